This is an optimization exercise on Yosys and OpenROAD, whose aim is small area and a short achievable clock period, not a production implementation. The RTL was checked by simulation tests, not by an equivalence proof against the original design. Order is by start time. A run may have started before the one above it ended, and the first run may already hold edits. The series may have gaps, and a smaller design here may also do less where the tests do not look.

$ cat design/flow/config.mk
export PLATFORM = sky130hd
export DESIGN_NAME = cal_abs_angle
export DESIGN_NICKNAME = cal_abs_angle
export VERILOG_FILES = /design/flow/design.v
export SDC_FILE = /design/flow/constraint.sdc
export NUM_CORES = 4
export LEC_CHECK = 0
export CAP_MARGIN = 20
export CORE_MARGIN = 2
export CORE_UTILIZATION = 40
export SLEW_MARGIN = 20
export SYNTH_MEMORY_MAX_BITS = 65536
$ cat design/flow/constraint.sdc
create_clock -name core_clock -period 28.0 [get_ports {clk}]
set_input_delay 5.6000 -clock core_clock [delete_from_list [all_inputs] [get_ports {clk}]]
set_output_delay 5.6000 -clock core_clock [all_outputs]
set_load 0.01 [all_outputs]
$ cat design/flow/design.v
module pow_2_mul_wrapper(
    input [7:0] data_i,
    output [15:0] data_o,
    input clk
    );
    reg [15:0] p;
    always @(posedge clk) p <= $signed(data_i) * $signed(data_i);
    assign data_o = p;
endmodule
module unsigned_pow_2_mul_wrapper(
    input           clk     ,
    input   [7:0]   data_i  ,
    output  [15:0]  data_o
    );
    reg [15:0] p;
    always @(posedge clk) p <= data_i * data_i;
    assign data_o = p;
endmodule
module mul_para_A_wrapper(
    input           clk             ,
    input [15:0]    atan_poly_pow_2 ,
    output [22:0]   mul_A_p
    );
    reg [22:0] p;
    always @(posedge clk) p <= $signed({7'b0, atan_poly_pow_2}) * $signed(-23'sd37);
    assign mul_A_p = p;
endmodule
module mul_para_B_wrapper(
    input           clk         ,
    input [7:0]     atan_poly_i ,
    output [15:0]   mul_B_p
    );
    reg [15:0] p;
    always @(posedge clk) p <= atan_poly_i * 16'd138;
    assign mul_B_p = p;
endmodule
module mul_k_gen_0_wrapper(
    input        clk,
    input [19:0] co_K,
    input [15:0] sqrt_poly_in,
    output [29:0] mid_mul_K
    );
    reg [29:0] p;
    wire [35:0] full = sqrt_poly_in * co_K;
    always @(posedge clk) p <= full[29:0];
    assign mid_mul_K = p;
endmodule
module co_K_rom_wrapper(
    input       clk,
    input       val_i,
    input [9:0] read_addr,
    output [19:0] para_out
    );
    reg [19:0] rom [0:1023];
    initial $readmemh("co_K_rom.hex", rom);
    reg [19:0] q;
    always @(posedge clk) if (val_i) q <= rom[read_addr];
    assign para_out = q;
endmodule
module co_B_rom_wrapper(
    input clk,
    input val_i,
    input [9:0] read_addr,
    output [15:0] para_out
    );
    reg [15:0] rom [0:1023];
    initial $readmemh("co_B_rom.hex", rom);
    reg [15:0] q;
    always @(posedge clk) if (val_i) q <= rom[read_addr];
    assign para_out = q;
endmodule
module cal_angle_div_wrapper(
    input         clk       ,
    input [15:0]  dividened ,
    input [7:0]   divisor   ,
    input         val_i     ,
    output        val_o     ,
    output [23:0] div_res
    );
    wire [14:0] n = dividened[14:0];
    wire [14:0] q = (divisor == 8'd0) ? 15'h7fff : n / divisor;
    wire [7:0]  r = (divisor == 8'd0) ? 8'd0 : n % divisor;
    reg  [23:0] res;
    reg         v;
    always @(posedge clk) begin
        res <= {1'b0, q, r};
        v   <= val_i;
    end
    assign div_res = res;
    assign val_o   = v;
endmodule
`timescale 1ns / 1ps
module pattern_match(
    input           clk         ,
    input           val_i       ,
    input [7:0]     real_i      ,
    input [7:0]     imag_i      ,
    output [7:0]    into_atan_poly,
    output [2:0]    case_flag   ,
    output          val_o       
    );
    reg [3:0] val_r;
    assign    val_o = val_r[3];
    always@(posedge clk) begin
        val_r[0] <= val_i;
        val_r[1] <= val_r[0];
        val_r[2] <= val_r[1];
        val_r[3] <= val_r[2];
    end
    wire [7:0] abs_real_w = (real_i[7]? ~real_i + 1'b1 : real_i) ;
    wire [7:0] abs_imag_w = (imag_i[7]? ~imag_i + 1'b1 : imag_i) ;
    reg  [7:0] abs_real_r;
    reg  [7:0] abs_imag_r;
    reg        real_sign_r;
    reg        imag_sign_r;
    always@(posedge clk) begin
        real_sign_r <= real_i[7];
        imag_sign_r <= imag_i[7];
        abs_real_r <= abs_real_w;
        abs_imag_r <= abs_imag_w;
    end
    wire real_sign = real_sign_r;
    wire imag_sign = imag_sign_r;
    wire imag_eq_zero = (abs_imag_r == 0)?1:0;
    wire real_eq_zero = (abs_real_r == 0)?1:0;
    wire div_sign = (real_sign ^ imag_sign) & (~imag_eq_zero) & (~real_eq_zero);
    wire imag_eq_real = (((abs_real_r == abs_imag_r)&&(~imag_eq_zero))?1'b1 : 1'b0);
    wire imag_ls_real = ((abs_real_r > abs_imag_r)?1'b1 : 1'b0);
    wire imag_bg_real = ((abs_real_r < abs_imag_r)?1'b1 : 1'b0);
    wire all_zero = (~(abs_real_r && abs_imag_r)); 
    wire abs_div_within = ~div_sign;
    wire abs_div_without = ((~div_sign) && ~(real_eq_zero && (imag_sign)));
    reg [2:0]   case_flag_r;
    reg [2:0]   case_flag_r_1;
    reg [15:0]  dividened_r;
    reg [7:0]   divisor_r;
    assign      case_flag = case_flag_r_1;
    always@(posedge clk) begin
        case_flag_r_1 <= case_flag_r;
    end
    always@(posedge clk) begin
        if(all_zero && val_r[1]) begin
            case_flag_r <= 0;
            dividened_r <= 0;
            divisor_r <= 1;
        end
        if((imag_ls_real || imag_eq_real) && val_r[1]) begin
            dividened_r <= {abs_imag_r, 7'b0};
            divisor_r <= abs_real_r;
            if(abs_div_within) begin
                if(real_sign)
                    case_flag_r <= 0;
                else
                    case_flag_r <= 1;
            end
            else begin
                if(real_sign)
                    case_flag_r <= 2;
                else
                    case_flag_r <= 3;
            end
        end
        if(imag_bg_real && val_r[1]) begin
            dividened_r <= {abs_real_r, 7'b0};
            divisor_r <= abs_imag_r;
            if(abs_div_without) begin
                if(real_sign)
                    case_flag_r <= 4;
                else
                    case_flag_r <= 5;
            end
            else begin
                if(real_sign)
                    case_flag_r <= 6;
                else
                    case_flag_r <= 7;
            end
        end   
    end
    wire    [23:0]  div_res;
    wire            div_val_o;
    assign          into_atan_poly = div_res[15:8];
    cal_angle_div_wrapper cal_angle_div(
        .clk      (clk) ,
        .dividened(dividened_r) ,   
        .divisor  (divisor_r) ,   
        .val_i    (val_r[2]) ,
        .val_o    (div_val_o) ,
        .div_res  (div_res)     
    );
endmodule
`timescale 1ns / 1ps
module atan_poly(
    input           clk         ,
    input           val_i       ,
    output          val_o       ,
    input   [7:0]   atan_poly_i ,
    output  [15:0]  atan_poly_o 
    );
    reg [3:0] val_r;
    assign val_o = val_r[2];
    always@(posedge clk) begin
      val_r[0] <= val_i;
      val_r[1] <= val_r[0];
      val_r[2] <= val_r[1];
      val_r[3] <= val_r[2];
    end
    wire [15:0] atan_poly_pow_2;
    unsigned_pow_2_mul_wrapper unsigned_pow_2_mul(
        .data_i(atan_poly_i),
        .data_o(atan_poly_pow_2),
        .clk(clk)
    );
    wire [15:0] mul_B_w;
    reg [15:0] add_C_r;
    reg [22:0] mid_res;
    mul_para_B_wrapper mul_para_B(
      .clk        (clk) ,
      .atan_poly_i(atan_poly_i) ,
      .mul_B_p    (mul_B_w) 
    );
    wire [22:0] mul_A_w;
    mul_para_A_wrapper mul_para_A(
      .clk            (clk) ,
      .atan_poly_pow_2(atan_poly_pow_2) ,
      .mul_A_p        (mul_A_w) 
    );
    assign atan_poly_o = {{3{mid_res[22]}}, mid_res[21:9]};
    always@(posedge clk) begin
        add_C_r <= mul_B_w - 16'h55 ;
        mid_res <= {add_C_r, 7'b0} + mul_A_w;
    end
endmodule
`timescale 1ns / 1ps
module cal_angle(
    input           clk     ,
    input           val_i   ,
    input  [7: 0]   real_i  ,
    input  [7: 0]   imag_i  ,
    output [15: 0]  angle_o ,
    output          val_o   
    );
    wire [2: 0] case_flag;
	wire [7: 0]	into_atan_poly;
	wire        pattern_match_val_o;
    pattern_match pattern_match_inst(
        .clk            (clk),
        .val_i          (val_i),
        .real_i         (real_i),
        .imag_i         (imag_i),
        .into_atan_poly (into_atan_poly),
        .case_flag      (case_flag),
        .val_o          (pattern_match_val_o)
    );
    wire [15: 0] atan_poly_o;
    wire		 atan_poly_val_o;
    atan_poly atan_poly_inst(
        .clk        (clk) ,
        .val_i      (pattern_match_val_o) ,
        .val_o      (atan_poly_val_o) ,
        .atan_poly_i(into_atan_poly) ,
        .atan_poly_o(atan_poly_o) 
    );
    reg   [1:0] val_r;
    assign      val_o = val_r[0];
    always@(posedge clk) begin
        val_r[0] <= atan_poly_val_o;
        val_r[1] <= val_r[0];
    end 
    localparam [15:0] pi_div_2_fix  = 16'd6434;
    localparam [15:0] pi_fix        = 16'd12868;
    reg [15:0] angle_r;
    reg [15:0] atan_poly_o_r;
    reg [15:0] pi_para_r;
    reg [8:0]  case_flag_r;
    always@(posedge clk) begin
        case_flag_r[2:0] <= case_flag;
        case_flag_r[5:3] <= case_flag_r[2:0];
        case_flag_r[8:6] <= case_flag_r[5:3];
    end
    always@(*) begin
        case(case_flag_r[8:6]) 
            0: begin 
                atan_poly_o_r =  atan_poly_o; 
                pi_para_r     =  -pi_fix; 
            end
            1 : begin 
                atan_poly_o_r =  atan_poly_o; 
                pi_para_r     =  0; 
            end 
            2 : begin 
                atan_poly_o_r =  -atan_poly_o; 
                pi_para_r     =  pi_fix; 
            end 
            3 : begin 
                atan_poly_o_r =  -atan_poly_o; 
                pi_para_r     =  0; 
            end
            4 : begin 
                atan_poly_o_r =  -atan_poly_o; 
                pi_para_r     =  -pi_div_2_fix; 
            end
            5 : begin 
                atan_poly_o_r =  -atan_poly_o; 
                pi_para_r     =  pi_div_2_fix; 
            end
            6 : begin 
                atan_poly_o_r =  atan_poly_o; 
                pi_para_r     =  pi_div_2_fix; 
            end
            7 : begin 
                atan_poly_o_r =  atan_poly_o; 
                pi_para_r     =  -pi_div_2_fix; 
            end
            default : begin
                atan_poly_o_r =  atan_poly_o; 
                pi_para_r     =  0; 
            end
        endcase
    end
    assign      angle_o = angle_r;
    always@(posedge clk) begin
        angle_r <= (atan_poly_val_o)?(atan_poly_o_r + pi_para_r):0;
    end
endmodule
`timescale 1ns / 1ps
module sqrt_lut(
    input        clk,
    input [15:0] sqrt_lut_i,
    input        val_i,
    output [7:0] sqrt_lut_o,
    output       val_o
    );
    reg  [2:0]  val_r;
    assign      val_o = val_r[2];
    always@(posedge clk) begin
        val_r[0] <= val_i;
        val_r[1] <= val_r[0];
        val_r[2] <= val_r[1];
    end
    wire [19:0] co_K;
    wire [15:0] co_B;
    co_K_rom_wrapper co_K_rom_inst(
        .clk(clk),
        .val_i(val_r[0]),
        .read_addr(sqrt_lut_i[13:4]),
        .para_out(co_K)
    );
    co_B_rom_wrapper co_B_rom_inst(
        .clk(clk),
        .val_i(val_r[1]),
        .read_addr(sqrt_lut_i_r[13:4]),
        .para_out(co_B)
    );
    reg [15:0] sqrt_lut_i_r;
    reg [15:0] sqrt_lut_i_r_1;
    always@(posedge clk) begin
        sqrt_lut_i_r <= sqrt_lut_i;
        sqrt_lut_i_r_1 <= sqrt_lut_i_r;
    end
    wire [29:0] mid_mul_K;
    mul_k_gen_0_wrapper mul_k(
        .clk(clk),
        .co_K(co_K),
        .sqrt_poly_in(sqrt_lut_i_r),
        .mid_mul_K(mid_mul_K)
    );
    wire [29:0] mid_add_B = mid_mul_K + {co_B, 14'b0};
    reg  [29:0] mid_add_B_r;
    always@(posedge clk) begin
        if(val_r[1])
            mid_add_B_r <= mid_add_B;
        else
            mid_add_B_r <= 0;
    end
    assign      sqrt_lut_o = mid_add_B[28:21];
endmodule
`timescale 1ns / 1ps
module cal_abs(
    input           clk     ,
    input           val_i   ,
    input [7:0]     real_i  ,
    input [7:0]     imag_i  ,
    output [7:0]    abs_o   ,
    output          val_o
    );
    wire [15:0] real_pow_2_w;
    wire [15:0] imag_pow_2_w;
    pow_2_mul_wrapper real_pow_2_mul(
        .data_i(real_i),
        .data_o(real_pow_2_w),
        .clk(clk)
    );
    pow_2_mul_wrapper imag_pow_2_mul(
        .data_i(imag_i),
        .data_o(imag_pow_2_w),
        .clk(clk)
    );
    reg [15:0] real_pow_2_r;
    reg [15:0] imag_pow_2_r;
    reg        val_r;
    always@(posedge clk) begin
        real_pow_2_r <= real_pow_2_w;
        imag_pow_2_r <= imag_pow_2_w;
        val_r <= val_i;
    end
    wire [15:0] sqrt_lut_in = real_pow_2_w + imag_pow_2_w;
    sqrt_lut sqrt_lut_inst(
        .clk(clk),
        .sqrt_lut_i(sqrt_lut_in),
        .val_i(val_r),
        .sqrt_lut_o(abs_o),
        .val_o(val_o)
    );
endmodule
`timescale 1ns / 1ps
module cal_abs_angle(
    input           clk     ,
    input [7:0]     real_i  ,
    input [7:0]     imag_i  ,
    input           val_i   ,
    output [7:0]    abs_o   ,
    output [15:0]   angle_o ,
    output          val_o   
    );
    wire        cal_abs_val_o;
    wire[7:0]   cal_abs_o;
    reg [7:0]   abs_o_r[4:0];
    cal_abs cal_abs_inst(
        .clk   (clk),
        .val_i (val_i),
        .real_i(real_i),
        .imag_i(imag_i),
        .abs_o (cal_abs_o),
        .val_o (cal_abs_val_o)
    );
    assign abs_o = abs_o_r[3];
    always@(posedge clk) begin
        abs_o_r[0] <= cal_abs_o;
        abs_o_r[1] <= abs_o_r[0];
        abs_o_r[2] <= abs_o_r[1];
        abs_o_r[3] <= abs_o_r[2];
        abs_o_r[4] <= abs_o_r[3];
    end
    wire cal_angle_val_o;
    cal_angle cal_angle_inst(
        .clk    (clk),
        .val_i  (val_i),
        .real_i (real_i),
        .imag_i (imag_i),
        .angle_o(angle_o),
        .val_o  (cal_angle_val_o)
    );
    assign val_o = cal_angle_val_o;
endmodule
$ cat design/flow/co_B_rom.hex
0000
00d4
0145
019b
01e3
0222
025a
028e
02be
02eb
0316
033e
0365
0389
03ad
03cf
03f0
0410
042f
044d
046a
0487
04a3
04be
04d9
04f3
050d
0526
053e
0556
056e
0586
059d
05b3
05c9
05df
05f5
060a
061f
0634
0649
065d
0671
0685
0698
06ab
06be
06d1
06e4
06f6
0709
071b
072d
073e
0750
0761
0773
0784
0795
07a6
07b6
07c7
07d7
07e7
07f8
0808
0817
0827
0837
0846
0856
0865
0874
0883
0892
08a1
08b0
08bf
08cd
08dc
08ea
08f8
0907
0915
0923
0931
093f
094c
095a
0968
0975
0983
0990
099e
09ab
09b8
09c5
09d2
09df
09ec
09f9
0a06
0a13
0a1f
0a2c
0a39
0a45
0a51
0a5e
0a6a
0a76
0a83
0a8f
0a9b
0aa7
0ab3
0abf
0acb
0ad7
0ae2
0aee
0afa
0b05
0b11
0b1c
0b28
0b33
0b3f
0b4a
0b55
0b61
0b6c
0b77
0b82
0b8d
0b98
0ba3
0bae
0bb9
0bc4
0bcf
0bda
0be5
0bef
0bfa
0c05
0c0f
0c1a
0c25
0c2f
0c3a
0c44
0c4f
0c59
0c63
0c6e
0c78
0c82
0c8c
0c96
0ca1
0cab
0cb5
0cbf
0cc9
0cd3
0cdd
0ce7
0cf1
0cfb
0d04
0d0e
0d18
0d22
0d2c
0d35
0d3f
0d49
0d52
0d5c
0d65
0d6f
0d78
0d82
0d8b
0d95
0d9e
0da8
0db1
0dba
0dc4
0dcd
0dd6
0ddf
0de9
0df2
0dfb
0e04
0e0d
0e16
0e1f
0e28
0e31
0e3a
0e43
0e4c
0e55
0e5e
0e67
0e70
0e79
0e82
0e8b
0e93
0e9c
0ea5
0eae
0eb6
0ebf
0ec8
0ed0
0ed9
0ee2
0eea
0ef3
0efb
0f04
0f0c
0f15
0f1d
0f26
0f2e
0f37
0f3f
0f47
0f50
0f58
0f60
0f69
0f71
0f79
0f82
0f8a
0f92
0f9a
0fa2
0fab
0fb3
0fbb
0fc3
0fcb
0fd3
0fdb
0fe3
0feb
0ff3
0ffc
1004
100b
1013
101b
1023
102b
1033
103b
1043
104b
1053
105a
1062
106a
1072
107a
1081
1089
1091
1099
10a0
10a8
10b0
10b7
10bf
10c7
10ce
10d6
10dd
10e5
10ed
10f4
10fc
1103
110b
1112
111a
1121
1129
1130
1138
113f
1146
114e
1155
115d
1164
116b
1173
117a
1181
1189
1190
1197
119e
11a6
11ad
11b4
11bb
11c3
11ca
11d1
11d8
11df
11e7
11ee
11f5
11fc
1203
120a
1211
1218
121f
1226
122d
1235
123c
1243
124a
1251
1258
125f
1265
126c
1273
127a
1281
1288
128f
1296
129d
12a4
12ab
12b1
12b8
12bf
12c6
12cd
12d4
12da
12e1
12e8
12ef
12f5
12fc
1303
130a
1310
1317
131e
1324
132b
1332
1338
133f
1346
134c
1353
135a
1360
1367
136d
1374
137b
1381
1388
138e
1395
139b
13a2
13a8
13af
13b5
13bc
13c2
13c9
13cf
13d6
13dc
13e3
13e9
13ef
13f6
13fc
1403
1409
140f
1416
141c
1423
1429
142f
1436
143c
1442
1449
144f
1455
145b
1462
1468
146e
1475
147b
1481
1487
148e
1494
149a
14a0
14a6
14ad
14b3
14b9
14bf
14c5
14cb
14d2
14d8
14de
14e4
14ea
14f0
14f6
14fc
1503
1509
150f
1515
151b
1521
1527
152d
1533
1539
153f
1545
154b
1551
1557
155d
1563
1569
156f
1575
157b
1581
1587
158d
1593
1599
159f
15a5
15aa
15b0
15b6
15bc
15c2
15c8
15ce
15d4
15da
15df
15e5
15eb
15f1
15f7
15fd
1602
1608
160e
1614
161a
161f
1625
162b
1631
1637
163c
1642
1648
164e
1653
1659
165f
1664
166a
1670
1676
167b
1681
1687
168c
1692
1698
169d
16a3
16a9
16ae
16b4
16ba
16bf
16c5
16ca
16d0
16d6
16db
16e1
16e6
16ec
16f2
16f7
16fd
1702
1708
170d
1713
1718
171e
1724
1729
172f
1734
173a
173f
1745
174a
1750
1755
175b
1760
1766
176b
1771
1776
177b
1781
1786
178c
1791
1797
179c
17a1
17a7
17ac
17b2
17b7
17bc
17c2
17c7
17cd
17d2
17d7
17dd
17e2
17e7
17ed
17f2
17f7
17fd
1802
1807
180d
1812
1817
181d
1822
1827
182d
1832
1837
183d
1842
1847
184c
1852
1857
185c
1861
1867
186c
1871
1876
187c
1881
1886
188b
1890
1896
189b
18a0
18a5
18aa
18b0
18b5
18ba
18bf
18c4
18ca
18cf
18d4
18d9
18de
18e3
18e8
18ee
18f3
18f8
18fd
1902
1907
190c
1911
1917
191c
1921
1926
192b
1930
1935
193a
193f
1944
1949
194e
1953
1958
195e
1963
1968
196d
1972
1977
197c
1981
1986
198b
1990
1995
199a
199f
19a4
19a9
19ae
19b3
19b8
19bd
19c2
19c7
19cc
19d1
19d6
19da
19df
19e4
19e9
19ee
19f3
19f8
19fd
1a02
1a07
1a0c
1a11
1a16
1a1b
1a1f
1a24
1a29
1a2e
1a33
1a38
1a3d
1a42
1a47
1a4b
1a50
1a55
1a5a
1a5f
1a64
1a69
1a6d
1a72
1a77
1a7c
1a81
1a86
1a8a
1a8f
1a94
1a99
1a9e
1aa2
1aa7
1aac
1ab1
1ab6
1aba
1abf
1ac4
1ac9
1ace
1ad2
1ad7
1adc
1ae1
1ae5
1aea
1aef
1af4
1af8
1afd
1b02
1b07
1b0b
1b10
1b15
1b1a
1b1e
1b23
1b28
1b2c
1b31
1b36
1b3b
1b3f
1b44
1b49
1b4d
1b52
1b57
1b5b
1b60
1b65
1b69
1b6e
1b73
1b77
1b7c
1b81
1b85
1b8a
1b8f
1b93
1b98
1b9d
1ba1
1ba6
1baa
1baf
1bb4
1bb8
1bbd
1bc2
1bc6
1bcb
1bcf
1bd4
1bd9
1bdd
1be2
1be6
1beb
1bef
1bf4
1bf9
1bfd
1c02
1c06
1c0b
1c0f
1c14
1c19
1c1d
1c22
1c26
1c2b
1c2f
1c34
1c38
1c3d
1c41
1c46
1c4b
1c4f
1c54
1c58
1c5d
1c61
1c66
1c6a
1c6f
1c73
1c78
1c7c
1c81
1c85
1c8a
1c8e
1c93
1c97
1c9c
1ca0
1ca4
1ca9
1cad
1cb2
1cb6
1cbb
1cbf
1cc4
1cc8
1ccd
1cd1
1cd5
1cda
1cde
1ce3
1ce7
1cec
1cf0
1cf4
1cf9
1cfd
1d02
1d06
1d0b
1d0f
1d13
1d18
1d1c
1d21
1d25
1d29
1d2e
1d32
1d36
1d3b
1d3f
1d44
1d48
1d4c
1d51
1d55
1d59
1d5e
1d62
1d67
1d6b
1d6f
1d74
1d78
1d7c
1d81
1d85
1d89
1d8e
1d92
1d96
1d9b
1d9f
1da3
1da8
1dac
1db0
1db4
1db9
1dbd
1dc1
1dc6
1dca
1dce
1dd3
1dd7
1ddb
1ddf
1de4
1de8
1dec
1df1
1df5
1df9
1dfd
1e02
1e06
1e0a
1e0e
1e13
1e17
1e1b
1e1f
1e24
1e28
1e2c
1e30
1e35
1e39
1e3d
1e41
1e46
1e4a
1e4e
1e52
1e56
1e5b
1e5f
1e63
1e67
1e6c
1e70
1e74
1e78
1e7c
1e81
1e85
1e89
1e8d
1e91
1e96
1e9a
1e9e
1ea2
1ea6
1eaa
1eaf
1eb3
1eb7
1ebb
1ebf
1ec3
1ec8
1ecc
1ed0
1ed4
1ed8
1edc
1ee0
1ee5
1ee9
1eed
1ef1
1ef5
1ef9
1efd
1f02
1f06
1f0a
1f0e
1f12
1f16
1f1a
1f1e
1f23
1f27
1f2b
1f2f
1f33
1f37
1f3b
1f3f
1f43
1f47
1f4c
1f50
1f54
1f58
1f5c
1f60
1f64
1f68
1f6c
1f70
1f74
1f78
1f7c
1f81
1f85
1f89
1f8d
1f91
1f95
1f99
1f9d
1fa1
1fa5
1fa9
1fad
1fb1
1fb5
1fb9
1fbd
1fc1
1fc5
1fc9
1fcd
1fd1
1fd5
1fd9
1fdd
1fe1
1fe5
1fe9
1fed
1ff1
1ff5
1ffa
$ cat design/flow/co_K_rom.hex
80000
3504f
28aee
224c2
1e377
1b516
191f1
1761e
15f61
14c58
13c1a
12e08
121b0
116be
10cf4
10421
0fc1e
0f4ce
0ee18
0e7e8
0e22e
0dcdb
0d7e4
0d33f
0cee3
0caca
0c6ed
0c346
0bfd1
0bc8a
0b96c
0b674
0b3a0
0b0ec
0ae57
0abde
0a97f
0a738
0a509
0a2ee
0a0e8
09ef5
09d13
09b42
09981
097cf
0962b
09494
0930a
0918c
09019
08eb1
08d53
08bff
08ab5
08974
0883b
0870a
085e2
084c0
083a6
08293
08187
08081
07f80
07e86
07d92
07ca3
07bb9
07ad4
079f5
07919
07843
07771
076a3
075d9
07513
07451
07393
072d8
07221
0716d
070bd
0700f
06f65
06ebe
06e1a
06d78
06cd9
06c3d
06ba4
06b0d
06a78
069e6
06956
068c9
0683d
067b4
0672d
066a8
06625
065a4
06524
064a7
0642b
063b2
06339
062c3
0624e
061db
06169
060f9
0608b
0601e
05fb2
05f48
05edf
05e77
05e11
05dac
05d48
05ce6
05c84
05c24
05bc5
05b68
05b0b
05aaf
05a55
059fb
059a3
0594c
058f5
058a0
0584b
057f8
057a5
05753
05702
056b2
05663
05615
055c8
0557b
0552f
054e4
0549a
05450
05407
053bf
05378
05331
052eb
052a6
05261
0521e
051da
05198
05156
05114
050d4
05093
05054
05015
04fd6
04f99
04f5b
04f1f
04ee2
04ea7
04e6c
04e31
04df7
04dbd
04d84
04d4b
04d13
04cdc
04ca5
04c6e
04c37
04c02
04bcc
04b97
04b63
04b2f
04afb
04ac8
04a95
04a63
04a30
049ff
049ce
0499d
0496c
0493c
0490c
048dd
048ae
0487f
04851
04823
047f5
047c8
0479b
0476e
04742
04716
046ea
046bf
04694
04669
0463e
04614
045ea
045c1
04598
0456f
04546
0451d
044f5
044cd
044a6
0447e
04457
04430
0440a
043e3
043bd
04398
04372
0434d
04328
04303
042de
042ba
04296
04272
0424e
0422a
04207
041e4
041c1
0419f
0417c
0415a
04138
04116
040f5
040d4
040b2
04091
04071
04050
04030
04010
03ff0
03fd0
03fb0
03f91
03f71
03f52
03f33
03f15
03ef6
03ed8
03eba
03e9b
03e7e
03e60
03e42
03e25
03e08
03deb
03dce
03db1
03d94
03d78
03d5c
03d40
03d24
03d08
03cec
03cd1
03cb5
03c9a
03c7f
03c64
03c49
03c2e
03c14
03bf9
03bdf
03bc5
03bab
03b91
03b77
03b5e
03b44
03b2b
03b12
03af9
03ae0
03ac7
03aae
03a96
03a7d
03a65
03a4c
03a34
03a1c
03a04
039ed
039d5
039bd
039a6
0398f
03977
03960
03949
03932
0391c
03905
038ee
038d8
038c1
038ab
03895
0387f
03869
03853
0383d
03828
03812
037fd
037e7
037d2
037bd
037a8
03793
0377e
03769
03754
03740
0372b
03717
03702
036ee
036da
036c6
036b2
0369e
0368a
03676
03662
0364f
0363b
03628
03615
03601
035ee
035db
035c8
035b5
035a2
0358f
0357d
0356a
03557
03545
03533
03520
0350e
034fc
034ea
034d8
034c6
034b4
034a2
03490
0347e
0346d
0345b
0344a
03438
03427
03416
03404
033f3
033e2
033d1
033c0
033af
0339f
0338e
0337d
0336c
0335c
0334b
0333b
0332b
0331a
0330a
032fa
032ea
032da
032c9
032ba
032aa
0329a
0328a
0327a
0326b
0325b
0324b
0323c
0322c
0321d
0320e
031fe
031ef
031e0
031d1
031c2
031b3
031a4
03195
03186
03177
03169
0315a
0314b
0313d
0312e
03120
03111
03103
030f4
030e6
030d8
030ca
030bb
030ad
0309f
03091
03083
03075
03068
0305a
0304c
0303e
03031
03023
03015
03008
02ffa
02fed
02fdf
02fd2
02fc5
02fb7
02faa
02f9d
02f90
02f83
02f76
02f69
02f5c
02f4f
02f42
02f35
02f28
02f1b
02f0f
02f02
02ef5
02ee9
02edc
02ecf
02ec3
02eb6
02eaa
02e9e
02e91
02e85
02e79
02e6c
02e60
02e54
02e48
02e3c
02e30
02e24
02e18
02e0c
02e00
02df4
02de8
02ddd
02dd1
02dc5
02db9
02dae
02da2
02d97
02d8b
02d7f
02d74
02d69
02d5d
02d52
02d46
02d3b
02d30
02d25
02d19
02d0e
02d03
02cf8
02ced
02ce2
02cd7
02ccc
02cc1
02cb6
02cab
02ca0
02c95
02c8a
02c80
02c75
02c6a
02c60
02c55
02c4a
02c40
02c35
02c2b
02c20
02c16
02c0b
02c01
02bf6
02bec
02be2
02bd7
02bcd
02bc3
02bb9
02bae
02ba4
02b9a
02b90
02b86
02b7c
02b72
02b68
02b5e
02b54
02b4a
02b40
02b36
02b2c
02b23
02b19
02b0f
02b05
02afc
02af2
02ae8
02adf
02ad5
02acc
02ac2
02ab8
02aaf
02aa5
02a9c
02a93
02a89
02a80
02a76
02a6d
02a64
02a5a
02a51
02a48
02a3f
02a36
02a2c
02a23
02a1a
02a11
02a08
029ff
029f6
029ed
029e4
029db
029d2
029c9
029c0
029b7
029ae
029a6
0299d
02994
0298b
02982
0297a
02971
02968
02960
02957
0294e
02946
0293d
02935
0292c
02924
0291b
02913
0290a
02902
028f9
028f1
028e9
028e0
028d8
028d0
028c7
028bf
028b7
028af
028a6
0289e
02896
0288e
02886
0287e
02876
0286e
02865
0285d
02855
0284d
02845
0283d
02836
0282e
02826
0281e
02816
0280e
02806
027fe
027f7
027ef
027e7
027df
027d8
027d0
027c8
027c0
027b9
027b1
027aa
027a2
0279a
02793
0278b
02784
0277c
02775
0276d
02766
0275e
02757
0274f
02748
02741
02739
02732
0272a
02723
0271c
02715
0270d
02706
026ff
026f8
026f0
026e9
026e2
026db
026d4
026cc
026c5
026be
026b7
026b0
026a9
026a2
0269b
02694
0268d
02686
0267f
02678
02671
0266a
02663
0265c
02655
0264f
02648
02641
0263a
02633
0262c
02626
0261f
02618
02611
0260b
02604
025fd
025f7
025f0
025e9
025e3
025dc
025d5
025cf
025c8
025c2
025bb
025b4
025ae
025a7
025a1
0259a
02594
0258d
02587
02580
0257a
02574
0256d
02567
02560
0255a
02554
0254d
02547
02541
0253a
02534
0252e
02528
02521
0251b
02515
0250f
02508
02502
024fc
024f6
024f0
024ea
024e3
024dd
024d7
024d1
024cb
024c5
024bf
024b9
024b3
024ad
024a7
024a1
0249b
02495
0248f
02489
02483
0247d
02477
02471
0246b
02465
0245f
0245a
02454
0244e
02448
02442
0243c
02437
02431
0242b
02425
0241f
0241a
02414
0240e
02409
02403
023fd
023f7
023f2
023ec
023e6
023e1
023db
023d6
023d0
023ca
023c5
023bf
023ba
023b4
023ae
023a9
023a3
0239e
02398
02393
0238d
02388
02382
0237d
02378
02372
0236d
02367
02362
0235c
02357
02352
0234c
02347
02342
0233c
02337
02332
0232c
02327
02322
0231c
02317
02312
0230d
02307
02302
022fd
022f8
022f2
022ed
022e8
022e3
022de
022d8
022d3
022ce
022c9
022c4
022bf
022ba
022b4
022af
022aa
022a5
022a0
0229b
02296
02291
0228c
02287
02282
0227d
02278
02273
0226e
02269
02264
0225f
0225a
02255
02250
0224b
02246
02241
0223c
02238
02233
0222e
02229
02224
0221f
0221a
02216
02211
0220c
02207
02202
021fd
021f9
021f4
021ef
021ea
021e6
021e1
021dc
021d7
021d3
021ce
021c9
021c4
021c0
021bb
021b6
021b2
021ad
021a8
021a4
0219f
0219a
02196
02191
0218d
02188
02183
0217f
0217a
02176
02171
0216d
02168
02163
0215f
0215a
02156
02151
0214d
02148
02144
0213f
0213b
02136
02132
0212d
02129
02125
02120
0211c
02117
02113
0210e
0210a
02106
02101
020fd
020f8
020f4
020f0
020eb
020e7
020e3
020de
020da
020d6
020d1
020cd
020c9
020c4
020c0
020bc
020b8
020b3
020af
020ab
020a6
020a2
0209e
0209a
02096
02091
0208d
02089
02085
02080
0207c
02078
02074
02070
0206c
02067
02063
0205f
0205b
02057
02053
0204f
0204b
02046
02042
0203e
0203a
02036
02032
0202e
0202a
02026
02022
0201e
0201a
02016
02012
0200e
0200a
02006
02002
$ cat design/flow/run.sh
#!/bin/bash
# synth_recipe.tcl (not shown) runs the flow's synth.tcl, then flattens the netlist and writes it again
# the make line also repeats each setting of config.mk as NAME=value (left out here)
make -C /OpenROAD-flow-scripts/flow DESIGN_CONFIG=/design/flow/config.mk WORK_HOME=/design/flow/orfs CLKGATE_MAP_FILE= SYNTH_SCRIPT=/design/flow/synth_recipe.tcl finish
==> results.json, run 1 <==
{
  "clock_path_buffers": 3,
  "synth-seq-cells": 278,
  "routabilityCongestion": 1.08,
  "cts_root_buf": "clkbuf_16",
  "die_area_mm2": 0.126,
  "start_kind": "flip-flop",
  "start_util_pct": 40.3,
  "cpMostUsedCell": "a21o_1",
  "synth_cells": 6617,
  "setup-tns-final_ps": 0,
  "drt-initial-drc-count": 7970,
  "relSlewSlack_pct": 6.80,
  "synth_area_mm2": 0.0491,
  "end_kind": "flip-flop",
  "num_vias": 51800,
  "clkTransAtPathRegs_ps": 60,
  "drt-total-wl_um": 200000,
  "worst_path_largest_cell_delay_ps": 530,
  "path_delay_family": "compound AO/OA/AOI/OAI gates",
  "layout_min_cycle_time_ps": 26460,
  "portBuffers": 42,
  "ios": 43,
  "first_global_vias": 49600,
  "die_width_um": 354,
  "ys.warnings.count": 15,
  "dp_hpwl_um": 141000,
  "hold_viol": 0,
  "cp.arrival_ps": 26880,
  "post-route-period-util_pct": 94.5,
  "crit_slowest_cell": "o41a_1",
  "ant_nets": 0,
  "synth_top_flop_cell": "dfxtp_1",
  "syn_area_per_cell_um2": 7.42,
  "gr-usage-all-layers_pct": 30.9,
  "grt_use_met2_pct": 46.0,
  "final_nets": 7186,
  "synth-edff-count": 51,
  "drive_gt1_share_pct": 6.26,
  "ys_seq_area_share_pct": 12.4,
  "crit_path_max_fanout": 7,
  "tightest_slew_ps": 1380,
  "firstDrtPassIters": 7,
  "cts.sinks": 278,
  "coreArea_mm2": 0.122,
  "antenna_found_initial": 8,
  "ys_types": 101,
  "cts_buffers": 34,
  "synth-async-reset-ratio_pct": 0,
  "max_freq_mhz": 37.8,
  "cts_max_level": 2,
  "rows": 128,
  "final_common_cell": "nand2_1",
  "skew_ps": 17.3,
  "drv_slew": 0,
  "drc": 0,
  "layout_common_cells": "nand2_1 (805), a21oi_1 (568), inv_1 (555)",
  "cts_tree": "built",
  "cp_num_buf_inv": 9,
  "grt_pass1_wl_um": 305000,
  "grt-ovfl-total": 0,
  "die_y_um": 354,
  "met1_usage_pct": 40.8,
  "wl_per_cell_um": 25.1,
  "worstSetupPathType": "reg2reg",
  "routed_via_density": 6.48,
  "clk_latency_ps": 550,
  "use_met3_pct": 7.98,
  "worst_ep_required_time_ps": 28410,
  "status": "finished clean",
  "grt_max_degree": 174,
  "finalSetupViolations": 0,
  "max_cap_violations": 0,
  "worstHoldPathType": "reg2reg",
  "syn_to_final_growth_pct": 6.67,
  "busiest_layer": "met2"
}
==> Yosys cell counts, drive strengths merged (48+ instances only) <==
cell type	count	area share, %
o221ai	56	1.0
nand2b	48	0.62
o22ai	72	0.92
clkbuf	417	3.2
a21o	59	0.90
buf	108	0.83
nand2	807	6.2
nand3	123	1.3
nor3	149	1.5
ha	456	12
a21oi	581	5.9
and2	166	2.1
o311ai	68	1.2
xnor2	141	2.5
inv	566	4.3
a311oi	69	1.2
a211oi	118	1.8
dfxtp	227	9.3
nor2	543	4.2
o21bai	52	0.79
a31oi	91	1.2
fa	378	15
o211ai	160	2.4
xor2	67	1.2
edfxtp	51	3.1
o21ai	472	4.8
o21a	63	0.96
==> path summary, 6_finish.rpt <==
path | slack, ps | start | to | cells past startpoint
setup reg to reg | 1540 | cal_angle_inst.pattern_match_inst.divisor_r[4] | flip-flop | 130
hold / removal | 330 | abs_o_r[2][7] | abs_o_r[3][7] | 0
hold reg to reg | 330 | abs_o_r[2][7] | abs_o_r[3][7] | 0
setup / recovery | 1540 | cal_angle_inst.pattern_match_inst.divisor_r[4] | flip-flop | 130
==> through the flow <==
step | hold WS, ps | cell area, um2 | instances | util [%] | setup slack [ps]
2_1_floorplan | 310 | 49100 | 6617 | - | 660
3_3_place_gp | 311 | 50800 | 7900 | 41.7 | 520
3_5_place_dp | 312 | 50800 | 7901 | 41.7 | 67.5
4_1_cts | 326 | 52000 | 7963 | 42.7 | 75.6
5_1_grt | 332 | 52400 | 7984 | 43.0 | -103
6_report | 326 | 52400 | 7990 | 43.0 | 1540
==> area by class of cell <==
type	instances	area, um2
Inverter	571	2160
Clock buffer	40	947
Timing Repair Buffer	206	1700
Multi-Input combinational cell	5243	39200
Tap cell	1625	2030
Fill cell	12500	69500
Sequential cell	278	6100
Clock inverter	20	211
Antenna cell	7	17.5
==> flip-flops by register name, indices dropped and copies added, names as in the netlist, 8 cells and up <==
register / cells
cal_abs_inst.sqrt_lut_inst.co_B_rom_inst.q: 13
abs_o_r: 32
cal_abs_inst.sqrt_lut_inst.co_K_rom_inst.q: 19
cal_angle_inst.case_flag_r: 9
cal_angle_inst.pattern_match_inst.cal_angle_div.res: 8
cal_angle_inst.atan_poly_inst.mid_res: 14
cal_angle_inst.pattern_match_inst.dividened_r: 8
cal_abs_inst.sqrt_lut_inst.mul_k.p: 15
cal_abs_inst.real_pow_2_mul.p: 15
cal_abs_inst.imag_pow_2_mul.p: 15
cal_angle_inst.pattern_match_inst.divisor_r: 8
cal_angle_inst.atan_poly_inst.mul_para_B.p: 14
cal_angle_inst.atan_poly_inst.mul_para_A.p: 16
cal_angle_inst.atan_poly_inst.unsigned_pow_2_mul.p: 15
cal_abs_inst.sqrt_lut_inst.sqrt_lut_i_r: 16
cal_angle_inst.angle_r: 16
cal_angle_inst.atan_poly_inst.add_C_r: 15
==> cells by family (layout without fill, tap and decap cells) <==
kind of cell             count (synthesis)  after routing  synth area share (%)
flip-flops                             278            278                  12.4
multiplexers                            81             81                  2.46
XOR/XNOR                               208            208                  3.73
AND/OR/NAND/NOR                       2004           2004                  18.2
buffers and inverters                 1096            837                  8.39
AO/OA/AOI/OAI                         2114           2114                  27.8
other                                    0              7                     0
adder cells (fa/ha/maj)                836            836                  27.1
==> routing by layer <==
metal	vias to the layer above	wire length (um)
met5	-	50
met4	8	13200
met3	904	23600
met2	3526	83500
met1	24500	80000
li1	22800	-
==> what timing repair did <==
item / in CTS / in global routing
setup endpoints to repair: 1 / 2
gates resized for setup: 1 / 61
pin swaps: 1 / 23
hold endpoints to repair: 0 / 0
hold buffers: 0 / 0
buffers inserted: 2 / 20
Power of run 1 is not shown: default switching activity piles up to over one toggle a cycle in this logic, so the estimate is an artifact.
--- run 2: outline of the changes from run 1 ---
design/flow/design.v: 455 -> 33160 lines; modules unchanged: 0
  atan_poly: edited, 41 -> 266 lines
  sqrt_lut: edited, 51 -> 32778 lines, shown in part
  cal_abs_angle: edited, 39 -> 116 lines
  removed: pow_2_mul_wrapper, unsigned_pow_2_mul_wrapper, mul_para_A_wrapper, mul_para_B_wrapper, mul_k_gen_0_wrapper, co_K_rom_wrapper, co_B_rom_wrapper, cal_angle_div_wrapper, pattern_match, cal_angle, cal_abs
  code outside the modules changed too, not shown
==> module atan_poly as of run 2 <==
module atan_poly(
    input      [7:0]  q,
    output reg [12:0] p
    );
    always @(*) begin
        case (q)
            8'd0: p = 13'd8170;
            8'd1: p = 13'd13;
            8'd2: p = 13'd47;
            8'd3: p = 13'd81;
            8'd4: p = 13'd115;
            8'd5: p = 13'd149;
            8'd6: p = 13'd183;
            8'd7: p = 13'd216;
            8'd8: p = 13'd250;
            8'd9: p = 13'd283;
            8'd10: p = 13'd316;
            8'd11: p = 13'd349;
            8'd12: p = 13'd382;
            8'd13: p = 13'd415;
            8'd14: p = 13'd447;
            8'd15: p = 13'd479;
            8'd16: p = 13'd512;
            8'd17: p = 13'd544;
            8'd18: p = 13'd576;
            8'd19: p = 13'd608;
            8'd20: p = 13'd639;
            8'd21: p = 13'd671;
            8'd22: p = 13'd702;
            8'd23: p = 13'd734;
            8'd24: p = 13'd765;
            8'd25: p = 13'd796;
            8'd26: p = 13'd826;
            8'd27: p = 13'd857;
            8'd28: p = 13'd888;
            8'd29: p = 13'd918;
            8'd30: p = 13'd948;
            8'd31: p = 13'd978;
            8'd32: p = 13'd1008;
            8'd33: p = 13'd1038;
            8'd34: p = 13'd1068;
            8'd35: p = 13'd1097;
            8'd36: p = 13'd1127;
            8'd37: p = 13'd1156;
            8'd38: p = 13'd1185;
            8'd39: p = 13'd1214;
            8'd40: p = 13'd1243;
            8'd41: p = 13'd1271;
            8'd42: p = 13'd1300;
            8'd43: p = 13'd1328;
            8'd44: p = 13'd1356;
            8'd45: p = 13'd1384;
            8'd46: p = 13'd1412;
            8'd47: p = 13'd1440;
            8'd48: p = 13'd1468;
            8'd49: p = 13'd1495;
            8'd50: p = 13'd1523;
            8'd51: p = 13'd1550;
            8'd52: p = 13'd1577;
            8'd53: p = 13'd1604;
            8'd54: p = 13'd1631;
            8'd55: p = 13'd1657;
            8'd56: p = 13'd1684;
            8'd57: p = 13'd1710;
            8'd58: p = 13'd1736;
            8'd59: p = 13'd1762;
            8'd60: p = 13'd1788;
            8'd61: p = 13'd1814;
            8'd62: p = 13'd1839;
            8'd63: p = 13'd1865;
            8'd64: p = 13'd1890;
            8'd65: p = 13'd1915;
            8'd66: p = 13'd1940;
            8'd67: p = 13'd1965;
            8'd68: p = 13'd1990;
            8'd69: p = 13'd2015;
            8'd70: p = 13'd2039;
            8'd71: p = 13'd2063;
            8'd72: p = 13'd2088;
            8'd73: p = 13'd2112;
            8'd74: p = 13'd2136;
            8'd75: p = 13'd2159;
            8'd76: p = 13'd2183;
            8'd77: p = 13'd2206;
            8'd78: p = 13'd2230;
            8'd79: p = 13'd2253;
            8'd80: p = 13'd2276;
            8'd81: p = 13'd2299;
            8'd82: p = 13'd2321;
            8'd83: p = 13'd2344;
            8'd84: p = 13'd2366;
            8'd85: p = 13'd2389;
            8'd86: p = 13'd2411;
            8'd87: p = 13'd2433;
            8'd88: p = 13'd2455;
            8'd89: p = 13'd2476;
            8'd90: p = 13'd2498;
            8'd91: p = 13'd2519;
            8'd92: p = 13'd2541;
            8'd93: p = 13'd2562;
            8'd94: p = 13'd2583;
            8'd95: p = 13'd2604;
            8'd96: p = 13'd2624;
            8'd97: p = 13'd2645;
            8'd98: p = 13'd2665;
            8'd99: p = 13'd2685;
            8'd100: p = 13'd2706;
            8'd101: p = 13'd2726;
            8'd102: p = 13'd2745;
            8'd103: p = 13'd2765;
            8'd104: p = 13'd2785;
            8'd105: p = 13'd2804;
            8'd106: p = 13'd2823;
            8'd107: p = 13'd2842;
            8'd108: p = 13'd2861;
            8'd109: p = 13'd2880;
            8'd110: p = 13'd2899;
            8'd111: p = 13'd2917;
            8'd112: p = 13'd2936;
            8'd113: p = 13'd2954;
            8'd114: p = 13'd2972;
            8'd115: p = 13'd2990;
            8'd116: p = 13'd3008;
            8'd117: p = 13'd3026;
            8'd118: p = 13'd3043;
            8'd119: p = 13'd3060;
            8'd120: p = 13'd3078;
            8'd121: p = 13'd3095;
            8'd122: p = 13'd3112;
            8'd123: p = 13'd3128;
            8'd124: p = 13'd3145;
            8'd125: p = 13'd3162;
            8'd126: p = 13'd3178;
            8'd127: p = 13'd3194;
            8'd128: p = 13'd3210;
            8'd129: p = 13'd3210;
            8'd130: p = 13'd3210;
            8'd131: p = 13'd3210;
            8'd132: p = 13'd3210;
            8'd133: p = 13'd3210;
            8'd134: p = 13'd3210;
            8'd135: p = 13'd3210;
            8'd136: p = 13'd3210;
            8'd137: p = 13'd3210;
            8'd138: p = 13'd3210;
            8'd139: p = 13'd3210;
            8'd140: p = 13'd3210;
            8'd141: p = 13'd3210;
            8'd142: p = 13'd3210;
            8'd143: p = 13'd3210;
            8'd144: p = 13'd3210;
            8'd145: p = 13'd3210;
            8'd146: p = 13'd3210;
            8'd147: p = 13'd3210;
            8'd148: p = 13'd3210;
            8'd149: p = 13'd3210;
            8'd150: p = 13'd3210;
            8'd151: p = 13'd3210;
            8'd152: p = 13'd3210;
            8'd153: p = 13'd3210;
            8'd154: p = 13'd3210;
            8'd155: p = 13'd3210;
            8'd156: p = 13'd3210;
            8'd157: p = 13'd3210;
            8'd158: p = 13'd3210;
            8'd159: p = 13'd3210;
            8'd160: p = 13'd3210;
            8'd161: p = 13'd3210;
            8'd162: p = 13'd3210;
            8'd163: p = 13'd3210;
            8'd164: p = 13'd3210;
            8'd165: p = 13'd3210;
            8'd166: p = 13'd3210;
            8'd167: p = 13'd3210;
            8'd168: p = 13'd3210;
            8'd169: p = 13'd3210;
            8'd170: p = 13'd3210;
            8'd171: p = 13'd3210;
            8'd172: p = 13'd3210;
            8'd173: p = 13'd3210;
            8'd174: p = 13'd3210;
            8'd175: p = 13'd3210;
            8'd176: p = 13'd3210;
            8'd177: p = 13'd3210;
            8'd178: p = 13'd3210;
            8'd179: p = 13'd3210;
            8'd180: p = 13'd3210;
            8'd181: p = 13'd3210;
            8'd182: p = 13'd3210;
            8'd183: p = 13'd3210;
            8'd184: p = 13'd3210;
            8'd185: p = 13'd3210;
            8'd186: p = 13'd3210;
            8'd187: p = 13'd3210;
            8'd188: p = 13'd3210;
            8'd189: p = 13'd3210;
            8'd190: p = 13'd3210;
            8'd191: p = 13'd3210;
            8'd192: p = 13'd3210;
            8'd193: p = 13'd3210;
            8'd194: p = 13'd3210;
            8'd195: p = 13'd3210;
            8'd196: p = 13'd3210;
            8'd197: p = 13'd3210;
            8'd198: p = 13'd3210;
            8'd199: p = 13'd3210;
            8'd200: p = 13'd3210;
            8'd201: p = 13'd3210;
            8'd202: p = 13'd3210;
            8'd203: p = 13'd3210;
            8'd204: p = 13'd3210;
            8'd205: p = 13'd3210;
            8'd206: p = 13'd3210;
            8'd207: p = 13'd3210;
            8'd208: p = 13'd3210;
            8'd209: p = 13'd3210;
            8'd210: p = 13'd3210;
            8'd211: p = 13'd3210;
            8'd212: p = 13'd3210;
            8'd213: p = 13'd3210;
            8'd214: p = 13'd3210;
            8'd215: p = 13'd3210;
            8'd216: p = 13'd3210;
            8'd217: p = 13'd3210;
            8'd218: p = 13'd3210;
            8'd219: p = 13'd3210;
            8'd220: p = 13'd3210;
            8'd221: p = 13'd3210;
            8'd222: p = 13'd3210;
            8'd223: p = 13'd3210;
            8'd224: p = 13'd3210;
            8'd225: p = 13'd3210;
            8'd226: p = 13'd3210;
            8'd227: p = 13'd3210;
            8'd228: p = 13'd3210;
            8'd229: p = 13'd3210;
            8'd230: p = 13'd3210;
            8'd231: p = 13'd3210;
            8'd232: p = 13'd3210;
            8'd233: p = 13'd3210;
            8'd234: p = 13'd3210;
            8'd235: p = 13'd3210;
            8'd236: p = 13'd3210;
            8'd237: p = 13'd3210;
            8'd238: p = 13'd3210;
            8'd239: p = 13'd3210;
            8'd240: p = 13'd3210;
            8'd241: p = 13'd3210;
            8'd242: p = 13'd3210;
            8'd243: p = 13'd3210;
            8'd244: p = 13'd3210;
            8'd245: p = 13'd3210;
            8'd246: p = 13'd3210;
            8'd247: p = 13'd3210;
            8'd248: p = 13'd3210;
            8'd249: p = 13'd3210;
            8'd250: p = 13'd3210;
            8'd251: p = 13'd3210;
            8'd252: p = 13'd3210;
            8'd253: p = 13'd3210;
            8'd254: p = 13'd3210;
            8'd255: p = 13'd3210;
            default: p = 13'd0;
        endcase
    end
endmodule
==> module sqrt_lut, changes in run 2, first 160 of 32826 lines <==
@@ -1,51 +1,32778 @@
 module sqrt_lut(
-    input        clk,
-    input [15:0] sqrt_lut_i,
-    input        val_i,
-    output [7:0] sqrt_lut_o,
-    output       val_o
+    input  [14:0] s,
+    output reg [7:0] v
     );
-    reg  [2:0]  val_r;
-    assign      val_o = val_r[2];
-    always@(posedge clk) begin
-        val_r[0] <= val_i;
-        val_r[1] <= val_r[0];
-        val_r[2] <= val_r[1];
+    always @(*) begin
+        case (s)
+0:v=0;
+1:v=0;
+2:v=0;
+3:v=0;
+4:v=1;
+5:v=1;
+6:v=1;
+7:v=1;
+8:v=2;
+9:v=2;
+10:v=2;
+11:v=2;
+12:v=3;
+13:v=3;
+14:v=3;
+15:v=3;
+16:v=3;
+17:v=3;
+18:v=3;
+19:v=3;
+20:v=3;
+21:v=3;
+22:v=3;
+23:v=3;
+24:v=4;
+25:v=4;
+26:v=4;
+27:v=4;
+28:v=4;
+29:v=4;
+30:v=4;
+31:v=4;
+32:v=5;
+33:v=5;
+34:v=5;
+35:v=5;
+36:v=5;
+37:v=5;
+38:v=5;
+39:v=5;
+40:v=5;
+41:v=5;
+42:v=5;
+43:v=5;
+44:v=6;
+45:v=6;
+46:v=6;
+47:v=6;
+48:v=6;
+49:v=6;
+50:v=6;
+51:v=6;
+52:v=6;
+53:v=6;
+54:v=6;
+55:v=6;
+56:v=7;
+57:v=7;
+58:v=7;
+59:v=7;
+60:v=7;
+61:v=7;
+62:v=7;
+63:v=7;
+64:v=7;
+65:v=7;
+66:v=7;
+67:v=7;
+68:v=7;
+69:v=7;
+70:v=7;
+71:v=7;
+72:v=8;
+73:v=8;
+74:v=8;
+75:v=8;
+76:v=8;
+77:v=8;
+78:v=8;
+79:v=8;
+80:v=8;
+81:v=8;
+82:v=8;
+83:v=8;
+84:v=8;
+85:v=8;
+86:v=8;
+87:v=8;
+88:v=9;
+89:v=9;
+90:v=9;
+91:v=9;
+92:v=9;
+93:v=9;
+94:v=9;
+95:v=9;
+96:v=9;
+97:v=9;
+98:v=9;
+99:v=9;
+100:v=9;
+101:v=9;
+102:v=9;
+103:v=9;
+104:v=9;
+105:v=9;
+106:v=9;
+107:v=9;
+108:v=10;
+109:v=10;
+110:v=10;
+111:v=10;
+112:v=10;
+113:v=10;
+114:v=10;
+115:v=10;
+116:v=10;
+117:v=10;
+118:v=10;
+119:v=10;
+120:v=10;
+121:v=10;
+122:v=10;
+123:v=10;
+124:v=10;
+125:v=10;
+126:v=10;
+127:v=10;
+128:v=10;
+129:v=10;
+130:v=11;
+131:v=11;
+132:v=11;
+133:v=11;
+134:v=11;
+135:v=11;
+136:v=11;
+137:v=11;
+138:v=11;
+139:v=11;
+140:v=11;
+141:v=11;
==> module cal_abs_angle as of run 2 <==
module cal_abs_angle(
    input           clk     ,
    input [7:0]     real_i  ,
    input [7:0]     imag_i  ,
    input           val_i   ,
    output [7:0]    abs_o   ,
    output [15:0]   angle_o ,
    output          val_o
    );
    reg [7:0] val_r;
    always @(posedge clk) val_r <= {val_r[6:0], val_i};
    assign val_o = val_r[7];
    reg [7:0] re1, im1, re2, im2, re3, im3;
    always @(posedge clk) begin
        re1 <= real_i; im1 <= imag_i;
        re2 <= re1;    im2 <= im1;
        re3 <= re2;    im3 <= im2;
    end
    wire       rs = re3[7];
    wire       is = im3[7];
    wire [7:0] a  = rs ? -re3 : re3;
    wire [7:0] b  = is ? -im3 : im3;
    wire       rz = (re3 == 8'd0);
    wire       iz = (im3 == 8'd0);
    wire       ge = (a >= b);
    wire       eq = (a == b);
    wire       ds = (rs ^ is) & ~iz & ~rz;
    reg  [2:0] cs_a;
    always @(*) begin
        if (rz & iz)       cs_a = 3'd0;
        else if (ge)       cs_a = ds ? (rs ? 3'd2 : 3'd3) : (rs ? 3'd0 : 3'd1);
        else               cs_a = (~ds & ~(rz & is)) ? (rs ? 3'd4 : 3'd5) : (rs ? 3'd6 : 3'd7);
    end
    wire [7:0] mn = ge ? b : a;
    wire [7:0] mx = ge ? a : b;
    wire       q7_a = eq & ~rz;
    wire [7:0] r0   = eq ? 8'd0 : mn;
    wire [7:0] d_a  = {mx[7:1], mx[0] | (rz & iz)};
    wire [8:0] t6   = {r0, 1'b0} - {1'b0, d_a};
    wire       q6_a = ~t6[8];
    wire [7:0] r1_a = q6_a ? t6[7:0] : {r0[6:0], 1'b0};
    wire [14:0] s_a = a * a + b * b;
    reg [14:0] s4;
    reg [7:0]  rem4, d4;
    reg [1:0]  q4;
    reg [2:0]  cs4;
    always @(posedge clk) begin
        s4   <= s_a;
        rem4 <= r1_a;
        d4   <= d_a;
        q4   <= {q7_a, q6_a};
        cs4  <= cs_a;
    end
    wire [7:0] abs_b;
    sqrt_lut sqrt_lut_inst(.s(s4), .v(abs_b));
    wire [8:0] t5 = {rem4, 1'b0} - {1'b0, d4};
    wire       q5 = ~t5[8];
    wire [7:0] u5 = q5 ? t5[7:0] : {rem4[6:0], 1'b0};
    wire [8:0] t4 = {u5, 1'b0} - {1'b0, d4};
    wire       q4b = ~t4[8];
    wire [7:0] u4 = q4b ? t4[7:0] : {u5[6:0], 1'b0};
    wire [8:0] t3 = {u4, 1'b0} - {1'b0, d4};
    wire       q3 = ~t3[8];
    wire [7:0] u3 = q3 ? t3[7:0] : {u4[6:0], 1'b0};
    reg [7:0] abs5, rem5, d5;
    reg [4:0] q5r;
    reg [2:0] cs5;
    always @(posedge clk) begin
        abs5 <= abs_b;
        rem5 <= u3;
        d5   <= d4;
        q5r  <= {q4, q5, q4b, q3};
        cs5  <= cs4;
    end
    wire [8:0] t2 = {rem5, 1'b0} - {1'b0, d5};
    wire       q2 = ~t2[8];
    wire [7:0] u2 = q2 ? t2[7:0] : {rem5[6:0], 1'b0};
    wire [8:0] t1 = {u2, 1'b0} - {1'b0, d5};
    wire       q1 = ~t1[8];
    wire [7:0] u1 = q1 ? t1[7:0] : {u2[6:0], 1'b0};
    wire [8:0] t0 = {u1, 1'b0} - {1'b0, d5};
    wire       q0 = ~t0[8];
    reg [7:0] abs6, q6r;
    reg [2:0] cs6;
    always @(posedge clk) begin
        abs6 <= abs5;
        q6r  <= {q5r, q2, q1, q0};
        cs6  <= cs5;
    end
    wire [12:0] p;
    atan_poly atan_poly_inst(.q(q6r), .p(p));
    wire [15:0] ps = {{3{p[12]}}, p};
    localparam [15:0] PI   = 16'd12868;
    localparam [15:0] PI_2 = 16'd6434;
    reg [15:0] ang_d;
    always @(*) begin
        case (cs6)
            3'd0: ang_d =  ps - PI;
            3'd1: ang_d =  ps;
            3'd2: ang_d =  PI - ps;
            3'd3: ang_d = -ps;
            3'd4: ang_d = -ps - PI_2;
            3'd5: ang_d =  PI_2 - ps;
            3'd6: ang_d =  ps + PI_2;
            default: ang_d = ps - PI_2;
        endcase
    end
    reg [7:0]  abs7;
    reg [15:0] ang7;
    always @(posedge clk) begin
        abs7 <= abs6;
        ang7 <= ang_d;
    end
    assign abs_o   = abs7;
    assign angle_o = ang7;
endmodule
removed: design/flow/co_B_rom.hex
removed: design/flow/co_K_rom.hex
--- a/design/flow/config.mk
+++ b/design/flow/config.mk
@@ -11,2 +11,2 @@
 export SLEW_MARGIN = 20
-export SYNTH_MEMORY_MAX_BITS = 65536
+export SYNTH_MEMORY_MAX_BITS = 262144
==> run 2 against run 1 <==
  * First-iteration DRC count is 65% lower
  * Routed wire length is 68% lower
  * Final area is 61% lower
  * Via count is 62% lower
  * Global-route usage is 5.0 points lower
  * Clock skew is 4.6 ps higher
  * Non-clock buffer count is 127 lower
  * Register-to-register slack better by 17000 ps
  * Cell count is 61% lower
  * Die area is 61% lower
  * Largest cell class unchanged
==> results.json, run 2 <==
{
  "layout_common_cells": "nor2_1 (255), nand2_1 (243), a21oi_1 (218)",
  "ant_nets": 0,
  "synth_top_flop_cell": "dfxtp_1",
  "routed_via_density": 6.32,
  "crit_path_max_fanout": 40,
  "reg2reg_setup_slack_ps": 18630,
  "routabilityCongestion": 0.936,
  "rsz0062_at_grt": "no",
  "tightest_slew_ps": 1010,
  "post_cts_buffers": 0,
  "setup-tns-final_ps": 0,
  "synth_commonest_cells": "nor2_1 (255), nand2_1 (243), a21oi_1 (218)",
  "antenna_cells": 0,
  "synth_cells": 2559,
  "start_kind": "flip-flop",
  "synth-seq-cells": 172,
  "skew_ps": 21.9,
  "die_y_um": 222,
  "syn_to_final_growth_pct": 7.30,
  "worstHoldPathType": "reg2reg",
  "end_kind": "flip-flop",
  "cts_buffers": 17,
  "crit_slowest_cell": "nor2_4",
  "drc": 0,
  "ios": 43,
  "status": "finished clean",
  "worstSetupPathType": "reg2reg",
  "cp.arrival_ps": 9740,
  "final_cell_area_mm2": 0.0204,
  "firstDrtPassIters": 19,
  "die_area_mm2": 0.0492,
  "drt-initial-drc-count": 2796,
  "cts_tree": "built",
  "grt_max_degree": 77,
  "cts.sinks": 172,
  "fillCellCount": 4735,
  "portBuffers": 42,
  "drt-total-wl_um": 65100,
  "post_cts_resize_count": 0,
  "ys_types": 90,
  "max_freq_mhz": 107,
  "ys_seq_area_share_pct": 18.2,
  "dp_hpwl_um": 46100,
  "cpMostUsedCell": "ha_1",
  "relSlewSlack_pct": 32.0,
  "final_nets": 2725,
  "layout_min_cycle_time_ps": 9370,
  "hold_viol": 0,
  "yosys-top-cells-area": "dfxtp_1 (18%), ha_1 (10%), fa_1 (8.0%), a21oi_1 (5.8%), o21ai_0 (5.3%)",
  "drv_slew": 0,
  "wl_per_cell_um": 21.0,
  "synth_area_leader_cell": "dfxtp_1",
  "start_util_pct": 40.7,
  "fin_util_pct": 43.6,
  "worst_path_largest_cell_delay_ps": 720,
  "top_register": "ang7",
  "antenna_found_initial": 1,
  "grt_pass1_wl_um": 103000,
  "placedInstanceArea_mm2": 0.0197,
  "synth_top_area_share_pct": 18.2,
  "final_common_cell": "nor2_1",
  "coreArea_mm2": 0.0467,
  "cts_max_level": 4,
  "die_width_um": 222,
  "clk_latency_ps": 480,
  "num_vias": 19600,
  "synth-async-reset-ratio_pct": 0,
  "grt-ovfl-total": 0,
  "largest_reg_flops": 16,
  "yosysMostFrequentCell": "nor2_1",
  "finalSetupViolations": 0,
  "cts_root_buf": "clkbuf_16",
  "rows": 79,
  "syn_area_per_cell_um2": 7.41,
  "worst_ep_required_time_ps": 28370,
  "drive_gt1_share_pct": 5.58,
  "gr-usage-all-layers_pct": 25.9,
  "ys.warnings.count": 3,
  "holdBufCountCts": 0,
  "post-route-period-util_pct": 33.5,
  "max_cap_violations": 0,
  "first_global_vias": 18800,
  "synth-edff-count": 0,
  "clock_path_buffers": 2,
  "synth_area_mm2": 0.0190,
  "clkTransAtPathRegs_ps": 90
}
## run 2: changes by cell type after synthesis, moves of 75 or more
cell      change
a211oi_1     -79
a21oi_1     -363
and2_1      -146
buf_1        -81
clkbuf_1    -276
fa_1        -302
ha_1        -303
inv_1       -393
nand2_1     -562
nand3_1      -75
nor2_1      -287
nor3_1       -90
o211ai_1    -123
o21ai_0     -270
## run 2: path summary, 6_finish.rpt
check	from	to	depth (start not counted)
max reg2reg	d5[0]	p[1]	32
max	d5[0]	p[1]	32
min	im2[5]	im3[5]	0
min reg2reg	im2[5]	im3[5]	0
## run 2: final cells by class
cell class	count	area, um2	area share (%)
multi-input cells	2027	14100	69.4
flip-flops and latches	172	3450	17.0
well taps	607	759	3.73
repair buffers	79	698	3.43
inverters	181	679	3.34
clock buffers	17	425	2.09
clock inverters	15	210	1.03
## run 2: cells by family after synthesis
| family | synth area share (%) |
|---|---|
| other | 0.0396 |
| buffers and inverters | 7.56 |
| DFF | 18.2 |
| adders and majority gates | 18.1 |
| and+or+nand+nor | 18.5 |
| muxes | 2.43 |
| xor gates and xnor gates | 4.80 |
| AOI/OAI and AO/OA | 30.4 |
## run 2: routing by layer
layer	share of wire, %	track usage, %	vias to the layer above
li1	-	-	9051
met1	41	33.8	9245
met2	45	41.0	1075
met3	9.8	5.92	208
met4	3.7	11.2	2
met5	0.020	0	-
## run 2: through the flow
| step | instances | hold slack [ps] | setup slack (ps) |
|---|---|---|---|
| floorplan | 2569 | 310 | 20050 |
| global placement | 3066 | 310 | 18740 |
| detailed placement | 3066 | 312 | 18760 |
| CTS | 3098 | 318 | 18740 |
| global route | 3098 | 330 | 18020 |
| finish | 3098 | 318 | 18630 |
## run 2: worst max-delay path, delay by kind of cell, from the launching register on
kind,cells,cell delay [ps]
DFF,1,480
buffers and inverters,5,1210
AOI/OAI and AO/OA,11,2740
adders and majority gates,4,1550
xor gates and xnor gates,3,440
and+or+nand+nor,7,2240
muxes,2,540
Power of run 2 is left out for the same reason.
==> run 3, diff against run 2 <==
--- a/design/flow/design.v
+++ b/design/flow/design.v
@@ -33056,3 +33056,3 @@
     assign val_o = val_r[7];
-    reg [7:0] re1, im1, re2, im2, re3, im3;
+    reg [7:0] re1, im1, re2, im2;
     always @(posedge clk) begin
@@ -33060,12 +33060,11 @@
         re2 <= re1;    im2 <= im1;
-        re3 <= re2;    im3 <= im2;
     end
-    wire       rs = re3[7];
-    wire       is = im3[7];
-    wire [7:0] a  = rs ? -re3 : re3;
-    wire [7:0] b  = is ? -im3 : im3;
-    wire       rz = (re3 == 8'd0);
-    wire       iz = (im3 == 8'd0);
+    wire       rs = re2[7];
+    wire       is = im2[7];
+    wire [7:0] a  = rs ? -re2 : re2;
+    wire [7:0] b  = is ? -im2 : im2;
+    wire       rz = (re2 == 8'd0);
+    wire       iz = (im2 == 8'd0);
     wire       ge = (a >= b);
-    wire       eq = (a == b);
+    wire       eq = (re2 == im2) | (re2 == -im2);
     wire       ds = (rs ^ is) & ~iz & ~rz;
@@ -33085,44 +33084,130 @@
     wire [7:0] r1_a = q6_a ? t6[7:0] : {r0[6:0], 1'b0};
-    wire [14:0] s_a = a * a + b * b;
-    reg [14:0] s4;
-    reg [7:0]  rem4, d4;
-    reg [1:0]  q4;
-    reg [2:0]  cs4;
-    always @(posedge clk) begin
-        s4   <= s_a;
-        rem4 <= r1_a;
-        d4   <= d_a;
-        q4   <= {q7_a, q6_a};
-        cs4  <= cs_a;
+    wire sq_0 = b[3] ^ (b[2] & b[3]) ^ (b[1] & b[4]);
+    wire sq_1 = (b[3] & (b[2] & b[3])) | (b[3] & (b[1] & b[4])) | ((b[2] & b[3]) & (b[1] & b[4]));
+    wire sq_2 = (b[2] & b[4]) ^ (b[1] & b[5]);
+    wire sq_3 = (b[2] & b[4]) & (b[1] & b[5]);
+    wire sq_4 = b[4] ^ (b[3] & b[4]) ^ (b[2] & b[5]);
+    wire sq_5 = (b[4] & (b[3] & b[4])) | (b[4] & (b[2] & b[5])) | ((b[3] & b[4]) & (b[2] & b[5]));
+    wire sq_6 = (b[1] & b[6]) ^ a[4];
+    wire sq_7 = (b[1] & b[6]) & a[4];
+    wire sq_8 = b[2] ^ (b[1] & b[2]) ^ (b[0] & b[3]);
+    wire sq_9 = (b[2] & (b[1] & b[2])) | (b[2] & (b[0] & b[3])) | ((b[1] & b[2]) & (b[0] & b[3]));
+    wire sq_10 = (b[1] & b[3]) ^ (b[0] & b[4]);
+    wire sq_11 = (b[1] & b[3]) & (b[0] & b[4]);
+    wire sq_12 = (b[0] & b[5]) ^ a[3] ^ (a[2] & a[3]);
+    wire sq_13 = ((b[0] & b[5]) & a[3]) | ((b[0] & b[5]) & (a[2] & a[3])) | (a[3] & (a[2] & a[3]));
+    wire sq_14 = (a[1] & a[4]) ^ (a[0] & a[5]);
+    wire sq_15 = (a[1] & a[4]) & (a[0] & a[5]);
+    wire sq_16 = sq_1 ^ (b[0] & b[6]) ^ (a[2] & a[4]);
+    wire sq_17 = (sq_1 & (b[0] & b[6])) | (sq_1 & (a[2] & a[4])) | ((b[0] & b[6]) & (a[2] & a[4]));
+    wire sq_18 = (a[1] & a[5]) ^ (a[0] & a[6]) ^ sq_2;
+    wire sq_19 = ((a[1] & a[5]) & (a[0] & a[6])) | ((a[1] & a[5]) & sq_2) | ((a[0] & a[6]) & sq_2);
+    wire sq_20 = sq_3 ^ (a[3] & a[4]) ^ (a[2] & a[5]);
+    wire sq_21 = (sq_3 & (a[3] & a[4])) | (sq_3 & (a[2] & a[5])) | ((a[3] & a[4]) & (a[2] & a[5]));
+    wire sq_22 = (a[1] & a[6]) ^ sq_4 ^ sq_6;
+    wire sq_23 = ((a[1] & a[6]) & sq_4) | ((a[1] & a[6]) & sq_6) | (sq_4 & sq_6);
+    wire sq_24 = sq_7 ^ sq_5 ^ (b[3] & b[5]);
+    wire sq_25 = (sq_7 & sq_5) | (sq_7 & (b[3] & b[5])) | (sq_5 & (b[3] & b[5]));
+    wire sq_26 = (b[2] & b[6]) ^ (a[3] & a[5]) ^ (a[2] & a[6]);
+    wire sq_27 = ((b[2] & b[6]) & (a[3] & a[5])) | ((b[2] & b[6]) & (a[2] & a[6])) | ((a[3] & a[5]) & (a[2] & a[6]));
+    wire sq_28 = b[5] ^ (b[4] & b[5]) ^ (b[3] & b[6]);
+    wire sq_29 = (b[5] & (b[4] & b[5])) | (b[5] & (b[3] & b[6])) | ((b[4] & b[5]) & (b[3] & b[6]));
+    wire sq_30 = a[5] ^ (a[4] & a[5]) ^ (a[3] & a[6]);
+    wire sq_31 = (a[5] & (a[4] & a[5])) | (a[5] & (a[3] & a[6])) | ((a[4] & a[5]) & (a[3] & a[6]));
+    wire sq_32 = b[1] ^ (b[0] & b[1]);
+    wire sq_33 = b[1] & (b[0] & b[1]);
+    wire sq_34 = a[2] ^ (a[1] & a[2]);
+    wire sq_35 = a[2] & (a[1] & a[2]);
+    wire sq_36 = sq_9 ^ (a[1] & a[3]) ^ (a[0] & a[4]);
+    wire sq_37 = (sq_9 & (a[1] & a[3])) | (sq_9 & (a[0] & a[4])) | ((a[1] & a[3]) & (a[0] & a[4]));
+    wire sq_38 = sq_11 ^ sq_0 ^ sq_12;
+    wire sq_39 = (sq_11 & sq_0) | (sq_11 & sq_12) | (sq_0 & sq_12);
+    wire sq_40 = sq_15 ^ sq_13 ^ sq_16;
+    wire sq_41 = (sq_15 & sq_13) | (sq_15 & sq_16) | (sq_13 & sq_16);
+    wire sq_42 = sq_19 ^ sq_17 ^ sq_20;
+    wire sq_43 = (sq_19 & sq_17) | (sq_19 & sq_20) | (sq_17 & sq_20);
+    wire sq_44 = sq_23 ^ sq_21 ^ sq_24;
+    wire sq_45 = (sq_23 & sq_21) | (sq_23 & sq_24) | (sq_21 & sq_24);
+    wire sq_46 = sq_27 ^ sq_25 ^ sq_28;
+    wire sq_47 = (sq_27 & sq_25) | (sq_27 & sq_28) | (sq_25 & sq_28);
+    wire sq_48 = sq_31 ^ sq_29 ^ (b[4] & b[6]);
+    wire sq_49 = (sq_31 & sq_29) | (sq_31 & (b[4] & b[6])) | (sq_29 & (b[4] & b[6]));
+    wire sq_50 = b[6] ^ (b[5] & b[6]) ^ a[6];
+    wire sq_51 = (b[6] & (b[5] & b[6])) | (b[6] & a[6]) | ((b[5] & b[6]) & a[6]);
+    wire sq_52 = a[1] ^ (a[0] & a[1]);
+    wire sq_53 = a[1] & (a[0] & a[1]);
+    wire sq_54 = sq_33 ^ (b[0] & b[2]) ^ (a[0] & a[2]);
+    wire sq_55 = (sq_33 & (b[0] & b[2])) | (sq_33 & (a[0] & a[2])) | ((b[0] & b[2]) & (a[0] & a[2]));
+    wire sq_56 = (a[0] & a[3]) ^ sq_8 ^ sq_34;
+    wire sq_57 = ((a[0] & a[3]) & sq_8) | ((a[0] & a[3]) & sq_34) | (sq_8 & sq_34);
+    wire sq_58 = sq_35 ^ sq_10 ^ sq_36;
+    wire sq_59 = (sq_35 & sq_10) | (sq_35 & sq_36) | (sq_10 & sq_36);
+    wire sq_60 = sq_37 ^ sq_14 ^ sq_38;
+    wire sq_61 = (sq_37 & sq_14) | (sq_37 & sq_38) | (sq_14 & sq_38);
+    wire sq_62 = sq_39 ^ sq_18 ^ sq_40;
+    wire sq_63 = (sq_39 & sq_18) | (sq_39 & sq_40) | (sq_18 & sq_40);
+    wire sq_64 = sq_41 ^ sq_22 ^ sq_42;
+    wire sq_65 = (sq_41 & sq_22) | (sq_41 & sq_42) | (sq_22 & sq_42);
+    wire sq_66 = sq_43 ^ sq_26 ^ sq_44;
+    wire sq_67 = (sq_43 & sq_26) | (sq_43 & sq_44) | (sq_26 & sq_44);
+    wire sq_68 = sq_45 ^ sq_30 ^ sq_46;
+    wire sq_69 = (sq_45 & sq_30) | (sq_45 & sq_46) | (sq_30 & sq_46);
+    wire sq_70 = sq_47 ^ (a[4] & a[6]) ^ sq_48;
+    wire sq_71 = (sq_47 & (a[4] & a[6])) | (sq_47 & sq_48) | ((a[4] & a[6]) & sq_48);
+    wire sq_72 = sq_49 ^ (a[5] & a[6]) ^ sq_50;
+    wire sq_73 = (sq_49 & (a[5] & a[6])) | (sq_49 & sq_50) | ((a[5] & a[6]) & sq_50);
+    wire [14:0] s_r0 = {a[7], sq_51, sq_72, sq_70, sq_68, sq_66, sq_64, sq_62, sq_60, sq_58, sq_56, sq_54, sq_52, 1'b0, a[0]};
+    wire [14:0] s_r1 = {b[7], sq_73, sq_71, sq_69, sq_67, sq_65, sq_63, sq_61, sq_59, sq_57, sq_55, sq_53, sq_32, 1'b0, b[0]};
+    wire [14:0] s_a  = s_r0 + s_r1;
+    reg [14:0] s3;
+    reg [7:0]  rem3, d3;
+    reg [1:0]  q3;
+    reg [2:0]  cs3;
+    always @(posedge clk) begin
+        s3   <= s_a;
+        rem3 <= r1_a;
+        d3   <= d_a;
+        q3   <= {q7_a, q6_a};
+        cs3  <= cs_a;
     end
     wire [7:0] abs_b;
-    sqrt_lut sqrt_lut_inst(.s(s4), .v(abs_b));
-    wire [8:0] t5 = {rem4, 1'b0} - {1'b0, d4};
-    wire       q5 = ~t5[8];
-    wire [7:0] u5 = q5 ? t5[7:0] : {rem4[6:0], 1'b0};
-    wire [8:0] t4 = {u5, 1'b0} - {1'b0, d4};
-    wire       q4b = ~t4[8];
-    wire [7:0] u4 = q4b ? t4[7:0] : {u5[6:0], 1'b0};
-    wire [8:0] t3 = {u4, 1'b0} - {1'b0, d4};
-    wire       q3 = ~t3[8];
-    wire [7:0] u3 = q3 ? t3[7:0] : {u4[6:0], 1'b0};
+    sqrt_lut sqrt_lut_inst(.s(s3), .v(abs_b));
+    wire [8:0] tb1 = {rem3, 1'b0} - {1'b0, d3};
+    wire       qb1 = ~tb1[8];
+    wire [7:0] ub1 = qb1 ? tb1[7:0] : {rem3[6:0], 1'b0};
+    wire [8:0] tb2 = {ub1, 1'b0} - {1'b0, d3};
+    wire       qb2 = ~tb2[8];
+    wire [7:0] ub2 = qb2 ? tb2[7:0] : {ub1[6:0], 1'b0};
+    reg [7:0] abs4, rem4, d4;
+    reg [3:0] q4;
+    reg [2:0] cs4;
+    always @(posedge clk) begin
+        abs4 <= abs_b;
+        rem4 <= ub2;
+        d4   <= d3;
+        q4   <= {q3, qb1, qb2};
+        cs4  <= cs3;
+    end
+    wire [8:0] tc1 = {rem4, 1'b0} - {1'b0, d4};
+    wire       qc1 = ~tc1[8];
+    wire [7:0] uc1 = qc1 ? tc1[7:0] : {rem4[6:0], 1'b0};
+    wire [8:0] tc2 = {uc1, 1'b0} - {1'b0, d4};
+    wire       qc2 = ~tc2[8];
+    wire [7:0] uc2 = qc2 ? tc2[7:0] : {uc1[6:0], 1'b0};
     reg [7:0] abs5, rem5, d5;
-    reg [4:0] q5r;
+    reg [5:0] q5;
     reg [2:0] cs5;
     always @(posedge clk) begin
-        abs5 <= abs_b;
-        rem5 <= u3;
+        abs5 <= abs4;
+        rem5 <= uc2;
         d5   <= d4;
-        q5r  <= {q4, q5, q4b, q3};
+        q5   <= {q4, qc1, qc2};
         cs5  <= cs4;
     end
-    wire [8:0] t2 = {rem5, 1'b0} - {1'b0, d5};
-    wire       q2 = ~t2[8];
-    wire [7:0] u2 = q2 ? t2[7:0] : {rem5[6:0], 1'b0};
-    wire [8:0] t1 = {u2, 1'b0} - {1'b0, d5};
-    wire       q1 = ~t1[8];
-    wire [7:0] u1 = q1 ? t1[7:0] : {u2[6:0], 1'b0};
-    wire [8:0] t0 = {u1, 1'b0} - {1'b0, d5};
-    wire       q0 = ~t0[8];
-    reg [7:0] abs6, q6r;
+    wire [8:0] td1 = {rem5, 1'b0} - {1'b0, d5};
+    wire       qd1 = ~td1[8];
+    wire [7:0] ud1 = qd1 ? td1[7:0] : {rem5[6:0], 1'b0};
+    wire [8:0] td2 = {ud1, 1'b0} - {1'b0, d5};
+    wire       qd2 = ~td2[8];
+    reg [7:0] abs6, q6;
     reg [2:0] cs6;
@@ -33130,3 +33215,3 @@
         abs6 <= abs5;
-        q6r  <= {q5r, q2, q1, q0};
+        q6   <= {q5, qd1, qd2};
         cs6  <= cs5;
@@ -33134,19 +33219,16 @@
     wire [12:0] p;
-    atan_poly atan_poly_inst(.q(q6r), .p(p));
-    wire [15:0] ps = {{3{p[12]}}, p};
-    localparam [15:0] PI   = 16'd12868;
-    localparam [15:0] PI_2 = 16'd6434;
-    reg [15:0] ang_d;
+    atan_poly atan_poly_inst(.q(q6), .p(p));
+    wire        neg = (cs6 == 3'd2) | (cs6 == 3'd3) | (cs6 == 3'd4) | (cs6 == 3'd5);
+    reg  [15:0] off;
     always @(*) begin
         case (cs6)
-            3'd0: ang_d =  ps - PI;
-            3'd1: ang_d =  ps;
-            3'd2: ang_d =  PI - ps;
-            3'd3: ang_d = -ps;
-            3'd4: ang_d = -ps - PI_2;
-            3'd5: ang_d =  PI_2 - ps;
-            3'd6: ang_d =  ps + PI_2;
-            default: ang_d = ps - PI_2;
+            3'd0: off = -16'd12868;
+            3'd2: off =  16'd12868;
+            3'd4, 3'd7: off = -16'd6434;
+            3'd5, 3'd6: off =  16'd6434;
+            default: off = 16'd0;
         endcase
     end
+    wire [15:0] px = {{3{p[12]}}, p} ^ {16{neg}};
+    wire [15:0] ang_e = off + px + {15'd0, neg};
     reg [7:0]  abs7;
@@ -33155,3 +33237,3 @@
         abs7 <= abs6;
-        ang7 <= ang_d;
+        ang7 <= ang_e;
     end
--- a/design/flow/config.mk
+++ b/design/flow/config.mk
@@ -11,2 +11,2 @@
 export SLEW_MARGIN = 20
-export SYNTH_MEMORY_MAX_BITS = 262144
+export SYNTH_MEMORY_MAX_BITS = 65536
==> run 3 against run 2 <==
  * The flow now stops in synthesis (1_2_yosys)
==> results.json, run 3 <==
{
  "status": "aborted with a tool error",
  "stop_stage": "synthesis (1_2_yosys)",
  "firstError": "ERROR: TCL interpreter returned an error: Source files actually used in the design:",
  "ys.warnings.count": 3
}
==> run 4, diff against run 3 <==
--- a/design/flow/config.mk
+++ b/design/flow/config.mk
@@ -11,2 +11,2 @@
 export SLEW_MARGIN = 20
-export SYNTH_MEMORY_MAX_BITS = 65536
+export SYNTH_MEMORY_MAX_BITS = 262144
==> run 4 against run 3 <==
  * The run now finishes clean
==> results.json, run 4 <==
{
  "status": "finished clean",
  "wl_per_cell_um": 20.8,
  "drc": 0,
  "max_cap_violations": 0,
  "clock_path_buffers": 2,
  "synth-edff-count": 0,
  "routabilityCongestion": 0.990,
  "worst_ep_required_time_ps": 22400,
  "rsz0062_at_grt": "no",
  "layout_common_cells": "nor2_1 (242), a21oi_1 (207), nand2_1 (190)",
  "ant_nets": 0,
  "synth_cells": 2187,
  "routed_via_density": 6.25,
  "worstHoldPathType": "reg2reg",
  "crit_path_max_fanout": 1,
  "rows": 74,
  "worstSetupPathType": "reg2out",
  "holdBufCountCts": 0,
  "path_delay_family": "buffers and inverters",
  "cts_tree": "built",
  "skew_ps": 10.4,
  "antenna_found_initial": 1,
  "antenna_cells": 0,
  "setup-tns-final_ps": 0,
  "hold_viol": 0,
  "drt-initial-drc-count": 2320,
  "crit_slowest_cell": "clkdlybuf4s50_1",
  "worst_path_largest_cell_delay_ps": 530,
  "cts_root_buf": "clkbuf_16",
  "gr-usage-all-layers_pct": 26.1,
  "cp.arrival_ps": 1330,
  "ios": 43,
  "cp_num_buf_inv": 1,
  "yosys-top-cells-area": "dfxtp_1 (23%), ha_1 (9.9%), a21oi_1 (6.3%), o21ai_0 (5.5%), nor2_1 (5.5%)",
  "clk_latency_ps": 490,
  "max_freq_mhz": 144,
  "synth_top_area_share_pct": 22.9,
  "top_register": "ang7",
  "tightest_slew_ps": 1100,
  "ys_seq_area_share_pct": 22.9,
  "die_width_um": 207,
  "grt_pass1_wl_um": 87900,
  "die_area_mm2": 0.0427,
  "synth_area_mm2": 0.0164,
  "finalSetupViolations": 0,
  "yosysMostFrequentCell": "nor2_1",
  "synth_commonest_cells": "nor2_1 (242), a21oi_1 (207), nand2_1 (190)",
  "num_vias": 16700,
  "drive_gt1_share_pct": 5.51,
  "grt-ovfl-total": 0,
  "drt-total-wl_um": 55700,
  "layout_min_cycle_time_ps": 6930,
  "start_kind": "flip-flop",
  "portBuffers": 42,
  "dp_hpwl_um": 39100,
  "die_y_um": 207,
  "clkTransAtPathRegs_ps": 80,
  "grt_max_degree": 79,
  "first_global_vias": 15800,
  "syn_to_final_growth_pct": 8.29,
  "ys.warnings.count": 3,
  "syn_area_per_cell_um2": 7.51,
  "crit_chain": "clkdlybuf4s50_1",
  "cts_buffers": 17,
  "post_cts_resize_count": 0,
  "end_kind": "output port",
  "cts.sinks": 188,
  "synth_area_leader_cell": "dfxtp_1",
  "coreArea_mm2": 0.0406,
  "start_util_pct": 40.4,
  "post_cts_buffers": 0,
  "synth-async-reset-ratio_pct": 0,
  "ys_types": 93,
  "synth_top_flop_cell": "dfxtp_1",
  "drv_slew": 0,
  "relSlewSlack_pct": 26.3,
  "synth-seq-cells": 188,
  "final_nets": 2305,
  "final_common_cell": "nor2_1",
  "firstDrtPassIters": 6,
  "post-route-period-util_pct": 24.7,
  "cts_max_level": 4,
  "largest_reg_flops": 16
}
[run 4: cell families (layout without fill, tap and decap cells)]
logic type               count (synthesis)  after routing  synth area share [%]
AO/OA/AOI/OAI                          771            771                  30.3
flip-flops                             188            188                  22.9
multiplexers                            34             34                  2.54
adder cells (fa/ha/maj)                160            160                  13.5
AND/OR/NAND/NOR                        664            664                  18.4
XOR/XNOR                               113            113                  6.32
buffers and inverters                  257            211                  6.03
[run 4: path summary, 6_finish.rpt]
path / start / to / slack [ps] / cells past startpoint
min reg2reg: abs5[4] / abs6[4] / 330 / 0
max reg2reg: im2[0] / rem3[6] / 21260 / 21
min: abs5[4] / abs6[4] / 330 / 0
max: abs7[2] / abs_o[2] / 21070 / 1
[run 4: area by class of cell]
class / instances / area (um2)
Fill cell: 4091 / 22900
Multi-Input combinational cell: 1742 / 11700
Sequential cell: 188 / 3770
Tap cell: 532 / 666
Timing Repair Buffer: 74 / 661
Clock buffer: 18 / 439
Inverter: 105 / 394
Clock inverter: 14 / 183
[run 4: stage by stage]
| step | util (%) | cell area, um2 | cells | worst slack, ps | hold WS (ps) |
|---|---|---|---|---|---|
| final | 43.8 | 17800 | 2673 | 21070 | 328 |
| after global routing | 43.8 | 17800 | 2673 | 20760 | 334 |
| after CTS | 43.8 | 17800 | 2673 | 21020 | 330 |
| after detailed placement | 42.2 | 17200 | 2641 | 21310 | 312 |
| after global placement | 42.2 | 17200 | 2641 | 21580 | 310 |
| after floorplan | - | 16400 | 2187 | 22070 | 310 |
[run 4: per-layer routing]
layer | vias to the layer above | wire length (um) | GRT usage [%]
li1 | 7795 | - | -
met1 | 7705 | 22600 | 34.0
met2 | 1001 | 24600 | 39.8
met3 | 209 | 5810 | 6.42
met4 | 0 | 2750 | 14.3
met5 | - | 0 | 0
Power of run 4 is left out for the same reason.
==> run 5, diff against run 4 <==
--- a/design/flow/design.v
+++ b/design/flow/design.v
@@ -1,266 +1,751 @@
-module atan_poly(
-    input      [7:0]  q,
-    output reg [12:0] p
-    );
-    always @(*) begin
-        case (q)
-            8'd0: p = 13'd8170;
-            8'd1: p = 13'd13;
-            8'd2: p = 13'd47;
-            8'd3: p = 13'd81;
-            8'd4: p = 13'd115;
-            8'd5: p = 13'd149;
-            8'd6: p = 13'd183;
-            8'd7: p = 13'd216;
-            8'd8: p = 13'd250;
-            8'd9: p = 13'd283;
-            8'd10: p = 13'd316;
-            8'd11: p = 13'd349;
-            8'd12: p = 13'd382;
-            8'd13: p = 13'd415;
-            8'd14: p = 13'd447;
-            8'd15: p = 13'd479;
-            8'd16: p = 13'd512;
-            8'd17: p = 13'd544;
-            8'd18: p = 13'd576;
-            8'd19: p = 13'd608;
-            8'd20: p = 13'd639;
-            8'd21: p = 13'd671;
-            8'd22: p = 13'd702;
-            8'd23: p = 13'd734;
-            8'd24: p = 13'd765;
-            8'd25: p = 13'd796;
-            8'd26: p = 13'd826;
-            8'd27: p = 13'd857;
-            8'd28: p = 13'd888;
-            8'd29: p = 13'd918;
-            8'd30: p = 13'd948;
-            8'd31: p = 13'd978;
-            8'd32: p = 13'd1008;
-            8'd33: p = 13'd1038;
-            8'd34: p = 13'd1068;
-            8'd35: p = 13'd1097;
-            8'd36: p = 13'd1127;
-            8'd37: p = 13'd1156;
-            8'd38: p = 13'd1185;
-            8'd39: p = 13'd1214;
-            8'd40: p = 13'd1243;
-            8'd41: p = 13'd1271;
-            8'd42: p = 13'd1300;
-            8'd43: p = 13'd1328;
-            8'd44: p = 13'd1356;
-            8'd45: p = 13'd1384;
-            8'd46: p = 13'd1412;
-            8'd47: p = 13'd1440;
-            8'd48: p = 13'd1468;
-            8'd49: p = 13'd1495;
-            8'd50: p = 13'd1523;
-            8'd51: p = 13'd1550;
-            8'd52: p = 13'd1577;
-            8'd53: p = 13'd1604;
-            8'd54: p = 13'd1631;
-            8'd55: p = 13'd1657;
-            8'd56: p = 13'd1684;
-            8'd57: p = 13'd1710;
-            8'd58: p = 13'd1736;
-            8'd59: p = 13'd1762;
-            8'd60: p = 13'd1788;
-            8'd61: p = 13'd1814;
-            8'd62: p = 13'd1839;
-            8'd63: p = 13'd1865;
-            8'd64: p = 13'd1890;
-            8'd65: p = 13'd1915;
-            8'd66: p = 13'd1940;
-            8'd67: p = 13'd1965;
-            8'd68: p = 13'd1990;
-            8'd69: p = 13'd2015;
-            8'd70: p = 13'd2039;
-            8'd71: p = 13'd2063;
-            8'd72: p = 13'd2088;
-            8'd73: p = 13'd2112;
-            8'd74: p = 13'd2136;
-            8'd75: p = 13'd2159;
-            8'd76: p = 13'd2183;
-            8'd77: p = 13'd2206;
-            8'd78: p = 13'd2230;
-            8'd79: p = 13'd2253;
-            8'd80: p = 13'd2276;
-            8'd81: p = 13'd2299;
-            8'd82: p = 13'd2321;
-            8'd83: p = 13'd2344;
-            8'd84: p = 13'd2366;
-            8'd85: p = 13'd2389;
-            8'd86: p = 13'd2411;
-            8'd87: p = 13'd2433;
-            8'd88: p = 13'd2455;
-            8'd89: p = 13'd2476;
-            8'd90: p = 13'd2498;
-            8'd91: p = 13'd2519;
-            8'd92: p = 13'd2541;
-            8'd93: p = 13'd2562;
-            8'd94: p = 13'd2583;
-            8'd95: p = 13'd2604;
-            8'd96: p = 13'd2624;
-            8'd97: p = 13'd2645;
-            8'd98: p = 13'd2665;
-            8'd99: p = 13'd2685;
-            8'd100: p = 13'd2706;
-            8'd101: p = 13'd2726;
-            8'd102: p = 13'd2745;
-            8'd103: p = 13'd2765;
-            8'd104: p = 13'd2785;
-            8'd105: p = 13'd2804;
-            8'd106: p = 13'd2823;
-            8'd107: p = 13'd2842;
-            8'd108: p = 13'd2861;
-            8'd109: p = 13'd2880;
-            8'd110: p = 13'd2899;
-            8'd111: p = 13'd2917;
-            8'd112: p = 13'd2936;
-            8'd113: p = 13'd2954;
-            8'd114: p = 13'd2972;
-            8'd115: p = 13'd2990;
-            8'd116: p = 13'd3008;
-            8'd117: p = 13'd3026;
-            8'd118: p = 13'd3043;
-            8'd119: p = 13'd3060;
-            8'd120: p = 13'd3078;
-            8'd121: p = 13'd3095;
-            8'd122: p = 13'd3112;
-            8'd123: p = 13'd3128;
-            8'd124: p = 13'd3145;
-            8'd125: p = 13'd3162;
-            8'd126: p = 13'd3178;
-            8'd127: p = 13'd3194;
-            8'd128: p = 13'd3210;
-            8'd129: p = 13'd3210;
-            8'd130: p = 13'd3210;
-            8'd131: p = 13'd3210;
-            8'd132: p = 13'd3210;
-            8'd133: p = 13'd3210;
-            8'd134: p = 13'd3210;
-            8'd135: p = 13'd3210;
-            8'd136: p = 13'd3210;
-            8'd137: p = 13'd3210;
-            8'd138: p = 13'd3210;
-            8'd139: p = 13'd3210;
-            8'd140: p = 13'd3210;
-            8'd141: p = 13'd3210;
-            8'd142: p = 13'd3210;
-            8'd143: p = 13'd3210;
-            8'd144: p = 13'd3210;
-            8'd145: p = 13'd3210;
-            8'd146: p = 13'd3210;
-            8'd147: p = 13'd3210;
-            8'd148: p = 13'd3210;
-            8'd149: p = 13'd3210;
-            8'd150: p = 13'd3210;
-            8'd151: p = 13'd3210;
-            8'd152: p = 13'd3210;
-            8'd153: p = 13'd3210;
-            8'd154: p = 13'd3210;
-            8'd155: p = 13'd3210;
-            8'd156: p = 13'd3210;
-            8'd157: p = 13'd3210;
-            8'd158: p = 13'd3210;
-            8'd159: p = 13'd3210;
-            8'd160: p = 13'd3210;
-            8'd161: p = 13'd3210;
-            8'd162: p = 13'd3210;
-            8'd163: p = 13'd3210;
-            8'd164: p = 13'd3210;
-            8'd165: p = 13'd3210;
-            8'd166: p = 13'd3210;
-            8'd167: p = 13'd3210;
-            8'd168: p = 13'd3210;
-            8'd169: p = 13'd3210;
-            8'd170: p = 13'd3210;
-            8'd171: p = 13'd3210;
-            8'd172: p = 13'd3210;
-            8'd173: p = 13'd3210;
-            8'd174: p = 13'd3210;
-            8'd175: p = 13'd3210;
-            8'd176: p = 13'd3210;
-            8'd177: p = 13'd3210;
-            8'd178: p = 13'd3210;
-            8'd179: p = 13'd3210;
-            8'd180: p = 13'd3210;
-            8'd181: p = 13'd3210;
-            8'd182: p = 13'd3210;
-            8'd183: p = 13'd3210;
-            8'd184: p = 13'd3210;
-            8'd185: p = 13'd3210;
-            8'd186: p = 13'd3210;
-            8'd187: p = 13'd3210;
-            8'd188: p = 13'd3210;
-            8'd189: p = 13'd3210;
-            8'd190: p = 13'd3210;
-            8'd191: p = 13'd3210;
-            8'd192: p = 13'd3210;
-            8'd193: p = 13'd3210;
-            8'd194: p = 13'd3210;
-            8'd195: p = 13'd3210;
-            8'd196: p = 13'd3210;
-            8'd197: p = 13'd3210;
-            8'd198: p = 13'd3210;
-            8'd199: p = 13'd3210;
-            8'd200: p = 13'd3210;
-            8'd201: p = 13'd3210;
-            8'd202: p = 13'd3210;
-            8'd203: p = 13'd3210;
-            8'd204: p = 13'd3210;
-            8'd205: p = 13'd3210;
-            8'd206: p = 13'd3210;
-            8'd207: p = 13'd3210;
-            8'd208: p = 13'd3210;
-            8'd209: p = 13'd3210;
-            8'd210: p = 13'd3210;
-            8'd211: p = 13'd3210;
-            8'd212: p = 13'd3210;
-            8'd213: p = 13'd3210;
-            8'd214: p = 13'd3210;
-            8'd215: p = 13'd3210;
-            8'd216: p = 13'd3210;
-            8'd217: p = 13'd3210;
-            8'd218: p = 13'd3210;
-            8'd219: p = 13'd3210;
-            8'd220: p = 13'd3210;
-            8'd221: p = 13'd3210;
-            8'd222: p = 13'd3210;
-            8'd223: p = 13'd3210;
-            8'd224: p = 13'd3210;
-            8'd225: p = 13'd3210;
-            8'd226: p = 13'd3210;
-            8'd227: p = 13'd3210;
-            8'd228: p = 13'd3210;
-            8'd229: p = 13'd3210;
-            8'd230: p = 13'd3210;
-            8'd231: p = 13'd3210;
-            8'd232: p = 13'd3210;
-            8'd233: p = 13'd3210;
-            8'd234: p = 13'd3210;
-            8'd235: p = 13'd3210;
-            8'd236: p = 13'd3210;
-            8'd237: p = 13'd3210;
-            8'd238: p = 13'd3210;
-            8'd239: p = 13'd3210;
-            8'd240: p = 13'd3210;
-            8'd241: p = 13'd3210;
-            8'd242: p = 13'd3210;
-            8'd243: p = 13'd3210;
-            8'd244: p = 13'd3210;
-            8'd245: p = 13'd3210;
-            8'd246: p = 13'd3210;
-            8'd247: p = 13'd3210;
-            8'd248: p = 13'd3210;
-            8'd249: p = 13'd3210;
-            8'd250: p = 13'd3210;
-            8'd251: p = 13'd3210;
-            8'd252: p = 13'd3210;
-            8'd253: p = 13'd3210;
-            8'd254: p = 13'd3210;
-            8'd255: p = 13'd3210;
-            default: p = 13'd0;
-        endcase
-    end
+module atan_poly(q, p);
+  input [7:0] q;
+  wire [7:0] q;
+  output [12:0] p;
+  wire [12:0] p;
+  wire _0_;
+  wire _100_;
+  wire _101_;
+  wire _102_;
+  wire _103_;
+  wire _104_;
+  wire _105_;
+  wire _106_;
+  wire _107_;
+  wire _108_;
+  wire _109_;
+  wire _10_;
+  wire _110_;
+  wire _111_;
+  wire _112_;
+  wire _113_;
+  wire _114_;
+  wire _115_;
+  wire _116_;
+  wire _117_;
+  wire _118_;
+  wire _119_;
+  wire _11_;
+  wire _120_;
+  wire _121_;
+  wire _122_;
+  wire _123_;
+  wire _124_;
+  wire _125_;
+  wire _126_;
+  wire _127_;
+  wire _128_;
+  wire _129_;
+  wire _12_;
+  wire _130_;
+  wire _131_;
+  wire _132_;
+  wire _133_;
+  wire _134_;
+  wire _135_;
+  wire _136_;
+  wire _137_;
+  wire _138_;
+  wire _139_;
+  wire _13_;
+  wire _140_;
+  wire _141_;
+  wire _142_;
+  wire _143_;
+  wire _144_;
+  wire _145_;
+  wire _146_;
+  wire _147_;
+  wire _148_;
+  wire _149_;
+  wire _14_;
+  wire _150_;
+  wire _151_;
+  wire _152_;
+  wire _153_;
+  wire _154_;
+  wire _155_;
+  wire _156_;
+  wire _157_;
+  wire _158_;
+  wire _159_;
+  wire _15_;
+  wire _160_;
+  wire _161_;
+  wire _162_;
+  wire _163_;
+  wire _164_;
+  wire _165_;
+  wire _166_;
+  wire _167_;
+  wire _168_;
+  wire _169_;
+  wire _16_;
+  wire _170_;
+  wire _171_;
+  wire _172_;
+  wire _173_;
+  wire _174_;
+  wire _175_;
+  wire _176_;
+  wire _177_;
+  wire _178_;
+  wire _179_;
+  wire _17_;
+  wire _180_;
+  wire _181_;
+  wire _182_;
+  wire _183_;
+  wire _184_;
+  wire _185_;
+  wire _186_;
+  wire _187_;
+  wire _188_;
+  wire _189_;
+  wire _18_;
+  wire _190_;
+  wire _191_;
+  wire _192_;
+  wire _193_;
+  wire _194_;
+  wire _195_;
+  wire _196_;
+  wire _197_;
+  wire _198_;
+  wire _199_;
+  wire _19_;
+  wire _1_;
+  wire _200_;
+  wire _201_;
+  wire _202_;
+  wire _203_;
+  wire _204_;
+  wire _205_;
+  wire _206_;
+  wire _207_;
+  wire _208_;
+  wire _209_;
+  wire _20_;
+  wire _210_;
+  wire _211_;
+  wire _212_;
+  wire _213_;
+  wire _214_;
+  wire _215_;
+  wire _216_;
+  wire _217_;
+  wire _218_;
+  wire _219_;
+  wire _21_;
+  wire _220_;
+  wire _221_;
+  wire _222_;
+  wire _223_;
+  wire _224_;
+  wire _225_;
+  wire _226_;
+  wire _227_;
+  wire _228_;
+  wire _229_;
+  wire _22_;
+  wire _230_;
+  wire _231_;
+  wire _232_;
+  wire _233_;
+  wire _234_;
+  wire _235_;
+  wire _236_;
+  wire _237_;
+  wire _238_;
+  wire _239_;
+  wire _23_;
+  wire _240_;
+  wire _241_;
+  wire _242_;
+  wire _243_;
+  wire _244_;
+  wire _245_;
+  wire _246_;
+  wire _247_;
+  wire _248_;
+  wire _249_;
+  wire _24_;
+  wire _250_;
+  wire _251_;
+  wire _252_;
+  wire _253_;
+  wire _254_;
+  wire _255_;
+  wire _256_;
+  wire _257_;
+  wire _258_;
+  wire _259_;
+  wire _25_;
+  wire _260_;
+  wire _261_;
+  wire _262_;
+  wire _263_;
+  wire _264_;
+  wire _265_;
+  wire _266_;
+  wire _267_;
+  wire _268_;
+  wire _269_;
+  wire _26_;
+  wire _270_;
+  wire _271_;
+  wire _272_;
+  wire _273_;
+  wire _274_;
+  wire _275_;
+  wire _276_;
+  wire _277_;
+  wire _278_;
+  wire _279_;
+  wire _27_;
+  wire _280_;
+  wire _281_;
+  wire _282_;
+  wire _283_;
+  wire _284_;
+  wire _285_;
+  wire _286_;
+  wire _287_;
+  wire _288_;
+  wire _289_;
+  wire _28_;
+  wire _290_;
+  wire _291_;
+  wire _292_;
+  wire _293_;
+  wire _294_;
+  wire _295_;
+  wire _296_;
+  wire _297_;
+  wire _298_;
+  wire _299_;
+  wire _29_;
+  wire _2_;
+  wire _300_;
+  wire _301_;
+  wire _302_;
+  wire _303_;
+  wire _304_;
+  wire _305_;
+  wire _306_;
+  wire _307_;
+  wire _308_;
+  wire _309_;
+  wire _30_;
+  wire _310_;
+  wire _311_;
+  wire _312_;
+  wire _313_;
+  wire _314_;
+  wire _315_;
+  wire _316_;
+  wire _317_;
+  wire _318_;
+  wire _319_;
+  wire _31_;
+  wire _320_;
+  wire _321_;
+  wire _322_;
+  wire _323_;
+  wire _324_;
+  wire _325_;
+  wire _326_;
+  wire _327_;
+  wire _328_;
+  wire _329_;
+  wire _32_;
+  wire _330_;
+  wire _331_;
+  wire _332_;
+  wire _333_;
+  wire _334_;
+  wire _335_;
+  wire _336_;
+  wire _337_;
+  wire _338_;
+  wire _339_;
+  wire _33_;
+  wire _340_;
+  wire _341_;
+  wire _342_;
+  wire _343_;
+  wire _344_;
+  wire _345_;
+  wire _346_;
+  wire _347_;
+  wire _348_;
+  wire _349_;
+  wire _34_;
+  wire _350_;
+  wire _351_;
+  wire _352_;
+  wire _353_;
+  wire _354_;
+  wire _355_;
+  wire _356_;
+  wire _357_;
+  wire _358_;
+  wire _359_;
+  wire _35_;
+  wire _360_;
+  wire _361_;
+  wire _362_;
+  wire _363_;
+  wire _364_;
+  wire _365_;
+  wire _36_;
+  wire _37_;
+  wire _38_;
+  wire _39_;
+  wire _3_;
+  wire _40_;
+  wire _41_;
+  wire _42_;
+  wire _43_;
+  wire _44_;
+  wire _45_;
+  wire _46_;
+  wire _47_;
+  wire _48_;
+  wire _49_;
+  wire _4_;
+  wire _50_;
+  wire _51_;
+  wire _52_;
+  wire _53_;
+  wire _54_;
+  wire _55_;
+  wire _56_;
+  wire _57_;
+  wire _58_;
+  wire _59_;
+  wire _5_;
+  wire _60_;
+  wire _61_;
+  wire _62_;
+  wire _63_;
+  wire _64_;
+  wire _65_;
+  wire _66_;
+  wire _67_;
+  wire _68_;
+  wire _69_;
+  wire _6_;
+  wire _70_;
+  wire _71_;
+  wire _72_;
+  wire _73_;
+  wire _74_;
+  wire _75_;
+  wire _76_;
+  wire _77_;
+  wire _78_;
+  wire _79_;
+  wire _7_;
+  wire _80_;
+  wire _81_;
+  wire _82_;
+  wire _83_;
+  wire _84_;
+  wire _85_;
+  wire _86_;
+  wire _87_;
+  wire _88_;
+  wire _89_;
+  wire _8_;
+  wire _90_;
+  wire _91_;
+  wire _92_;
+  wire _93_;
+  wire _94_;
+  wire _95_;
+  wire _96_;
+  wire _97_;
+  wire _98_;
+  wire _99_;
+  wire _9_;
+  assign _344_ = ~q[3];
+  assign _343_ = ~q[0];
+  assign _342_ = ~q[4];
+  assign _341_ = ~q[5];
+  assign _340_ = q[3] | q[2];
+  assign _339_ = q[1] | q[2];
+  assign _338_ = q[3] | _339_;
+  assign _337_ = q[0] | q[4];
+  assign _336_ = ~(q[3] | q[4]);
+  assign _335_ = _343_ & ~(_339_);
+  assign _334_ = ~(_336_ & _335_);
+  assign _333_ = q[5] | _334_;
+  assign _332_ = q[6] | _333_;
+  assign _331_ = ~(q[1] & q[0]);
+  assign _330_ = ~(q[1] & q[2]);
+  assign _329_ = _343_ | _330_;
+  assign _328_ = ~(_336_ & _329_);
+  assign _327_ = q[5] | _328_;
+  assign _326_ = q[6] & _327_;
+  assign _325_ = ~(q[7] | _326_);
+  assign p[11] = ~(_332_ & _325_);
+  assign _324_ = q[3] & q[4];
+  assign _323_ = ~(q[5] & _324_);
+  assign _322_ = q[6] & _323_;
+  assign _321_ = ~(_327_ & _322_);
+  assign _320_ = ~(q[5] ^ _334_);
+  assign _319_ = q[6] | _320_;
+  assign _318_ = _321_ & _319_;
+  assign p[10] = q[7] | _318_;
+  assign _317_ = _341_ & _328_;
+  assign _316_ = ~(q[0] & q[2]);
+  assign _315_ = ~(_330_ & _316_);
+  assign _314_ = ~(_324_ & _315_);
+  assign _313_ = ~(_317_ & _314_);
+  assign _312_ = _340_ | ~(_331_);
+  assign _311_ = ~(q[4] & _312_);
+  assign _310_ = q[5] | ~(q[4]);
+  assign _309_ = _311_ & _310_;
+  assign _308_ = _334_ & _309_;
+  assign _307_ = q[6] | _308_;
+  assign _306_ = ~(_322_ & _313_);
+  assign _305_ = _307_ & _306_;
+  assign p[9] = ~(q[7] | _305_);
+  assign _304_ = q[4] & ~(q[3]);
+  assign _303_ = ~(q[3] & _315_);
+  assign _302_ = q[4] & _303_;
+  assign _301_ = ~(_338_ & _302_);
+  assign _300_ = ~(_317_ & _301_);
+  assign _299_ = ~(q[3] & _339_);
+  assign _298_ = _342_ & _299_;
+  assign _297_ = ~(q[5] & _298_);
+  assign _296_ = _323_ & _297_;
+  assign _295_ = ~(_300_ & _296_);
+  assign _294_ = q[6] & _295_;
+  assign _293_ = q[3] | _335_;
+  assign _292_ = q[1] | ~(q[3]);
+  assign _291_ = q[2] | ~(q[3]);
+  assign _290_ = q[2] | _292_;
+  assign _289_ = ~(_293_ & _290_);
+  assign _288_ = ~(_342_ & _289_);
+  assign _287_ = ~(_312_ & _302_);
+  assign _286_ = q[5] & _288_;
+  assign _285_ = ~(_287_ & _286_);
+  assign _284_ = _336_ | ~(_335_);
+  assign _283_ = _341_ & _284_;
+  assign _282_ = _293_ & _283_;
+  assign _281_ = ~(q[6] | _282_);
+  assign _280_ = ~(_285_ & _281_);
+  assign _279_ = ~(q[7] | _294_);
+  assign p[8] = _280_ & _279_;
+  assign _278_ = ~(q[3] & _330_);
+  assign _277_ = _344_ | _315_;
+  assign _276_ = q[1] | ~(q[2]);
+  assign _275_ = q[3] | ~(q[1]);
+  assign _274_ = _344_ & _276_;
+  assign _273_ = q[2] | ~(q[1]);
+  assign _272_ = q[1] & ~(q[0]);
+  assign _271_ = ~(q[1] & _316_);
+  assign _270_ = ~(_274_ & _271_);
+  assign _269_ = ~(_277_ & _270_);
+  assign _268_ = ~(q[4] & _269_);
+  assign _267_ = _342_ & _291_;
+  assign _266_ = ~(_270_ & _267_);
+  assign _265_ = _341_ & _266_;
+  assign _264_ = ~(_268_ & _265_);
+  assign _263_ = ~(_340_ & _298_);
+  assign _262_ = _335_ | ~(_304_);
+  assign _261_ = q[5] & _262_;
+  assign _260_ = ~(_263_ & _261_);
+  assign _259_ = q[0] | ~(q[2]);
+  assign _258_ = q[1] | _259_;
+  assign _257_ = q[2] | ~(q[0]);
+  assign _256_ = _273_ & _257_;
+  assign _255_ = _258_ & _256_;
+  assign _254_ = ~(_344_ & _255_);
+  assign _253_ = q[3] & _273_;
+  assign _252_ = ~(_276_ & _253_);
+  assign _251_ = _342_ & _252_;
+  assign _250_ = ~(_254_ & _251_);
+  assign _249_ = _311_ | ~(_277_);
+  assign _248_ = q[5] & _249_;
+  assign _247_ = ~(_250_ & _248_);
+  assign _246_ = q[4] & ~(q[2]);
+  assign _245_ = _304_ & ~(q[2]);
+  assign _244_ = _341_ & ~(_245_);
+  assign _243_ = ~(_255_ & _244_);
+  assign _242_ = _247_ & _243_;
+  assign _241_ = q[6] | _242_;
+  assign _240_ = q[6] & _260_;
+  assign _239_ = _264_ & _240_;
+  assign _238_ = ~(q[7] | _239_);
+  assign p[7] = ~(_241_ & _238_);
+  assign _237_ = ~(q[1] ^ q[0]);
+  assign _236_ = _237_ | ~(q[2]);
+  assign _235_ = _339_ & _236_;
+  assign _234_ = _304_ & _235_;
+  assign _233_ = ~(_258_ & _253_);
+  assign _232_ = _342_ | _233_;
+  assign _231_ = q[1] | ~(_257_);
+  assign _230_ = _259_ & _231_;
+  assign _229_ = q[3] & ~(q[4]);
+  assign _228_ = _230_ | ~(_229_);
+  assign _227_ = q[1] & _259_;
+  assign _226_ = ~(_336_ & _227_);
+  assign _225_ = _228_ & _226_;
+  assign _224_ = _341_ & ~(_234_);
+  assign _223_ = _225_ & _224_;
+  assign _222_ = ~(_232_ & _223_);
+  assign _221_ = ~(_274_ & _259_);
+  assign _220_ = _233_ & _221_;
+  assign _219_ = ~(_342_ & _220_);
+  assign _218_ = ~(_291_ & _256_);
+  assign _217_ = ~(q[4] & _218_);
+  assign _216_ = q[5] & _217_;
+  assign _215_ = ~(_219_ & _216_);
+  assign _214_ = _344_ | _235_;
+  assign _213_ = _316_ & _237_;
+  assign _212_ = ~(_344_ & _213_);
+  assign _211_ = q[4] & _212_;
+  assign _210_ = ~(_214_ & _211_);
+  assign _209_ = ~(_292_ & _212_);
+  assign _208_ = ~(_342_ & _209_);
+  assign _207_ = ~(_210_ & _208_);
+  assign _206_ = ~(q[5] & _207_);
+  assign _205_ = q[0] | _245_;
+  assign _204_ = ~(q[1] ^ _205_);
+  assign _203_ = ~(_341_ & _204_);
+  assign _202_ = ~(_206_ & _203_);
+  assign _201_ = q[6] | _202_;
+  assign _200_ = q[6] & _215_;
+  assign _199_ = _222_ & _200_;
+  assign _198_ = ~(q[7] | _199_);
+  assign p[6] = _201_ & _198_;
+  assign _197_ = q[0] ^ q[2];
+  assign _196_ = ~_197_;
+  assign _195_ = ~(q[1] & _197_);
+  assign _194_ = ~(_257_ & _236_);
+  assign _193_ = ~(_344_ & _194_);
+  assign _192_ = _344_ | _197_;
+  assign _191_ = ~(_193_ & _192_);
+  assign _190_ = ~(q[4] & _191_);
+  assign _189_ = q[0] & ~(q[4]);
+  assign _188_ = q[0] & _336_;
+  assign _187_ = ~(_330_ & _188_);
+  assign _186_ = q[0] | ~(q[3]);
+  assign _185_ = q[4] | _186_;
+  assign _184_ = q[5] & _185_;
+  assign _183_ = _187_ & _184_;
+  assign _182_ = ~(_190_ & _183_);
+  assign _181_ = ~(_344_ & _197_);
+  assign _180_ = ~(_186_ & _181_);
+  assign _179_ = ~(q[4] & _180_);
+  assign _178_ = ~(_337_ & _179_);
+  assign _177_ = _341_ & _178_;
+  assign _176_ = ~(q[6] | _177_);
+  assign _175_ = _182_ & _176_;
+  assign _174_ = q[2] | _272_;
+  assign _173_ = ~(_259_ & _174_);
+  assign _172_ = ~(_304_ & _173_);
+  assign _171_ = _343_ & ~(_330_);
+  assign _170_ = q[2] | ~(_237_);
+  assign _169_ = q[3] & _170_;
+  assign _168_ = q[2] | _237_;
+  assign _167_ = _171_ | ~(_169_);
+  assign _166_ = _344_ & ~(_171_);
+  assign _165_ = ~(_174_ & _166_);
+  assign _164_ = _342_ & _165_;
+  assign _163_ = ~(_167_ & _164_);
+  assign _162_ = ~(_172_ & _163_);
+  assign _161_ = ~(_341_ & _162_);
+  assign _160_ = ~(_292_ & _275_);
+  assign _159_ = _316_ ^ _160_;
+  assign _158_ = ~(_342_ & _159_);
+  assign _157_ = ~(_274_ & _168_);
+  assign _156_ = ~(q[3] & q[1]);
+  assign _155_ = ~(q[4] & _156_);
+  assign _154_ = _342_ | _274_;
+  assign _153_ = q[4] & _157_;
+  assign _152_ = ~(_156_ & _153_);
+  assign _151_ = q[5] & _158_;
+  assign _150_ = ~(_152_ & _151_);
+  assign _149_ = q[1] | _197_;
+  assign _148_ = _271_ & _149_;
+  assign _147_ = q[3] & _271_;
+  assign _146_ = ~(q[3] & _148_);
+  assign _145_ = _310_ | _146_;
+  assign _144_ = q[6] & _145_;
+  assign _143_ = _150_ & _144_;
+  assign _142_ = ~(_161_ & _143_);
+  assign _141_ = ~(q[7] | _175_);
+  assign p[5] = _142_ & _141_;
+  assign _140_ = _290_ & ~(_237_);
+  assign _139_ = ~(_167_ & _153_);
+  assign _138_ = ~(_342_ & _140_);
+  assign _137_ = ~(_139_ & _138_);
+  assign _136_ = ~(_341_ & _137_);
+  assign _135_ = q[4] | _197_;
+  assign _134_ = _292_ | ~(_257_);
+  assign _133_ = _231_ | ~(_229_);
+  assign _132_ = q[5] & _133_;
+  assign _131_ = _135_ & _132_;
+  assign _130_ = ~(_179_ & _131_);
+  assign _129_ = q[6] & _130_;
+  assign _128_ = _136_ & _129_;
+  assign _127_ = _335_ | ~(_329_);
+  assign _126_ = ~(_344_ & _127_);
+  assign _125_ = ~(_267_ & _126_);
+  assign _124_ = q[2] | _331_;
+  assign _123_ = ~(_274_ & _124_);
+  assign _122_ = q[4] & _134_;
+  assign _121_ = ~(_123_ & _122_);
+  assign _120_ = q[5] & _121_;
+  assign _119_ = ~(_125_ & _120_);
+  assign _118_ = _312_ & _244_;
+  assign _117_ = ~(q[6] | _118_);
+  assign _116_ = ~(_119_ & _117_);
+  assign _115_ = ~(q[7] | _128_);
+  assign p[4] = _116_ & _115_;
+  assign _114_ = ~(_181_ & _146_);
+  assign _113_ = ~(q[4] & _114_);
+  assign _112_ = _229_ | _189_;
+  assign _111_ = _253_ | ~(_112_);
+  assign _110_ = ~(_196_ & _112_);
+  assign _109_ = _111_ & _110_;
+  assign _108_ = _341_ & _109_;
+  assign _107_ = ~(_113_ & _108_);
+  assign _106_ = ~(_339_ & _197_);
+  assign _105_ = _278_ | _106_;
+  assign _104_ = ~(_275_ & _105_);
+  assign _103_ = ~(_342_ & _104_);
+  assign _102_ = _324_ | _246_;
+  assign _101_ = ~(_290_ & _102_);
+  assign _100_ = q[5] & _101_;
+  assign _99_ = ~(_103_ & _100_);
+  assign _98_ = ~(_107_ & _99_);
+  assign _97_ = ~(q[6] & _98_);
+  assign _96_ = _291_ | _237_;
+  assign _95_ = _330_ & _259_;
+  assign _94_ = _96_ & _95_;
+  assign _93_ = _340_ | ~(_237_);
+  assign _345_ = ~(_94_ & _93_);
+  assign _346_ = ~(q[4] & _345_);
+  assign _347_ = ~(_336_ & _230_);
+  assign _348_ = _132_ & _347_;
+  assign _349_ = ~(_346_ & _348_);
+  assign _350_ = _276_ & _195_;
+  assign _351_ = q[3] | _350_;
+  assign _352_ = ~(_342_ & _351_);
+  assign _353_ = ~(_340_ & _302_);
+  assign _354_ = _352_ & _353_;
+  assign _355_ = ~(_341_ & _354_);
+  assign _356_ = _349_ & _355_;
+  assign _357_ = q[6] | _356_;
+  assign _358_ = _97_ & _357_;
+  assign p[3] = q[7] | _358_;
+  assign _359_ = _174_ & _95_;
+  assign _360_ = ~(_324_ & _359_);
+  assign _361_ = ~(_304_ & _231_);
+  assign _362_ = ~(q[2] | q[4]);
+  assign _363_ = _331_ & _362_;
+  assign _364_ = ~(_275_ & _363_);
+  assign _365_ = q[6] & _364_;
+  assign _0_ = _361_ & _365_;
+  assign _1_ = ~(_360_ & _0_);
+  assign _2_ = ~(_214_ & _102_);
+  assign _3_ = q[3] | _237_;
+  assign _4_ = _298_ & _3_;
+  assign _5_ = ~(q[6] | _4_);
+  assign _6_ = ~(_2_ & _5_);
+  assign _7_ = ~(_1_ & _6_);
+  assign _8_ = ~(_341_ & _7_);
+  assign _9_ = ~(_257_ & _234_);
+  assign _10_ = ~(_316_ & _169_);
+  assign _11_ = ~(_170_ & _166_);
+  assign _12_ = _10_ & _11_;
+  assign _13_ = ~(_342_ & _12_);
+  assign _14_ = ~(_324_ & _227_);
+  assign _15_ = _9_ & _14_;
+  assign _16_ = _13_ & _15_;
+  assign _17_ = q[6] | _16_;
+  assign _18_ = _236_ & _229_;
+  assign _19_ = ~(_170_ & _18_);
+  assign _20_ = ~(_304_ & _227_);
+  assign _21_ = _339_ | ~(_324_);
+  assign _22_ = q[6] & _21_;
+  assign _23_ = _20_ & _22_;
+  assign _24_ = _23_ & ~(_188_);
+  assign _25_ = ~(_19_ & _24_);
+  assign _26_ = q[5] & _25_;
+  assign _27_ = ~(_17_ & _26_);
+  assign _28_ = _8_ & _27_;
+  assign p[2] = ~(q[7] | _28_);
+  assign _29_ = _274_ | _147_;
+  assign _30_ = ~(_342_ & _29_);
+  assign _31_ = q[4] & _233_;
+  assign _32_ = ~(_193_ & _31_);
+  assign _33_ = ~(_30_ & _32_);
+  assign _34_ = ~(q[5] & _33_);
+  assign _35_ = q[3] | _197_;
+  assign _36_ = ~(_146_ & _35_);
+  assign _37_ = q[2] | _275_;
+  assign _38_ = ~(_229_ & _350_);
+  assign _39_ = ~(q[4] & _36_);
+  assign _40_ = _37_ & _39_;
+  assign _41_ = ~(_38_ & _40_);
+  assign _42_ = ~(_341_ & _41_);
+  assign _43_ = q[6] & _34_;
+  assign _44_ = ~(_42_ & _43_);
+  assign _45_ = _192_ | ~(_339_);
+  assign _46_ = ~(_102_ & _45_);
+  assign _47_ = q[3] | _148_;
+  assign _48_ = ~(_298_ & _47_);
+  assign _49_ = ~(_291_ & _272_);
+  assign _50_ = _343_ | _292_;
+  assign _51_ = _49_ & _50_;
+  assign _52_ = ~(_257_ & _51_);
+  assign _53_ = ~(q[4] & _52_);
+  assign _54_ = q[5] & _53_;
+  assign _55_ = ~(_48_ & _54_);
+  assign _56_ = ~(_111_ & _46_);
+  assign _57_ = ~(_341_ & _56_);
+  assign _58_ = ~(_55_ & _57_);
+  assign _59_ = ~(q[6] | _58_);
+  assign _60_ = ~(q[7] | _59_);
+  assign p[1] = ~(_44_ & _60_);
+  assign _61_ = _169_ | _154_;
+  assign _62_ = _186_ | ~(_330_);
+  assign _63_ = _342_ & _62_;
+  assign _64_ = ~(_126_ & _63_);
+  assign _65_ = _61_ & _64_;
+  assign _66_ = ~(_341_ & _65_);
+  assign _67_ = _338_ & _35_;
+  assign _68_ = ~(_298_ & _67_);
+  assign _69_ = _344_ & _168_;
+  assign _70_ = ~(_95_ & _69_);
+  assign _71_ = q[4] & _278_;
+  assign _72_ = ~(_70_ & _71_);
+  assign _73_ = q[5] & _68_;
+  assign _74_ = _72_ & _73_;
+  assign _75_ = ~(_166_ | _155_);
+  assign _76_ = ~(_192_ & _75_);
+  assign _77_ = ~(_267_ & _231_);
+  assign _78_ = _184_ & _77_;
+  assign _79_ = ~(_76_ & _78_);
+  assign _80_ = ~(_259_ & _169_);
+  assign _81_ = ~(_211_ & _80_);
+  assign _82_ = ~(q[2] & _160_);
+  assign _83_ = ~(_343_ & _82_);
+  assign _84_ = _342_ & _50_;
+  assign _85_ = ~(_83_ & _84_);
+  assign _86_ = _81_ & _85_;
+  assign _87_ = ~(_341_ & _86_);
+  assign _88_ = q[6] & _79_;
+  assign _89_ = ~(_87_ & _88_);
+  assign _90_ = ~(q[6] | _74_);
+  assign _91_ = ~(_66_ & _90_);
+  assign _92_ = _89_ & _91_;
+  assign p[0] = ~(q[7] | _92_);
+  assign p[12] = ~(q[7] | _332_);
 endmodule
@@ -33081,5 +33566,2 @@
     wire [7:0] d_a  = {mx[7:1], mx[0] | (rz & iz)};
-    wire [8:0] t6   = {r0, 1'b0} - {1'b0, d_a};
-    wire       q6_a = ~t6[8];
-    wire [7:0] r1_a = q6_a ? t6[7:0] : {r0[6:0], 1'b0};
     wire sq_0 = b[3] ^ (b[2] & b[3]) ^ (b[1] & b[4]);
@@ -33163,3 +33645,3 @@
     reg [7:0]  rem3, d3;
-    reg [1:0]  q3;
+    reg        q3;
     reg [2:0]  cs3;
@@ -33167,5 +33649,5 @@
         s3   <= s_a;
-        rem3 <= r1_a;
+        rem3 <= r0;
         d3   <= d_a;
-        q3   <= {q7_a, q6_a};
+        q3   <= q7_a;
         cs3  <= cs_a;
@@ -33174,10 +33656,8 @@
     sqrt_lut sqrt_lut_inst(.s(s3), .v(abs_b));
-    wire [8:0] tb1 = {rem3, 1'b0} - {1'b0, d3};
-    wire       qb1 = ~tb1[8];
-    wire [7:0] ub1 = qb1 ? tb1[7:0] : {rem3[6:0], 1'b0};
-    wire [8:0] tb2 = {ub1, 1'b0} - {1'b0, d3};
-    wire       qb2 = ~tb2[8];
-    wire [7:0] ub2 = qb2 ? tb2[7:0] : {ub1[6:0], 1'b0};
+    wire       qb1, qb2;
+    wire [7:0] ub1, ub2;
+    divstep_fast sb1(.r(rem3), .d(d3), .q(qb1), .u(ub1));
+    divstep_slow sb2(.r(ub1),  .d(d3), .q(qb2), .u(ub2));
     reg [7:0] abs4, rem4, d4;
-    reg [3:0] q4;
+    reg [2:0] q4;
     reg [2:0] cs4;
@@ -33190,10 +33670,8 @@
     end
-    wire [8:0] tc1 = {rem4, 1'b0} - {1'b0, d4};
-    wire       qc1 = ~tc1[8];
-    wire [7:0] uc1 = qc1 ? tc1[7:0] : {rem4[6:0], 1'b0};
-    wire [8:0] tc2 = {uc1, 1'b0} - {1'b0, d4};
-    wire       qc2 = ~tc2[8];
-    wire [7:0] uc2 = qc2 ? tc2[7:0] : {uc1[6:0], 1'b0};
+    wire       qc1, qc2;
+    wire [7:0] uc1, uc2;
+    divstep_fast sc1(.r(rem4), .d(d4), .q(qc1), .u(uc1));
+    divstep_slow sc2(.r(uc1),  .d(d4), .q(qc2), .u(uc2));
     reg [7:0] abs5, rem5, d5;
-    reg [5:0] q5;
+    reg [4:0] q5;
     reg [2:0] cs5;
@@ -33206,7 +33684,8 @@
     end
-    wire [8:0] td1 = {rem5, 1'b0} - {1'b0, d5};
-    wire       qd1 = ~td1[8];
-    wire [7:0] ud1 = qd1 ? td1[7:0] : {rem5[6:0], 1'b0};
-    wire [8:0] td2 = {ud1, 1'b0} - {1'b0, d5};
-    wire       qd2 = ~td2[8];
+    wire       qd1, qd2;
+    wire [7:0] ud1, ud2;
+    divstep_fast sd1(.r(rem5), .d(d5), .q(qd1), .u(ud1));
+    divstep_fast sd2(.r(ud1),  .d(d5), .q(qd2), .u(ud2));
+    wire [8:0] td3 = {ud2, 1'b0} - {1'b0, d5};
+    wire       qd3 = ~td3[8];
     reg [7:0] abs6, q6;
@@ -33215,3 +33694,3 @@
         abs6 <= abs5;
-        q6   <= {q5, qd1, qd2};
+        q6   <= {q5, qd1, qd2, qd3};
         cs6  <= cs5;
@@ -33242 +33721,30 @@
 endmodule
+module divstep_fast(
+    input  [7:0] r,
+    input  [7:0] d,
+    output       q,
+    output [7:0] u
+    );
+    wire [8:0] t = {r, 1'b0} - {1'b0, d};
+    assign q = ~t[8];
+    assign u = q ? t[7:0] : {r[6:0], 1'b0};
+endmodule
+module divstep_slow(
+    input  [7:0] r,
+    input  [7:0] d,
+    output       q,
+    output [7:0] u
+    );
+    wire [8:0] x = {r, 1'b0};
+    wire [8:0] y = {1'b0, d};
+    wire [9:0] bw;
+    wire [8:0] t;
+    assign bw[0] = 1'b0;
+    genvar i;
+    generate for (i = 0; i < 9; i = i + 1) begin : g
+        assign t[i]    = x[i] ^ y[i] ^ bw[i];
+        assign bw[i+1] = (~x[i] & y[i]) | (~(x[i] ^ y[i]) & bw[i]);
+    end endgenerate
+    assign q = ~bw[9];
+    assign u = q ? t[7:0] : x[7:0];
+endmodule
==> run 5 against run 4 <==
  * Still clean
  * Final area decreased by 6.2%
  * Die area fell by 5.9%
  * Synthesized cell count fell by 6.4%
  * Via count down 7.3%
  * Cell count is 6.2% lower
  * Routed wire length shrank 11%
  * Maximum frequency rose by 0.39%
  * Critical endpoint is now abs_o[0]
  * Largest cell class unchanged
==> results.json, run 5 <==
{
  "cts_buffers": 17,
  "synth_commonest_cells": "nor2_1 (235), a21oi_1 (215), dfxtp_1 (180)",
  "post-route-period-util_pct": 24.6,
  "worst_ep_required_time_ps": 22400,
  "relSlewSlack_pct": 16.9,
  "busiest_layer": "met2",
  "first_global_vias": 14400,
  "synth_area_leader_cell": "dfxtp_1",
  "top_register": "ang7",
  "start_kind": "flip-flop",
  "drv_slew": 0,
  "grt_use_met2_pct": 36.3,
  "max_cap_violations": 0,
  "hold_viol": 0,
  "synth_top_area_share_pct": 23.3,
  "cp_num_buf_inv": 1,
  "die_area_mm2": 0.0402,
  "cp.arrival_ps": 1300,
  "synth_top_flop_cell": "dfxtp_1",
  "yosys-top-cells-area": "dfxtp_1 (23%), ha_1 (8.8%), a21oi_1 (7.0%), nor2_1 (5.7%), fa_1 (5.4%)",
  "grt-ovfl-total": 0,
  "drc": 0,
  "ys_seq_area_share_pct": 23.3,
  "tightest_slew_ps": 1240,
  "drt-initial-drc-count": 1851,
  "layout_min_cycle_time_ps": 6900,
  "ys.warnings.count": 2,
  "drt-total-wl_um": 49400,
  "cts_root_buf": "clkbuf_16",
  "cts_tree": "built",
  "firstDrtPassIters": 7,
  "grt_pass1_wl_um": 78500,
  "status": "finished clean",
  "synth_area_mm2": 0.0154,
  "path_delay_family": "buffers and inverters",
  "syn_area_per_cell_um2": 7.54,
  "ant_nets": 0,
  "crit_slowest_cell": "clkdlybuf4s50_1",
  "dp_hpwl_um": 34900,
  "reg2reg_setup_slack_ps": 22190,
  "antenna_cells": 0,
  "die_width_um": 200,
  "skew_ps": 16.1,
  "antenna_found_initial": 0,
  "clock_path_buffers": 2,
  "wl_per_cell_um": 19.7,
  "clk_latency_ps": 450,
  "rows": 71,
  "max_freq_mhz": 145,
  "die_y_um": 200,
  "cts.sinks": 180,
  "coreArea_mm2": 0.0378,
  "rsz0062_at_grt": "no",
  "portBuffers": 42,
  "synth-edff-count": 0,
  "num_vias": 15500,
  "routabilityCongestion": 1.01,
  "clkTransAtPathRegs_ps": 80,
  "synth-async-reset-ratio_pct": 0,
  "setup-tns-final_ps": 0,
  "met1_usage_pct": 32.7,
  "grt_max_degree": 77,
  "ios": 43,
  "start_util_pct": 40.8,
  "r2r_start": "d3[2]",
  "final_common_cell": "nor2_1",
  "holdBufCountCts": 0,
  "ys_types": 82,
  "synth-seq-cells": 180,
  "worstHoldPathType": "reg2reg",
  "yosysMostFrequentCell": "nor2_1",
  "worstSetupPathType": "reg2out",
  "post_cts_resize_count": 0,
  "crit_chain": "clkdlybuf4s50_1",
  "use_met3_pct": 5.60,
  "post_cts_buffers": 0,
  "min_from": "q4[2]",
  "crit_path_max_fanout": 1,
  "final_nets": 2151,
  "syn_to_final_growth_pct": 8.00,
  "gr-usage-all-layers_pct": 23.9,
  "synth_cells": 2048,
  "drive_gt1_share_pct": 5.71,
  "routed_via_density": 6.18,
  "cts_max_level": 4,
  "finalSetupViolations": 0,
  "worst_path_largest_cell_delay_ps": 540,
  "layout_common_cells": "nor2_1 (235), a21oi_1 (214), dfxtp_1 (174)",
  "end_kind": "output port",
  "crit_path_start": "abs7[0]",
  "largest_reg_flops": 16
}
==> run 5: cell count changes in the layout (fill, tap and decap cells not counted), sizes merged, moves of 8 or more <==
cell / previous run / this run
fa: 29 / 42
o221ai: 19 / 11
nand3: 29 / 38
ha: 130 / 109
dfxtp: 188 / 180
a21o: 28 / 14
o21ai: 190 / 162
xnor2: 72 / 60
nor3: 55 / 46
o21a: 27 / 14
nand2: 190 / 153
==> run 5: cells by family after synthesis <==
group	Yosys count	synth area share, %
buffers and inverters	263	6.89
adder cells (fa/ha/maj)	151	14.3
flip-flops	180	23.3
XOR/XNOR	95	5.39
multiplexers	36	2.70
AND/OR/NAND/NOR	618	18.3
AO/OA/AOI/OAI	705	29.1
==> run 5: cell type report <==
class | instances | area, um2
clock inverter | 14 | 178
timing repair buffer | 69 | 623
multi-input combinational | 1605 | 10800
fill | 3809 | 21200
tap | 511 | 639
clock buffer | 18 | 439
sequential | 180 | 3610
inverter | 109 | 409
==> run 5: through the flow <==
| step | hold slack (ps) | std cells | utilization, % | cell area (um2) | worst slack (ps) |
|---|---|---|---|---|---|
| 3_5_place_dp | 312 | 2474 | 42.4 | 16100 | 21550 |
| 5_1_grt | 318 | 2506 | 44.1 | 16700 | 21020 |
| 6_report | 311 | 2506 | 44.1 | 16700 | 21100 |
| 3_3_place_gp | 311 | 2474 | 42.4 | 16100 | 21570 |
| 2_1_floorplan | 310 | 2048 | - | 15400 | 22070 |
| 4_1_cts | 314 | 2506 | 44.1 | 16700 | 21050 |
==> run 5: metal layers <==
| layer | vias to the layer above | wire [um] |
|---|---|---|
| met3 | 137 | 5050 |
| met1 | 7229 | 21400 |
| met2 | 879 | 21300 |
| li1 | 7242 | - |
| met4 | 0 | 1740 |
| met5 | - | 0 |
==> run 5: final timing paths <==
path,endpoint,cells past startpoint
setup / recovery,abs_o[0],1
hold / removal,q5[4],0
setup reg to reg,rem4[6],20
hold reg to reg,q5[4],0
Power of run 5 is not shown: the default activity estimate is doubtful for this run.
==> run 6, diff against run 5 <==
==> design/flow/flow/run.sh (new file) <==
#!/bin/bash
# Own layout flow: the standard flow (standard.sh) with two changes:
#  - synthesis is synth_recipe.tcl's, but ABC maps the logic with the
#    area-oriented flow/abc_area.script instead of ORFS's speed script
#    (same registers: ABC only maps the combinational logic);
#  - the port buffers that buffer_ports inserts are sky130_fd_sc_hd__buf_2.
# Each step's output goes to a log file of its own in the work folder.
set -euo pipefail
W=$PWD
export OWN_ABC_SCRIPT=$W/flow/abc_area.script
sed "s#SYNTH_SCRIPT=[^ ]*#SYNTH_SCRIPT=$W/flow/synth.tcl#" standard.sh > "$W/own_synth.sh"
bash "$W/own_synth.sh" synth > "$W/flow_synth.log" 2>&1
export BUFFER_PORTS_ARGS="-buffer_cell sky130_fd_sc_hd__buf_2"
bash standard.sh > "$W/flow_layout.log" 2>&1
==> design/flow/flow/abc_area.script (new file) <==
strash
&get -n
&dch -f
&nf -R 1000
&put
topo
stime -c
==> design/flow/flow/synth.tcl (new file) <==
# synth_recipe.tcl (the standard synthesis), except that ABC maps the logic with
# flow/abc_area.script instead of ORFS's speed script.
proc synth {args} { yosys synth -nofsm -noshare {*}$args }
proc abc {args} {
  set i [lsearch -exact $args -script]
  if {$i >= 0} { lset args [expr {$i + 1}] $::env(OWN_ABC_SCRIPT) }
  yosys abc {*}$args
}
source $::env(SCRIPTS_DIR)/synth.tcl
# left out here: clear keep_hierarchy, flatten, clean up, hide names made inside functions, write 1_2_yosys.v
==> design/flow/standard.sh (new file) <==
#!/bin/bash
# synth_recipe.tcl (not shown) runs the flow's synth.tcl, then flattens the netlist and writes it again
# the make line also repeats each setting of config.mk as NAME=value (left out here)
make -C /OpenROAD-flow-scripts/flow DESIGN_CONFIG=/design/flow/config.mk WORK_HOME=/design/flow/orfs CLKGATE_MAP_FILE= SYNTH_SCRIPT=/design/flow/synth_recipe.tcl "${@:-finish}"
removed: design/flow/run.sh
==> run 6 against run 5 <==
  * Global-route usage increased by 1.1 points
  * Clock-buffer cell count decreased by 1
  * First-iteration DRC count increased by 22%
  * Maximum frequency increased by 6.5%
  * Still clean
  * Critical path depth unchanged
  * Die area decreased by 11%
  * Clock skew increased by 6.3 ps
  * Sequential cell count unchanged
  * Via count decreased by 7.9%
  * Cell count decreased by 6.6%
  * Sequential share of layout area increased by 1.9 points
  * Register-to-register slack got worse by 330 ps
==> results.json, run 6 <==
{
  "fillCellCount": 3431,
  "max_freq_mhz": 154,
  "grt_max_degree": 71,
  "firstDrtPassIters": 7,
  "first_global_vias": 13300,
  "yosys-top-cells-area": "dfxtp_1 (26%), ha_1 (9.9%), a21oi_1 (7.8%), o21ai_0 (7.2%), fa_1 (6.1%)",
  "crit_slowest_cell": "dfxtp_1",
  "ios": 43,
  "synth_cells": 1789,
  "drv_slew": 0,
  "drc": 0,
  "finalSetupViolations": 0,
  "cts_max_level": 4,
  "multi_input_area_mm2": 0.00977,
  "skew_ps": 22.3,
  "die_area_mm2": 0.0359,
  "crit_path_max_fanout": 1,
  "crit_chain": "buf_2",
  "top_register": "ang7",
  "cts_tree": "built",
  "rsz0062_at_grt": "no",
  "end_kind": "output port",
  "start_util_pct": 40.9,
  "coreArea_mm2": 0.0337,
  "largest_reg_flops": 16,
  "synth_top_area_share_pct": 26.2,
  "worstHoldPathType": "reg2reg",
  "clk_latency_ps": 460,
  "clock_path_buffers": 2,
  "path_delay_family": "flip-flops",
  "yosysMostFrequentCell": "nor2_1",
  "layout_common_cells": "nor2_1 (217), a21oi_1 (215), nand2_1 (198)",
  "worstSetupPathType": "reg2out",
  "drt-total-wl_um": 45200,
  "drive_gt1_share_pct": 5.87,
  "wl_per_cell_um": 19.3,
  "post_cts_buffers": 0,
  "relSlewSlack_pct": 29.5,
  "cp.arrival_ps": 880,
  "antenna_cells": 0,
  "synth_top_flop_cell": "dfxtp_1",
  "post-route-period-util_pct": 23.1,
  "hold_viol": 0,
  "die_y_um": 190,
  "die_width_um": 190,
  "setup-tns-final_ps": 0,
  "max_cap_violations": 0,
  "syn_area_per_cell_um2": 7.70,
  "ys_types": 56,
  "post_cts_resize_count": 0,
  "synth-seq-cells": 180,
  "synth-edff-count": 0,
  "routed_via_density": 6.09,
  "routabilityCongestion": 1.01,
  "cts_root_buf": "clkbuf_16",
  "portBuffers": 42,
  "cts_buffers": 17,
  "dp_hpwl_um": 32000,
  "register_area_mm2": 0.00361,
  "synth_commonest_cells": "nor2_1 (217), a21oi_1 (215), nand2_1 (198), o21ai_0 (198), dfxtp_1 (180)",
  "grt-ovfl-total": 0,
  "layout_min_cycle_time_ps": 6480,
  "synth_area_mm2": 0.0138,
  "syn_to_final_growth_pct": 11.5,
  "clkTransAtPathRegs_ps": 70,
  "tightest_slew_ps": 1050,
  "rows": 67,
  "worst_path_largest_cell_delay_ps": 310,
  "start_kind": "flip-flop",
  "worst_ep_required_time_ps": 22400,
  "gr-usage-all-layers_pct": 25.0,
  "final_common_cell": "nor2_1",
  "status": "finished clean",
  "ant_nets": 0,
  "cp_num_buf_inv": 1,
  "synth-async-reset-ratio_pct": 0,
  "num_vias": 14300,
  "ys.warnings.count": 2,
  "cts.sinks": 180,
  "final_nets": 2048,
  "antenna_found_initial": 0,
  "drt-initial-drc-count": 2260,
  "holdBufCountCts": 0,
  "grt_pass1_wl_um": 71700,
  "synth_area_leader_cell": "dfxtp_1",
  "ys_seq_area_share_pct": 26.2
}
run 6: changes by cell type in the layout (fill, tap and decap cells not counted), sizes merged, moves of 11 or more:
cell,previous run,this run
inv,112,7
clkinv,11,113
buf,27,72
nand2,153,198
clkdlybuf4s50,42,0
o21ai,162,198
a211oi,41,16
nor2,239,217
nor2b,33,13
mux2i,18,4
nand2b,32,18
or2,18,5
o21a,14,3
run 6: final timing paths:
check,to,slack (ps),from,cells past startpoint
hold / removal,abs5[4],320,abs4[4],0
setup / recovery,val_o,21520,val_r[7],1
hold reg to reg,abs5[4],320,abs4[4],0
setup reg to reg,q6[0],21860,rem5[0],27
run 6: stage by stage:
stage	setup WS (ps)	util, %	cells	instance area, um2	hold WS, ps
2_1_floorplan	22070	-	1789	13800	310
3_3_place_gp	21980	43.8	2308	14800	309
3_5_place_dp	21870	43.8	2308	14800	312
4_1_cts	21490	45.6	2340	15400	325
5_1_grt	21050	45.6	2340	15400	330
6_report	21520	45.6	2340	15400	323
run 6: cell type report:
class | instances | share of cell area, %
multi-input combinational | 1502 | 63.6
clock buffer | 17 | 2.77
tap | 448 | 3.65
sequential | 180 | 23.5
timing repair buffer | 72 | 2.84
inverter | 106 | 2.59
clock inverter | 15 | 1.06
run 6: routing by layer:
| metal | GRT usage, % | up-vias | wire (um) |
|---|---|---|---|
| met5 | 0 | - | 0 |
| met2 | 38.3 | 870 | 19900 |
| met4 | 10.9 | 0 | 1650 |
| met3 | 6.05 | 155 | 4790 |
| li1 | - | 6732 | - |
| met1 | 33.4 | 6499 | 18900 |
run 6: kinds of logic (layout without fill, tap and decap cells):
family                   Yosys count  count (layout)  synth area share (%)
multiplexers                      21              21                  1.84
buffers and inverters            107             210                  2.92
XOR/XNOR                          97              97                  6.17
AO/OA/AOI/OAI                    670             670                  29.4
adder cells (fa/ha/maj)          151             151                  16.0
AND/OR/NAND/NOR                  563             563                  17.5
flip-flops                       180             180                  26.2
Power of run 6 is not shown: the default activity estimate is doubtful for this run.
==> run 7, diff against run 6 <==
==> design/flow/design.v (replaced) <==
module atan_poly(q, p);
  input [7:0] q;
  wire [7:0] q;
  output [12:0] p;
  wire [12:0] p;
  wire _0_;
  wire _100_;
  wire _101_;
  wire _102_;
  wire _103_;
  wire _104_;
  wire _105_;
  wire _106_;
  wire _107_;
  wire _108_;
  wire _109_;
  wire _10_;
  wire _110_;
  wire _111_;
  wire _112_;
  wire _113_;
  wire _114_;
  wire _115_;
  wire _116_;
  wire _117_;
  wire _118_;
  wire _119_;
  wire _11_;
  wire _120_;
  wire _121_;
  wire _122_;
  wire _123_;
  wire _124_;
  wire _125_;
  wire _126_;
  wire _127_;
  wire _128_;
  wire _129_;
  wire _12_;
  wire _130_;
  wire _131_;
  wire _132_;
  wire _133_;
  wire _134_;
  wire _135_;
  wire _136_;
  wire _137_;
  wire _138_;
  wire _139_;
  wire _13_;
  wire _140_;
  wire _141_;
  wire _142_;
  wire _143_;
  wire _144_;
  wire _145_;
  wire _146_;
  wire _147_;
  wire _148_;
  wire _149_;
  wire _14_;
  wire _150_;
  wire _151_;
  wire _152_;
  wire _153_;
  wire _154_;
  wire _155_;
  wire _156_;
  wire _157_;
  wire _158_;
  wire _159_;
  wire _15_;
  wire _160_;
  wire _161_;
  wire _162_;
  wire _163_;
  wire _164_;
  wire _165_;
  wire _166_;
  wire _167_;
  wire _168_;
  wire _169_;
  wire _16_;
  wire _170_;
  wire _171_;
  wire _172_;
  wire _173_;
  wire _174_;
  wire _175_;
  wire _176_;
  wire _177_;
  wire _178_;
  wire _179_;
  wire _17_;
  wire _180_;
  wire _181_;
  wire _182_;
  wire _183_;
  wire _184_;
  wire _185_;
  wire _186_;
  wire _187_;
  wire _188_;
  wire _189_;
  wire _18_;
  wire _190_;
  wire _191_;
  wire _192_;
  wire _193_;
  wire _194_;
  wire _195_;
  wire _196_;
  wire _197_;
  wire _198_;
  wire _199_;
  wire _19_;
  wire _1_;
  wire _200_;
  wire _201_;
  wire _202_;
  wire _203_;
  wire _204_;
  wire _205_;
  wire _206_;
  wire _207_;
  wire _208_;
  wire _209_;
  wire _20_;
  wire _210_;
  wire _211_;
  wire _212_;
  wire _213_;
  wire _214_;
  wire _215_;
  wire _216_;
  wire _217_;
  wire _218_;
  wire _219_;
  wire _21_;
  wire _220_;
  wire _221_;
  wire _222_;
  wire _223_;
  wire _224_;
  wire _225_;
  wire _226_;
  wire _227_;
  wire _228_;
  wire _229_;
  wire _22_;
  wire _230_;
  wire _231_;
  wire _232_;
  wire _233_;
  wire _234_;
  wire _235_;
  wire _236_;
  wire _237_;
  wire _238_;
  wire _239_;
  wire _23_;
  wire _240_;
  wire _241_;
  wire _242_;
  wire _243_;
  wire _244_;
  wire _245_;
  wire _246_;
  wire _247_;
  wire _248_;
  wire _249_;
  wire _24_;
  wire _250_;
  wire _251_;
  wire _252_;
  wire _253_;
  wire _254_;
  wire _255_;
  wire _256_;
  wire _257_;
  wire _258_;
  wire _259_;
  wire _25_;
  wire _260_;
  wire _261_;
  wire _262_;
  wire _263_;
  wire _264_;
  wire _265_;
  wire _266_;
  wire _267_;
  wire _268_;
  wire _269_;
  wire _26_;
  wire _270_;
  wire _271_;
  wire _272_;
  wire _273_;
  wire _274_;
  wire _275_;
  wire _276_;
  wire _277_;
  wire _278_;
  wire _279_;
  wire _27_;
  wire _280_;
  wire _281_;
  wire _282_;
  wire _283_;
  wire _284_;
  wire _285_;
  wire _286_;
  wire _287_;
  wire _288_;
  wire _289_;
  wire _28_;
  wire _290_;
  wire _291_;
  wire _292_;
  wire _293_;
  wire _294_;
  wire _295_;
  wire _296_;
  wire _297_;
  wire _298_;
  wire _299_;
  wire _29_;
  wire _2_;
  wire _300_;
  wire _301_;
  wire _302_;
  wire _303_;
  wire _304_;
  wire _305_;
  wire _306_;
  wire _307_;
  wire _308_;
  wire _309_;
  wire _30_;
  wire _310_;
  wire _311_;
  wire _312_;
  wire _313_;
  wire _314_;
  wire _315_;
  wire _316_;
  wire _317_;
  wire _318_;
  wire _319_;
  wire _31_;
  wire _320_;
  wire _321_;
  wire _322_;
  wire _323_;
  wire _324_;
  wire _325_;
  wire _326_;
  wire _327_;
  wire _328_;
  wire _329_;
  wire _32_;
  wire _330_;
  wire _331_;
  wire _332_;
  wire _333_;
  wire _334_;
  wire _335_;
  wire _336_;
  wire _337_;
  wire _338_;
  wire _339_;
  wire _33_;
  wire _340_;
  wire _341_;
  wire _342_;
  wire _343_;
  wire _344_;
  wire _34_;
  wire _35_;
  wire _36_;
  wire _37_;
  wire _38_;
  wire _39_;
  wire _3_;
  wire _40_;
  wire _41_;
  wire _42_;
  wire _43_;
  wire _44_;
  wire _45_;
  wire _46_;
  wire _47_;
  wire _48_;
  wire _49_;
  wire _4_;
  wire _50_;
  wire _51_;
  wire _52_;
  wire _53_;
  wire _54_;
  wire _55_;
  wire _56_;
  wire _57_;
  wire _58_;
  wire _59_;
  wire _5_;
  wire _60_;
  wire _61_;
  wire _62_;
  wire _63_;
  wire _64_;
  wire _65_;
  wire _66_;
  wire _67_;
  wire _68_;
  wire _69_;
  wire _6_;
  wire _70_;
  wire _71_;
  wire _72_;
  wire _73_;
  wire _74_;
  wire _75_;
  wire _76_;
  wire _77_;
  wire _78_;
  wire _79_;
  wire _7_;
  wire _80_;
  wire _81_;
  wire _82_;
  wire _83_;
  wire _84_;
  wire _85_;
  wire _86_;
  wire _87_;
  wire _88_;
  wire _89_;
  wire _8_;
  wire _90_;
  wire _91_;
  wire _92_;
  wire _93_;
  wire _94_;
  wire _95_;
  wire _96_;
  wire _97_;
  wire _98_;
  wire _99_;
  wire _9_;
  assign _323_ = ~q[4];
  assign _322_ = ~q[2];
  assign _321_ = q[0] & q[1];
  assign _320_ = _321_ & ~(_322_);
  assign _319_ = _320_ | q[3];
  assign _318_ = _323_ & ~(_319_);
  assign _317_ = _318_ & ~(q[5]);
  assign _316_ = q[6] & ~(_317_);
  assign _315_ = ~(q[5] | q[6]);
  assign _314_ = ~_315_;
  assign _313_ = ~(q[0] | q[1]);
  assign _312_ = ~_313_;
  assign _311_ = ~(q[2] | q[3]);
  assign _310_ = _311_ & ~(_321_);
  assign _309_ = _310_ & ~(q[4]);
  assign _308_ = _309_ & ~(_312_);
  assign _307_ = _308_ & ~(_314_);
  assign _306_ = _307_ | q[7];
  assign p[11] = _306_ | _316_;
  assign _305_ = ~(q[4] & q[3]);
  assign _304_ = q[5] & ~(_305_);
  assign _303_ = ~_304_;
  assign _302_ = ~(_303_ & _316_);
  assign _301_ = _315_ & ~(_308_);
  assign _300_ = ~q[6];
  assign _299_ = ~q[5];
  assign _298_ = _311_ & ~(_323_);
  assign _297_ = _299_ & ~(_298_);
  assign _296_ = _313_ & ~(q[2]);
  assign _295_ = q[2] & ~(_313_);
  assign _294_ = ~(_295_ | _296_);
  assign _293_ = _297_ & ~(_294_);
  assign _292_ = _300_ & ~(_293_);
  assign _291_ = _292_ & _308_;
  assign _290_ = _291_ | _301_;
  assign _289_ = _302_ & ~(_290_);
  assign p[10] = _289_ | q[7];
  assign _288_ = ~q[3];
  assign _287_ = _295_ & ~(_288_);
  assign _286_ = q[4] & ~(_287_);
  assign _285_ = q[2] & ~(q[3]);
  assign _284_ = _285_ & ~(q[1]);
  assign _283_ = _323_ & ~(_284_);
  assign _282_ = _283_ & _319_;
  assign _281_ = ~(_282_ | _286_);
  assign _280_ = _299_ & ~(_281_);
  assign _279_ = _303_ & ~(_280_);
  assign _278_ = _279_ | _300_;
  assign _277_ = _300_ & ~(_308_);
  assign _276_ = _310_ & ~(_299_);
  assign _275_ = q[4] & ~(_276_);
  assign _274_ = _277_ & ~(_275_);
  assign _273_ = _274_ | q[7];
  assign p[9] = _278_ & ~(_273_);
  assign _272_ = q[4] & ~(_311_);
  assign _271_ = _272_ & ~(_287_);
  assign _270_ = _299_ & ~(_271_);
  assign _269_ = ~(q[1] | q[3]);
  assign _268_ = ~(_269_ | _285_);
  assign _267_ = _268_ | _321_;
  assign _266_ = ~(q[2] | q[1]);
  assign _265_ = q[3] & ~(_266_);
  assign _264_ = _265_ | _323_;
  assign _263_ = _267_ & ~(_264_);
  assign _262_ = ~(_263_ | _318_);
  assign _261_ = ~(_262_ & _270_);
  assign _260_ = _265_ | q[4];
  assign _259_ = q[5] & ~(_260_);
  assign _258_ = _259_ | _304_;
  assign _257_ = _261_ & ~(_258_);
  assign _256_ = _257_ | _300_;
  assign _255_ = ~(_260_ | _308_);
  assign _254_ = _286_ & ~(_310_);
  assign _253_ = _254_ | _255_;
  assign _252_ = q[5] & ~(q[6]);
  assign _251_ = ~_252_;
  assign _250_ = _253_ & ~(_251_);
  assign _249_ = q[3] & ~(_296_);
  assign _248_ = _301_ & ~(_249_);
  assign _247_ = _248_ | q[7];
  assign _246_ = _247_ | _250_;
  assign p[8] = _256_ & ~(_246_);
  assign _245_ = q[3] & ~(_295_);
  assign _244_ = q[2] & ~(_321_);
  assign _243_ = ~(_244_ | _268_);
  assign _242_ = ~(_243_ | _245_);
  assign _241_ = _244_ | q[4];
  assign _240_ = _241_ | _242_;
  assign _239_ = _242_ & ~(_323_);
  assign _238_ = _240_ & ~(_239_);
  assign _237_ = _238_ | q[5];
  assign _236_ = _260_ | _311_;
  assign _235_ = q[4] & ~(q[3]);
  assign _234_ = _235_ & ~(_296_);
  assign _233_ = _234_ | _299_;
  assign _232_ = _236_ & ~(_233_);
  assign _231_ = _237_ & ~(_232_);
  assign _230_ = _231_ | _300_;
  assign _229_ = q[3] & ~(q[1]);
  assign _228_ = _229_ & ~(q[2]);
  assign _227_ = _323_ & ~(_228_);
  assign _226_ = ~(_229_ | _294_);
  assign _225_ = _226_ | ~(_227_);
  assign _224_ = q[4] & ~(_310_);
  assign _223_ = _224_ & ~(_245_);
  assign _222_ = _223_ | _299_;
  assign _221_ = _225_ & ~(_222_);
  assign _220_ = _292_ & ~(_221_);
  assign _219_ = _230_ & ~(_220_);
  assign p[7] = _219_ | q[7];
  assign _218_ = q[2] & q[1];
  assign _217_ = ~(_313_ | _321_);
  assign _216_ = _288_ & ~(_217_);
  assign _215_ = _216_ & ~(_218_);
  assign _214_ = q[4] & ~(_215_);
  assign _213_ = _286_ & ~(_228_);
  assign _212_ = _213_ | _321_;
  assign _211_ = ~(_212_ & _214_);
  assign _210_ = ~(_215_ | _229_);
  assign _209_ = _323_ & ~(_210_);
  assign _208_ = _211_ & ~(_209_);
  assign _207_ = _300_ & ~(_208_);
  assign _206_ = ~(_226_ | _244_);
  assign _205_ = _206_ | _323_;
  assign _204_ = q[3] & ~(q[2]);
  assign _203_ = _323_ & ~(_204_);
  assign _202_ = _260_ & ~(_203_);
  assign _201_ = q[3] & ~(_313_);
  assign _200_ = _201_ | ~(_244_);
  assign _199_ = _200_ & ~(_202_);
  assign _198_ = _205_ & ~(_199_);
  assign _197_ = q[6] & ~(_198_);
  assign _196_ = _197_ | _299_;
  assign _195_ = _196_ | _207_;
  assign _194_ = ~q[1];
  assign _193_ = q[2] & ~(q[0]);
  assign _192_ = _193_ ^ _194_;
  assign _191_ = _288_ & ~(_192_);
  assign _190_ = _213_ & ~(_191_);
  assign _189_ = _323_ & ~(_267_);
  assign _188_ = _201_ & ~(_241_);
  assign _187_ = _188_ | _189_;
  assign _186_ = _187_ | _300_;
  assign _185_ = _186_ | _190_;
  assign _184_ = ~q[0];
  assign _183_ = _184_ & ~(_298_);
  assign _182_ = _183_ ^ q[1];
  assign _181_ = _300_ & ~(_182_);
  assign _180_ = _185_ & ~(_181_);
  assign _179_ = _299_ & ~(_180_);
  assign _178_ = _179_ | q[7];
  assign p[6] = _195_ & ~(_178_);
  assign _177_ = ~(q[2] | q[0]);
  assign _176_ = q[2] & q[0];
  assign _175_ = _194_ & ~(_176_);
  assign _174_ = ~(_175_ | _320_);
  assign _173_ = ~(_174_ | _177_);
  assign _172_ = q[3] & ~(_173_);
  assign _171_ = q[4] & ~(_172_);
  assign _170_ = ~(_177_ | _176_);
  assign _169_ = ~(_170_ | _175_);
  assign _168_ = ~(_169_ & _288_);
  assign _167_ = ~(_168_ & _171_);
  assign _166_ = ~_283_;
  assign _165_ = _177_ | _288_;
  assign _164_ = _175_ & ~(_165_);
  assign _163_ = ~(_164_ | _169_);
  assign _162_ = _163_ & ~(_166_);
  assign _161_ = _167_ & ~(_162_);
  assign _160_ = _299_ & ~(_161_);
  assign _159_ = _174_ ^ _288_;
  assign _158_ = _159_ | q[4];
  assign _157_ = q[4] & ~(_229_);
  assign _156_ = _310_ & ~(_313_);
  assign _155_ = ~(_156_ | _284_);
  assign _154_ = _155_ & _157_;
  assign _153_ = _158_ & ~(_154_);
  assign _152_ = q[5] & ~(_153_);
  assign _151_ = _152_ | _300_;
  assign _150_ = _151_ | _160_;
  assign _149_ = _184_ & ~(_218_);
  assign _148_ = ~(_149_ | _319_);
  assign _147_ = q[3] & ~(_170_);
  assign _146_ = _147_ | _323_;
  assign _145_ = _146_ | _148_;
  assign _144_ = q[0] & ~(q[3]);
  assign _143_ = _144_ & ~(_218_);
  assign _142_ = q[3] & ~(q[0]);
  assign _141_ = _323_ & ~(_142_);
  assign _140_ = _141_ & ~(_143_);
  assign _139_ = _140_ | _251_;
  assign _138_ = _145_ & ~(_139_);
  assign _137_ = _288_ & ~(_170_);
  assign _136_ = q[0] & q[3];
  assign _135_ = _136_ | _323_;
  assign _134_ = ~(_135_ | _137_);
  assign _133_ = _315_ & ~(_183_);
  assign _132_ = _133_ & ~(_134_);
  assign _131_ = _132_ | q[7];
  assign _130_ = _131_ | _138_;
  assign p[5] = _150_ & ~(_130_);
  assign _129_ = q[0] | ~(q[1]);
  assign _128_ = _129_ & ~(_173_);
  assign _127_ = _288_ & ~(_128_);
  assign _126_ = q[0] & ~(q[2]);
  assign _125_ = _194_ & ~(_126_);
  assign _124_ = _125_ | _127_;
  assign _123_ = _124_ & ~(_284_);
  assign _122_ = _123_ | _323_;
  assign _121_ = _137_ & ~(_217_);
  assign _120_ = _203_ & ~(_121_);
  assign _119_ = _120_ | _299_;
  assign _118_ = _122_ & ~(_119_);
  assign _117_ = _297_ & ~(_310_);
  assign _116_ = _117_ | q[6];
  assign _115_ = _116_ | _118_;
  assign _114_ = q[3] & ~(_169_);
  assign _113_ = _155_ & ~(_114_);
  assign _112_ = _285_ & ~(_129_);
  assign _111_ = _112_ | _323_;
  assign _110_ = _111_ | _164_;
  assign _109_ = _110_ | _113_;
  assign _108_ = _217_ & _227_;
  assign _107_ = _109_ & ~(_108_);
  assign _106_ = _107_ | q[5];
  assign _105_ = _170_ & ~(_142_);
  assign _104_ = _193_ & ~(_194_);
  assign _103_ = _104_ | q[4];
  assign _102_ = _103_ | _105_;
  assign _101_ = _134_ | _299_;
  assign _100_ = _102_ & ~(_101_);
  assign _99_ = _100_ | _300_;
  assign _98_ = _106_ & ~(_99_);
  assign _97_ = _98_ | q[7];
  assign p[4] = _115_ & ~(_97_);
  assign _96_ = ~(_128_ ^ _311_);
  assign _95_ = _96_ | _323_;
  assign _94_ = _313_ | q[3];
  assign _93_ = _94_ | _244_;
  assign _92_ = _229_ & ~(_126_);
  assign _91_ = _92_ | q[4];
  assign _90_ = _93_ & ~(_91_);
  assign _89_ = _95_ & ~(_90_);
  assign _88_ = _89_ | _299_;
  assign _87_ = _282_ | _309_;
  assign _86_ = _270_ & ~(_87_);
  assign _85_ = _88_ & ~(_86_);
  assign _84_ = _85_ | q[6];
  assign _83_ = ~_137_;
  assign _82_ = _83_ & ~(_172_);
  assign _81_ = q[4] & ~(_82_);
  assign _80_ = ~(_144_ | _202_);
  assign _79_ = _80_ & ~(_147_);
  assign _78_ = _79_ | q[5];
  assign _77_ = _78_ | _81_;
  assign _76_ = q[3] | ~(q[1]);
  assign _75_ = q[3] & ~(_192_);
  assign _74_ = _75_ & ~(_169_);
  assign _73_ = _323_ & ~(_74_);
  assign _72_ = ~(_73_ & _76_);
  assign _324_ = _272_ & ~(_265_);
  assign _325_ = _324_ | _299_;
  assign _326_ = _72_ & ~(_325_);
  assign _327_ = _326_ | _300_;
  assign _328_ = _77_ & ~(_327_);
  assign _329_ = _84_ & ~(_328_);
  assign p[3] = _329_ | q[7];
  assign _330_ = _322_ & ~(_72_);
  assign _331_ = _323_ & ~(_330_);
  assign _332_ = _157_ | _286_;
  assign _333_ = _165_ & ~(_125_);
  assign _334_ = _332_ & ~(_333_);
  assign _335_ = _334_ | q[5];
  assign _336_ = _335_ | _331_;
  assign _337_ = _174_ & ~(_288_);
  assign _338_ = _337_ | _184_;
  assign _339_ = _149_ & _265_;
  assign _340_ = _338_ & ~(_339_);
  assign _341_ = _340_ | q[4];
  assign _342_ = _263_ | _299_;
  assign _343_ = _341_ & ~(_342_);
  assign _344_ = _336_ & ~(_343_);
  assign _0_ = _344_ | _300_;
  assign _1_ = ~(_105_ & q[1]);
  assign _2_ = _176_ & ~(_288_);
  assign _3_ = _2_ | _296_;
  assign _4_ = _1_ & ~(_3_);
  assign _5_ = _4_ | q[4];
  assign _6_ = _157_ & ~(_192_);
  assign _7_ = _6_ & ~(_148_);
  assign _8_ = _5_ & ~(_7_);
  assign _9_ = _252_ & ~(_8_);
  assign _10_ = _75_ | ~(_272_);
  assign _11_ = _227_ & ~(_216_);
  assign _12_ = _11_ | _314_;
  assign _13_ = _10_ & ~(_12_);
  assign _14_ = _13_ | q[7];
  assign _15_ = _14_ | _9_;
  assign p[2] = _0_ & ~(_15_);
  assign _16_ = _244_ | ~(_268_);
  assign _17_ = _73_ & ~(_16_);
  assign _18_ = _170_ & ~(_268_);
  assign _19_ = _171_ & ~(_18_);
  assign _20_ = _19_ | q[5];
  assign _21_ = _20_ | _17_;
  assign _22_ = _337_ & ~(_194_);
  assign _23_ = _22_ | _166_;
  assign _24_ = _213_ & ~(_148_);
  assign _25_ = _24_ | _299_;
  assign _26_ = _23_ & ~(_25_);
  assign _27_ = _21_ & ~(_26_);
  assign _28_ = q[6] & ~(_27_);
  assign _29_ = ~(_126_ | _242_);
  assign _30_ = ~(_284_ | _320_);
  assign _31_ = _30_ & ~(_29_);
  assign _32_ = _31_ | _323_;
  assign _33_ = _173_ & ~(q[3]);
  assign _34_ = _227_ & ~(_33_);
  assign _35_ = _32_ & ~(_34_);
  assign _36_ = _35_ | _299_;
  assign _37_ = _299_ & ~(_80_);
  assign _38_ = _272_ & ~(_114_);
  assign _39_ = _37_ & ~(_38_);
  assign _40_ = _39_ | q[6];
  assign _41_ = _36_ & ~(_40_);
  assign _42_ = _41_ | q[7];
  assign p[1] = _42_ | _28_;
  assign _43_ = _29_ | q[4];
  assign _44_ = ~_204_;
  assign _45_ = _217_ | _44_;
  assign _46_ = _45_ & ~(_269_);
  assign _47_ = _272_ & ~(_46_);
  assign _48_ = _47_ | q[5];
  assign _49_ = _43_ & ~(_48_);
  assign _50_ = _49_ | q[6];
  assign _51_ = ~(_127_ | _218_);
  assign _52_ = _51_ | _323_;
  assign _53_ = _260_ | _310_;
  assign _54_ = _83_ & ~(_53_);
  assign _55_ = _54_ | _299_;
  assign _56_ = _52_ & ~(_55_);
  assign _57_ = _56_ | _50_;
  assign _58_ = _201_ & ~(_163_);
  assign _59_ = _214_ & ~(_58_);
  assign _60_ = _217_ | ~(_267_);
  assign _61_ = _60_ & ~(_148_);
  assign _62_ = _227_ & ~(_61_);
  assign _63_ = _62_ | _59_;
  assign _64_ = _63_ | q[5];
  assign _65_ = _44_ & ~(_125_);
  assign _66_ = _141_ & ~(_65_);
  assign _67_ = _110_ & ~(_66_);
  assign _68_ = q[5] & ~(_67_);
  assign _69_ = _68_ | _300_;
  assign _70_ = _64_ & ~(_69_);
  assign _71_ = _70_ | ~(_57_);
  assign p[0] = _71_ & ~(q[7]);
  assign p[12] = _307_ & ~(q[7]);
endmodule
module sqrt_lut(s, v);
  input [14:0] s;
  wire [14:0] s;
  output [7:0] v;
  wire [7:0] v;
  wire _0_;
  wire _1000_;
  wire _1001_;
  wire _1002_;
  wire _1003_;
  wire _1004_;
  wire _1005_;
  wire _1006_;
  wire _1007_;
  wire _1008_;
  wire _1009_;
  wire _100_;
  wire _1010_;
  wire _1011_;
  wire _1012_;
  wire _1013_;
  wire _1014_;
  wire _1015_;
  wire _1016_;
  wire _1017_;
  wire _1018_;
  wire _1019_;
  wire _101_;
  wire _1020_;
  wire _1021_;
  wire _1022_;
  wire _1023_;
  wire _1024_;
  wire _1025_;
  wire _1026_;
  wire _1027_;
  wire _1028_;
  wire _1029_;
  wire _102_;
  wire _1030_;
  wire _1031_;
  wire _1032_;
  wire _1033_;
  wire _1034_;
  wire _1035_;
  wire _1036_;
  wire _1037_;
  wire _1038_;
  wire _1039_;
  wire _103_;
  wire _1040_;
  wire _1041_;
  wire _1042_;
  wire _1043_;
  wire _1044_;
  wire _1045_;
  wire _1046_;
  wire _1047_;
  wire _1048_;
  wire _1049_;
  wire _104_;
  wire _1050_;
  wire _1051_;
  wire _1052_;
  wire _1053_;
  wire _1054_;
  wire _1055_;
  wire _1056_;
  wire _1057_;
  wire _1058_;
  wire _1059_;
  wire _105_;
  wire _1060_;
  wire _1061_;
  wire _1062_;
  wire _1063_;
  wire _1064_;
  wire _1065_;
  wire _1066_;
  wire _1067_;
  wire _1068_;
  wire _1069_;
  wire _106_;
  wire _1070_;
  wire _1071_;
  wire _1072_;
  wire _1073_;
  wire _1074_;
  wire _1075_;
  wire _1076_;
  wire _1077_;
  wire _1078_;
  wire _1079_;
  wire _107_;
  wire _1080_;
  wire _1081_;
  wire _1082_;
  wire _1083_;
  wire _1084_;
  wire _1085_;
  wire _1086_;
  wire _1087_;
  wire _1088_;
  wire _1089_;
  wire _108_;
  wire _1090_;
  wire _1091_;
  wire _1092_;
  wire _1093_;
  wire _1094_;
  wire _1095_;
  wire _1096_;
  wire _1097_;
  wire _1098_;
  wire _1099_;
  wire _109_;
  wire _10_;
  wire _1100_;
  wire _1101_;
  wire _1102_;
  wire _1103_;
  wire _110_;
  wire _111_;
  wire _112_;
  wire _113_;
  wire _114_;
  wire _115_;
  wire _116_;
  wire _117_;
  wire _118_;
  wire _119_;
  wire _11_;
  wire _120_;
  wire _121_;
  wire _122_;
  wire _123_;
  wire _124_;
  wire _125_;
  wire _126_;
  wire _127_;
  wire _128_;
  wire _129_;
  wire _12_;
  wire _130_;
  wire _131_;
  wire _132_;
  wire _133_;
  wire _134_;
  wire _135_;
  wire _136_;
  wire _137_;
  wire _138_;
  wire _139_;
  wire _13_;
  wire _140_;
  wire _141_;
  wire _142_;
  wire _143_;
  wire _144_;
  wire _145_;
  wire _146_;
  wire _147_;
  wire _148_;
  wire _149_;
  wire _14_;
  wire _150_;
  wire _151_;
  wire _152_;
  wire _153_;
  wire _154_;
  wire _155_;
  wire _156_;
  wire _157_;
  wire _158_;
  wire _159_;
  wire _15_;
  wire _160_;
  wire _161_;
  wire _162_;
  wire _163_;
  wire _164_;
  wire _165_;
  wire _166_;
  wire _167_;
  wire _168_;
  wire _169_;
  wire _16_;
  wire _170_;
  wire _171_;
  wire _172_;
  wire _173_;
  wire _174_;
  wire _175_;
  wire _176_;
  wire _177_;
  wire _178_;
  wire _179_;
  wire _17_;
  wire _180_;
  wire _181_;
  wire _182_;
  wire _183_;
  wire _184_;
  wire _185_;
  wire _186_;
  wire _187_;
  wire _188_;
  wire _189_;
  wire _18_;
  wire _190_;
  wire _191_;
  wire _192_;
  wire _193_;
  wire _194_;
  wire _195_;
  wire _196_;
  wire _197_;
  wire _198_;
  wire _199_;
  wire _19_;
  wire _1_;
  wire _200_;
  wire _201_;
  wire _202_;
  wire _203_;
  wire _204_;
  wire _205_;
  wire _206_;
  wire _207_;
  wire _208_;
  wire _209_;
  wire _20_;
  wire _210_;
  wire _211_;
  wire _212_;
  wire _213_;
  wire _214_;
  wire _215_;
  wire _216_;
  wire _217_;
  wire _218_;
  wire _219_;
  wire _21_;
  wire _220_;
  wire _221_;
  wire _222_;
  wire _223_;
  wire _224_;
  wire _225_;
  wire _226_;
  wire _227_;
  wire _228_;
  wire _229_;
  wire _22_;
  wire _230_;
  wire _231_;
  wire _232_;
  wire _233_;
  wire _234_;
  wire _235_;
  wire _236_;
  wire _237_;
  wire _238_;
  wire _239_;
  wire _23_;
  wire _240_;
  wire _241_;
  wire _242_;
  wire _243_;
  wire _244_;
  wire _245_;
  wire _246_;
  wire _247_;
  wire _248_;
  wire _249_;
  wire _24_;
  wire _250_;
  wire _251_;
  wire _252_;
  wire _253_;
  wire _254_;
  wire _255_;
  wire _256_;
  wire _257_;
  wire _258_;
  wire _259_;
  wire _25_;
  wire _260_;
  wire _261_;
  wire _262_;
  wire _263_;
  wire _264_;
  wire _265_;
  wire _266_;
  wire _267_;
  wire _268_;
  wire _269_;
  wire _26_;
  wire _270_;
  wire _271_;
  wire _272_;
  wire _273_;
  wire _274_;
  wire _275_;
  wire _276_;
  wire _277_;
  wire _278_;
  wire _279_;
  wire _27_;
  wire _280_;
  wire _281_;
  wire _282_;
  wire _283_;
  wire _284_;
  wire _285_;
  wire _286_;
  wire _287_;
  wire _288_;
  wire _289_;
  wire _28_;
  wire _290_;
  wire _291_;
  wire _292_;
  wire _293_;
  wire _294_;
  wire _295_;
  wire _296_;
  wire _297_;
  wire _298_;
  wire _299_;
  wire _29_;
  wire _2_;
  wire _300_;
  wire _301_;
  wire _302_;
  wire _303_;
  wire _304_;
  wire _305_;
  wire _306_;
  wire _307_;
  wire _308_;
  wire _309_;
  wire _30_;
  wire _310_;
  wire _311_;
  wire _312_;
  wire _313_;
  wire _314_;
  wire _315_;
  wire _316_;
  wire _317_;
  wire _318_;
  wire _319_;
  wire _31_;
  wire _320_;
  wire _321_;
  wire _322_;
  wire _323_;
  wire _324_;
  wire _325_;
  wire _326_;
  wire _327_;
  wire _328_;
  wire _329_;
  wire _32_;
  wire _330_;
  wire _331_;
  wire _332_;
  wire _333_;
  wire _334_;
  wire _335_;
  wire _336_;
  wire _337_;
  wire _338_;
  wire _339_;
  wire _33_;
  wire _340_;
  wire _341_;
  wire _342_;
  wire _343_;
  wire _344_;
  wire _345_;
  wire _346_;
  wire _347_;
  wire _348_;
  wire _349_;
  wire _34_;
  wire _350_;
  wire _351_;
  wire _352_;
  wire _353_;
  wire _354_;
  wire _355_;
  wire _356_;
  wire _357_;
  wire _358_;
  wire _359_;
  wire _35_;
  wire _360_;
  wire _361_;
  wire _362_;
  wire _363_;
  wire _364_;
  wire _365_;
  wire _366_;
  wire _367_;
  wire _368_;
  wire _369_;
  wire _36_;
  wire _370_;
  wire _371_;
  wire _372_;
  wire _373_;
  wire _374_;
  wire _375_;
  wire _376_;
  wire _377_;
  wire _378_;
  wire _379_;
  wire _37_;
  wire _380_;
  wire _381_;
  wire _382_;
  wire _383_;
  wire _384_;
  wire _385_;
  wire _386_;
  wire _387_;
  wire _388_;
  wire _389_;
  wire _38_;
  wire _390_;
  wire _391_;
  wire _392_;
  wire _393_;
  wire _394_;
  wire _395_;
  wire _396_;
  wire _397_;
  wire _398_;
  wire _399_;
  wire _39_;
  wire _3_;
  wire _400_;
  wire _401_;
  wire _402_;
  wire _403_;
  wire _404_;
  wire _405_;
  wire _406_;
  wire _407_;
  wire _408_;
  wire _409_;
  wire _40_;
  wire _410_;
  wire _411_;
  wire _412_;
  wire _413_;
  wire _414_;
  wire _415_;
  wire _416_;
  wire _417_;
  wire _418_;
  wire _419_;
  wire _41_;
  wire _420_;
  wire _421_;
  wire _422_;
  wire _423_;
  wire _424_;
  wire _425_;
  wire _426_;
  wire _427_;
  wire _428_;
  wire _429_;
  wire _42_;
  wire _430_;
  wire _431_;
  wire _432_;
  wire _433_;
  wire _434_;
  wire _435_;
  wire _436_;
  wire _437_;
  wire _438_;
  wire _439_;
  wire _43_;
  wire _440_;
  wire _441_;
  wire _442_;
  wire _443_;
  wire _444_;
  wire _445_;
  wire _446_;
  wire _447_;
  wire _448_;
  wire _449_;
  wire _44_;
  wire _450_;
  wire _451_;
  wire _452_;
  wire _453_;
  wire _454_;
  wire _455_;
  wire _456_;
  wire _457_;
  wire _458_;
  wire _459_;
  wire _45_;
  wire _460_;
  wire _461_;
  wire _462_;
  wire _463_;
  wire _464_;
  wire _465_;
  wire _466_;
  wire _467_;
  wire _468_;
  wire _469_;
  wire _46_;
  wire _470_;
  wire _471_;
  wire _472_;
  wire _473_;
  wire _474_;
  wire _475_;
  wire _476_;
  wire _477_;
  wire _478_;
  wire _479_;
  wire _47_;
  wire _480_;
  wire _481_;
  wire _482_;
  wire _483_;
  wire _484_;
  wire _485_;
  wire _486_;
  wire _487_;
  wire _488_;
  wire _489_;
  wire _48_;
  wire _490_;
  wire _491_;
  wire _492_;
  wire _493_;
  wire _494_;
  wire _495_;
  wire _496_;
  wire _497_;
  wire _498_;
  wire _499_;
  wire _49_;
  wire _4_;
  wire _500_;
  wire _501_;
  wire _502_;
  wire _503_;
  wire _504_;
  wire _505_;
  wire _506_;
  wire _507_;
  wire _508_;
  wire _509_;
  wire _50_;
  wire _510_;
  wire _511_;
  wire _512_;
  wire _513_;
  wire _514_;
  wire _515_;
  wire _516_;
  wire _517_;
  wire _518_;
  wire _519_;
  wire _51_;
  wire _520_;
  wire _521_;
  wire _522_;
  wire _523_;
  wire _524_;
  wire _525_;
  wire _526_;
  wire _527_;
  wire _528_;
  wire _529_;
  wire _52_;
  wire _530_;
  wire _531_;
  wire _532_;
  wire _533_;
  wire _534_;
  wire _535_;
  wire _536_;
  wire _537_;
  wire _538_;
  wire _539_;
  wire _53_;
  wire _540_;
  wire _541_;
  wire _542_;
  wire _543_;
  wire _544_;
  wire _545_;
  wire _546_;
  wire _547_;
  wire _548_;
  wire _549_;
  wire _54_;
  wire _550_;
  wire _551_;
  wire _552_;
  wire _553_;
  wire _554_;
  wire _555_;
  wire _556_;
  wire _557_;
  wire _558_;
  wire _559_;
  wire _55_;
  wire _560_;
  wire _561_;
  wire _562_;
  wire _563_;
  wire _564_;
  wire _565_;
  wire _566_;
  wire _567_;
  wire _568_;
  wire _569_;
  wire _56_;
  wire _570_;
  wire _571_;
  wire _572_;
  wire _573_;
  wire _574_;
  wire _575_;
  wire _576_;
  wire _577_;
  wire _578_;
  wire _579_;
  wire _57_;
  wire _580_;
  wire _581_;
  wire _582_;
  wire _583_;
  wire _584_;
  wire _585_;
  wire _586_;
  wire _587_;
  wire _588_;
  wire _589_;
  wire _58_;
  wire _590_;
  wire _591_;
  wire _592_;
  wire _593_;
  wire _594_;
  wire _595_;
  wire _596_;
  wire _597_;
  wire _598_;
  wire _599_;
  wire _59_;
  wire _5_;
  wire _600_;
  wire _601_;
  wire _602_;
  wire _603_;
  wire _604_;
  wire _605_;
  wire _606_;
  wire _607_;
  wire _608_;
  wire _609_;
  wire _60_;
  wire _610_;
  wire _611_;
  wire _612_;
  wire _613_;
  wire _614_;
  wire _615_;
  wire _616_;
  wire _617_;
  wire _618_;
  wire _619_;
  wire _61_;
  wire _620_;
  wire _621_;
  wire _622_;
  wire _623_;
  wire _624_;
  wire _625_;
  wire _626_;
  wire _627_;
  wire _628_;
  wire _629_;
  wire _62_;
  wire _630_;
  wire _631_;
  wire _632_;
  wire _633_;
  wire _634_;
  wire _635_;
  wire _636_;
  wire _637_;
  wire _638_;
  wire _639_;
  wire _63_;
  wire _640_;
  wire _641_;
  wire _642_;
  wire _643_;
  wire _644_;
  wire _645_;
  wire _646_;
  wire _647_;
  wire _648_;
  wire _649_;
  wire _64_;
  wire _650_;
  wire _651_;
  wire _652_;
  wire _653_;
  wire _654_;
  wire _655_;
  wire _656_;
  wire _657_;
  wire _658_;
  wire _659_;
  wire _65_;
  wire _660_;
  wire _661_;
  wire _662_;
  wire _663_;
  wire _664_;
  wire _665_;
  wire _666_;
  wire _667_;
  wire _668_;
  wire _669_;
  wire _66_;
  wire _670_;
  wire _671_;
  wire _672_;
  wire _673_;
  wire _674_;
  wire _675_;
  wire _676_;
  wire _677_;
  wire _678_;
  wire _679_;
  wire _67_;
  wire _680_;
  wire _681_;
  wire _682_;
  wire _683_;
  wire _684_;
  wire _685_;
  wire _686_;
  wire _687_;
  wire _688_;
  wire _689_;
  wire _68_;
  wire _690_;
  wire _691_;
  wire _692_;
  wire _693_;
  wire _694_;
  wire _695_;
  wire _696_;
  wire _697_;
  wire _698_;
  wire _699_;
  wire _69_;
  wire _6_;
  wire _700_;
  wire _701_;
  wire _702_;
  wire _703_;
  wire _704_;
  wire _705_;
  wire _706_;
  wire _707_;
  wire _708_;
  wire _709_;
  wire _70_;
  wire _710_;
  wire _711_;
  wire _712_;
  wire _713_;
  wire _714_;
  wire _715_;
  wire _716_;
  wire _717_;
  wire _718_;
  wire _719_;
  wire _71_;
  wire _720_;
  wire _721_;
  wire _722_;
  wire _723_;
  wire _724_;
  wire _725_;
  wire _726_;
  wire _727_;
  wire _728_;
  wire _729_;
  wire _72_;
  wire _730_;
  wire _731_;
  wire _732_;
  wire _733_;
  wire _734_;
  wire _735_;
  wire _736_;
  wire _737_;
  wire _738_;
  wire _739_;
  wire _73_;
  wire _740_;
  wire _741_;
  wire _742_;
  wire _743_;
  wire _744_;
  wire _745_;
  wire _746_;
  wire _747_;
  wire _748_;
  wire _749_;
  wire _74_;
  wire _750_;
  wire _751_;
  wire _752_;
  wire _753_;
  wire _754_;
  wire _755_;
  wire _756_;
  wire _757_;
  wire _758_;
  wire _759_;
  wire _75_;
  wire _760_;
  wire _761_;
  wire _762_;
  wire _763_;
  wire _764_;
  wire _765_;
  wire _766_;
  wire _767_;
  wire _768_;
  wire _769_;
  wire _76_;
  wire _770_;
  wire _771_;
  wire _772_;
  wire _773_;
  wire _774_;
  wire _775_;
  wire _776_;
  wire _777_;
  wire _778_;
  wire _779_;
  wire _77_;
  wire _780_;
  wire _781_;
  wire _782_;
  wire _783_;
  wire _784_;
  wire _785_;
  wire _786_;
  wire _787_;
  wire _788_;
  wire _789_;
  wire _78_;
  wire _790_;
  wire _791_;
  wire _792_;
  wire _793_;
  wire _794_;
  wire _795_;
  wire _796_;
  wire _797_;
  wire _798_;
  wire _799_;
  wire _79_;
  wire _7_;
  wire _800_;
  wire _801_;
  wire _802_;
  wire _803_;
  wire _804_;
  wire _805_;
  wire _806_;
  wire _807_;
  wire _808_;
  wire _809_;
  wire _80_;
  wire _810_;
  wire _811_;
  wire _812_;
  wire _813_;
  wire _814_;
  wire _815_;
  wire _816_;
  wire _817_;
  wire _818_;
  wire _819_;
  wire _81_;
  wire _820_;
  wire _821_;
  wire _822_;
  wire _823_;
  wire _824_;
  wire _825_;
  wire _826_;
  wire _827_;
  wire _828_;
  wire _829_;
  wire _82_;
  wire _830_;
  wire _831_;
  wire _832_;
  wire _833_;
  wire _834_;
  wire _835_;
  wire _836_;
  wire _837_;
  wire _838_;
  wire _839_;
  wire _83_;
  wire _840_;
  wire _841_;
  wire _842_;
  wire _843_;
  wire _844_;
  wire _845_;
  wire _846_;
  wire _847_;
  wire _848_;
  wire _849_;
  wire _84_;
  wire _850_;
  wire _851_;
  wire _852_;
  wire _853_;
  wire _854_;
  wire _855_;
  wire _856_;
  wire _857_;
  wire _858_;
  wire _859_;
  wire _85_;
  wire _860_;
  wire _861_;
  wire _862_;
  wire _863_;
  wire _864_;
  wire _865_;
  wire _866_;
  wire _867_;
  wire _868_;
  wire _869_;
  wire _86_;
  wire _870_;
  wire _871_;
  wire _872_;
  wire _873_;
  wire _874_;
  wire _875_;
  wire _876_;
  wire _877_;
  wire _878_;
  wire _879_;
  wire _87_;
  wire _880_;
  wire _881_;
  wire _882_;
  wire _883_;
  wire _884_;
  wire _885_;
  wire _886_;
  wire _887_;
  wire _888_;
  wire _889_;
  wire _88_;
  wire _890_;
  wire _891_;
  wire _892_;
  wire _893_;
  wire _894_;
  wire _895_;
  wire _896_;
  wire _897_;
  wire _898_;
  wire _899_;
  wire _89_;
  wire _8_;
  wire _900_;
  wire _901_;
  wire _902_;
  wire _903_;
  wire _904_;
  wire _905_;
  wire _906_;
  wire _907_;
  wire _908_;
  wire _909_;
  wire _90_;
  wire _910_;
  wire _911_;
  wire _912_;
  wire _913_;
  wire _914_;
  wire _915_;
  wire _916_;
  wire _917_;
  wire _918_;
  wire _919_;
  wire _91_;
  wire _920_;
  wire _921_;
  wire _922_;
  wire _923_;
  wire _924_;
  wire _925_;
  wire _926_;
  wire _927_;
  wire _928_;
  wire _929_;
  wire _92_;
  wire _930_;
  wire _931_;
  wire _932_;
  wire _933_;
  wire _934_;
  wire _935_;
  wire _936_;
  wire _937_;
  wire _938_;
  wire _939_;
  wire _93_;
  wire _940_;
  wire _941_;
  wire _942_;
  wire _943_;
  wire _944_;
  wire _945_;
  wire _946_;
  wire _947_;
  wire _948_;
  wire _949_;
  wire _94_;
  wire _950_;
  wire _951_;
  wire _952_;
  wire _953_;
  wire _954_;
  wire _955_;
  wire _956_;
  wire _957_;
  wire _958_;
  wire _959_;
  wire _95_;
  wire _960_;
  wire _961_;
  wire _962_;
  wire _963_;
  wire _964_;
  wire _965_;
  wire _966_;
  wire _967_;
  wire _968_;
  wire _969_;
  wire _96_;
  wire _970_;
  wire _971_;
  wire _972_;
  wire _973_;
  wire _974_;
  wire _975_;
  wire _976_;
  wire _977_;
  wire _978_;
  wire _979_;
  wire _97_;
  wire _980_;
  wire _981_;
  wire _982_;
  wire _983_;
  wire _984_;
  wire _985_;
  wire _986_;
  wire _987_;
  wire _988_;
  wire _989_;
  wire _98_;
  wire _990_;
  wire _991_;
  wire _992_;
  wire _993_;
  wire _994_;
  wire _995_;
  wire _996_;
  wire _997_;
  wire _998_;
  wire _999_;
  wire _99_;
  wire _9_;
  assign _1080_ = ~s[14];
  assign _1079_ = ~s[13];
  assign _1078_ = s[12] & ~(s[13]);
  assign _1077_ = ~(s[9] | s[8]);
  assign _1076_ = ~_1077_;
  assign _1075_ = ~(s[4] | s[3]);
  assign _1074_ = ~_1075_;
  assign _1073_ = ~(s[7] | s[5]);
  assign _1072_ = _1073_ & ~(s[6]);
  assign _1071_ = _1072_ & ~(_1074_);
  assign _1070_ = _1071_ & ~(_1076_);
  assign _1069_ = s[10] | s[11];
  assign _1068_ = _1070_ & ~(_1069_);
  assign _1067_ = _1078_ & ~(_1068_);
  assign _1066_ = _1079_ & ~(_1067_);
  assign _1065_ = _1080_ & ~(_1066_);
  assign _1064_ = ~(s[6] | s[5]);
  assign _1063_ = ~(s[7] | s[4]);
  assign _1062_ = _1063_ & _1064_;
  assign _1061_ = ~_1062_;
  assign _1060_ = s[8] & s[7];
  assign _1059_ = ~_1060_;
  assign _1058_ = ~s[8];
  assign _1057_ = ~s[6];
  assign _1056_ = s[7] & s[5];
  assign _1055_ = _1056_ & ~(_1057_);
  assign _1054_ = _1058_ & ~(_1055_);
  assign _1053_ = _1059_ & ~(_1054_);
  assign _1052_ = _1061_ & ~(_1053_);
  assign _1051_ = s[4] & ~(s[5]);
  assign _1050_ = s[5] & ~(s[4]);
  assign _1049_ = ~(_1050_ | _1051_);
  assign _1048_ = ~(s[8] | s[10]);
  assign _1047_ = ~(_1048_ & _1049_);
  assign _1046_ = _1052_ & ~(_1047_);
  assign _1045_ = s[4] & ~(s[3]);
  assign _1044_ = ~_1045_;
  assign _1043_ = _1055_ & ~(_1044_);
  assign _1042_ = s[9] & s[10];
  assign _1041_ = ~(_1042_ & s[8]);
  assign _1040_ = _1043_ & ~(_1041_);
  assign _1039_ = s[11] & ~(_1040_);
  assign _1038_ = ~s[7];
  assign _1037_ = s[5] & s[4];
  assign _1036_ = _1037_ & ~(_1057_);
  assign _1035_ = _1038_ & ~(_1036_);
  assign _1034_ = s[6] & s[4];
  assign _1033_ = ~(s[8] | s[7]);
  assign _1032_ = _1033_ & ~(_1034_);
  assign _1031_ = ~(s[5] | s[4]);
  assign _1030_ = _1031_ & ~(s[6]);
  assign _1029_ = ~(s[9] | s[10]);
  assign _1028_ = ~_1029_;
  assign _1027_ = _1028_ | _1030_;
  assign _1026_ = _1027_ | _1032_;
  assign _1025_ = _1035_ & ~(_1026_);
  assign _1024_ = ~s[9];
  assign _1023_ = _1024_ & ~(_1060_);
  assign _1022_ = ~_1023_;
  assign _1021_ = s[11] | ~(s[10]);
  assign _1020_ = s[8] & ~(_1062_);
  assign _1019_ = _1020_ & _1021_;
  assign _1018_ = _1022_ & ~(_1019_);
  assign _1017_ = _1018_ | _1025_;
  assign _1016_ = _1017_ | _1039_;
  assign _1015_ = _1016_ | _1046_;
  assign _1014_ = s[14] & ~(s[13]);
  assign _1013_ = _1067_ | ~(_1014_);
  assign _1012_ = _1015_ & ~(_1013_);
  assign v[6] = _1012_ | _1065_;
  assign _1011_ = ~(s[12] | s[11]);
  assign _1010_ = _1011_ & ~(_1042_);
  assign _1009_ = _1010_ & ~(s[13]);
  assign _1008_ = ~s[10];
  assign _1007_ = _1060_ & ~(_1008_);
  assign _1006_ = _1009_ & ~(_1007_);
  assign _1005_ = s[7] & ~(s[6]);
  assign _1004_ = _1058_ & ~(_1005_);
  assign _1003_ = s[4] & ~(_1004_);
  assign _1002_ = s[6] & s[5];
  assign _1001_ = _1002_ & ~(s[8]);
  assign _1000_ = ~(_1001_ | _1003_);
  assign _999_ = s[5] & ~(s[7]);
  assign _998_ = ~_999_;
  assign _997_ = _998_ | _1000_;
  assign _996_ = s[8] & ~(s[6]);
  assign _995_ = _996_ & ~(_1037_);
  assign _994_ = _997_ & ~(_995_);
  assign _993_ = ~(s[6] | s[4]);
  assign _992_ = _1049_ | _993_;
  assign _991_ = _1005_ & _1037_;
  assign _990_ = _992_ & ~(_991_);
  assign _989_ = _1058_ & ~(_990_);
  assign _988_ = _994_ & ~(_989_);
  assign _987_ = _1008_ & ~(_988_);
  assign _986_ = _987_ | s[9];
  assign _985_ = _987_ & ~(_1061_);
  assign _984_ = s[9] & ~(s[8]);
  assign _983_ = _984_ & ~(_1035_);
  assign _982_ = _983_ | _985_;
  assign _981_ = _986_ & ~(_982_);
  assign _980_ = _1006_ & ~(_981_);
  assign _979_ = ~(s[7] | s[6]);
  assign _978_ = _979_ & _1077_;
  assign _977_ = _978_ & ~(s[10]);
  assign _976_ = s[11] & ~(s[12]);
  assign _975_ = _976_ & ~(_977_);
  assign _974_ = _975_ & ~(_1040_);
  assign _973_ = _974_ | _980_;
  assign _972_ = ~(_1021_ | _1070_);
  assign _971_ = ~(_972_ & _1080_);
  assign _970_ = _973_ & ~(_971_);
  assign _969_ = ~_1031_;
  assign _968_ = s[6] & ~(_1029_);
  assign _967_ = _968_ | _969_;
  assign _966_ = _1037_ | s[6];
  assign _965_ = _1008_ & ~(_966_);
  assign _964_ = _967_ & ~(_965_);
  assign _963_ = _1033_ & ~(_964_);
  assign _962_ = s[10] & ~(_963_);
  assign _961_ = _1010_ & ~(_962_);
  assign _960_ = _1014_ | _1067_;
  assign _959_ = ~(_960_ | _961_);
  assign _958_ = s[14] & ~(_973_);
  assign _957_ = _958_ | _959_;
  assign v[5] = _957_ | _970_;
  assign _956_ = _1029_ & ~(_1058_);
  assign _955_ = s[2] & s[3];
  assign _954_ = s[1] & s[3];
  assign _953_ = ~(_954_ | _955_);
  assign _952_ = _953_ & _1062_;
  assign _951_ = _956_ & ~(_952_);
  assign _950_ = _1029_ & ~(_951_);
  assign _949_ = s[7] & ~(s[8]);
  assign _948_ = _1029_ & ~(_949_);
  assign _947_ = _1031_ & ~(_955_);
  assign _946_ = s[6] & ~(_947_);
  assign _945_ = s[8] & ~(s[7]);
  assign _944_ = _946_ & ~(_945_);
  assign _943_ = _944_ | ~(_948_);
  assign _942_ = ~_945_;
  assign _941_ = ~(s[1] | s[0]);
  assign _940_ = _941_ & ~(s[2]);
  assign _939_ = s[3] & ~(_940_);
  assign _938_ = _1030_ & ~(_939_);
  assign _937_ = _938_ & ~(_942_);
  assign _936_ = ~(_937_ | _943_);
  assign _935_ = s[9] & s[8];
  assign _934_ = ~(s[7] | s[10]);
  assign _933_ = ~s[4];
  assign _932_ = _933_ & ~(_955_);
  assign _931_ = _1002_ & ~(_932_);
  assign _930_ = _934_ & ~(_931_);
  assign _929_ = _930_ & _935_;
  assign _928_ = ~(s[13] | s[12]);
  assign _927_ = ~_928_;
  assign _926_ = _927_ | _929_;
  assign _925_ = ~(_926_ | _936_);
  assign _924_ = ~(_925_ & _950_);
  assign _923_ = ~(s[13] | s[11]);
  assign _922_ = s[12] & ~(_923_);
  assign _921_ = s[13] & s[11];
  assign _920_ = _950_ & ~(_921_);
  assign _919_ = _922_ & ~(_920_);
  assign _918_ = v[6] & ~(_919_);
  assign _917_ = _924_ & ~(_918_);
  assign _916_ = _917_ | _961_;
  assign _915_ = _1029_ & ~(_1020_);
  assign _914_ = s[8] & s[3];
  assign _913_ = _914_ | ~(_915_);
  assign _912_ = _972_ | s[14];
  assign _911_ = _913_ & ~(_912_);
  assign _910_ = _928_ & ~(_911_);
  assign _909_ = _916_ & ~(_910_);
  assign _908_ = _1060_ & _1031_;
  assign _907_ = ~_908_;
  assign _906_ = _1033_ & ~(s[4]);
  assign _905_ = ~s[5];
  assign _904_ = _1033_ & ~(_905_);
  assign _903_ = s[4] | ~(s[6]);
  assign _902_ = _905_ & ~(_903_);
  assign _901_ = _902_ | _904_;
  assign _900_ = _901_ & ~(_906_);
  assign _899_ = _907_ & ~(_900_);
  assign _898_ = _1024_ & ~(_899_);
  assign _897_ = _945_ & ~(_1030_);
  assign _896_ = _1024_ & ~(_1064_);
  assign _895_ = _897_ & ~(_896_);
  assign _894_ = s[4] & ~(s[7]);
  assign _893_ = _894_ & _1002_;
  assign _892_ = _1034_ & _1077_;
  assign _891_ = _892_ | _1069_;
  assign _890_ = _891_ | _893_;
  assign _889_ = _890_ | _895_;
  assign _888_ = s[8] & ~(s[9]);
  assign _887_ = ~_888_;
  assign _886_ = _991_ & ~(_887_);
  assign _885_ = s[5] & ~(s[6]);
  assign _884_ = ~_885_;
  assign _883_ = _906_ & ~(_884_);
  assign _882_ = _999_ | s[6];
  assign _881_ = _984_ & ~(_882_);
  assign _880_ = _881_ | _883_;
  assign _879_ = _880_ | _886_;
  assign _878_ = _879_ | _889_;
  assign _877_ = _878_ | _898_;
  assign _876_ = _1054_ | _1024_;
  assign _875_ = _978_ | s[10];
  assign _874_ = _876_ & ~(_875_);
  assign _873_ = _1039_ & ~(_874_);
  assign _872_ = ~_1033_;
  assign _871_ = _1064_ & ~(s[8]);
  assign _870_ = _872_ & ~(_871_);
  assign _869_ = _1060_ & ~(s[9]);
  assign _868_ = _869_ | _1021_;
  assign _867_ = _870_ & ~(_868_);
  assign _866_ = _867_ | _1080_;
  assign _865_ = _866_ | _873_;
  assign _864_ = _877_ & ~(_865_);
  assign v[4] = _864_ | _909_;
  assign _863_ = _945_ & _1064_;
  assign _862_ = _945_ & _1034_;
  assign _861_ = _862_ | _863_;
  assign _860_ = _1075_ & ~(s[2]);
  assign _859_ = _860_ & ~(s[1]);
  assign _858_ = _861_ & ~(_859_);
  assign _857_ = _979_ | s[4];
  assign _856_ = ~(_857_ | _870_);
  assign _855_ = s[6] & ~(s[7]);
  assign _854_ = _855_ | _1005_;
  assign _853_ = _1050_ & ~(_854_);
  assign _852_ = _991_ | _1028_;
  assign _851_ = _852_ | _853_;
  assign _850_ = _851_ | _856_;
  assign _849_ = _850_ | _858_;
  assign _848_ = s[3] & ~(s[4]);
  assign _847_ = _848_ & _1064_;
  assign _846_ = _847_ & ~(_942_);
  assign _845_ = s[10] & ~(_846_);
  assign _844_ = s[8] | s[5];
  assign _843_ = _1034_ & ~(_844_);
  assign _842_ = _1002_ | s[7];
  assign _841_ = ~(_935_ | _1077_);
  assign _840_ = ~(_841_ | _842_);
  assign _839_ = _840_ & ~(_843_);
  assign _838_ = _845_ & ~(_839_);
  assign _837_ = s[9] & ~(s[10]);
  assign _836_ = s[8] & s[6];
  assign _835_ = ~_836_;
  assign _834_ = _1062_ & ~(_1058_);
  assign _833_ = _835_ & ~(_834_);
  assign _832_ = s[6] & ~(s[5]);
  assign _831_ = ~_832_;
  assign _830_ = _1058_ & ~(_894_);
  assign _829_ = _831_ & ~(_830_);
  assign _828_ = _969_ & ~(_829_);
  assign _827_ = _833_ & ~(_828_);
  assign _826_ = _837_ & ~(_827_);
  assign _825_ = _826_ | _838_;
  assign _824_ = _849_ & ~(_825_);
  assign _823_ = _1008_ & ~(_1051_);
  assign _822_ = _935_ | _1038_;
  assign _821_ = _822_ | _823_;
  assign _820_ = _870_ & ~(_821_);
  assign _819_ = _820_ | s[11];
  assign _818_ = _819_ | _824_;
  assign _817_ = _842_ & ~(_887_);
  assign _816_ = s[10] & ~(s[9]);
  assign _815_ = ~_816_;
  assign _814_ = _1077_ & ~(_979_);
  assign _813_ = _815_ & ~(_814_);
  assign _812_ = _1054_ & ~(_813_);
  assign _811_ = _1008_ & ~(_1054_);
  assign _810_ = ~(_811_ | _812_);
  assign _809_ = ~(_810_ | _817_);
  assign _808_ = _1039_ & ~(_809_);
  assign _807_ = _808_ | _927_;
  assign _806_ = _818_ & ~(_807_);
  assign _805_ = ~s[11];
  assign _804_ = _1033_ & _1064_;
  assign _803_ = _1042_ & ~(_804_);
  assign _802_ = ~(s[8] | s[6]);
  assign _801_ = _802_ & ~(s[7]);
  assign _800_ = _848_ & _801_;
  assign _799_ = _803_ & ~(_800_);
  assign _798_ = _805_ & ~(_799_);
  assign _797_ = _798_ | s[13];
  assign _796_ = ~s[12];
  assign _795_ = _796_ & ~(_803_);
  assign _794_ = _795_ | _1011_;
  assign _793_ = _797_ & ~(_794_);
  assign _792_ = _793_ | _1080_;
  assign _791_ = _792_ | _806_;
  assign _790_ = ~(_938_ | _942_);
  assign _789_ = ~(s[10] | s[12]);
  assign _788_ = ~(_789_ & _1023_);
  assign _787_ = _788_ | _790_;
  assign _786_ = ~(s[12] & s[11]);
  assign _785_ = _1011_ | ~(_786_);
  assign _784_ = _787_ & ~(_785_);
  assign _783_ = ~(s[5] | s[3]);
  assign _782_ = _783_ & ~(s[4]);
  assign _781_ = s[6] & ~(_782_);
  assign _780_ = ~(_781_ | _872_);
  assign _779_ = _780_ & ~(s[9]);
  assign _778_ = s[10] & ~(_779_);
  assign _777_ = _784_ & ~(_778_);
  assign _776_ = _777_ | s[13];
  assign _775_ = _977_ & _782_;
  assign _774_ = _775_ & _784_;
  assign _773_ = _776_ & ~(_774_);
  assign _772_ = ~_1042_;
  assign _771_ = ~(_780_ | _772_);
  assign _770_ = _786_ | _950_;
  assign _769_ = _1058_ & ~(_780_);
  assign _768_ = ~(_769_ & _1008_);
  assign _767_ = _768_ & ~(_1071_);
  assign _766_ = _767_ | _810_;
  assign _765_ = ~_1011_;
  assign _764_ = _837_ | _935_;
  assign _763_ = s[6] & ~(_1031_);
  assign _762_ = _1033_ & ~(_763_);
  assign _761_ = _939_ & ~(_1057_);
  assign _760_ = _762_ & ~(_761_);
  assign _759_ = _764_ & ~(_760_);
  assign _758_ = _759_ | _765_;
  assign _757_ = _766_ & ~(_758_);
  assign _756_ = _770_ & ~(_757_);
  assign _755_ = ~(_756_ | _771_);
  assign _754_ = _755_ | _773_;
  assign _753_ = _762_ & ~(_1028_);
  assign _752_ = _753_ | _789_;
  assign _751_ = _953_ & ~(_969_);
  assign _750_ = s[6] & ~(_751_);
  assign _749_ = _1033_ & ~(_750_);
  assign _748_ = _837_ & ~(_749_);
  assign _747_ = _752_ & ~(_748_);
  assign _746_ = _747_ | _805_;
  assign _745_ = _950_ & ~(s[11]);
  assign _744_ = _745_ | _961_;
  assign _743_ = _746_ & ~(_744_);
  assign _742_ = s[13] & ~(_743_);
  assign _741_ = _742_ | s[14];
  assign _740_ = _754_ & ~(_741_);
  assign v[3] = _791_ & ~(_740_);
  assign _739_ = _1041_ | _1072_;
  assign _738_ = s[4] & ~(_953_);
  assign _737_ = _905_ & ~(_738_);
  assign _736_ = _737_ & _978_;
  assign _735_ = ~(_736_ | _786_);
  assign _734_ = _963_ | ~(_735_);
  assign _733_ = _734_ | _875_;
  assign _732_ = _1064_ & ~(_738_);
  assign _731_ = ~(_732_ | _1059_);
  assign _730_ = ~(_731_ | _815_);
  assign _729_ = ~_976_;
  assign _728_ = _748_ | _729_;
  assign _727_ = _728_ | _730_;
  assign _726_ = ~s[2];
  assign _725_ = s[4] & s[3];
  assign _724_ = _725_ & ~(_726_);
  assign _723_ = s[7] & ~(s[5]);
  assign _722_ = _723_ & _724_;
  assign _721_ = ~(_722_ | _870_);
  assign _720_ = _721_ & ~(_815_);
  assign _719_ = s[12] & ~(_720_);
  assign _718_ = _719_ | _735_;
  assign _717_ = _837_ | _951_;
  assign _716_ = _718_ & ~(_717_);
  assign _715_ = _1064_ & ~(_725_);
  assign _714_ = _715_ & ~(s[7]);
  assign _713_ = s[8] & ~(_714_);
  assign _712_ = _1029_ & ~(_713_);
  assign _711_ = _961_ & ~(_712_);
  assign _710_ = _711_ | _716_;
  assign _709_ = _727_ & ~(_710_);
  assign _708_ = _733_ & ~(_709_);
  assign _707_ = _739_ & ~(_708_);
  assign _706_ = _707_ | _1079_;
  assign _705_ = s[7] & ~(_715_);
  assign _704_ = _1029_ & ~(_1071_);
  assign _703_ = _704_ | _775_;
  assign _702_ = _715_ | s[8];
  assign _701_ = _766_ & ~(_702_);
  assign _700_ = _701_ | ~(_703_);
  assign _699_ = _700_ & ~(_771_);
  assign _698_ = _699_ | _705_;
  assign _697_ = ~(_761_ | _763_);
  assign _696_ = _1033_ & ~(_1024_);
  assign _695_ = ~(_696_ | _1070_);
  assign _694_ = _697_ & ~(_695_);
  assign _693_ = _694_ | _1029_;
  assign _692_ = ~(_693_ | _713_);
  assign _691_ = _692_ | _765_;
  assign _690_ = _698_ & ~(_691_);
  assign _689_ = _731_ | ~(_837_);
  assign _688_ = _951_ | _805_;
  assign _687_ = _688_ | _771_;
  assign _686_ = _689_ & ~(_687_);
  assign _685_ = _1048_ & ~(_705_);
  assign _684_ = _976_ & ~(_685_);
  assign _683_ = s[12] & ~(s[11]);
  assign _682_ = _984_ & ~(_1008_);
  assign _681_ = _682_ & ~(_705_);
  assign _680_ = _681_ | ~(_683_);
  assign _679_ = ~(_680_ | _704_);
  assign _678_ = _679_ | _684_;
  assign _677_ = _678_ | _686_;
  assign _676_ = _677_ | _690_;
  assign _675_ = _715_ & ~(_872_);
  assign _674_ = s[9] & ~(_675_);
  assign _673_ = _674_ | _779_;
  assign _672_ = _784_ & ~(_673_);
  assign _671_ = _672_ | s[13];
  assign _670_ = _676_ & ~(_671_);
  assign _669_ = _706_ & ~(_670_);
  assign _668_ = _1080_ & ~(_669_);
  assign _667_ = s[5] & ~(_939_);
  assign _666_ = _801_ & ~(_667_);
  assign _665_ = _802_ & _1056_;
  assign _664_ = _665_ | _1072_;
  assign _663_ = s[3] & ~(s[8]);
  assign _662_ = _664_ & ~(_663_);
  assign _661_ = _870_ & ~(_662_);
  assign _660_ = s[4] | ~(s[9]);
  assign _659_ = _660_ | _661_;
  assign _658_ = _859_ & _1072_;
  assign _657_ = _885_ & ~(s[7]);
  assign _656_ = s[8] & ~(_657_);
  assign _655_ = _656_ & ~(_658_);
  assign _654_ = _1045_ & ~(s[7]);
  assign _653_ = s[6] & ~(_654_);
  assign _652_ = _1024_ & ~(_653_);
  assign _651_ = _905_ & ~(_652_);
  assign _650_ = _655_ & ~(_651_);
  assign _649_ = _650_ | s[10];
  assign _648_ = _659_ & ~(_649_);
  assign _647_ = _648_ | _666_;
  assign _646_ = s[4] & ~(s[6]);
  assign _645_ = ~_646_;
  assign _644_ = ~(s[2] | s[3]);
  assign _643_ = _644_ & _1073_;
  assign _642_ = _643_ | _645_;
  assign _641_ = _722_ | _1076_;
  assign _640_ = _642_ & ~(_641_);
  assign _639_ = _984_ & ~(_1005_);
  assign _638_ = _639_ | s[5];
  assign _637_ = _855_ | _933_;
  assign _636_ = _638_ & ~(_637_);
  assign _635_ = _636_ | _640_;
  assign _634_ = _1057_ & ~(_696_);
  assign _633_ = _1037_ & ~(_634_);
  assign _632_ = _723_ | _1002_;
  assign _631_ = ~(_632_ | _857_);
  assign _630_ = _1002_ & ~(s[7]);
  assign _629_ = _630_ | _631_;
  assign _628_ = _629_ | _633_;
  assign _627_ = _635_ & ~(_628_);
  assign _626_ = _647_ & ~(_627_);
  assign _625_ = _1038_ & ~(_992_);
  assign _624_ = s[7] & s[6];
  assign _623_ = _624_ & _1031_;
  assign _622_ = _623_ | _664_;
  assign _621_ = _622_ | _625_;
  assign _620_ = _621_ | s[8];
  assign _619_ = ~(_845_ & _835_);
  assign _618_ = _619_ | ~(_620_);
  assign _617_ = ~(_618_ & _1009_);
  assign _616_ = _617_ | _626_;
  assign _615_ = _945_ & _1002_;
  assign _614_ = _1021_ | _1024_;
  assign _613_ = _614_ | _615_;
  assign _612_ = _613_ | _762_;
  assign _611_ = s[7] & ~(_836_);
  assign _610_ = _611_ & ~(_871_);
  assign _609_ = ~s[3];
  assign _608_ = _908_ & ~(_609_);
  assign _607_ = _608_ | _610_;
  assign _606_ = _607_ | _612_;
  assign _605_ = _816_ & ~(_721_);
  assign _604_ = ~(_605_ | _837_);
  assign _603_ = _902_ & _914_;
  assign _602_ = _603_ | _996_;
  assign _601_ = _1052_ & ~(_602_);
  assign _600_ = _601_ | _604_;
  assign _599_ = _624_ & ~(_1031_);
  assign _598_ = _1008_ & ~(_599_);
  assign _597_ = _598_ & _814_;
  assign _596_ = _644_ & _1037_;
  assign _595_ = _979_ & ~(_596_);
  assign _594_ = _595_ & _682_;
  assign _593_ = ~(_594_ | _817_);
  assign _592_ = ~(_593_ & _1039_);
  assign _591_ = _592_ | _597_;
  assign _590_ = _600_ & ~(_591_);
  assign _589_ = _606_ & ~(_590_);
  assign _588_ = _928_ & ~(_589_);
  assign _587_ = ~(_1034_ & _609_);
  assign _586_ = _587_ & ~(_863_);
  assign _585_ = _1045_ & ~(_1058_);
  assign _584_ = _585_ | _586_;
  assign _583_ = _842_ & ~(s[8]);
  assign _582_ = _583_ | _1043_;
  assign _581_ = _584_ & ~(_582_);
  assign _580_ = _581_ | _1024_;
  assign _579_ = s[13] | s[10];
  assign _578_ = _579_ | _935_;
  assign _577_ = _580_ & ~(_578_);
  assign _576_ = _786_ & ~(_577_);
  assign _575_ = s[14] & ~(_576_);
  assign _574_ = _792_ & ~(_575_);
  assign _573_ = _574_ | _588_;
  assign _572_ = _616_ & ~(_573_);
  assign v[2] = _572_ | _668_;
  assign _571_ = s[5] & ~(_932_);
  assign _570_ = _802_ & ~(_571_);
  assign _569_ = _570_ | _1033_;
  assign _568_ = _1008_ & ~(_569_);
  assign _567_ = _568_ | _837_;
  assign _566_ = _1038_ & ~(_763_);
  assign _565_ = _935_ & ~(_566_);
  assign _564_ = _565_ | _730_;
  assign _563_ = _564_ | _567_;
  assign _562_ = _1036_ & ~(_1059_);
  assign _561_ = _748_ & ~(_562_);
  assign _560_ = _561_ | _805_;
  assign _559_ = _563_ & ~(_560_);
  assign _558_ = _796_ & ~(_559_);
  assign _557_ = s[13] & ~(_558_);
  assign _556_ = _1033_ & _1051_;
  assign _555_ = _1072_ & ~(_556_);
  assign _554_ = _555_ | _841_;
  assign _553_ = s[7] & ~(_947_);
  assign _552_ = ~_553_;
  assign _551_ = _705_ | _887_;
  assign _550_ = _552_ & ~(_551_);
  assign _549_ = _550_ | _1021_;
  assign _548_ = _554_ & ~(_549_);
  assign _547_ = _993_ | _1038_;
  assign _546_ = _1056_ | ~(_984_);
  assign _545_ = _547_ & ~(_546_);
  assign _544_ = ~(_545_ | _1069_);
  assign _543_ = _888_ & ~(_714_);
  assign _542_ = _544_ & ~(_543_);
  assign _541_ = _542_ | _548_;
  assign _540_ = _541_ | _557_;
  assign _539_ = _734_ | _977_;
  assign _538_ = _1024_ & ~(_539_);
  assign _537_ = ~_984_;
  assign _536_ = _983_ & ~(_598_);
  assign _535_ = _536_ | _537_;
  assign _534_ = _605_ | _951_;
  assign _533_ = _535_ & ~(_534_);
  assign _532_ = _533_ | _796_;
  assign _531_ = _539_ & ~(_532_);
  assign _530_ = _531_ | _538_;
  assign _529_ = _540_ & ~(_530_);
  assign _528_ = _1033_ & ~(_946_);
  assign _527_ = ~(_528_ | _731_);
  assign _526_ = _527_ | ~(_837_);
  assign _525_ = s[8] & ~(_1064_);
  assign _524_ = _525_ & ~(_547_);
  assign _523_ = _771_ & ~(_524_);
  assign _522_ = _1055_ & ~(_932_);
  assign _521_ = _1077_ & ~(_1008_);
  assign _520_ = _521_ & ~(_522_);
  assign _519_ = _951_ | ~(_1078_);
  assign _518_ = _519_ | _520_;
  assign _517_ = _518_ | _523_;
  assign _516_ = _526_ & ~(_517_);
  assign _515_ = s[9] & ~(_947_);
  assign _514_ = _515_ | _571_;
  assign _513_ = _979_ & ~(_514_);
  assign _512_ = _513_ | _1058_;
  assign _511_ = _780_ | _1008_;
  assign _510_ = s[9] & ~(_934_);
  assign _509_ = _510_ & ~(_715_);
  assign _508_ = _511_ & ~(_509_);
  assign _507_ = _512_ & ~(_508_);
  assign _506_ = _925_ & ~(_507_);
  assign _505_ = _506_ | _923_;
  assign _504_ = _505_ | _516_;
  assign _503_ = _504_ | _529_;
  assign _502_ = _553_ ^ s[6];
  assign _501_ = _502_ | _766_;
  assign _500_ = _801_ & ~(_1045_);
  assign _499_ = _780_ & ~(_500_);
  assign _498_ = _832_ & _945_;
  assign _497_ = _904_ | _1002_;
  assign _496_ = _497_ | _498_;
  assign _495_ = _496_ & ~(_932_);
  assign _494_ = _1038_ & ~(_663_);
  assign _493_ = _715_ & ~(_494_);
  assign _492_ = _615_ | _1028_;
  assign _491_ = _492_ | _493_;
  assign _490_ = _491_ | _495_;
  assign _489_ = _490_ | _499_;
  assign _488_ = _501_ & ~(_489_);
  assign _487_ = _810_ & ~(_571_);
  assign _486_ = _487_ | _552_;
  assign _485_ = ~_624_;
  assign _484_ = _485_ & ~(_714_);
  assign _483_ = _872_ & ~(_484_);
  assign _482_ = _483_ | _1042_;
  assign _481_ = _482_ | _693_;
  assign _480_ = _486_ & ~(_481_);
  assign _479_ = _705_ & ~(_931_);
  assign _478_ = ~(_479_ | _601_);
  assign _477_ = _771_ & ~(_478_);
  assign _476_ = _477_ | s[12];
  assign _475_ = _476_ | _480_;
  assign _474_ = _475_ | _488_;
  assign _473_ = _1042_ & ~(_553_);
  assign _472_ = s[6] & ~(_473_);
  assign _471_ = _947_ | s[9];
  assign _470_ = _571_ | _942_;
  assign _469_ = _471_ & ~(_470_);
  assign _468_ = _1041_ & ~(_469_);
  assign _467_ = _468_ | _472_;
  assign _466_ = _1035_ & ~(_815_);
  assign _465_ = _466_ | _1077_;
  assign _464_ = _1029_ & ~(_1075_);
  assign _463_ = _780_ & ~(_464_);
  assign _462_ = _465_ & ~(_463_);
  assign _461_ = _705_ | _1008_;
  assign _460_ = _714_ | s[8];
  assign _459_ = _461_ & ~(_460_);
  assign _458_ = _459_ | _796_;
  assign _457_ = _458_ | _462_;
  assign _456_ = _457_ | ~(_467_);
  assign _455_ = ~(_456_ & _923_);
  assign _454_ = _474_ & ~(_455_);
  assign _453_ = _454_ | s[14];
  assign _452_ = _503_ & ~(_453_);
  assign _451_ = s[2] & ~(_941_);
  assign _450_ = ~(_451_ | _1044_);
  assign _449_ = _450_ | _942_;
  assign _448_ = _449_ & ~(_935_);
  assign _447_ = _646_ & _1073_;
  assign _446_ = _857_ & ~(_447_);
  assign _445_ = _446_ | _448_;
  assign _444_ = _979_ & ~(_1037_);
  assign _443_ = _444_ & ~(_667_);
  assign _442_ = _1075_ | ~(_1056_);
  assign _441_ = _903_ & ~(_442_);
  assign _440_ = _441_ | _537_;
  assign _439_ = _440_ | _443_;
  assign _438_ = _1064_ & _1075_;
  assign _437_ = s[5] & ~(_857_);
  assign _436_ = _437_ | _438_;
  assign _435_ = _640_ & ~(_436_);
  assign _434_ = _435_ | ~(_439_);
  assign _433_ = _434_ & ~(_623_);
  assign _432_ = _445_ & ~(_433_);
  assign _431_ = _432_ | s[10];
  assign _430_ = _836_ & ~(_999_);
  assign _429_ = s[8] & ~(s[5]);
  assign _428_ = _429_ & _1005_;
  assign _427_ = ~(_428_ | _430_);
  assign _426_ = _427_ & ~(_945_);
  assign _425_ = _645_ & ~(_426_);
  assign _424_ = _425_ | _621_;
  assign _423_ = _498_ | _772_;
  assign _422_ = _423_ | _603_;
  assign _421_ = _424_ & ~(_422_);
  assign _420_ = ~(_1034_ | _993_);
  assign _419_ = _1054_ & ~(_420_);
  assign _418_ = _1034_ | _1038_;
  assign _417_ = _1001_ & ~(_418_);
  assign _416_ = _665_ | _429_;
  assign _415_ = _416_ | _417_;
  assign _414_ = _415_ | _419_;
  assign _413_ = _885_ & _955_;
  assign _412_ = _413_ | _1024_;
  assign _411_ = ~(_412_ & _845_);
  assign _410_ = _414_ & ~(_411_);
  assign _409_ = s[3] & ~(s[7]);
  assign _408_ = _1034_ & ~(_409_);
  assign _407_ = _408_ | _885_;
  assign _406_ = _407_ | _658_;
  assign _405_ = ~(_956_ & _998_);
  assign _404_ = _406_ & ~(_405_);
  assign _403_ = _404_ | _410_;
  assign _402_ = _403_ | _421_;
  assign _401_ = _431_ & ~(_402_);
  assign _400_ = _401_ | _765_;
  assign _399_ = _947_ | ~(_1005_);
  assign _398_ = _908_ & ~(_399_);
  assign _397_ = _1024_ & ~(_398_);
  assign _396_ = _566_ | _1053_;
  assign _395_ = _397_ & ~(_396_);
  assign _394_ = _935_ & ~(_1043_);
  assign _393_ = _594_ | _1008_;
  assign _392_ = _393_ | _394_;
  assign _391_ = _392_ | _395_;
  assign _390_ = s[8] & ~(_848_);
  assign _389_ = _723_ & ~(_390_);
  assign _388_ = _837_ & ~(_389_);
  assign _387_ = _388_ | _847_;
  assign _386_ = _862_ | _1005_;
  assign _385_ = _802_ & _1031_;
  assign _384_ = _385_ | _615_;
  assign _383_ = _384_ | _386_;
  assign _382_ = _383_ | _893_;
  assign _381_ = _387_ & ~(_382_);
  assign _380_ = _585_ & ~(_884_);
  assign _379_ = _949_ & _1031_;
  assign _378_ = _979_ & ~(_1031_);
  assign _377_ = _378_ | _379_;
  assign _376_ = _802_ | ~(_1029_);
  assign _375_ = _376_ | _430_;
  assign _374_ = ~(_375_ | _377_);
  assign _373_ = _374_ & ~(_380_);
  assign _372_ = _373_ | _381_;
  assign _371_ = _391_ & ~(_372_);
  assign _370_ = _976_ & ~(_371_);
  assign _369_ = _1059_ & ~(_580_);
  assign _368_ = ~(_394_ | _915_);
  assign _367_ = ~(_368_ & _798_);
  assign _366_ = _367_ | _369_;
  assign _365_ = _599_ & ~(_1058_);
  assign _364_ = _1029_ & ~(_365_);
  assign _363_ = s[11] & ~(_364_);
  assign _362_ = _363_ | _796_;
  assign _361_ = _366_ & ~(_362_);
  assign _360_ = _361_ | _370_;
  assign _359_ = _400_ & ~(_360_);
  assign _358_ = _1014_ & ~(_359_);
  assign _357_ = _935_ & ~(s[11]);
  assign _356_ = _1008_ & ~(_357_);
  assign _355_ = _729_ & ~(_356_);
  assign _354_ = _355_ | _795_;
  assign _353_ = _935_ & ~(_547_);
  assign _352_ = ~(_353_ | _765_);
  assign _351_ = ~(s[13] & s[14]);
  assign _350_ = _351_ | _1010_;
  assign _349_ = _350_ | _352_;
  assign _348_ = _354_ & ~(_349_);
  assign _347_ = _348_ | _358_;
  assign v[1] = _347_ | _452_;
  assign _346_ = _903_ | ~(_1033_);
  assign _345_ = _832_ & ~(s[3]);
  assign _344_ = ~(_345_ | _1051_);
  assign _343_ = s[7] & ~(_344_);
  assign _342_ = _902_ & ~(_343_);
  assign _341_ = _833_ & ~(_497_);
  assign _340_ = _341_ | _342_;
  assign _339_ = _346_ & ~(_340_);
  assign _338_ = _339_ | _1024_;
  assign _337_ = ~(_831_ & _897_);
  assign _336_ = _1050_ & ~(_1038_);
  assign _335_ = _336_ & _663_;
  assign _334_ = _907_ & ~(_335_);
  assign _333_ = _1033_ & ~(s[5]);
  assign _332_ = _333_ | _417_;
  assign _331_ = _332_ | ~(_334_);
  assign _330_ = _337_ & ~(_331_);
  assign _329_ = _843_ | s[9];
  assign _328_ = _624_ & _429_;
  assign _327_ = _328_ | _380_;
  assign _326_ = _327_ | _329_;
  assign _325_ = _330_ & ~(_326_);
  assign _324_ = _338_ & ~(_325_);
  assign _323_ = _1064_ & ~(_1063_);
  assign _322_ = _323_ & ~(_390_);
  assign _321_ = _322_ | s[10];
  assign _320_ = _321_ | _324_;
  assign _319_ = _595_ | _870_;
  assign _318_ = _1043_ | _1038_;
  assign _317_ = _630_ & ~(_1044_);
  assign _316_ = _847_ | _1058_;
  assign _315_ = _316_ | _317_;
  assign _314_ = _318_ & ~(_315_);
  assign _313_ = _319_ & ~(_314_);
  assign _312_ = _313_ | _1024_;
  assign _311_ = ~(_1001_ | _1030_);
  assign _310_ = _1033_ & _1034_;
  assign _309_ = _1060_ & ~(_1002_);
  assign _308_ = _309_ | _995_;
  assign _307_ = _308_ | _310_;
  assign _306_ = _311_ & ~(_307_);
  assign _305_ = _397_ & ~(_306_);
  assign _304_ = _305_ | _1008_;
  assign _303_ = _312_ & ~(_304_);
  assign _302_ = _320_ & ~(_303_);
  assign _301_ = _302_ | _729_;
  assign _300_ = ~(_630_ | _571_);
  assign _299_ = _300_ | _407_;
  assign _298_ = ~(_882_ | _1049_);
  assign _297_ = _298_ | _343_;
  assign _296_ = _299_ & ~(_297_);
  assign _295_ = _296_ | _1058_;
  assign _294_ = _295_ & ~(_419_);
  assign _293_ = _1032_ & ~(_726_);
  assign _292_ = _293_ | _1008_;
  assign _291_ = _292_ | _294_;
  assign _290_ = _644_ & _1030_;
  assign _289_ = _290_ | _418_;
  assign _288_ = _289_ | _440_;
  assign _287_ = _848_ | s[8];
  assign _286_ = ~(_644_ & _1057_);
  assign _285_ = ~(_286_ & _1073_);
  assign _284_ = _287_ & ~(_285_);
  assign _283_ = _288_ & ~(_284_);
  assign _282_ = _1008_ & ~(_283_);
  assign _281_ = ~(_667_ & _1058_);
  assign _280_ = _281_ & ~(_1049_);
  assign _279_ = _979_ & ~(_280_);
  assign _278_ = _279_ | _1024_;
  assign _277_ = _278_ | _282_;
  assign _276_ = _291_ & ~(_277_);
  assign _275_ = s[3] | ~(s[2]);
  assign _274_ = ~(_275_ & _1031_);
  assign _273_ = _345_ | _1037_;
  assign _272_ = _274_ & ~(_273_);
  assign _271_ = _1038_ & ~(_272_);
  assign _270_ = _848_ & _1005_;
  assign _269_ = _270_ | _336_;
  assign _268_ = _860_ & ~(_485_);
  assign _267_ = _268_ | _269_;
  assign _266_ = _267_ | _271_;
  assign _265_ = _635_ & ~(_266_);
  assign _264_ = _1029_ & ~(_265_);
  assign _263_ = _871_ | _1003_;
  assign _262_ = _263_ | _846_;
  assign _261_ = _262_ | _332_;
  assign _260_ = ~(_644_ & s[7]);
  assign _259_ = _844_ | ~(_646_);
  assign _258_ = _260_ & ~(_259_);
  assign _257_ = _258_ | _815_;
  assign _256_ = _261_ & ~(_257_);
  assign _255_ = _256_ | _264_;
  assign _254_ = _255_ | _276_;
  assign _253_ = ~(s[5] | s[10]);
  assign _252_ = _860_ | ~(_934_);
  assign _251_ = _252_ & ~(_253_);
  assign _250_ = _888_ & ~(_251_);
  assign _249_ = _644_ & ~(s[1]);
  assign _248_ = _1072_ & ~(_249_);
  assign _247_ = _248_ & ~(_450_);
  assign _246_ = _653_ & ~(_1037_);
  assign _245_ = _246_ | _247_;
  assign _244_ = _250_ & ~(_245_);
  assign _243_ = _244_ | _765_;
  assign _242_ = _254_ & ~(_243_);
  assign _241_ = _581_ | ~(_837_);
  assign _240_ = _521_ | _796_;
  assign _239_ = _241_ & ~(_240_);
  assign _238_ = _657_ | _772_;
  assign _237_ = _802_ & ~(_609_);
  assign _236_ = _237_ | _556_;
  assign _235_ = _385_ | _428_;
  assign _234_ = _235_ | _236_;
  assign _233_ = _234_ | _238_;
  assign _232_ = _334_ & ~(_233_);
  assign _231_ = _363_ & ~(_232_);
  assign _230_ = _948_ & ~(_834_);
  assign _229_ = ~(_1056_ & s[8]);
  assign _228_ = _644_ & ~(_229_);
  assign _227_ = _799_ & ~(_228_);
  assign _226_ = _227_ | _230_;
  assign _225_ = _524_ | s[11];
  assign _224_ = _226_ & ~(_225_);
  assign _223_ = _224_ | _231_;
  assign _222_ = _239_ & ~(_223_);
  assign _221_ = _222_ | s[13];
  assign _220_ = _221_ | _242_;
  assign _219_ = _301_ & ~(_220_);
  assign _218_ = _1075_ & ~(s[7]);
  assign _217_ = _644_ & _646_;
  assign _216_ = _217_ | _218_;
  assign _215_ = _216_ | _427_;
  assign _214_ = s[7] & ~(_259_);
  assign _213_ = _657_ & _914_;
  assign _212_ = _213_ | s[9];
  assign _211_ = _212_ | _214_;
  assign _210_ = _211_ | ~(_215_);
  assign _209_ = ~(_210_ & _352_);
  assign _208_ = _935_ & ~(_444_);
  assign _207_ = _1008_ & ~(_208_);
  assign _206_ = _795_ & ~(_207_);
  assign _205_ = _356_ | _1042_;
  assign _204_ = s[11] & ~(_764_);
  assign _203_ = _1077_ & ~(_624_);
  assign _202_ = _203_ | _796_;
  assign _201_ = _202_ | _204_;
  assign _200_ = _205_ & ~(_201_);
  assign _199_ = s[14] & ~(_200_);
  assign _1081_ = _199_ & ~(_206_);
  assign _1082_ = ~(_1081_ & _209_);
  assign _1083_ = _1082_ & ~(_1014_);
  assign _1084_ = _1083_ | _219_;
  assign _1085_ = ~(_1051_ & s[6]);
  assign _1086_ = _409_ & ~(_1085_);
  assign _1087_ = _420_ & _783_;
  assign _1088_ = _1087_ | _1076_;
  assign _1089_ = _1088_ | _1086_;
  assign _1090_ = _932_ & ~(_998_);
  assign _1091_ = _1090_ | _1089_;
  assign _1092_ = _953_ & _993_;
  assign _1093_ = _1092_ | _884_;
  assign _1094_ = _1037_ & ~(_249_);
  assign _1095_ = _942_ | _782_;
  assign _1096_ = _1095_ | _1094_;
  assign _1097_ = _1093_ & ~(_1096_);
  assign _1098_ = _1091_ & ~(_1097_);
  assign _1099_ = _933_ & ~(_761_);
  assign _1100_ = _1056_ & ~(_1099_);
  assign _1101_ = _903_ | _726_;
  assign _1102_ = _1101_ & ~(_859_);
  assign _1103_ = _906_ & ~(s[2]);
  assign _0_ = _996_ | ~(_1031_);
  assign _1_ = _725_ & _885_;
  assign _2_ = _0_ & ~(_1_);
  assign _3_ = _2_ | _1103_;
  assign _4_ = _1102_ & ~(_3_);
  assign _5_ = _4_ | _1100_;
  assign _6_ = _5_ | _1098_;
  assign _7_ = _1060_ & ~(_715_);
  assign _8_ = s[6] & ~(_859_);
  assign _9_ = _8_ | _1002_;
  assign _10_ = _9_ & ~(_571_);
  assign _11_ = _7_ & ~(_10_);
  assign _12_ = _11_ | _1028_;
  assign _13_ = _6_ & ~(_12_);
  assign _14_ = _8_ | _838_;
  assign _15_ = _769_ & ~(_479_);
  assign _16_ = _7_ & ~(_1036_);
  assign _17_ = _16_ | _772_;
  assign _18_ = _17_ | _15_;
  assign _19_ = _14_ & ~(_18_);
  assign _20_ = s[4] & ~(_249_);
  assign _21_ = _1073_ & ~(_20_);
  assign _22_ = _750_ & ~(_21_);
  assign _23_ = _715_ & ~(_553_);
  assign _24_ = _23_ | _569_;
  assign _25_ = _24_ | _22_;
  assign _26_ = ~(_725_ & s[5]);
  assign _27_ = _26_ & _1054_;
  assign _28_ = _27_ & ~(_697_);
  assign _29_ = ~(_674_ & _1008_);
  assign _30_ = _29_ | _28_;
  assign _31_ = _25_ & ~(_30_);
  assign _32_ = _725_ & _1056_;
  assign _33_ = _998_ & ~(_32_);
  assign _34_ = _8_ & ~(_33_);
  assign _35_ = _571_ | ~(_1005_);
  assign _36_ = ~(_35_ & _713_);
  assign _37_ = _36_ | _34_;
  assign _38_ = ~(_1031_ & _726_);
  assign _39_ = _1005_ & ~(_38_);
  assign _40_ = _438_ | s[8];
  assign _41_ = ~(_40_ | _39_);
  assign _42_ = _41_ & ~(_750_);
  assign _43_ = _832_ & ~(_1038_);
  assign _44_ = _43_ & ~(_20_);
  assign _45_ = _44_ | _815_;
  assign _46_ = _45_ | _42_;
  assign _47_ = _37_ & ~(_46_);
  assign _48_ = _47_ | _765_;
  assign _49_ = _48_ | _31_;
  assign _50_ = _49_ | _19_;
  assign _51_ = _50_ | _13_;
  assign _52_ = _444_ & ~(_1008_);
  assign _53_ = _52_ | _467_;
  assign _54_ = s[5] & ~(_859_);
  assign _55_ = _54_ & _949_;
  assign _56_ = _484_ & ~(_55_);
  assign _57_ = _837_ & ~(_56_);
  assign _58_ = _466_ & ~(_769_);
  assign _59_ = _58_ | _680_;
  assign _60_ = ~(_953_ & _1030_);
  assign _61_ = ~(_1029_ & s[7]);
  assign _62_ = _60_ & ~(_61_);
  assign _63_ = _62_ | _1071_;
  assign _64_ = _996_ & ~(s[5]);
  assign _65_ = _64_ & ~(_20_);
  assign _66_ = _63_ & ~(_65_);
  assign _67_ = _485_ | _737_;
  assign _68_ = _1077_ & ~(_67_);
  assign _69_ = _68_ | _66_;
  assign _70_ = _69_ | _59_;
  assign _71_ = _70_ | _57_;
  assign _72_ = _53_ & ~(_71_);
  assign _73_ = _675_ | s[7];
  assign _74_ = _514_ & ~(_73_);
  assign _75_ = _1059_ & ~(_738_);
  assign _76_ = _54_ & ~(_75_);
  assign _77_ = _854_ & ~(_76_);
  assign _78_ = _77_ | _1008_;
  assign _79_ = _78_ | _74_;
  assign _80_ = _1094_ | ~(_979_);
  assign _81_ = ~(_80_ & _685_);
  assign _82_ = s[9] & ~(_81_);
  assign _83_ = _930_ & ~(_658_);
  assign _84_ = _67_ & ~(_83_);
  assign _85_ = _935_ & ~(_84_);
  assign _86_ = _85_ | _82_;
  assign _87_ = _1002_ & ~(_1075_);
  assign _88_ = _87_ | ~(_790_);
  assign _89_ = _20_ | _844_;
  assign _90_ = ~(_1042_ & s[7]);
  assign _91_ = _90_ | _751_;
  assign _92_ = _89_ & ~(_91_);
  assign _93_ = _943_ & ~(_92_);
  assign _94_ = _88_ & ~(_93_);
  assign _95_ = ~(_1092_ | _1064_);
  assign _96_ = ~(_949_ & _1029_);
  assign _97_ = _95_ & ~(_96_);
  assign _98_ = _779_ | _729_;
  assign _99_ = _98_ | _97_;
  assign _100_ = _99_ | _94_;
  assign _101_ = _100_ | _86_;
  assign _102_ = _79_ & ~(_101_);
  assign _103_ = _731_ | _1024_;
  assign _104_ = s[10] & ~(s[2]);
  assign _105_ = _1033_ | _609_;
  assign _106_ = _105_ | _104_;
  assign _107_ = _1036_ & ~(_106_);
  assign _108_ = ~(_253_ & _726_);
  assign _109_ = _1032_ & ~(_108_);
  assign _110_ = _109_ | _107_;
  assign _111_ = _769_ & ~(_110_);
  assign _112_ = _111_ | _103_;
  assign _113_ = _1077_ & ~(_522_);
  assign _114_ = _995_ & ~(_737_);
  assign _115_ = _114_ | _113_;
  assign _116_ = _643_ & ~(s[4]);
  assign _117_ = _979_ | _1008_;
  assign _118_ = _117_ | _116_;
  assign _119_ = _115_ & ~(_118_);
  assign _120_ = _1033_ & ~(_87_);
  assign _121_ = _950_ & ~(_120_);
  assign _122_ = _95_ & _869_;
  assign _123_ = _122_ | _786_;
  assign _124_ = _123_ | _121_;
  assign _125_ = _124_ | _119_;
  assign _126_ = _112_ & ~(_125_);
  assign _127_ = _126_ | s[13];
  assign _128_ = _127_ | _102_;
  assign _129_ = _128_ | _72_;
  assign _130_ = _51_ & ~(_129_);
  assign _131_ = _624_ & ~(_644_);
  assign _132_ = _887_ & ~(_131_);
  assign _133_ = _132_ & ~(_599_);
  assign _134_ = ~(_133_ | _731_);
  assign _135_ = _983_ & _587_;
  assign _136_ = _945_ & ~(_763_);
  assign _137_ = _136_ | _1008_;
  assign _138_ = _137_ | _135_;
  assign _139_ = _138_ | _134_;
  assign _140_ = _568_ & ~(_1022_);
  assign _141_ = _713_ & ~(_562_);
  assign _142_ = _748_ & ~(_141_);
  assign _143_ = _142_ | _140_;
  assign _144_ = _139_ & ~(_143_);
  assign _145_ = _144_ | _805_;
  assign _146_ = _1002_ & ~(_860_);
  assign _147_ = _1033_ & ~(_146_);
  assign _148_ = _713_ | s[9];
  assign _149_ = _148_ | _147_;
  assign _150_ = _644_ & ~(_1002_);
  assign _151_ = _365_ & ~(_150_);
  assign _152_ = _565_ | ~(_544_);
  assign _153_ = _152_ | _151_;
  assign _154_ = _149_ & ~(_153_);
  assign _155_ = ~(_1055_ & _1074_);
  assign _156_ = _663_ | _1072_;
  assign _157_ = _156_ | _583_;
  assign _158_ = _155_ & ~(_157_);
  assign _159_ = _762_ | _772_;
  assign _160_ = _159_ | _158_;
  assign _161_ = ~(_1089_ | _484_);
  assign _162_ = _161_ | _549_;
  assign _163_ = _160_ & ~(_162_);
  assign _164_ = _163_ | _154_;
  assign _165_ = _145_ & ~(_164_);
  assign _166_ = _165_ | s[12];
  assign _167_ = _934_ & ~(s[6]);
  assign _168_ = _713_ & ~(_167_);
  assign _169_ = _515_ | _724_;
  assign _170_ = _253_ | _1058_;
  assign _171_ = _170_ | _860_;
  assign _172_ = _169_ & ~(_171_);
  assign _173_ = _172_ | _168_;
  assign _174_ = ~(_173_ | _539_);
  assign _175_ = _290_ | _1059_;
  assign _176_ = ~(_175_ & _605_);
  assign _177_ = _977_ & ~(_1037_);
  assign _178_ = _177_ | _536_;
  assign _179_ = _951_ & ~(_522_);
  assign _180_ = _1073_ & ~(_724_);
  assign _181_ = _180_ | _117_;
  assign _182_ = _624_ | ~(_935_);
  assign _183_ = _182_ | _32_;
  assign _184_ = _181_ & ~(_183_);
  assign _185_ = _184_ | _179_;
  assign _186_ = _185_ | _178_;
  assign _187_ = _176_ & ~(_186_);
  assign _188_ = _683_ & ~(_187_);
  assign _189_ = _188_ | _1079_;
  assign _190_ = _189_ | _174_;
  assign _191_ = _166_ & ~(_190_);
  assign _192_ = _191_ | _130_;
  assign _193_ = _1080_ & ~(_192_);
  assign v[0] = _1084_ & ~(_193_);
  assign _194_ = _525_ | _893_;
  assign _195_ = ~(_194_ | _323_);
  assign _196_ = _195_ & ~(_631_);
  assign _197_ = _1029_ & ~(_196_);
  assign _198_ = _1006_ & ~(_197_);
  assign v[7] = s[14] & ~(_198_);
endmodule
module cal_abs_angle(
    input           clk     ,
    input [7:0]     real_i  ,
    input [7:0]     imag_i  ,
    input           val_i   ,
    output [7:0]    abs_o   ,
    output [15:0]   angle_o ,
    output          val_o
    );
    reg [7:0] val_r;
    always @(posedge clk) val_r <= {val_r[6:0], val_i};
    assign val_o = val_r[7];
    reg [7:0] re1, im1, re2, im2;
    always @(posedge clk) begin
        re1 <= real_i; im1 <= imag_i;
        re2 <= re1;    im2 <= im1;
    end
    wire       rs = re2[7];
    wire       is = im2[7];
    wire [7:0] a  = rs ? -re2 : re2;
    wire [7:0] b  = is ? -im2 : im2;
    wire       rz = (re2 == 8'd0);
    wire       iz = (im2 == 8'd0);
    wire       ge = (a >= b);
    wire       eq = (re2 == im2) | (re2 == -im2);
    wire       ds = (rs ^ is) & ~iz & ~rz;
    reg  [2:0] cs_a;
    always @(*) begin
        if (rz & iz)       cs_a = 3'd0;
        else if (ge)       cs_a = ds ? (rs ? 3'd2 : 3'd3) : (rs ? 3'd0 : 3'd1);
        else               cs_a = (~ds & ~(rz & is)) ? (rs ? 3'd4 : 3'd5) : (rs ? 3'd6 : 3'd7);
    end
    wire [7:0] mn = ge ? b : a;
    wire [7:0] mx = ge ? a : b;
    wire       q7_a = eq & ~rz;
    wire [7:0] r0   = eq ? 8'd0 : mn;
    wire [7:0] d_a  = {mx[7:1], mx[0] | (rz & iz)};
    wire sq_0 = b[3] ^ (b[2] & b[3]) ^ (b[1] & b[4]);
    wire sq_1 = (b[3] & (b[2] & b[3])) | (b[3] & (b[1] & b[4])) | ((b[2] & b[3]) & (b[1] & b[4]));
    wire sq_2 = (b[2] & b[4]) ^ (b[1] & b[5]);
    wire sq_3 = (b[2] & b[4]) & (b[1] & b[5]);
    wire sq_4 = b[4] ^ (b[3] & b[4]) ^ (b[2] & b[5]);
    wire sq_5 = (b[4] & (b[3] & b[4])) | (b[4] & (b[2] & b[5])) | ((b[3] & b[4]) & (b[2] & b[5]));
    wire sq_6 = (b[1] & b[6]) ^ a[4];
    wire sq_7 = (b[1] & b[6]) & a[4];
    wire sq_8 = b[2] ^ (b[1] & b[2]) ^ (b[0] & b[3]);
    wire sq_9 = (b[2] & (b[1] & b[2])) | (b[2] & (b[0] & b[3])) | ((b[1] & b[2]) & (b[0] & b[3]));
    wire sq_10 = (b[1] & b[3]) ^ (b[0] & b[4]);
    wire sq_11 = (b[1] & b[3]) & (b[0] & b[4]);
    wire sq_12 = (b[0] & b[5]) ^ a[3] ^ (a[2] & a[3]);
    wire sq_13 = ((b[0] & b[5]) & a[3]) | ((b[0] & b[5]) & (a[2] & a[3])) | (a[3] & (a[2] & a[3]));
    wire sq_14 = (a[1] & a[4]) ^ (a[0] & a[5]);
    wire sq_15 = (a[1] & a[4]) & (a[0] & a[5]);
    wire sq_16 = sq_1 ^ (b[0] & b[6]) ^ (a[2] & a[4]);
    wire sq_17 = (sq_1 & (b[0] & b[6])) | (sq_1 & (a[2] & a[4])) | ((b[0] & b[6]) & (a[2] & a[4]));
    wire sq_18 = (a[1] & a[5]) ^ (a[0] & a[6]) ^ sq_2;
    wire sq_19 = ((a[1] & a[5]) & (a[0] & a[6])) | ((a[1] & a[5]) & sq_2) | ((a[0] & a[6]) & sq_2);
    wire sq_20 = sq_3 ^ (a[3] & a[4]) ^ (a[2] & a[5]);
    wire sq_21 = (sq_3 & (a[3] & a[4])) | (sq_3 & (a[2] & a[5])) | ((a[3] & a[4]) & (a[2] & a[5]));
    wire sq_22 = (a[1] & a[6]) ^ sq_4 ^ sq_6;
    wire sq_23 = ((a[1] & a[6]) & sq_4) | ((a[1] & a[6]) & sq_6) | (sq_4 & sq_6);
    wire sq_24 = sq_7 ^ sq_5 ^ (b[3] & b[5]);
    wire sq_25 = (sq_7 & sq_5) | (sq_7 & (b[3] & b[5])) | (sq_5 & (b[3] & b[5]));
    wire sq_26 = (b[2] & b[6]) ^ (a[3] & a[5]) ^ (a[2] & a[6]);
    wire sq_27 = ((b[2] & b[6]) & (a[3] & a[5])) | ((b[2] & b[6]) & (a[2] & a[6])) | ((a[3] & a[5]) & (a[2] & a[6]));
    wire sq_28 = b[5] ^ (b[4] & b[5]) ^ (b[3] & b[6]);
    wire sq_29 = (b[5] & (b[4] & b[5])) | (b[5] & (b[3] & b[6])) | ((b[4] & b[5]) & (b[3] & b[6]));
    wire sq_30 = a[5] ^ (a[4] & a[5]) ^ (a[3] & a[6]);
    wire sq_31 = (a[5] & (a[4] & a[5])) | (a[5] & (a[3] & a[6])) | ((a[4] & a[5]) & (a[3] & a[6]));
    wire sq_32 = b[1] ^ (b[0] & b[1]);
    wire sq_33 = b[1] & (b[0] & b[1]);
    wire sq_34 = a[2] ^ (a[1] & a[2]);
    wire sq_35 = a[2] & (a[1] & a[2]);
    wire sq_36 = sq_9 ^ (a[1] & a[3]) ^ (a[0] & a[4]);
    wire sq_37 = (sq_9 & (a[1] & a[3])) | (sq_9 & (a[0] & a[4])) | ((a[1] & a[3]) & (a[0] & a[4]));
    wire sq_38 = sq_11 ^ sq_0 ^ sq_12;
    wire sq_39 = (sq_11 & sq_0) | (sq_11 & sq_12) | (sq_0 & sq_12);
    wire sq_40 = sq_15 ^ sq_13 ^ sq_16;
    wire sq_41 = (sq_15 & sq_13) | (sq_15 & sq_16) | (sq_13 & sq_16);
    wire sq_42 = sq_19 ^ sq_17 ^ sq_20;
    wire sq_43 = (sq_19 & sq_17) | (sq_19 & sq_20) | (sq_17 & sq_20);
    wire sq_44 = sq_23 ^ sq_21 ^ sq_24;
    wire sq_45 = (sq_23 & sq_21) | (sq_23 & sq_24) | (sq_21 & sq_24);
    wire sq_46 = sq_27 ^ sq_25 ^ sq_28;
    wire sq_47 = (sq_27 & sq_25) | (sq_27 & sq_28) | (sq_25 & sq_28);
    wire sq_48 = sq_31 ^ sq_29 ^ (b[4] & b[6]);
    wire sq_49 = (sq_31 & sq_29) | (sq_31 & (b[4] & b[6])) | (sq_29 & (b[4] & b[6]));
    wire sq_50 = b[6] ^ (b[5] & b[6]) ^ a[6];
    wire sq_51 = (b[6] & (b[5] & b[6])) | (b[6] & a[6]) | ((b[5] & b[6]) & a[6]);
    wire sq_52 = a[1] ^ (a[0] & a[1]);
    wire sq_53 = a[1] & (a[0] & a[1]);
    wire sq_54 = sq_33 ^ (b[0] & b[2]) ^ (a[0] & a[2]);
    wire sq_55 = (sq_33 & (b[0] & b[2])) | (sq_33 & (a[0] & a[2])) | ((b[0] & b[2]) & (a[0] & a[2]));
    wire sq_56 = (a[0] & a[3]) ^ sq_8 ^ sq_34;
    wire sq_57 = ((a[0] & a[3]) & sq_8) | ((a[0] & a[3]) & sq_34) | (sq_8 & sq_34);
    wire sq_58 = sq_35 ^ sq_10 ^ sq_36;
    wire sq_59 = (sq_35 & sq_10) | (sq_35 & sq_36) | (sq_10 & sq_36);
    wire sq_60 = sq_37 ^ sq_14 ^ sq_38;
    wire sq_61 = (sq_37 & sq_14) | (sq_37 & sq_38) | (sq_14 & sq_38);
    wire sq_62 = sq_39 ^ sq_18 ^ sq_40;
    wire sq_63 = (sq_39 & sq_18) | (sq_39 & sq_40) | (sq_18 & sq_40);
    wire sq_64 = sq_41 ^ sq_22 ^ sq_42;
    wire sq_65 = (sq_41 & sq_22) | (sq_41 & sq_42) | (sq_22 & sq_42);
    wire sq_66 = sq_43 ^ sq_26 ^ sq_44;
    wire sq_67 = (sq_43 & sq_26) | (sq_43 & sq_44) | (sq_26 & sq_44);
    wire sq_68 = sq_45 ^ sq_30 ^ sq_46;
    wire sq_69 = (sq_45 & sq_30) | (sq_45 & sq_46) | (sq_30 & sq_46);
    wire sq_70 = sq_47 ^ (a[4] & a[6]) ^ sq_48;
    wire sq_71 = (sq_47 & (a[4] & a[6])) | (sq_47 & sq_48) | ((a[4] & a[6]) & sq_48);
    wire sq_72 = sq_49 ^ (a[5] & a[6]) ^ sq_50;
    wire sq_73 = (sq_49 & (a[5] & a[6])) | (sq_49 & sq_50) | ((a[5] & a[6]) & sq_50);
    wire [14:0] s_r0 = {a[7], sq_51, sq_72, sq_70, sq_68, sq_66, sq_64, sq_62, sq_60, sq_58, sq_56, sq_54, sq_52, 1'b0, a[0]};
    wire [14:0] s_r1 = {b[7], sq_73, sq_71, sq_69, sq_67, sq_65, sq_63, sq_61, sq_59, sq_57, sq_55, sq_53, sq_32, 1'b0, b[0]};
    wire [14:0] s_a  = s_r0 + s_r1;
    reg [14:0] s3;
    reg [7:0]  rem3, d3;
    reg        q3;
    reg [2:0]  cs3;
    always @(posedge clk) begin
        s3   <= s_a;
        rem3 <= r0;
        d3   <= d_a;
        q3   <= q7_a;
        cs3  <= cs_a;
    end
    wire [7:0] abs_b;
    sqrt_lut sqrt_lut_inst(.s(s3), .v(abs_b));
    wire       qb1, qb2;
    wire [7:0] ub1, ub2;
    divstep_fast sb1(.r(rem3), .d(d3), .q(qb1), .u(ub1));
    divstep_slow sb2(.r(ub1),  .d(d3), .q(qb2), .u(ub2));
    reg [7:0] abs4, rem4, d4;
    reg [2:0] q4;
    reg [2:0] cs4;
    always @(posedge clk) begin
        abs4 <= abs_b;
        rem4 <= ub2;
        d4   <= d3;
        q4   <= {q3, qb1, qb2};
        cs4  <= cs3;
    end
    wire       qc1, qc2;
    wire [7:0] uc1, uc2;
    divstep_fast sc1(.r(rem4), .d(d4), .q(qc1), .u(uc1));
    divstep_slow sc2(.r(uc1),  .d(d4), .q(qc2), .u(uc2));
    reg [7:0] abs5, rem5, d5;
    reg [4:0] q5;
    reg [2:0] cs5;
    always @(posedge clk) begin
        abs5 <= abs4;
        rem5 <= uc2;
        d5   <= d4;
        q5   <= {q4, qc1, qc2};
        cs5  <= cs4;
    end
    wire       qd1, qd2;
    wire [7:0] ud1, ud2;
    divstep_fast sd1(.r(rem5), .d(d5), .q(qd1), .u(ud1));
    divstep_fast sd2(.r(ud1),  .d(d5), .q(qd2), .u(ud2));
    wire [8:0] td3 = {ud2, 1'b0} - {1'b0, d5};
    wire       qd3 = ~td3[8];
    reg [7:0] abs6, q6;
    reg [2:0] cs6;
    always @(posedge clk) begin
        abs6 <= abs5;
        q6   <= {q5, qd1, qd2, qd3};
        cs6  <= cs5;
    end
    wire [12:0] p;
    atan_poly atan_poly_inst(.q(q6), .p(p));
    wire        neg = (cs6 == 3'd2) | (cs6 == 3'd3) | (cs6 == 3'd4) | (cs6 == 3'd5);
    reg  [15:0] off;
    always @(*) begin
        case (cs6)
            3'd0: off = -16'd12868;
            3'd2: off =  16'd12868;
            3'd4, 3'd7: off = -16'd6434;
            3'd5, 3'd6: off =  16'd6434;
            default: off = 16'd0;
        endcase
    end
    wire [15:0] px = {{3{p[12]}}, p} ^ {16{neg}};
    wire [15:0] ang_e = off + px + {15'd0, neg};
    reg [7:0]  abs7;
    reg [15:0] ang7;
    always @(posedge clk) begin
        abs7 <= abs6;
        ang7 <= ang_e;
    end
    assign abs_o   = abs7;
    assign angle_o = ang7;
endmodule
module divstep_fast(
    input  [7:0] r,
    input  [7:0] d,
    output       q,
    output [7:0] u
    );
    wire [8:0] t = {r, 1'b0} - {1'b0, d};
    assign q = ~t[8];
    assign u = q ? t[7:0] : {r[6:0], 1'b0};
endmodule
module divstep_slow(
    input  [7:0] r,
    input  [7:0] d,
    output       q,
    output [7:0] u
    );
    wire [8:0] x = {r, 1'b0};
    wire [8:0] y = {1'b0, d};
    wire [9:0] bw;
    wire [8:0] t;
    assign bw[0] = 1'b0;
    genvar i;
    generate for (i = 0; i < 9; i = i + 1) begin : g
        assign t[i]    = x[i] ^ y[i] ^ bw[i];
        assign bw[i+1] = (~x[i] & y[i]) | (~(x[i] ^ y[i]) & bw[i]);
    end endgenerate
    assign q = ~bw[9];
    assign u = q ? t[7:0] : x[7:0];
endmodule
==> run 7 against run 6 <==
  * Non-clock buffer count up 10
  * Utilization up 0.34 points
  * Synthesized cell count down 4.8%
  * Area after synthesis down 3.6%
  * Cell count down 3.5%
  * Worst hold slack about the same
  * Sequential cell count unchanged
  * Critical endpoint is now abs_o[5]
  * Largest cell class unchanged
  * Highest routed layer unchanged
==> results.json, run 7 <==
{
  "ios": 43,
  "clk_latency_ps": 450,
  "ys.warnings.count": 1,
  "placedInstanceArea_mm2": 0.0143,
  "final_nets": 1975,
  "cp.arrival_ps": 870,
  "routed_via_density": 6.17,
  "start_util_pct": 40.7,
  "firstDrtPassIters": 8,
  "holdBufCountCts": 0,
  "layout_min_cycle_time_ps": 6470,
  "place_ws_ps": 21960,
  "synth_commonest_cells": "nor2_1 (219), a21oi_1 (199), nand2_1 (188)",
  "portBuffers": 42,
  "die_area_mm2": 0.0347,
  "cts_tree": "built",
  "tightest_slew_ps": 1090,
  "die_width_um": 186,
  "synth_area_leader_cell": "dfxtp_1",
  "min_from": "q5[1]",
  "drc": 0,
  "antenna_found_initial": 0,
  "cts_buffers": 17,
  "ys_seq_area_share_pct": 27.1,
  "start_kind": "flip-flop",
  "syn_area_per_cell_um2": 7.80,
  "post_cts_resize_count": 0,
  "gr-usage-all-layers_pct": 28.5,
  "syn_to_final_growth_pct": 12.8,
  "multi_input_area_mm2": 0.00927,
  "ys_types": 58,
  "synth_cells": 1703,
  "crit_path_max_fanout": 1,
  "max_cap_violations": 0,
  "max_freq_mhz": 155,
  "final_cell_area_mm2": 0.0150,
  "crit_slowest_cell": "dfxtp_1",
  "reg2reg_setup_slack_ps": 22140,
  "drv_slew": 0,
  "first_global_vias": 13400,
  "worstSetupPathType": "reg2out",
  "top_register": "ang7",
  "drive_gt1_share_pct": 6.39,
  "yosysMostFrequentCell": "nor2_1",
  "crit_path_start": "abs7[5]",
  "cts_max_level": 4,
  "rows": 66,
  "worst_path_largest_cell_delay_ps": 310,
  "layout_common_cells": "nor2_1 (218), a21oi_1 (199), nand2_1 (188)",
  "grt_max_degree": 49,
  "register_area_mm2": 0.00360,
  "synth_top_area_share_pct": 27.1,
  "crit_chain": "buf_2",
  "synth-seq-cells": 180,
  "end_kind": "output port",
  "synth-async-reset-ratio_pct": 0,
  "ant_nets": 0,
  "path_delay_family": "flip-flops",
  "wl_per_cell_um": 21.5,
  "finalSetupViolations": 0,
  "worstHoldPathType": "reg2reg",
  "status": "finished clean",
  "drt-total-wl_um": 48600,
  "hold_viol": 0,
  "antenna_cells": 0,
  "setup-tns-final_ps": 0,
  "clock_path_buffers": 2,
  "grt_pass1_wl_um": 76200,
  "skew_ps": 13.9,
  "worst_ep_required_time_ps": 22400,
  "post-route-period-util_pct": 23.1,
  "largest_reg_flops": 16,
  "r2r_start": "rem3[0]",
  "num_vias": 13900,
  "cts_root_buf": "clkbuf_16",
  "final_common_cell": "nor2_1",
  "synth_top_flop_cell": "dfxtp_1",
  "layout_setup_ws_ps": 21530,
  "coreArea_mm2": 0.0326,
  "die_y_um": 186,
  "cp_num_buf_inv": 1,
  "rsz0062_at_grt": "no",
  "routabilityCongestion": 1.05,
  "synth_area_mm2": 0.0133,
  "post_cts_buffers": 0,
  "synth-edff-count": 0,
  "relSlewSlack_pct": 26.4,
  "dp_hpwl_um": 35200,
  "fillCellCount": 3287,
  "cts.sinks": 180,
  "grt-ovfl-total": 0,
  "clkTransAtPathRegs_ps": 70,
  "yosys-top-cells-area": "dfxtp_1 (27%), ha_1 (11%), a21oi_1 (7.5%), fa_1 (6.3%), nor2_1 (6.2%)",
  "drt-initial-drc-count": 1893
}
## run 7: metrics by stage
step,std cells,util (%),hold slack (ps)
2_1_floorplan,1703,-,310
3_3_place_gp,2226,44.0,310
3_5_place_dp,2226,44.0,312
4_1_cts,2258,45.9,325
5_1_grt,2258,45.9,326
6_report,2258,45.9,323
## run 7: layout make-up
class	count	share of cell area [%]
Clock buffer	18	2.93
Tap cell	442	3.69
Inverter	111	2.78
Clock inverter	14	1.24
Sequential cell	180	24.1
Timing Repair Buffer	82	3.41
Multi-Input combinational cell	1411	61.9
## run 7: cells by family after synthesis
logic type	count (synthesis)	share of synthesized area, %
AOI/OAI and AO/OA	545	25.0
muxes	22	1.82
and+or+nand+nor	592	19.6
buffers and inverters	112	3.17
adders and majority gates	154	16.9
DFF	180	27.1
xor gates and xnor gates	98	6.46
## run 7: final timing paths
path,endpoint,cells past startpoint
worst min-delay path,q6[4],0
worst max register to register,rem4[1],21
worst max-delay path,abs_o[5],1
worst min register to register,q6[4],0
## run 7: per-layer routing
layer	track usage [%]	wire, um	up-vias
met3	8.22	5360	218
met4	14.5	2620	0
met5	0	0	-
met2	42.9	20500	938
li1	-	-	6347
met1	37.2	20100	6422
Power of run 7 is not shown: the default activity estimate is doubtful for this run.
==> run 8, diff against run 7 <==
--- a/design/flow/design.v
+++ b/design/flow/design.v
@@ -3060,3 +3060,3 @@
     wire [7:0] ub1, ub2;
-    divstep_fast sb1(.r(rem3), .d(d3), .q(qb1), .u(ub1));
+    divstep_slow sb1(.r(rem3), .d(d3), .q(qb1), .u(ub1));
     divstep_slow sb2(.r(ub1),  .d(d3), .q(qb2), .u(ub2));
@@ -3074,3 +3074,3 @@
     wire [7:0] uc1, uc2;
-    divstep_fast sc1(.r(rem4), .d(d4), .q(qc1), .u(uc1));
+    divstep_slow sc1(.r(rem4), .d(d4), .q(qc1), .u(uc1));
     divstep_slow sc2(.r(uc1),  .d(d4), .q(qc2), .u(uc2));
@@ -3088,3 +3088,3 @@
     wire [7:0] ud1, ud2;
-    divstep_fast sd1(.r(rem5), .d(d5), .q(qd1), .u(ud1));
+    divstep_slow sd1(.r(rem5), .d(d5), .q(qd1), .u(ud1));
     divstep_fast sd2(.r(ud1),  .d(d5), .q(qd2), .u(ud2));
--- a/design/flow/flow/run.sh
+++ b/design/flow/flow/run.sh
@@ -4,3 +4,4 @@
 #    area-oriented flow/abc_area.script instead of ORFS's speed script
-#    (same registers: ABC only maps the combinational logic);
+#    (same registers: ABC only maps the combinational logic), and without
+#    the extraction of adder cells before ABC;
 #  - the port buffers that buffer_ports inserts are sky130_fd_sc_hd__buf_2.
--- a/design/flow/flow/synth.tcl
+++ b/design/flow/flow/synth.tcl
@@ -1,3 +1,6 @@
 # synth_recipe.tcl (the standard synthesis), except that ABC maps the logic with
-# flow/abc_area.script instead of ORFS's speed script.
+# flow/abc_area.script instead of ORFS's speed script, and that adders are not
+# first extracted into half/full-adder cells (ABC maps that logic with the rest).
+# Neither touches the registers, which come from the same passes as in the
+# standard synthesis.
 proc synth {args} { yosys synth -nofsm -noshare {*}$args }
@@ -8,2 +11,3 @@
 }
+proc extract_fa {args} { puts "extract_fa skipped by the own flow" }
 source $::env(SCRIPTS_DIR)/synth.tcl
==> run 8 against run 7 <==
  * Largest cell class unchanged
  * Final area fell by 5.5%
  * Non-clock buffer count up 2
  * Worst setup slack worse by 6.3 ps
  * Area after synthesis decreased by 5.8%
  * Sequential cell count unchanged
  * Clock-buffer cell count is the same
  * Via count is 3.2% higher
==> results.json, run 8 <==
{
  "status": "finished clean",
  "start_kind": "flip-flop",
  "post-route-period-util_pct": 23.1,
  "worstSetupPathType": "reg2out",
  "cts_max_level": 4,
  "clock_path_buffers": 2,
  "synth_top_area_share_pct": 28.8,
  "dp_hpwl_um": 35900,
  "rows": 64,
  "crit_slowest_cell": "dfxtp_1",
  "synth_cells": 1775,
  "cp_num_buf_inv": 1,
  "synth_area_leader_cell": "dfxtp_1",
  "finalSetupViolations": 0,
  "firstDrtPassIters": 6,
  "die_y_um": 181,
  "relSlewSlack_pct": 26.1,
  "clk_latency_ps": 440,
  "holdBufCountCts": 0,
  "end_kind": "output port",
  "synth-edff-count": 0,
  "worst_path_largest_cell_delay_ps": 310,
  "ys_types": 57,
  "setup-tns-final_ps": 0,
  "synth-async-reset-ratio_pct": 0,
  "final_nets": 1896,
  "final_common_cell": "nand2_1",
  "max_freq_mhz": 154,
  "ys_seq_area_share_pct": 28.8,
  "syn_area_per_cell_um2": 7.05,
  "grt_pass1_wl_um": 77700,
  "post_cts_buffers": 0,
  "die_width_um": 181,
  "rsz0062_at_grt": "no",
  "yosysMostFrequentCell": "nand2_1",
  "drc": 0,
  "antenna_cells": 0,
  "post_cts_resize_count": 0,
  "ys.warnings.count": 1,
  "coreArea_mm2": 0.0307,
  "die_area_mm2": 0.0327,
  "synth_area_mm2": 0.0125,
  "holdWs_ps": 323,
  "grt-ovfl-total": 0,
  "drv_slew": 0,
  "max_cap_violations": 0,
  "grt_max_degree": 55,
  "gr-usage-all-layers_pct": 30.3,
  "synth_top_flop_cell": "dfxtp_1",
  "worstHoldPathType": "reg2reg",
  "cts_root_buf": "clkbuf_16",
  "syn_to_final_growth_pct": 13.1,
  "cts.sinks": 180,
  "top_register": "ang7",
  "crit_chain": "buf_2",
  "synth_commonest_cells": "nand2_1 (291), nor2_1 (224), dfxtp_1 (180)",
  "layout_min_cycle_time_ps": 6480,
  "skew_ps": 8.73,
  "path_delay_family": "flip-flops",
  "ant_nets": 0,
  "cts_buffers": 17,
  "cp.arrival_ps": 880,
  "antenna_found_initial": 0,
  "yosys-top-cells-area": "dfxtp_1 (29%), nand2_1 (8.7%), xnor2_1 (8.3%), a21oi_1 (7.2%), nor2_1 (6.7%)",
  "drive_gt1_share_pct": 6.24,
  "synth-seq-cells": 180,
  "worst_ep_required_time_ps": 22400,
  "layout_common_cells": "nand2_1 (291), nor2_1 (222), a21oi_1 (179), dfxtp_1 (179), o21ai_0 (156)",
  "largest_reg_flops": 16,
  "clkTransAtPathRegs_ps": 70,
  "routed_via_density": 6.29,
  "portBuffers": 42,
  "crit_path_max_fanout": 1,
  "ios": 43,
  "wl_per_cell_um": 21.8,
  "drt-total-wl_um": 49900,
  "register_area_mm2": 0.00360,
  "fillCellCount": 3157,
  "hold_viol": 0,
  "routabilityCongestion": 1.02,
  "start_util_pct": 40.8,
  "cts_tree": "built",
  "tightest_slew_ps": 1090,
  "drt-initial-drc-count": 1799,
  "first_global_vias": 13700,
  "num_vias": 14400,
  "multi_input_area_mm2": 0.00874
}
[run 8: cell count changes after synthesis, moves of 23 or more]
cell	change
ha_1	-112
nand2_1	+103
clkinv_1	-65
xnor2_1	+54
fa_1	-42
or2_0	+37
o21ai_0	+23
[run 8: final timing paths]
kind,startpoint,end,slack (ps),cells past startpoint
setup reg to reg,q6[0],ang7[12],22290,21
hold / removal,cs4[2],cs5[2],320,0
hold reg to reg,cs4[2],cs5[2],320,0
setup / recovery,ang7[14],angle_o[14],21520,1
[run 8: area by class of cell]
type                    instances  share of cell area (%)
multi-input cells            1549                    61.8
flip-flops and latches        180                    25.5
repair buffers                 84                    3.71
well taps                     396                    3.50
clock buffers                  18                    3.10
clock inverters                13                    1.23
inverters                      46                    1.22
[run 8: metrics by stage]
step | std cells | instance area (um2) | worst slack, ps | util [%]
final | 2286 | 14100 | 21520 | 46.1
after global routing | 2286 | 14100 | 21470 | 46.1
after CTS | 2286 | 14100 | 21500 | 46.1
after detailed placement | 2255 | 13500 | 21990 | 44.1
after global placement | 2255 | 13500 | 22000 | 44.1
after floorplan | 1775 | 12500 | 22070 | -
[run 8: worst reg2reg max path, cell delays in order (launching register included)]
cell	delay (ps)
dfxtp_1	810
or2_0	620
nand2_1	160
nand2_1	130
a21boi_0	330
nor2_1	110
o31ai_1	200
o21ai_0	230
o21ai_0	280
xnor2_1	190
xnor2_1	190
nor2b_1	180
a21oi_1	80
maj3_1	430
o21ai_0	340
a31oi_1	200
nor4b_1	340
nor2_1	120
nor3_1	150
nor2_1	100
o31ai_1	280
xor2_1	170
[run 8: routing by layer]
layer  wire [um]  GRT usage [%]  vias up
met1       20300           38.4     6650
met3        5290           8.73      232
met2       21400           46.3      845
met4        2910           16.3        0
met5           0              0        -
li1            -              -     6650
[run 8: cell families after synthesis]
| logic type | count (synthesis) | synth area share (%) |
|---|---|---|
| other | 1 | 0.0300 |
| AOI/OAI and AO/OA | 568 | 27.8 |
| buffers and inverters | 46 | 1.38 |
| xor gates and xnor gates | 171 | 12.0 |
| and+or+nand+nor | 784 | 28.0 |
| DFF | 180 | 28.8 |
| muxes | 4 | 0.320 |
| adders and majority gates | 21 | 1.68 |
Power of run 8 is not shown: the default activity estimate is doubtful for this run.
==> run 9, diff against run 8 <==
--- a/design/flow/config.mk
+++ b/design/flow/config.mk
@@ -10,2 +10,3 @@
 export CORE_UTILIZATION = 40
+export CTS_BUF_LIST = sky130_fd_sc_hd__clkbuf_8
 export SLEW_MARGIN = 20
==> run 9 against run 8 <==
  * Still clean
  * Worst setup slack got worse by 49 ps
  * Routed wire length fell by 0.64%
  * Final area fell by 1.4%
  * Sequential share of layout area rose by 0.35 points
  * Clock skew rose by 4.5 ps
  * First-iteration DRC count fell by 3.8%
  * Synthesized cell count did not move
  * Register-to-register slack barely moved
  * Critical path type unchanged
==> results.json, run 9 <==
{
  "worstSetupPathType": "reg2out",
  "coreArea_mm2": 0.0307,
  "worstHoldPathType": "reg2reg",
  "cts_buffers": 17,
  "wl_per_cell_um": 21.7,
  "worst_path_largest_cell_delay_ps": 320,
  "synth-edff-count": 0,
  "status": "finished clean",
  "relSlewSlack_pct": 27.1,
  "antenna_found_initial": 0,
  "cts_root_buf": "clkbuf_8",
  "hold_viol": 0,
  "start_util_pct": 40.8,
  "setup-tns-final_ps": 0,
  "post_cts_buffers": 0,
  "die_area_mm2": 0.0327,
  "drt-initial-drc-count": 1731,
  "start_kind": "flip-flop",
  "final_nets": 1896,
  "synth_commonest_cells": "nand2_1 (291), nor2_1 (224), dfxtp_1 (180)",
  "drc": 0,
  "crit_slowest_cell": "dfxtp_1",
  "syn_to_final_growth_pct": 11.6,
  "max_cap_violations": 0,
  "first_global_vias": 13600,
  "worst_ep_required_time_ps": 22400,
  "routed_via_density": 6.26,
  "gr-usage-all-layers_pct": 30.1,
  "stdcell_count": 2286,
  "grt_pass1_wl_um": 77200,
  "routabilityCongestion": 1.02,
  "synth_top_area_share_pct": 28.8,
  "clk_latency_ps": 480,
  "synth_top_flop_cell": "dfxtp_1",
  "post-route-period-util_pct": 23.3,
  "holdBufCountCts": 0,
  "finalSetupViolations": 0,
  "largest_reg_flops": 16,
  "firstDrtPassIters": 6,
  "skew_ps": 13.3,
  "die_y_um": 181,
  "rows": 64,
  "post_cts_resize_count": 0,
  "synth_area_leader_cell": "dfxtp_1",
  "crit_path_max_fanout": 1,
  "clkTransAtPathRegs_ps": 90,
  "portBuffers": 42,
  "die_width_um": 181,
  "holdWs_ps": 326,
  "dp.cells": 2255,
  "synth_area_mm2": 0.0125,
  "ios": 43,
  "drt-total-wl_um": 49600,
  "tightest_slew_ps": 1080,
  "cp.arrival_ps": 930,
  "rsz0062_at_grt": "no",
  "grt_max_degree": 55,
  "max_freq_mhz": 153,
  "synth_cells": 1775,
  "crit_chain": "buf_2",
  "path_delay_family": "flip-flops",
  "synth-seq-cells": 180,
  "layout_common_cells": "nand2_1 (291), nor2_1 (223), a21oi_1 (179), dfxtp_1 (179), o21ai_0 (156)",
  "top_register": "ang7",
  "syn_area_per_cell_um2": 7.05,
  "drv_slew": 0,
  "ant_nets": 0,
  "synth-async-reset-ratio_pct": 0,
  "cts_max_level": 4,
  "cp_num_buf_inv": 1,
  "grt-ovfl-total": 0,
  "ys_types": 57,
  "cts.sinks": 180,
  "drive_gt1_share_pct": 6.19,
  "ys.warnings.count": 1,
  "antenna_cells": 0,
  "clock_path_buffers": 2,
  "layout_min_cycle_time_ps": 6530,
  "num_vias": 14300,
  "cts_tree": "built",
  "end_kind": "output port",
  "dp_hpwl_um": 35900,
  "yosysMostFrequentCell": "nand2_1",
  "final_common_cell": "nand2_1",
  "yosys-top-cells-area": "dfxtp_1 (29%), nand2_1 (8.7%), xnor2_1 (8.3%), a21oi_1 (7.2%), nor2_1 (6.7%)",
  "ys_seq_area_share_pct": 28.8
}
==> run 9: cells by family (layout without fill, tap and decap cells) <==
family | Yosys count | count (layout) | share of synthesized area [%]
and+or+nand+nor | 784 | 784 | 28.0
AOI/OAI and AO/OA | 568 | 568 | 27.8
DFF | 180 | 180 | 28.8
xor gates and xnor gates | 171 | 171 | 12.0
buffers and inverters | 46 | 161 | 1.38
adders and majority gates | 21 | 21 | 1.68
muxes | 4 | 4 | 0.320
other | 1 | 1 | 0.0300
==> run 9: metrics by stage <==
step / setup WS [ps] / utilization, % / instance area (um2)
2_1_floorplan: 22070 / - / 12500
3_3_place_gp: 22000 / 44.1 / 13500
3_5_place_dp: 21990 / 44.1 / 13500
4_1_cts: 21440 / 45.5 / 14000
5_1_grt: 21390 / 45.5 / 14000
6_report: 21470 / 45.5 / 14000
==> run 9: path summary, 6_finish.rpt <==
kind              startpoint          end  slack [ps]  depth (start not counted)
hold / removal        cs4[2]       cs5[2]         330                          0
hold reg to reg       cs4[2]       cs5[2]         330                          0
setup / recovery    ang7[14]  angle_o[14]       21470                          1
setup reg to reg       q6[1]     ang7[12]       22290                         21
==> run 9: cell type report <==
cell class | count | area (um2)
clock buffers | 18 | 248
clock inverters | 13 | 174
fillers | 3180 | 16700
inverters | 46 | 173
multi-input cells | 1549 | 8730
flip-flops and latches | 180 | 3600
well taps | 396 | 495
repair buffers | 84 | 526
==> run 9: per-layer routing <==
| metal | vias to the layer above | part of all wire, % | global-route usage, % |
|---|---|---|---|
| li1 | 6652 | - | - |
| met4 | 0 | 5.4 | 15.7 |
| met5 | - | 0 | 0 |
| met1 | 6616 | 41 | 38.2 |
| met3 | 199 | 11 | 9.03 |
| met2 | 843 | 43 | 45.9 |
Power of run 9 is not shown: the default activity estimate is doubtful for this run.
==> run 10, diff against run 9 <==
--- a/design/flow/config.mk
+++ b/design/flow/config.mk
@@ -9,3 +9,3 @@
 export CORE_MARGIN = 2
-export CORE_UTILIZATION = 40
+export CORE_UTILIZATION = 55
 export CTS_BUF_LIST = sky130_fd_sc_hd__clkbuf_8
==> run 10 against run 9 <==
  * Still clean
  * Worst hold slack got worse by 14 ps
  * Worst setup slack got worse by 2.3 ps
  * Cell count fell by 5.0%
  * Global-route usage rose by 8.3 points
  * Critical path type unchanged
  * Critical endpoint is now angle_o[13]
==> results.json, run 10 <==
{
  "status": "finished clean",
  "ys_seq_area_share_pct": 28.8,
  "multi_input_area_mm2": 0.00874,
  "skew_ps": 26.4,
  "crit_slowest_cell": "dfxtp_1",
  "portBuffers": 42,
  "post_cts_buffers": 0,
  "layout_common_cells": "nand2_1 (291), nor2_1 (223), dfxtp_1 (180)",
  "fin_util_pct": 61.2,
  "synth_commonest_cells": "nand2_1 (291), nor2_1 (224), dfxtp_1 (180)",
  "max_cap_violations": 0,
  "cts_max_level": 4,
  "max_freq_mhz": 153,
  "rows": 55,
  "start_kind": "flip-flop",
  "cts.sinks": 180,
  "antenna_cells": 0,
  "final_nets": 1892,
  "worstHoldPathType": "reg2reg",
  "die_width_um": 155,
  "ios": 43,
  "firstDrtPassIters": 8,
  "dp_hpwl_um": 33800,
  "min_from": "abs5[4]",
  "synth-edff-count": 0,
  "fillCellCount": 2037,
  "final_common_cell": "nand2_1",
  "setup-tns-final_ps": 0,
  "drt-initial-drc-count": 2033,
  "cts_root_buf": "clkbuf_8",
  "syn_area_per_cell_um2": 7.05,
  "drive_gt1_share_pct": 6.04,
  "ys_types": 57,
  "clk_latency_ps": 470,
  "reg2reg_setup_slack_ps": 22420,
  "clkTransAtPathRegs_ps": 120,
  "grt_pass1_wl_um": 73100,
  "num_vias": 14800,
  "holdPathEnd": "abs6[4]",
  "synth-async-reset-ratio_pct": 0,
  "synth_area_leader_cell": "dfxtp_1",
  "tightest_slew_ps": 1090,
  "synth_area_mm2": 0.0125,
  "holdBufCountCts": 0,
  "rsz0062_at_grt": "no",
  "wl_per_cell_um": 21.6,
  "syn_to_final_growth_pct": 10.1,
  "synth-seq-cells": 180,
  "crit_path_max_fanout": 1,
  "hold_depth": 0,
  "layout_min_cycle_time_ps": 6530,
  "die_y_um": 155,
  "routed_via_density": 6.80,
  "yosysMostFrequentCell": "nand2_1",
  "ys.warnings.count": 1,
  "cp_num_buf_inv": 1,
  "worst_path_largest_cell_delay_ps": 340,
  "drv_slew": 0,
  "start_util_pct": 55.6,
  "r2r_start": "d5[1]",
  "place_ws_ps": 21960,
  "finalSetupViolations": 0,
  "top_register": "ang7",
  "rr_worst_depth": 32,
  "crit_chain": "buf_2",
  "end_kind": "output port",
  "first_global_vias": 13900,
  "synth_cells": 1775,
  "post-route-period-util_pct": 23.3,
  "coreArea_mm2": 0.0225,
  "drt-total-wl_um": 47000,
  "post_cts_resize_count": 0,
  "clock_path_buffers": 2,
  "cts_buffers": 17,
  "path_delay_family": "flip-flops",
  "ant_nets": 0,
  "cp.arrival_ps": 930,
  "hold_viol": 0,
  "drc": 0,
  "synth_top_area_share_pct": 28.8,
  "yosys-top-cells-area": "dfxtp_1 (29%), nand2_1 (8.7%), xnor2_1 (8.3%), a21oi_1 (7.2%), nor2_1 (6.7%)",
  "largest_reg_flops": 16,
  "layout_setup_ws_ps": 21470,
  "relSlewSlack_pct": 26.9,
  "holdWs_ps": 312,
  "gr-usage-all-layers_pct": 38.4,
  "grt-ovfl-total": 0,
  "synth_top_flop_cell": "dfxtp_1",
  "grt_max_degree": 55,
  "cts_tree": "built",
  "worstSetupPathType": "reg2out",
  "antenna_found_initial": 2,
  "worst_ep_required_time_ps": 22400,
  "register_area_mm2": 0.00360,
  "routabilityCongestion": 1.10,
  "r2r-end": "q6[0]",
  "die_area_mm2": 0.0240
}
[run 10: metal layers]
metal | vias to the layer above | GRT usage [%] | part of all wire (%)
li1 | 6650 | - | -
met3 | 325 | 12.4 | 14
met1 | 6630 | 46.9 | 37
met2 | 1171 | 60.4 | 43
met5 | - | 0 | 0.043
met4 | 4 | 20.3 | 6.5
[run 10: area by class of cell]
class | instances | share of cell area, %
Clock buffer | 20 | 2.00
Tap cell | 285 | 2.59
Inverter | 46 | 1.25
Sequential cell | 180 | 26.2
Clock inverter | 12 | 0.945
Multi-Input combinational cell | 1549 | 63.5
Timing Repair Buffer | 80 | 3.60
[run 10: per-stage QoR]
| step | instance area, um2 | cells |
|---|---|---|
| 5_1_grt | 13800 | 2172 |
| 6_report | 13800 | 2172 |
| 2_1_floorplan | 12500 | 1775 |
| 3_3_place_gp | 13400 | 2140 |
| 4_1_cts | 13800 | 2172 |
| 3_5_place_dp | 13400 | 2140 |
[run 10: worst max-delay path by stage]
stage                        start          end  slack [ps]  depth (start not counted)
after floorplan            abs7[0]     abs_o[0]       22070                          0
final                     ang7[13]  angle_o[13]       21470                          1
after detailed placement  ang7[14]  angle_o[14]       21960                          1
after global placement     ang7[4]   angle_o[4]       22000                          1
after global routing      ang7[13]  angle_o[13]       21410                          1
after CTS                 ang7[13]  angle_o[13]       21440                          1
[run 10: cell families after synthesis]
group	synth area share [%]
AO/OA/AOI/OAI	27.8
XOR/XNOR	12.0
adder cells (fa/ha/maj)	1.68
buffers and inverters	1.38
flip-flops	28.8
multiplexers	0.320
other	0.0300
AND/OR/NAND/NOR	28.0
Power of run 10 is not shown: the default activity estimate is doubtful for this run.
==> run 11, diff against run 10 <==
--- a/design/flow/flow/run.sh
+++ b/design/flow/flow/run.sh
@@ -4,4 +4,4 @@
 #    area-oriented flow/abc_area.script instead of ORFS's speed script
-#    (same registers: ABC only maps the combinational logic), and without
-#    the extraction of adder cells before ABC;
+#    (same registers: ABC only maps the combinational logic), and with full
+#    adder cells extracted only in the sum-of-squares tree (flow/synth.tcl);
 #  - the port buffers that buffer_ports inserts are sky130_fd_sc_hd__buf_2.
==> design/flow/flow/synth.tcl (replaced) <==
# synth_recipe.tcl (the standard synthesis), except that ABC maps the logic with
# flow/abc_area.script instead of ORFS's speed script, and that half/full-adder
# cells are extracted only as full adders and only in the logic that feeds the
# sum-of-squares registers s3 (the carry-save tree); ABC maps the rest.
# Neither touches the registers, which come from the same passes as in the
# standard synthesis.
proc synth {args} { yosys synth -nofsm -noshare {*}$args }
proc abc {args} {
  set i [lsearch -exact $args -script]
  if {$i >= 0} { lset args [expr {$i + 1}] $::env(OWN_ABC_SCRIPT) }
  yosys abc {*}$args
}
proc extract_fa {args} { yosys extract_fa -fa {*}$args c:s3* %ci* }
source $::env(SCRIPTS_DIR)/synth.tcl
# left out here: clear keep_hierarchy, flatten, clean up, hide names made inside functions, write 1_2_yosys.v
--- a/design/flow/config.mk
+++ b/design/flow/config.mk
@@ -9,3 +9,3 @@
 export CORE_MARGIN = 2
-export CORE_UTILIZATION = 55
+export CORE_UTILIZATION = 40
 export CTS_BUF_LIST = sky130_fd_sc_hd__clkbuf_8
==> run 11 against run 10 <==
  * Via count fell by 6.6%
  * Sequential cell count did not move
  * First-iteration DRC count rose by 1.6%
  * Sequential share of layout area fell by 0.18 points
  * Worst setup slack got worse by 15 ps
  * Area after synthesis fell by 0.44%
==> results.json, run 11 <==
{
  "status": "finished clean",
  "ys.warnings.count": 1,
  "synth_top_flop_cell": "dfxtp_1",
  "ant_nets": 0,
  "cp_num_buf_inv": 1,
  "place_ws_ps": 21970,
  "routabilityCongestion": 1.02,
  "clk_latency_ps": 500,
  "die_y_um": 180,
  "synth_area_mm2": 0.0125,
  "max_freq_mhz": 153,
  "crit_chain": "buf_2",
  "drc": 0,
  "layout_min_cycle_time_ps": 6540,
  "synth-async-reset-ratio_pct": 0,
  "drive_gt1_share_pct": 6.29,
  "post_cts_buffers": 0,
  "fin_util_pct": 45.4,
  "synth-compound-area-share_pct": 28.8,
  "ios": 43,
  "coreArea_mm2": 0.0306,
  "crit_path_max_fanout": 1,
  "holdBufCountCts": 0,
  "cts_tree": "built",
  "skew_ps": 21.7,
  "routed_via_density": 6.25,
  "hold_viol": 0,
  "cts_buffers": 17,
  "synth_commonest_cells": "nand2_1 (234), nor2_1 (224), dfxtp_1 (180)",
  "synthMuxAreaShare_pct": 0.161,
  "holdWs_ps": 334,
  "worstSetupPathType": "reg2out",
  "drt-initial-drc-count": 2066,
  "post-route-period-util_pct": 23.4,
  "worstHoldPathType": "reg2reg",
  "ys_types": 58,
  "tightest_slew_ps": 1140,
  "crit_path_start": "abs7[1]",
  "rows": 64,
  "cts_root_buf": "clkbuf_8",
  "r2r_start": "im2[0]",
  "cts.sinks": 180,
  "path_delay_family": "flip-flops",
  "finalSetupViolations": 0,
  "max_cap_violations": 0,
  "firstDrtPassIters": 8,
  "synth_area_leader_cell": "dfxtp_1",
  "synth_xor_area_share_pct": 10.5,
  "yosys-top-cells-area": "dfxtp_1 (29%), xnor2_1 (7.5%), nand2_1 (7.1%), a21oi_1 (6.8%), nor2_1 (6.8%)",
  "final_nets": 1840,
  "synth_adder_area_share_pct": 4.90,
  "gr-usage-all-layers_pct": 29.6,
  "start_util_pct": 40.7,
  "yosys.area_share.simple_pct": 24.9,
  "cp.arrival_ps": 940,
  "synth-seq-cells": 180,
  "portBuffers": 42,
  "clock_path_buffers": 2,
  "ys_seq_area_share_pct": 28.9,
  "crit_slowest_cell": "dfxtp_1",
  "layout_common_cells": "nand2_1 (234), nor2_1 (224), dfxtp_1 (178)",
  "synth-edff-count": 0,
  "relSlewSlack_pct": 23.5,
  "largest_reg_flops": 16,
  "drt-total-wl_um": 48900,
  "wl_per_cell_um": 22.2,
  "top_register": "ang7",
  "yosysMostFrequentCell": "nand2_1",
  "start_kind": "flip-flop",
  "drv_slew": 0,
  "cts_max_level": 4,
  "worst_path_largest_cell_delay_ps": 330,
  "worst_ep_required_time_ps": 22400,
  "layout_setup_ws_ps": 21460,
  "grt_max_degree": 57,
  "grt-ovfl-total": 0,
  "synth_top_area_share_pct": 28.9,
  "min_from": "abs5[4]",
  "post_cts_resize_count": 0,
  "die_width_um": 180,
  "synth_top_family_by_area": "compound AO/OA/AOI/OAI gates",
  "num_vias": 13800,
  "syn_to_final_growth_pct": 11.5,
  "setup-tns-final_ps": 0,
  "clkTransAtPathRegs_ps": 110,
  "rsz0062_at_grt": "no",
  "first_global_vias": 12800,
  "grt_pass1_wl_um": 75500,
  "synth_cells": 1699,
  "end_kind": "output port",
  "antenna_found_initial": 1,
  "dp_hpwl_um": 35700,
  "die_area_mm2": 0.0326,
  "syn_area_per_cell_um2": 7.33,
  "final_common_cell": "nand2_1"
}
[run 11: changes by cell type after synthesis, sizes merged, moves of 6 or more]
cell	previous run	this run
nand2	291	234
and2	27	21
nor2b	17	23
o21ai	156	164
clkinv	46	57
maj3	21	13
a21oi	179	169
xor2	52	44
fa	0	24
xnor2	119	106
nand4	15	8
nand3	67	48
a22oi	5	15
or2	42	35
[run 11: final cells by class]
type,instances,area [um2]
antenna,1,2.50
clock buffer,17,234
clock inverter,15,198
fill,3165,16700
inverter,57,214
multi-input combinational,1462,8640
sequential,180,3610
tap,396,495
timing repair buffer,80,495
[run 11: stage by stage]
step | std cells | cell area, um2
finish | 2208 | 13900
global route | 2207 | 13900
CTS | 2207 | 13900
detailed placement | 2175 | 13400
global placement | 2175 | 13400
floorplan | 1699 | 12500
[run 11: layer usage]
layer  routed length (um)  share of wire, %  GRT usage [%]  up-vias
met1                21200                43           41.4     6352
met5                   68              0.14           1.19        -
li1                     -                 -              -     6387
met2                19500                40           41.6      904
met3                 6380                13           9.80      152
met4                 1750               3.6           11.8        4
[run 11: worst paths after layout]
check / slack, ps / depth (start not counted) / endpoint
min: 330 / 0 / abs6[4]
max: 21460 / 1 / abs_o[1]
min reg2reg: 330 / 0 / abs6[4]
max reg2reg: 22220 / 23 / s3[14]
[run 11: cell families after synthesis]
kind of cell / count (synthesis)
AO/OA/AOI/OAI: 578
XOR/XNOR: 150
adder cells (fa/ha/maj): 37
buffers and inverters: 57
flip-flops: 180
multiplexers: 2
other: 1
AND/OR/NAND/NOR: 694
Power of run 11 is not shown: the default activity estimate is doubtful for this run.
==> run 12, diff against run 11 <==
--- a/design/flow/design.v
+++ b/design/flow/design.v
@@ -2968,40 +2968,52 @@
     wire [7:0] d_a  = {mx[7:1], mx[0] | (rz & iz)};
-    wire sq_0 = b[3] ^ (b[2] & b[3]) ^ (b[1] & b[4]);
-    wire sq_1 = (b[3] & (b[2] & b[3])) | (b[3] & (b[1] & b[4])) | ((b[2] & b[3]) & (b[1] & b[4]));
-    wire sq_2 = (b[2] & b[4]) ^ (b[1] & b[5]);
-    wire sq_3 = (b[2] & b[4]) & (b[1] & b[5]);
-    wire sq_4 = b[4] ^ (b[3] & b[4]) ^ (b[2] & b[5]);
-    wire sq_5 = (b[4] & (b[3] & b[4])) | (b[4] & (b[2] & b[5])) | ((b[3] & b[4]) & (b[2] & b[5]));
-    wire sq_6 = (b[1] & b[6]) ^ a[4];
-    wire sq_7 = (b[1] & b[6]) & a[4];
-    wire sq_8 = b[2] ^ (b[1] & b[2]) ^ (b[0] & b[3]);
-    wire sq_9 = (b[2] & (b[1] & b[2])) | (b[2] & (b[0] & b[3])) | ((b[1] & b[2]) & (b[0] & b[3]));
-    wire sq_10 = (b[1] & b[3]) ^ (b[0] & b[4]);
-    wire sq_11 = (b[1] & b[3]) & (b[0] & b[4]);
-    wire sq_12 = (b[0] & b[5]) ^ a[3] ^ (a[2] & a[3]);
-    wire sq_13 = ((b[0] & b[5]) & a[3]) | ((b[0] & b[5]) & (a[2] & a[3])) | (a[3] & (a[2] & a[3]));
-    wire sq_14 = (a[1] & a[4]) ^ (a[0] & a[5]);
-    wire sq_15 = (a[1] & a[4]) & (a[0] & a[5]);
-    wire sq_16 = sq_1 ^ (b[0] & b[6]) ^ (a[2] & a[4]);
-    wire sq_17 = (sq_1 & (b[0] & b[6])) | (sq_1 & (a[2] & a[4])) | ((b[0] & b[6]) & (a[2] & a[4]));
-    wire sq_18 = (a[1] & a[5]) ^ (a[0] & a[6]) ^ sq_2;
-    wire sq_19 = ((a[1] & a[5]) & (a[0] & a[6])) | ((a[1] & a[5]) & sq_2) | ((a[0] & a[6]) & sq_2);
-    wire sq_20 = sq_3 ^ (a[3] & a[4]) ^ (a[2] & a[5]);
-    wire sq_21 = (sq_3 & (a[3] & a[4])) | (sq_3 & (a[2] & a[5])) | ((a[3] & a[4]) & (a[2] & a[5]));
-    wire sq_22 = (a[1] & a[6]) ^ sq_4 ^ sq_6;
-    wire sq_23 = ((a[1] & a[6]) & sq_4) | ((a[1] & a[6]) & sq_6) | (sq_4 & sq_6);
-    wire sq_24 = sq_7 ^ sq_5 ^ (b[3] & b[5]);
-    wire sq_25 = (sq_7 & sq_5) | (sq_7 & (b[3] & b[5])) | (sq_5 & (b[3] & b[5]));
-    wire sq_26 = (b[2] & b[6]) ^ (a[3] & a[5]) ^ (a[2] & a[6]);
-    wire sq_27 = ((b[2] & b[6]) & (a[3] & a[5])) | ((b[2] & b[6]) & (a[2] & a[6])) | ((a[3] & a[5]) & (a[2] & a[6]));
-    wire sq_28 = b[5] ^ (b[4] & b[5]) ^ (b[3] & b[6]);
-    wire sq_29 = (b[5] & (b[4] & b[5])) | (b[5] & (b[3] & b[6])) | ((b[4] & b[5]) & (b[3] & b[6]));
-    wire sq_30 = a[5] ^ (a[4] & a[5]) ^ (a[3] & a[6]);
-    wire sq_31 = (a[5] & (a[4] & a[5])) | (a[5] & (a[3] & a[6])) | ((a[4] & a[5]) & (a[3] & a[6]));
-    wire sq_32 = b[1] ^ (b[0] & b[1]);
-    wire sq_33 = b[1] & (b[0] & b[1]);
-    wire sq_34 = a[2] ^ (a[1] & a[2]);
-    wire sq_35 = a[2] & (a[1] & a[2]);
-    wire sq_36 = sq_9 ^ (a[1] & a[3]) ^ (a[0] & a[4]);
-    wire sq_37 = (sq_9 & (a[1] & a[3])) | (sq_9 & (a[0] & a[4])) | ((a[1] & a[3]) & (a[0] & a[4]));
+    reg [7:0]  rem3, d3;
+    reg        q3;
+    reg [2:0]  cs3;
+    always @(posedge clk) begin
+        rem3 <= r0;
+        d3   <= d_a;
+        q3   <= q7_a;
+        cs3  <= cs_a;
+    end
+    wire [7:0] mn_b = q3 ? d3 : rem3;
+    wire [7:0] sqa  = d3;
+    wire [7:0] sqb  = mn_b;
+    wire sq_0 = sqb[3] ^ (sqb[2] & sqb[3]) ^ (sqb[1] & sqb[4]);
+    wire sq_1 = (sqb[3] & (sqb[2] & sqb[3])) | (sqb[3] & (sqb[1] & sqb[4])) | ((sqb[2] & sqb[3]) & (sqb[1] & sqb[4]));
+    wire sq_2 = (sqb[2] & sqb[4]) ^ (sqb[1] & sqb[5]);
+    wire sq_3 = (sqb[2] & sqb[4]) & (sqb[1] & sqb[5]);
+    wire sq_4 = sqb[4] ^ (sqb[3] & sqb[4]) ^ (sqb[2] & sqb[5]);
+    wire sq_5 = (sqb[4] & (sqb[3] & sqb[4])) | (sqb[4] & (sqb[2] & sqb[5])) | ((sqb[3] & sqb[4]) & (sqb[2] & sqb[5]));
+    wire sq_6 = (sqb[1] & sqb[6]) ^ sqa[4];
+    wire sq_7 = (sqb[1] & sqb[6]) & sqa[4];
+    wire sq_8 = sqb[2] ^ (sqb[1] & sqb[2]) ^ (sqb[0] & sqb[3]);
+    wire sq_9 = (sqb[2] & (sqb[1] & sqb[2])) | (sqb[2] & (sqb[0] & sqb[3])) | ((sqb[1] & sqb[2]) & (sqb[0] & sqb[3]));
+    wire sq_10 = (sqb[1] & sqb[3]) ^ (sqb[0] & sqb[4]);
+    wire sq_11 = (sqb[1] & sqb[3]) & (sqb[0] & sqb[4]);
+    wire sq_12 = (sqb[0] & sqb[5]) ^ sqa[3] ^ (sqa[2] & sqa[3]);
+    wire sq_13 = ((sqb[0] & sqb[5]) & sqa[3]) | ((sqb[0] & sqb[5]) & (sqa[2] & sqa[3])) | (sqa[3] & (sqa[2] & sqa[3]));
+    wire sq_14 = (sqa[1] & sqa[4]) ^ (sqa[0] & sqa[5]);
+    wire sq_15 = (sqa[1] & sqa[4]) & (sqa[0] & sqa[5]);
+    wire sq_16 = sq_1 ^ (sqb[0] & sqb[6]) ^ (sqa[2] & sqa[4]);
+    wire sq_17 = (sq_1 & (sqb[0] & sqb[6])) | (sq_1 & (sqa[2] & sqa[4])) | ((sqb[0] & sqb[6]) & (sqa[2] & sqa[4]));
+    wire sq_18 = (sqa[1] & sqa[5]) ^ (sqa[0] & sqa[6]) ^ sq_2;
+    wire sq_19 = ((sqa[1] & sqa[5]) & (sqa[0] & sqa[6])) | ((sqa[1] & sqa[5]) & sq_2) | ((sqa[0] & sqa[6]) & sq_2);
+    wire sq_20 = sq_3 ^ (sqa[3] & sqa[4]) ^ (sqa[2] & sqa[5]);
+    wire sq_21 = (sq_3 & (sqa[3] & sqa[4])) | (sq_3 & (sqa[2] & sqa[5])) | ((sqa[3] & sqa[4]) & (sqa[2] & sqa[5]));
+    wire sq_22 = (sqa[1] & sqa[6]) ^ sq_4 ^ sq_6;
+    wire sq_23 = ((sqa[1] & sqa[6]) & sq_4) | ((sqa[1] & sqa[6]) & sq_6) | (sq_4 & sq_6);
+    wire sq_24 = sq_7 ^ sq_5 ^ (sqb[3] & sqb[5]);
+    wire sq_25 = (sq_7 & sq_5) | (sq_7 & (sqb[3] & sqb[5])) | (sq_5 & (sqb[3] & sqb[5]));
+    wire sq_26 = (sqb[2] & sqb[6]) ^ (sqa[3] & sqa[5]) ^ (sqa[2] & sqa[6]);
+    wire sq_27 = ((sqb[2] & sqb[6]) & (sqa[3] & sqa[5])) | ((sqb[2] & sqb[6]) & (sqa[2] & sqa[6])) | ((sqa[3] & sqa[5]) & (sqa[2] & sqa[6]));
+    wire sq_28 = sqb[5] ^ (sqb[4] & sqb[5]) ^ (sqb[3] & sqb[6]);
+    wire sq_29 = (sqb[5] & (sqb[4] & sqb[5])) | (sqb[5] & (sqb[3] & sqb[6])) | ((sqb[4] & sqb[5]) & (sqb[3] & sqb[6]));
+    wire sq_30 = sqa[5] ^ (sqa[4] & sqa[5]) ^ (sqa[3] & sqa[6]);
+    wire sq_31 = (sqa[5] & (sqa[4] & sqa[5])) | (sqa[5] & (sqa[3] & sqa[6])) | ((sqa[4] & sqa[5]) & (sqa[3] & sqa[6]));
+    wire sq_32 = sqb[1] ^ (sqb[0] & sqb[1]);
+    wire sq_33 = sqb[1] & (sqb[0] & sqb[1]);
+    wire sq_34 = sqa[2] ^ (sqa[1] & sqa[2]);
+    wire sq_35 = sqa[2] & (sqa[1] & sqa[2]);
+    wire sq_36 = sq_9 ^ (sqa[1] & sqa[3]) ^ (sqa[0] & sqa[4]);
+    wire sq_37 = (sq_9 & (sqa[1] & sqa[3])) | (sq_9 & (sqa[0] & sqa[4])) | ((sqa[1] & sqa[3]) & (sqa[0] & sqa[4]));
     wire sq_38 = sq_11 ^ sq_0 ^ sq_12;
@@ -3016,12 +3028,12 @@
     wire sq_47 = (sq_27 & sq_25) | (sq_27 & sq_28) | (sq_25 & sq_28);
-    wire sq_48 = sq_31 ^ sq_29 ^ (b[4] & b[6]);
-    wire sq_49 = (sq_31 & sq_29) | (sq_31 & (b[4] & b[6])) | (sq_29 & (b[4] & b[6]));
-    wire sq_50 = b[6] ^ (b[5] & b[6]) ^ a[6];
-    wire sq_51 = (b[6] & (b[5] & b[6])) | (b[6] & a[6]) | ((b[5] & b[6]) & a[6]);
-    wire sq_52 = a[1] ^ (a[0] & a[1]);
-    wire sq_53 = a[1] & (a[0] & a[1]);
-    wire sq_54 = sq_33 ^ (b[0] & b[2]) ^ (a[0] & a[2]);
-    wire sq_55 = (sq_33 & (b[0] & b[2])) | (sq_33 & (a[0] & a[2])) | ((b[0] & b[2]) & (a[0] & a[2]));
-    wire sq_56 = (a[0] & a[3]) ^ sq_8 ^ sq_34;
-    wire sq_57 = ((a[0] & a[3]) & sq_8) | ((a[0] & a[3]) & sq_34) | (sq_8 & sq_34);
+    wire sq_48 = sq_31 ^ sq_29 ^ (sqb[4] & sqb[6]);
+    wire sq_49 = (sq_31 & sq_29) | (sq_31 & (sqb[4] & sqb[6])) | (sq_29 & (sqb[4] & sqb[6]));
+    wire sq_50 = sqb[6] ^ (sqb[5] & sqb[6]) ^ sqa[6];
+    wire sq_51 = (sqb[6] & (sqb[5] & sqb[6])) | (sqb[6] & sqa[6]) | ((sqb[5] & sqb[6]) & sqa[6]);
+    wire sq_52 = sqa[1] ^ (sqa[0] & sqa[1]);
+    wire sq_53 = sqa[1] & (sqa[0] & sqa[1]);
+    wire sq_54 = sq_33 ^ (sqb[0] & sqb[2]) ^ (sqa[0] & sqa[2]);
+    wire sq_55 = (sq_33 & (sqb[0] & sqb[2])) | (sq_33 & (sqa[0] & sqa[2])) | ((sqb[0] & sqb[2]) & (sqa[0] & sqa[2]));
+    wire sq_56 = (sqa[0] & sqa[3]) ^ sq_8 ^ sq_34;
+    wire sq_57 = ((sqa[0] & sqa[3]) & sq_8) | ((sqa[0] & sqa[3]) & sq_34) | (sq_8 & sq_34);
     wire sq_58 = sq_35 ^ sq_10 ^ sq_36;
@@ -3038,22 +3050,9 @@
     wire sq_69 = (sq_45 & sq_30) | (sq_45 & sq_46) | (sq_30 & sq_46);
-    wire sq_70 = sq_47 ^ (a[4] & a[6]) ^ sq_48;
-    wire sq_71 = (sq_47 & (a[4] & a[6])) | (sq_47 & sq_48) | ((a[4] & a[6]) & sq_48);
-    wire sq_72 = sq_49 ^ (a[5] & a[6]) ^ sq_50;
-    wire sq_73 = (sq_49 & (a[5] & a[6])) | (sq_49 & sq_50) | ((a[5] & a[6]) & sq_50);
-    wire [14:0] s_r0 = {a[7], sq_51, sq_72, sq_70, sq_68, sq_66, sq_64, sq_62, sq_60, sq_58, sq_56, sq_54, sq_52, 1'b0, a[0]};
-    wire [14:0] s_r1 = {b[7], sq_73, sq_71, sq_69, sq_67, sq_65, sq_63, sq_61, sq_59, sq_57, sq_55, sq_53, sq_32, 1'b0, b[0]};
-    wire [14:0] s_a  = s_r0 + s_r1;
-    reg [14:0] s3;
-    reg [7:0]  rem3, d3;
-    reg        q3;
-    reg [2:0]  cs3;
-    always @(posedge clk) begin
-        s3   <= s_a;
-        rem3 <= r0;
-        d3   <= d_a;
-        q3   <= q7_a;
-        cs3  <= cs_a;
-    end
-    wire [7:0] abs_b;
-    sqrt_lut sqrt_lut_inst(.s(s3), .v(abs_b));
+    wire sq_70 = sq_47 ^ (sqa[4] & sqa[6]) ^ sq_48;
+    wire sq_71 = (sq_47 & (sqa[4] & sqa[6])) | (sq_47 & sq_48) | ((sqa[4] & sqa[6]) & sq_48);
+    wire sq_72 = sq_49 ^ (sqa[5] & sqa[6]) ^ sq_50;
+    wire sq_73 = (sq_49 & (sqa[5] & sqa[6])) | (sq_49 & sq_50) | ((sqa[5] & sqa[6]) & sq_50);
+    wire [14:0] s_r0 = {sqa[7], sq_51, sq_72, sq_70, sq_68, sq_66, sq_64, sq_62, sq_60, sq_58, sq_56, sq_54, sq_52, 1'b0, sqa[0]};
+    wire [14:0] s_r1 = {sqb[7], sq_73, sq_71, sq_69, sq_67, sq_65, sq_63, sq_61, sq_59, sq_57, sq_55, sq_53, sq_32, 1'b0, sqb[0]};
+    wire [14:0] s_b  = s_r0 + s_r1;
     wire       qb1, qb2;
@@ -3062,3 +3061,4 @@
     divstep_slow sb2(.r(ub1),  .d(d3), .q(qb2), .u(ub2));
-    reg [7:0] abs4, rem4, d4;
+    reg [14:0] s4;
+    reg [7:0] rem4, d4;
     reg [2:0] q4;
@@ -3066,3 +3066,3 @@
     always @(posedge clk) begin
-        abs4 <= abs_b;
+        s4   <= s_b;
         rem4 <= ub2;
@@ -3072,2 +3072,4 @@
     end
+    wire [7:0] abs_c;
+    sqrt_lut sqrt_lut_inst(.s(s4), .v(abs_c));
     wire       qc1, qc2;
@@ -3080,3 +3082,3 @@
     always @(posedge clk) begin
-        abs5 <= abs4;
+        abs5 <= abs_c;
         rem5 <= uc2;
--- a/design/flow/flow/synth.tcl
+++ b/design/flow/flow/synth.tcl
@@ -3,3 +3,3 @@
 # cells are extracted only as full adders and only in the logic that feeds the
-# sum-of-squares registers s3 (the carry-save tree); ABC maps the rest.
+# sum-of-squares registers s4 (the carry-save tree); ABC maps the rest.
 # Neither touches the registers, which come from the same passes as in the
@@ -12,3 +12,3 @@
 }
-proc extract_fa {args} { yosys extract_fa -fa {*}$args c:s3* %ci* }
+proc extract_fa {args} { yosys extract_fa -fa {*}$args c:s4* %ci* }
 source $::env(SCRIPTS_DIR)/synth.tcl
==> run 12 against run 11 <==
  * Worst hold slack got worse by 3.5 ps
  * Via count increased by 0.78%
  * Maximum frequency increased by 0.46%
  * Cell count rose by 0.18%
  * Global-route usage rose by 2.4 points
  * Sequential cell count is 8 lower
  * Non-clock buffer count grew 2
  * Area after synthesis decreased by 1.5%
  * Largest cell class unchanged
  * Highest routed layer is now met4
==> results.json, run 12 <==
{
  "drt-initial-drc-count": 1886,
  "worstSetupPathType": "reg2out",
  "synth_area_leader_cell": "dfxtp_1",
  "cts_max_level": 4,
  "synth_top_area_share_pct": 28.1,
  "drc": 0,
  "r2r-end": "rem4[5]",
  "crit_slowest_cell": "dfxtp_1",
  "skew_ps": 14.8,
  "yosys.area_share.simple_pct": 25.8,
  "largest_reg_flops": 16,
  "gr-usage-all-layers_pct": 32.1,
  "crit_chain": "buf_2",
  "max_freq_mhz": 154,
  "rsz0062_at_grt": "no",
  "firstDrtPassIters": 8,
  "final_cell_area_mm2": 0.0137,
  "start_kind": "flip-flop",
  "hold_depth": 0,
  "post-route-period-util_pct": 23.3,
  "yosys-top-cells-area": "dfxtp_1 (28%), nand2_1 (8.0%), xnor2_1 (7.3%), a21oi_1 (6.9%), o21ai_0 (6.9%)",
  "worst_path_largest_cell_delay_ps": 320,
  "min_from": "q4[2]",
  "multi_input_area_mm2": 0.00862,
  "setup-tns-final_ps": 0,
  "cts.sinks": 172,
  "worstHoldPathType": "reg2reg",
  "antenna_found_initial": 0,
  "r2r_start": "d3[1]",
  "ant_nets": 0,
  "fin_util_pct": 44.9,
  "ios": 43,
  "cts_root_buf": "clkbuf_8",
  "clkTransAtPathRegs_ps": 90,
  "layout_min_cycle_time_ps": 6510,
  "drive_gt1_share_pct": 6.33,
  "register_area_mm2": 0.00344,
  "tightest_slew_ps": 1020,
  "routed_via_density": 6.29,
  "drt-total-wl_um": 50800,
  "final_nets": 1845,
  "dp_hpwl_um": 37300,
  "synth_top_flop_cell": "dfxtp_1",
  "clk_latency_ps": 480,
  "synth-edff-count": 0,
  "routabilityCongestion": 1.02,
  "yosysMostFrequentCell": "nand2_1",
  "post_cts_buffers": 0,
  "syn_to_final_growth_pct": 11.3,
  "rows": 64,
  "worst_ep_required_time_ps": 22400,
  "crit_path_max_fanout": 1,
  "holdPathEnd": "q5[4]",
  "layout_common_cells": "nand2_1 (262), nor2_1 (218), dfxtp_1 (172)",
  "synth_adder_area_share_pct": 5.14,
  "relSlewSlack_pct": 32.0,
  "reg2reg_setup_slack_ps": 21940,
  "final_common_cell": "nand2_1",
  "fillCellCount": 3173,
  "synth_cells": 1702,
  "grt-ovfl-total": 0,
  "finalSetupViolations": 0,
  "rr_worst_depth": 24,
  "grt_pass1_wl_um": 77500,
  "holdBufCountCts": 0,
  "synth_xor_area_share_pct": 10.3,
  "start_util_pct": 40.3,
  "synth_area_mm2": 0.0123,
  "die_width_um": 179,
  "cp.arrival_ps": 910,
  "clock_path_buffers": 2,
  "path_delay_family": "flip-flops",
  "post_cts_resize_count": 0,
  "cp_num_buf_inv": 1,
  "num_vias": 13900,
  "ys_types": 58,
  "portBuffers": 42,
  "grt_max_degree": 54,
  "die_y_um": 179,
  "cts_buffers": 17,
  "hold_viol": 0,
  "top_register": "ang7",
  "wl_per_cell_um": 22.9,
  "ys_seq_area_share_pct": 28.1,
  "synth-compound-area-share_pct": 27.8,
  "synth_commonest_cells": "nand2_1 (262), nor2_1 (219), dfxtp_1 (172)",
  "synth_top_family_by_area": "compound AO/OA/AOI/OAI gates",
  "placedInstanceArea_mm2": 0.0133,
  "synth-seq-cells": 172,
  "max_cap_violations": 0,
  "synthMuxAreaShare_pct": 0.979,
  "first_global_vias": 13100,
  "ys.warnings.count": 1,
  "end_kind": "output port",
  "die_area_mm2": 0.0321,
  "status": "finished clean",
  "drv_slew": 0,
  "coreArea_mm2": 0.0304,
  "cts_tree": "built",
  "synth-async-reset-ratio_pct": 0,
  "syn_area_per_cell_um2": 7.21,
  "antenna_cells": 0
}
run 12: cell families after synthesis:
group,Yosys count
AOI/OAI and AO/OA,561
adders and majority gates,39
and+or+nand+nor,713
xor gates and xnor gates,145
muxes,12
buffers and inverters,59
other,1
DFF,172
run 12: layer usage:
| layer | vias up | track usage (%) | share of wire [%] |
|---|---|---|---|
| li1 | 6382 | - | - |
| met1 | 6474 | 41.9 | 42 |
| met2 | 856 | 49.6 | 43 |
| met3 | 194 | 7.72 | 9.9 |
| met4 | 0 | 15.3 | 5.0 |
| met5 | - | 0 | 0 |
run 12: worst max-delay path by stage:
stage	from	to	depth (start not counted)
2_1_floorplan	abs7[0]	abs_o[0]	0
3_3_place_gp	abs7[2]	abs_o[2]	1
3_5_place_dp	d3[1]	rem4[5]	24
4_1_cts	abs7[1]	abs_o[1]	1
5_1_grt	d3[1]	rem4[5]	25
6_report	ang7[5]	angle_o[5]	1
run 12: final cells by class:
class,count,share of cell area (%)
sequential,172,25.2
inverter,59,1.62
clock inverter,15,1.04
tap,396,3.63
multi-input combinational,1471,63.1
clock buffer,17,1.71
timing repair buffer,82,3.74
run 12: stage by stage:
step / hold slack, ps / instances / setup WS, ps
after detailed placement: 312 / 2180 / 21940
final: 330 / 2212 / 21490
after CTS: 325 / 2212 / 21430
after global routing: 337 / 2212 / 21270
after global placement: 310 / 2180 / 22000
after floorplan: 310 / 1702 / 22070
Power of run 12 is not shown: default switching activity piles up to over one toggle a cycle in this logic, so the estimate is an artifact.
==> run 13, diff against run 12 <==
--- a/design/flow/config.mk
+++ b/design/flow/config.mk
@@ -10,3 +10,3 @@
 export CORE_UTILIZATION = 40
-export CTS_BUF_LIST = sky130_fd_sc_hd__clkbuf_8
+export CTS_BUF_LIST = sky130_fd_sc_hd__clkbuf_8 sky130_fd_sc_hd__clkbuf_16
 export SLEW_MARGIN = 20
==> run 13 against run 12 <==
  * Sequential cell count did not move
  * Final area rose by 1.4%
  * Global-route usage rose by 0.22 points
  * Routed wire length rose by 0.34%
  * Clock skew fell by 4.0 ps
  * Via count rose by 0.12%
  * Critical path depth did not move
  * Cell count did not move
  * Register-to-register slack got worse by 40 ps
  * Highest routed layer unchanged
==> results.json, run 13 <==
{
  "yosysMostFrequentCell": "nand2_1",
  "crit_slowest_cell": "dfxtp_1",
  "final_nets": 1845,
  "cts.sinks": 172,
  "finalSetupViolations": 0,
  "hold_viol": 0,
  "grt_max_degree": 54,
  "synth_top_flop_cell": "dfxtp_1",
  "gr-usage-all-layers_pct": 32.3,
  "synth_area_mm2": 0.0123,
  "layout_min_cycle_time_ps": 6460,
  "post-route-period-util_pct": 23.1,
  "rr_worst_depth": 24,
  "top_register": "ang7",
  "portBuffers": 42,
  "die_area_mm2": 0.0321,
  "grt_pass1_wl_um": 78000,
  "drive_gt1_share_pct": 6.33,
  "first_global_vias": 13200,
  "layout_common_cells": "nand2_1 (262), nor2_1 (218), dfxtp_1 (172)",
  "dp_hpwl_um": 37300,
  "cp_num_buf_inv": 1,
  "reg2reg_setup_slack_ps": 21900,
  "start_util_pct": 40.3,
  "crit_cells": 1,
  "crit_chain": "buf_2",
  "synth-seq-cells": 172,
  "antenna_cells": 0,
  "stdcell_count": 2212,
  "max_freq_mhz": 155,
  "routed_via_density": 6.29,
  "ant_nets": 0,
  "coreArea_mm2": 0.0304,
  "rsz0062_at_grt": "no",
  "die_y_um": 179,
  "synth_top_area_share_pct": 28.1,
  "tightest_slew_ps": 1010,
  "drt-initial-drc-count": 1889,
  "clk_latency_ps": 440,
  "cts_buffers": 17,
  "synth_top_family_by_area": "compound AO/OA/AOI/OAI gates",
  "worstSetupPathType": "reg2out",
  "syn_area_per_cell_um2": 7.21,
  "die_width_um": 179,
  "largest_reg_flops": 16,
  "synth-edff-count": 0,
  "syn_to_final_growth_pct": 12.9,
  "synth_commonest_cells": "nand2_1 (262), nor2_1 (219), dfxtp_1 (172)",
  "worst_ep_required_time_ps": 22400,
  "r2r_start": "d3[1]",
  "synth-compound-area-share_pct": 27.8,
  "synthMuxAreaShare_pct": 0.979,
  "num_vias": 13900,
  "rows": 64,
  "crit_path_start": "ang7[5]",
  "worstHoldPathType": "reg2reg",
  "dp.cells": 2180,
  "synth_adder_area_share_pct": 5.14,
  "path_delay_family": "flip-flops",
  "synth_xor_area_share_pct": 10.3,
  "drv_slew": 0,
  "grt-ovfl-total": 0,
  "end_kind": "output port",
  "ios": 43,
  "antenna_found_initial": 0,
  "cts_root_buf": "clkbuf_16",
  "drc": 0,
  "routabilityCongestion": 1.02,
  "ys_types": 58,
  "cts_tree": "built",
  "firstDrtPassIters": 6,
  "synth-async-reset-ratio_pct": 0,
  "r2r-end": "rem4[5]",
  "crit_path_max_fanout": 1,
  "yosys.area_share.simple_pct": 25.8,
  "post_cts_resize_count": 0,
  "yosys-top-cells-area": "dfxtp_1 (28%), nand2_1 (8.0%), xnor2_1 (7.3%), a21oi_1 (6.9%), o21ai_0 (6.9%)",
  "ys_seq_area_share_pct": 28.1,
  "clkTransAtPathRegs_ps": 70,
  "crit_end": "angle_o[5]",
  "cp.arrival_ps": 860,
  "start_kind": "flip-flop",
  "ys.warnings.count": 1,
  "cts_max_level": 4,
  "max_cap_violations": 0,
  "skew_ps": 10.8,
  "wl_per_cell_um": 23.0,
  "drt-total-wl_um": 50900,
  "status": "finished clean",
  "post_cts_buffers": 0,
  "worst_path_largest_cell_delay_ps": 310,
  "final_common_cell": "nand2_1",
  "synth_area_leader_cell": "dfxtp_1",
  "synth_cells": 1702,
  "relSlewSlack_pct": 32.6,
  "clock_path_buffers": 2,
  "setup-tns-final_ps": 0,
  "holdBufCountCts": 0,
  "hold_depth": 0
}
run 13: cell types whose count changed in the layout (fill, tap and decap cells not counted):
| cell | previous run | this run |
|---|---|---|
| clkbuf_16 | 0 | 17 |
| clkbuf_8 | 17 | 0 |
run 13: logic make-up after synthesis:
kind of cell             count (synthesis)
AND/OR/NAND/NOR                        713
AO/OA/AOI/OAI                          561
flip-flops                             172
XOR/XNOR                               145
buffers and inverters                   59
adder cells (fa/ha/maj)                 39
multiplexers                            12
other                                    1
run 13: worst min-delay path by stage:
stage	start	to	slack, ps
after detailed placement	im1[2]	im2[2]	310
after floorplan	abs5[0]	abs6[0]	310
after global placement	im1[7]	im2[7]	310
final	q4[2]	q5[4]	330
after CTS	q4[2]	q5[4]	320
after global routing	val_r[6]	val_r[7]	330
run 13: metrics by stage:
stage	worst slack [ps]	util [%]	hold WS, ps	cell area (um2)
after floorplan	22070	-	310	12300
final	21540	45.5	325	13900
after global placement	22000	43.6	310	13300
after detailed placement	21940	43.6	312	13300
after CTS	21510	45.5	325	13800
after global routing	21270	45.5	330	13900
run 13: per-layer routing:
metal	track usage, %	wire (um)
met1	42.2	21300
met2	49.1	21700
met3	7.99	5180
met4	16.8	2790
met5	0	0
run 13: area by class of cell:
cell class                      count  area (um2)
Fill cell                        3149       16600
Multi-Input combinational cell   1471        8620
Sequential cell                   172        3440
Timing Repair Buffer               82         510
Tap cell                          396         495
Clock buffer                       17         425
Inverter                           59         221
Clock inverter                     15         143
Power of run 13 is left out for the same reason.
==> run 14, diff against run 13 <==
==> design/flow/design.v (replaced) <==
module atan_poly(q, p);
  input [7:0] q;
  wire [7:0] q;
  output [12:0] p;
  wire [12:0] p;
  wire _0_;
  wire _100_;
  wire _101_;
  wire _102_;
  wire _103_;
  wire _104_;
  wire _105_;
  wire _106_;
  wire _107_;
  wire _108_;
  wire _109_;
  wire _10_;
  wire _110_;
  wire _111_;
  wire _112_;
  wire _113_;
  wire _114_;
  wire _115_;
  wire _116_;
  wire _117_;
  wire _118_;
  wire _119_;
  wire _11_;
  wire _120_;
  wire _121_;
  wire _122_;
  wire _123_;
  wire _124_;
  wire _125_;
  wire _126_;
  wire _127_;
  wire _128_;
  wire _129_;
  wire _12_;
  wire _130_;
  wire _131_;
  wire _132_;
  wire _133_;
  wire _134_;
  wire _135_;
  wire _136_;
  wire _137_;
  wire _138_;
  wire _139_;
  wire _13_;
  wire _140_;
  wire _141_;
  wire _142_;
  wire _143_;
  wire _144_;
  wire _145_;
  wire _146_;
  wire _147_;
  wire _148_;
  wire _149_;
  wire _14_;
  wire _150_;
  wire _151_;
  wire _152_;
  wire _153_;
  wire _154_;
  wire _155_;
  wire _156_;
  wire _157_;
  wire _158_;
  wire _159_;
  wire _15_;
  wire _160_;
  wire _161_;
  wire _162_;
  wire _163_;
  wire _164_;
  wire _165_;
  wire _166_;
  wire _167_;
  wire _168_;
  wire _169_;
  wire _16_;
  wire _170_;
  wire _171_;
  wire _172_;
  wire _173_;
  wire _174_;
  wire _175_;
  wire _176_;
  wire _177_;
  wire _178_;
  wire _179_;
  wire _17_;
  wire _180_;
  wire _181_;
  wire _182_;
  wire _183_;
  wire _184_;
  wire _185_;
  wire _186_;
  wire _187_;
  wire _188_;
  wire _189_;
  wire _18_;
  wire _190_;
  wire _191_;
  wire _192_;
  wire _193_;
  wire _194_;
  wire _195_;
  wire _196_;
  wire _197_;
  wire _198_;
  wire _199_;
  wire _19_;
  wire _1_;
  wire _200_;
  wire _201_;
  wire _202_;
  wire _203_;
  wire _204_;
  wire _205_;
  wire _206_;
  wire _207_;
  wire _208_;
  wire _209_;
  wire _20_;
  wire _210_;
  wire _211_;
  wire _212_;
  wire _213_;
  wire _214_;
  wire _215_;
  wire _216_;
  wire _217_;
  wire _218_;
  wire _219_;
  wire _21_;
  wire _220_;
  wire _221_;
  wire _222_;
  wire _223_;
  wire _224_;
  wire _225_;
  wire _226_;
  wire _227_;
  wire _228_;
  wire _229_;
  wire _22_;
  wire _230_;
  wire _231_;
  wire _232_;
  wire _233_;
  wire _234_;
  wire _235_;
  wire _236_;
  wire _237_;
  wire _238_;
  wire _239_;
  wire _23_;
  wire _240_;
  wire _241_;
  wire _242_;
  wire _243_;
  wire _244_;
  wire _245_;
  wire _246_;
  wire _247_;
  wire _248_;
  wire _249_;
  wire _24_;
  wire _250_;
  wire _251_;
  wire _252_;
  wire _253_;
  wire _254_;
  wire _255_;
  wire _256_;
  wire _257_;
  wire _258_;
  wire _259_;
  wire _25_;
  wire _260_;
  wire _261_;
  wire _262_;
  wire _263_;
  wire _264_;
  wire _265_;
  wire _266_;
  wire _267_;
  wire _268_;
  wire _269_;
  wire _26_;
  wire _270_;
  wire _271_;
  wire _272_;
  wire _273_;
  wire _274_;
  wire _275_;
  wire _276_;
  wire _277_;
  wire _278_;
  wire _279_;
  wire _27_;
  wire _280_;
  wire _281_;
  wire _282_;
  wire _283_;
  wire _284_;
  wire _285_;
  wire _286_;
  wire _287_;
  wire _288_;
  wire _289_;
  wire _28_;
  wire _290_;
  wire _291_;
  wire _292_;
  wire _293_;
  wire _294_;
  wire _295_;
  wire _296_;
  wire _297_;
  wire _298_;
  wire _299_;
  wire _29_;
  wire _2_;
  wire _300_;
  wire _301_;
  wire _302_;
  wire _303_;
  wire _304_;
  wire _305_;
  wire _306_;
  wire _307_;
  wire _308_;
  wire _309_;
  wire _30_;
  wire _310_;
  wire _311_;
  wire _312_;
  wire _313_;
  wire _314_;
  wire _315_;
  wire _316_;
  wire _317_;
  wire _318_;
  wire _319_;
  wire _31_;
  wire _320_;
  wire _321_;
  wire _322_;
  wire _323_;
  wire _324_;
  wire _325_;
  wire _326_;
  wire _327_;
  wire _328_;
  wire _329_;
  wire _32_;
  wire _330_;
  wire _331_;
  wire _332_;
  wire _333_;
  wire _334_;
  wire _335_;
  wire _336_;
  wire _337_;
  wire _338_;
  wire _339_;
  wire _33_;
  wire _340_;
  wire _341_;
  wire _342_;
  wire _343_;
  wire _344_;
  wire _34_;
  wire _35_;
  wire _36_;
  wire _37_;
  wire _38_;
  wire _39_;
  wire _3_;
  wire _40_;
  wire _41_;
  wire _42_;
  wire _43_;
  wire _44_;
  wire _45_;
  wire _46_;
  wire _47_;
  wire _48_;
  wire _49_;
  wire _4_;
  wire _50_;
  wire _51_;
  wire _52_;
  wire _53_;
  wire _54_;
  wire _55_;
  wire _56_;
  wire _57_;
  wire _58_;
  wire _59_;
  wire _5_;
  wire _60_;
  wire _61_;
  wire _62_;
  wire _63_;
  wire _64_;
  wire _65_;
  wire _66_;
  wire _67_;
  wire _68_;
  wire _69_;
  wire _6_;
  wire _70_;
  wire _71_;
  wire _72_;
  wire _73_;
  wire _74_;
  wire _75_;
  wire _76_;
  wire _77_;
  wire _78_;
  wire _79_;
  wire _7_;
  wire _80_;
  wire _81_;
  wire _82_;
  wire _83_;
  wire _84_;
  wire _85_;
  wire _86_;
  wire _87_;
  wire _88_;
  wire _89_;
  wire _8_;
  wire _90_;
  wire _91_;
  wire _92_;
  wire _93_;
  wire _94_;
  wire _95_;
  wire _96_;
  wire _97_;
  wire _98_;
  wire _99_;
  wire _9_;
  assign _323_ = ~q[4];
  assign _322_ = ~q[2];
  assign _321_ = q[0] & q[1];
  assign _320_ = _321_ & ~(_322_);
  assign _319_ = _320_ | q[3];
  assign _318_ = _323_ & ~(_319_);
  assign _317_ = _318_ & ~(q[5]);
  assign _316_ = q[6] & ~(_317_);
  assign _315_ = ~(q[5] | q[6]);
  assign _314_ = ~_315_;
  assign _313_ = ~(q[0] | q[1]);
  assign _312_ = ~_313_;
  assign _311_ = ~(q[2] | q[3]);
  assign _310_ = _311_ & ~(_321_);
  assign _309_ = _310_ & ~(q[4]);
  assign _308_ = _309_ & ~(_312_);
  assign _307_ = _308_ & ~(_314_);
  assign _306_ = _307_ | q[7];
  assign p[11] = _306_ | _316_;
  assign _305_ = ~(q[4] & q[3]);
  assign _304_ = q[5] & ~(_305_);
  assign _303_ = ~_304_;
  assign _302_ = ~(_303_ & _316_);
  assign _301_ = _315_ & ~(_308_);
  assign _300_ = ~q[6];
  assign _299_ = ~q[5];
  assign _298_ = _311_ & ~(_323_);
  assign _297_ = _299_ & ~(_298_);
  assign _296_ = _313_ & ~(q[2]);
  assign _295_ = q[2] & ~(_313_);
  assign _294_ = ~(_295_ | _296_);
  assign _293_ = _297_ & ~(_294_);
  assign _292_ = _300_ & ~(_293_);
  assign _291_ = _292_ & _308_;
  assign _290_ = _291_ | _301_;
  assign _289_ = _302_ & ~(_290_);
  assign p[10] = _289_ | q[7];
  assign _288_ = ~q[3];
  assign _287_ = _295_ & ~(_288_);
  assign _286_ = q[4] & ~(_287_);
  assign _285_ = q[2] & ~(q[3]);
  assign _284_ = _285_ & ~(q[1]);
  assign _283_ = _323_ & ~(_284_);
  assign _282_ = _283_ & _319_;
  assign _281_ = ~(_282_ | _286_);
  assign _280_ = _299_ & ~(_281_);
  assign _279_ = _303_ & ~(_280_);
  assign _278_ = _279_ | _300_;
  assign _277_ = _300_ & ~(_308_);
  assign _276_ = _310_ & ~(_299_);
  assign _275_ = q[4] & ~(_276_);
  assign _274_ = _277_ & ~(_275_);
  assign _273_ = _274_ | q[7];
  assign p[9] = _278_ & ~(_273_);
  assign _272_ = q[4] & ~(_311_);
  assign _271_ = _272_ & ~(_287_);
  assign _270_ = _299_ & ~(_271_);
  assign _269_ = ~(q[1] | q[3]);
  assign _268_ = ~(_269_ | _285_);
  assign _267_ = _268_ | _321_;
  assign _266_ = ~(q[2] | q[1]);
  assign _265_ = q[3] & ~(_266_);
  assign _264_ = _265_ | _323_;
  assign _263_ = _267_ & ~(_264_);
  assign _262_ = ~(_263_ | _318_);
  assign _261_ = ~(_262_ & _270_);
  assign _260_ = _265_ | q[4];
  assign _259_ = q[5] & ~(_260_);
  assign _258_ = _259_ | _304_;
  assign _257_ = _261_ & ~(_258_);
  assign _256_ = _257_ | _300_;
  assign _255_ = ~(_260_ | _308_);
  assign _254_ = _286_ & ~(_310_);
  assign _253_ = _254_ | _255_;
  assign _252_ = q[5] & ~(q[6]);
  assign _251_ = ~_252_;
  assign _250_ = _253_ & ~(_251_);
  assign _249_ = q[3] & ~(_296_);
  assign _248_ = _301_ & ~(_249_);
  assign _247_ = _248_ | q[7];
  assign _246_ = _247_ | _250_;
  assign p[8] = _256_ & ~(_246_);
  assign _245_ = q[3] & ~(_295_);
  assign _244_ = q[2] & ~(_321_);
  assign _243_ = ~(_244_ | _268_);
  assign _242_ = ~(_243_ | _245_);
  assign _241_ = _244_ | q[4];
  assign _240_ = _241_ | _242_;
  assign _239_ = _242_ & ~(_323_);
  assign _238_ = _240_ & ~(_239_);
  assign _237_ = _238_ | q[5];
  assign _236_ = _260_ | _311_;
  assign _235_ = q[4] & ~(q[3]);
  assign _234_ = _235_ & ~(_296_);
  assign _233_ = _234_ | _299_;
  assign _232_ = _236_ & ~(_233_);
  assign _231_ = _237_ & ~(_232_);
  assign _230_ = _231_ | _300_;
  assign _229_ = q[3] & ~(q[1]);
  assign _228_ = _229_ & ~(q[2]);
  assign _227_ = _323_ & ~(_228_);
  assign _226_ = ~(_229_ | _294_);
  assign _225_ = _226_ | ~(_227_);
  assign _224_ = q[4] & ~(_310_);
  assign _223_ = _224_ & ~(_245_);
  assign _222_ = _223_ | _299_;
  assign _221_ = _225_ & ~(_222_);
  assign _220_ = _292_ & ~(_221_);
  assign _219_ = _230_ & ~(_220_);
  assign p[7] = _219_ | q[7];
  assign _218_ = q[2] & q[1];
  assign _217_ = ~(_313_ | _321_);
  assign _216_ = _288_ & ~(_217_);
  assign _215_ = _216_ & ~(_218_);
  assign _214_ = q[4] & ~(_215_);
  assign _213_ = _286_ & ~(_228_);
  assign _212_ = _213_ | _321_;
  assign _211_ = ~(_212_ & _214_);
  assign _210_ = ~(_215_ | _229_);
  assign _209_ = _323_ & ~(_210_);
  assign _208_ = _211_ & ~(_209_);
  assign _207_ = _300_ & ~(_208_);
  assign _206_ = ~(_226_ | _244_);
  assign _205_ = _206_ | _323_;
  assign _204_ = q[3] & ~(q[2]);
  assign _203_ = _323_ & ~(_204_);
  assign _202_ = _260_ & ~(_203_);
  assign _201_ = q[3] & ~(_313_);
  assign _200_ = _201_ | ~(_244_);
  assign _199_ = _200_ & ~(_202_);
  assign _198_ = _205_ & ~(_199_);
  assign _197_ = q[6] & ~(_198_);
  assign _196_ = _197_ | _299_;
  assign _195_ = _196_ | _207_;
  assign _194_ = ~q[1];
  assign _193_ = q[2] & ~(q[0]);
  assign _192_ = _193_ ^ _194_;
  assign _191_ = _288_ & ~(_192_);
  assign _190_ = _213_ & ~(_191_);
  assign _189_ = _323_ & ~(_267_);
  assign _188_ = _201_ & ~(_241_);
  assign _187_ = _188_ | _189_;
  assign _186_ = _187_ | _300_;
  assign _185_ = _186_ | _190_;
  assign _184_ = ~q[0];
  assign _183_ = _184_ & ~(_298_);
  assign _182_ = _183_ ^ q[1];
  assign _181_ = _300_ & ~(_182_);
  assign _180_ = _185_ & ~(_181_);
  assign _179_ = _299_ & ~(_180_);
  assign _178_ = _179_ | q[7];
  assign p[6] = _195_ & ~(_178_);
  assign _177_ = ~(q[2] | q[0]);
  assign _176_ = q[2] & q[0];
  assign _175_ = _194_ & ~(_176_);
  assign _174_ = ~(_175_ | _320_);
  assign _173_ = ~(_174_ | _177_);
  assign _172_ = q[3] & ~(_173_);
  assign _171_ = q[4] & ~(_172_);
  assign _170_ = ~(_177_ | _176_);
  assign _169_ = ~(_170_ | _175_);
  assign _168_ = ~(_169_ & _288_);
  assign _167_ = ~(_168_ & _171_);
  assign _166_ = ~_283_;
  assign _165_ = _177_ | _288_;
  assign _164_ = _175_ & ~(_165_);
  assign _163_ = ~(_164_ | _169_);
  assign _162_ = _163_ & ~(_166_);
  assign _161_ = _167_ & ~(_162_);
  assign _160_ = _299_ & ~(_161_);
  assign _159_ = _174_ ^ _288_;
  assign _158_ = _159_ | q[4];
  assign _157_ = q[4] & ~(_229_);
  assign _156_ = _310_ & ~(_313_);
  assign _155_ = ~(_156_ | _284_);
  assign _154_ = _155_ & _157_;
  assign _153_ = _158_ & ~(_154_);
  assign _152_ = q[5] & ~(_153_);
  assign _151_ = _152_ | _300_;
  assign _150_ = _151_ | _160_;
  assign _149_ = _184_ & ~(_218_);
  assign _148_ = ~(_149_ | _319_);
  assign _147_ = q[3] & ~(_170_);
  assign _146_ = _147_ | _323_;
  assign _145_ = _146_ | _148_;
  assign _144_ = q[0] & ~(q[3]);
  assign _143_ = _144_ & ~(_218_);
  assign _142_ = q[3] & ~(q[0]);
  assign _141_ = _323_ & ~(_142_);
  assign _140_ = _141_ & ~(_143_);
  assign _139_ = _140_ | _251_;
  assign _138_ = _145_ & ~(_139_);
  assign _137_ = _288_ & ~(_170_);
  assign _136_ = q[0] & q[3];
  assign _135_ = _136_ | _323_;
  assign _134_ = ~(_135_ | _137_);
  assign _133_ = _315_ & ~(_183_);
  assign _132_ = _133_ & ~(_134_);
  assign _131_ = _132_ | q[7];
  assign _130_ = _131_ | _138_;
  assign p[5] = _150_ & ~(_130_);
  assign _129_ = q[0] | ~(q[1]);
  assign _128_ = _129_ & ~(_173_);
  assign _127_ = _288_ & ~(_128_);
  assign _126_ = q[0] & ~(q[2]);
  assign _125_ = _194_ & ~(_126_);
  assign _124_ = _125_ | _127_;
  assign _123_ = _124_ & ~(_284_);
  assign _122_ = _123_ | _323_;
  assign _121_ = _137_ & ~(_217_);
  assign _120_ = _203_ & ~(_121_);
  assign _119_ = _120_ | _299_;
  assign _118_ = _122_ & ~(_119_);
  assign _117_ = _297_ & ~(_310_);
  assign _116_ = _117_ | q[6];
  assign _115_ = _116_ | _118_;
  assign _114_ = q[3] & ~(_169_);
  assign _113_ = _155_ & ~(_114_);
  assign _112_ = _285_ & ~(_129_);
  assign _111_ = _112_ | _323_;
  assign _110_ = _111_ | _164_;
  assign _109_ = _110_ | _113_;
  assign _108_ = _217_ & _227_;
  assign _107_ = _109_ & ~(_108_);
  assign _106_ = _107_ | q[5];
  assign _105_ = _170_ & ~(_142_);
  assign _104_ = _193_ & ~(_194_);
  assign _103_ = _104_ | q[4];
  assign _102_ = _103_ | _105_;
  assign _101_ = _134_ | _299_;
  assign _100_ = _102_ & ~(_101_);
  assign _99_ = _100_ | _300_;
  assign _98_ = _106_ & ~(_99_);
  assign _97_ = _98_ | q[7];
  assign p[4] = _115_ & ~(_97_);
  assign _96_ = ~(_128_ ^ _311_);
  assign _95_ = _96_ | _323_;
  assign _94_ = _313_ | q[3];
  assign _93_ = _94_ | _244_;
  assign _92_ = _229_ & ~(_126_);
  assign _91_ = _92_ | q[4];
  assign _90_ = _93_ & ~(_91_);
  assign _89_ = _95_ & ~(_90_);
  assign _88_ = _89_ | _299_;
  assign _87_ = _282_ | _309_;
  assign _86_ = _270_ & ~(_87_);
  assign _85_ = _88_ & ~(_86_);
  assign _84_ = _85_ | q[6];
  assign _83_ = ~_137_;
  assign _82_ = _83_ & ~(_172_);
  assign _81_ = q[4] & ~(_82_);
  assign _80_ = ~(_144_ | _202_);
  assign _79_ = _80_ & ~(_147_);
  assign _78_ = _79_ | q[5];
  assign _77_ = _78_ | _81_;
  assign _76_ = q[3] | ~(q[1]);
  assign _75_ = q[3] & ~(_192_);
  assign _74_ = _75_ & ~(_169_);
  assign _73_ = _323_ & ~(_74_);
  assign _72_ = ~(_73_ & _76_);
  assign _324_ = _272_ & ~(_265_);
  assign _325_ = _324_ | _299_;
  assign _326_ = _72_ & ~(_325_);
  assign _327_ = _326_ | _300_;
  assign _328_ = _77_ & ~(_327_);
  assign _329_ = _84_ & ~(_328_);
  assign p[3] = _329_ | q[7];
  assign _330_ = _322_ & ~(_72_);
  assign _331_ = _323_ & ~(_330_);
  assign _332_ = _157_ | _286_;
  assign _333_ = _165_ & ~(_125_);
  assign _334_ = _332_ & ~(_333_);
  assign _335_ = _334_ | q[5];
  assign _336_ = _335_ | _331_;
  assign _337_ = _174_ & ~(_288_);
  assign _338_ = _337_ | _184_;
  assign _339_ = _149_ & _265_;
  assign _340_ = _338_ & ~(_339_);
  assign _341_ = _340_ | q[4];
  assign _342_ = _263_ | _299_;
  assign _343_ = _341_ & ~(_342_);
  assign _344_ = _336_ & ~(_343_);
  assign _0_ = _344_ | _300_;
  assign _1_ = ~(_105_ & q[1]);
  assign _2_ = _176_ & ~(_288_);
  assign _3_ = _2_ | _296_;
  assign _4_ = _1_ & ~(_3_);
  assign _5_ = _4_ | q[4];
  assign _6_ = _157_ & ~(_192_);
  assign _7_ = _6_ & ~(_148_);
  assign _8_ = _5_ & ~(_7_);
  assign _9_ = _252_ & ~(_8_);
  assign _10_ = _75_ | ~(_272_);
  assign _11_ = _227_ & ~(_216_);
  assign _12_ = _11_ | _314_;
  assign _13_ = _10_ & ~(_12_);
  assign _14_ = _13_ | q[7];
  assign _15_ = _14_ | _9_;
  assign p[2] = _0_ & ~(_15_);
  assign _16_ = _244_ | ~(_268_);
  assign _17_ = _73_ & ~(_16_);
  assign _18_ = _170_ & ~(_268_);
  assign _19_ = _171_ & ~(_18_);
  assign _20_ = _19_ | q[5];
  assign _21_ = _20_ | _17_;
  assign _22_ = _337_ & ~(_194_);
  assign _23_ = _22_ | _166_;
  assign _24_ = _213_ & ~(_148_);
  assign _25_ = _24_ | _299_;
  assign _26_ = _23_ & ~(_25_);
  assign _27_ = _21_ & ~(_26_);
  assign _28_ = q[6] & ~(_27_);
  assign _29_ = ~(_126_ | _242_);
  assign _30_ = ~(_284_ | _320_);
  assign _31_ = _30_ & ~(_29_);
  assign _32_ = _31_ | _323_;
  assign _33_ = _173_ & ~(q[3]);
  assign _34_ = _227_ & ~(_33_);
  assign _35_ = _32_ & ~(_34_);
  assign _36_ = _35_ | _299_;
  assign _37_ = _299_ & ~(_80_);
  assign _38_ = _272_ & ~(_114_);
  assign _39_ = _37_ & ~(_38_);
  assign _40_ = _39_ | q[6];
  assign _41_ = _36_ & ~(_40_);
  assign _42_ = _41_ | q[7];
  assign p[1] = _42_ | _28_;
  assign _43_ = _29_ | q[4];
  assign _44_ = ~_204_;
  assign _45_ = _217_ | _44_;
  assign _46_ = _45_ & ~(_269_);
  assign _47_ = _272_ & ~(_46_);
  assign _48_ = _47_ | q[5];
  assign _49_ = _43_ & ~(_48_);
  assign _50_ = _49_ | q[6];
  assign _51_ = ~(_127_ | _218_);
  assign _52_ = _51_ | _323_;
  assign _53_ = _260_ | _310_;
  assign _54_ = _83_ & ~(_53_);
  assign _55_ = _54_ | _299_;
  assign _56_ = _52_ & ~(_55_);
  assign _57_ = _56_ | _50_;
  assign _58_ = _201_ & ~(_163_);
  assign _59_ = _214_ & ~(_58_);
  assign _60_ = _217_ | ~(_267_);
  assign _61_ = _60_ & ~(_148_);
  assign _62_ = _227_ & ~(_61_);
  assign _63_ = _62_ | _59_;
  assign _64_ = _63_ | q[5];
  assign _65_ = _44_ & ~(_125_);
  assign _66_ = _141_ & ~(_65_);
  assign _67_ = _110_ & ~(_66_);
  assign _68_ = q[5] & ~(_67_);
  assign _69_ = _68_ | _300_;
  assign _70_ = _64_ & ~(_69_);
  assign _71_ = _70_ | ~(_57_);
  assign p[0] = _71_ & ~(q[7]);
  assign p[12] = _307_ & ~(q[7]);
endmodule
module sqrt_lut(
    input  [14:0] s,
    output [7:0]  v
    );
    wire [7:0] g;
    sqrt_lut_gray tab(.s(s), .v(g));
    assign v[7] = g[7];
    genvar i;
    generate for (i = 6; i >= 0; i = i - 1) begin : dec
        assign v[i] = v[i+1] ^ g[i];
    end endgenerate
endmodule
module sqrt_lut_gray(s, v);
  input [14:0] s;
  wire [14:0] s;
  output [7:0] v;
  wire [7:0] v;
  wire _0_;
  wire _100_;
  wire _101_;
  wire _102_;
  wire _103_;
  wire _104_;
  wire _105_;
  wire _106_;
  wire _107_;
  wire _108_;
  wire _109_;
  wire _10_;
  wire _110_;
  wire _111_;
  wire _112_;
  wire _113_;
  wire _114_;
  wire _115_;
  wire _116_;
  wire _117_;
  wire _118_;
  wire _119_;
  wire _11_;
  wire _120_;
  wire _121_;
  wire _122_;
  wire _123_;
  wire _124_;
  wire _125_;
  wire _126_;
  wire _127_;
  wire _128_;
  wire _129_;
  wire _12_;
  wire _130_;
  wire _131_;
  wire _132_;
  wire _133_;
  wire _134_;
  wire _135_;
  wire _136_;
  wire _137_;
  wire _138_;
  wire _139_;
  wire _13_;
  wire _140_;
  wire _141_;
  wire _142_;
  wire _143_;
  wire _144_;
  wire _145_;
  wire _146_;
  wire _147_;
  wire _148_;
  wire _149_;
  wire _14_;
  wire _150_;
  wire _151_;
  wire _152_;
  wire _153_;
  wire _154_;
  wire _155_;
  wire _156_;
  wire _157_;
  wire _158_;
  wire _159_;
  wire _15_;
  wire _160_;
  wire _161_;
  wire _162_;
  wire _163_;
  wire _164_;
  wire _165_;
  wire _166_;
  wire _167_;
  wire _168_;
  wire _169_;
  wire _16_;
  wire _170_;
  wire _171_;
  wire _172_;
  wire _173_;
  wire _174_;
  wire _175_;
  wire _176_;
  wire _177_;
  wire _178_;
  wire _179_;
  wire _17_;
  wire _180_;
  wire _181_;
  wire _182_;
  wire _183_;
  wire _184_;
  wire _185_;
  wire _186_;
  wire _187_;
  wire _188_;
  wire _189_;
  wire _18_;
  wire _190_;
  wire _191_;
  wire _192_;
  wire _193_;
  wire _194_;
  wire _195_;
  wire _196_;
  wire _197_;
  wire _198_;
  wire _199_;
  wire _19_;
  wire _1_;
  wire _200_;
  wire _201_;
  wire _202_;
  wire _203_;
  wire _204_;
  wire _205_;
  wire _206_;
  wire _207_;
  wire _208_;
  wire _209_;
  wire _20_;
  wire _210_;
  wire _211_;
  wire _212_;
  wire _213_;
  wire _214_;
  wire _215_;
  wire _216_;
  wire _217_;
  wire _218_;
  wire _219_;
  wire _21_;
  wire _220_;
  wire _221_;
  wire _222_;
  wire _223_;
  wire _224_;
  wire _225_;
  wire _226_;
  wire _227_;
  wire _228_;
  wire _229_;
  wire _22_;
  wire _230_;
  wire _231_;
  wire _232_;
  wire _233_;
  wire _234_;
  wire _235_;
  wire _236_;
  wire _237_;
  wire _238_;
  wire _239_;
  wire _23_;
  wire _240_;
  wire _241_;
  wire _242_;
  wire _243_;
  wire _244_;
  wire _245_;
  wire _246_;
  wire _247_;
  wire _248_;
  wire _249_;
  wire _24_;
  wire _250_;
  wire _251_;
  wire _252_;
  wire _253_;
  wire _254_;
  wire _255_;
  wire _256_;
  wire _257_;
  wire _258_;
  wire _259_;
  wire _25_;
  wire _260_;
  wire _261_;
  wire _262_;
  wire _263_;
  wire _264_;
  wire _265_;
  wire _266_;
  wire _267_;
  wire _268_;
  wire _269_;
  wire _26_;
  wire _270_;
  wire _271_;
  wire _272_;
  wire _273_;
  wire _274_;
  wire _275_;
  wire _276_;
  wire _277_;
  wire _278_;
  wire _279_;
  wire _27_;
  wire _280_;
  wire _281_;
  wire _282_;
  wire _283_;
  wire _284_;
  wire _285_;
  wire _286_;
  wire _287_;
  wire _288_;
  wire _289_;
  wire _28_;
  wire _290_;
  wire _291_;
  wire _292_;
  wire _293_;
  wire _294_;
  wire _295_;
  wire _296_;
  wire _297_;
  wire _298_;
  wire _299_;
  wire _29_;
  wire _2_;
  wire _300_;
  wire _301_;
  wire _302_;
  wire _303_;
  wire _304_;
  wire _305_;
  wire _306_;
  wire _307_;
  wire _308_;
  wire _309_;
  wire _30_;
  wire _310_;
  wire _311_;
  wire _312_;
  wire _313_;
  wire _314_;
  wire _315_;
  wire _316_;
  wire _317_;
  wire _318_;
  wire _319_;
  wire _31_;
  wire _320_;
  wire _321_;
  wire _322_;
  wire _323_;
  wire _324_;
  wire _325_;
  wire _326_;
  wire _327_;
  wire _328_;
  wire _329_;
  wire _32_;
  wire _330_;
  wire _331_;
  wire _332_;
  wire _333_;
  wire _334_;
  wire _335_;
  wire _336_;
  wire _337_;
  wire _338_;
  wire _339_;
  wire _33_;
  wire _340_;
  wire _341_;
  wire _342_;
  wire _343_;
  wire _344_;
  wire _345_;
  wire _346_;
  wire _347_;
  wire _348_;
  wire _349_;
  wire _34_;
  wire _350_;
  wire _351_;
  wire _352_;
  wire _353_;
  wire _354_;
  wire _355_;
  wire _356_;
  wire _357_;
  wire _358_;
  wire _359_;
  wire _35_;
  wire _360_;
  wire _361_;
  wire _362_;
  wire _363_;
  wire _364_;
  wire _365_;
  wire _366_;
  wire _367_;
  wire _368_;
  wire _369_;
  wire _36_;
  wire _370_;
  wire _371_;
  wire _372_;
  wire _373_;
  wire _374_;
  wire _375_;
  wire _376_;
  wire _377_;
  wire _378_;
  wire _379_;
  wire _37_;
  wire _380_;
  wire _381_;
  wire _382_;
  wire _383_;
  wire _384_;
  wire _385_;
  wire _386_;
  wire _387_;
  wire _388_;
  wire _389_;
  wire _38_;
  wire _390_;
  wire _391_;
  wire _392_;
  wire _393_;
  wire _394_;
  wire _395_;
  wire _396_;
  wire _397_;
  wire _398_;
  wire _399_;
  wire _39_;
  wire _3_;
  wire _400_;
  wire _401_;
  wire _402_;
  wire _403_;
  wire _404_;
  wire _405_;
  wire _406_;
  wire _407_;
  wire _408_;
  wire _409_;
  wire _40_;
  wire _410_;
  wire _411_;
  wire _412_;
  wire _413_;
  wire _414_;
  wire _415_;
  wire _416_;
  wire _417_;
  wire _418_;
  wire _419_;
  wire _41_;
  wire _420_;
  wire _421_;
  wire _422_;
  wire _423_;
  wire _424_;
  wire _425_;
  wire _426_;
  wire _427_;
  wire _428_;
  wire _429_;
  wire _42_;
  wire _430_;
  wire _431_;
  wire _432_;
  wire _433_;
  wire _434_;
  wire _435_;
  wire _436_;
  wire _437_;
  wire _438_;
  wire _439_;
  wire _43_;
  wire _440_;
  wire _441_;
  wire _442_;
  wire _443_;
  wire _444_;
  wire _445_;
  wire _446_;
  wire _447_;
  wire _448_;
  wire _449_;
  wire _44_;
  wire _450_;
  wire _451_;
  wire _452_;
  wire _453_;
  wire _454_;
  wire _455_;
  wire _456_;
  wire _457_;
  wire _458_;
  wire _459_;
  wire _45_;
  wire _460_;
  wire _461_;
  wire _462_;
  wire _463_;
  wire _464_;
  wire _465_;
  wire _466_;
  wire _467_;
  wire _468_;
  wire _469_;
  wire _46_;
  wire _470_;
  wire _471_;
  wire _472_;
  wire _473_;
  wire _474_;
  wire _475_;
  wire _476_;
  wire _477_;
  wire _478_;
  wire _479_;
  wire _47_;
  wire _480_;
  wire _481_;
  wire _482_;
  wire _483_;
  wire _484_;
  wire _485_;
  wire _486_;
  wire _487_;
  wire _488_;
  wire _489_;
  wire _48_;
  wire _490_;
  wire _491_;
  wire _492_;
  wire _493_;
  wire _494_;
  wire _495_;
  wire _496_;
  wire _497_;
  wire _498_;
  wire _499_;
  wire _49_;
  wire _4_;
  wire _500_;
  wire _501_;
  wire _502_;
  wire _503_;
  wire _504_;
  wire _505_;
  wire _506_;
  wire _507_;
  wire _508_;
  wire _509_;
  wire _50_;
  wire _510_;
  wire _511_;
  wire _512_;
  wire _513_;
  wire _514_;
  wire _515_;
  wire _516_;
  wire _517_;
  wire _518_;
  wire _519_;
  wire _51_;
  wire _520_;
  wire _521_;
  wire _522_;
  wire _523_;
  wire _524_;
  wire _525_;
  wire _526_;
  wire _527_;
  wire _528_;
  wire _529_;
  wire _52_;
  wire _530_;
  wire _531_;
  wire _532_;
  wire _533_;
  wire _534_;
  wire _535_;
  wire _536_;
  wire _537_;
  wire _538_;
  wire _539_;
  wire _53_;
  wire _540_;
  wire _541_;
  wire _542_;
  wire _543_;
  wire _544_;
  wire _545_;
  wire _546_;
  wire _547_;
  wire _548_;
  wire _549_;
  wire _54_;
  wire _550_;
  wire _551_;
  wire _552_;
  wire _553_;
  wire _554_;
  wire _555_;
  wire _556_;
  wire _557_;
  wire _558_;
  wire _559_;
  wire _55_;
  wire _560_;
  wire _561_;
  wire _562_;
  wire _563_;
  wire _564_;
  wire _565_;
  wire _566_;
  wire _567_;
  wire _568_;
  wire _569_;
  wire _56_;
  wire _570_;
  wire _571_;
  wire _572_;
  wire _573_;
  wire _574_;
  wire _575_;
  wire _576_;
  wire _577_;
  wire _578_;
  wire _579_;
  wire _57_;
  wire _580_;
  wire _581_;
  wire _582_;
  wire _583_;
  wire _584_;
  wire _585_;
  wire _586_;
  wire _587_;
  wire _588_;
  wire _589_;
  wire _58_;
  wire _590_;
  wire _591_;
  wire _592_;
  wire _593_;
  wire _594_;
  wire _595_;
  wire _596_;
  wire _597_;
  wire _598_;
  wire _599_;
  wire _59_;
  wire _5_;
  wire _600_;
  wire _601_;
  wire _602_;
  wire _603_;
  wire _604_;
  wire _605_;
  wire _606_;
  wire _607_;
  wire _608_;
  wire _609_;
  wire _60_;
  wire _610_;
  wire _611_;
  wire _612_;
  wire _613_;
  wire _614_;
  wire _615_;
  wire _616_;
  wire _617_;
  wire _618_;
  wire _619_;
  wire _61_;
  wire _620_;
  wire _621_;
  wire _622_;
  wire _623_;
  wire _624_;
  wire _625_;
  wire _626_;
  wire _627_;
  wire _628_;
  wire _629_;
  wire _62_;
  wire _630_;
  wire _631_;
  wire _632_;
  wire _633_;
  wire _634_;
  wire _635_;
  wire _636_;
  wire _637_;
  wire _638_;
  wire _639_;
  wire _63_;
  wire _640_;
  wire _641_;
  wire _642_;
  wire _643_;
  wire _644_;
  wire _645_;
  wire _646_;
  wire _647_;
  wire _648_;
  wire _649_;
  wire _64_;
  wire _650_;
  wire _651_;
  wire _652_;
  wire _653_;
  wire _654_;
  wire _655_;
  wire _656_;
  wire _657_;
  wire _658_;
  wire _659_;
  wire _65_;
  wire _660_;
  wire _661_;
  wire _662_;
  wire _663_;
  wire _664_;
  wire _665_;
  wire _666_;
  wire _667_;
  wire _668_;
  wire _669_;
  wire _66_;
  wire _670_;
  wire _671_;
  wire _672_;
  wire _673_;
  wire _674_;
  wire _675_;
  wire _676_;
  wire _677_;
  wire _678_;
  wire _679_;
  wire _67_;
  wire _680_;
  wire _681_;
  wire _682_;
  wire _683_;
  wire _684_;
  wire _685_;
  wire _686_;
  wire _687_;
  wire _688_;
  wire _689_;
  wire _68_;
  wire _690_;
  wire _691_;
  wire _692_;
  wire _693_;
  wire _694_;
  wire _695_;
  wire _696_;
  wire _697_;
  wire _698_;
  wire _699_;
  wire _69_;
  wire _6_;
  wire _700_;
  wire _701_;
  wire _702_;
  wire _703_;
  wire _704_;
  wire _705_;
  wire _706_;
  wire _707_;
  wire _708_;
  wire _709_;
  wire _70_;
  wire _710_;
  wire _711_;
  wire _712_;
  wire _713_;
  wire _714_;
  wire _715_;
  wire _716_;
  wire _717_;
  wire _718_;
  wire _719_;
  wire _71_;
  wire _720_;
  wire _721_;
  wire _722_;
  wire _723_;
  wire _724_;
  wire _725_;
  wire _726_;
  wire _727_;
  wire _728_;
  wire _729_;
  wire _72_;
  wire _730_;
  wire _731_;
  wire _732_;
  wire _733_;
  wire _734_;
  wire _735_;
  wire _736_;
  wire _737_;
  wire _738_;
  wire _739_;
  wire _73_;
  wire _740_;
  wire _741_;
  wire _742_;
  wire _743_;
  wire _744_;
  wire _745_;
  wire _746_;
  wire _747_;
  wire _748_;
  wire _749_;
  wire _74_;
  wire _750_;
  wire _751_;
  wire _752_;
  wire _753_;
  wire _754_;
  wire _755_;
  wire _756_;
  wire _757_;
  wire _758_;
  wire _759_;
  wire _75_;
  wire _760_;
  wire _761_;
  wire _762_;
  wire _763_;
  wire _764_;
  wire _765_;
  wire _766_;
  wire _767_;
  wire _768_;
  wire _769_;
  wire _76_;
  wire _770_;
  wire _771_;
  wire _772_;
  wire _773_;
  wire _774_;
  wire _775_;
  wire _776_;
  wire _777_;
  wire _778_;
  wire _779_;
  wire _77_;
  wire _780_;
  wire _781_;
  wire _782_;
  wire _783_;
  wire _784_;
  wire _785_;
  wire _786_;
  wire _787_;
  wire _788_;
  wire _789_;
  wire _78_;
  wire _790_;
  wire _791_;
  wire _792_;
  wire _793_;
  wire _794_;
  wire _795_;
  wire _796_;
  wire _797_;
  wire _798_;
  wire _799_;
  wire _79_;
  wire _7_;
  wire _800_;
  wire _801_;
  wire _802_;
  wire _803_;
  wire _804_;
  wire _805_;
  wire _806_;
  wire _807_;
  wire _808_;
  wire _809_;
  wire _80_;
  wire _810_;
  wire _811_;
  wire _812_;
  wire _813_;
  wire _814_;
  wire _815_;
  wire _816_;
  wire _817_;
  wire _818_;
  wire _819_;
  wire _81_;
  wire _820_;
  wire _821_;
  wire _822_;
  wire _823_;
  wire _824_;
  wire _825_;
  wire _826_;
  wire _827_;
  wire _828_;
  wire _829_;
  wire _82_;
  wire _830_;
  wire _831_;
  wire _832_;
  wire _833_;
  wire _834_;
  wire _835_;
  wire _836_;
  wire _837_;
  wire _838_;
  wire _839_;
  wire _83_;
  wire _840_;
  wire _841_;
  wire _842_;
  wire _843_;
  wire _844_;
  wire _845_;
  wire _846_;
  wire _847_;
  wire _848_;
  wire _849_;
  wire _84_;
  wire _850_;
  wire _851_;
  wire _852_;
  wire _853_;
  wire _854_;
  wire _855_;
  wire _856_;
  wire _857_;
  wire _858_;
  wire _859_;
  wire _85_;
  wire _860_;
  wire _861_;
  wire _862_;
  wire _863_;
  wire _864_;
  wire _865_;
  wire _866_;
  wire _867_;
  wire _868_;
  wire _869_;
  wire _86_;
  wire _870_;
  wire _871_;
  wire _872_;
  wire _873_;
  wire _874_;
  wire _875_;
  wire _876_;
  wire _877_;
  wire _878_;
  wire _879_;
  wire _87_;
  wire _880_;
  wire _881_;
  wire _88_;
  wire _89_;
  wire _8_;
  wire _90_;
  wire _91_;
  wire _92_;
  wire _93_;
  wire _94_;
  wire _95_;
  wire _96_;
  wire _97_;
  wire _98_;
  wire _99_;
  wire _9_;
  assign _742_ = _746_ & ~(s[5]);
  assign _741_ = ~(s[9] | s[10]);
  assign _740_ = ~_741_;
  assign _739_ = _740_ | _843_;
  assign _738_ = _739_ | _742_;
  assign _737_ = _738_ | _743_;
  assign _736_ = _737_ | _748_;
  assign _735_ = _791_ & ~(_812_);
  assign _734_ = s[9] & s[7];
  assign _733_ = _734_ & ~(_845_);
  assign _732_ = _813_ & ~(_733_);
  assign _731_ = _732_ & ~(_735_);
  assign _730_ = _773_ & ~(_731_);
  assign _729_ = ~(s[10] | s[8]);
  assign _728_ = ~(s[5] & s[7]);
  assign _727_ = s[6] & ~(_728_);
  assign _726_ = _729_ & ~(_727_);
  assign _725_ = _740_ & ~(_726_);
  assign _724_ = s[11] & ~(_725_);
  assign _723_ = ~_844_;
  assign _722_ = ~(_858_ & s[9]);
  assign _721_ = _723_ & ~(_722_);
  assign _720_ = _796_ & ~(_793_);
  assign _719_ = _856_ & ~(_786_);
  assign _718_ = _719_ | _720_;
  assign _717_ = _721_ & ~(_718_);
  assign _716_ = _717_ | _724_;
  assign _715_ = _716_ | _730_;
  assign _714_ = _736_ & ~(_715_);
  assign _713_ = _800_ & ~(_714_);
  assign _712_ = s[8] & s[7];
  assign _711_ = ~_712_;
  assign _710_ = s[3] & s[2];
  assign _709_ = _742_ & ~(_710_);
  assign _708_ = s[8] & ~(_709_);
  assign _707_ = _711_ & ~(_708_);
  assign _706_ = s[3] & s[8];
  assign _705_ = ~(_764_ | s[1]);
  assign _704_ = _706_ & ~(_705_);
  assign _703_ = _704_ | _740_;
  assign _702_ = _707_ & ~(_703_);
  assign _701_ = ~(s[12] & s[11]);
  assign _700_ = _701_ & ~(_764_);
  assign _699_ = _700_ | s[13];
  assign _698_ = _699_ | _702_;
  assign _697_ = s[11] | ~(s[13]);
  assign _696_ = s[11] & ~(s[12]);
  assign _695_ = _706_ & s[0];
  assign _694_ = _696_ & ~(_695_);
  assign _693_ = _697_ & ~(_694_);
  assign _692_ = _702_ & ~(_693_);
  assign _691_ = s[13] & ~(s[12]);
  assign _690_ = _691_ | _692_;
  assign _689_ = _690_ | ~(_698_);
  assign _688_ = _689_ & ~(s[14]);
  assign v[4] = _688_ | _713_;
  assign _687_ = ~_764_;
  assign _686_ = s[9] & ~(s[10]);
  assign _685_ = ~_686_;
  assign _684_ = _823_ & ~(_840_);
  assign _683_ = _856_ & ~(_840_);
  assign _682_ = s[4] & ~(s[7]);
  assign _681_ = _682_ & _854_;
  assign _680_ = _681_ | _683_;
  assign _679_ = _680_ | _684_;
  assign _678_ = _831_ & ~(_679_);
  assign _677_ = _678_ | _685_;
  assign _676_ = _741_ & ~(_769_);
  assign _675_ = _676_ | _829_;
  assign _674_ = ~_786_;
  assign _673_ = _826_ & ~(s[7]);
  assign _672_ = _674_ & ~(_673_);
  assign _671_ = _672_ | _840_;
  assign _670_ = _682_ & _845_;
  assign _669_ = _671_ & ~(_670_);
  assign _668_ = ~(s[2] | s[1]);
  assign _667_ = _668_ & ~(s[3]);
  assign _666_ = _667_ & ~(_768_);
  assign _665_ = _666_ & _683_;
  assign _664_ = ~(_746_ | _795_);
  assign _663_ = _723_ & ~(_664_);
  assign _662_ = _663_ | _665_;
  assign _661_ = _669_ & ~(_662_);
  assign _660_ = _675_ & ~(_661_);
  assign _659_ = ~_856_;
  assign _658_ = ~(s[5] | s[7]);
  assign _657_ = _658_ & ~(s[4]);
  assign _656_ = _657_ | ~(_659_);
  assign _655_ = _840_ & ~(_656_);
  assign _654_ = s[10] & ~(_825_);
  assign _653_ = _845_ & ~(_761_);
  assign _652_ = _760_ & ~(_653_);
  assign _651_ = _652_ | _654_;
  assign _650_ = _651_ & ~(_655_);
  assign _649_ = _650_ | _660_;
  assign _648_ = _677_ & ~(_649_);
  assign _647_ = _648_ | _687_;
  assign _646_ = ~s[10];
  assign _645_ = _791_ & ~(_727_);
  assign _644_ = _645_ | _646_;
  assign _643_ = _824_ & ~(_740_);
  assign _642_ = _644_ & ~(_643_);
  assign _641_ = _696_ & ~(_642_);
  assign _640_ = s[12] & ~(s[11]);
  assign _639_ = s[3] & ~(s[4]);
  assign _638_ = _833_ & ~(_639_);
  assign _637_ = _781_ & ~(_638_);
  assign _636_ = _765_ & ~(_637_);
  assign _635_ = _640_ & ~(_636_);
  assign _634_ = _635_ | _801_;
  assign _633_ = _634_ | _641_;
  assign _632_ = _647_ & ~(_633_);
  assign _631_ = s[4] & ~(s[3]);
  assign _630_ = _827_ & ~(_631_);
  assign _629_ = _630_ & _854_;
  assign _628_ = _629_ | _781_;
  assign _627_ = _839_ & ~(_710_);
  assign _626_ = ~(s[0] | s[1]);
  assign _625_ = s[3] & ~(_626_);
  assign _624_ = _627_ & ~(_625_);
  assign _623_ = s[6] & ~(_624_);
  assign _622_ = _628_ & ~(_623_);
  assign _621_ = _622_ | _722_;
  assign _620_ = _852_ & ~(_838_);
  assign _619_ = _827_ & ~(_620_);
  assign _618_ = ~(_765_ & s[11]);
  assign _617_ = _760_ & ~(s[12]);
  assign _616_ = _617_ | ~(_618_);
  assign _615_ = _616_ & ~(_619_);
  assign _614_ = ~(s[9] | s[11]);
  assign _613_ = ~_614_;
  assign _612_ = _765_ & ~(s[12]);
  assign _611_ = _613_ & ~(_612_);
  assign _610_ = _619_ & ~(_611_);
  assign _609_ = _640_ & ~(s[10]);
  assign _608_ = _609_ | _848_;
  assign _607_ = _608_ | _610_;
  assign _606_ = _607_ | _615_;
  assign _605_ = _621_ & ~(_606_);
  assign _604_ = ~_729_;
  assign _603_ = s[3] & ~(_668_);
  assign _602_ = _603_ & ~(_856_);
  assign _601_ = _656_ & ~(_602_);
  assign _600_ = _601_ & ~(_604_);
  assign _599_ = _741_ | ~(_696_);
  assign _598_ = _599_ | _600_;
  assign _597_ = _741_ & ~(_802_);
  assign _596_ = ~(_597_ & _840_);
  assign _595_ = _656_ & ~(_596_);
  assign _594_ = _595_ | _640_;
  assign _593_ = _598_ & ~(_594_);
  assign _592_ = _756_ & ~(_593_);
  assign _591_ = _799_ & _845_;
  assign _590_ = _591_ | _618_;
  assign _589_ = ~(_691_ & s[14]);
  assign _588_ = _590_ & ~(_589_);
  assign _587_ = _588_ | _592_;
  assign _586_ = _587_ | _605_;
  assign v[3] = _586_ | _632_;
  assign _585_ = s[5] | ~(s[3]);
  assign _584_ = _839_ & ~(_585_);
  assign _583_ = _823_ & ~(_584_);
  assign _582_ = _583_ & _815_;
  assign _581_ = _767_ & ~(_841_);
  assign _580_ = s[11] & ~(s[10]);
  assign _579_ = _785_ | ~(_580_);
  assign _578_ = _579_ | _581_;
  assign _577_ = _578_ | _582_;
  assign _576_ = _834_ | _839_;
  assign _575_ = _710_ & ~(_576_);
  assign _574_ = ~_784_;
  assign _573_ = ~(s[3] | s[2]);
  assign _572_ = _845_ & ~(_573_);
  assign _571_ = _574_ & ~(_572_);
  assign _570_ = _571_ | _839_;
  assign _569_ = s[3] & s[4];
  assign _568_ = _658_ & ~(_569_);
  assign _567_ = _568_ & ~(_840_);
  assign _566_ = _823_ & ~(s[4]);
  assign _565_ = _566_ | _796_;
  assign _564_ = _565_ | _567_;
  assign _563_ = _570_ & ~(_564_);
  assign _562_ = _563_ | _575_;
  assign _561_ = s[5] & ~(s[4]);
  assign _560_ = _561_ & _838_;
  assign _559_ = _750_ | s[9];
  assign _558_ = _559_ | _560_;
  assign _557_ = _562_ & ~(_558_);
  assign _556_ = s[5] & ~(s[7]);
  assign _555_ = _854_ & ~(_790_);
  assign _554_ = _555_ | _556_;
  assign _553_ = _796_ & ~(_742_);
  assign _552_ = ~(_683_ & _674_);
  assign _551_ = _552_ & ~(_553_);
  assign _550_ = _554_ & ~(_551_);
  assign _549_ = ~(_556_ | _638_);
  assign _548_ = _821_ & ~(_549_);
  assign _547_ = _832_ & ~(_813_);
  assign _546_ = _547_ | _767_;
  assign _545_ = _546_ | _548_;
  assign _544_ = _545_ | _550_;
  assign _543_ = _544_ | _557_;
  assign _542_ = _560_ & ~(_624_);
  assign _541_ = _542_ | _857_;
  assign _540_ = _543_ & ~(_541_);
  assign _539_ = ~(_750_ | _837_);
  assign _538_ = _539_ & ~(_792_);
  assign _537_ = _769_ & _796_;
  assign _536_ = _538_ & ~(_537_);
  assign _535_ = ~(_536_ & _574_);
  assign _534_ = ~(_614_ & s[10]);
  assign _533_ = _535_ & ~(_534_);
  assign _532_ = _583_ | s[11];
  assign _531_ = _532_ | _655_;
  assign _530_ = ~_765_;
  assign _529_ = _573_ & _786_;
  assign _528_ = _781_ & ~(_529_);
  assign _527_ = _528_ | _530_;
  assign _526_ = _531_ & ~(_527_);
  assign _525_ = _526_ | _533_;
  assign _524_ = _525_ | _540_;
  assign _523_ = _577_ & ~(_524_);
  assign _522_ = _845_ & ~(_569_);
  assign _521_ = ~(_522_ | _611_);
  assign _520_ = _807_ & ~(_521_);
  assign _519_ = ~(_520_ | _848_);
  assign _518_ = _519_ | s[13];
  assign _517_ = _518_ | _523_;
  assign _516_ = s[10] & s[8];
  assign _515_ = ~(_516_ | _729_);
  assign _514_ = _827_ & ~(_515_);
  assign _513_ = _712_ & ~(s[9]);
  assign _512_ = _513_ | _821_;
  assign _511_ = _512_ | _514_;
  assign _510_ = _522_ & ~(_821_);
  assign _509_ = _510_ | s[11];
  assign _508_ = _511_ & ~(_509_);
  assign _507_ = ~s[11];
  assign _506_ = _507_ & ~(_515_);
  assign _505_ = _506_ | _827_;
  assign _504_ = _846_ | s[7];
  assign _503_ = ~(_504_ & _522_);
  assign _502_ = _505_ & ~(_503_);
  assign _501_ = _734_ & ~(_522_);
  assign _500_ = _501_ | _846_;
  assign _499_ = _500_ & _580_;
  assign _498_ = _499_ | _502_;
  assign _497_ = _498_ | _508_;
  assign _496_ = _519_ & ~(_497_);
  assign _495_ = _496_ | s[12];
  assign _494_ = _517_ & ~(_495_);
  assign _493_ = ~s[5];
  assign _492_ = _569_ & ~(_668_);
  assign _491_ = _493_ & ~(_492_);
  assign _490_ = _491_ & ~(s[6]);
  assign _489_ = _712_ & ~(_490_);
  assign _488_ = _489_ | _507_;
  assign _487_ = _591_ & ~(_569_);
  assign _486_ = _487_ | _685_;
  assign _485_ = _488_ & ~(_486_);
  assign _484_ = s[10] & ~(_500_);
  assign _483_ = _484_ | ~(_519_);
  assign _482_ = _483_ | _485_;
  assign _481_ = _858_ & ~(_801_);
  assign _480_ = s[9] & ~(_628_);
  assign _479_ = _481_ & ~(_480_);
  assign _478_ = ~(s[13] & s[14]);
  assign _477_ = s[11] & ~(_478_);
  assign _476_ = _477_ | _802_;
  assign _475_ = _476_ | _479_;
  assign _474_ = _482_ & ~(_475_);
  assign _473_ = _474_ | _494_;
  assign _472_ = ~_799_;
  assign _471_ = ~(s[10] | s[7]);
  assign _470_ = _471_ & _845_;
  assign _469_ = _472_ & ~(_470_);
  assign _468_ = _469_ | _569_;
  assign _467_ = _840_ & ~(_654_);
  assign _466_ = _468_ & ~(_467_);
  assign _465_ = _646_ & ~(_466_);
  assign _464_ = _488_ & ~(_465_);
  assign _463_ = s[9] | s[12];
  assign _462_ = _463_ | _464_;
  assign _461_ = _842_ | s[12];
  assign _460_ = ~_773_;
  assign _459_ = ~(s[4] & s[7]);
  assign _458_ = _710_ & ~(_459_);
  assign _457_ = _735_ & ~(_458_);
  assign _456_ = _457_ | _460_;
  assign _455_ = _461_ & ~(_456_);
  assign _454_ = _491_ & _775_;
  assign _453_ = _580_ | ~(_756_);
  assign _452_ = _453_ | _454_;
  assign _451_ = _452_ | _455_;
  assign _450_ = _462_ & ~(_451_);
  assign v[2] = _473_ & ~(_450_);
  assign _449_ = s[9] & ~(_712_);
  assign _448_ = _449_ & ~(_708_);
  assign _447_ = s[6] & ~(_627_);
  assign _446_ = ~(_447_ | _826_);
  assign _445_ = _446_ & ~(_472_);
  assign _444_ = _445_ | s[9];
  assign _443_ = s[5] & ~(_627_);
  assign _442_ = _443_ & ~(_793_);
  assign _441_ = _646_ & ~(_442_);
  assign _440_ = ~(_441_ & _827_);
  assign _439_ = _444_ & ~(_440_);
  assign _438_ = ~_696_;
  assign _437_ = ~(_446_ & _646_);
  assign _436_ = _856_ & ~(_443_);
  assign _435_ = _471_ | ~(_785_);
  assign _434_ = _435_ | _436_;
  assign _433_ = _437_ & ~(_434_);
  assign _432_ = _433_ | _438_;
  assign _431_ = _432_ | _439_;
  assign _430_ = _684_ & ~(_769_);
  assign _429_ = _597_ & ~(_430_);
  assign _428_ = _429_ | _640_;
  assign _427_ = ~_760_;
  assign _426_ = _427_ | ~(_816_);
  assign _425_ = _686_ & ~(_436_);
  assign _424_ = _734_ & ~(_446_);
  assign _423_ = _424_ | _707_;
  assign _422_ = _423_ | _425_;
  assign _421_ = _426_ & ~(_422_);
  assign _420_ = _428_ & ~(_421_);
  assign _419_ = _431_ & ~(_420_);
  assign _418_ = _419_ | _448_;
  assign _417_ = _765_ | _827_;
  assign _416_ = ~(_417_ | _709_);
  assign _415_ = _793_ & ~(_443_);
  assign _414_ = _415_ | _840_;
  assign _413_ = _415_ & ~(s[10]);
  assign _412_ = _414_ & ~(_413_);
  assign _411_ = _416_ & ~(_412_);
  assign _410_ = _727_ & ~(_627_);
  assign _409_ = _410_ | s[8];
  assign _408_ = ~(_409_ | _416_);
  assign _407_ = _408_ | _741_;
  assign _406_ = _407_ | _411_;
  assign _405_ = _727_ & ~(_853_);
  assign _404_ = _659_ & ~(_405_);
  assign _403_ = _404_ | ~(_443_);
  assign _402_ = ~(_826_ & _840_);
  assign _401_ = _402_ & ~(_747_);
  assign _400_ = _627_ & ~(_401_);
  assign _399_ = _683_ | _740_;
  assign _398_ = _399_ | _851_;
  assign _397_ = _447_ & _854_;
  assign _396_ = _397_ | _398_;
  assign _395_ = _396_ | _400_;
  assign _394_ = _403_ & ~(_395_);
  assign _393_ = _394_ | _687_;
  assign _392_ = _406_ & ~(_393_);
  assign _391_ = _445_ | _685_;
  assign _390_ = _841_ & ~(_409_);
  assign _389_ = _811_ & ~(_746_);
  assign _388_ = _389_ | _701_;
  assign _387_ = _388_ | _390_;
  assign _386_ = _391_ & ~(_387_);
  assign _385_ = _386_ | s[14];
  assign _384_ = _385_ | _392_;
  assign _383_ = _418_ & ~(_384_);
  assign _382_ = s[3] | ~(s[8]);
  assign _381_ = ~(_382_ & _765_);
  assign _380_ = ~(_381_ | _815_);
  assign _379_ = s[8] & ~(_656_);
  assign _378_ = ~(_750_ | _797_);
  assign _377_ = _378_ | _379_;
  assign _376_ = _742_ | s[10];
  assign _375_ = _376_ & ~(_729_);
  assign _374_ = _829_ & ~(_375_);
  assign _373_ = _786_ & ~(s[3]);
  assign _372_ = _783_ & ~(_373_);
  assign _371_ = _372_ | s[10];
  assign _370_ = _371_ | _374_;
  assign _369_ = _377_ & ~(_370_);
  assign _368_ = _710_ & ~(s[5]);
  assign _367_ = _368_ & _745_;
  assign _366_ = _844_ | ~(_760_);
  assign _365_ = ~(_366_ | _367_);
  assign _364_ = _365_ & ~(_655_);
  assign _363_ = _364_ | _438_;
  assign _362_ = _363_ | _369_;
  assign _361_ = _362_ | _380_;
  assign _360_ = _428_ | _801_;
  assign _359_ = _855_ & ~(_768_);
  assign _358_ = ~_791_;
  assign _357_ = ~(_481_ & _358_);
  assign _356_ = ~(_357_ | _359_);
  assign _355_ = _356_ & ~(_808_);
  assign _354_ = _360_ & ~(_355_);
  assign _353_ = _832_ | ~(_785_);
  assign _352_ = _791_ & ~(_657_);
  assign _351_ = _784_ & ~(_769_);
  assign _350_ = _786_ & ~(_751_);
  assign _349_ = _350_ | _747_;
  assign _348_ = _349_ | _351_;
  assign _347_ = _352_ & ~(_348_);
  assign _346_ = _353_ & ~(_347_);
  assign _345_ = _346_ | _646_;
  assign _344_ = _710_ & ~(s[4]);
  assign _343_ = _827_ & ~(_344_);
  assign _342_ = _838_ & ~(_343_);
  assign _341_ = _769_ & _784_;
  assign _340_ = _786_ & _844_;
  assign _339_ = _340_ | _530_;
  assign _338_ = _339_ | _341_;
  assign _337_ = _338_ | _342_;
  assign _336_ = _536_ & ~(_337_);
  assign _335_ = _345_ & ~(_336_);
  assign _334_ = ~s[2];
  assign _333_ = _626_ | _334_;
  assign _332_ = _333_ & _843_;
  assign _331_ = ~(_769_ | _786_);
  assign _330_ = _331_ & ~(_332_);
  assign _329_ = _512_ | _653_;
  assign _328_ = _329_ | _330_;
  assign _327_ = _799_ | _793_;
  assign _326_ = ~(_327_ & _449_);
  assign _325_ = ~(s[5] | s[9]);
  assign _324_ = _325_ & _712_;
  assign _323_ = _326_ & ~(_324_);
  assign _322_ = s[4] & ~(_323_);
  assign _321_ = _846_ | ~(_823_);
  assign _320_ = _561_ & ~(_321_);
  assign _319_ = _320_ | _375_;
  assign _318_ = _319_ | _322_;
  assign _317_ = _328_ & ~(_318_);
  assign _316_ = _317_ | _687_;
  assign _315_ = _335_ & ~(_316_);
  assign _314_ = _315_ | _354_;
  assign _313_ = _361_ & ~(_314_);
  assign _312_ = _712_ & ~(_746_);
  assign _311_ = ~(_312_ & _612_);
  assign _310_ = _609_ & ~(_846_);
  assign _309_ = _807_ | ~(s[13]);
  assign _308_ = _309_ | _696_;
  assign _307_ = _308_ | _310_;
  assign _306_ = _311_ & ~(_307_);
  assign _305_ = _306_ | _756_;
  assign _304_ = _305_ | _313_;
  assign _303_ = _304_ | _383_;
  assign _302_ = _530_ | _767_;
  assign _301_ = _777_ & ~(_302_);
  assign _300_ = _719_ | _507_;
  assign _299_ = _823_ & ~(_839_);
  assign _298_ = _299_ | ~(_726_);
  assign _297_ = _300_ & ~(_298_);
  assign _296_ = _741_ | _802_;
  assign _295_ = _296_ | _297_;
  assign _294_ = _295_ | _301_;
  assign _293_ = s[7] & ~(_415_);
  assign _292_ = _791_ & ~(_293_);
  assign _291_ = _809_ | s[10];
  assign _290_ = _291_ | _292_;
  assign _289_ = _379_ & ~(_530_);
  assign _288_ = _289_ | _438_;
  assign _287_ = _290_ & ~(_288_);
  assign _286_ = ~_756_;
  assign _285_ = _712_ & ~(_709_);
  assign _284_ = _285_ | _427_;
  assign _283_ = _840_ & ~(_553_);
  assign _282_ = _686_ & ~(_283_);
  assign _281_ = _282_ | _687_;
  assign _280_ = _284_ & ~(_281_);
  assign _279_ = _280_ | _286_;
  assign _278_ = _279_ | _287_;
  assign _277_ = _294_ & ~(_278_);
  assign v[1] = _303_ & ~(_277_);
  assign _276_ = _686_ & ~(_665_);
  assign _275_ = ~(_667_ & _856_);
  assign _274_ = _719_ | s[8];
  assign _273_ = _275_ & ~(_274_);
  assign _272_ = _823_ & ~(_491_);
  assign _271_ = _272_ | _273_;
  assign _270_ = _276_ & ~(_271_);
  assign _269_ = _760_ & ~(_822_);
  assign _268_ = _668_ & _853_;
  assign _267_ = s[5] & ~(_268_);
  assign _266_ = _793_ & ~(_267_);
  assign _265_ = ~(_266_ | _711_);
  assign _264_ = _269_ & ~(_265_);
  assign _263_ = _853_ | ~(_673_);
  assign _262_ = _746_ & ~(_603_);
  assign _261_ = ~(_262_ | _845_);
  assign _260_ = s[7] & ~(_261_);
  assign _259_ = _263_ & ~(_260_);
  assign _258_ = _741_ & ~(_259_);
  assign _257_ = _258_ | _264_;
  assign _256_ = _257_ | _270_;
  assign _255_ = ~(_712_ | _799_);
  assign _254_ = s[4] & ~(_667_);
  assign _253_ = _493_ & ~(_254_);
  assign _252_ = ~(_253_ & _838_);
  assign _251_ = ~(_252_ & _255_);
  assign _250_ = _845_ & ~(_840_);
  assign _249_ = _839_ & ~(_603_);
  assign _248_ = _249_ & _250_;
  assign _247_ = _251_ & ~(_248_);
  assign _246_ = _765_ & ~(_247_);
  assign _245_ = _741_ & ~(_255_);
  assign _244_ = _245_ | _438_;
  assign _243_ = ~(_492_ & s[10]);
  assign _242_ = _243_ | ~(_255_);
  assign _241_ = _259_ & ~(_242_);
  assign _240_ = _241_ | _244_;
  assign _239_ = _240_ | _246_;
  assign _238_ = _239_ | _256_;
  assign _237_ = ~_573_;
  assign _236_ = _657_ & ~(_237_);
  assign _235_ = _236_ | s[9];
  assign _234_ = _489_ & ~(_235_);
  assign _233_ = _659_ & ~(_235_);
  assign _232_ = _840_ & ~(_233_);
  assign _231_ = _232_ | _234_;
  assign _230_ = _710_ & _786_;
  assign _229_ = _230_ & _720_;
  assign _228_ = _231_ & ~(_229_);
  assign _227_ = _228_ | _646_;
  assign _226_ = _245_ & _259_;
  assign _225_ = ~_569_;
  assign _224_ = _727_ & ~(_225_);
  assign _223_ = _729_ & ~(_841_);
  assign _222_ = _223_ & ~(_224_);
  assign _221_ = _222_ | _802_;
  assign _220_ = _221_ | _226_;
  assign _219_ = _227_ & ~(_220_);
  assign _218_ = _720_ & ~(_253_);
  assign _217_ = _224_ | s[9];
  assign _216_ = _217_ | _601_;
  assign _215_ = ~(_267_ | _723_);
  assign _214_ = _215_ | _216_;
  assign _213_ = _214_ | _218_;
  assign _212_ = _666_ | ~(_751_);
  assign _211_ = _711_ | _810_;
  assign _210_ = ~(_211_ & _500_);
  assign _209_ = _212_ & ~(_210_);
  assign _208_ = _209_ | _460_;
  assign _207_ = _213_ & ~(_208_);
  assign _206_ = _753_ & ~(_249_);
  assign _205_ = _826_ | _827_;
  assign _204_ = _205_ | _206_;
  assign _203_ = _792_ & ~(_253_);
  assign _202_ = _673_ & ~(_225_);
  assign _201_ = _493_ & ~(_569_);
  assign _200_ = _201_ & _838_;
  assign _199_ = _200_ | _722_;
  assign _198_ = _199_ | _202_;
  assign _197_ = _198_ | _203_;
  assign _196_ = _204_ & ~(_197_);
  assign _195_ = _786_ & ~(_827_);
  assign _194_ = _569_ | s[7];
  assign _193_ = _194_ & ~(_195_);
  assign _192_ = _193_ | _368_;
  assign _191_ = _666_ | s[6];
  assign _190_ = _192_ & ~(_191_);
  assign _189_ = _727_ & ~(_624_);
  assign _188_ = _746_ & ~(_573_);
  assign _187_ = _568_ & ~(_188_);
  assign _186_ = _187_ | s[8];
  assign _185_ = _186_ | _189_;
  assign _184_ = _185_ | _190_;
  assign _183_ = _810_ & ~(_667_);
  assign _182_ = _183_ | _723_;
  assign _181_ = _261_ & ~(_182_);
  assign _180_ = _858_ & ~(s[9]);
  assign _179_ = ~_684_;
  assign _178_ = _666_ | _179_;
  assign _177_ = ~(_178_ & _180_);
  assign _176_ = _177_ | _181_;
  assign _175_ = _184_ & ~(_176_);
  assign _174_ = _175_ | _640_;
  assign _173_ = _174_ | _196_;
  assign _172_ = _173_ | _207_;
  assign _171_ = _172_ | _219_;
  assign _170_ = _238_ & ~(_171_);
  assign _169_ = _646_ & ~(_684_);
  assign _168_ = _513_ & ~(_253_);
  assign _167_ = _169_ & ~(_168_);
  assign _166_ = _719_ & ~(_841_);
  assign _165_ = _516_ & ~(_166_);
  assign _164_ = _165_ | _167_;
  assign _163_ = ~(_262_ & _854_);
  assign _162_ = _163_ & ~(_821_);
  assign _161_ = _266_ & ~(_162_);
  assign _160_ = _164_ & ~(_161_);
  assign _159_ = _272_ & ~(_358_);
  assign _158_ = _159_ | _160_;
  assign _157_ = _799_ | ~(_640_);
  assign _156_ = _158_ & ~(_157_);
  assign _155_ = _156_ | _848_;
  assign _154_ = _155_ | _170_;
  assign _153_ = _840_ & ~(_728_);
  assign _152_ = _153_ | _841_;
  assign _151_ = ~(_796_ & _793_);
  assign _150_ = _237_ & ~(_151_);
  assign _149_ = _150_ | _152_;
  assign _148_ = _825_ | s[4];
  assign _147_ = _148_ & ~(_742_);
  assign _146_ = _147_ | _149_;
  assign _145_ = ~(_573_ & s[4]);
  assign _144_ = _683_ & ~(_145_);
  assign _143_ = ~(_799_ & s[6]);
  assign _142_ = _585_ & ~(_143_);
  assign _141_ = _142_ | s[10];
  assign _140_ = _141_ | _144_;
  assign _139_ = _683_ & ~(_674_);
  assign _138_ = _576_ & ~(_139_);
  assign _137_ = _449_ & ~(_138_);
  assign _136_ = _137_ | _140_;
  assign _135_ = _769_ & ~(_573_);
  assign _134_ = _135_ | _784_;
  assign _133_ = _331_ | _358_;
  assign _132_ = _134_ & ~(_133_);
  assign _131_ = _785_ & ~(_566_);
  assign _130_ = _131_ & ~(_195_);
  assign _129_ = _827_ & ~(_576_);
  assign _128_ = ~(_573_ | _769_);
  assign _127_ = _856_ & ~(_128_);
  assign _126_ = _127_ | _129_;
  assign _125_ = _130_ & ~(_126_);
  assign _124_ = _125_ | _132_;
  assign _123_ = _124_ | _136_;
  assign _122_ = _146_ & ~(_123_);
  assign _121_ = _630_ | _493_;
  assign _120_ = ~(_121_ | _344_);
  assign _119_ = _753_ & ~(_120_);
  assign _118_ = _784_ & _786_;
  assign _117_ = _118_ | _658_;
  assign _116_ = _117_ | _836_;
  assign _115_ = _116_ | _152_;
  assign _114_ = _115_ | _119_;
  assign _113_ = _331_ | _838_;
  assign _112_ = _113_ | _655_;
  assign _111_ = _795_ & ~(_839_);
  assign _110_ = _111_ & ~(_572_);
  assign _109_ = _110_ | _558_;
  assign _108_ = _112_ & ~(_109_);
  assign _107_ = ~(_682_ | _786_);
  assign _106_ = _838_ & ~(_107_);
  assign _105_ = _106_ | _646_;
  assign _104_ = _105_ | _108_;
  assign _103_ = _114_ & ~(_104_);
  assign _102_ = _103_ | _687_;
  assign _101_ = _102_ | _122_;
  assign _100_ = _752_ | s[9];
  assign _99_ = _734_ | _838_;
  assign _98_ = _99_ | _742_;
  assign _97_ = _98_ | _566_;
  assign _96_ = _100_ & ~(_97_);
  assign _95_ = _659_ & ~(_684_);
  assign _94_ = _325_ & ~(_95_);
  assign _93_ = _639_ & ~(_325_);
  assign _92_ = _93_ | _854_;
  assign _91_ = ~(s[5] & s[9]);
  assign _90_ = ~(_91_ & _784_);
  assign _89_ = _92_ & ~(_90_);
  assign _88_ = _89_ | s[10];
  assign _87_ = _88_ | _94_;
  assign _86_ = _87_ | _96_;
  assign _85_ = ~(_539_ | _706_);
  assign _84_ = _255_ & ~(_85_);
  assign _83_ = ~(_84_ | _530_);
  assign _859_ = _727_ | _767_;
  assign _860_ = _551_ & ~(_859_);
  assign _861_ = _760_ & ~(_860_);
  assign _862_ = _861_ | _438_;
  assign _863_ = _862_ | _83_;
  assign _864_ = _86_ & ~(_863_);
  assign _865_ = _845_ & ~(_841_);
  assign _866_ = ~(_865_ & _630_);
  assign _867_ = s[8] & ~(_195_);
  assign _868_ = ~(_867_ & _169_);
  assign _869_ = _866_ & ~(_868_);
  assign _870_ = _811_ & ~(_188_);
  assign _871_ = _791_ & ~(_471_);
  assign _872_ = _871_ | s[11];
  assign _873_ = _872_ | _870_;
  assign _874_ = _873_ | _869_;
  assign _875_ = _728_ & ~(_658_);
  assign _876_ = s[8] & ~(_875_);
  assign _877_ = _555_ | _673_;
  assign _878_ = _796_ & ~(s[3]);
  assign _879_ = _878_ | _299_;
  assign _880_ = _879_ | _877_;
  assign _881_ = _880_ | _876_;
  assign _0_ = _341_ | _590_;
  assign _1_ = _881_ & ~(_0_);
  assign _2_ = _1_ | _802_;
  assign _3_ = _874_ & ~(_2_);
  assign _4_ = _3_ | _801_;
  assign _5_ = _4_ | _864_;
  assign _6_ = _101_ & ~(_5_);
  assign _7_ = _707_ ^ s[9];
  assign _8_ = _201_ | _646_;
  assign _9_ = _230_ | ~(_855_);
  assign _10_ = _8_ & ~(_9_);
  assign _11_ = _10_ | _7_;
  assign _12_ = _573_ | _493_;
  assign _13_ = ~(_719_ & _686_);
  assign _14_ = _12_ & ~(_13_);
  assign _15_ = _14_ | _507_;
  assign _16_ = _11_ & ~(_15_);
  assign _17_ = _742_ & ~(_237_);
  assign _18_ = _17_ | _711_;
  assign _19_ = _18_ | _441_;
  assign _20_ = _719_ & ~(_604_);
  assign _21_ = _20_ | _613_;
  assign _22_ = _19_ & ~(_21_);
  assign _23_ = _658_ & ~(_710_);
  assign _24_ = _289_ & ~(_23_);
  assign _25_ = ~(_569_ | _823_);
  assign _26_ = _811_ & ~(_25_);
  assign _27_ = _26_ | _802_;
  assign _28_ = _27_ | _24_;
  assign _29_ = _28_ | _22_;
  assign _30_ = _29_ | _16_;
  assign _31_ = _404_ & ~(_568_);
  assign _32_ = _31_ | ~(_83_);
  assign _33_ = _493_ & ~(_128_);
  assign _34_ = _33_ | _179_;
  assign _35_ = _826_ & ~(_573_);
  assign _36_ = _798_ & ~(_35_);
  assign _37_ = _34_ & ~(_36_);
  assign _38_ = ~(_37_ | _740_);
  assign _39_ = _686_ & ~(_379_);
  assign _40_ = _269_ & _852_;
  assign _41_ = _40_ | _39_;
  assign _42_ = _41_ | _38_;
  assign _43_ = _32_ & ~(_42_);
  assign _44_ = _764_ & ~(_43_);
  assign _45_ = _466_ | _841_;
  assign _46_ = _334_ & ~(_852_);
  assign _47_ = _269_ & ~(_46_);
  assign _48_ = _438_ | _513_;
  assign _49_ = _48_ | _47_;
  assign _50_ = _45_ & ~(_49_);
  assign _51_ = _50_ | _286_;
  assign _52_ = _51_ | _44_;
  assign _53_ = _30_ & ~(_52_);
  assign _54_ = s[7] & ~(_833_);
  assign _55_ = _832_ | _853_;
  assign _56_ = _121_ & ~(_55_);
  assign _57_ = _56_ | _54_;
  assign _58_ = _250_ & ~(_145_);
  assign _59_ = _58_ | _835_;
  assign _60_ = _57_ & ~(_59_);
  assign _61_ = _180_ & ~(_60_);
  assign _62_ = _846_ & ~(_300_);
  assign _63_ = _807_ | s[12];
  assign _64_ = _63_ | _62_;
  assign _65_ = _64_ | _61_;
  assign _66_ = _507_ & ~(_822_);
  assign _67_ = _66_ | _740_;
  assign _68_ = _765_ & _776_;
  assign _69_ = _68_ | _802_;
  assign _70_ = _67_ & ~(_69_);
  assign _71_ = _70_ | _478_;
  assign _72_ = _65_ & ~(_71_);
  assign _73_ = _72_ | _53_;
  assign _74_ = _73_ | _6_;
  assign v[0] = _154_ & ~(_74_);
  assign _75_ = _745_ | ~(_352_);
  assign _76_ = _538_ & ~(_75_);
  assign _77_ = _760_ & ~(_712_);
  assign _78_ = _77_ | _686_;
  assign _79_ = _78_ | _359_;
  assign _80_ = _79_ | _76_;
  assign _81_ = s[13] | ~(_764_);
  assign _82_ = _80_ & ~(_81_);
  assign v[7] = s[14] & ~(_82_);
  assign _858_ = ~(s[10] | s[11]);
  assign _857_ = ~_858_;
  assign _856_ = ~(s[6] | s[7]);
  assign _855_ = _856_ & ~(s[9]);
  assign _854_ = ~(s[5] | s[8]);
  assign _853_ = ~(s[3] | s[4]);
  assign _852_ = ~(_853_ & _854_);
  assign _851_ = _855_ & ~(_852_);
  assign _850_ = _851_ & ~(_857_);
  assign _849_ = s[12] & ~(_850_);
  assign _848_ = s[13] | s[14];
  assign _847_ = _848_ | _849_;
  assign _846_ = s[9] & s[8];
  assign _845_ = ~(s[5] | s[6]);
  assign _844_ = s[8] & ~(s[7]);
  assign _843_ = _844_ & _845_;
  assign _842_ = _846_ & ~(_843_);
  assign _841_ = ~s[9];
  assign _840_ = ~s[8];
  assign _839_ = ~s[4];
  assign _838_ = ~(s[6] | s[8]);
  assign _837_ = _838_ & ~(s[5]);
  assign _836_ = _837_ & ~(_839_);
  assign _835_ = _840_ & ~(_836_);
  assign _834_ = s[5] | ~(s[6]);
  assign _833_ = s[5] & ~(s[6]);
  assign _832_ = _834_ & ~(_833_);
  assign _831_ = ~(_832_ & _835_);
  assign _830_ = _841_ & ~(_831_);
  assign _829_ = ~(s[9] | s[7]);
  assign _828_ = _829_ & ~(s[4]);
  assign _827_ = ~s[7];
  assign _826_ = s[5] & s[6];
  assign _825_ = _827_ & ~(_826_);
  assign _824_ = _825_ | _840_;
  assign _823_ = s[6] & s[7];
  assign _822_ = _840_ & ~(_823_);
  assign _821_ = s[9] & ~(s[8]);
  assign _820_ = s[4] & ~(_821_);
  assign _819_ = _822_ | ~(_820_);
  assign _818_ = _824_ & ~(_819_);
  assign _817_ = _818_ | _828_;
  assign _816_ = _817_ | _830_;
  assign _815_ = _816_ | _842_;
  assign _814_ = _815_ | _857_;
  assign _813_ = ~_846_;
  assign _812_ = s[7] & ~(_845_);
  assign _811_ = _812_ & ~(_813_);
  assign _810_ = _826_ & ~(_839_);
  assign _809_ = _810_ & _811_;
  assign _808_ = _809_ & ~(s[3]);
  assign _807_ = s[10] & s[11];
  assign _806_ = _807_ & _808_;
  assign _805_ = s[12] | s[13];
  assign _804_ = _805_ | _806_;
  assign _803_ = _814_ & ~(_804_);
  assign v[6] = _847_ & ~(_803_);
  assign _802_ = ~s[12];
  assign _801_ = s[13] | ~(s[14]);
  assign _800_ = _802_ & ~(_801_);
  assign _799_ = ~(s[8] | s[7]);
  assign _798_ = _799_ & ~(_810_);
  assign _797_ = s[9] & ~(_798_);
  assign _796_ = s[7] & ~(s[8]);
  assign _795_ = _796_ & ~(s[5]);
  assign _794_ = _795_ | s[11];
  assign _793_ = ~s[6];
  assign _792_ = _844_ & ~(_793_);
  assign _791_ = ~(s[9] | s[8]);
  assign _790_ = s[4] | ~(s[6]);
  assign _789_ = _791_ & ~(_790_);
  assign _788_ = _789_ | _792_;
  assign _787_ = _788_ | _794_;
  assign _786_ = s[5] & s[4];
  assign _785_ = s[8] & ~(s[9]);
  assign _784_ = s[7] & ~(s[6]);
  assign _783_ = _784_ & _785_;
  assign _782_ = _783_ & ~(_786_);
  assign _781_ = _799_ & ~(s[6]);
  assign _780_ = _781_ & _820_;
  assign _779_ = _780_ | _782_;
  assign _778_ = _779_ | _787_;
  assign _777_ = _778_ | _797_;
  assign _776_ = s[8] | ~(s[11]);
  assign _775_ = _855_ & ~(_776_);
  assign _774_ = _775_ & ~(s[10]);
  assign _773_ = s[10] & ~(s[11]);
  assign _772_ = _773_ | _774_;
  assign _771_ = _772_ | ~(_777_);
  assign _770_ = ~(_771_ & _800_);
  assign _769_ = ~(s[5] | s[4]);
  assign _768_ = ~_769_;
  assign _767_ = _781_ & ~(_768_);
  assign _766_ = s[10] & ~(_767_);
  assign _765_ = s[9] & s[10];
  assign _764_ = ~(s[12] | s[11]);
  assign _763_ = _765_ | ~(_764_);
  assign _762_ = ~(_763_ | _766_);
  assign _761_ = ~s[3];
  assign _760_ = s[10] & ~(s[9]);
  assign _759_ = _760_ & ~(_761_);
  assign _758_ = _759_ | _848_;
  assign _757_ = _762_ & ~(_758_);
  assign _756_ = s[13] & ~(s[14]);
  assign _755_ = _756_ & ~(_762_);
  assign _754_ = _755_ | _757_;
  assign v[5] = _770_ & ~(_754_);
  assign _753_ = s[6] & s[8];
  assign _752_ = _834_ & ~(_753_);
  assign _751_ = s[6] & ~(s[7]);
  assign _750_ = _751_ & _786_;
  assign _749_ = _752_ & ~(_750_);
  assign _748_ = _768_ & ~(_749_);
  assign _747_ = _751_ & ~(s[5]);
  assign _746_ = ~(s[6] | s[4]);
  assign _745_ = _746_ & ~(_827_);
  assign _744_ = ~(_745_ | _747_);
  assign _743_ = _840_ & ~(_744_);
endmodule
module cal_abs_angle(
    input           clk     ,
    input [7:0]     real_i  ,
    input [7:0]     imag_i  ,
    input           val_i   ,
    output [7:0]    abs_o   ,
    output [15:0]   angle_o ,
    output          val_o
    );
    reg [7:0] val_r;
    always @(posedge clk) val_r <= {val_r[6:0], val_i};
    assign val_o = val_r[7];
    reg [7:0] re1, im1, re2, im2;
    always @(posedge clk) begin
        re1 <= real_i; im1 <= imag_i;
        re2 <= re1;    im2 <= im1;
    end
    wire       rs = re2[7];
    wire       is = im2[7];
    wire [7:0] a  = rs ? -re2 : re2;
    wire [7:0] b  = is ? -im2 : im2;
    wire       rz = (re2 == 8'd0);
    wire       iz = (im2 == 8'd0);
    wire       ge = (a >= b);
    wire       eq = (re2 == im2) | (re2 == -im2);
    wire       ds = (rs ^ is) & ~iz & ~rz;
    reg  [2:0] cs_a;
    always @(*) begin
        if (rz & iz)       cs_a = 3'd0;
        else if (ge)       cs_a = ds ? (rs ? 3'd2 : 3'd3) : (rs ? 3'd0 : 3'd1);
        else               cs_a = (~ds & ~(rz & is)) ? (rs ? 3'd4 : 3'd5) : (rs ? 3'd6 : 3'd7);
    end
    wire [7:0] mn = ge ? b : a;
    wire [7:0] mx = ge ? a : b;
    wire       q7_a = eq & ~rz;
    wire [7:0] r0   = eq ? 8'd0 : mn;
    wire [7:0] d_a  = {mx[7:1], mx[0] | (rz & iz)};
    reg [7:0]  rem3, d3;
    reg        q3;
    reg [2:0]  cs3;
    always @(posedge clk) begin
        rem3 <= r0;
        d3   <= d_a;
        q3   <= q7_a;
        cs3  <= cs_a;
    end
    wire [7:0] mn_b = q3 ? d3 : rem3;
    wire [7:0] sqa  = d3;
    wire [7:0] sqb  = mn_b;
    wire sq_0 = sqb[3] ^ (sqb[2] & sqb[3]) ^ (sqb[1] & sqb[4]);
    wire sq_1 = (sqb[3] & (sqb[2] & sqb[3])) | (sqb[3] & (sqb[1] & sqb[4])) | ((sqb[2] & sqb[3]) & (sqb[1] & sqb[4]));
    wire sq_2 = (sqb[2] & sqb[4]) ^ (sqb[1] & sqb[5]);
    wire sq_3 = (sqb[2] & sqb[4]) & (sqb[1] & sqb[5]);
    wire sq_4 = sqb[4] ^ (sqb[3] & sqb[4]) ^ (sqb[2] & sqb[5]);
    wire sq_5 = (sqb[4] & (sqb[3] & sqb[4])) | (sqb[4] & (sqb[2] & sqb[5])) | ((sqb[3] & sqb[4]) & (sqb[2] & sqb[5]));
    wire sq_6 = (sqb[1] & sqb[6]) ^ sqa[4];
    wire sq_7 = (sqb[1] & sqb[6]) & sqa[4];
    wire sq_8 = sqb[2] ^ (sqb[1] & sqb[2]) ^ (sqb[0] & sqb[3]);
    wire sq_9 = (sqb[2] & (sqb[1] & sqb[2])) | (sqb[2] & (sqb[0] & sqb[3])) | ((sqb[1] & sqb[2]) & (sqb[0] & sqb[3]));
    wire sq_10 = (sqb[1] & sqb[3]) ^ (sqb[0] & sqb[4]);
    wire sq_11 = (sqb[1] & sqb[3]) & (sqb[0] & sqb[4]);
    wire sq_12 = (sqb[0] & sqb[5]) ^ sqa[3] ^ (sqa[2] & sqa[3]);
    wire sq_13 = ((sqb[0] & sqb[5]) & sqa[3]) | ((sqb[0] & sqb[5]) & (sqa[2] & sqa[3])) | (sqa[3] & (sqa[2] & sqa[3]));
    wire sq_14 = (sqa[1] & sqa[4]) ^ (sqa[0] & sqa[5]);
    wire sq_15 = (sqa[1] & sqa[4]) & (sqa[0] & sqa[5]);
    wire sq_16 = sq_1 ^ (sqb[0] & sqb[6]) ^ (sqa[2] & sqa[4]);
    wire sq_17 = (sq_1 & (sqb[0] & sqb[6])) | (sq_1 & (sqa[2] & sqa[4])) | ((sqb[0] & sqb[6]) & (sqa[2] & sqa[4]));
    wire sq_18 = (sqa[1] & sqa[5]) ^ (sqa[0] & sqa[6]) ^ sq_2;
    wire sq_19 = ((sqa[1] & sqa[5]) & (sqa[0] & sqa[6])) | ((sqa[1] & sqa[5]) & sq_2) | ((sqa[0] & sqa[6]) & sq_2);
    wire sq_20 = sq_3 ^ (sqa[3] & sqa[4]) ^ (sqa[2] & sqa[5]);
    wire sq_21 = (sq_3 & (sqa[3] & sqa[4])) | (sq_3 & (sqa[2] & sqa[5])) | ((sqa[3] & sqa[4]) & (sqa[2] & sqa[5]));
    wire sq_22 = (sqa[1] & sqa[6]) ^ sq_4 ^ sq_6;
    wire sq_23 = ((sqa[1] & sqa[6]) & sq_4) | ((sqa[1] & sqa[6]) & sq_6) | (sq_4 & sq_6);
    wire sq_24 = sq_7 ^ sq_5 ^ (sqb[3] & sqb[5]);
    wire sq_25 = (sq_7 & sq_5) | (sq_7 & (sqb[3] & sqb[5])) | (sq_5 & (sqb[3] & sqb[5]));
    wire sq_26 = (sqb[2] & sqb[6]) ^ (sqa[3] & sqa[5]) ^ (sqa[2] & sqa[6]);
    wire sq_27 = ((sqb[2] & sqb[6]) & (sqa[3] & sqa[5])) | ((sqb[2] & sqb[6]) & (sqa[2] & sqa[6])) | ((sqa[3] & sqa[5]) & (sqa[2] & sqa[6]));
    wire sq_28 = sqb[5] ^ (sqb[4] & sqb[5]) ^ (sqb[3] & sqb[6]);
    wire sq_29 = (sqb[5] & (sqb[4] & sqb[5])) | (sqb[5] & (sqb[3] & sqb[6])) | ((sqb[4] & sqb[5]) & (sqb[3] & sqb[6]));
    wire sq_30 = sqa[5] ^ (sqa[4] & sqa[5]) ^ (sqa[3] & sqa[6]);
    wire sq_31 = (sqa[5] & (sqa[4] & sqa[5])) | (sqa[5] & (sqa[3] & sqa[6])) | ((sqa[4] & sqa[5]) & (sqa[3] & sqa[6]));
    wire sq_32 = sqb[1] ^ (sqb[0] & sqb[1]);
    wire sq_33 = sqb[1] & (sqb[0] & sqb[1]);
    wire sq_34 = sqa[2] ^ (sqa[1] & sqa[2]);
    wire sq_35 = sqa[2] & (sqa[1] & sqa[2]);
    wire sq_36 = sq_9 ^ (sqa[1] & sqa[3]) ^ (sqa[0] & sqa[4]);
    wire sq_37 = (sq_9 & (sqa[1] & sqa[3])) | (sq_9 & (sqa[0] & sqa[4])) | ((sqa[1] & sqa[3]) & (sqa[0] & sqa[4]));
    wire sq_38 = sq_11 ^ sq_0 ^ sq_12;
    wire sq_39 = (sq_11 & sq_0) | (sq_11 & sq_12) | (sq_0 & sq_12);
    wire sq_40 = sq_15 ^ sq_13 ^ sq_16;
    wire sq_41 = (sq_15 & sq_13) | (sq_15 & sq_16) | (sq_13 & sq_16);
    wire sq_42 = sq_19 ^ sq_17 ^ sq_20;
    wire sq_43 = (sq_19 & sq_17) | (sq_19 & sq_20) | (sq_17 & sq_20);
    wire sq_44 = sq_23 ^ sq_21 ^ sq_24;
    wire sq_45 = (sq_23 & sq_21) | (sq_23 & sq_24) | (sq_21 & sq_24);
    wire sq_46 = sq_27 ^ sq_25 ^ sq_28;
    wire sq_47 = (sq_27 & sq_25) | (sq_27 & sq_28) | (sq_25 & sq_28);
    wire sq_48 = sq_31 ^ sq_29 ^ (sqb[4] & sqb[6]);
    wire sq_49 = (sq_31 & sq_29) | (sq_31 & (sqb[4] & sqb[6])) | (sq_29 & (sqb[4] & sqb[6]));
    wire sq_50 = sqb[6] ^ (sqb[5] & sqb[6]) ^ sqa[6];
    wire sq_51 = (sqb[6] & (sqb[5] & sqb[6])) | (sqb[6] & sqa[6]) | ((sqb[5] & sqb[6]) & sqa[6]);
    wire sq_52 = sqa[1] ^ (sqa[0] & sqa[1]);
    wire sq_53 = sqa[1] & (sqa[0] & sqa[1]);
    wire sq_54 = sq_33 ^ (sqb[0] & sqb[2]) ^ (sqa[0] & sqa[2]);
    wire sq_55 = (sq_33 & (sqb[0] & sqb[2])) | (sq_33 & (sqa[0] & sqa[2])) | ((sqb[0] & sqb[2]) & (sqa[0] & sqa[2]));
    wire sq_56 = (sqa[0] & sqa[3]) ^ sq_8 ^ sq_34;
    wire sq_57 = ((sqa[0] & sqa[3]) & sq_8) | ((sqa[0] & sqa[3]) & sq_34) | (sq_8 & sq_34);
    wire sq_58 = sq_35 ^ sq_10 ^ sq_36;
    wire sq_59 = (sq_35 & sq_10) | (sq_35 & sq_36) | (sq_10 & sq_36);
    wire sq_60 = sq_37 ^ sq_14 ^ sq_38;
    wire sq_61 = (sq_37 & sq_14) | (sq_37 & sq_38) | (sq_14 & sq_38);
    wire sq_62 = sq_39 ^ sq_18 ^ sq_40;
    wire sq_63 = (sq_39 & sq_18) | (sq_39 & sq_40) | (sq_18 & sq_40);
    wire sq_64 = sq_41 ^ sq_22 ^ sq_42;
    wire sq_65 = (sq_41 & sq_22) | (sq_41 & sq_42) | (sq_22 & sq_42);
    wire sq_66 = sq_43 ^ sq_26 ^ sq_44;
    wire sq_67 = (sq_43 & sq_26) | (sq_43 & sq_44) | (sq_26 & sq_44);
    wire sq_68 = sq_45 ^ sq_30 ^ sq_46;
    wire sq_69 = (sq_45 & sq_30) | (sq_45 & sq_46) | (sq_30 & sq_46);
    wire sq_70 = sq_47 ^ (sqa[4] & sqa[6]) ^ sq_48;
    wire sq_71 = (sq_47 & (sqa[4] & sqa[6])) | (sq_47 & sq_48) | ((sqa[4] & sqa[6]) & sq_48);
    wire sq_72 = sq_49 ^ (sqa[5] & sqa[6]) ^ sq_50;
    wire sq_73 = (sq_49 & (sqa[5] & sqa[6])) | (sq_49 & sq_50) | ((sqa[5] & sqa[6]) & sq_50);
    wire [14:0] s_r0 = {sqa[7], sq_51, sq_72, sq_70, sq_68, sq_66, sq_64, sq_62, sq_60, sq_58, sq_56, sq_54, sq_52, 1'b0, sqa[0]};
    wire [14:0] s_r1 = {sqb[7], sq_73, sq_71, sq_69, sq_67, sq_65, sq_63, sq_61, sq_59, sq_57, sq_55, sq_53, sq_32, 1'b0, sqb[0]};
    wire [14:0] s_b  = s_r0 + s_r1;
    wire       qb1, qb2;
    wire [7:0] ub1, ub2;
    divstep_slow sb1(.r(rem3), .d(d3), .q(qb1), .u(ub1));
    divstep_slow sb2(.r(ub1),  .d(d3), .q(qb2), .u(ub2));
    reg [14:0] s4;
    reg [7:0] rem4, d4;
    reg [2:0] q4;
    reg [2:0] cs4;
    always @(posedge clk) begin
        s4   <= s_b;
        rem4 <= ub2;
        d4   <= d3;
        q4   <= {q3, qb1, qb2};
        cs4  <= cs3;
    end
    wire [7:0] abs_c;
    sqrt_lut sqrt_lut_inst(.s(s4), .v(abs_c));
    wire       qc1, qc2;
    wire [7:0] uc1, uc2;
    divstep_slow sc1(.r(rem4), .d(d4), .q(qc1), .u(uc1));
    divstep_slow sc2(.r(uc1),  .d(d4), .q(qc2), .u(uc2));
    reg [7:0] abs5, rem5, d5;
    reg [4:0] q5;
    reg [2:0] cs5;
    always @(posedge clk) begin
        abs5 <= abs_c;
        rem5 <= uc2;
        d5   <= d4;
        q5   <= {q4, qc1, qc2};
        cs5  <= cs4;
    end
    wire       qd1, qd2;
    wire [7:0] ud1, ud2;
    divstep_slow sd1(.r(rem5), .d(d5), .q(qd1), .u(ud1));
    divstep_fast sd2(.r(ud1),  .d(d5), .q(qd2), .u(ud2));
    wire [8:0] td3 = {ud2, 1'b0} - {1'b0, d5};
    wire       qd3 = ~td3[8];
    reg [7:0] abs6, q6;
    reg [2:0] cs6;
    always @(posedge clk) begin
        abs6 <= abs5;
        q6   <= {q5, qd1, qd2, qd3};
        cs6  <= cs5;
    end
    wire [12:0] p;
    atan_poly atan_poly_inst(.q(q6), .p(p));
    wire        neg = (cs6 == 3'd2) | (cs6 == 3'd3) | (cs6 == 3'd4) | (cs6 == 3'd5);
    reg  [15:0] off;
    always @(*) begin
        case (cs6)
            3'd0: off = -16'd12868;
            3'd2: off =  16'd12868;
            3'd4, 3'd7: off = -16'd6434;
            3'd5, 3'd6: off =  16'd6434;
            default: off = 16'd0;
        endcase
    end
    wire [15:0] px = {{3{p[12]}}, p} ^ {16{neg}};
    wire [15:0] ang_e = off + px + {15'd0, neg};
    reg [7:0]  abs7;
    reg [15:0] ang7;
    always @(posedge clk) begin
        abs7 <= abs6;
        ang7 <= ang_e;
    end
    assign abs_o   = abs7;
    assign angle_o = ang7;
endmodule
module divstep_fast(
    input  [7:0] r,
    input  [7:0] d,
    output       q,
    output [7:0] u
    );
    wire [8:0] t = {r, 1'b0} - {1'b0, d};
    assign q = ~t[8];
    assign u = q ? t[7:0] : {r[6:0], 1'b0};
endmodule
module divstep_slow(
    input  [7:0] r,
    input  [7:0] d,
    output       q,
    output [7:0] u
    );
    wire [8:0] x = {r, 1'b0};
    wire [8:0] y = {1'b0, d};
    wire [9:0] bw;
    wire [8:0] t;
    assign bw[0] = 1'b0;
    genvar i;
    generate for (i = 0; i < 9; i = i + 1) begin : g
        assign t[i]    = x[i] ^ y[i] ^ bw[i];
        assign bw[i+1] = (~x[i] & y[i]) | (~(x[i] ^ y[i]) & bw[i]);
    end endgenerate
    assign q = ~bw[9];
    assign u = q ? t[7:0] : x[7:0];
endmodule
--- a/design/flow/config.mk
+++ b/design/flow/config.mk
@@ -10,3 +10,3 @@
 export CORE_UTILIZATION = 40
-export CTS_BUF_LIST = sky130_fd_sc_hd__clkbuf_8 sky130_fd_sc_hd__clkbuf_16
+export CTS_BUF_LIST = sky130_fd_sc_hd__clkbuf_8
 export SLEW_MARGIN = 20
==> run 14 against run 13 <==
  * Critical endpoint is now val_o
  * Final area decreased by 5.3%
  * Via count decreased by 11%
  * Area after synthesis decreased by 4.3%
  * Synthesized cell count decreased by 7.1%
  * Still clean on timing, DRC and antenna
  * Routed wire length decreased by 21%
  * Cell count decreased by 6.5%
  * Clock skew increased by 13 ps
  * Sequential cell count unchanged
  * Critical path depth unchanged
  * Non-clock buffer count decreased by 11
  * First-iteration DRC count decreased by 30%
==> results.json, run 14 <==
{
  "tightest_slew_ps": 995,
  "yosys-top-cells-area": "dfxtp_1 (29%), xnor2_1 (8.4%), nor2_1 (6.7%), nand2_1 (6.5%), a21oi_1 (6.3%)",
  "antenna_cells": 0,
  "worst_path_largest_cell_delay_ps": 310,
  "syn_to_final_growth_pct": 11.7,
  "cts_max_level": 4,
  "first_global_vias": 11500,
  "coreArea_mm2": 0.0288,
  "synth-async-reset-ratio_pct": 0,
  "cts_buffers": 17,
  "synth-seq-cells": 172,
  "synth_commonest_cells": "nor2_1 (209), nand2_1 (202), dfxtp_1 (172)",
  "dp_hpwl_um": 29100,
  "hold_viol": 0,
  "grt_pass1_wl_um": 62500,
  "routed_via_density": 5.98,
  "end_kind": "output port",
  "portBuffers": 42,
  "grt-ovfl-total": 0,
  "largest_reg_flops": 16,
  "drt-total-wl_um": 40100,
  "drt-initial-drc-count": 1316,
  "worst_ep_required_time_ps": 22400,
  "layout_min_cycle_time_ps": 6510,
  "cp_num_buf_inv": 1,
  "start_kind": "flip-flop",
  "holdWs_ps": 308,
  "synthMuxAreaShare_pct": 1.28,
  "drc": 0,
  "ys_seq_area_share_pct": 29.3,
  "clkTransAtPathRegs_ps": 120,
  "final_nets": 1714,
  "synth_area_mm2": 0.0118,
  "synth_top_area_share_pct": 29.3,
  "wl_per_cell_um": 19.4,
  "rsz0062_at_grt": "no",
  "routabilityCongestion": 1.00,
  "max_freq_mhz": 154,
  "worstSetupPathType": "reg2out",
  "synth_top_family_by_area": "simple AND/OR/NAND/NOR gates",
  "num_vias": 12400,
  "cp.arrival_ps": 910,
  "max_cap_violations": 0,
  "rows": 62,
  "start_util_pct": 40.8,
  "ys_types": 54,
  "ios": 43,
  "synth-compound-area-share_pct": 25.0,
  "cts.sinks": 172,
  "crit_path_max_fanout": 1,
  "synth_top_flop_cell": "dfxtp_1",
  "cts_root_buf": "clkbuf_8",
  "synth_adder_area_share_pct": 5.03,
  "synth_xor_area_share_pct": 11.9,
  "ys.warnings.count": 1,
  "post_cts_buffers": 0,
  "final_common_cell": "nor2_1",
  "cts_tree": "built",
  "skew_ps": 24.0,
  "clk_latency_ps": 470,
  "syn_area_per_cell_um2": 7.43,
  "clock_path_buffers": 2,
  "synth-edff-count": 0,
  "antenna_found_initial": 1,
  "setup-tns-final_ps": 0,
  "post_cts_resize_count": 0,
  "ant_nets": 0,
  "die_y_um": 175,
  "relSlewSlack_pct": 31.9,
  "layout_common_cells": "nor2_1 (209), nand2_1 (202), dfxtp_1 (171)",
  "crit_slowest_cell": "dfxtp_1",
  "post-route-period-util_pct": 23.3,
  "fin_util_pct": 45.6,
  "synth_area_leader_cell": "dfxtp_1",
  "gr-usage-all-layers_pct": 25.7,
  "drv_slew": 0,
  "die_width_um": 175,
  "path_delay_family": "flip-flops",
  "drive_gt1_share_pct": 6.29,
  "finalSetupViolations": 0,
  "die_area_mm2": 0.0308,
  "worstHoldPathType": "reg2reg",
  "yosysMostFrequentCell": "nor2_1",
  "status": "finished clean",
  "holdBufCountCts": 0,
  "grt_max_degree": 67,
  "crit_chain": "buf_2",
  "top_register": "ang7",
  "synth_cells": 1582,
  "firstDrtPassIters": 7,
  "yosys.area_share.simple_pct": 25.7
}
## run 14: cell count changes after synthesis, moves of 11 or more
cell / before / now
a211oi_1: 12 / 29
nor2b_1: 20 / 34
o21ai_0: 169 / 134
nor4_1: 13 / 24
a21oi_1: 169 / 149
a31oi_1: 48 / 36
nand2_1: 262 / 202
xnor2_1: 102 / 113
## run 14: final cells by class
class                   instances  area [um2]
flip-flops and latches        172        3440
repair buffers                 71         428
fillers                      2973       15700
clock buffers                  17         234
inverters                      56         210
well taps                     384         480
clock inverters                15         218
multi-input cells            1354        8110
## run 14: cell families (layout without fill, tap and decap cells)
logic type               after synthesis  in the layout
flip-flops                           172            172
AND/OR/NAND/NOR                      662            662
adder cells (fa/ha/maj)               35             35
multiplexers                          15             15
other                                  1              1
XOR/XNOR                             159            159
AO/OA/AOI/OAI                        482            482
buffers and inverters                 56            159
## run 14: worst paths after layout
check                           cells past startpoint  endpoint  slack (ps)      from
worst max-delay path                                1     val_o       21490  val_r[7]
worst min register to register                      0  val_r[4]         310  val_r[3]
worst min-delay path                                0  val_r[4]         310  val_r[3]
worst max register to register                     26   rem4[4]       21990     d3[1]
## run 14: stage by stage
| stage | cells | setup WS (ps) | instance area, um2 |
|---|---|---|---|
| finish | 2069 | 21490 | 13100 |
| floorplan | 1582 | 22070 | 11800 |
| CTS | 2068 | 21450 | 13100 |
| detailed placement | 2036 | 21940 | 12700 |
| global route | 2069 | 21340 | 13100 |
| global placement | 2036 | 22000 | 12700 |
## run 14: layer usage
layer	up-vias	wire (um)	part of all wire, %	GRT usage [%]
met5	-	77	0.19	1.44
met4	4	1730	4.3	11.1
met3	129	3700	9.2	5.76
met2	713	17000	42	39.3
met1	5654	17700	44	34.6
li1	5863	-	-	-
Power of run 14 is left out for the same reason.
==> run 15, diff against run 14 <==
--- a/design/flow/config.mk
+++ b/design/flow/config.mk
@@ -10,3 +10,2 @@
 export CORE_UTILIZATION = 40
-export CTS_BUF_LIST = sky130_fd_sc_hd__clkbuf_8
 export SLEW_MARGIN = 20
==> run 15 against run 14 <==
  * Via count shrank 0.22%
  * Sequential cell count is the same
  * Worst setup slack gained 46 ps
  * Final area grew 1.5%
  * Non-clock buffer count is the same
  * Cell count is the same
  * Synthesized cell count is the same
  * Maximum frequency grew 0.72%
  * Critical path type unchanged
==> results.json, run 15 <==
{
  "rows": 62,
  "layout_min_cycle_time_ps": 6470,
  "clkTransAtPathRegs_ps": 80,
  "syn_area_per_cell_um2": 7.43,
  "final_common_cell": "nor2_1",
  "synth_cells": 1582,
  "m1WireLength_um": 17300,
  "drv_slew": 0,
  "first_global_vias": 11500,
  "die_y_um": 175,
  "fin_util_pct": 46.3,
  "layout_common_cells": "nor2_1 (209), nand2_1 (202), dfxtp_1 (171)",
  "ios": 43,
  "met3WireLength_um": 4070,
  "synth_area_leader_cell": "dfxtp_1",
  "start_util_pct": 40.8,
  "yosysMostFrequentCell": "nor2_1",
  "worst_path_largest_cell_delay_ps": 300,
  "clk_latency_ps": 440,
  "dp_hpwl_um": 29100,
  "die_area_mm2": 0.0308,
  "end_kind": "output port",
  "cts_max_level": 4,
  "rsz0062_at_grt": "no",
  "cts.sinks": 172,
  "skew_ps": 19.7,
  "antenna_cells": 0,
  "synth_top_area_share_pct": 29.3,
  "synth-seq-cells": 172,
  "worstSetupPathType": "reg2out",
  "gr-usage-all-layers_pct": 25.9,
  "routed-wl-met2_um": 17100,
  "max_freq_mhz": 155,
  "ant_nets": 0,
  "fillCellCount": 2950,
  "synth-async-reset-ratio_pct": 0,
  "relSlewSlack_pct": 31.9,
  "final_nets": 1714,
  "syn_to_final_growth_pct": 13.3,
  "finalSetupViolations": 0,
  "worstHoldPathType": "reg2reg",
  "crit_chain": "buf_2",
  "holdWs_ps": 315,
  "status": "finished clean",
  "hold_viol": 0,
  "portBuffers": 42,
  "drt-initial-drc-count": 1457,
  "post_cts_buffers": 0,
  "coreArea_mm2": 0.0288,
  "drt-total-wl_um": 40200,
  "path_delay_family": "flip-flops",
  "clock_path_buffers": 2,
  "ys_seq_area_share_pct": 29.3,
  "tightest_slew_ps": 995,
  "wl_per_cell_um": 19.4,
  "synth_top_flop_cell": "dfxtp_1",
  "worst_ep_required_time_ps": 22400,
  "final_cell_area_mm2": 0.0133,
  "die_width_um": 175,
  "route.top_layer_used": "met5",
  "cp_num_buf_inv": 1,
  "antenna_found_initial": 0,
  "routed_via_density": 5.96,
  "top_register": "ang7",
  "synth_area_mm2": 0.0118,
  "cts_tree": "built",
  "drive_gt1_share_pct": 6.29,
  "num_vias": 12300,
  "max_cap_violations": 0,
  "setup-tns-final_ps": 0,
  "grt_pass1_wl_um": 62800,
  "cts_root_buf": "clkbuf_16",
  "cts_buffers": 17,
  "routabilityCongestion": 1.00,
  "drc": 0,
  "start_kind": "flip-flop",
  "post_cts_resize_count": 0,
  "grt-ovfl-total": 0,
  "ys_types": 54,
  "grt_max_degree": 67,
  "holdBufCountCts": 0,
  "crit_slowest_cell": "dfxtp_1",
  "post-route-period-util_pct": 23.1,
  "yosys-top-cells-area": "dfxtp_1 (29%), xnor2_1 (8.4%), nor2_1 (6.7%), nand2_1 (6.5%), a21oi_1 (6.3%)",
  "largest_reg_flops": 16,
  "synth_commonest_cells": "nor2_1 (209), nand2_1 (202), dfxtp_1 (172)",
  "synth-edff-count": 0,
  "placedInstanceArea_mm2": 0.0127,
  "ys.warnings.count": 1,
  "firstDrtPassIters": 6,
  "crit_path_max_fanout": 1,
  "cp.arrival_ps": 870
}
==> run 15: layout make-up <==
cell class / instances / area, um2 / share of cell area, %
clock buffers: 17 / 425 / 3.19
clock inverters: 15 / 218 / 1.63
inverters: 56 / 210 / 1.58
multi-input cells: 1354 / 8110 / 60.9
flip-flops and latches: 172 / 3440 / 25.9
well taps: 384 / 480 / 3.61
repair buffers: 71 / 428 / 3.21
==> run 15: logic make-up after synthesis <==
kind of cell	after synthesis	share of synthesized area, %
AND/OR/NAND/NOR	662	25.7
adder cells (fa/ha/maj)	35	5.03
AO/OA/AOI/OAI	482	25.0
buffers and inverters	56	1.79
multiplexers	15	1.28
flip-flops	172	29.3
XOR/XNOR	159	11.9
other	1	0.0319
==> run 15: final timing paths <==
kind | start | end | slack, ps | depth (start not counted)
setup / recovery | val_r[7] | val_o | 21530 | 1
hold / removal | val_r[3] | val_r[4] | 310 | 0
setup reg to reg | d3[1] | rem4[3] | 21990 | 25
hold reg to reg | val_r[3] | val_r[4] | 310 | 0
==> run 15: through the flow <==
stage,setup WS (ps),std cells
floorplan,22070,1582
global placement,22000,2036
detailed placement,21940,2036
CTS,21500,2068
global route,21350,2069
finish,21530,2069
==> run 15: routing by layer <==
| layer | GRT usage [%] | up-vias |
|---|---|---|
| met5 | 1.44 | - |
| met4 | 11.1 | 2 |
| met3 | 6.00 | 126 |
| met2 | 39.6 | 729 |
| met1 | 34.8 | 5610 |
| li1 | - | 5869 |
Power of run 15 is left out for the same reason.
==> run 16, diff against run 15 <==
--- a/design/flow/config.mk
+++ b/design/flow/config.mk
@@ -9,3 +9,4 @@
 export CORE_MARGIN = 2
-export CORE_UTILIZATION = 40
+export CORE_UTILIZATION = 50
+export CTS_BUF_LIST = sky130_fd_sc_hd__clkbuf_8
 export SLEW_MARGIN = 20
==> run 16 against run 15 <==
  * Area after synthesis unchanged
  * Worst setup slack lost 46 ps
  * Clock skew is 8.0 ps higher
  * Sequential share of layout area grew 0.68 points
  * Worst hold slack improved by 17 ps
  * Maximum frequency fell by 0.71%
  * Non-clock buffer count shrank 6
  * Largest cell class unchanged
  * Highest routed layer is now met4
==> results.json, run 16 <==
{
  "path_delay_family": "flip-flops",
  "worst_ep_required_time_ps": 22400,
  "routed-wl-met2_um": 16800,
  "wl_per_cell_um": 18.9,
  "synth-edff-count": 0,
  "synth_area_leader_cell": "dfxtp_1",
  "max_freq_mhz": 154,
  "portBuffers": 42,
  "grt_pass1_wl_um": 59900,
  "drv_slew": 0,
  "ys_seq_area_share_pct": 29.3,
  "post_cts_buffers": 0,
  "cts_buffers": 17,
  "cts_max_level": 4,
  "synth_top_area_share_pct": 29.3,
  "hold_depth": 0,
  "yosysMostFrequentCell": "nor2_1",
  "yosys-top-cells-area": "dfxtp_1 (29%), xnor2_1 (8.4%), nor2_1 (6.7%), nand2_1 (6.5%), a21oi_1 (6.3%)",
  "dp.cells": 1965,
  "synth-async-reset-ratio_pct": 0,
  "clk_latency_ps": 470,
  "grt_max_degree": 66,
  "worst_path_largest_cell_delay_ps": 320,
  "fillCellCount": 2310,
  "top_register": "ang7",
  "worstSetupPathType": "reg2out",
  "drive_gt1_share_pct": 5.84,
  "holdBufCountCts": 0,
  "cp.arrival_ps": 910,
  "final_nets": 1708,
  "antenna_cells": 0,
  "syn_area_per_cell_um2": 7.43,
  "die_area_mm2": 0.0247,
  "antenna_found_initial": 1,
  "drt-initial-drc-count": 1643,
  "post_cts_resize_count": 0,
  "met3WireLength_um": 3910,
  "rr_worst_depth": 25,
  "drt-total-wl_um": 37700,
  "start_kind": "flip-flop",
  "final_common_cell": "nor2_1",
  "synth_top_flop_cell": "dfxtp_1",
  "status": "finished clean",
  "cts_tree": "built",
  "synth_commonest_cells": "nor2_1 (209), nand2_1 (202), dfxtp_1 (172)",
  "clkTransAtPathRegs_ps": 120,
  "skew_ps": 27.7,
  "crit_slowest_cell": "dfxtp_1",
  "num_vias": 12500,
  "coreArea_mm2": 0.0233,
  "route.top_layer_used": "met4",
  "syn_to_final_growth_pct": 10.4,
  "cts.sinks": 172,
  "cp_num_buf_inv": 1,
  "routabilityCongestion": 1.06,
  "tightest_slew_ps": 1080,
  "ys_types": 54,
  "worstHoldPathType": "reg2reg",
  "synth_area_mm2": 0.0118,
  "first_global_vias": 11300,
  "largest_reg_flops": 16,
  "rows": 56,
  "crit_path_max_fanout": 1,
  "crit_cells": 1,
  "relSlewSlack_pct": 27.5,
  "ys.warnings.count": 1,
  "rsz0062_at_grt": "no",
  "end_kind": "output port",
  "drc": 0,
  "grt-ovfl-total": 0,
  "ant_nets": 0,
  "firstDrtPassIters": 6,
  "setup-tns-final_ps": 0,
  "synth_cells": 1582,
  "hold_viol": 0,
  "max_cap_violations": 0,
  "stdcell_count": 1998,
  "die_width_um": 157,
  "ios": 43,
  "clock_path_buffers": 2,
  "m1WireLength_um": 15100,
  "layout_min_cycle_time_ps": 6510,
  "layout_setup_ws_ps": 21490,
  "routed_via_density": 6.25,
  "post-route-period-util_pct": 23.3,
  "place_ws_ps": 21740,
  "die_y_um": 157,
  "crit_chain": "buf_2",
  "synth-seq-cells": 172,
  "start_util_pct": 50.5,
  "gr-usage-all-layers_pct": 30.7,
  "layout_common_cells": "nor2_1 (209), nand2_1 (202), dfxtp_1 (171)",
  "cts_root_buf": "clkbuf_8",
  "finalSetupViolations": 0,
  "dp_hpwl_um": 27800
}
run 16: changes by cell type in the layout (fill, tap and decap cells not counted), moves of 2 or more:
cell / change
clkbuf_8: +17
buf_4: -6
inv_12: +2
clkbuf_16: -17
run 16: layer usage:
metal / global-route usage (%) / vias to the layer above
met5: 0 / -
met3: 7.60 / 172
met2: 48.2 / 759
met4: 14.7 / 0
met1: 39.4 / 5697
li1: - / 5868
run 16: per-stage QoR:
step,hold slack [ps],utilization (%),area (um2)
6_report,332,55.8,13000
5_1_grt,338,55.8,13000
4_1_cts,333,55.7,13000
3_5_place_dp,312,53.8,12500
3_3_place_gp,310,53.8,12500
2_1_floorplan,310,-,11800
run 16: worst paths after layout:
path	from	endpoint	slack [ps]
hold / removal	q5[0]	q6[3]	330
hold reg to reg	q5[0]	q6[3]	330
setup reg to reg	d3[1]	rem4[3]	21760
setup / recovery	val_r[7]	val_o	21490
run 16: area by class of cell:
cell class              instances  area [um2]  share of cell area, %
clock buffers                  17         234                   1.80
repair buffers                 65         383                   2.95
inverters                      56         210                   1.62
clock inverters                15         209                   1.61
multi-input cells            1354        8100                   62.4
flip-flops and latches        172        3440                   26.5
well taps                     319         399                   3.08
run 16: kinds of logic after synthesis:
group / share of synthesized area (%)
AND/OR/NAND/NOR: 25.7
AO/OA/AOI/OAI: 25.0
flip-flops: 29.3
XOR/XNOR: 11.9
buffers and inverters: 1.79
adder cells (fa/ha/maj): 5.03
multiplexers: 1.28
other: 0.0319
Power of run 16 is left out for the same reason.
==> run 17, diff against run 16 <==
--- a/design/flow/config.mk
+++ b/design/flow/config.mk
@@ -10,3 +10,3 @@
 export CORE_UTILIZATION = 50
-export CTS_BUF_LIST = sky130_fd_sc_hd__clkbuf_8
+export CTS_CLUSTER_SIZE = 30
 export SLEW_MARGIN = 20
==> run 17 against run 16 <==
  * Non-clock buffer count shrank 1
  * Maximum frequency rose by 0.74%
  * Critical path depth stayed put
  * Utilization rose by 0.79 points
  * Area after synthesis did not move
  * Synthesized cell count unchanged
  * Worst setup slack gained 48 ps
  * Cell count about the same
  * Register-to-register slack got worse by 70 ps
  * Critical path type unchanged
  * Largest cell class unchanged
==> results.json, run 17 <==
{
  "status": "finished clean",
  "multi_input_area_mm2": 0.00810,
  "cts_root_buf": "clkbuf_16",
  "ys_types": 54,
  "drt-total-wl_um": 37700,
  "setup-tns-final_ps": 0,
  "die_width_um": 157,
  "finalSetupViolations": 0,
  "firstDrtPassIters": 6,
  "syn_to_final_growth_pct": 12.0,
  "cts.sinks": 172,
  "relSlewSlack_pct": 26.5,
  "top_register": "ang7",
  "worstHoldPathType": "reg2reg",
  "rows": 56,
  "clock_path_buffers": 2,
  "grt-ovfl-total": 0,
  "synth-async-reset-ratio_pct": 0,
  "synth_commonest_cells": "nor2_1 (209), nand2_1 (202), dfxtp_1 (172)",
  "crit_slowest_cell": "dfxtp_1",
  "wl_per_cell_um": 18.9,
  "post_cts_resize_count": 0,
  "clkTransAtPathRegs_ps": 80,
  "cp.arrival_ps": 870,
  "rsz0062_at_grt": "no",
  "synth_cells": 1582,
  "drive_gt1_share_pct": 5.78,
  "gr-usage-all-layers_pct": 30.8,
  "die_area_mm2": 0.0247,
  "tightest_slew_ps": 1070,
  "drv_slew": 0,
  "hold_viol": 0,
  "synth-edff-count": 0,
  "worst_ep_required_time_ps": 22400,
  "routed_via_density": 6.24,
  "ant_nets": 0,
  "worstSetupPathType": "reg2out",
  "synth_area_leader_cell": "dfxtp_1",
  "cts_max_level": 4,
  "syn_area_per_cell_um2": 7.43,
  "ys_seq_area_share_pct": 29.3,
  "cts_tree": "built",
  "ios": 43,
  "register_area_mm2": 0.00344,
  "grt_max_degree": 66,
  "num_vias": 12500,
  "ys.warnings.count": 1,
  "drc": 0,
  "cts_buffers": 17,
  "final_common_cell": "nor2_1",
  "end_kind": "output port",
  "max_freq_mhz": 155,
  "antenna_cells": 0,
  "max_cap_violations": 0,
  "yosys-top-cells-area": "dfxtp_1 (29%), xnor2_1 (8.4%), nor2_1 (6.7%), nand2_1 (6.5%), a21oi_1 (6.3%)",
  "start_util_pct": 50.5,
  "worst_path_largest_cell_delay_ps": 300,
  "fillCellCount": 2278,
  "yosysMostFrequentCell": "nor2_1",
  "clk_latency_ps": 440,
  "final_cell_area_mm2": 0.0132,
  "dp_hpwl_um": 27800,
  "placedInstanceArea_mm2": 0.0125,
  "synth_area_mm2": 0.0118,
  "holdBufCountCts": 0,
  "grt_pass1_wl_um": 60200,
  "drt-initial-drc-count": 1552,
  "synth_top_area_share_pct": 29.3,
  "antenna_found_initial": 1,
  "crit_chain": "buf_2",
  "die_y_um": 157,
  "crit_path_max_fanout": 1,
  "synth-seq-cells": 172,
  "path_delay_family": "flip-flops",
  "post-route-period-util_pct": 23.1,
  "routabilityCongestion": 1.06,
  "synth_top_flop_cell": "dfxtp_1",
  "coreArea_mm2": 0.0233,
  "final_nets": 1707,
  "cp_num_buf_inv": 1,
  "layout_min_cycle_time_ps": 6470,
  "post_cts_buffers": 0,
  "portBuffers": 42,
  "layout_common_cells": "nor2_1 (209), nand2_1 (202), dfxtp_1 (171)",
  "first_global_vias": 11400,
  "skew_ps": 21.1,
  "largest_reg_flops": 16,
  "start_kind": "flip-flop"
}
==> run 17: cell counts after synthesis <==
Identical to the previous run, type by type.
==> run 17: final timing paths <==
kind / startpoint / endpoint / slack [ps] / cells after the start
setup / recovery: val_r[7] / val_o / 21530 / 1
hold / removal: abs6[5] / abs7[5] / 330 / 0
setup reg to reg: d3[1] / rem4[4] / 21690 / 24
hold reg to reg: abs6[5] / abs7[5] / 330 / 0
==> run 17: metal layers <==
layer	global-route usage (%)	share of wire (%)	wire [um]	vias to the layer above
met5	0	0	0	-
met4	15.5	4.9	1850	0
met3	7.19	11	4100	171
met2	48.7	45	16900	757
met1	39.4	39	14800	5642
li1	-	-	-	5886
==> run 17: cell families (layout without fill, tap and decap cells) <==
kind of cell,Yosys count,after routing,synth area share (%)
AOI/OAI and AO/OA,482,482,25.0
xor gates and xnor gates,159,159,11.9
adders and majority gates,35,35,5.03
buffers and inverters,56,152,1.79
DFF,172,172,29.3
muxes,15,15,1.28
other,1,1,0.0319
and+or+nand+nor,662,662,25.7
==> run 17: final cells by class <==
type	count	area share [%]
Clock inverter	15	1.59
Timing Repair Buffer	64	2.85
Multi-Input combinational cell	1354	61.5
Clock buffer	17	3.23
Inverter	56	1.60
Sequential cell	172	26.2
Tap cell	319	3.03
==> run 17: stage by stage <==
stage | worst slack [ps] | hold slack, ps | util (%) | std cells
6_report | 21530 | 327 | 56.6 | 1997
5_1_grt | 21130 | 330 | 56.6 | 1997
4_1_cts | 21510 | 326 | 56.6 | 1997
3_5_place_dp | 21740 | 312 | 53.8 | 1965
3_3_place_gp | 21890 | 310 | 53.8 | 1965
2_1_floorplan | 22070 | 310 | - | 1582
Power of run 17 is left out for the same reason.

[separate check: timing with driven ports]
The flow's constraints put no driver on any port. The routed layouts listed below were extracted and timed again, unchanged, in two steps. Step 1 assumes that a clkbuf_16 drives the clock port and a buf_2 every other input. Step 2 also shifts input and output timing later by t, the mid clock arrival at the registers, as if the neighbouring blocks saw the same clock. a / b / c = ideal ports / drivers / drivers and shift; a / b = the first two.
run	shift t [ns]	setup WS [ns]	worst slew at a driven data input, ns
run 1	0.606	1.537 / 1.537 / 1.537	0.05
run 2	0.526	18.629 / 18.629 / 18.629	0.04
run 4	0.528	21.072 / 21.024 / 21.259	0.04
run 5	0.491	21.099 / 21.046 / 21.538	0.04
run 6	0.502	21.519 / 21.468 / 21.859	0.03
run 7	0.491	21.529 / 21.477 / 21.969	0.03
run 8	0.492	21.523 / 21.468 / 21.961	0.03
run 9	0.526	21.474 / 21.424 / 21.950	0.03
run 10	0.502	21.471 / 21.423 / 21.925	0.03
run 11	0.540	21.456 / 21.410 / 21.949	0.03
run 12	0.527	21.486 / 21.432 / 21.939	0.04
run 13	0.490	21.538 / 21.480 / 21.896	0.04
run 14	0.510	21.486 / 21.438 / 21.948	0.03
run 15	0.485	21.532 / 21.480 / 21.965	0.03
run 16	0.508	21.486 / 21.437 / 21.757	0.03
run 17	0.480	21.534 / 21.485 / 21.687	0.03
After both steps setup and hold are still met in every run listed.
